Context: an optimization exercise on an open-source flow, tuned for small area. The choices shown serve that exercise and are no tape-out recipe.
At most, simulation tests tie the RTL to the original design; equivalence was not proved.
Order is by start time. A run may have started before the one above it ended, and the first run may already hold edits.
Some runs may be left out. An edit can pass the tests and still lose a function that they never use.
For runs 2 to 7, 24 to 34 and 38, only the layout was checked, not whether the RTL still works.

==> design.v <==
module buffer(
input    wire          i_clk,
input    wire [1:0]    i_wr_addr,
input    wire [1:0]    i_rd_addr,
input    wire          i_wr_en,
input    wire [46:0]   i_wr_data,
output   wire [46:0]   o_rd_data
);
reg [46:0] mem [0:3];
assign o_rd_data  =  mem[i_rd_addr];
always @(posedge i_clk)
begin
    if(i_wr_en)
	    mem[i_wr_addr]    <=    i_wr_data;
end
endmodule
module cmd_int(
input    wire        i_clk,
input    wire        i_rst,
input    wire        i_data_valid,
input    wire [7:0]  i_data,
output   reg         o_buff_en,
output   wire        o_data_valid,
output   wire [7:0]  o_data,
output   reg         o_srst,
output   reg         o_pgrm_icap,
output   wire [26:0] o_ddr_strt_addr,
output   wire [19:0] o_trans_len,
output   reg         o_load,
input    wire  [19:0]i_icap_clk_cnt,
input    wire  [19:0]i_total_clk_cnt,
input    wire        i_uart_tx_buffer_full,
input    wire        i_dma_done,
output   reg         o_pr_reset
);
reg  [7:0]  cmd_reg [3:0];
reg  [3:0]  state;
wire [31:0] cmd;
reg  [3:0]  len_reg[0:5];
reg  [3:0]  addr_reg[0:5];
reg  [4:0]  len_cnt;
reg  [7:0]  tx_data;
reg         tx_valid;
reg         buff_wr_en;
reg  [1:0]  buff_wr_addr;
reg  [1:0]  buff_rd_addr;
reg  [7:0]  config_cnter[0:3];
wire [26:0] buff_ddr_strt_addr;
wire [19:0] buff_trans_len;
reg         clr_cmd;
wire [1:0]  ncon_idx = i_data - 8'h30;  
parameter CMOD = 'd0,
          DMOD = 'd1,
			 SADR = 'd2,
			 SLEN = 'd3,
			 SRST = 'd4,
			 PICP = 'd5,
			 RST1 = 'd6,
			 RST2 = 'd7,
			 CINT = 'd8,
			 START ='d9,
			 NCON = 'd10,
			 RPRR = 'd11;
assign cmd              = {cmd_reg[3],cmd_reg[2],cmd_reg[1],cmd_reg[0]};
assign o_data_valid     = (state == DMOD) ? 1'b0: i_data_valid|tx_valid;
assign o_data           = tx_valid ? tx_data : i_data;
assign o_trans_len      = (state == START) ? buff_trans_len : {len_reg[0],len_reg[1],len_reg[2],len_reg[3],len_reg[4],len_reg[5]};
assign o_ddr_strt_addr  = (state == START) ? buff_ddr_strt_addr: {addr_reg[0],addr_reg[1],addr_reg[2],addr_reg[3],addr_reg[4],addr_reg[5]};
always @(posedge i_clk)
begin
    if(i_rst|clr_cmd)
	begin
	    cmd_reg[0] <= 0;
	    cmd_reg[1] <= 0;
	    cmd_reg[2] <= 0;
	    cmd_reg[3] <= 0;
	end
	else
	begin
	    if(i_data_valid)
		begin
		   cmd_reg[0] <= i_data;
			cmd_reg[1] <= cmd_reg[0];
			cmd_reg[2] <= cmd_reg[1];
			cmd_reg[3] <= cmd_reg[2];
		end
	end
end
always @(posedge i_clk)
begin
   if(i_rst)
	begin
	   state         <=  CMOD;
		o_buff_en     <=  1'b0;
		len_cnt       <=  0;
		o_srst        <=  1'b0;
		o_pgrm_icap   <=  1'b0;
		o_load        <=  1'b0;
		tx_valid      <=  1'b0;
		buff_wr_en    <=  1'b0;
		buff_wr_addr  <=  2'b00;
      config_cnter[0] <= 0;
      config_cnter[1] <= 0;
      config_cnter[2] <= 0;
      config_cnter[3] <= 0;
		clr_cmd        <=  0;
		o_pr_reset    <=   1'b0;
   end
	else
    begin
	    case(state)
		    CMOD:begin
			   o_buff_en   <= 1'b0;
			   o_srst      <= 1'b0;
		      o_pgrm_icap <= 1'b0;
				o_load      <= 1'b0;
				len_cnt     <= 0;
				tx_valid    <= 1'b0;   
			   if(cmd == 'h444D4F44)
				begin
				   state       <= DMOD;
					buff_wr_en  <= 1'b1;
					clr_cmd     <= 1'b1;
				end
				else if(cmd == 'h53414452)
				begin
				   state <= SADR;
				end
				else if(cmd == 'h534C454E)
				begin
				    state <= SLEN;
				end
				else if(cmd == 'h53525354)
				begin
				    state <= SRST;
				end
				else if(cmd == 'h50494350)
				begin
				   state <= PICP;
					o_pgrm_icap <= 1'b1;
					clr_cmd <= 1'b1;
				end
				else if(cmd == 'h52535431)
				begin
				    state    <= RST1;
					 len_cnt  <= 19;
					 clr_cmd <= 1'b1;
				end
				else if(cmd == 'h52535432)
				begin
				    state    <= RST2;
					 len_cnt  <= 19;
					 clr_cmd <= 1'b1;
				end
				else if(cmd == 'h43494E54)
				begin
				    state    <=    CINT;
					 clr_cmd <= 1'b1;
				end
            else if(cmd == 'h4E434F4E)
            begin
                state   <= NCON;
            end
            else if(cmd == 'h52505252)
				begin
				    state <= RPRR;
				end
			end
			DMOD:begin
			   buff_wr_en   <= 1'b0;
				clr_cmd      <= 1'b0;
			   if(cmd == 'h434D4F44)
				begin
				    state     <= CMOD;
					 o_buff_en <= 1'b0;
					 buff_wr_addr <= buff_wr_addr + 1;
				end
				o_buff_en <= 1'b1;    
			end
			SADR:begin
			   clr_cmd      <= 1'b0;
			   if(i_data_valid)
				begin
				   if(i_data < 58) 
				       addr_reg[len_cnt] <= i_data - 'h30;
					else
					    addr_reg[len_cnt] <= i_data - 'h37;
					len_cnt <= len_cnt + 1;
					if(len_cnt == 5)
					begin
					    state <= CMOD;
						o_load        <=  1'b1;
					end	
				end
			end
			SLEN:begin
			   clr_cmd      <= 1'b0;
			   if(i_data_valid)
				begin
				   if(i_data < 58) 
				       len_reg[len_cnt] <= i_data - 'h30;
					else
  					     len_reg[len_cnt] <= i_data - 'h37;
					len_cnt <= len_cnt + 1;
					if(len_cnt == 5)
					begin
					    state     <= CMOD;
					    o_load    <=  1'b1;
					end	
				end
			end
			SRST:begin
			   clr_cmd      <= 1'b0;
			   if(cmd == 'h434D4F44)
				begin
				    state     <= CMOD;
			       o_srst    <= 1'b0;
				end
				else
				    o_srst    <= 1'b1;
			end
			RPRR:begin
			   clr_cmd      <= 1'b0;
			   if(cmd == 'h434D4F44)
				begin
				    state       <= CMOD;
			       o_pr_reset  <= 1'b0;
				end
				else
				    o_pr_reset    <= 1'b1;
			end
			PICP:begin
			   o_pgrm_icap <= 1'b0;
				clr_cmd      <= 1'b0;
				if(i_dma_done)
				begin
				    state    <= CMOD;
				end	
			end	
         RST1:begin
			    clr_cmd      <= 1'b0;
			    if(~i_uart_tx_buffer_full & len_cnt != 31)
			    begin
			       tx_data <= i_icap_clk_cnt[len_cnt] + 'h30;
			       len_cnt <= len_cnt - 1;
			       tx_valid <= 1'b1;
			    end
             else
			        tx_valid <= 1'b0;
			    if(len_cnt == 31)
			    begin
			        state <= CMOD;
			    end	
         end	
         RST2:begin
			    clr_cmd      <= 1'b0;
			    if(~i_uart_tx_buffer_full & len_cnt != 31)
			    begin
			        tx_data <= i_total_clk_cnt[len_cnt] + 'h30;
			        len_cnt <= len_cnt - 1;
			        tx_valid <= 1'b1;
			    end	
			    else
			        tx_valid <= 1'b0;
			    if(len_cnt == 31)
			    begin
			        state <= CMOD;
			    end	
         end
         CINT:begin
			    clr_cmd      <= 1'b0;
			   if(i_data_valid)
				begin
				   buff_rd_addr    <=    i_data - 'h30;    
					o_load          <=    1'b1;
					state           <=    START;
				end	
         end
         START:begin
			   o_pgrm_icap         <=    1'b1;
				o_load              <=    1'b0;
				state               <=    PICP;
            config_cnter[buff_rd_addr] <= config_cnter[buff_rd_addr] + 1;
         end
         NCON:begin
              if(i_data_valid)
              begin
                tx_data <= config_cnter[ncon_idx] + 'h30;
				    tx_valid <= 1'b1;
                state    <= CMOD;
              end
         end			
		endcase
    end
end
buffer addr_len_buffer(
 .i_clk(i_clk),
 .i_wr_addr(buff_wr_addr),
 .i_rd_addr(buff_rd_addr),
 .i_wr_en(buff_wr_en),
 .i_wr_data({o_ddr_strt_addr,o_trans_len}),
 .o_rd_data({buff_ddr_strt_addr,buff_trans_len})
);
endmodule
==> run.sh <==
#!/bin/bash
# synth_recipe.tcl (not shown) runs the flow's synth.tcl, then flattens the netlist and writes it again
# the make line also repeats each setting of config.mk as NAME=value (left out here)
make -C /OpenROAD-flow-scripts/flow DESIGN_CONFIG=/design/flow/config.mk WORK_HOME=/design/flow/orfs CLKGATE_MAP_FILE= SYNTH_SCRIPT=/design/flow/synth_recipe.tcl finish
==> config.mk <==
export PLATFORM = sky130hd
export DESIGN_NAME = cmd_int
export DESIGN_NICKNAME = cmd_int
export VERILOG_FILES = /design/flow/design.v
export SDC_FILE = /design/flow/constraint.sdc
export NUM_CORES = 8
export LEC_CHECK = 0
export CAP_MARGIN = 20
export CORE_MARGIN = 2
export CORE_UTILIZATION = 40
export SLEW_MARGIN = 20
==> constraint.sdc <==
create_clock -name core_clock -period 5.0 [get_ports {i_clk}]
set_input_delay 1.0000 -clock core_clock [delete_from_list [all_inputs] [get_ports {i_clk}]]
set_output_delay 1.0000 -clock core_clock [all_outputs]
set_load 0.01 [all_outputs]
==> run summary, run 1 <==
status=timing/DRC/antenna clean; area delta synth->final=19.11%; layout cells sized above 1=15.28%; Core ar.=35,400 um2; crit path kind=flip-flop to output port; clock latency on the worst-skew pair=0.52 ns; cts repair resizes=0; post-cts hold buffer count=0; fmax=236.2 MHz; Largest register FFs=188; RSZ-0062 raised after global routing=no; top cell type's share of synthesized area=57.38%; PortBufs=113; vias per inst=5.408; first-pass GRT wire length=51.86 mm; ANT cells=0; CP top delay family=simple AND/OR/NAND/NOR gates; synth unique cells=65; CTS sink count=327; total CTS buffers=36; number of synthesized flops with an enable pin=274; nets@finish=1,183; Final Hold Fails=0; vias in the first global route=8,724; dpl cells=1,542; Top FF cell, synth=edfxtp_1; critical path's largest stage delay=0.62 ns; CP Data Required Time=4.00 ns; Cell Area, Synth=14,340 um2; most numerous cell in the Yosys netlist=edfxtp_1; clock skew=0.01930 ns; Slew headroom=27.37%; DRT Pass-1 Iters=5; nature of the critical path startpoint=flip-flop; Syn Inst Count=1,004; Post-Route WL=33.16 mm; Clock Tree Buf Depth=3; WP data arrival=3.23 ns; Cell Count, Final, Fillers Out=1,606; I/O Pins=114; Yosys top cell by area=edfxtp_1; Initial Util=40.51%; Synth area leaders=edfxtp_1 57%, mux4_2 11%, dfxtp_1 7.4%; sequential share of the synthesized area=64.78%; clk slew on worst S/H paths=0.06 ns; Site Rows=69; most common library cells after synthesis=274 x edfxtp_1, 168 x nand2_1, 97 x nor2_1; Setup TNS=0 ns; CP bufs+invs=2; htree depth=2; TritonCTS clock tree=done; part of the cycle the worst path needs=84.68%; Syn Area/Cell=14.28 um2; gr ovfl total=0; WL/cell=20.65 um; die area=37,380 um2; initial antenna violation count=0; max-slew violations=0; largest net degree at the start of global routing=48; Clock Tree Root=clkbuf_16; GPL Wtd Cong=0.7915; yosys synthesis warning count=3; vias=8,686; final setup vio count=0; DRC violations left=0; die height=193.3 um; Slew @ Worst Pin=1.089 ns; GRT Util Overall=17.74%; HP Class=flip-flop to flip-flop; FF+latch count, synth=327; fillcell total=3,097; slowest cell on the critical path=clkdlybuf4s50_1; crit path max fanout=20; Antenna Nets Post-Route=0; number of max-cap violations=0; Die Wd=193.3 um; CP most frequent cell=nand2_1; Detail Placement HPWL=21.90 mm; crit path cell chain=nor2_1 -> nand2_1 -> nor2_4 -> buf_4 -> nand2_1 -> nand2_1 -> clkdlybuf4s50_1; DRT iter0 DRCs=544; final worst path period need=4.234 ns; CP endpoint kind=output port; Post-CTS Setup Inserts=0; Async SR Flop Fraction=0%
-- final timing paths --
| path | cells after the start | slack [ns] | startpoint | to |
|---|---|---|---|---|
| max reg2reg | 5 | 2.15 | state[2]$_SDFFE_PP0P_ | config_cnter[0][7]$_SDFFCE_PN0P_ |
| min reg2reg | 2 | 0.48 | o_srst$_SDFFE_PP0P_ | o_srst$_SDFFE_PP0P_ |
| max | 7 | 0.77 | state[2]$_SDFFE_PP0P_ | o_trans_len[2] |
| min | 2 | 0.48 | o_srst$_SDFFE_PP0P_ | o_srst$_SDFFE_PP0P_ |
-- logic make-up (layout without fill, tap and decap cells) --
group,count (synthesis),count (layout),share of synthesized area (%)
AO/OA/AOI/OAI,55,55,2.627
XOR/XNOR,20,20,1.222
adder cells (fa/ha/maj),11,11,1.012
buffers and inverters,72,213,2.068
flip-flops,327,327,64.78
multiplexers,125,125,14.75
AND/OR/NAND/NOR,394,394,13.54
-- area by class of cell --
type	instances	area (um2)	area share (%)
Multi-Input combinational cell	605	4775	27.96
Sequential cell	327	9294	54.42
Inverter	19	71.32	0.4176
Clock buffer	52	1012	5.927
Clock inverter	12	96.34	0.5641
Timing Repair Buffer	130	1254	7.341
Tap cell	461	576.8	3.377
-- cells in the final DEF, fill, tap and decap left out, types with 4 or more instances in the layout --
cell / synthesis / final
mux2_2: 10 / 10
nor4_1: 10 / 10
nor2_1: 97 / 96
nor2b_1: 9 / 9
o21ai_0: 8 / 8
nor3_1: 20 / 20
nand4_1: 7 / 7
buf_4: 1 / 17
ha_1: 10 / 10
clkinv_1: 1 / 6
nand2_1: 168 / 168
o22ai_1: 6 / 6
nand2b_1: 10 / 10
mux4_2: 68 / 68
a21oi_1: 19 / 19
or2_2: 4 / 4
clkbuf_16: 0 / 37
nor3b_1: 4 / 4
edfxtp_1: 274 / 274
or3_1: 7 / 7
a211oi_1: 5 / 5
xnor2_1: 11 / 11
nor4_2: 6 / 6
mux2i_1: 47 / 47
nand3_1: 16 / 15
inv_1: 18 / 18
clkbuf_1: 37 / 12
and2_1: 11 / 7
clkdlybuf4s50_1: 0 / 112
xor2_1: 9 / 9
dfxtp_1: 53 / 51
-- worst reg2reg max path, stage by stage, from the launching register on --
cell and delay, ns:
dfxtp_1 0.52, nor2_1 0.37, nand3_2 0.21, or2_1 0.38
or3_1 0.54, nand2b_1 0.46
-- per-layer routing --
metal / vias up / share of wire, % / GRT usage (%)
li1: 4012 / - / -
met1: 4382 / 45 / 24.88
met2: 241 / 47 / 28.37
met3: 51 / 5.9 / 3.696
met4: 0 / 2.1 / 4.439
met5: - / 0 / 0
-- stage by stage --
stage | hold slack, ns | cell area, um2 | setup slack, ns | util (%)
2_1_floorplan | 0.4665 | 14340 | 1.996 | -
3_3_place_gp | 0.4746 | 15970 | 1.330 | 45.12
3_5_place_dp | 0.4722 | 15970 | 1.281 | 45.12
4_1_cts | 0.4827 | 17080 | 0.7293 | 48.25
5_1_grt | 0.5181 | 17080 | 0.5036 | 48.25
6_report | 0.4838 | 17080 | 0.7659 | 48.25
Power of run 1 is not shown: the default activity estimate is doubtful for this run.
==> inputs of run 2 (changes only) <==
==> design.v (replaced) <==
module cmd_int(
input    wire        i_clk,
input    wire        i_rst,
input    wire        i_data_valid,
input    wire [7:0]  i_data,
output   reg         o_buff_en,
output   wire        o_data_valid,
output   wire [7:0]  o_data,
output   reg         o_srst,
output   reg         o_pgrm_icap,
output   wire [26:0] o_ddr_strt_addr,
output   wire [19:0] o_trans_len,
output   reg         o_load,
input    wire  [19:0]i_icap_clk_cnt,
input    wire  [19:0]i_total_clk_cnt,
input    wire        i_uart_tx_buffer_full,
input    wire        i_dma_done,
output   reg         o_pr_reset
);
function [5:0] ac_next;
  input [5:0] s;
  input [7:0] c;
  begin
    case (s)
      6'd0:  
        case (c)
          8'h43: ac_next = 6'd1;
          8'h44: ac_next = 6'd2;
          8'h4E: ac_next = 6'd3;
          8'h50: ac_next = 6'd4;
          8'h52: ac_next = 6'd5;
          8'h53: ac_next = 6'd6;
          default: ac_next = 6'd0;
        endcase
      6'd1:  
        case (c)
          8'h43: ac_next = 6'd1;
          8'h44: ac_next = 6'd2;
          8'h49: ac_next = 6'd7;
          8'h4D: ac_next = 6'd8;
          8'h4E: ac_next = 6'd3;
          8'h50: ac_next = 6'd4;
          8'h52: ac_next = 6'd5;
          8'h53: ac_next = 6'd6;
          default: ac_next = 6'd0;
        endcase
      6'd2:  
        case (c)
          8'h43: ac_next = 6'd1;
          8'h44: ac_next = 6'd2;
          8'h4D: ac_next = 6'd9;
          8'h4E: ac_next = 6'd3;
          8'h50: ac_next = 6'd4;
          8'h52: ac_next = 6'd5;
          8'h53: ac_next = 6'd6;
          default: ac_next = 6'd0;
        endcase
      6'd3:  
        case (c)
          8'h43: ac_next = 6'd10;
          8'h44: ac_next = 6'd2;
          8'h4E: ac_next = 6'd3;
          8'h50: ac_next = 6'd4;
          8'h52: ac_next = 6'd5;
          8'h53: ac_next = 6'd6;
          default: ac_next = 6'd0;
        endcase
      6'd4:  
        case (c)
          8'h43: ac_next = 6'd1;
          8'h44: ac_next = 6'd2;
          8'h49: ac_next = 6'd11;
          8'h4E: ac_next = 6'd3;
          8'h50: ac_next = 6'd4;
          8'h52: ac_next = 6'd5;
          8'h53: ac_next = 6'd6;
          default: ac_next = 6'd0;
        endcase
      6'd5:  
        case (c)
          8'h43: ac_next = 6'd1;
          8'h44: ac_next = 6'd2;
          8'h4E: ac_next = 6'd3;
          8'h50: ac_next = 6'd12;
          8'h52: ac_next = 6'd5;
          8'h53: ac_next = 6'd13;
          default: ac_next = 6'd0;
        endcase
      6'd6:  
        case (c)
          8'h41: ac_next = 6'd14;
          8'h43: ac_next = 6'd1;
          8'h44: ac_next = 6'd2;
          8'h4C: ac_next = 6'd15;
          8'h4E: ac_next = 6'd3;
          8'h50: ac_next = 6'd4;
          8'h52: ac_next = 6'd16;
          8'h53: ac_next = 6'd6;
          default: ac_next = 6'd0;
        endcase
      6'd7:  
        case (c)
          8'h43: ac_next = 6'd1;
          8'h44: ac_next = 6'd2;
          8'h4E: ac_next = 6'd17;
          8'h50: ac_next = 6'd4;
          8'h52: ac_next = 6'd5;
          8'h53: ac_next = 6'd6;
          default: ac_next = 6'd0;
        endcase
      6'd8:  
        case (c)
          8'h43: ac_next = 6'd1;
          8'h44: ac_next = 6'd2;
          8'h4E: ac_next = 6'd3;
          8'h4F: ac_next = 6'd18;
          8'h50: ac_next = 6'd4;
          8'h52: ac_next = 6'd5;
          8'h53: ac_next = 6'd6;
          default: ac_next = 6'd0;
        endcase
      6'd9:  
        case (c)
          8'h43: ac_next = 6'd1;
          8'h44: ac_next = 6'd2;
          8'h4E: ac_next = 6'd3;
          8'h4F: ac_next = 6'd19;
          8'h50: ac_next = 6'd4;
          8'h52: ac_next = 6'd5;
          8'h53: ac_next = 6'd6;
          default: ac_next = 6'd0;
        endcase
      6'd10:  
        case (c)
          8'h43: ac_next = 6'd1;
          8'h44: ac_next = 6'd2;
          8'h49: ac_next = 6'd7;
          8'h4D: ac_next = 6'd8;
          8'h4E: ac_next = 6'd3;
          8'h4F: ac_next = 6'd20;
          8'h50: ac_next = 6'd4;
          8'h52: ac_next = 6'd5;
          8'h53: ac_next = 6'd6;
          default: ac_next = 6'd0;
        endcase
      6'd11:  
        case (c)
          8'h43: ac_next = 6'd21;
          8'h44: ac_next = 6'd2;
          8'h4E: ac_next = 6'd3;
          8'h50: ac_next = 6'd4;
          8'h52: ac_next = 6'd5;
          8'h53: ac_next = 6'd6;
          default: ac_next = 6'd0;
        endcase
      6'd12:  
        case (c)
          8'h43: ac_next = 6'd1;
          8'h44: ac_next = 6'd2;
          8'h49: ac_next = 6'd11;
          8'h4E: ac_next = 6'd3;
          8'h50: ac_next = 6'd4;
          8'h52: ac_next = 6'd22;
          8'h53: ac_next = 6'd6;
          default: ac_next = 6'd0;
        endcase
      6'd13:  
        case (c)
          8'h41: ac_next = 6'd14;
          8'h43: ac_next = 6'd1;
          8'h44: ac_next = 6'd2;
          8'h4C: ac_next = 6'd15;
          8'h4E: ac_next = 6'd3;
          8'h50: ac_next = 6'd4;
          8'h52: ac_next = 6'd16;
          8'h53: ac_next = 6'd6;
          8'h54: ac_next = 6'd23;
          default: ac_next = 6'd0;
        endcase
      6'd14:  
        case (c)
          8'h43: ac_next = 6'd1;
          8'h44: ac_next = 6'd24;
          8'h4E: ac_next = 6'd3;
          8'h50: ac_next = 6'd4;
          8'h52: ac_next = 6'd5;
          8'h53: ac_next = 6'd6;
          default: ac_next = 6'd0;
        endcase
      6'd15:  
        case (c)
          8'h43: ac_next = 6'd1;
          8'h44: ac_next = 6'd2;
          8'h45: ac_next = 6'd25;
          8'h4E: ac_next = 6'd3;
          8'h50: ac_next = 6'd4;
          8'h52: ac_next = 6'd5;
          8'h53: ac_next = 6'd6;
          default: ac_next = 6'd0;
        endcase
      6'd16:  
        case (c)
          8'h43: ac_next = 6'd1;
          8'h44: ac_next = 6'd2;
          8'h4E: ac_next = 6'd3;
          8'h50: ac_next = 6'd12;
          8'h52: ac_next = 6'd5;
          8'h53: ac_next = 6'd26;
          default: ac_next = 6'd0;
        endcase
      6'd17:  
        case (c)
          8'h43: ac_next = 6'd10;
          8'h44: ac_next = 6'd2;
          8'h4E: ac_next = 6'd3;
          8'h50: ac_next = 6'd4;
          8'h52: ac_next = 6'd5;
          8'h53: ac_next = 6'd6;
          8'h54: ac_next = 6'd27;
          default: ac_next = 6'd0;
        endcase
      6'd18:  
        case (c)
          8'h43: ac_next = 6'd1;
          8'h44: ac_next = 6'd28;
          8'h4E: ac_next = 6'd3;
          8'h50: ac_next = 6'd4;
          8'h52: ac_next = 6'd5;
          8'h53: ac_next = 6'd6;
          default: ac_next = 6'd0;
        endcase
      6'd19:  
        case (c)
          8'h43: ac_next = 6'd1;
          8'h44: ac_next = 6'd29;
          8'h4E: ac_next = 6'd3;
          8'h50: ac_next = 6'd4;
          8'h52: ac_next = 6'd5;
          8'h53: ac_next = 6'd6;
          default: ac_next = 6'd0;
        endcase
      6'd20:  
        case (c)
          8'h43: ac_next = 6'd1;
          8'h44: ac_next = 6'd2;
          8'h4E: ac_next = 6'd30;
          8'h50: ac_next = 6'd4;
          8'h52: ac_next = 6'd5;
          8'h53: ac_next = 6'd6;
          default: ac_next = 6'd0;
        endcase
      6'd21:  
        case (c)
          8'h43: ac_next = 6'd1;
          8'h44: ac_next = 6'd2;
          8'h49: ac_next = 6'd7;
          8'h4D: ac_next = 6'd8;
          8'h4E: ac_next = 6'd3;
          8'h50: ac_next = 6'd31;
          8'h52: ac_next = 6'd5;
          8'h53: ac_next = 6'd6;
          default: ac_next = 6'd0;
        endcase
      6'd22:  
        case (c)
          8'h43: ac_next = 6'd1;
          8'h44: ac_next = 6'd2;
          8'h4E: ac_next = 6'd3;
          8'h50: ac_next = 6'd12;
          8'h52: ac_next = 6'd32;
          8'h53: ac_next = 6'd13;
          default: ac_next = 6'd0;
        endcase
      6'd23:  
        case (c)
          8'h31: ac_next = 6'd33;
          8'h32: ac_next = 6'd34;
          8'h43: ac_next = 6'd1;
          8'h44: ac_next = 6'd2;
          8'h4E: ac_next = 6'd3;
          8'h50: ac_next = 6'd4;
          8'h52: ac_next = 6'd5;
          8'h53: ac_next = 6'd6;
          default: ac_next = 6'd0;
        endcase
      6'd24:  
        case (c)
          8'h43: ac_next = 6'd1;
          8'h44: ac_next = 6'd2;
          8'h4D: ac_next = 6'd9;
          8'h4E: ac_next = 6'd3;
          8'h50: ac_next = 6'd4;
          8'h52: ac_next = 6'd35;
          8'h53: ac_next = 6'd6;
          default: ac_next = 6'd0;
        endcase
      6'd25:  
        case (c)
          8'h43: ac_next = 6'd1;
          8'h44: ac_next = 6'd2;
          8'h4E: ac_next = 6'd36;
          8'h50: ac_next = 6'd4;
          8'h52: ac_next = 6'd5;
          8'h53: ac_next = 6'd6;
          default: ac_next = 6'd0;
        endcase
      6'd26:  
        case (c)
          8'h41: ac_next = 6'd14;
          8'h43: ac_next = 6'd1;
          8'h44: ac_next = 6'd2;
          8'h4C: ac_next = 6'd15;
          8'h4E: ac_next = 6'd3;
          8'h50: ac_next = 6'd4;
          8'h52: ac_next = 6'd16;
          8'h53: ac_next = 6'd6;
          8'h54: ac_next = 6'd37;
          default: ac_next = 6'd0;
        endcase
      6'd27:  
        case (c)
          8'h43: ac_next = 6'd1;
          8'h44: ac_next = 6'd2;
          8'h4E: ac_next = 6'd3;
          8'h50: ac_next = 6'd4;
          8'h52: ac_next = 6'd5;
          8'h53: ac_next = 6'd6;
          default: ac_next = 6'd0;
        endcase
      6'd28:  
        case (c)
          8'h43: ac_next = 6'd1;
          8'h44: ac_next = 6'd2;
          8'h4D: ac_next = 6'd9;
          8'h4E: ac_next = 6'd3;
          8'h50: ac_next = 6'd4;
          8'h52: ac_next = 6'd5;
          8'h53: ac_next = 6'd6;
          default: ac_next = 6'd0;
        endcase
      6'd29:  
        case (c)
          8'h43: ac_next = 6'd1;
          8'h44: ac_next = 6'd2;
          8'h4D: ac_next = 6'd9;
          8'h4E: ac_next = 6'd3;
          8'h50: ac_next = 6'd4;
          8'h52: ac_next = 6'd5;
          8'h53: ac_next = 6'd6;
          default: ac_next = 6'd0;
        endcase
      6'd30:  
        case (c)
          8'h43: ac_next = 6'd10;
          8'h44: ac_next = 6'd2;
          8'h4E: ac_next = 6'd3;
          8'h50: ac_next = 6'd4;
          8'h52: ac_next = 6'd5;
          8'h53: ac_next = 6'd6;
          default: ac_next = 6'd0;
        endcase
      6'd31:  
        case (c)
          8'h43: ac_next = 6'd1;
          8'h44: ac_next = 6'd2;
          8'h49: ac_next = 6'd11;
          8'h4E: ac_next = 6'd3;
          8'h50: ac_next = 6'd4;
          8'h52: ac_next = 6'd5;
          8'h53: ac_next = 6'd6;
          default: ac_next = 6'd0;
        endcase
      6'd32:  
        case (c)
          8'h43: ac_next = 6'd1;
          8'h44: ac_next = 6'd2;
          8'h4E: ac_next = 6'd3;
          8'h50: ac_next = 6'd12;
          8'h52: ac_next = 6'd5;
          8'h53: ac_next = 6'd13;
          default: ac_next = 6'd0;
        endcase
      6'd33:  
        case (c)
          8'h43: ac_next = 6'd1;
          8'h44: ac_next = 6'd2;
          8'h4E: ac_next = 6'd3;
          8'h50: ac_next = 6'd4;
          8'h52: ac_next = 6'd5;
          8'h53: ac_next = 6'd6;
          default: ac_next = 6'd0;
        endcase
      6'd34:  
        case (c)
          8'h43: ac_next = 6'd1;
          8'h44: ac_next = 6'd2;
          8'h4E: ac_next = 6'd3;
          8'h50: ac_next = 6'd4;
          8'h52: ac_next = 6'd5;
          8'h53: ac_next = 6'd6;
          default: ac_next = 6'd0;
        endcase
      6'd35:  
        case (c)
          8'h43: ac_next = 6'd1;
          8'h44: ac_next = 6'd2;
          8'h4E: ac_next = 6'd3;
          8'h50: ac_next = 6'd12;
          8'h52: ac_next = 6'd5;
          8'h53: ac_next = 6'd13;
          default: ac_next = 6'd0;
        endcase
      6'd36:  
        case (c)
          8'h43: ac_next = 6'd10;
          8'h44: ac_next = 6'd2;
          8'h4E: ac_next = 6'd3;
          8'h50: ac_next = 6'd4;
          8'h52: ac_next = 6'd5;
          8'h53: ac_next = 6'd6;
          default: ac_next = 6'd0;
        endcase
      6'd37:  
        case (c)
          8'h31: ac_next = 6'd33;
          8'h32: ac_next = 6'd34;
          8'h43: ac_next = 6'd1;
          8'h44: ac_next = 6'd2;
          8'h4E: ac_next = 6'd3;
          8'h50: ac_next = 6'd4;
          8'h52: ac_next = 6'd5;
          8'h53: ac_next = 6'd6;
          default: ac_next = 6'd0;
        endcase
      default: ac_next = 6'd0;
    endcase
  end
endfunction
localparam [5:0] AC_CMOD = 6'd28;
localparam [5:0] AC_DMOD = 6'd29;
localparam [5:0] AC_SADR = 6'd35;
localparam [5:0] AC_SLEN = 6'd36;
localparam [5:0] AC_SRST = 6'd37;
localparam [5:0] AC_PICP = 6'd31;
localparam [5:0] AC_RST1 = 6'd33;
localparam [5:0] AC_RST2 = 6'd34;
localparam [5:0] AC_CINT = 6'd27;
localparam [5:0] AC_NCON = 6'd30;
localparam [5:0] AC_RPRR = 6'd32;
localparam [5:0] AC_ROOT = 6'd0;
localparam [5:0] AC_PEND = 6'd38;
localparam [3:0] CMOD = 4'd0, DMOD = 4'd1, SADR = 4'd2, SLEN = 4'd3, SRST = 4'd4,
                 PICP = 4'd5, RST1 = 4'd6, RST2 = 4'd7, CINT = 4'd8, START = 4'd9,
                 NCON = 4'd10, RPRR = 4'd11;
reg  [5:0]  ac;
reg  [3:0]  state;
reg  [4:0]  len_cnt;
reg         tx_valid;
reg         tx_bit;
reg  [1:0]  buff_wr_addr;
reg  [1:0]  buff_rd_addr;
reg  [7:0]  config_cnter [0:3];
reg  [23:0] addr_reg;                
reg  [19:0] len_reg;                 
reg  [43:0] mem [0:3];               
wire m_cmod = (ac == AC_CMOD);
wire st_cmod  = (state == CMOD);
wire st_start = (state == START);
wire buff_wr_en = (state == DMOD) & (ac == AC_PEND);
wire [7:0] cnt_sel = config_cnter[buff_rd_addr];
wire [7:0] tx_data = st_cmod ? {cnt_sel[7:4] + 4'd3, cnt_sel[3:0]} : {7'b0011000, tx_bit};
assign o_data_valid = (state == DMOD) ? 1'b0 : i_data_valid | tx_valid;
assign o_data       = tx_valid ? tx_data : i_data;
wire [43:0] rd_data = mem[buff_rd_addr];
assign o_ddr_strt_addr = {3'b000, st_start ? rd_data[43:20] : addr_reg};
assign o_trans_len     = st_start ? rd_data[19:0] : len_reg;
wire [3:0] digit = (i_data < 8'd58) ? i_data[3:0] : i_data[3:0] + 4'd9;
wire       rst_bit = (state == RST1) ? i_icap_clk_cnt[len_cnt] : i_total_clk_cnt[len_cnt];
always @(posedge i_clk) begin
    if (i_rst)
        ac <= AC_ROOT;
    else if (st_cmod & ((ac == AC_DMOD) | (ac == AC_PICP) | (ac == AC_RST1) | (ac == AC_RST2) | (ac == AC_CINT)))
        ac <= AC_PEND;
    else if (ac == AC_PEND)
        ac <= AC_ROOT;
    else if (i_data_valid)
        ac <= ac_next(ac, i_data);
end
always @(posedge i_clk) begin
    if (~i_rst & (state == SADR) & i_data_valid) begin
        case (len_cnt[2:0])
            3'd0: addr_reg[23:20] <= digit;
            3'd1: addr_reg[19:16] <= digit;
            3'd2: addr_reg[15:12] <= digit;
            3'd3: addr_reg[11:8]  <= digit;
            3'd4: addr_reg[7:4]   <= digit;
            default: addr_reg[3:0] <= digit;
        endcase
    end
    if (~i_rst & (state == SLEN) & i_data_valid) begin
        case (len_cnt[2:0])
            3'd1: len_reg[19:16] <= digit;
            3'd2: len_reg[15:12] <= digit;
            3'd3: len_reg[11:8]  <= digit;
            3'd4: len_reg[7:4]   <= digit;
            3'd5: len_reg[3:0]   <= digit;
            default: ;
        endcase
    end
    if (buff_wr_en)
        mem[buff_wr_addr] <= {addr_reg, len_reg};
    if (~i_rst & (((state == CINT) | (state == NCON)) & i_data_valid))
        buff_rd_addr <= i_data[1:0];
end
always @(posedge i_clk) begin
    if (i_rst) begin
        state        <= CMOD;
        o_buff_en    <= 1'b0;
        len_cnt      <= 5'd0;
        o_srst       <= 1'b0;
        o_pgrm_icap  <= 1'b0;
        o_load       <= 1'b0;
        tx_valid     <= 1'b0;
        buff_wr_addr <= 2'b00;
        config_cnter[0] <= 8'd0;
        config_cnter[1] <= 8'd0;
        config_cnter[2] <= 8'd0;
        config_cnter[3] <= 8'd0;
        o_pr_reset   <= 1'b0;
    end else begin
        case (state)
            CMOD: begin
                o_buff_en   <= 1'b0;
                o_srst      <= 1'b0;
                o_pgrm_icap <= 1'b0;
                o_load      <= 1'b0;
                len_cnt     <= 5'd0;
                tx_valid    <= 1'b0;
                case (ac)
                    AC_DMOD: state <= DMOD;
                    AC_SADR: state <= SADR;
                    AC_SLEN: state <= SLEN;
                    AC_SRST: state <= SRST;
                    AC_PICP: begin state <= PICP; o_pgrm_icap <= 1'b1; end
                    AC_RST1: begin state <= RST1; len_cnt <= 5'd19; end
                    AC_RST2: begin state <= RST2; len_cnt <= 5'd19; end
                    AC_CINT: state <= CINT;
                    AC_NCON: state <= NCON;
                    AC_RPRR: state <= RPRR;
                    default: ;
                endcase
            end
            DMOD: begin
                if (m_cmod) begin
                    state        <= CMOD;
                    buff_wr_addr <= buff_wr_addr + 2'd1;
                end
                o_buff_en <= 1'b1;
            end
            SADR, SLEN: begin
                if (i_data_valid) begin
                    len_cnt <= len_cnt + 5'd1;
                    if (len_cnt == 5'd5) begin
                        state  <= CMOD;
                        o_load <= 1'b1;
                    end
                end
            end
            SRST: begin
                if (m_cmod) state <= CMOD;
                o_srst <= ~m_cmod;
            end
            RPRR: begin
                if (m_cmod) state <= CMOD;
                o_pr_reset <= ~m_cmod;
            end
            PICP: begin
                o_pgrm_icap <= 1'b0;
                if (i_dma_done) state <= CMOD;
            end
            RST1, RST2: begin
                if (~i_uart_tx_buffer_full & (len_cnt != 5'd31)) begin
                    tx_bit   <= rst_bit;
                    len_cnt  <= len_cnt - 5'd1;
                    tx_valid <= 1'b1;
                end else
                    tx_valid <= 1'b0;
                if (len_cnt == 5'd31) state <= CMOD;
            end
            CINT: begin
                if (i_data_valid) begin
                    o_load <= 1'b1;
                    state  <= START;
                end
            end
            START: begin
                o_pgrm_icap <= 1'b1;
                o_load      <= 1'b0;
                state       <= PICP;
                config_cnter[buff_rd_addr] <= cnt_sel + 8'd1;
            end
            NCON: begin
                if (i_data_valid) begin
                    tx_valid <= 1'b1;
                    state    <= CMOD;
                end
            end
            default: ;
        endcase
    end
end
endmodule
--- a/config.mk
+++ b/config.mk
@@ -8,4 +8,5 @@
 export CAP_MARGIN = 20
 export CORE_MARGIN = 2
 export CORE_UTILIZATION = 40
+export CTS_BUF_LIST = sky130_fd_sc_hd__clkbuf_4
 export SLEW_MARGIN = 20
==> run 2 against run 1 <==
Still clean on timing, DRC and antenna. Register-to-register slack worse by 0.65 ns. Global-route usage up 3.6 points. Cell area down 2.7%. Synthesized area down 2.2%. Final cell count up 7.0%. Clock skew up 0.031 ns. Hold slack better by 0.0012 ns. First-iteration DRC count up 60%. Flip-flop and latch count down 47. Maximum frequency down 2.7%. Non-clock buffer count up 11.
==> run summary, run 2 <==
status=timing/DRC/antenna clean; mux cell area share after synthesis=14.40% (-0.35 points); busiest grt layer=met2; number of max-cap violations=0 (unchanged); clock skew=0.05037 ns (+0.03107 ns); final worst path period need=4.352 ns (+0.1175 ns); part of the cycle the worst path needs=87.03% (+2.3 points); cell depth of the worst hold path=2 (unchanged); Async SR Flop Fraction=0% (unchanged); post-cts hold buffer count=0 (unchanged); number of synthesized flops with an enable pin=255 (-6.9%); Cell Area, Synth=14,020 um2 (-2.2%); endpoint with the worst hold slack=o_srst$_SDFFE_PP0P_; WL/cell=22.48 um (+8.9%); FF+latch count, synth=280 (-14%); Die Wd=191.2 um (-1.1%); Antenna Nets Post-Route=0 (unchanged); most numerous cell in the Yosys netlist=edfxtp_1; PortBufs=110 (-2.7%); r2r setup slk=1.50 ns (-0.65 ns); first-pass GRT wire length=58.51 mm (+13%); placed instance area=15,670 um2 (-1.9%); nature of the critical path startpoint=flip-flop; DRT iter0 DRCs=870 (+60%); crit path kind=flip-flop to output port; vias in the first global route=9,621 (+10%); CTS sink count=280 (-14%); die area=36,560 um2 (-2.2%); Largest register FFs=176 (-6.4%); gr ovfl total=0 (unchanged); grt met1 use=29.22% (+4.3 points); I/O Pins=114 (unchanged); Synth area leaders=edfxtp_1 55%, mux4_2 10%, mux2_2 3.6%; Post-Route WL=38.62 mm (+16%); layout cells sized above 1=23.16% (+7.9 points); Compound-Gate Fraction of Synth Area=8.810% (+6.2 points); HP Class=flip-flop to flip-flop; main combinational cell family by area after synthesis=multiplexers; largest net degree at the start of global routing=45 (-6.3%); Slew headroom=32.56% (+5.2 points); Yosys top cell by area=edfxtp_1; most frequent cells in the layout=255 x edfxtp_1, 110 x clkdlybuf4s50_1, 109 x clkbuf_4; Post-Synth Adder-Cell Area=1.392% (+0.38 points); final instance area=16,620 um2 (-2.7%); clk slew on worst S/H paths=0.07 ns (about the same); dpl ws=0.9751 ns (-0.3062 ns); XOR/XNOR Fraction of Synth Area=1.250% (+0.028 points); Syn Area/Cell=13.10 um2 (-8.3%); clock latency on the worst-skew pair=0.71 ns (+0.19 ns); die height=191.2 um (-1.1%); Initial Util=40.58% (+0.070 points); nets@finish=1,277 (+7.9%); fmax=229.8 MHz (-2.7%); vias per inst=5.703 (+5.4%); Detail Placement HPWL=25.92 mm (+18%); final setup vio count=0 (unchanged); fillcell total=3,089 (-0.26%); Global Route met3 Usage=4.626% (+0.93 points); Slew @ Worst Pin=1.009 ns (-0.08055 ns); area delta synth->final=18.55%; Setup TNS=0 ns (unchanged); initial antenna violation count=3 (+3); Top FF cell, synth=edfxtp_1; RSZ-0062 raised after global routing=no; TritonCTS clock tree=done; crit path max fanout=33 (+65%); WP data arrival=3.35 ns (+0.12 ns); GRT met2 Usage=33.15% (+4.8 points); reg-to-reg endpoint=config_cnter[1][5]$_SDFFCE_PN0P_; min-delay src=o_srst$_SDFFE_PP0P_; Clock Tree Root=clkbuf_4; GRT Util Overall=21.38% (+3.6 points); most common cell after layout, fill and taps aside=edfxtp_1; htree depth=3 (+1); vias=9,797 (+13%); area share of and/or/nand/nor cells after synthesis=12.82% (-0.72 points); Post-CTS Setup Inserts=0 (unchanged); yosys synthesis warning count=1 (-2); top cell type's share of synthesized area=54.63% (-2.8 points); reg2reg start=state[1]$_SDFFE_PP0P_; sequential share of the synthesized area=58.20% (-6.6 points); Clock Tree Buf Depth=3 (unchanged); Site Rows=68 (-1.4%); Final Hold Fails=0 (unchanged); most common library cells after synthesis=255 x edfxtp_1, 100 x nor2_1, 64 x clkbuf_1, 64 x mux4_2, 53 x nand2_1; final setup margin=0.6485 ns (-0.1175 ns); synth unique cells=80 (+23%); CP endpoint kind=output port; Syn Inst Count=1,070 (+6.6%); max-slew violations=0 (unchanged); cts repair resizes=0 (unchanged); Core ar.=34,540 um2 (-2.4%); DRT Pass-1 Iters=6 (+1); Worst Reg-to-Reg Cells=6 (+1); DRC violations left=0 (unchanged); CP Data Required Time=4.00 ns (about the same); GPL Wtd Cong=0.9699 (+23%); total CTS buffers=75 (+110%)
[run 2: cell types whose count changed in the layout (fill, tap and decap cells not counted), moves of 16 or more]
| cell | before | now |
|---|---|---|
| clkbuf_4 | 0 | 109 |
| dfxtp_1 | 51 | 21 |
| a21oi_1 | 19 | 43 |
| edfxtp_1 | 274 | 255 |
| nand2_1 | 168 | 53 |
| mux2_2 | 10 | 45 |
| mux2i_1 | 47 | 7 |
| nand3_1 | 15 | 31 |
| clkbuf_16 | 37 | 0 |
| o21ai_0 | 8 | 42 |
[run 2: per-stage QoR]
step                utilization, %  instances  hold slack, ns
floorplan                        -       1072          0.4692
global placement             45.36       1587          0.4714
detailed placement           45.36       1587          0.4774
CTS                          48.09       1716          0.4940
global route                 48.11       1718          0.5320
finish                       48.11       1718          0.4850
[run 2: layout make-up]
cell class / instances / area, um2 / share of cell area [%]
Antenna cell: 2 / 5.005 / 0.03012
Clock buffer: 109 / 818.3 / 4.924
Clock inverter: 20 / 123.9 / 0.7454
Inverter: 29 / 108.9 / 0.6551
Multi-Input combinational cell: 682 / 5468 / 32.90
Sequential cell: 280 / 8165 / 49.14
Tap cell: 455 / 569.3 / 3.426
Timing Repair Buffer: 141 / 1359 / 8.177
[run 2: worst max-delay path by stage]
stage | slack, ns | endpoint | depth (start not counted) | from
final | 0.65 | o_ddr_strt_addr[1] | 5 | state[1]$_SDFFE_PP0P_
after CTS | 0.56 | o_ddr_strt_addr[1] | 5 | state[1]$_SDFFE_PP0P_
after global placement | 0.98 | ac[0]$_SDFFE_PP0P_ | 8 | i_data[2]
after global routing | 0.47 | o_ddr_strt_addr[1] | 5 | state[1]$_SDFFE_PP0P_
after floorplan | 1.72 | o_ddr_strt_addr[10] | 5 | flip-flop
after detailed placement | 0.98 | o_data[2] | 4 | i_data[2]
[run 2: metal layers]
layer / vias up / routed length (um)
met1: 4892 / 17140
met3: 65 / 2168
li1: 4493 / -
met5: - / 0
met4: 0 / 1071
met2: 347 / 18230
[run 2: critical path, cell delays in order, from the launching register on]
cell	delay, ns
dfxtp_1	0.48
nor2_1	0.34
and3_2	0.59
buf_12	0.31
mux2_2	0.37
clkdlybuf4s50_1	0.55
[run 2: kinds of logic (layout without fill, tap and decap cells)]
family                     count (synthesis)  after routing
and+or+nand+nor                          340            340
DFF                                      280            280
AOI/OAI and AO/OA                        188            188
muxes                                    116            116
buffers and inverters                    110            299
xor gates and xnor gates                  20             20
adders and majority gates                 15             15
other                                      1              5
Power of run 2 is not shown: the default activity estimate is doubtful for this run.
==> inputs of run 3 (changes only) <==
--- a/config.mk
+++ b/config.mk
@@ -5,8 +5,9 @@
 export SDC_FILE = /design/flow/constraint.sdc
 export NUM_CORES = 8
 export LEC_CHECK = 0
+export ABC_AREA = 1
 export CAP_MARGIN = 20
 export CORE_MARGIN = 2
 export CORE_UTILIZATION = 40
-export CTS_BUF_LIST = sky130_fd_sc_hd__clkbuf_4
+export CTS_BUF_LIST = sky130_fd_sc_hd__clkbuf_2 sky130_fd_sc_hd__clkbuf_4
 export SLEW_MARGIN = 20
==> run 3 against run 2 <==
Still clean on timing, DRC and antenna. Synthesized area grew 0.92%. Critical path depth is 1 higher. Clock skew grew 0.0053 ns. Via count rose by 19%. Die area grew 0.90%. Critical endpoint is now o_ddr_strt_addr[22]. Final cell count increased by 27%. Highest routed layer unchanged. Cell area grew 0.93%.
==> run summary, run 3 <==
sequential share of the synthesized area=57.67% (-0.53 points); clk slew on worst S/H paths=0.06 ns (about the same); Cell Area, Synth=14,150 um2 (+0.92%); CTS sink count=280 (unchanged); final worst path period need=4.363 ns (+0.01181 ns); part of the cycle the worst path needs=87.27% (+0.24 points); GPL Wtd Cong=0.9793 (+0.97%); Async SR Flop Fraction=0% (unchanged); RSZ-0062 raised after global routing=no; Slew headroom=38.15% (+5.6 points); clock skew=0.05568 ns (+0.005315 ns); Final Hold Fails=0 (unchanged); fillcell total=3,292 (+6.6%); Syn Area/Cell=9.288 um2 (-29%); crit path cell chain=nand2_1 -> nor2_4 -> buf_12 -> nor2_1 -> a31oi_1 -> clkdlybuf4s50_1; slowest cell on the critical path=nor2_4; htree depth=3 (unchanged); Synth area leaders=edfxtp_1 54%, nor2_1 9.5%, nand2_1 6.7%; critical path's largest stage delay=0.72 ns (+0.13 ns); I/O Pins=114 (unchanged); Antenna Nets Post-Route=0 (unchanged); die area=36,890 um2 (+0.90%); Initial Util=40.75% (+0.17 points); WL/cell=18.12 um (-19%); TritonCTS clock tree=done; nets@finish=1,741 (+36%); PortBufs=110 (unchanged); clock latency on the worst-skew pair=0.70 ns (about the same); nature of the critical path startpoint=flip-flop; vias=11,610 (+19%); cts repair resizes=0 (unchanged); DRT Pass-1 Iters=6 (unchanged); most frequent cells in the layout=354 x nor2_1, 255 x edfxtp_1, 254 x nand2_1; max-slew violations=0 (unchanged); yosys synthesis warning count=1 (unchanged); WP data arrival=3.36 ns (about the same); DRT iter0 DRCs=1,136 (+31%); CP endpoint kind=output port; total CTS buffers=76 (+1.3%); Post-Route WL=39.61 mm (+2.6%); Detail Placement HPWL=25.86 mm (-0.21%); CP Data Required Time=4.00 ns (about the same); top cell type's share of synthesized area=54.13% (-0.50 points); Largest register FFs=176 (unchanged); HP Class=flip-flop to flip-flop; Core ar.=34,710 um2 (+0.49%); synth unique cells=62 (-23%); vias per inst=5.311 (-6.9%); number of synthesized flops with an enable pin=255 (unchanged); crit path kind=flip-flop to output port; post-cts hold buffer count=0 (unchanged); CP top delay family=simple AND/OR/NAND/NOR gates; Register Area=8163 um2 (about the same); fmax=229.2 MHz (-0.27%); die height=192.1 um (+0.45%); CP bufs+invs=2 (unchanged); first-pass GRT wire length=62.19 mm (+6.3%); Site Rows=68 (unchanged); Clock Tree Root=clkbuf_4; most numerous cell in the Yosys netlist=nor2_1; Syn Inst Count=1,523 (+42%); status=timing/DRC/antenna clean; layout cells sized above 1=13.53% (-9.6 points); vias in the first global route=11,390 (+18%); final setup vio count=0 (unchanged); Top FF cell, synth=edfxtp_1; FF+latch count, synth=280 (unchanged); Die Wd=192.1 um (+0.45%); GRT Util Overall=21.85% (+0.47 points); area delta synth->final=18.57% (about the same); area of the multi-input gates=5328 um2 (-2.6%); DRC violations left=0 (unchanged); Yosys top cell by area=edfxtp_1; largest net degree at the start of global routing=89 (+98%); Clock Tree Buf Depth=3 (unchanged); Post-CTS Setup Inserts=0 (unchanged); initial antenna violation count=2 (-1); Slew @ Worst Pin=0.9256 ns (-0.08332 ns); most common cell after layout, fill and taps aside=nor2_1; most common library cells after synthesis=359 x nor2_1, 255 x edfxtp_1, 254 x nand2_1; gr ovfl total=0 (unchanged); number of max-cap violations=0 (unchanged); Setup TNS=0 ns (unchanged); crit path max fanout=51 (+55%)
## run 3: logic make-up (layout without fill, tap and decap cells)
logic type / after synthesis / in the layout / share of synthesized area (%)
and+or+nand+nor: 767 / 767 / 23.28
AOI/OAI and AO/OA: 286 / 286 / 12.11
DFF: 280 / 280 / 57.67
buffers and inverters: 166 / 370 / 5.042
adders and majority gates: 15 / 15 / 1.380
xor gates and xnor gates: 8 / 8 / 0.4953
other: 1 / 5 / 0.02651
## run 3: final cells by class
cell class / instances / area share, %
Clock inverter: 17 / 0.9176
Inverter: 107 / 2.424
Multi-Input combinational cell: 1079 / 31.76
Clock buffer: 117 / 5.237
Antenna cell: 2 / 0.02984
Sequential cell: 280 / 48.67
Timing Repair Buffer: 129 / 7.564
Tap cell: 455 / 3.394
## run 3: worst register-to-register path, cell delays in order, from the launching register on
cell and delay [ns]:
dfxtp_1 0.40, nand2_1 0.24, nor2_4 0.73, inv_1 0.33
nor2_4 0.29, inv_1 0.18, nor2_1 0.16, nand2_1 0.26
nand2_1 0.46
## run 3: metal layers
metal | wire length [um] | global-route usage [%]
met5 | 0 | 0
met4 | 1016 | 7.986
met3 | 2758 | 3.965
met2 | 18240 | 34.59
met1 | 17590 | 30.04
## run 3: through the flow
step / util (%) / cell area (um2) / cells / setup slack, ns / hold WS, ns
after detailed placement: 45.33 / 15740 / 2050 / 1.265 / 0.4659
after floorplan: - / 14150 / 1525 / 1.630 / 0.4823
final: 48.32 / 16770 / 2186 / 0.6367 / 0.4745
after CTS: 48.30 / 16770 / 2184 / 0.6162 / 0.4808
after global placement: 45.33 / 15740 / 2050 / 1.280 / 0.4569
after global routing: 48.32 / 16770 / 2186 / 0.4511 / 0.5030
## run 3: final timing paths
path,start,end,slack (ns),cells past startpoint
worst max-delay path,state[3]$_SDFFE_PP0P_,o_ddr_strt_addr[22],0.64,6
worst min-delay path,o_buff_en$_SDFFE_PP0P_,o_buff_en$_SDFFE_PP0P_,0.47,2
worst max register to register,state[3]$_SDFFE_PP0P_,config_cnter[0][1]$_SDFFCE_PN0P_,1.54,8
worst min register to register,o_buff_en$_SDFFE_PP0P_,o_buff_en$_SDFFE_PP0P_,0.47,2
Power of run 3 is not shown: the default activity estimate is doubtful for this run.
==> inputs of run 4 (changes only) <==
==> design.v (replaced) <==
module cmd_int(
input    wire        i_clk,
input    wire        i_rst,
input    wire        i_data_valid,
input    wire [7:0]  i_data,
output   reg         o_buff_en,
output   wire        o_data_valid,
output   wire [7:0]  o_data,
output   reg         o_srst,
output   reg         o_pgrm_icap,
output   wire [26:0] o_ddr_strt_addr,
output   wire [19:0] o_trans_len,
output   reg         o_load,
input    wire  [19:0]i_icap_clk_cnt,
input    wire  [19:0]i_total_clk_cnt,
input    wire        i_uart_tx_buffer_full,
input    wire        i_dma_done,
output   reg         o_pr_reset
);
function [3:0] cls;
  input [7:0] c;
  case (c)
    8'h31: cls = 4'd1;  
    8'h32: cls = 4'd2;  
    8'h41: cls = 4'd3;  
    8'h43: cls = 4'd4;  
    8'h44: cls = 4'd5;  
    8'h45: cls = 4'd6;  
    8'h49: cls = 4'd7;  
    8'h4C: cls = 4'd8;  
    8'h4D: cls = 4'd9;  
    8'h4E: cls = 4'd10;  
    8'h4F: cls = 4'd11;  
    8'h50: cls = 4'd12;  
    8'h52: cls = 4'd13;  
    8'h53: cls = 4'd14;  
    8'h54: cls = 4'd15;  
    default: cls = 4'd0;
  endcase
endfunction
function [5:0] ac_next;
  input [5:0] s;
  input [7:0] c;
  reg [3:0] cc;
  reg [5:0] x;
  begin
    cc = cls(c);
    x = 6'd0;
    if ((cc == 4'd1) & ((s == 6'd61) | (s == 6'd63))) x = x | 6'd1;  
    if ((cc == 4'd2) & ((s == 6'd61) | (s == 6'd63))) x = x | 6'd1;  
    if ((cc == 4'd3) & ((s[5:2] == 4'd14))) x = x | 6'd1;  
    if ((cc == 4'd4) & ((s[5:2] == 4'd10))) x = x | 6'd1;  
    if ((cc == 4'd4) & ((s == 6'd30))) x = x | 6'd2;  
    if ((cc == 4'd5) & ((s == 6'd13))) x = x | 6'd1;  
    if ((cc == 4'd5) & ((s == 6'd45))) x = x | 6'd2;  
    if ((cc == 4'd5) & ((s == 6'd46))) x = x | 6'd3;  
    if ((cc == 4'd6) & ((s == 6'd33))) x = x | 6'd1;  
    if ((cc == 4'd7) & ((s[5:2] == 4'd4))) x = x | 6'd1;  
    if ((cc == 4'd7) & ((s[5:2] == 4'd12))) x = x | 6'd2;  
    if ((cc == 4'd8) & ((s[5:2] == 4'd14))) x = x | 6'd1;  
    if ((cc == 4'd9) & ((s[5:2] == 4'd4))) x = x | 6'd1;  
    if ((cc == 4'd9) & ((s[5:2] == 4'd5))) x = x | 6'd2;  
    if ((cc == 4'd10) & ((s == 6'd29))) x = x | 6'd1;  
    if ((cc == 4'd10) & ((s == 6'd47))) x = x | 6'd2;  
    if ((cc == 4'd10) & ((s == 6'd25))) x = x | 6'd3;  
    if ((cc == 4'd11) & ((s == 6'd37))) x = x | 6'd1;  
    if ((cc == 4'd11) & ((s == 6'd38))) x = x | 6'd2;  
    if ((cc == 4'd11) & ((s == 6'd17))) x = x | 6'd3;  
    if ((cc == 4'd12) & ((s[5:2] == 4'd13) | (s == 6'd1))) x = x | 6'd1;  
    if ((cc == 4'd12) & ((s == 6'd18))) x = x | 6'd2;  
    if ((cc == 4'd13) & ((s == 6'd54))) x = x | 6'd53;  
    if ((cc == 4'd13) & ((s[5:2] == 4'd14))) x = x | 6'd1;  
    if ((cc == 4'd13) & ((s == 6'd49))) x = x | 6'd2;  
    if ((cc == 4'd13) & ((s == 6'd21))) x = x | 6'd3;  
    if ((cc == 4'd14) & ((s == 6'd1) | (s == 6'd52) | (s == 6'd54) | (s == 6'd55))) x = x | 6'd1;  
    if ((cc == 4'd14) & ((s == 6'd53))) x = x | 6'd2;  
    if ((cc == 4'd15) & ((s == 6'd57))) x = x | 6'd1;  
    if ((cc == 4'd15) & ((s == 6'd41))) x = x | 6'd2;  
    if ((cc == 4'd15) & ((s == 6'd58))) x = x | 6'd3;  
    ac_next = {cc, 2'd0} ^ x;
  end
endfunction
localparam [5:0] AC_CMOD = 6'd22;
localparam [5:0] AC_DMOD = 6'd23;
localparam [5:0] AC_SADR = 6'd55;
localparam [5:0] AC_SLEN = 6'd43;
localparam [5:0] AC_SRST = 6'd63;
localparam [5:0] AC_PICP = 6'd50;
localparam [5:0] AC_RST1 = 6'd5;
localparam [5:0] AC_RST2 = 6'd9;
localparam [5:0] AC_CINT = 6'd62;
localparam [5:0] AC_NCON = 6'd42;
localparam [5:0] AC_RPRR = 6'd1;
localparam [5:0] AC_ROOT = 6'd0;
localparam [5:0] AC_PEND = 6'd2;
localparam [3:0] CMOD = 4'd0, DMOD = 4'd1, SADR = 4'd2, SLEN = 4'd3, SRST = 4'd4,
                 PICP = 4'd5, RST1 = 4'd6, RST2 = 4'd7, CINT = 4'd8, START = 4'd9,
                 NCON = 4'd10, RPRR = 4'd11;
reg  [$bits(AC_ROOT)-1:0] ac;
reg  [3:0]  state;
reg  [4:0]  len_cnt;
reg         tx_valid;
reg         tx_bit;
reg  [1:0]  buff_wr_addr;
reg  [3:0]  sel;                     
reg  [7:0]  cnt0, cnt1, cnt2, cnt3;  
reg  [23:0] addr_reg;                
reg  [19:0] len_reg;                 
reg  [43:0] mem0, mem1, mem2, mem3;  
wire m_cmod   = (ac == AC_CMOD);
wire st_cmod  = (state == CMOD);
wire st_start = (state == START);
wire buff_wr_en = (state == DMOD) & (ac == AC_PEND);
wire [7:0] cnt_sel = ({8{sel[0]}} & cnt0) | ({8{sel[1]}} & cnt1) | ({8{sel[2]}} & cnt2) | ({8{sel[3]}} & cnt3);
wire [7:0] tx_data = st_cmod ? {cnt_sel[7:4] + 4'd3, cnt_sel[3:0]} : {7'b0011000, tx_bit};
assign o_data_valid = (state == DMOD) ? 1'b0 : i_data_valid | tx_valid;
assign o_data       = tx_valid ? tx_data : i_data;
wire [43:0] rd_data = ({44{sel[0]}} & mem0) | ({44{sel[1]}} & mem1) | ({44{sel[2]}} & mem2) | ({44{sel[3]}} & mem3);
wire [43:0] out_data = st_start ? rd_data : {addr_reg, len_reg};
assign o_ddr_strt_addr = {3'b000, out_data[43:20]};
assign o_trans_len     = out_data[19:0];
wire [3:0] digit = (i_data < 8'd58) ? i_data[3:0] : i_data[3:0] + 4'd9;
wire       rst_bit = (state == RST1) ? i_icap_clk_cnt[len_cnt] : i_total_clk_cnt[len_cnt];
always @(posedge i_clk) begin
    if (i_rst)
        ac <= AC_ROOT;
    else if (st_cmod & ((ac == AC_DMOD) | (ac == AC_PICP) | (ac == AC_RST1) | (ac == AC_RST2) | (ac == AC_CINT)))
        ac <= AC_PEND;
    else if (ac == AC_PEND)
        ac <= AC_ROOT;
    else if (i_data_valid)
        ac <= ac_next(ac, i_data);
end
always @(posedge i_clk)
    sel <= {4{((state == CINT) | (state == NCON)) & i_data_valid}} &
           {i_data[1:0] == 2'd3, i_data[1:0] == 2'd2, i_data[1:0] == 2'd1, i_data[1:0] == 2'd0};
always @(posedge i_clk) begin
    if (~i_rst & (state == SADR) & i_data_valid) begin
        case (len_cnt[2:0])
            3'd0: addr_reg[23:20] <= digit;
            3'd1: addr_reg[19:16] <= digit;
            3'd2: addr_reg[15:12] <= digit;
            3'd3: addr_reg[11:8]  <= digit;
            3'd4: addr_reg[7:4]   <= digit;
            default: addr_reg[3:0] <= digit;
        endcase
    end
    if (~i_rst & (state == SLEN) & i_data_valid) begin
        case (len_cnt[2:0])
            3'd1: len_reg[19:16] <= digit;
            3'd2: len_reg[15:12] <= digit;
            3'd3: len_reg[11:8]  <= digit;
            3'd4: len_reg[7:4]   <= digit;
            3'd5: len_reg[3:0]   <= digit;
            default: ;
        endcase
    end
    if (buff_wr_en) begin
        case (buff_wr_addr)
            2'd0: mem0 <= {addr_reg, len_reg};
            2'd1: mem1 <= {addr_reg, len_reg};
            2'd2: mem2 <= {addr_reg, len_reg};
            default: mem3 <= {addr_reg, len_reg};
        endcase
    end
end
wire [7:0] cnt_inc = cnt_sel + 8'd1;
always @(posedge i_clk) begin
    if (i_rst) begin
        cnt0 <= 8'd0; cnt1 <= 8'd0; cnt2 <= 8'd0; cnt3 <= 8'd0;
    end else if (st_start) begin
        if (sel[0]) cnt0 <= cnt_inc;
        if (sel[1]) cnt1 <= cnt_inc;
        if (sel[2]) cnt2 <= cnt_inc;
        if (sel[3]) cnt3 <= cnt_inc;
    end
end
always @(posedge i_clk) begin
    if (i_rst) begin
        state        <= CMOD;
        o_buff_en    <= 1'b0;
        len_cnt      <= 5'd0;
        o_srst       <= 1'b0;
        o_pgrm_icap  <= 1'b0;
        o_load       <= 1'b0;
        tx_valid     <= 1'b0;
        buff_wr_addr <= 2'b00;
        o_pr_reset   <= 1'b0;
    end else begin
        case (state)
            CMOD: begin
                o_buff_en   <= 1'b0;
                o_srst      <= 1'b0;
                o_pgrm_icap <= 1'b0;
                o_load      <= 1'b0;
                len_cnt     <= 5'd0;
                tx_valid    <= 1'b0;
                case (ac)
                    AC_DMOD: state <= DMOD;
                    AC_SADR: state <= SADR;
                    AC_SLEN: state <= SLEN;
                    AC_SRST: state <= SRST;
                    AC_PICP: begin state <= PICP; o_pgrm_icap <= 1'b1; end
                    AC_RST1: begin state <= RST1; len_cnt <= 5'd19; end
                    AC_RST2: begin state <= RST2; len_cnt <= 5'd19; end
                    AC_CINT: state <= CINT;
                    AC_NCON: state <= NCON;
                    AC_RPRR: state <= RPRR;
                    default: ;
                endcase
            end
            DMOD: begin
                if (m_cmod) begin
                    state        <= CMOD;
                    buff_wr_addr <= buff_wr_addr + 2'd1;
                end
                o_buff_en <= 1'b1;
            end
            SADR, SLEN: begin
                if (i_data_valid) begin
                    len_cnt <= len_cnt + 5'd1;
                    if (len_cnt == 5'd5) begin
                        state  <= CMOD;
                        o_load <= 1'b1;
                    end
                end
            end
            SRST: begin
                if (m_cmod) state <= CMOD;
                o_srst <= ~m_cmod;
            end
            RPRR: begin
                if (m_cmod) state <= CMOD;
                o_pr_reset <= ~m_cmod;
            end
            PICP: begin
                o_pgrm_icap <= 1'b0;
                if (i_dma_done) state <= CMOD;
            end
            RST1, RST2: begin
                if (~i_uart_tx_buffer_full & (len_cnt != 5'd31)) begin
                    tx_bit   <= rst_bit;
                    len_cnt  <= len_cnt - 5'd1;
                    tx_valid <= 1'b1;
                end else
                    tx_valid <= 1'b0;
                if (len_cnt == 5'd31) state <= CMOD;
            end
            CINT: begin
                if (i_data_valid) begin
                    o_load <= 1'b1;
                    state  <= START;
                end
            end
            START: begin
                o_pgrm_icap <= 1'b1;
                o_load      <= 1'b0;
                state       <= PICP;
            end
            NCON: begin
                if (i_data_valid) begin
                    tx_valid <= 1'b1;
                    state    <= CMOD;
                end
            end
            default: ;
        endcase
    end
end
endmodule
==> config.mk (replaced) <==
export PLATFORM = sky130hd
export DESIGN_NAME = cmd_int
export DESIGN_NICKNAME = cmd_int
export VERILOG_FILES = /design/flow/design.v
export SDC_FILE = /design/flow/constraint.sdc
export NUM_CORES = 8
export LEC_CHECK = 0
export CAP_MARGIN = 20
export CORE_MARGIN = 2
export CORE_UTILIZATION = 40
export CTS_BUF_LIST = sky130_fd_sc_hd__clkbuf_8
export CTS_CLUSTER_DIAMETER = 50
export CTS_CLUSTER_SIZE = 20
export SLEW_MARGIN = 20
==> run 4 against run 3 <==
Register-to-register slack improved by 0.27 ns. Utilization decreased by 1.6 points. Critical path depth unchanged. Non-clock buffer count decreased by 1. Global-route usage decreased by 3.3 points. Cell area decreased by 13%. Final cell count decreased by 29%. Still clean.
==> run summary, run 4 <==
PortBufs=110 (unchanged); clk slew on worst S/H paths=0.09 ns (+0.03 ns); HP Class=flip-flop to flip-flop; Yosys top cell by area=edfxtp_1; most common library cells after synthesis=221 x edfxtp_1, 119 x nor2_1, 97 x a21oi_1; r2r setup slk=1.81 ns (+0.27 ns); initial antenna violation count=0 (-2); Initial Util=40.29% (-0.46 points); nets@finish=1,205 (-31%); first-pass GRT wire length=48.63 mm (-22%); DRT Pass-1 Iters=5 (-1); die height=181.6 um (-5.5%); synth unique cells=73 (+18%); GRT Util Overall=18.52% (-3.3 points); largest net degree at the start of global routing=56 (-37%); layout cells sized above 1=9.075% (-4.5 points); top cell type's share of synthesized area=52.61% (-1.5 points); slowest cell on the critical path=dfxtp_1; FF+latch count, synth=280 (unchanged); most frequent cells in the layout=221 x edfxtp_1, 119 x nor2_1, 109 x clkdlybuf4s50_1; Post-Route WL=30.97 mm (-22%); area of the multi-input gates=4408 um2 (-17%); clock latency on the worst-skew pair=0.60 ns (-0.10 ns); critical path's largest stage delay=0.63 ns (-0.09 ns); most numerous cell in the Yosys netlist=edfxtp_1; die area=32,970 um2 (-11%); Site Rows=65 (-4.4%); sequential share of the synthesized area=61.97% (+4.3 points); fmax=229.9 MHz (+0.33%); Syn Area/Cell=11.83 um2 (+27%); gr ovfl total=0 (unchanged); Slew @ Worst Pin=1.089 ns (+0.1638 ns); most common cell after layout, fill and taps aside=edfxtp_1; status=timing/DRC/antenna clean; crit path kind=flip-flop to output port; DRT iter0 DRCs=610 (-46%); Register Area=7823 um2 (-4.2%); max-slew violations=0 (unchanged); fillcell total=2,847 (-14%); Worst Setup SP=state[3]$_SDFFE_PP0P_; htree depth=1 (-2); yosys synthesis warning count=1 (unchanged); number of max-cap violations=0 (unchanged); vias per inst=5.661 (+6.6%); CP Data Required Time=4.00 ns (about the same); Detail Placement HPWL=19.37 mm (-25%); Worst Reg-to-Reg Cells=7 (-1); part of the cycle the worst path needs=86.98% (-0.28 points); placed instance area=14,040 um2 (-11%); WL/cell=19.87 um (+9.6%); Core ar.=31,310 um2 (-9.8%); area delta synth->final=15.97%; Async SR Flop Fraction=0% (unchanged); reg2reg start=state[2]$_SDFFE_PP0P_; Post-CTS Setup Inserts=0 (unchanged); ANT cells=0 (-2); Final Hold Fails=0 (unchanged); final worst path period need=4.349 ns (-0.01416 ns); Syn Inst Count=1,066 (-30%); Cell Area, Synth=12,610 um2 (-11%); final instance area=14,630 um2 (-13%); vias in the first global route=8,657 (-24%); Clock Tree Buf Depth=3 (unchanged); Clock Tree Root=clkbuf_8; Die Wd=181.6 um (-5.5%); CP endpoint kind=output port; post-cts hold buffer count=0 (unchanged); reg-to-reg endpoint=tx_bit$_DFFE_PP_; crit path cell chain=nor2b_1 -> and3_4 -> buf_4 -> nor2_1 -> a21oi_1 -> clkdlybuf4s50_1; number of synthesized flops with an enable pin=221 (-13%); CTS sink count=280 (unchanged); RSZ-0062 raised after global routing=no; nature of the critical path startpoint=flip-flop; TritonCTS clock tree=done; I/O Pins=114 (unchanged); cts repair resizes=0 (unchanged); Slew headroom=27.21% (-11 points); total CTS buffers=27 (-64%); vias=8,825 (-24%); final setup vio count=0 (unchanged); crit path max fanout=36 (-29%); WP data arrival=3.35 ns (about the same); GPL Wtd Cong=0.9010 (-8.0%); Antenna Nets Post-Route=0 (unchanged); Setup TNS=0 ns (unchanged); crit path to=o_trans_len[8]; clock skew=0.04157 ns (-0.01411 ns); Synth area leaders=edfxtp_1 53%, dfxtp_1 9.4%, a21oi_1 3.8%; Top FF cell, synth=edfxtp_1; DRC violations left=0 (unchanged)
## run 4: cell count changes in the layout (fill, tap and decap cells not counted), moves of 57 or more
cell      delta
o21ai_0    -119
inv_1       -63
clkbuf_4   -117
nand2_1    -181
a21oi_1     +57
nor2_1     -235
## run 4: worst min path at each step
stage,from,endpoint,slack [ns],cells after the start
floorplan,cnt0[1]$_SDFFE_PP0P_,cnt0[1]$_SDFFE_PP0P_,0.44,2
global placement,cnt2[5]$_SDFFE_PP0P_,cnt2[5]$_SDFFE_PP0P_,0.44,2
detailed placement,cnt2[6]$_SDFFE_PP0P_,cnt2[6]$_SDFFE_PP0P_,0.45,2
CTS,cnt2[1]$_SDFFE_PP0P_,cnt2[1]$_SDFFE_PP0P_,0.46,2
global route,cnt1[3]$_SDFFE_PP0P_,cnt1[3]$_SDFFE_PP0P_,0.48,2
finish,cnt2[1]$_SDFFE_PP0P_,cnt2[1]$_SDFFE_PP0P_,0.46,2
## run 4: through the flow
stage,setup WS (ns),cells,utilization (%),hold WS (ns)
finish,0.6508,1559,46.72,0.4576
global route,0.5372,1559,46.72,0.4759
CTS,0.6799,1559,46.72,0.4605
detailed placement,1.164,1510,44.83,0.4488
global placement,1.175,1510,44.83,0.4424
floorplan,1.887,1068,-,0.4360
## run 4: layout make-up
| type | count | area share, % |
|---|---|---|
| clock buffers | 27 | 2.540 |
| clock inverters | 22 | 1.505 |
| inverters | 16 | 0.4105 |
| multi-input cells | 684 | 30.13 |
| flip-flops and latches | 280 | 53.47 |
| well taps | 402 | 3.438 |
| repair buffers | 128 | 8.502 |
## run 4: logic make-up (layout without fill, tap and decap cells)
| kind of cell | count (synthesis) | after routing | synth area share, % |
|---|---|---|---|
| simple gates | 334 | 334 | 12.68 |
| compound gates | 293 | 293 | 16.43 |
| flops | 280 | 280 | 61.97 |
| buf+inv | 104 | 193 | 3.402 |
| mux | 22 | 22 | 2.767 |
| xor+xnor | 17 | 17 | 1.180 |
| fa+ha+maj | 15 | 15 | 1.547 |
| other cells | 1 | 3 | 0.02973 |
## run 4: layer usage
layer | global-route usage (%) | share of wire [%] | vias to the layer above
li1 | - | - | 4218
met4 | 4.585 | 2.0 | 0
met5 | 0 | 0 | -
met2 | 30.73 | 47 | 257
met3 | 2.547 | 5.0 | 44
met1 | 25.81 | 46 | 4306
## run 4: worst max-delay path, delay by kind of cell (launching register included)
| kind | cells | cell delay (ns) |
|---|---|---|
| AOI/OAI and AO/OA | 1 | 0.35 |
| buffers and inverters | 2 | 1.00 |
| DFF | 1 | 0.63 |
| and+or+nand+nor | 3 | 0.80 |
Power of run 4 is not shown: the default activity estimate is doubtful for this run.
==> inputs of run 5 (changes only) <==
--- a/config.mk
+++ b/config.mk
@@ -8,7 +8,7 @@
 export CAP_MARGIN = 20
 export CORE_MARGIN = 2
 export CORE_UTILIZATION = 40
-export CTS_BUF_LIST = sky130_fd_sc_hd__clkbuf_8
-export CTS_CLUSTER_DIAMETER = 50
-export CTS_CLUSTER_SIZE = 20
+export CTS_BUF_LIST = sky130_fd_sc_hd__clkbuf_16
+export CTS_CLUSTER_DIAMETER = 60
+export CTS_CLUSTER_SIZE = 25
 export SLEW_MARGIN = 20
==> run 5 against run 4 <==
Setup slack gained 0.049 ns. Still clean on timing, DRC and antenna. First-iteration DRC count grew 19%. Critical path type unchanged. Wire length shrank 0.31%. Global-route usage is essentially flat. Largest cell class unchanged.
==> run summary, run 5 <==
clock latency on the worst-skew pair=0.53 ns (-0.07 ns); r2r setup slk=1.78 ns (-0.03 ns); Antenna Nets Post-Route=0 (unchanged); most numerous cell in the Yosys netlist=edfxtp_1; Detail Placement HPWL=19.37 mm (unchanged); first-pass GRT wire length=48.50 mm (-0.27%); CTS sink count=280 (unchanged); Post-CTS Setup Inserts=0 (unchanged); Slew @ Worst Pin=1.029 ns (-0.06057 ns); endpoint with the worst hold slack=cnt2[1]$_SDFFE_PP0P_; reg2reg start=state[2]$_SDFFE_PP0P_; Core ar.=31,310 um2 (unchanged); Syn Area/Cell=11.83 um2 (unchanged); CP Data Required Time=4.00 ns (about the same); most common library cells after synthesis=221 x edfxtp_1, 119 x nor2_1, 97 x a21oi_1; Die Wd=181.6 um (unchanged); initial antenna violation count=0 (unchanged); CP endpoint kind=output port; Site Rows=65 (unchanged); TritonCTS clock tree=done; clock skew=0.02879 ns (-0.01278 ns); final worst path period need=4.301 ns (-0.04854 ns); Syn Inst Count=1,066 (unchanged); number of max-cap violations=0 (unchanged); Clock Tree Root=clkbuf_16; reg-to-reg endpoint=tx_bit$_DFFE_PP_; clk slew on worst S/H paths=0.09 ns (about the same); sequential share of the synthesized area=61.97% (unchanged); nature of the critical path startpoint=flip-flop; DRC violations left=0 (unchanged); die area=32,970 um2 (unchanged); Top FF cell, synth=edfxtp_1; GRT Util Overall=18.51% (about the same); top cell type's share of synthesized area=52.61% (unchanged); Setup TNS=0 ns (unchanged); die height=181.6 um (unchanged); FF+latch count, synth=280 (unchanged); Final Hold Fails=0 (unchanged); vias in the first global route=8,547 (-1.3%); post-cts hold buffer count=0 (unchanged); cts repair resizes=0 (unchanged); Yosys top cell by area=edfxtp_1; total CTS buffers=21 (-22%); Worst Reg-to-Reg Cells=7 (unchanged); Async SR Flop Fraction=0% (unchanged); number of synthesized flops with an enable pin=221 (unchanged); synth unique cells=73 (unchanged); yosys synthesis warning count=1 (unchanged); PortBufs=110 (unchanged); most common cell after layout, fill and taps aside=edfxtp_1; DRT iter0 DRCs=723 (+19%); cell depth of the worst hold path=2 (unchanged); ANT cells=0 (unchanged); RSZ-0062 raised after global routing=no; vias per inst=5.678 (+0.30%); I/O Pins=114 (unchanged); DRT Pass-1 Iters=4 (-1); layout cells sized above 1=8.202% (-0.87 points); nets@finish=1,199 (-0.50%); Cell Area, Synth=12,610 um2 (unchanged); vias=8,789 (-0.41%); final setup vio count=0 (unchanged); HP Class=flip-flop to flip-flop; min-delay src=cnt2[1]$_SDFFE_PP0P_; most frequent cells in the layout=221 x edfxtp_1, 119 x nor2_1, 109 x clkdlybuf4s50_1; Initial Util=40.29% (unchanged); largest net degree at the start of global routing=56 (unchanged); fmax=232.5 MHz (+1.1%); Post-Route WL=30.87 mm (-0.31%); max-slew violations=0 (unchanged); area delta synth->final=17.04%; WL/cell=19.94 um (+0.40%); part of the cycle the worst path needs=86.01% (-0.97 points); gr ovfl total=0 (unchanged); crit path max fanout=36 (unchanged); Slew headroom=31.07% (+3.9 points); WP data arrival=3.30 ns (-0.05 ns); crit path kind=flip-flop to output port; Synth area leaders=edfxtp_1 53%, dfxtp_1 9.4%, a21oi_1 3.8%; GPL Wtd Cong=0.9010 (unchanged); status=timing/DRC/antenna clean; Clock Tree Buf Depth=3 (unchanged); htree depth=1 (unchanged)
-- run 5: changes by cell type in the layout (fill, tap and decap cells not counted), sizes merged --
cell and change:
clkinv -4, inv +4, clkinvlp -3, bufinv -2, clkbuf -6
-- run 5: cells by family (layout without fill, tap and decap cells) --
family / after synthesis / count (layout) / share of synthesized area (%)
AOI/OAI and AO/OA: 293 / 293 / 16.43
other: 1 / 3 / 0.02973
xor gates and xnor gates: 17 / 17 / 1.180
adders and majority gates: 15 / 15 / 1.547
and+or+nand+nor: 334 / 334 / 12.68
muxes: 22 / 22 / 2.767
DFF: 280 / 280 / 61.97
buffers and inverters: 104 / 182 / 3.402
-- run 5: layer usage --
layer	vias to the layer above	global-route usage, %	part of all wire (%)
met5	-	0	0
met4	0	4.195	1.9
met3	35	2.547	4.8
met2	231	30.76	48
met1	4308	25.90	46
li1	4215	-	-
-- run 5: how the worst max path moves through the flow --
stage,startpoint,endpoint,slack [ns],depth (start not counted)
after floorplan,i_data[0],ac[0]$_SDFFE_PP0P_,1.89,11
after global placement,i_data[0],ac[0]$_SDFFE_PP0P_,1.18,10
after detailed placement,i_data[0],ac[0]$_SDFFE_PP0P_,1.16,10
after CTS,state[3]$_SDFFE_PP0P_,o_trans_len[8],0.72,6
after global routing,state[3]$_SDFFE_PP0P_,o_trans_len[8],0.59,6
final,state[3]$_SDFFE_PP0P_,o_trans_len[8],0.70,6
-- run 5: critical path, stage by stage (launching register included) --
cell,delay (ns)
dfxtp_1,0.64
nor2b_1,0.40
and3_4,0.32
buf_4,0.38
nor2_1,0.07
a21oi_1,0.34
clkdlybuf4s50_1,0.61
-- run 5: metrics by stage --
step	cells	hold slack (ns)	setup slack (ns)	instance area [um2]	util (%)
3_5_place_dp	1510	0.4488	1.164	14040	44.83
6_report	1548	0.4586	0.6994	14760	47.15
4_1_cts	1548	0.4602	0.7208	14760	47.15
5_1_grt	1548	0.4735	0.5924	14760	47.15
2_1_floorplan	1068	0.4360	1.887	12620	-
3_3_place_gp	1510	0.4424	1.175	14040	44.83
-- run 5: cell type report --
class	instances	area, um2
fillers	2818	16550
flip-flops and latches	280	7823
multi-input cells	684	4408
repair buffers	128	1244
clock buffers	21	525.5
well taps	402	503.0
clock inverters	17	201.4
inverters	16	60.06
Power of run 5 is not shown: the default activity estimate is doubtful for this run.
==> inputs of run 6 (changes only) <==
==> flow/run.sh (new file) <==
#!/bin/bash
# Own layout flow: the standard ORFS flow (standard.sh, unchanged synthesis),
# with two layout settings that ORFS reads from the environment:
#  - the port buffers that buffer_ports inserts use the smallest buffer cell
#    (every input and output port still gets its own buffer);
#  - clock tree synthesis without dummy loads, with the clustering given below.
set -euo pipefail
export BUFFER_PORTS_ARGS="-buffer_cell sky130_fd_sc_hd__buf_1"
export CTS_ARGS="-sink_clustering_enable -repair_clock_nets -buf_list sky130_fd_sc_hd__clkbuf_8 -sink_clustering_size 20 -sink_clustering_max_diameter 50"
bash standard.sh finish > flow_standard.log 2>&1
==> standard.sh (new file) <==
#!/bin/bash
# synth_recipe.tcl (not shown) runs the flow's synth.tcl, then flattens the netlist and writes it again
# the make line also repeats each setting of config.mk as NAME=value (left out here)
make -C /OpenROAD-flow-scripts/flow DESIGN_CONFIG=/design/flow/config.mk WORK_HOME=/design/flow/orfs CLKGATE_MAP_FILE= SYNTH_SCRIPT=/design/flow/synth_recipe.tcl "${@:-finish}"
--- a/config.mk
+++ b/config.mk
@@ -8,7 +8,4 @@
 export CAP_MARGIN = 20
 export CORE_MARGIN = 2
 export CORE_UTILIZATION = 40
-export CTS_BUF_LIST = sky130_fd_sc_hd__clkbuf_16
-export CTS_CLUSTER_DIAMETER = 60
-export CTS_CLUSTER_SIZE = 25
 export SLEW_MARGIN = 20
removed: run.sh
==> run 6 against run 5 <==
Maximum frequency grew 6.7%. Via count grew 0.38%. Final cell count grew 0.58%. Count of clock-buffer cells in the layout grew 8. Critical path depth is the same. Synthesized cell count is the same. Setup slack gained 0.27 ns. Hold slack gained 0.0017 ns. Clock skew grew 0.0076 ns. Non-clock buffer count shrank 4. First-iteration DRC count shrank 2.6%. Global-route usage shrank 0.26 points. Largest cell class unchanged.
==> run summary, run 6 <==
status=timing/DRC/antenna clean; CTS sink count=280 (unchanged); cts repair resizes=0 (unchanged); vias in the first global route=8,528 (-0.22%); min-delay src=cnt2[1]$_SDFFE_PP0P_; number of max-cap violations=0 (unchanged); crit path max fanout=41 (+14%); Die Wd=181.6 um (unchanged); most common library cells after synthesis=221 x edfxtp_1, 119 x nor2_1, 97 x a21oi_1; yosys synthesis warning count=1 (unchanged); most frequent cells in the layout=221 x edfxtp_1, 119 x nor2_1, 109 x buf_1; Syn Area/Cell=11.83 um2 (unchanged); Antenna Nets Post-Route=0 (unchanged); final worst path period need=4.030 ns (-0.2708 ns); number of synthesized flops with an enable pin=221 (unchanged); Core ar.=31,310 um2 (unchanged); Clock Tree Root=clkbuf_8; Initial Util=40.29% (unchanged); DRC violations left=0 (unchanged); Async SR Flop Fraction=0% (unchanged); clk slew on worst S/H paths=0.10 ns (about the same); nature of the critical path startpoint=flip-flop; dpl cells=1,506 (-0.26%); CP endpoint kind=output port; max-slew violations=0 (unchanged); GPL Wtd Cong=0.8732 (-3.1%); synth unique cells=73 (unchanged); Slew headroom=24.51% (-6.6 points); vias per inst=5.666 (-0.20%); placed instance area=13,330 um2 (-5.1%); total CTS buffers=28 (+33%); first-pass GRT wire length=47.84 mm (-1.4%); fillcell total=2,918 (+3.5%); htree depth=1 (unchanged); initial antenna violation count=0 (unchanged); die area=32,970 um2 (unchanged); ANT cells=0 (unchanged); DRT iter0 DRCs=704 (-2.6%); crit path kind=flip-flop to output port; Setup TNS=0 ns (unchanged); Worst Reg-to-Reg Cells=4 (-3); I/O Pins=114 (unchanged); Yosys top cell by area=edfxtp_1; Syn Inst Count=1,066 (unchanged); Post-Route WL=30.57 mm (-0.97%); vias=8,822 (+0.38%); largest net degree at the start of global routing=55 (-1.8%); PortBufs=110 (unchanged); part of the cycle the worst path needs=80.60% (-5.4 points); RSZ-0062 raised after global routing=no; die height=181.6 um (unchanged); Site Rows=65 (unchanged); fin util=44.66% (-2.5 points); most common cell after layout, fill and taps aside=edfxtp_1; fmax=248.1 MHz (+6.7%); gr ovfl total=0 (unchanged); Final Hold Fails=0 (unchanged); HP Class=flip-flop to flip-flop; WP data arrival=3.03 ns (-0.27 ns); TritonCTS clock tree=done; sequential share of the synthesized area=61.97% (unchanged); area of the multi-input gates=4408 um2 (unchanged); most numerous cell in the Yosys netlist=edfxtp_1; area delta synth->final=10.84%; endpoint with the worst hold slack=cnt2[1]$_SDFFE_PP0P_; final setup vio count=0 (unchanged); reg-to-reg endpoint=mem0[2]$_DFFE_PP_; DRT Pass-1 Iters=6 (+2); Post-CTS Setup Inserts=0 (unchanged); top cell type's share of synthesized area=52.61% (unchanged); final instance area=13,980 um2 (-5.3%); CP Data Required Time=4.00 ns (about the same); cell depth of the worst hold path=2 (unchanged); GRT Util Overall=18.25% (-0.26 points); post-cts hold buffer count=0 (unchanged); nets@finish=1,202 (+0.25%); clock skew=0.03641 ns (+0.007626 ns); WL/cell=19.64 um (-1.5%); Cell Area, Synth=12,610 um2 (unchanged); Register Area=7823 um2 (unchanged); reg2reg start=ac[2]$_SDFFE_PP0P_; FF+latch count, synth=280 (unchanged); r2r setup slk=1.79 ns (about the same); Clock Tree Buf Depth=3 (unchanged); Synth area leaders=edfxtp_1 53%, dfxtp_1 9.4%, a21oi_1 3.8%; layout cells sized above 1=8.658% (+0.46 points); Slew @ Worst Pin=1.124 ns (+0.09479 ns); Top FF cell, synth=edfxtp_1; clock latency on the worst-skew pair=0.60 ns (+0.07 ns); Cell Count, Final, Fillers Out=1,557 (+0.58%); Detail Placement HPWL=18.59 mm (-4.0%)
run 6: cell type report:
class	count	area share [%]
sequential	280	55.95
multi-input combinational	684	31.53
timing repair buffer	124	3.803
tap	402	3.597
clock buffer	29	2.855
clock inverter	22	1.843
inverter	16	0.4295
run 6: cells by family (layout without fill, tap and decap cells):
family | Yosys count | in the layout | synth area share (%)
AOI/OAI and AO/OA | 293 | 293 | 16.43
xor gates and xnor gates | 17 | 17 | 1.180
adders and majority gates | 15 | 15 | 1.547
buffers and inverters | 104 | 191 | 3.402
DFF | 280 | 280 | 61.97
muxes | 22 | 22 | 2.767
other | 1 | 3 | 0.02973
and+or+nand+nor | 334 | 334 | 12.68
run 6: worst max-delay path by stage:
stage | startpoint | endpoint | slack, ns | cells past startpoint
2_1_floorplan | i_data[0] | ac[0]$_SDFFE_PP0P_ | 1.89 | 11
3_5_place_dp | i_data[4] | ac[0]$_SDFFE_PP0P_ | 1.47 | 8
6_report | state[3]$_SDFFE_PP0P_ | o_trans_len[7] | 0.97 | 6
3_3_place_gp | i_data[4] | ac[0]$_SDFFE_PP0P_ | 1.53 | 8
4_1_cts | state[3]$_SDFFE_PP0P_ | o_trans_len[15] | 0.95 | 6
5_1_grt | state[3]$_SDFFE_PP0P_ | o_trans_len[7] | 0.70 | 6
run 6: through the flow:
step / hold slack [ns] / setup slack, ns
after global routing: 0.4824 / 0.6953
after CTS: 0.4635 / 0.9511
final: 0.4603 / 0.9701
after global placement: 0.4422 / 1.528
after floorplan: 0.4360 / 1.887
after detailed placement: 0.4470 / 1.471
run 6: worst max-delay path, stage by stage, from the launching register on:
cell	delay, ns
dfxtp_1	0.64
nor2b_1	0.40
and3_4	0.56
buf_4	0.36
nor2_1	0.06
a21oi_1	0.23
buf_1	0.18
run 6: layer usage:
layer,vias to the layer above,global-route usage (%),wire (um)
met5,-,0,0
met4,0,4.293,576
met3,56,2.427,1547
met2,280,31.07,14900
met1,4277,24.89,13550
li1,4209,-,-
Power of run 6 is not shown: the default activity estimate is doubtful for this run.
==> inputs of run 7 (changes only) <==
--- a/flow/run.sh
+++ b/flow/run.sh
@@ -6,5 +6,5 @@
 #  - clock tree synthesis without dummy loads, with the clustering given below.
 set -euo pipefail
 export BUFFER_PORTS_ARGS="-buffer_cell sky130_fd_sc_hd__buf_1"
-export CTS_ARGS="-sink_clustering_enable -repair_clock_nets -buf_list sky130_fd_sc_hd__clkbuf_8 -sink_clustering_size 20 -sink_clustering_max_diameter 50"
+export CTS_ARGS="-sink_clustering_enable -repair_clock_nets -dont_use_dummy_load -buf_list sky130_fd_sc_hd__clkbuf_8 -sink_clustering_size 20 -sink_clustering_max_diameter 50"
 bash standard.sh finish > flow_standard.log 2>&1
==> run 7 against run 6 <==
Non-clock buffer count stayed put. Still clean. Clock skew is 0.023 ns higher. Sequential share of layout area is 1.1 points higher. Hold slack worse by 0.0012 ns. Count of clock-buffer cells in the layout is 1 lower. Critical path type unchanged. Utilization is 0.87 points lower.
==> run summary, run 7 <==
post-cts hold buffer count=0 (unchanged); most frequent cells in the layout=221 x edfxtp_1, 119 x nor2_1, 109 x buf_1; status=timing/DRC/antenna clean; most common cell after layout, fill and taps aside=edfxtp_1; CP Data Required Time=4.00 ns (about the same); most common library cells after synthesis=221 x edfxtp_1, 119 x nor2_1, 97 x a21oi_1; Synth area leaders=edfxtp_1 53%, dfxtp_1 9.4%, a21oi_1 3.8%; Setup TNS=0 ns (unchanged); crit path max fanout=41 (unchanged); GRT Util Overall=18.17% (-0.072 points); clk slew on worst S/H paths=0.10 ns (about the same); die area=32,970 um2 (unchanged); Core ar.=31,310 um2 (unchanged); DRT iter0 DRCs=792 (+13%); Syn Inst Count=1,066 (unchanged); number of max-cap violations=0 (unchanged); Clock Tree Root=clkbuf_8; Post-CTS Setup Inserts=0 (unchanged); FF+latch count, synth=280 (unchanged); number of synthesized flops with an enable pin=221 (unchanged); layout cells sized above 1=7.244% (-1.4 points); crit path kind=flip-flop to output port; clock skew=0.05902 ns (+0.02260 ns); most numerous cell in the Yosys netlist=edfxtp_1; nature of the critical path startpoint=flip-flop; htree depth=1 (unchanged); Slew @ Worst Pin=1.131 ns (+0.006984 ns); first-pass GRT wire length=47.62 mm (-0.46%); Yosys top cell by area=edfxtp_1; Final Hold Fails=0 (unchanged); Antenna Nets Post-Route=0 (unchanged); cts repair resizes=0 (unchanged); Die Wd=181.6 um (unchanged); Cell Area, Synth=12,610 um2 (unchanged); placed instance area=13,330 um2 (unchanged); WP data arrival=2.98 ns (-0.05 ns); ANT cells=0 (unchanged); Clock Tree Buf Depth=3 (unchanged); GPL Wtd Cong=0.8732 (unchanged); CP endpoint kind=output port; WL/cell=19.91 um (+1.4%); largest net degree at the start of global routing=55 (unchanged); gr ovfl total=0 (unchanged); Detail Placement HPWL=18.59 mm (unchanged); top cell type's share of synthesized area=52.61% (unchanged); CTS sink count=280 (unchanged); yosys synthesis warning count=1 (unchanged); synth unique cells=73 (unchanged); Slew headroom=24.04% (-0.47 points); final worst path period need=3.977 ns (-0.05298 ns); TritonCTS clock tree=done; nets@finish=1,202 (unchanged); Async SR Flop Fraction=0% (unchanged); Syn Area/Cell=11.83 um2 (unchanged); Initial Util=40.29% (unchanged); Worst Setup SP=state[3]$_SDFFE_PP0P_; vias per inst=5.699 (+0.59%); fillcell total=2,939 (+0.72%); final instance area=13,710 um2 (-1.9%); max-slew violations=0 (unchanged); RSZ-0062 raised after global routing=no; die height=181.6 um (unchanged); HP Class=flip-flop to flip-flop; I/O Pins=114 (unchanged); DRC violations left=0 (unchanged); vias in the first global route=8,512 (-0.19%); vias=8,743 (-0.90%); DRT Pass-1 Iters=5 (-1); min-delay src=cnt2[1]$_SDFFE_PP0P_; Post-Route WL=30.54 mm (-0.12%); initial antenna violation count=0 (unchanged); clock latency on the worst-skew pair=0.58 ns (-0.02 ns); final setup vio count=0 (unchanged); reg2reg start=ac[2]$_SDFFE_PP0P_; Site Rows=65 (unchanged); PortBufs=110 (unchanged); part of the cycle the worst path needs=79.54% (-1.1 points); sequential share of the synthesized area=61.97% (unchanged); Top FF cell, synth=edfxtp_1; total CTS buffers=28 (unchanged); area delta synth->final=8.688%; fmax=251.5 MHz (+1.3%)
## run 7: cell types whose count changed in the layout (fill, tap and decap cells not counted), sizes merged
cell      delta
clkinv      -10
inv         -10
bufinv       -1
clkbuf       -1
clkinvlp     -1
## run 7: layout make-up
| class | count | area, um2 | area share, % |
|---|---|---|---|
| Clock buffer | 28 | 385.4 | 2.811 |
| Inverter | 16 | 60.06 | 0.4380 |
| Multi-Input combinational cell | 684 | 4408 | 32.15 |
| Sequential cell | 280 | 7823 | 57.05 |
| Tap cell | 402 | 503.0 | 3.669 |
| Timing Repair Buffer | 124 | 531.8 | 3.878 |
## run 7: final timing paths
check                              end  slack [ns]  cells after the start
hold / removal    cnt2[1]$_SDFFE_PP0P_        0.46                      2
hold reg to reg   cnt2[1]$_SDFFE_PP0P_        0.46                      2
setup reg to reg     mem0[2]$_DFFE_PP_        1.81                      4
setup / recovery        o_trans_len[7]        1.02                      6
## run 7: logic make-up after synthesis
family,Yosys count,share of synthesized area [%]
mux,22,2.767
simple gates,334,12.68
buf+inv,104,3.402
compound gates,293,16.43
xor+xnor,17,1.180
other cells,1,0.02973
fa+ha+maj,15,1.547
flops,280,61.97
## run 7: critical path, cell delays in order (launching register included)
cell and delay, ns:
dfxtp_1 0.62, nor2b_1 0.39, and3_4 0.57, buf_4 0.36
nor2_1 0.06, a21oi_1 0.23, buf_1 0.18
## run 7: metrics by stage
| stage | hold WS [ns] | std cells | utilization (%) | setup slack (ns) |
|---|---|---|---|---|
| after global routing | 0.4791 | 1534 | 43.79 | 0.7547 |
| after detailed placement | 0.4470 | 1506 | 42.56 | 1.471 |
| after floorplan | 0.4360 | 1068 | - | 1.887 |
| after global placement | 0.4422 | 1506 | 42.56 | 1.528 |
| after CTS | 0.4599 | 1534 | 43.79 | 1.013 |
| final | 0.4591 | 1534 | 43.79 | 1.023 |
## run 7: layer usage
metal / track usage (%) / wire [um]
met2: 31.03 / 14900
met4: 4.033 / 502
met5: 0 / 0
met1: 24.75 / 13690
met3: 2.507 / 1443
Power of run 7 is not shown: the default activity estimate is doubtful for this run.
==> inputs of run 8 (changes only) <==
--- a/design.v
+++ b/design.v
@@ -93,10 +93,11 @@
 localparam [5:0] AC_RPRR = 6'd1;
 localparam [5:0] AC_ROOT = 6'd0;
 localparam [5:0] AC_PEND = 6'd2;
+localparam AC_W = 6;
 localparam [3:0] CMOD = 4'd0, DMOD = 4'd1, SADR = 4'd2, SLEN = 4'd3, SRST = 4'd4,
                  PICP = 4'd5, RST1 = 4'd6, RST2 = 4'd7, CINT = 4'd8, START = 4'd9,
                  NCON = 4'd10, RPRR = 4'd11;
-reg  [$bits(AC_ROOT)-1:0] ac;
+reg  [AC_W-1:0] ac;
 reg  [3:0]  state;
 reg  [4:0]  len_cnt;
 reg         tx_valid;
@@ -120,7 +121,9 @@
 assign o_ddr_strt_addr = {3'b000, out_data[43:20]};
 assign o_trans_len     = out_data[19:0];
 wire [3:0] digit = (i_data < 8'd58) ? i_data[3:0] : i_data[3:0] + 4'd9;
-wire       rst_bit = (state == RST1) ? i_icap_clk_cnt[len_cnt] : i_total_clk_cnt[len_cnt];
+wire [19:0] icap_rev  = {i_icap_clk_cnt[0], i_icap_clk_cnt[1], i_icap_clk_cnt[2], i_icap_clk_cnt[3], i_icap_clk_cnt[4], i_icap_clk_cnt[5], i_icap_clk_cnt[6], i_icap_clk_cnt[7], i_icap_clk_cnt[8], i_icap_clk_cnt[9], i_icap_clk_cnt[10], i_icap_clk_cnt[11], i_icap_clk_cnt[12], i_icap_clk_cnt[13], i_icap_clk_cnt[14], i_icap_clk_cnt[15], i_icap_clk_cnt[16], i_icap_clk_cnt[17], i_icap_clk_cnt[18], i_icap_clk_cnt[19]};
+wire [19:0] total_rev = {i_total_clk_cnt[0], i_total_clk_cnt[1], i_total_clk_cnt[2], i_total_clk_cnt[3], i_total_clk_cnt[4], i_total_clk_cnt[5], i_total_clk_cnt[6], i_total_clk_cnt[7], i_total_clk_cnt[8], i_total_clk_cnt[9], i_total_clk_cnt[10], i_total_clk_cnt[11], i_total_clk_cnt[12], i_total_clk_cnt[13], i_total_clk_cnt[14], i_total_clk_cnt[15], i_total_clk_cnt[16], i_total_clk_cnt[17], i_total_clk_cnt[18], i_total_clk_cnt[19]};
+wire       rst_bit = (state == RST1) ? icap_rev[len_cnt] : total_rev[len_cnt];
 always @(posedge i_clk) begin
     if (i_rst)
         ac <= AC_ROOT;
@@ -164,16 +167,13 @@
         endcase
     end
 end
-wire [7:0] cnt_inc = cnt_sel + 8'd1;
-always @(posedge i_clk) begin
-    if (i_rst) begin
-        cnt0 <= 8'd0; cnt1 <= 8'd0; cnt2 <= 8'd0; cnt3 <= 8'd0;
-    end else if (st_start) begin
-        if (sel[0]) cnt0 <= cnt_inc;
-        if (sel[1]) cnt1 <= cnt_inc;
-        if (sel[2]) cnt2 <= cnt_inc;
-        if (sel[3]) cnt3 <= cnt_inc;
-    end
+wire [7:0] cnt_d  = (cnt_sel + 8'd1) & {8{~i_rst}};
+wire [3:0] cnt_we = {4{i_rst}} | ({4{st_start}} & sel);
+always @(posedge i_clk) begin
+    if (cnt_we[0]) cnt0 <= cnt_d;
+    if (cnt_we[1]) cnt1 <= cnt_d;
+    if (cnt_we[2]) cnt2 <= cnt_d;
+    if (cnt_we[3]) cnt3 <= cnt_d;
 end
 always @(posedge i_clk) begin
     if (i_rst) begin
@@ -201,8 +201,8 @@
                     AC_SLEN: state <= SLEN;
                     AC_SRST: state <= SRST;
                     AC_PICP: begin state <= PICP; o_pgrm_icap <= 1'b1; end
-                    AC_RST1: begin state <= RST1; len_cnt <= 5'd19; end
-                    AC_RST2: begin state <= RST2; len_cnt <= 5'd19; end
+                    AC_RST1: state <= RST1;
+                    AC_RST2: state <= RST2;
                     AC_CINT: state <= CINT;
                     AC_NCON: state <= NCON;
                     AC_RPRR: state <= RPRR;
@@ -238,13 +238,13 @@
                 if (i_dma_done) state <= CMOD;
             end
             RST1, RST2: begin
-                if (~i_uart_tx_buffer_full & (len_cnt != 5'd31)) begin
+                if (~i_uart_tx_buffer_full & (len_cnt != 5'd20)) begin
                     tx_bit   <= rst_bit;
-                    len_cnt  <= len_cnt - 5'd1;
+                    len_cnt  <= len_cnt + 5'd1;
                     tx_valid <= 1'b1;
                 end else
                     tx_valid <= 1'b0;
-                if (len_cnt == 5'd31) state <= CMOD;
+                if (len_cnt == 5'd20) state <= CMOD;
             end
             CINT: begin
                 if (i_data_valid) begin
==> run 8 against run 7 <==
Cell area shrank 1.0%. Synthesized area shrank 1.7%. Critical path depth is the same. Die area shrank 1.7%. Utilization grew 0.58 points. Non-clock buffer count grew 4. Clock skew grew 0.037 ns. Global-route usage is essentially flat. Largest cell class unchanged.
==> run summary, run 8 <==
status=timing/DRC/antenna clean; crit path kind=flip-flop to output port; most numerous cell in the Yosys netlist=edfxtp_1; mux cell area share after synthesis=2.856% (+0.089 points); Slew headroom=30.13% (+6.1 points); CTS sink count=280 (unchanged); DRC violations left=0 (unchanged); number of max-cap violations=0 (unchanged); synth unique cells=69 (-5.5%); vias in the first global route=8,096 (-4.9%); crit path cell chain=nand2b_1 -> nor2_4 -> buf_4 -> nor2_1 -> a31oi_1 -> buf_1; Cell Area, Synth=12,400 um2 (-1.7%); area share of and/or/nand/nor cells after synthesis=11.23% (-1.4 points); dpl ws=1.446 ns (-0.02446 ns); CP Data Required Time=4.00 ns (about the same); Antenna Nets Post-Route=0 (unchanged); slowest cell on the critical path=nor2_4; Initial Util=40.53% (+0.24 points); vias=8,298 (-5.1%); FF+latch count, synth=280 (unchanged); GPL Wtd Cong=0.8567 (-1.9%); Final Hold Fails=0 (unchanged); clock skew=0.09621 ns (+0.03719 ns); fmax=248.3 MHz (-1.2%); Syn Area/Cell=13.10 um2 (+11%); Detail Placement HPWL=19.10 mm (+2.7%); Post-CTS Setup Inserts=0 (unchanged); dpl cells=1,402 (-6.9%); most common library cells after synthesis=253 x edfxtp_1, 111 x a22oi_1, 88 x nor2_1; final setup margin=0.9731 ns (-0.05004 ns); Slew @ Worst Pin=1.043 ns (-0.08777 ns); I/O Pins=114 (unchanged); Post-Route WL=30.22 mm (-1.0%); ANT cells=0 (unchanged); main combinational cell family by area after synthesis=compound AO/OA/AOI/OAI gates; Core ar.=30,590 um2 (-2.3%); die area=32,420 um2 (-1.7%); Top FF cell, synth=edfxtp_1; clock latency on the worst-skew pair=0.59 ns (about the same); Cell Count, Final, Fillers Out=1,428 (-6.9%); vias per inst=5.811 (+2.0%); Yosys top cell by area=edfxtp_1; gr ovfl total=0 (unchanged); HP Class=flip-flop to flip-flop; clk slew on worst S/H paths=0.06 ns (-0.04 ns); most frequent cells in the layout=253 x edfxtp_1, 111 x a22oi_1, 110 x buf_1; crit path max fanout=32 (-22%); sequential share of the synthesized area=65.64% (+3.7 points); layout cells sized above 1=8.043% (+0.80 points); CP endpoint kind=output port; WP data arrival=3.03 ns (+0.05 ns); top cell type's share of synthesized area=61.28% (+8.7 points); RSZ-0062 raised after global routing=no; nets@finish=1,103 (-8.2%); DRT Pass-1 Iters=5 (unchanged); Syn Inst Count=946 (-11%); Die Wd=180.0 um (-0.85%); critical path's largest stage delay=0.80 ns (+0.18 ns); GRT Util Overall=18.19% (+0.020 points); Setup TNS=0 ns (unchanged); largest net degree at the start of global routing=33 (-40%); PortBufs=110 (unchanged); most common cell after layout, fill and taps aside=edfxtp_1; post-cts hold buffer count=0 (unchanged); htree depth=1 (unchanged); initial antenna violation count=0 (unchanged); nature of the critical path startpoint=flip-flop; part of the cycle the worst path needs=80.54% (+1.0 points); total CTS buffers=26 (-7.1%); final setup vio count=0 (unchanged); max-slew violations=0 (unchanged); Async SR Flop Fraction=0% (unchanged); XOR/XNOR Fraction of Synth Area=1.130% (-0.050 points); yosys synthesis warning count=1 (unchanged); WL/cell=21.16 um (+6.3%); TritonCTS clock tree=done; number of synthesized flops with an enable pin=253 (+14%); DRT iter0 DRCs=624 (-21%); fin util=44.36% (+0.58 points); Clock Tree Buf Depth=3 (unchanged); Synth area leaders=edfxtp_1 61%, a22oi_1 6.7%, dfxtp_1 4.4%; cts repair resizes=0 (unchanged); final worst path period need=4.027 ns (+0.05004 ns); die height=180.0 um (-0.85%); Site Rows=64 (-1.5%); area delta synth->final=9.467%; Post-Synth Adder-Cell Area=1.615% (+0.068 points); Clock Tree Root=clkbuf_8; first-pass GRT wire length=47.06 mm (-1.2%); Compound-Gate Fraction of Synth Area=14.42% (-2.0 points)
-- run 8: changes by cell type after synthesis, sizes merged, moves of 32 or more --
cell and change:
a21oi -77, a22o -45, a31oi +37, a22oi +95
dfxtp -32, edfxtp +32, a221oi -39
-- run 8: final timing paths --
kind	startpoint	endpoint	slack, ns	cells past startpoint
worst min-delay path	o_buff_en$_SDFFE_PP0P_	o_buff_en$_SDFFE_PP0P_	0.50	2
worst max register to register	ac[0]$_SDFFE_PP0P_	mem2[24]$_DFFE_PP_	1.83	5
worst max-delay path	state[3]$_SDFFE_PP0P_	o_trans_len[3]	0.97	6
worst min register to register	o_buff_en$_SDFFE_PP0P_	o_buff_en$_SDFFE_PP0P_	0.50	2
-- run 8: metal layers --
metal	GRT usage, %	part of all wire [%]	vias to the layer above
li1	-	-	3853
met1	25.55	45	4134
met2	30.41	48	272
met3	2.486	5.1	39
met4	3.806	2.0	0
met5	0	0	-
-- run 8: per-stage QoR --
stage	hold slack, ns	instance area, um2
detailed placement	0.4864	13210
global route	0.5376	13570
finish	0.4987	13570
global placement	0.4683	13210
floorplan	0.4692	12400
CTS	0.5027	13570
-- run 8: area by class of cell --
class	instances	area [um2]
fill	2786	17020
sequential	280	8143
multi-input combinational	575	3928
timing repair buffer	128	560.5
tap	396	495.5
clock buffer	26	357.8
inverter	23	86.33
-- run 8: cells by family (layout without fill, tap and decap cells) --
logic type	count (synthesis)	in the layout
AO/OA/AOI/OAI	246	246
buffers and inverters	93	177
multiplexers	20	20
XOR/XNOR	16	16
AND/OR/NAND/NOR	274	274
adder cells (fa/ha/maj)	16	16
other	1	3
flip-flops	280	280
-- run 8: worst max-delay path, delay by kind of cell, from the launching register on --
family          cells  cell delay [ns]
simple gates        3             1.10
flops               1             0.66
buf+inv             2             0.52
compound gates      1             0.20
Power of run 8 is not shown: the default activity estimate is doubtful for this run.
==> inputs of run 9 (changes only) <==
--- a/config.mk
+++ b/config.mk
@@ -5,7 +5,7 @@
 export SDC_FILE = /design/flow/constraint.sdc
 export NUM_CORES = 8
 export LEC_CHECK = 0
-export CAP_MARGIN = 20
+export CAP_MARGIN = 0
 export CORE_MARGIN = 2
 export CORE_UTILIZATION = 40
-export SLEW_MARGIN = 20
+export SLEW_MARGIN = 0
==> run 9 against run 8 <==
Count of clock-buffer cells in the layout unchanged. Critical path depth unchanged. First-iteration DRC count unchanged. Largest cell class unchanged. Utilization unchanged. Register-to-register slack about the same. Via count unchanged. Wire length unchanged. Synthesized area unchanged. Clock skew unchanged.
==> run summary, run 9 <==
WL/cell=21.16 um (unchanged); Synth area leaders=edfxtp_1 61%, a22oi_1 6.7%, dfxtp_1 4.4%; Worst Reg-to-Reg Cells=5 (unchanged); FF+latch count, synth=280 (unchanged); fmax=248.3 MHz (unchanged); Post-Route WL=30.22 mm (unchanged); crit path max fanout=32 (unchanged); CP endpoint kind=output port; DRT Pass-1 Iters=5 (unchanged); Post-CTS Setup Inserts=0 (unchanged); endpoint with the worst hold slack=o_buff_en$_SDFFE_PP0P_; vias per inst=5.811 (unchanged); PortBufs=110 (unchanged); cell depth of the worst hold path=2 (unchanged); most frequent cells in the layout=253 x edfxtp_1, 111 x a22oi_1, 110 x buf_1; Initial Util=40.53% (unchanged); number of synthesized flops with an enable pin=253 (unchanged); fillcell total=2,786 (unchanged); initial antenna violation count=0 (unchanged); main combinational cell family by area after synthesis=compound AO/OA/AOI/OAI gates; Clock Tree Root=clkbuf_8; Die Wd=180.0 um (unchanged); GRT Util Overall=18.19% (unchanged); sequential share of the synthesized area=65.64% (unchanged); clock latency on the worst-skew pair=0.59 ns (about the same); part of the cycle the worst path needs=80.54% (unchanged); most common library cells after synthesis=253 x edfxtp_1, 111 x a22oi_1, 88 x nor2_1; crit path cell chain=nand2b_1 -> nor2_4 -> buf_4 -> nor2_1 -> a31oi_1 -> buf_1; final setup vio count=0 (unchanged); Slew @ Worst Pin=1.043 ns (unchanged); r2r setup slk=1.83 ns (about the same); max-slew violations=0 (unchanged); Antenna Nets Post-Route=0 (unchanged); DRT iter0 DRCs=624 (unchanged); Top FF cell, synth=edfxtp_1; cts repair resizes=0 (unchanged); first-pass GRT wire length=47.06 mm (unchanged); die area=32,420 um2 (unchanged); vias=8,298 (unchanged); CTS sink count=280 (unchanged); slowest cell on the critical path=nor2_4; area share of and/or/nand/nor cells after synthesis=11.23% (unchanged); Detail Placement HPWL=19.10 mm (unchanged); synth unique cells=69 (unchanged); total CTS buffers=26 (unchanged); XOR/XNOR Fraction of Synth Area=1.130% (unchanged); nets@finish=1,103 (unchanged); vias in the first global route=8,096 (unchanged); number of max-cap violations=0 (unchanged); critical path's largest stage delay=0.80 ns (about the same); area delta synth->final=9.467% (unchanged); HP Class=flip-flop to flip-flop; Syn Area/Cell=13.10 um2 (unchanged); Clock Tree Buf Depth=3 (unchanged); final worst path period need=4.027 ns (unchanged); htree depth=1 (unchanged); Final Hold Fails=0 (unchanged); RSZ-0062 raised after global routing=no; reg2reg start=ac[0]$_SDFFE_PP0P_; Post-Synth Adder-Cell Area=1.615% (unchanged); top cell type's share of synthesized area=61.28% (unchanged); DRC violations left=0 (unchanged); reg-to-reg endpoint=mem2[24]$_DFFE_PP_; Slew headroom=30.13% (unchanged); most common cell after layout, fill and taps aside=edfxtp_1; clock skew=0.09621 ns (unchanged); Syn Inst Count=946 (unchanged); largest net degree at the start of global routing=33 (unchanged); I/O Pins=114 (unchanged); Compound-Gate Fraction of Synth Area=14.42% (unchanged); nature of the critical path startpoint=flip-flop; Site Rows=64 (unchanged); Async SR Flop Fraction=0% (unchanged); layout cells sized above 1=8.043% (unchanged); min-delay src=o_buff_en$_SDFFE_PP0P_; gr ovfl total=0 (unchanged); mux cell area share after synthesis=2.856% (unchanged); crit path kind=flip-flop to output port; TritonCTS clock tree=done; post-cts hold buffer count=0 (unchanged); Setup TNS=0 ns (unchanged); WP data arrival=3.03 ns (about the same); CP Data Required Time=4.00 ns (about the same); ANT cells=0 (unchanged); yosys synthesis warning count=1 (unchanged); most numerous cell in the Yosys netlist=edfxtp_1; die height=180.0 um (unchanged); Cell Area, Synth=12,400 um2 (unchanged); GPL Wtd Cong=0.8567 (unchanged); status=timing/DRC/antenna clean; Core ar.=30,590 um2 (unchanged); Yosys top cell by area=edfxtp_1; clk slew on worst S/H paths=0.06 ns (about the same)
[run 9: cell counts after synthesis]
Identical to the previous run, type by type.
[run 9: worst max path at each step]
| stage | from | endpoint | slack [ns] | cells past startpoint |
|---|---|---|---|---|
| after floorplan | i_data[3] | ac[0]$_SDFFE_PP0P_ | 1.97 | 8 |
| after global routing | state[3]$_SDFFE_PP0P_ | o_trans_len[3] | 0.72 | 6 |
| after CTS | state[3]$_SDFFE_PP0P_ | o_trans_len[3] | 0.92 | 6 |
| final | state[3]$_SDFFE_PP0P_ | o_trans_len[3] | 0.97 | 6 |
| after global placement | i_data[2] | ac[0]$_SDFFE_PP0P_ | 1.48 | 8 |
| after detailed placement | i_data[2] | ac[0]$_SDFFE_PP0P_ | 1.45 | 8 |
[run 9: cells by family after synthesis]
kind of cell,after synthesis
flip-flops,280
AND/OR/NAND/NOR,274
AO/OA/AOI/OAI,246
buffers and inverters,93
multiplexers,20
adder cells (fa/ha/maj),16
XOR/XNOR,16
other,1
[run 9: per-stage QoR]
stage / cells / utilization, % / setup slack (ns) / area, um2 / hold slack, ns
after floorplan: 948 / - / 1.965 / 12400 / 0.4692
after global placement: 1402 / 43.19 / 1.481 / 13210 / 0.4683
after detailed placement: 1402 / 43.19 / 1.446 / 13210 / 0.4864
after CTS: 1428 / 44.36 / 0.9162 / 13570 / 0.5027
after global routing: 1428 / 44.36 / 0.7195 / 13570 / 0.5376
final: 1428 / 44.36 / 0.9731 / 13570 / 0.4987
[run 9: routing by layer]
metal | track usage, % | routed length, um | share of wire (%)
met5 | 0 | 0 | 0
met4 | 3.806 | 600 | 2.0
met3 | 2.486 | 1528 | 5.1
met2 | 30.41 | 14610 | 48
met1 | 25.55 | 13480 | 45
[run 9: worst max-delay path: cells and delay by family (launching register included)]
family	cells	cell delay (ns)
AND/OR/NAND/NOR	3	1.10
AO/OA/AOI/OAI	1	0.20
flip-flops	1	0.66
buffers and inverters	2	0.52
[run 9: area by class of cell]
| class | count | area (um2) | share of cell area [%] |
|---|---|---|---|
| clock buffer | 26 | 357.8 | 2.637 |
| inverter | 23 | 86.33 | 0.6362 |
| multi-input combinational | 575 | 3928 | 28.94 |
| sequential | 280 | 8143 | 60.00 |
| tap | 396 | 495.5 | 3.651 |
| timing repair buffer | 128 | 560.5 | 4.131 |
Power of run 9 is not shown: the default activity estimate is doubtful for this run.
==> inputs of run 10 (changes only) <==
--- a/config.mk
+++ b/config.mk
@@ -5,7 +5,8 @@
 export SDC_FILE = /design/flow/constraint.sdc
 export NUM_CORES = 8
 export LEC_CHECK = 0
-export CAP_MARGIN = 0
+export CAP_MARGIN = 20
 export CORE_MARGIN = 2
-export CORE_UTILIZATION = 40
-export SLEW_MARGIN = 0
+export CORE_UTILIZATION = 60
+export PLACE_DENSITY = 0.7
+export SLEW_MARGIN = 20
==> run 10 against run 9 <==
Still clean. Sequential share of layout area grew 0.93 points. Count of clock-buffer cells in the layout is 2 lower. Hold slack got worse by 0.0035 ns. Clock skew decreased by 0.030 ns. Critical path depth unchanged. Critical endpoint is now o_ddr_strt_addr[0].
==> run summary, run 10 <==
GRT Util Overall=25.46% (+7.3 points); critical path's largest stage delay=0.72 ns (-0.08 ns); yosys synthesis warning count=1 (unchanged); number of max-cap violations=0 (unchanged); number of synthesized flops with an enable pin=253 (unchanged); Clock Tree Buf Depth=3 (unchanged); status=timing/DRC/antenna clean; nature of the critical path startpoint=flip-flop; Top FF cell, synth=edfxtp_1; final worst path period need=4.003 ns (-0.02361 ns); nets@finish=1,098 (-0.45%); WHS=0.4952 ns (-0.003548 ns); GPL Wtd Cong=0.8881 (+3.7%); top cell type's share of synthesized area=61.28% (unchanged); Async SR Flop Fraction=0% (unchanged); ANT cells=0 (unchanged); first-pass GRT wire length=43.73 mm (-7.1%); slowest cell on the critical path=nor2_4; crit path cell chain=nand2b_1 -> nor2_4 -> buf_4 -> nor2_1 -> a31oi_1 -> buf_1; TritonCTS clock tree=done; post-cts hold buffer count=0 (unchanged); die height=147.7 um (-18%); Register Area=8143 um2 (unchanged); Die Wd=147.7 um (-18%); fmax=249.8 MHz (+0.59%); most numerous cell in the Yosys netlist=edfxtp_1; die area=21,830 um2 (-33%); WL/cell=21.58 um (+2.0%); most frequent cells in the layout=253 x edfxtp_1, 111 x a22oi_1, 110 x buf_1; dpl ws=1.410 ns (-0.03616 ns); Clock Tree Root=clkbuf_8; Antenna Nets Post-Route=0 (unchanged); most common cell after layout, fill and taps aside=edfxtp_1; HP Class=flip-flop to flip-flop; synth unique cells=69 (unchanged); Setup TNS=0 ns (unchanged); FF+latch count, synth=280 (unchanged); final setup vio count=0 (unchanged); max-slew violations=0 (unchanged); gr ovfl total=0 (unchanged); vias=8,339 (+0.49%); final setup margin=0.9967 ns (+0.02361 ns); largest net degree at the start of global routing=37 (+12%); Site Rows=52 (-19%); Initial Util=61.27% (+21 points); crit path max fanout=30 (-6.3%); clock latency on the worst-skew pair=0.58 ns (about the same); WP data arrival=3.00 ns (-0.03 ns); Slew @ Worst Pin=1.047 ns (+0.004203 ns); Yosys top cell by area=edfxtp_1; DRC violations left=0 (unchanged); DRT iter0 DRCs=806 (+29%); clock skew=0.06617 ns (-0.03004 ns); clk slew on worst S/H paths=0.12 ns (+0.06 ns); area of the multi-input gates=3928 um2 (unchanged); DRT Pass-1 Iters=5 (unchanged); Post-Route WL=27.98 mm (-7.4%); layout cells sized above 1=7.595% (-0.45 points); RSZ-0062 raised after global routing=no; cts repair resizes=0 (unchanged); total CTS buffers=24 (-7.7%); Core ar.=20,230 um2 (-34%); Post-CTS Setup Inserts=0 (unchanged); CP endpoint kind=output port; CP Data Required Time=4.00 ns (about the same); Slew headroom=29.55% (-0.58 points); vias per inst=6.429 (+11%); Cell Area, Synth=12,400 um2 (unchanged); area delta synth->final=7.792%; crit path kind=flip-flop to output port; CTS sink count=280 (unchanged); Synth area leaders=edfxtp_1 61%, a22oi_1 6.7%, dfxtp_1 4.4%; Syn Inst Count=946 (unchanged); Detail Placement HPWL=17.59 mm (-7.9%); part of the cycle the worst path needs=80.07% (-0.47 points); PortBufs=110 (unchanged); vias in the first global route=7,955 (-1.7%); most common library cells after synthesis=253 x edfxtp_1, 111 x a22oi_1, 88 x nor2_1; htree depth=1 (unchanged); Final Hold Fails=0 (unchanged); Syn Area/Cell=13.10 um2 (unchanged); sequential share of the synthesized area=65.64% (unchanged); fillcell total=1,510 (-46%); initial antenna violation count=0 (unchanged); I/O Pins=114 (unchanged)
run 10: layout make-up:
class                      count  share of cell area, %
clock buffer                  24                  2.472
inverter                      23                 0.6461
multi-input combinational    575                  29.39
sequential                   280                  60.94
tap                          270                  2.528
timing repair buffer         125                  4.026
run 10: critical path: cells and delay by family (launching register included):
family	cells	cell delay, ns
flops	1	0.66
simple gates	3	1.04
compound gates	1	0.16
buf+inv	2	0.59
run 10: stage by stage:
| step | utilization [%] | area (um2) | std cells |
|---|---|---|---|
| 3_5_place_dp | 64.41 | 13030 | 1273 |
| 2_1_floorplan | - | 12400 | 948 |
| 3_3_place_gp | 64.41 | 13030 | 1273 |
| 5_1_grt | 66.04 | 13360 | 1297 |
| 4_1_cts | 66.04 | 13360 | 1297 |
| 6_report | 66.04 | 13360 | 1297 |
run 10: worst paths after layout:
check,endpoint,slack (ns),cells after the start,from
setup reg to reg,mem1[31]$_DFFE_PP_,1.74,5,ac[2]$_SDFFE_PP0P_
hold / removal,mem0[43]$_DFFE_PP_,0.50,0,addr_reg[23]$_DFFE_PP_
hold reg to reg,mem0[43]$_DFFE_PP_,0.50,0,addr_reg[23]$_DFFE_PP_
setup / recovery,o_ddr_strt_addr[0],1.0,6,state[3]$_SDFFE_PP0P_
run 10: logic make-up (layout without fill, tap and decap cells):
logic type | count (synthesis) | in the layout | synth area share (%)
and+or+nand+nor | 274 | 274 | 11.23
AOI/OAI and AO/OA | 246 | 246 | 14.42
buffers and inverters | 93 | 172 | 3.068
adders and majority gates | 16 | 16 | 1.615
other | 1 | 3 | 0.03025
muxes | 20 | 20 | 2.856
xor gates and xnor gates | 16 | 16 | 1.130
DFF | 280 | 280 | 65.64
run 10: per-layer routing:
metal | part of all wire [%] | track usage, % | vias up | wire length, um
met5 | 0 | 0 | - | 0
met4 | 1.6 | 5.529 | 0 | 453
met3 | 7.7 | 3.549 | 39 | 2153
met2 | 49 | 42.02 | 364 | 13620
met1 | 42 | 36.72 | 4087 | 11750
li1 | - | - | 3849 | -
Power of run 10 is not shown: the default activity estimate is doubtful for this run.
==> inputs of run 11 (changes only) <==
--- a/flow/run.sh
+++ b/flow/run.sh
@@ -6,5 +6,5 @@
 #  - clock tree synthesis without dummy loads, with the clustering given below.
 set -euo pipefail
 export BUFFER_PORTS_ARGS="-buffer_cell sky130_fd_sc_hd__buf_1"
-export CTS_ARGS="-sink_clustering_enable -repair_clock_nets -dont_use_dummy_load -buf_list sky130_fd_sc_hd__clkbuf_8 -sink_clustering_size 20 -sink_clustering_max_diameter 50"
+export CTS_ARGS="-sink_clustering_enable -repair_clock_nets -dont_use_dummy_load -buf_list sky130_fd_sc_hd__clkbuf_8 -sink_clustering_size 14 -sink_clustering_max_diameter 40"
 bash standard.sh finish > flow_standard.log 2>&1
==> run 11 against run 10 <==
Global-route usage down 0.093 points. Die area unchanged. Critical endpoint unchanged. Cell area up 0.62%. Via count up 0.80%.
==> run summary, run 11 <==
part of the cycle the worst path needs=80.31% (+0.24 points); vias in the first global route=7,974 (+0.24%); cts repair resizes=0 (unchanged); clock skew=0.05247 ns (-0.01370 ns); reg-to-reg endpoint=mem1[21]$_DFFE_PP_; first-pass GRT wire length=43.64 mm (-0.21%); HP Class=flip-flop to flip-flop; most common cell after layout, fill and taps aside=edfxtp_1; mux cell area share after synthesis=2.856% (unchanged); layout cells sized above 1=8.132% (+0.54 points); number of synthesized flops with an enable pin=253 (unchanged); CP endpoint kind=output port; area share of and/or/nand/nor cells after synthesis=11.23% (unchanged); clk slew on worst S/H paths=0.05 ns (-0.07 ns); PortBufs=110 (unchanged); yosys synthesis warning count=1 (unchanged); Site Rows=52 (unchanged); Clock Tree Buf Depth=3 (unchanged); Post-Route WL=28.00 mm (about the same); area delta synth->final=8.458%; main combinational cell family by area after synthesis=compound AO/OA/AOI/OAI gates; CP Data Required Time=4.00 ns (about the same); Synth area leaders=edfxtp_1 61%, a22oi_1 6.7%, dfxtp_1 4.4%; Die Wd=147.7 um (unchanged); vias=8,406 (+0.80%); GRT Util Overall=25.36% (-0.093 points); placed instance area=13,030 um2 (unchanged); r2r setup slk=1.78 ns (+0.04 ns); crit path max fanout=30 (unchanged); crit path kind=flip-flop to output port; DRT iter0 DRCs=790 (-2.0%); FF+latch count, synth=280 (unchanged); Yosys top cell by area=edfxtp_1; Setup TNS=0 ns (unchanged); final setup vio count=0 (unchanged); initial antenna violation count=0 (unchanged); die height=147.7 um (unchanged); final worst path period need=4.015 ns (+0.01197 ns); clock latency on the worst-skew pair=0.56 ns (-0.02 ns); Core ar.=20,230 um2 (unchanged); CTS sink count=280 (unchanged); WHS=0.4962 ns (+0.0009730 ns); XOR/XNOR Fraction of Synth Area=1.130% (unchanged); reg2reg start=ac[0]$_SDFFE_PP0P_; Slew headroom=30.64% (+1.1 points); Antenna Nets Post-Route=0 (unchanged); Clock Tree Root=clkbuf_8; vias per inst=6.451 (+0.34%); WL/cell=21.49 um (-0.40%); DRC violations left=0 (unchanged); Syn Area/Cell=13.10 um2 (unchanged); Post-CTS Setup Inserts=0 (unchanged); Worst Reg-to-Reg Cells=5 (unchanged); largest net degree at the start of global routing=37 (unchanged); Worst Setup SP=state[0]$_SDFFE_PP0P_; dpl cells=1,273 (unchanged); die area=21,830 um2 (unchanged); Slew @ Worst Pin=1.031 ns (-0.01621 ns); sequential share of the synthesized area=65.64% (unchanged); TritonCTS clock tree=done; RSZ-0062 raised after global routing=no; Cell Count, Final, Fillers Out=1,303 (+0.46%); post-cts hold buffer count=0 (unchanged); final instance area=13,450 um2 (+0.62%); status=timing/DRC/antenna clean; nets@finish=1,104 (+0.55%); WP data arrival=3.02 ns (+0.02 ns); max-slew violations=0 (unchanged); top cell type's share of synthesized area=61.28% (unchanged); Cell Area, Synth=12,400 um2 (unchanged); gr ovfl total=0 (unchanged); synth unique cells=69 (unchanged); I/O Pins=114 (unchanged); nature of the critical path startpoint=flip-flop; Top FF cell, synth=edfxtp_1; Syn Inst Count=946 (unchanged); number of max-cap violations=0 (unchanged); Post-Synth Adder-Cell Area=1.615% (unchanged); Detail Placement HPWL=17.59 mm (unchanged); most common library cells after synthesis=253 x edfxtp_1, 111 x a22oi_1, 88 x nor2_1; Async SR Flop Fraction=0% (unchanged); GPL Wtd Cong=0.8881 (unchanged); ANT cells=0 (unchanged); most numerous cell in the Yosys netlist=edfxtp_1; fmax=249.0 MHz (-0.30%); DRT Pass-1 Iters=6 (+1); crit path to=o_ddr_strt_addr[0]; Initial Util=61.27% (unchanged); most frequent cells in the layout=253 x edfxtp_1, 111 x a22oi_1, 110 x buf_1; total CTS buffers=30 (+25%); htree depth=1 (unchanged); Final Hold Fails=0 (unchanged); Compound-Gate Fraction of Synth Area=14.42% (unchanged)
==> run 11: cell type report <==
cell class                 instances  area, um2
tap                              270      337.8
sequential                       280       8143
clock buffer                      30      412.9
timing repair buffer             125      538.0
inverter                          23      86.33
multi-input combinational        575       3928
fill                            1490       6789
==> run 11: critical path: stages (launching register included) <==
cell	delay (ns)
dfxtp_1	0.68
nand2b_1	0.25
nor2_4	0.70
buf_4	0.42
nor2_1	0.07
a31oi_1	0.16
buf_1	0.17
==> run 11: kinds of logic after synthesis <==
group           count (synthesis)
compound gates                246
xor+xnor                       16
fa+ha+maj                      16
buf+inv                        93
flops                         280
mux                            20
other cells                     1
simple gates                  274
==> run 11: per-stage QoR <==
step | worst slack (ns) | utilization, %
final | 0.9847 | 66.45
after global placement | 1.455 | 64.41
after global routing | 0.6879 | 66.45
after CTS | 0.9597 | 66.45
after detailed placement | 1.410 | 64.41
after floorplan | 1.965 | -
==> run 11: layer usage <==
| metal | global-route usage [%] | part of all wire, % | vias up |
|---|---|---|---|
| li1 | - | - | 3867 |
| met1 | 36.49 | 42 | 4103 |
| met2 | 41.81 | 48 | 394 |
| met3 | 3.858 | 7.8 | 42 |
| met4 | 5.337 | 1.6 | 0 |
| met5 | 0 | 0 | - |
==> run 11: worst min-delay path by stage <==
stage               depth (start not counted)                         start                            to  slack [ns]
global placement                            2        o_buff_en$_SDFFE_PP0P_        o_buff_en$_SDFFE_PP0P_        0.47
detailed placement                          2        o_buff_en$_SDFFE_PP0P_        o_buff_en$_SDFFE_PP0P_        0.48
floorplan                                   2  buff_wr_addr[1]$_SDFFE_PP0P_  buff_wr_addr[1]$_SDFFE_PP0P_        0.47
global route                                2        o_buff_en$_SDFFE_PP0P_        o_buff_en$_SDFFE_PP0P_        0.51
CTS                                         2        o_buff_en$_SDFFE_PP0P_        o_buff_en$_SDFFE_PP0P_        0.50
finish                                      2        o_buff_en$_SDFFE_PP0P_        o_buff_en$_SDFFE_PP0P_        0.50
Power of run 11 is not shown: the default activity estimate is doubtful for this run.
==> inputs of run 12 (changes only) <==
--- a/flow/run.sh
+++ b/flow/run.sh
@@ -6,5 +6,5 @@
 #  - clock tree synthesis without dummy loads, with the clustering given below.
 set -euo pipefail
 export BUFFER_PORTS_ARGS="-buffer_cell sky130_fd_sc_hd__buf_1"
-export CTS_ARGS="-sink_clustering_enable -repair_clock_nets -dont_use_dummy_load -buf_list sky130_fd_sc_hd__clkbuf_8 -sink_clustering_size 14 -sink_clustering_max_diameter 40"
+export CTS_ARGS="-sink_clustering_enable -repair_clock_nets -dont_use_dummy_load -buf_list sky130_fd_sc_hd__clkbuf_16 -sink_clustering_size 24 -sink_clustering_max_diameter 40"
 bash standard.sh finish > flow_standard.log 2>&1
==> run 12 against run 11 <==
Register-to-register slack worse by 0.02 ns. Synthesized cell count is the same. First-iteration DRC count down 4.1%. Global-route usage is 0.40 points higher. Via count is 0.43% lower. Final cell count is the same. Hold slack lost 0.0014 ns. Setup slack worse by 0.0081 ns. Clock skew down 0.019 ns.
==> run summary, run 12 <==
reg2reg start=ac[2]$_SDFFE_PP0P_; Syn Inst Count=946 (unchanged); vias=8,370 (-0.43%); most frequent cells in the layout=253 x edfxtp_1, 111 x a22oi_1, 110 x buf_1; I/O Pins=114 (unchanged); Setup TNS=0 ns (unchanged); final worst path period need=4.023 ns (+0.008106 ns); most common cell after layout, fill and taps aside=edfxtp_1; CP Data Required Time=4.00 ns (about the same); Site Rows=52 (unchanged); PortBufs=110 (unchanged); clock latency on the worst-skew pair=0.54 ns (-0.02 ns); Worst Reg-to-Reg Cells=5 (unchanged); post-cts hold buffer count=0 (unchanged); final setup vio count=0 (unchanged); RSZ-0062 raised after global routing=no; initial antenna violation count=0 (unchanged); die height=147.7 um (unchanged); HP Class=flip-flop to flip-flop; Final Hold Fails=0 (unchanged); Async SR Flop Fraction=0% (unchanged); clk slew on worst S/H paths=0.04 ns (about the same); crit path cell chain=nand2b_1 -> nor2_4 -> buf_4 -> nor2_1 -> a31oi_1 -> buf_1; top cell type's share of synthesized area=61.28% (unchanged); Clock Tree Root=clkbuf_16; Core ar.=20,230 um2 (unchanged); Antenna Nets Post-Route=0 (unchanged); status=timing/DRC/antenna clean; WL/cell=21.75 um (+1.2%); Yosys top cell by area=edfxtp_1; clock skew=0.03353 ns (-0.01894 ns); critical path's largest stage delay=0.70 ns (about the same); crit path kind=flip-flop to output port; reg-to-reg endpoint=mem1[21]$_DFFE_PP_; Cell Area, Synth=12,400 um2 (unchanged); Synth area leaders=edfxtp_1 61%, a22oi_1 6.7%, dfxtp_1 4.4%; die area=21,830 um2 (unchanged); most numerous cell in the Yosys netlist=edfxtp_1; gr ovfl total=0 (unchanged); CP endpoint kind=output port; GRT Util Overall=25.77% (+0.40 points); TritonCTS clock tree=done; r2r setup slk=1.76 ns (-0.02 ns); max-slew violations=0 (unchanged); number of max-cap violations=0 (unchanged); yosys synthesis warning count=1 (unchanged); Slew headroom=26.99% (-3.7 points); ANT cells=0 (unchanged); Die Wd=147.7 um (unchanged); Post-CTS Setup Inserts=0 (unchanged); CP bufs+invs=2 (unchanged); crit path max fanout=30 (unchanged); nets@finish=1,104 (unchanged); FF+latch count, synth=280 (unchanged); htree depth=1 (unchanged); crit path to=o_trans_len[18]; Detail Placement HPWL=17.59 mm (unchanged); WP data arrival=3.02 ns (about the same); first-pass GRT wire length=44.25 mm (+1.4%); Syn Area/Cell=13.10 um2 (unchanged); CP top delay family=simple AND/OR/NAND/NOR gates; nature of the critical path startpoint=flip-flop; cts repair resizes=0 (unchanged); number of synthesized flops with an enable pin=253 (unchanged); sequential share of the synthesized area=65.64% (unchanged); part of the cycle the worst path needs=80.47% (+0.16 points); DRT Pass-1 Iters=5 (-1); most common library cells after synthesis=253 x edfxtp_1, 111 x a22oi_1, 88 x nor2_1; Post-Route WL=28.33 mm (+1.2%); slowest cell on the critical path=nor2_4; synth unique cells=69 (unchanged); GPL Wtd Cong=0.8881 (unchanged); layout cells sized above 1=8.132% (unchanged); area delta synth->final=11.18%; DRC violations left=0 (unchanged); Top FF cell, synth=edfxtp_1; Worst Setup SP=state[0]$_SDFFE_PP0P_; WP depth=6 (unchanged); fmax=248.5 MHz (-0.20%); total CTS buffers=30 (unchanged); DRT iter0 DRCs=758 (-4.1%); Initial Util=61.27% (unchanged); vias per inst=6.424 (-0.43%); Clock Tree Buf Depth=3 (unchanged); min-delay src=o_buff_en$_SDFFE_PP0P_; largest net degree at the start of global routing=37 (unchanged); Slew @ Worst Pin=1.085 ns (+0.05429 ns); CTS sink count=280 (unchanged); vias in the first global route=8,074 (+1.3%)
==> run 12: cell counts after synthesis <==
No cell type changed its count.
==> run 12: layout make-up <==
type,instances,area (um2)
flip-flops and latches,280,8143
fillers,1442,6451
well taps,270,337.8
multi-input cells,575,3928
inverters,23,86.33
clock buffers,30,750.7
repair buffers,125,538.0
==> run 12: worst min-delay path by stage <==
stage                                    to  slack (ns)  cells after the start
2_1_floorplan  buff_wr_addr[1]$_SDFFE_PP0P_        0.47                      2
3_3_place_gp         o_buff_en$_SDFFE_PP0P_        0.47                      2
3_5_place_dp         o_buff_en$_SDFFE_PP0P_        0.48                      2
4_1_cts        buff_wr_addr[1]$_SDFFE_PP0P_        0.50                      2
5_1_grt              o_buff_en$_SDFFE_PP0P_        0.51                      2
6_report             o_buff_en$_SDFFE_PP0P_        0.49                      2
==> run 12: cells by family after synthesis <==
group                    count (synthesis)  share of synthesized area (%)
AO/OA/AOI/OAI                          246                          14.42
XOR/XNOR                                16                          1.130
multiplexers                            20                          2.856
flip-flops                             280                          65.64
buffers and inverters                   93                          3.068
other                                    1                        0.03025
AND/OR/NAND/NOR                        274                          11.23
adder cells (fa/ha/maj)                 16                          1.615
==> run 12: tightest hold or removal path, stage by stage, from the launching register on <==
cell and delay [ns]:
dfxtp_1 0.32, a21oi_1 0.06, nor2_1 0.07
==> run 12: per-layer routing <==
layer  part of all wire [%]  track usage (%)  vias to the layer above
li1                       -                -                     3873
met1                     42            36.19                     4070
met2                     49            42.70                      375
met3                    7.4            4.074                       52
met4                    2.1            6.683                        0
met5                      0                0                        -
==> run 12: per-stage QoR <==
| stage | cell area, um2 | std cells | util, % | worst slack (ns) | hold slack (ns) |
|---|---|---|---|---|---|
| after floorplan | 12400 | 948 | - | 1.965 | 0.4692 |
| after global placement | 13030 | 1273 | 64.41 | 1.455 | 0.4669 |
| after detailed placement | 13030 | 1273 | 64.41 | 1.410 | 0.4829 |
| after CTS | 13780 | 1303 | 68.12 | 0.9445 | 0.5007 |
| after global routing | 13780 | 1303 | 68.12 | 0.7030 | 0.5125 |
| final | 13780 | 1303 | 68.12 | 0.9766 | 0.4947 |
Power of run 12 is not shown: the default activity estimate is doubtful for this run.
==> inputs of run 13 (changes only) <==
--- a/design.v
+++ b/design.v
@@ -104,6 +104,7 @@
 reg         tx_bit;
 reg  [1:0]  buff_wr_addr;
 reg  [3:0]  sel;                     
+reg         cur_sel;                 
 reg  [7:0]  cnt0, cnt1, cnt2, cnt3;  
 reg  [23:0] addr_reg;                
 reg  [19:0] len_reg;                 
@@ -116,8 +117,9 @@
 wire [7:0] tx_data = st_cmod ? {cnt_sel[7:4] + 4'd3, cnt_sel[3:0]} : {7'b0011000, tx_bit};
 assign o_data_valid = (state == DMOD) ? 1'b0 : i_data_valid | tx_valid;
 assign o_data       = tx_valid ? tx_data : i_data;
-wire [43:0] rd_data = ({44{sel[0]}} & mem0) | ({44{sel[1]}} & mem1) | ({44{sel[2]}} & mem2) | ({44{sel[3]}} & mem3);
-wire [43:0] out_data = st_start ? rd_data : {addr_reg, len_reg};
+wire [3:0]  rd_sel  = sel & {4{~cur_sel}};
+wire [43:0] rd_data = ({44{rd_sel[0]}} & mem0) | ({44{rd_sel[1]}} & mem1) | ({44{rd_sel[2]}} & mem2) | ({44{rd_sel[3]}} & mem3);
+wire [43:0] out_data = rd_data | ({44{cur_sel}} & {addr_reg, len_reg});
 assign o_ddr_strt_addr = {3'b000, out_data[43:20]};
 assign o_trans_len     = out_data[19:0];
 wire [3:0] digit = (i_data < 8'd58) ? i_data[3:0] : i_data[3:0] + 4'd9;
@@ -134,9 +136,12 @@
     else if (i_data_valid)
         ac <= ac_next(ac, i_data);
 end
-always @(posedge i_clk)
+always @(posedge i_clk) begin
+    cur_sel <= i_rst | ~((state == CINT) & i_data_valid);
     sel <= {4{((state == CINT) | (state == NCON)) & i_data_valid}} &
            {i_data[1:0] == 2'd3, i_data[1:0] == 2'd2, i_data[1:0] == 2'd1, i_data[1:0] == 2'd0};
+    tx_bit  <= rst_bit;    
+end
 always @(posedge i_clk) begin
     if (~i_rst & (state == SADR) & i_data_valid) begin
         case (len_cnt[2:0])
@@ -239,7 +244,6 @@
             end
             RST1, RST2: begin
                 if (~i_uart_tx_buffer_full & (len_cnt != 5'd20)) begin
-                    tx_bit   <= rst_bit;
                     len_cnt  <= len_cnt + 5'd1;
                     tx_valid <= 1'b1;
                 end else
--- a/flow/run.sh
+++ b/flow/run.sh
@@ -6,5 +6,5 @@
 #  - clock tree synthesis without dummy loads, with the clustering given below.
 set -euo pipefail
 export BUFFER_PORTS_ARGS="-buffer_cell sky130_fd_sc_hd__buf_1"
-export CTS_ARGS="-sink_clustering_enable -repair_clock_nets -dont_use_dummy_load -buf_list sky130_fd_sc_hd__clkbuf_16 -sink_clustering_size 24 -sink_clustering_max_diameter 40"
+export CTS_ARGS="-sink_clustering_enable -repair_clock_nets -dont_use_dummy_load -buf_list sky130_fd_sc_hd__clkbuf_8 -sink_clustering_size 14 -sink_clustering_max_diameter 40"
 bash standard.sh finish > flow_standard.log 2>&1
==> run 13 against run 12 <==
Flip-flop and latch count increased by 1. Cell area decreased by 2.4%. Count of clock-buffer cells in the layout increased by 4. Critical path type unchanged. Hold slack got worse by 0.026 ns. Clock skew increased by 0.019 ns. Still clean. Global-route usage decreased by 0.69 points. Die area decreased by 0.24%.
==> run summary, run 13 <==
status=timing/DRC/antenna clean; fmax=273.2 MHz (+9.9%); area of the multi-input gates=3897 um2 (-0.76%); initial antenna violation count=0 (unchanged); synth unique cells=78 (+13%); post-cts hold buffer count=0 (unchanged); Initial Util=61.12% (-0.15 points); Top FF cell, synth=edfxtp_1; vias=8,197 (-2.1%); sequential share of the synthesized area=65.88% (+0.24 points); TritonCTS clock tree=done; DRT Pass-1 Iters=5 (unchanged); Post-CTS Setup Inserts=0 (unchanged); vias in the first global route=7,786 (-3.6%); total CTS buffers=34 (+13%); CP Data Required Time=4.00 ns (about the same); Synth area leaders=edfxtp_1 61%, a22oi_1 6.3%, dfxtp_1 4.7%; PortBufs=110 (unchanged); die height=147.6 um (-0.12%); Final Hold Fails=0 (unchanged); Clock Tree Root=clkbuf_8; Syn Area/Cell=13.13 um2 (+0.18%); WL/cell=21.12 um (-2.9%); most common cell after layout, fill and taps aside=edfxtp_1; largest net degree at the start of global routing=45 (+22%); nature of the critical path startpoint=flip-flop; number of max-cap violations=0 (unchanged); CP endpoint kind=output port; RSZ-0062 raised after global routing=no; area delta synth->final=8.751%; crit path kind=flip-flop to output port; Setup TNS=0 ns (unchanged); number of synthesized flops with an enable pin=252 (-0.40%); yosys synthesis warning count=1 (unchanged); WP data arrival=2.66 ns (-0.36 ns); top cell type's share of synthesized area=61.19% (-0.094 points); Detail Placement HPWL=17.29 mm (-1.7%); most common library cells after synthesis=252 x edfxtp_1, 104 x a22oi_1, 85 x nand2_1; vias per inst=6.257 (-2.6%); Syn Inst Count=942 (-0.42%); DRC violations left=0 (unchanged); I/O Pins=114 (unchanged); layout cells sized above 1=8.750% (+0.62 points); WHS=0.4687 ns (-0.02606 ns); Slew headroom=32.03% (+5.0 points); final worst path period need=3.661 ns (-0.3625 ns); Die Wd=147.6 um (-0.12%); Yosys top cell by area=edfxtp_1; clk slew on worst S/H paths=0.06 ns (+0.02 ns); most numerous cell in the Yosys netlist=edfxtp_1; cts repair resizes=0 (unchanged); ANT cells=0 (unchanged); gr ovfl total=0 (unchanged); Post-Route WL=27.67 mm (-2.3%); Core ar.=20,230 um2 (unchanged); Antenna Nets Post-Route=0 (unchanged); fillcell total=1,511 (+4.8%); htree depth=2 (+1); most frequent cells in the layout=252 x edfxtp_1, 110 x buf_1, 104 x a22oi_1; Clock Tree Buf Depth=3 (unchanged); Slew @ Worst Pin=1.015 ns (-0.07053 ns); Site Rows=52 (unchanged); GPL Wtd Cong=0.9082 (+2.3%); part of the cycle the worst path needs=73.22% (-7.3 points); clock skew=0.05299 ns (+0.01946 ns); CTS sink count=281 (+0.36%); HP Class=flip-flop to flip-flop; FF+latch count, synth=281 (+0.36%); crit path max fanout=29 (-3.3%); Async SR Flop Fraction=0% (unchanged); GRT Util Overall=25.07% (-0.69 points); Register Area=8149 um2 (about the same); final setup vio count=0 (unchanged); DRT iter0 DRCs=670 (-12%); max-slew violations=0 (unchanged); clock latency on the worst-skew pair=0.53 ns (about the same); nets@finish=1,111 (+0.63%); first-pass GRT wire length=42.67 mm (-3.6%); Cell Area, Synth=12,370 um2 (-0.24%); die area=21,780 um2 (-0.24%)
[run 13: worst paths after layout]
path | start | cells after the start | to | slack, ns
worst max-delay path | sel[0]$_DFF_P_ | 5 | o_trans_len[11] | 1.34
worst min-delay path | o_srst$_SDFFE_PP0P_ | 2 | o_srst$_SDFFE_PP0P_ | 0.47
worst max register to register | ac[2]$_SDFFE_PP0P_ | 5 | mem0[1]$_DFFE_PP_ | 1.51
worst min register to register | o_srst$_SDFFE_PP0P_ | 2 | o_srst$_SDFFE_PP0P_ | 0.47
[run 13: kinds of logic (layout without fill, tap and decap cells)]
group,Yosys count,after routing,synth area share [%]
AND/OR/NAND/NOR,318,318,13.27
flip-flops,281,281,65.88
AO/OA/AOI/OAI,208,208,12.16
buffers and inverters,83,179,3.126
multiplexers,20,20,2.843
adder cells (fa/ha/maj),16,16,1.619
XOR/XNOR,15,15,1.062
other,1,3,0.03032
[run 13: per-stage QoR]
stage          utilization, %  instance area, um2  std cells  worst slack, ns
5_1_grt                 66.47               13450       1310            1.217
3_5_place_dp            64.15               12980       1276            1.453
3_3_place_gp            64.15               12980       1276            1.573
2_1_floorplan               -               12370        944            1.900
4_1_cts                 66.47               13450       1310            1.327
6_report                66.47               13450       1310            1.339
[run 13: layout make-up]
| class | instances | share of cell area (%) |
|---|---|---|
| multi-input cells | 580 | 28.98 |
| flip-flops and latches | 281 | 60.59 |
| well taps | 270 | 2.512 |
| inverters | 21 | 0.5861 |
| repair buffers | 124 | 3.852 |
| clock buffers | 34 | 3.479 |
[run 13: critical path, cell delays in order, from the launching register on]
cell	delay (ns)
dfxtp_1	0.61
nor2b_4	0.77
buf_4	0.37
a22oi_1	0.11
nand3_1	0.13
buf_1	0.17
[run 13: metal layers]
layer / track usage [%] / share of wire, % / vias to the layer above
met4: 7.404 / 2.4 / 0
met5: 0 / 0 / -
met1: 35.70 / 44 / 4030
li1: - / - / 3818
met3: 3.395 / 5.8 / 51
met2: 41.00 / 48 / 298
Power of run 13 is not shown: the default activity estimate is doubtful for this run.
==> inputs of run 14 (changes only) <==
--- a/config.mk
+++ b/config.mk
@@ -7,6 +7,6 @@
 export LEC_CHECK = 0
 export CAP_MARGIN = 20
 export CORE_MARGIN = 2
-export CORE_UTILIZATION = 60
-export PLACE_DENSITY = 0.7
+export CORE_UTILIZATION = 70
+export PLACE_DENSITY = 0.8
 export SLEW_MARGIN = 20
==> run 14 against run 13 <==
Utilization up 11 points. Still clean. Global-route usage increased by 6.6 points. Via count up 4.6%.
==> run summary, run 14 <==
CTS sink count=281 (unchanged); vias in the first global route=8,314 (+6.8%); nature of the critical path startpoint=flip-flop; most frequent cells in the layout=252 x edfxtp_1, 110 x buf_1, 104 x a22oi_1; FF+latch count, synth=281 (unchanged); ANT cells=0 (unchanged); total CTS buffers=30 (-12%); cell depth of the worst hold path=2 (unchanged); Setup TNS=0 ns (unchanged); Yosys top cell by area=edfxtp_1; slowest cell on the critical path=nor2b_4; final instance area=13,340 um2 (-0.83%); final worst path period need=3.705 ns (+0.04448 ns); TritonCTS clock tree=done; clk slew on worst S/H paths=0.07 ns (about the same); reg-to-reg endpoint=mem2[25]$_DFFE_PP_; Worst Setup SP=sel[2]$_DFF_P_; most common cell after layout, fill and taps aside=edfxtp_1; grt met1 use=43.33% (+7.6 points); Post-Route WL=29.29 mm (+5.9%); crit path max fanout=24 (-17%); area of the multi-input gates=3875 um2 (-0.58%); WHS=0.4987 ns (+0.03006 ns); clock skew=0.07160 ns (+0.01861 ns); GRT Util Overall=31.65% (+6.6 points); Die Wd=136.9 um (-7.2%); layout cells sized above 1=8.373% (-0.38 points); CP Data Required Time=4.00 ns (about the same); Final Hold Fails=0 (unchanged); Top FF cell, synth=edfxtp_1; part of the cycle the worst path needs=74.11% (+0.89 points); I/O Pins=114 (unchanged); placed instance area=12,920 um2 (-0.43%); number of max-cap violations=0 (unchanged); crit path kind=flip-flop to output port; htree depth=1 (-1); Slew @ Worst Pin=0.9805 ns (-0.03416 ns); GRT met2 Usage=53.33% (+12 points); dpl cells=1,234 (-3.3%); RSZ-0062 raised after global routing=no; critical path's largest stage delay=0.71 ns (-0.06 ns); PortBufs=110 (unchanged); Worst Reg-to-Reg Cells=5 (unchanged); cts repair resizes=0 (unchanged); Core ar.=17,300 um2 (-15%); vias per inst=6.781 (+8.4%); DRC violations left=0 (unchanged); status=timing/DRC/antenna clean; HP Class=flip-flop to flip-flop; DRT Pass-1 Iters=6 (+1); DRT iter0 DRCs=919 (+37%); fillcell total=1,029 (-32%); max-slew violations=0 (unchanged); Clock Tree Root=clkbuf_8; initial antenna violation count=0 (unchanged); synth unique cells=78 (unchanged); die height=136.9 um (-7.2%); Post-CTS Setup Inserts=0 (unchanged); yosys synthesis warning count=1 (unchanged); Slew headroom=34.03% (+2.0 points); final setup vio count=0 (unchanged); CP bufs+invs=2 (unchanged); largest net degree at the start of global routing=45 (unchanged); busiest grt layer=met2; Cell Area, Synth=12,370 um2 (unchanged); Async SR Flop Fraction=0% (unchanged); nets@finish=1,110 (-0.090%); GPL Wtd Cong=0.9337 (+2.8%); fmax=269.9 MHz (-1.2%); most common library cells after synthesis=252 x edfxtp_1, 104 x a22oi_1, 85 x nand2_1; WP data arrival=2.71 ns (+0.05 ns); Initial Util=71.50% (+10 points); number of synthesized flops with an enable pin=252 (unchanged); Synth area leaders=edfxtp_1 61%, a22oi_1 6.3%, dfxtp_1 4.7%; Cell Count, Final, Fillers Out=1,264 (-3.5%); Global Route met3 Usage=4.667% (+1.3 points); reg2reg start=ac[2]$_SDFFE_PP0P_; Syn Inst Count=942 (unchanged); Syn Area/Cell=13.13 um2 (unchanged); endpoint with the worst hold slack=o_srst$_SDFFE_PP0P_; Site Rows=48 (-7.7%); sequential share of the synthesized area=65.88% (unchanged); CP top delay family=simple AND/OR/NAND/NOR gates; top cell type's share of synthesized area=61.19% (unchanged); Register Area=8149 um2 (unchanged); Detail Placement HPWL=18.57 mm (+7.4%); CP endpoint kind=output port; Antenna Nets Post-Route=0 (unchanged); die area=18,750 um2 (-14%); gr ovfl total=0 (unchanged); WL/cell=23.17 um (+9.7%); first-pass GRT wire length=45.15 mm (+5.8%); post-cts hold buffer count=0 (unchanged); r2r setup slk=1.64 ns (+0.13 ns); vias=8,571 (+4.6%); crit path cell chain=nor2b_4 -> buf_4 -> a22oi_1 -> nand3_1 -> buf_1; min-delay src=o_srst$_SDFFE_PP0P_; clock latency on the worst-skew pair=0.58 ns (+0.05 ns); most numerous cell in the Yosys netlist=edfxtp_1; Clock Tree Buf Depth=3 (unchanged); area delta synth->final=7.851%
==> run 14: changes by cell type in the layout (fill, tap and decap cells not counted), sizes merged <==
cell    change
clkbuf      -4
buf         +3
==> run 14: how the worst max path moves through the flow <==
| stage | slack (ns) | cells past startpoint | to |
|---|---|---|---|
| 2_1_floorplan | 1.90 | 5 | mem0[0]$_DFFE_PP_ |
| 3_3_place_gp | 1.49 | 10 | ac[0]$_SDFFE_PP0P_ |
| 3_5_place_dp | 1.49 | 10 | ac[0]$_SDFFE_PP0P_ |
| 4_1_cts | 1.32 | 5 | o_trans_len[13] |
| 5_1_grt | 1.18 | 5 | o_trans_len[0] |
| 6_report | 1.29 | 5 | o_ddr_strt_addr[12] |
==> run 14: final cells by class <==
class                           instances  area share, %
Sequential cell                       281          61.10
Multi-Input combinational cell        580          29.05
Timing Repair Buffer                  127          4.053
Clock buffer                           30          3.096
Tap cell                              225          2.111
Inverter                               21         0.5910
==> run 14: kinds of logic (layout without fill, tap and decap cells) <==
kind of cell,count (synthesis),count (layout),synth area share [%]
compound gates,208,208,12.16
buf+inv,83,178,3.126
flops,281,281,65.88
other cells,1,3,0.03032
xor+xnor,15,15,1.062
simple gates,318,318,13.27
fa+ha+maj,16,16,1.619
mux,20,20,2.843
==> run 14: metrics by stage <==
step,worst slack [ns],util (%)
floorplan,1.900,-
global placement,1.487,74.73
detailed placement,1.490,74.73
CTS,1.319,77.11
global route,1.178,77.11
finish,1.295,77.11
==> run 14: worst min-delay path: cells and delay by family (launching register included) <==
| kind | cells | cell delay, ns |
|---|---|---|
| simple gates | 1 | 0.07 |
| compound gates | 1 | 0.06 |
| flops | 1 | 0.32 |
==> run 14: routing by layer <==
layer	up-vias	share of wire, %
met4	0	2.2
met3	63	9.1
met2	552	50
li1	3815	-
met1	4141	39
met5	-	0
Power of run 14 is not shown: the default activity estimate is doubtful for this run.
==> inputs of run 15 (changes only) <==
--- a/flow/run.sh
+++ b/flow/run.sh
@@ -6,5 +6,5 @@
 #  - clock tree synthesis without dummy loads, with the clustering given below.
 set -euo pipefail
 export BUFFER_PORTS_ARGS="-buffer_cell sky130_fd_sc_hd__buf_1"
-export CTS_ARGS="-sink_clustering_enable -repair_clock_nets -dont_use_dummy_load -buf_list sky130_fd_sc_hd__clkbuf_8 -sink_clustering_size 14 -sink_clustering_max_diameter 40"
+export CTS_ARGS="-sink_clustering_enable -repair_clock_nets -dont_use_dummy_load -buf_list sky130_fd_sc_hd__clkbuf_16 -sink_clustering_size 30 -sink_clustering_max_diameter 35"
 bash standard.sh finish > flow_standard.log 2>&1
==> run 15 against run 14 <==
Still clean. Setup slack gained 0.0050 ns. Synthesized cell count did not move. Cell area up 3.8%. Register-to-register slack is essentially flat. Critical path type unchanged.
==> run summary, run 15 <==
fin util=80.08% (+3.0 points); die height=136.9 um (unchanged); most common library cells after synthesis=252 x edfxtp_1, 104 x a22oi_1, 85 x nand2_1; Setup TNS=0 ns (unchanged); crit path max fanout=30 (+25%); area delta synth->final=12.00%; Post-CTS Setup Inserts=0 (unchanged); TritonCTS clock tree=done; area of the multi-input gates=3875 um2 (unchanged); HP Class=flip-flop to flip-flop; Syn Inst Count=942 (unchanged); yosys synthesis warning count=1 (unchanged); Async SR Flop Fraction=0% (unchanged); DRT Pass-1 Iters=8 (+2); vias per inst=6.925 (+2.1%); clk slew on worst S/H paths=0.06 ns (about the same); post-cts hold buffer count=0 (unchanged); nets@finish=1,117 (+0.63%); Yosys top cell by area=edfxtp_1; FF+latch count, synth=281 (unchanged); clock skew=0.08165 ns (+0.01005 ns); crit path cell chain=nor2b_4 -> buf_4 -> a22oi_1 -> nand3_1 -> buf_1; total CTS buffers=37 (+23%); most numerous cell in the Yosys netlist=edfxtp_1; layout cells sized above 1=8.987% (+0.61 points); CTS sink count=281 (unchanged); GRT Util Overall=33.11% (+1.5 points); crit path kind=flip-flop to output port; RSZ-0062 raised after global routing=no; Syn Area/Cell=13.13 um2 (unchanged); most frequent cells in the layout=252 x edfxtp_1, 110 x buf_1, 104 x a22oi_1; Cell Area, Synth=12,370 um2 (unchanged); Slew headroom=22.05% (-12 points); fmax=270.2 MHz (+0.14%); status=timing/DRC/antenna clean; gr ovfl total=0 (unchanged); number of synthesized flops with an enable pin=252 (unchanged); Clock Tree Buf Depth=3 (unchanged); top cell type's share of synthesized area=61.19% (unchanged); initial antenna violation count=0 (unchanged); part of the cycle the worst path needs=74.01% (-0.10 points); Initial Util=71.50% (unchanged); Register Area=8149 um2 (unchanged); sequential share of the synthesized area=65.88% (unchanged); WL/cell=24.19 um (+4.4%); Site Rows=48 (unchanged); Synth area leaders=edfxtp_1 61%, a22oi_1 6.3%, dfxtp_1 4.7%; Top FF cell, synth=edfxtp_1; Die Wd=136.9 um (unchanged); Post-Route WL=30.75 mm (+5.0%); Final Hold Fails=0 (unchanged); ANT cells=0 (unchanged); htree depth=2 (+1); DRC violations left=0 (unchanged); number of max-cap violations=0 (unchanged); vias=8,802 (+2.7%); nature of the critical path startpoint=flip-flop; Slew @ Worst Pin=1.159 ns (+0.1781 ns); CP endpoint kind=output port; Clock Tree Root=clkbuf_16; largest net degree at the start of global routing=45 (unchanged); critical path's largest stage delay=0.61 ns (-0.10 ns); I/O Pins=114 (unchanged); DRT iter0 DRCs=1,133 (+23%); CP top delay family=simple AND/OR/NAND/NOR gates; CP Data Required Time=4.00 ns (about the same); final worst path period need=3.700 ns (-0.004990 ns); CP bufs+invs=2 (unchanged); die area=18,750 um2 (unchanged); cts repair resizes=0 (unchanged); PortBufs=110 (unchanged); GPL Wtd Cong=0.9337 (unchanged); synth unique cells=78 (unchanged); Detail Placement HPWL=18.57 mm (unchanged); Antenna Nets Post-Route=0 (unchanged); clock latency on the worst-skew pair=0.53 ns (-0.05 ns); max-slew violations=0 (unchanged); most common cell after layout, fill and taps aside=edfxtp_1; vias in the first global route=8,496 (+2.2%); first-pass GRT wire length=46.66 mm (+3.3%); final setup vio count=0 (unchanged); Core ar.=17,300 um2 (unchanged); r2r setup slk=1.64 ns (about the same); slowest cell on the critical path=dfxtp_1; fillcell total=953 (-7.4%); WP data arrival=2.70 ns (about the same)
==> run 15: changes by cell type in the layout (fill, tap and decap cells not counted), sizes merged <==
cell	previous run	this run
clkbuf	30	37
==> run 15: final timing paths <==
kind                                           start                   to  depth (start not counted)
worst max-delay path                  sel[3]$_DFF_P_  o_ddr_strt_addr[13]                          5
worst min-delay path            len_reg[3]$_DFFE_PP_    mem0[3]$_DFFE_PP_                          0
worst max register to register    ac[2]$_SDFFE_PP0P_   mem2[22]$_DFFE_PP_                          5
worst min register to register  len_reg[3]$_DFFE_PP_    mem0[3]$_DFFE_PP_                          0
==> run 15: per-stage QoR <==
step / setup slack (ns) / area (um2) / instances / hold slack (ns)
finish: 1.300 / 13850 / 1271 / 0.4936
global route: 1.217 / 13850 / 1271 / 0.5026
CTS: 1.330 / 13850 / 1271 / 0.4951
detailed placement: 1.490 / 12920 / 1234 / 0.4825
global placement: 1.487 / 12920 / 1234 / 0.4890
floorplan: 1.900 / 12370 / 944 / 0.4826
==> run 15: area by class of cell <==
cell class | count | area share [%]
flip-flops and latches | 281 | 58.83
multi-input cells | 580 | 27.98
clock buffers | 37 | 6.685
repair buffers | 127 | 3.902
well taps | 225 | 2.033
inverters | 21 | 0.5691
==> run 15: routing by layer <==
layer	track usage [%]	vias up	part of all wire [%]
li1	-	3850	-
met1	44.94	4236	38
met2	54.89	629	50
met5	0	-	0
met3	5.444	87	9.6
met4	11.86	0	2.9
==> run 15: logic make-up after synthesis <==
logic type,Yosys count,synth area share (%)
muxes,20,2.843
other,1,0.03032
xor gates and xnor gates,15,1.062
and+or+nand+nor,318,13.27
buffers and inverters,83,3.126
adders and majority gates,16,1.619
DFF,281,65.88
AOI/OAI and AO/OA,208,12.16
Power of run 15 is not shown: the default activity estimate is doubtful for this run.
==> inputs of run 16 (changes only) <==
--- a/flow/run.sh
+++ b/flow/run.sh
@@ -6,5 +6,5 @@
 #  - clock tree synthesis without dummy loads, with the clustering given below.
 set -euo pipefail
 export BUFFER_PORTS_ARGS="-buffer_cell sky130_fd_sc_hd__buf_1"
-export CTS_ARGS="-sink_clustering_enable -repair_clock_nets -dont_use_dummy_load -buf_list sky130_fd_sc_hd__clkbuf_16 -sink_clustering_size 30 -sink_clustering_max_diameter 35"
+export CTS_ARGS="-sink_clustering_enable -repair_clock_nets -dont_use_dummy_load -buf_list sky130_fd_sc_hd__clkbuf_8 -sink_clustering_size 18 -sink_clustering_max_diameter 35"
 bash standard.sh finish > flow_standard.log 2>&1
==> run 16 against run 15 <==
Synthesized area did not move. Via count fell by 3.0%. Still clean. Critical path type unchanged. Cell area fell by 3.0%.
==> run summary, run 16 <==
DRC violations left=0 (unchanged); TritonCTS clock tree=done; ANT cells=0 (unchanged); gr ovfl total=0 (unchanged); Setup TNS=0 ns (unchanged); sequential share of the synthesized area=65.88% (unchanged); status=timing/DRC/antenna clean; clock skew=0.1101 ns (+0.02844 ns); post-cts hold buffer count=0 (unchanged); slowest cell on the critical path=nor2b_4; most frequent cells in the layout=252 x edfxtp_1, 110 x buf_1, 104 x a22oi_1; RSZ-0062 raised after global routing=no; Clock Tree Buf Depth=3 (unchanged); XOR/XNOR Fraction of Synth Area=1.062% (unchanged); Syn Area/Cell=13.13 um2 (unchanged); Initial Util=71.50% (unchanged); most common library cells after synthesis=252 x edfxtp_1, 104 x a22oi_1, 85 x nand2_1; CP bufs+invs=2 (unchanged); Detail Placement HPWL=18.57 mm (unchanged); Core ar.=17,300 um2 (unchanged); CP endpoint kind=output port; yosys synthesis warning count=1 (unchanged); Final Hold Fails=0 (unchanged); Syn Inst Count=942 (unchanged); Compound-Gate Fraction of Synth Area=12.16% (unchanged); area share of and/or/nand/nor cells after synthesis=13.27% (unchanged); layout cells sized above 1=8.987% (unchanged); DRT iter0 DRCs=1,078 (-4.9%); DRT Pass-1 Iters=7 (-1); final setup vio count=0 (unchanged); Clock Tree Root=clkbuf_8; vias per inst=6.721 (-3.0%); Async SR Flop Fraction=0% (unchanged); crit path cell chain=nor2b_4 -> buf_4 -> a22oi_1 -> nand3_1 -> buf_1; Post-CTS Setup Inserts=0 (unchanged); die height=136.9 um (unchanged); vias in the first global route=8,327 (-2.0%); FF+latch count, synth=281 (unchanged); Post-Synth Adder-Cell Area=1.619% (unchanged); PortBufs=110 (unchanged); clock latency on the worst-skew pair=0.56 ns (+0.03 ns); vias=8,542 (-3.0%); HP Class=flip-flop to flip-flop; clk slew on worst S/H paths=0.10 ns (+0.04 ns); main combinational cell family by area after synthesis=simple AND/OR/NAND/NOR gates; crit path kind=flip-flop to output port; critical path's largest stage delay=0.71 ns (+0.10 ns); htree depth=2 (unchanged); synth unique cells=78 (unchanged); largest net degree at the start of global routing=45 (unchanged); I/O Pins=114 (unchanged); nature of the critical path startpoint=flip-flop; WL/cell=23.52 um (-2.8%); Post-Route WL=29.89 mm (-2.8%); most common cell after layout, fill and taps aside=edfxtp_1; Site Rows=48 (unchanged); total CTS buffers=37 (unchanged); part of the cycle the worst path needs=73.65% (-0.36 points); Die Wd=136.9 um (unchanged); initial antenna violation count=0 (unchanged); number of max-cap violations=0 (unchanged); number of synthesized flops with an enable pin=252 (unchanged); top cell type's share of synthesized area=61.19% (unchanged); fmax=271.6 MHz (+0.49%); Synth area leaders=edfxtp_1 61%, a22oi_1 6.3%, dfxtp_1 4.7%; first-pass GRT wire length=45.49 mm (-2.5%); CP top delay family=simple AND/OR/NAND/NOR gates; WP data arrival=2.68 ns (-0.02 ns); CTS sink count=281 (unchanged); area delta synth->final=8.630%; GPL Wtd Cong=0.9337 (unchanged); Cell Area, Synth=12,370 um2 (unchanged); Antenna Nets Post-Route=0 (unchanged); nets@finish=1,117 (unchanged); cts repair resizes=0 (unchanged); final worst path period need=3.682 ns (-0.01803 ns); most numerous cell in the Yosys netlist=edfxtp_1; Top FF cell, synth=edfxtp_1; mux cell area share after synthesis=2.843% (unchanged); crit path max fanout=24 (-20%); die area=18,750 um2 (unchanged); Yosys top cell by area=edfxtp_1; GRT Util Overall=32.27% (-0.84 points); Slew @ Worst Pin=1.140 ns (-0.01808 ns); CP Data Required Time=4.00 ns (about the same); max-slew violations=0 (unchanged); Slew headroom=23.27% (+1.2 points)
[run 16: cell counts after synthesis]
Identical to the previous run, type by type.
[run 16: worst reg2reg max path: cells and delay by family, from the launching register on]
kind | cells | cell delay [ns]
buffers and inverters | 1 | 0.43
DFF | 1 | 0.51
and+or+nand+nor | 4 | 2.10
[run 16: stage by stage]
stage	cell area (um2)	utilization, %	setup slack, ns	std cells	hold slack, ns
after global routing	13430	77.67	1.199	1271	0.4874
final	13430	77.67	1.318	1271	0.4564
after detailed placement	12920	74.73	1.490	1234	0.4825
after global placement	12920	74.73	1.487	1234	0.4890
after CTS	13430	77.67	1.339	1271	0.4501
after floorplan	12370	-	1.900	944	0.4826
[run 16: logic make-up (layout without fill, tap and decap cells)]
kind of cell    count (synthesis)  count (layout)
xor+xnor                       15              15
simple gates                  318             318
other cells                     1               3
buf+inv                        83             185
mux                            20              20
flops                         281             281
compound gates                208             208
fa+ha+maj                      16              16
[run 16: area by class of cell]
type	instances	area [um2]
multi-input combinational	580	3875
sequential	281	8149
timing repair buffer	127	540.5
inverter	21	78.83
clock buffer	37	509.2
tap	225	281.5
fill	1005	3862
[run 16: metal layers]
| layer | wire length, um | track usage (%) |
|---|---|---|
| met2 | 15020 | 53.36 |
| met5 | 0 | 0 |
| met3 | 2642 | 5.556 |
| met1 | 11400 | 43.40 |
| met4 | 832 | 12.26 |
[run 16: final timing paths]
| check | from | end | slack [ns] | cells after the start |
|---|---|---|---|---|
| worst max-delay path | sel[2]$_DFF_P_ | o_ddr_strt_addr[20] | 1.32 | 5 |
| worst max register to register | ac[2]$_SDFFE_PP0P_ | mem2[22]$_DFFE_PP_ | 1.69 | 5 |
| worst min register to register | addr_reg[18]$_DFFE_PP_ | mem0[38]$_DFFE_PP_ | 0.46 | 0 |
| worst min-delay path | addr_reg[18]$_DFFE_PP_ | mem0[38]$_DFFE_PP_ | 0.46 | 0 |
Power of run 16 is not shown: the default activity estimate is doubtful for this run.
==> inputs of run 17 (changes only) <==
--- a/flow/run.sh
+++ b/flow/run.sh
@@ -6,5 +6,5 @@
 #  - clock tree synthesis without dummy loads, with the clustering given below.
 set -euo pipefail
 export BUFFER_PORTS_ARGS="-buffer_cell sky130_fd_sc_hd__buf_1"
-export CTS_ARGS="-sink_clustering_enable -repair_clock_nets -dont_use_dummy_load -buf_list sky130_fd_sc_hd__clkbuf_8 -sink_clustering_size 18 -sink_clustering_max_diameter 35"
+export CTS_ARGS="-sink_clustering_enable -repair_clock_nets -dont_use_dummy_load -buf_list sky130_fd_sc_hd__clkbuf_16 -sink_clustering_size 40 -sink_clustering_max_diameter 40"
 bash standard.sh finish > flow_standard.log 2>&1
==> run 17 against run 16 <==
Setup slack lost 0.082 ns. Global-route usage grew 0.38 points. Still clean on timing, DRC and antenna. Critical path type unchanged. Via count grew 1.4%. Maximum frequency shrank 2.2%.
==> run summary, run 17 <==
Final Hold Fails=0 (unchanged); CP bufs+invs=2 (unchanged); Initial Util=71.50% (unchanged); placed instance area=12,920 um2 (unchanged); final instance area=13,680 um2 (+1.8%); vias per inst=6.852 (+2.0%); Syn Inst Count=942 (unchanged); status=timing/DRC/antenna clean; Setup TNS=0 ns (unchanged); crit path cell chain=nor2b_4 -> buf_4 -> a22oi_1 -> nand3_1 -> buf_1; Site Rows=48 (unchanged); dpl ws=1.490 ns (unchanged); Post-CTS Setup Inserts=0 (unchanged); I/O Pins=114 (unchanged); part of the cycle the worst path needs=75.29% (+1.6 points); RSZ-0062 raised after global routing=no; GPL Wtd Cong=0.9337 (unchanged); CTS sink count=281 (unchanged); critical path's largest stage delay=0.72 ns (about the same); largest net degree at the start of global routing=45 (unchanged); post-cts hold buffer count=0 (unchanged); htree depth=1 (-1); number of max-cap violations=0 (unchanged); HP Class=flip-flop to flip-flop; initial antenna violation count=0 (unchanged); Async SR Flop Fraction=0% (unchanged); WP data arrival=2.76 ns (+0.08 ns); clk slew on worst S/H paths=0.05 ns (-0.05 ns); sequential share of the synthesized area=65.88% (unchanged); DRC violations left=0 (unchanged); yosys synthesis warning count=1 (unchanged); Cell Count, Final, Fillers Out=1,264 (-0.55%); layout cells sized above 1=8.470% (-0.52 points); most common library cells after synthesis=252 x edfxtp_1, 104 x a22oi_1, 85 x nand2_1; ANT cells=0 (unchanged); CP endpoint kind=output port; Die Wd=136.9 um (unchanged); DRT iter0 DRCs=994 (-7.8%); vias in the first global route=8,483 (+1.9%); Yosys top cell by area=edfxtp_1; Syn Area/Cell=13.13 um2 (unchanged); CP top delay family=simple AND/OR/NAND/NOR gates; WL/cell=24.06 um (+2.3%); first-pass GRT wire length=46.27 mm (+1.7%); area delta synth->final=10.63%; most numerous cell in the Yosys netlist=edfxtp_1; PortBufs=110 (unchanged); Detail Placement HPWL=18.57 mm (unchanged); number of synthesized flops with an enable pin=252 (unchanged); final worst path period need=3.765 ns (+0.08234 ns); slowest cell on the critical path=nor2b_4; final setup vio count=0 (unchanged); nets@finish=1,110 (-0.63%); clock latency on the worst-skew pair=0.55 ns (about the same); DRT Pass-1 Iters=6 (-1); Core ar.=17,300 um2 (unchanged); total CTS buffers=30 (-19%); max-slew violations=0 (unchanged); FF+latch count, synth=281 (unchanged); GRT Util Overall=32.65% (+0.38 points); nature of the critical path startpoint=flip-flop; Slew headroom=35.35% (+12 points); Clock Tree Root=clkbuf_16; Synth area leaders=edfxtp_1 61%, a22oi_1 6.3%, dfxtp_1 4.7%; crit path max fanout=24 (unchanged); dpl cells=1,234 (unchanged); most frequent cells in the layout=252 x edfxtp_1, 110 x buf_1, 104 x a22oi_1; final setup margin=1.235 ns (-0.08234 ns); cts repair resizes=0 (unchanged); synth unique cells=78 (unchanged); vias=8,661 (+1.4%); Post-Route WL=30.42 mm (+1.8%); Cell Area, Synth=12,370 um2 (unchanged); Slew @ Worst Pin=0.9698 ns (-0.1707 ns); TritonCTS clock tree=done; fmax=265.6 MHz (-2.2%); die height=136.9 um (unchanged); Top FF cell, synth=edfxtp_1; crit path kind=flip-flop to output port; clock skew=0.05742 ns (-0.05268 ns); most common cell after layout, fill and taps aside=edfxtp_1; top cell type's share of synthesized area=61.19% (unchanged); Clock Tree Buf Depth=3 (unchanged); CP Data Required Time=4.00 ns (about the same); gr ovfl total=0 (unchanged); Antenna Nets Post-Route=0 (unchanged); die area=18,750 um2 (unchanged)
==> run 17: layer usage <==
metal,GRT usage [%],routed length [um]
met1,44.18,11510
met4,11.23,827
met3,4.519,2723
met5,0,0
met2,55.11,15350
==> run 17: kinds of logic after synthesis <==
logic type | synth area share (%)
xor+xnor | 1.062
simple gates | 13.27
fa+ha+maj | 1.619
buf+inv | 3.126
other cells | 0.03032
flops | 65.88
compound gates | 12.16
mux | 2.843
==> run 17: worst paths after layout <==
path / startpoint / end / slack, ns / cells past startpoint
worst max-delay path: sel[2]$_DFF_P_ / o_ddr_strt_addr[3] / 1.24 / 5
worst min-delay path: o_srst$_SDFFE_PP0P_ / o_srst$_SDFFE_PP0P_ / 0.50 / 2
worst max register to register: ac[2]$_SDFFE_PP0P_ / mem2[25]$_DFFE_PP_ / 1.62 / 5
worst min register to register: o_srst$_SDFFE_PP0P_ / o_srst$_SDFFE_PP0P_ / 0.50 / 2
==> run 17: final cells by class <==
| cell class | count | area, um2 |
|---|---|---|
| Timing Repair Buffer | 127 | 540.5 |
| Tap cell | 225 | 281.5 |
| Inverter | 21 | 78.83 |
| Fill cell | 976 | 3615 |
| Clock buffer | 30 | 750.7 |
| Sequential cell | 281 | 8149 |
| Multi-Input combinational cell | 580 | 3881 |
==> run 17: worst min-delay path: cells and delay by family, from the launching register on <==
kind            cells  cell delay [ns]
simple gates        1             0.07
compound gates      1             0.06
flops               1             0.32
==> run 17: per-stage QoR <==
step	utilization, %	hold WS (ns)
detailed placement	74.73	0.4825
global placement	74.73	0.4890
global route	79.10	0.5036
floorplan	-	0.4826
CTS	79.07	0.4957
finish	79.10	0.5034
Power of run 17 is not shown: the default activity estimate is doubtful for this run.
==> inputs of run 18 (changes only) <==
--- a/flow/run.sh
+++ b/flow/run.sh
@@ -6,5 +6,5 @@
 #  - clock tree synthesis without dummy loads, with the clustering given below.
 set -euo pipefail
 export BUFFER_PORTS_ARGS="-buffer_cell sky130_fd_sc_hd__buf_1"
-export CTS_ARGS="-sink_clustering_enable -repair_clock_nets -dont_use_dummy_load -buf_list sky130_fd_sc_hd__clkbuf_16 -sink_clustering_size 40 -sink_clustering_max_diameter 40"
+export CTS_ARGS="-sink_clustering_enable -repair_clock_nets -dont_use_dummy_load -buf_list sky130_fd_sc_hd__clkbuf_4 -sink_clustering_size 12 -sink_clustering_max_diameter 40"
 bash standard.sh finish > flow_standard.log 2>&1
==> run 18 against run 17 <==
Still clean on timing, DRC and antenna. Clock skew rose by 0.0057 ns. Wire length shrank 8.0%. Cell area is 3.9% lower. Count of clock-buffer cells in the layout unchanged. Hold slack hardly changed. Utilization shrank 3.1 points. Sequential share of layout area grew 2.4 points. Flip-flop and latch count unchanged. Global-route usage down 2.6 points. Synthesized cell count did not move. Critical path type unchanged. Critical endpoint is now o_trans_len[0]. Highest routed layer unchanged.
==> run summary, run 18 <==
status=timing/DRC/antenna clean; DRT iter0 DRCs=846 (-15%); Syn Area/Cell=13.13 um2 (unchanged); Async SR Flop Fraction=0% (unchanged); final setup vio count=0 (unchanged); nets@finish=1,110 (unchanged); reg2reg start=ac[2]$_SDFFE_PP0P_; die area=18,750 um2 (unchanged); area delta synth->final=6.354%; Clock Tree Buf Depth=3 (unchanged); GPL Wtd Cong=0.9337 (unchanged); min-delay src=addr_reg[19]$_DFFE_PP_; fillcell total=1,081 (+11%); fmax=262.0 MHz (-1.4%); Initial Util=71.50% (unchanged); Worst Reg-to-Reg Cells=5 (unchanged); CP bufs+invs=2 (unchanged); crit path max fanout=24 (unchanged); reg-to-reg endpoint=mem2[43]$_DFFE_PP_; GRT Util Overall=30.06% (-2.6 points); cell depth of the worst hold path=0 (-2); clk slew on worst S/H paths=0.11 ns (+0.06 ns); Core ar.=17,300 um2 (unchanged); vias in the first global route=8,043 (-5.2%); most frequent cells in the layout=252 x edfxtp_1, 110 x buf_1, 104 x a22oi_1; DRT Pass-1 Iters=6 (unchanged); FF+latch count, synth=281 (unchanged); vias=8,395 (-3.1%); RSZ-0062 raised after global routing=no; PortBufs=110 (unchanged); most numerous cell in the Yosys netlist=edfxtp_1; CP Data Required Time=4.00 ns (about the same); Post-CTS Setup Inserts=0 (unchanged); I/O Pins=114 (unchanged); initial antenna violation count=1 (+1); Top FF cell, synth=edfxtp_1; total CTS buffers=30 (unchanged); cts repair resizes=0 (unchanged); yosys synthesis warning count=1 (unchanged); top cell type's share of synthesized area=61.19% (unchanged); Clock Tree Root=clkbuf_4; post-cts hold buffer count=0 (unchanged); Synth area leaders=edfxtp_1 61%, a22oi_1 6.3%, dfxtp_1 4.7%; WL/cell=22.11 um (-8.1%); first-pass GRT wire length=42.92 mm (-7.2%); Yosys top cell by area=edfxtp_1; CP endpoint kind=output port; gr ovfl total=0 (unchanged); clock skew=0.06310 ns (+0.005683 ns); r2r setup slk=1.66 ns (+0.04 ns); DRC violations left=0 (unchanged); nature of the critical path startpoint=flip-flop; Detail Placement HPWL=18.57 mm (unchanged); largest net degree at the start of global routing=45 (unchanged); WP data arrival=2.82 ns (+0.06 ns); layout cells sized above 1=8.373% (-0.096 points); CP top delay family=simple AND/OR/NAND/NOR gates; Cell Area, Synth=12,370 um2 (unchanged); Post-Route WL=27.98 mm (-8.0%); endpoint with the worst hold slack=mem1[39]$_DFFE_PP_; final worst path period need=3.816 ns (+0.05181 ns); part of the cycle the worst path needs=76.33% (+1.0 points); Final Hold Fails=0 (unchanged); crit path cell chain=nor2b_4 -> buf_4 -> a22oi_1 -> nand3_1 -> buf_1; vias per inst=6.636 (-3.1%); Syn Inst Count=942 (unchanged); CTS sink count=281 (unchanged); crit path kind=flip-flop to output port; HP Class=flip-flop to flip-flop; number of synthesized flops with an enable pin=252 (unchanged); most common cell after layout, fill and taps aside=edfxtp_1; TritonCTS clock tree=done; htree depth=1 (unchanged); die height=136.9 um (unchanged); max-slew violations=0 (unchanged); clock latency on the worst-skew pair=0.68 ns (+0.13 ns); Antenna Nets Post-Route=0 (unchanged); sequential share of the synthesized area=65.88% (unchanged); most common library cells after synthesis=252 x edfxtp_1, 104 x a22oi_1, 85 x nand2_1; Setup TNS=0 ns (unchanged); critical path's largest stage delay=0.71 ns (about the same); Die Wd=136.9 um (unchanged); Site Rows=48 (unchanged); synth unique cells=78 (unchanged); number of max-cap violations=0 (unchanged); slowest cell on the critical path=nor2b_4; Slew @ Worst Pin=0.9837 ns (+0.01390 ns); Slew headroom=33.82% (-1.5 points)
-- run 18: cell counts after synthesis --
Identical to the previous run, type by type.
-- run 18: worst register-to-register path, cell delays in order, from the launching register on --
cell and delay [ns]:
dfxtp_1 0.51, or2_2 0.45, or4_1 0.50, nor4_1 0.39, and2_2 0.76, buf_4 0.44
-- run 18: logic make-up (layout without fill, tap and decap cells) --
group | Yosys count | in the layout | synth area share, %
AO/OA/AOI/OAI | 208 | 208 | 12.16
other | 1 | 4 | 0.03032
adder cells (fa/ha/maj) | 16 | 16 | 1.619
multiplexers | 20 | 20 | 2.843
AND/OR/NAND/NOR | 318 | 318 | 13.27
flip-flops | 281 | 281 | 65.88
XOR/XNOR | 15 | 15 | 1.062
buffers and inverters | 83 | 178 | 3.126
-- run 18: through the flow --
step,utilization [%],worst slack [ns],cells,hold slack (ns),cell area (um2)
after global placement,74.73,1.487,1234,0.4890,12920
after CTS,76.03,1.195,1264,0.4961,13150
after global routing,76.04,1.023,1265,0.5013,13150
after floorplan,-,1.900,944,0.4826,12370
after detailed placement,74.73,1.490,1234,0.4825,12920
final,76.04,1.184,1265,0.5033,13150
-- run 18: metal layers --
metal  track usage [%]  part of all wire [%]  vias up  wire, um
met4             9.851                   2.5        0       700
met2             49.31                    49      474     13800
li1                  -                     -     3842         -
met3             4.333                   8.5       58      2375
met5                 0                     0        -         0
met1             42.13                    40     4021     11100
-- run 18: how the worst max path moves through the flow --
stage,depth (start not counted),end,startpoint
floorplan,5,mem0[0]$_DFFE_PP_,ac[2]$_SDFFE_PP0P_
global placement,10,ac[0]$_SDFFE_PP0P_,i_data[1]
detailed placement,10,ac[0]$_SDFFE_PP0P_,i_data[1]
CTS,5,o_ddr_strt_addr[20],sel[2]$_DFF_P_
global route,5,o_trans_len[0],sel[2]$_DFF_P_
finish,5,o_trans_len[0],sel[2]$_DFF_P_
-- run 18: layout make-up --
type                            count  area (um2)  area share, %
Clock buffer                       30       225.2          1.712
Sequential cell                   281        8149          61.96
Tap cell                          225       281.5          2.140
Multi-Input combinational cell    580        3875          29.46
Timing Repair Buffer              127       540.5          4.110
Inverter                           21       78.83         0.5993
Antenna cell                        1       2.502        0.01903
Power of run 18 is not shown: the default activity estimate is doubtful for this run.
==> inputs of run 19 (changes only) <==
--- a/flow/run.sh
+++ b/flow/run.sh
@@ -6,5 +6,5 @@
 #  - clock tree synthesis without dummy loads, with the clustering given below.
 set -euo pipefail
 export BUFFER_PORTS_ARGS="-buffer_cell sky130_fd_sc_hd__buf_1"
-export CTS_ARGS="-sink_clustering_enable -repair_clock_nets -dont_use_dummy_load -buf_list sky130_fd_sc_hd__clkbuf_4 -sink_clustering_size 12 -sink_clustering_max_diameter 40"
+export CTS_ARGS="-sink_clustering_enable -repair_clock_nets -dont_use_dummy_load -buf_list sky130_fd_sc_hd__clkbuf_4 -sink_clustering_size 10 -sink_clustering_max_diameter 30"
 bash standard.sh finish > flow_standard.log 2>&1
--- a/config.mk
+++ b/config.mk
@@ -7,6 +7,6 @@
 export LEC_CHECK = 0
 export CAP_MARGIN = 20
 export CORE_MARGIN = 2
-export CORE_UTILIZATION = 70
-export PLACE_DENSITY = 0.8
+export CORE_UTILIZATION = 80
+export PLACE_DENSITY = 0.9
 export SLEW_MARGIN = 20
==> run 19 against run 18 <==
Via count increased by 11%. Count of clock-buffer cells in the layout rose by 11. First-iteration DRC count up 88%. Die area shrank 12%. Utilization increased by 11 points. Critical endpoint is now o_trans_len[10]. Largest cell class unchanged.
==> run summary, run 19 <==
status=timing/DRC/antenna clean; Antenna Nets Post-Route=0 (unchanged); WHS=0.4994 ns (-0.003968 ns); number of synthesized flops with an enable pin=252 (unchanged); Clock Tree Buf Depth=3 (unchanged); Site Rows=45 (-6.3%); clk slew on worst S/H paths=0.10 ns (about the same); Async SR Flop Fraction=0% (unchanged); TritonCTS clock tree=done; total CTS buffers=41 (+37%); PortBufs=110 (unchanged); Final Hold Fails=0 (unchanged); gr ovfl total=0 (unchanged); die area=16,470 um2 (-12%); synth unique cells=78 (unchanged); clock skew=0.1088 ns (+0.04572 ns); initial antenna violation count=1 (unchanged); post-cts hold buffer count=0 (unchanged); CP Data Required Time=4.00 ns (about the same); sequential share of the synthesized area=65.88% (unchanged); most common cell after layout, fill and taps aside=edfxtp_1; largest net degree at the start of global routing=45 (unchanged); Worst Reg-to-Reg Cells=5 (unchanged); Syn Area/Cell=13.13 um2 (unchanged); final instance area=13,160 um2 (about the same); max-slew violations=0 (unchanged); htree depth=2 (+1); Setup TNS=0 ns (unchanged); die height=128.3 um (-6.3%); cell depth of the worst hold path=0 (unchanged); nets@finish=1,117 (+0.63%); Core ar.=15,150 um2 (-12%); crit path kind=flip-flop to output port; first-pass GRT wire length=48.55 mm (+13%); GPL Wtd Cong=0.9483 (+1.6%); final setup vio count=0 (unchanged); placed instance area=12,840 um2 (-0.65%); top cell type's share of synthesized area=61.19% (unchanged); Synth area leaders=edfxtp_1 61%, a22oi_1 6.3%, dfxtp_1 4.7%; Post-CTS Setup Inserts=0 (unchanged); clock latency on the worst-skew pair=0.67 ns (about the same); layout cells sized above 1=9.082% (+0.71 points); CP endpoint kind=output port; Post-Route WL=32.39 mm (+16%); nature of the critical path startpoint=flip-flop; Initial Util=81.65% (+10 points); Top FF cell, synth=edfxtp_1; HP Class=flip-flop to flip-flop; FF+latch count, synth=281 (unchanged); Syn Inst Count=942 (unchanged); number of max-cap violations=0 (unchanged); vias per inst=7.513 (+13%); DRT iter0 DRCs=1,588 (+88%); vias in the first global route=8,579 (+6.7%); CTS sink count=281 (unchanged); Yosys top cell by area=edfxtp_1; I/O Pins=114 (unchanged); most common library cells after synthesis=252 x edfxtp_1, 104 x a22oi_1, 85 x nand2_1; part of the cycle the worst path needs=79.41% (+3.1 points); WL/cell=26.23 um (+19%); DRT Pass-1 Iters=9 (+3); DRC violations left=0 (unchanged); Clock Tree Root=clkbuf_4; GRT Util Overall=39.42% (+9.4 points); WP data arrival=2.97 ns (+0.15 ns); fmax=251.8 MHz (-3.9%); yosys synthesis warning count=1 (unchanged); RSZ-0062 raised after global routing=no; cts repair resizes=0 (unchanged); Slew headroom=24.10% (-9.7 points); Detail Placement HPWL=19.50 mm (+5.0%); Cell Area, Synth=12,370 um2 (unchanged); Slew @ Worst Pin=1.136 ns (+0.1524 ns); most numerous cell in the Yosys netlist=edfxtp_1; fillcell total=607 (-44%); crit path max fanout=32 (+33%); vias=9,278 (+11%); most frequent cells in the layout=252 x edfxtp_1, 110 x buf_1, 104 x a22oi_1; area delta synth->final=6.414% (about the same); Die Wd=128.3 um (-6.3%); final worst path period need=3.971 ns (+0.1542 ns)
run 19: cell type report:
class / instances / area [um2] / area share [%]
repair buffers: 123 / 508.0 / 3.860
clock buffers: 41 / 307.8 / 2.339
flip-flops and latches: 281 / 8149 / 61.92
well taps: 188 / 235.2 / 1.787
multi-input cells: 580 / 3879 / 29.47
inverters: 21 / 78.83 / 0.5990
diodes: 1 / 2.502 / 0.01902
run 19: per-stage QoR:
| stage | cells | setup slack, ns | util [%] |
|---|---|---|---|
| CTS | 1233 | 1.090 | 86.82 |
| detailed placement | 1192 | 1.478 | 84.78 |
| global route | 1235 | 0.9238 | 86.89 |
| global placement | 1192 | 1.505 | 84.78 |
| finish | 1235 | 1.029 | 86.89 |
| floorplan | 944 | 1.900 | - |
run 19: layer usage:
layer	vias to the layer above	share of wire (%)	GRT usage, %
met5	-	0	0
met4	0	3.9	14.09
met3	158	13	7.859
met2	973	50	66.96
met1	4298	33	51.63
li1	3849	-	-
run 19: final timing paths:
kind	startpoint	end	slack, ns
setup / recovery	sel[3]$_DFF_P_	o_trans_len[10]	1.03
hold reg to reg	len_reg[7]$_DFFE_PP_	mem1[7]$_DFFE_PP_	0.50
setup reg to reg	ac[3]$_SDFFE_PP0P_	mem1[34]$_DFFE_PP_	1.35
hold / removal	len_reg[7]$_DFFE_PP_	mem1[7]$_DFFE_PP_	0.50
run 19: cells by family (layout without fill, tap and decap cells):
group | count (synthesis) | in the layout | synth area share (%)
adder cells (fa/ha/maj) | 16 | 16 | 1.619
buffers and inverters | 83 | 185 | 3.126
XOR/XNOR | 15 | 15 | 1.062
other | 1 | 4 | 0.03032
AO/OA/AOI/OAI | 208 | 208 | 12.16
multiplexers | 20 | 20 | 2.843
flip-flops | 281 | 281 | 65.88
AND/OR/NAND/NOR | 318 | 318 | 13.27
run 19: worst max-delay path: stages, from the launching register on:
cell,delay (ns)
dfxtp_1,0.62
nor2b_4,0.87
buf_4,0.34
a22oi_1,0.12
nand3_1,0.19
buf_1,0.18
Power of run 19 is not shown: the default activity estimate is doubtful for this run.
==> inputs of run 20 (changes only) <==
--- a/flow/run.sh
+++ b/flow/run.sh
@@ -6,5 +6,5 @@
 #  - clock tree synthesis without dummy loads, with the clustering given below.
 set -euo pipefail
 export BUFFER_PORTS_ARGS="-buffer_cell sky130_fd_sc_hd__buf_1"
-export CTS_ARGS="-sink_clustering_enable -repair_clock_nets -dont_use_dummy_load -buf_list sky130_fd_sc_hd__clkbuf_4 -sink_clustering_size 10 -sink_clustering_max_diameter 30"
+export CTS_ARGS="-sink_clustering_enable -repair_clock_nets -dont_use_dummy_load -buf_list sky130_fd_sc_hd__clkbuf_2 -sink_clustering_size 6 -sink_clustering_max_diameter 25"
 bash standard.sh finish > flow_standard.log 2>&1
--- a/config.mk
+++ b/config.mk
@@ -7,6 +7,6 @@
 export LEC_CHECK = 0
 export CAP_MARGIN = 20
 export CORE_MARGIN = 2
-export CORE_UTILIZATION = 80
-export PLACE_DENSITY = 0.9
+export CORE_UTILIZATION = 70
+export PLACE_DENSITY = 0.8
 export SLEW_MARGIN = 20
==> run 20 against run 19 <==
Count of clock-buffer cells in the layout is 17 higher. Sequential share of layout area shrank 0.26 points. Final cell count is 4.6% higher. Flip-flop and latch count did not move. Maximum frequency grew 0.47%. Highest routed layer unchanged.
==> run summary, run 20 <==
final instance area=13,220 um2 (+0.42%); WL/cell=21.87 um (-17%); clk slew on worst S/H paths=0.11 ns (about the same); Cell Area, Synth=12,370 um2 (unchanged); reg2reg start=ac[3]$_SDFFE_PP0P_; placed instance area=12,920 um2 (+0.65%); clock latency on the worst-skew pair=0.82 ns (+0.15 ns); initial antenna violation count=0 (-1); Initial Util=71.50% (-10 points); cts repair resizes=0 (unchanged); HP Class=flip-flop to flip-flop; number of max-cap violations=0 (unchanged); Post-CTS Setup Inserts=0 (unchanged); max-slew violations=0 (unchanged); Async SR Flop Fraction=0% (unchanged); Setup TNS=0 ns (unchanged); Compound-Gate Fraction of Synth Area=12.16% (unchanged); Slew headroom=32.20% (+8.1 points); area of the multi-input gates=3875 um2 (about the same); WP data arrival=2.95 ns (-0.02 ns); PortBufs=110 (unchanged); gr ovfl total=0 (unchanged); DRT Pass-1 Iters=6 (-3); most numerous cell in the Yosys netlist=edfxtp_1; first-pass GRT wire length=43.40 mm (-11%); Worst Reg-to-Reg Cells=5 (unchanged); total CTS buffers=58 (+41%); GPL Wtd Cong=0.9337 (-1.5%); Syn Area/Cell=13.13 um2 (unchanged); Yosys top cell by area=edfxtp_1; crit path to=o_ddr_strt_addr[20]; crit path max fanout=24 (-25%); crit path kind=flip-flop to output port; htree depth=2 (unchanged); clock skew=0.1239 ns (+0.01507 ns); Syn Inst Count=942 (unchanged); fillcell total=1,092 (+80%); vias per inst=6.529 (-13%); I/O Pins=114 (unchanged); GRT Util Overall=30.50% (-8.9 points); ANT cells=0 (-1); XOR/XNOR Fraction of Synth Area=1.062% (unchanged); r2r setup slk=1.64 ns (+0.29 ns); fmax=253.0 MHz (+0.47%); Top FF cell, synth=edfxtp_1; most common library cells after synthesis=252 x edfxtp_1, 104 x a22oi_1, 85 x nand2_1; most frequent cells in the layout=252 x edfxtp_1, 110 x buf_1, 104 x a22oi_1; Post-Route WL=28.25 mm (-13%); DRT iter0 DRCs=860 (-46%); CP endpoint kind=output port; Clock Tree Root=clkbuf_2; reg-to-reg endpoint=mem2[42]$_DFFE_PP_; CP Data Required Time=4.00 ns (about the same); min-delay src=addr_reg[10]$_DFFE_PP_; DRC violations left=0 (unchanged); part of the cycle the worst path needs=79.04% (-0.37 points); layout cells sized above 1=10.78% (+1.7 points); sequential share of the synthesized area=65.88% (unchanged); Synth area leaders=edfxtp_1 61%, a22oi_1 6.3%, dfxtp_1 4.7%; area share of and/or/nand/nor cells after synthesis=13.27% (unchanged); RSZ-0062 raised after global routing=no; Final Hold Fails=0 (unchanged); synth unique cells=78 (unchanged); TritonCTS clock tree=done; Detail Placement HPWL=18.57 mm (-4.8%); FF+latch count, synth=281 (unchanged); yosys synthesis warning count=1 (unchanged); vias in the first global route=8,207 (-4.3%); fin util=76.40% (-10 points); CTS sink count=281 (unchanged); post-cts hold buffer count=0 (unchanged); Worst Setup SP=sel[2]$_DFF_P_; die height=136.9 um (+6.7%); area delta synth->final=6.860%; Clock Tree Buf Depth=3 (unchanged); most common cell after layout, fill and taps aside=edfxtp_1; main combinational cell family by area after synthesis=simple AND/OR/NAND/NOR gates; largest net degree at the start of global routing=45 (unchanged); number of synthesized flops with an enable pin=252 (unchanged); nets@finish=1,138 (+1.9%); final setup vio count=0 (unchanged); mux cell area share after synthesis=2.843% (unchanged); Die Wd=136.9 um (+6.7%); Register Area=8149 um2 (unchanged); top cell type's share of synthesized area=61.19% (unchanged); vias=8,436 (-9.1%); die area=18,750 um2 (+14%); Antenna Nets Post-Route=0 (unchanged); Site Rows=48 (+6.7%); status=timing/DRC/antenna clean; nature of the critical path startpoint=flip-flop; final worst path period need=3.952 ns (-0.01854 ns); Slew @ Worst Pin=1.008 ns (-0.1284 ns); Post-Synth Adder-Cell Area=1.619% (unchanged); Core ar.=17,300 um2 (+14%)
[run 20: cell counts after synthesis]
No cell type changed its count.
[run 20: stage by stage]
step                      worst slack, ns  cells  hold slack [ns]
after floorplan                     1.900    944           0.4826
after global routing               0.8947   1292           0.4912
after global placement              1.487   1234           0.4890
after CTS                           1.011   1292           0.4933
final                               1.048   1292           0.4617
after detailed placement            1.490   1234           0.4825
[run 20: cell type report]
type | count | area share (%)
Tap cell | 225 | 2.130
Multi-Input combinational cell | 580 | 29.32
Sequential cell | 281 | 61.66
Timing Repair Buffer | 127 | 4.090
Clock buffer | 58 | 2.197
Inverter | 21 | 0.5965
[run 20: per-layer routing]
layer  up-vias  global-route usage [%]  wire (um)
li1       3898                       -          -
met1      4031                   42.13      11240
met2       456                   49.97      14160
met3        51                   5.630       2315
met4         0                   9.622        534
met5         -                       0          0
[run 20: cell families (layout without fill, tap and decap cells)]
group,Yosys count,count (layout)
other,1,3
adders and majority gates,16,16
muxes,20,20
DFF,281,281
and+or+nand+nor,318,318
AOI/OAI and AO/OA,208,208
buffers and inverters,83,206
xor gates and xnor gates,15,15
[run 20: worst max-delay path, cell delays in order, from the launching register on]
cell,delay [ns]
dfxtp_1,0.58
nor2b_4,0.72
buf_4,0.41
a22oi_1,0.11
nand3_1,0.15
buf_1,0.17
[run 20: worst min path at each step]
stage,cells after the start,slack (ns),endpoint
2_1_floorplan,0,0.48,mem0[0]$_DFFE_PP_
3_3_place_gp,2,0.49,o_srst$_SDFFE_PP0P_
3_5_place_dp,2,0.48,o_srst$_SDFFE_PP0P_
4_1_cts,0,0.49,mem2[30]$_DFFE_PP_
5_1_grt,0,0.49,mem3[34]$_DFFE_PP_
6_report,0,0.46,mem2[30]$_DFFE_PP_
Power of run 20 is not shown: the default activity estimate is doubtful for this run.
==> inputs of run 21 (changes only) <==
--- a/flow/run.sh
+++ b/flow/run.sh
@@ -6,5 +6,5 @@
 #  - clock tree synthesis without dummy loads, with the clustering given below.
 set -euo pipefail
 export BUFFER_PORTS_ARGS="-buffer_cell sky130_fd_sc_hd__buf_1"
-export CTS_ARGS="-sink_clustering_enable -repair_clock_nets -dont_use_dummy_load -buf_list sky130_fd_sc_hd__clkbuf_2 -sink_clustering_size 6 -sink_clustering_max_diameter 25"
+export CTS_ARGS="-sink_clustering_enable -repair_clock_nets -dont_use_dummy_load -buf_list sky130_fd_sc_hd__clkbuf_4 -sink_clustering_buffer sky130_fd_sc_hd__clkbuf_4 -tree_buf sky130_fd_sc_hd__clkbuf_8 -sink_clustering_size 12 -sink_clustering_max_diameter 40"
 bash standard.sh finish > flow_standard.log 2>&1
==> run 21 against run 20 <==
Still clean on timing, DRC and antenna. Die area unchanged. Synthesized cell count did not move. Wire length is 0.98% lower. Final cell count shrank 2.1%. Clock skew is 0.061 ns lower. Flip-flop and latch count is the same. Hold slack improved by 0.042 ns. Setup slack improved by 0.14 ns. Global-route usage is 0.45 points lower. Register-to-register slack better by 0.02 ns. Critical path depth did not move. Critical path type unchanged. Critical endpoint is now o_trans_len[0].
==> run summary, run 21 <==
largest net degree at the start of global routing=45 (unchanged); RSZ-0062 raised after global routing=no; most common cell after layout, fill and taps aside=edfxtp_1; crit path max fanout=24 (unchanged); most common library cells after synthesis=252 x edfxtp_1, 104 x a22oi_1, 85 x nand2_1; fmax=262.0 MHz (+3.6%); FF+latch count, synth=281 (unchanged); layout cells sized above 1=8.373% (-2.4 points); DRT Pass-1 Iters=6 (unchanged); Post-Synth Adder-Cell Area=1.619% (unchanged); max-slew violations=0 (unchanged); Site Rows=48 (unchanged); initial antenna violation count=1 (+1); most numerous cell in the Yosys netlist=edfxtp_1; Slew headroom=33.82% (+1.6 points); vias=8,395 (-0.49%); part of the cycle the worst path needs=76.33% (-2.7 points); main combinational cell family by area after synthesis=simple AND/OR/NAND/NOR gates; final setup vio count=0 (unchanged); Yosys top cell by area=edfxtp_1; top cell type's share of synthesized area=61.19% (unchanged); Cell Area, Synth=12,370 um2 (unchanged); clk slew on worst S/H paths=0.11 ns (about the same); post-cts hold buffer count=0 (unchanged); vias per inst=6.636 (+1.6%); area share of and/or/nand/nor cells after synthesis=13.27% (unchanged); WL/cell=22.11 um (+1.1%); Clock Tree Buf Depth=3 (unchanged); Post-CTS Setup Inserts=0 (unchanged); sequential share of the synthesized area=65.88% (unchanged); HP Class=flip-flop to flip-flop; GPL Wtd Cong=0.9337 (unchanged); critical path's largest stage delay=0.71 ns (about the same); nature of the critical path startpoint=flip-flop; CP endpoint kind=output port; Syn Inst Count=942 (unchanged); slowest cell on the critical path=nor2b_4; crit path cell chain=nor2b_4 -> buf_4 -> a22oi_1 -> nand3_1 -> buf_1; clock latency on the worst-skew pair=0.68 ns (-0.14 ns); Top FF cell, synth=edfxtp_1; CP bufs+invs=2 (unchanged); Setup TNS=0 ns (unchanged); first-pass GRT wire length=42.92 mm (-1.1%); number of synthesized flops with an enable pin=252 (unchanged); CP Data Required Time=4.00 ns (about the same); Post-Route WL=27.98 mm (-0.98%); total CTS buffers=30 (-48%); number of max-cap violations=0 (unchanged); Synth area leaders=edfxtp_1 61%, a22oi_1 6.3%, dfxtp_1 4.7%; Clock Tree Root=clkbuf_4; Detail Placement HPWL=18.57 mm (unchanged); XOR/XNOR Fraction of Synth Area=1.062% (unchanged); area delta synth->final=6.354%; Compound-Gate Fraction of Synth Area=12.16% (unchanged); nets@finish=1,110 (-2.5%); WP data arrival=2.82 ns (-0.13 ns); Cell Count, Final, Fillers Out=1,265 (-2.1%); DRC violations left=0 (unchanged); mux cell area share after synthesis=2.843% (unchanged); final worst path period need=3.816 ns (-0.1357 ns); die area=18,750 um2 (unchanged); CTS sink count=281 (unchanged); PortBufs=110 (unchanged); GRT Util Overall=30.06% (-0.45 points); Syn Area/Cell=13.13 um2 (unchanged); I/O Pins=114 (unchanged); dpl cells=1,234 (unchanged); status=timing/DRC/antenna clean; htree depth=1 (-1); Slew @ Worst Pin=0.9837 ns (-0.02405 ns); Final Hold Fails=0 (unchanged); Die Wd=136.9 um (unchanged); gr ovfl total=0 (unchanged); synth unique cells=78 (unchanged); cts repair resizes=0 (unchanged); CP top delay family=simple AND/OR/NAND/NOR gates; die height=136.9 um (unchanged); Antenna Nets Post-Route=0 (unchanged); yosys synthesis warning count=1 (unchanged); crit path kind=flip-flop to output port; DRT iter0 DRCs=846 (-1.6%); Async SR Flop Fraction=0% (unchanged); most frequent cells in the layout=252 x edfxtp_1, 110 x buf_1, 104 x a22oi_1; Initial Util=71.50% (unchanged); clock skew=0.06310 ns (-0.06079 ns); TritonCTS clock tree=done; vias in the first global route=8,043 (-2.0%); Core ar.=17,300 um2 (unchanged)
==> run 21: cell counts after synthesis <==
No cell type changed its count.
==> run 21: cell type report <==
class | count | area (um2)
clock buffers | 30 | 225.2
multi-input cells | 580 | 3875
diodes | 1 | 2.502
flip-flops and latches | 281 | 8149
well taps | 225 | 281.5
fillers | 1081 | 4144
inverters | 21 | 78.83
repair buffers | 127 | 540.5
==> run 21: worst paths after layout <==
| kind | startpoint | end | slack, ns | cells past startpoint |
|---|---|---|---|---|
| setup / recovery | sel[2]$_DFF_P_ | o_trans_len[0] | 1.18 | 5 |
| hold / removal | addr_reg[19]$_DFFE_PP_ | mem1[39]$_DFFE_PP_ | 0.50 | 0 |
| setup reg to reg | ac[2]$_SDFFE_PP0P_ | mem2[43]$_DFFE_PP_ | 1.66 | 5 |
| hold reg to reg | addr_reg[19]$_DFFE_PP_ | mem1[39]$_DFFE_PP_ | 0.50 | 0 |
==> run 21: per-layer routing <==
metal	wire, um	GRT usage (%)
met1	11100	42.13
met2	13800	49.31
met3	2375	4.333
met4	700	9.851
met5	0	0
==> run 21: kinds of logic (layout without fill, tap and decap cells) <==
kind of cell,count (synthesis),after routing
AND/OR/NAND/NOR,318,318
flip-flops,281,281
AO/OA/AOI/OAI,208,208
buffers and inverters,83,178
multiplexers,20,20
adder cells (fa/ha/maj),16,16
XOR/XNOR,15,15
other,1,4
==> run 21: through the flow <==
step           cell area [um2]  worst slack (ns)  hold WS [ns]  util, %
3_3_place_gp             12920             1.487        0.4890    74.73
4_1_cts                  13150             1.195        0.4961    76.03
6_report                 13150             1.184        0.5033    76.04
3_5_place_dp             12920             1.490        0.4825    74.73
5_1_grt                  13150             1.023        0.5013    76.04
2_1_floorplan            12370             1.900        0.4826        -
Power of run 21 is not shown: the default activity estimate is doubtful for this run.
==> inputs of run 22 (changes only) <==
==> flow/run.sh (replaced) <==
#!/bin/bash
# Own layout flow: the standard ORFS flow (standard.sh, unchanged synthesis),
# with two layout settings that ORFS reads from the environment:
#  - the port buffers that buffer_ports inserts use the smallest buffer cell
#    (every input and output port still gets its own buffer);
#  - clock tree synthesis without dummy loads, with the clustering given below.
set -euo pipefail
export BUFFER_PORTS_ARGS="-buffer_cell sky130_fd_sc_hd__buf_1"
export CTS_ARGS="-sink_clustering_enable -repair_clock_nets -dont_use_dummy_load -buf_list sky130_fd_sc_hd__clkbuf_4 sky130_fd_sc_hd__clkbuf_8 -sink_clustering_size 12 -sink_clustering_max_diameter 40"
bash standard.sh finish > flow_standard.log 2>&1
==> run 22 against run 21 <==
Synthesized area unchanged. Synthesized cell count unchanged. The run now fails in clock tree synthesis (4_1_cts).
==> run summary, run 22 <==
status=did not finish; stage reached=clock tree synthesis (4_1_cts); Error=[ERROR STA-0564] clock_tree_synthesis positional arguments not supported.; Initial Util=71.50% (unchanged); Site Rows=48 (unchanged); Detail Placement HPWL=18.57 mm (unchanged); Async SR Flop Fraction=0% (unchanged); FF+latch count, synth=281 (unchanged); yosys synthesis warning count=1 (unchanged); most numerous cell in the Yosys netlist=edfxtp_1; Die Wd=136.9 um (unchanged); GPL Wtd Cong=0.9337 (unchanged); synth unique cells=78 (unchanged); Syn Inst Count=942 (unchanged); PortBufs=110 (unchanged); die height=136.9 um (unchanged); number of synthesized flops with an enable pin=252 (unchanged); top cell type's share of synthesized area=61.19% (unchanged); Syn Area/Cell=13.13 um2 (unchanged); Top FF cell, synth=edfxtp_1; I/O Pins=114 (unchanged); Synth area leaders=edfxtp_1 61%, a22oi_1 6.3%, dfxtp_1 4.7%; sequential share of the synthesized area=65.88% (unchanged); Cell Area, Synth=12,370 um2 (unchanged); most common library cells after synthesis=252 x edfxtp_1, 104 x a22oi_1, 85 x nand2_1; Yosys top cell by area=edfxtp_1
[run 22: cell counts after synthesis]
No cell type changed its count.
[run 22: logic make-up after synthesis]
kind of cell	count (synthesis)	share of synthesized area, %
muxes	20	2.843
adders and majority gates	16	1.619
buffers and inverters	83	3.126
DFF	281	65.88
other	1	0.03032
and+or+nand+nor	318	13.27
xor gates and xnor gates	15	1.062
AOI/OAI and AO/OA	208	12.16
[run 22: worst max-delay path by stage]
stage / start / end / slack, ns / cells after the start
3_5_place_dp: i_data[1] / ac[0]$_SDFFE_PP0P_ / 1.49 / 10
2_1_floorplan: ac[2]$_SDFFE_PP0P_ / mem0[0]$_DFFE_PP_ / 1.90 / 5
3_3_place_gp: i_data[1] / ac[0]$_SDFFE_PP0P_ / 1.49 / 10
[run 22: through the flow]
step                      worst slack (ns)  instances  cell area, um2  util, %
after floorplan                      1.900        944           12370        -
after global placement               1.487       1234           12920    74.73
after detailed placement             1.490       1234           12920    74.73
==> inputs of run 23 (changes only) <==
--- a/flow/run.sh
+++ b/flow/run.sh
@@ -6,5 +6,5 @@
 #  - clock tree synthesis without dummy loads, with the clustering given below.
 set -euo pipefail
 export BUFFER_PORTS_ARGS="-buffer_cell sky130_fd_sc_hd__buf_1"
-export CTS_ARGS="-sink_clustering_enable -repair_clock_nets -dont_use_dummy_load -buf_list sky130_fd_sc_hd__clkbuf_4 sky130_fd_sc_hd__clkbuf_8 -sink_clustering_size 12 -sink_clustering_max_diameter 40"
+export CTS_ARGS="-sink_clustering_enable -repair_clock_nets -dont_use_dummy_load -buf_list sky130_fd_sc_hd__clkbuf_4 -sink_clustering_size 10 -sink_clustering_max_diameter 30"
 bash standard.sh finish > flow_standard.log 2>&1
==> run 23 against run 22 <==
Now clean on timing, DRC and antenna. Synthesized area unchanged. Synthesized cell count unchanged.
==> run summary, run 23 <==
status=timing/DRC/antenna clean; cts repair resizes=0; first-pass GRT wire length=43.55 mm; most numerous cell in the Yosys netlist=edfxtp_1; final instance area=13,240 um2; cell depth of the worst hold path=0; CTS sink count=281; gr ovfl total=0; RSZ-0062 raised after global routing=no; total CTS buffers=41; I/O Pins=114 (unchanged); top cell type's share of synthesized area=61.19% (unchanged); PortBufs=110 (unchanged); reg2reg start=ac[2]$_SDFFE_PP0P_; reg-to-reg endpoint=mem2[22]$_DFFE_PP_; sequential share of the synthesized area=65.88% (unchanged); WHS=0.4741 ns; yosys synthesis warning count=1 (unchanged); Die Wd=136.9 um (unchanged); vias per inst=6.693; most common cell after layout, fill and taps aside=edfxtp_1; CP Data Required Time=4.00 ns; number of synthesized flops with an enable pin=252 (unchanged); Core ar.=17,300 um2; final setup vio count=0; Top FF cell, synth=edfxtp_1; clock skew=0.08230 ns; Post-Route WL=28.49 mm; WL/cell=22.32 um; Worst Reg-to-Reg Cells=5; clock latency on the worst-skew pair=0.64 ns; GPL Wtd Cong=0.9337 (unchanged); clk slew on worst S/H paths=0.10 ns; WP data arrival=2.78 ns; Syn Area/Cell=13.13 um2 (unchanged); layout cells sized above 1=9.333%; placed instance area=12,920 um2 (unchanged); nets@finish=1,121; GRT Util Overall=30.68%; crit path max fanout=24; synth unique cells=78 (unchanged); FF+latch count, synth=281 (unchanged); die area=18,750 um2; DRT Pass-1 Iters=5; Yosys top cell by area=edfxtp_1; Final Hold Fails=0; fillcell total=1,062; Syn Inst Count=942 (unchanged); Clock Tree Root=clkbuf_4; part of the cycle the worst path needs=75.51%; number of max-cap violations=0; endpoint with the worst hold slack=mem1[39]$_DFFE_PP_; Post-CTS Setup Inserts=0; Slew @ Worst Pin=1.076 ns; HP Class=flip-flop to flip-flop; Clock Tree Buf Depth=3; Detail Placement HPWL=18.57 mm (unchanged); Cell Area, Synth=12,370 um2 (unchanged); vias=8,540; Antenna Nets Post-Route=0; most frequent cells in the layout=252 x edfxtp_1, 110 x buf_1, 104 x a22oi_1; vias in the first global route=8,226; most common library cells after synthesis=252 x edfxtp_1, 104 x a22oi_1, 85 x nand2_1; max-slew violations=0; fmax=264.9 MHz; CP endpoint kind=output port; DRT iter0 DRCs=764; final worst path period need=3.776 ns; min-delay src=addr_reg[19]$_DFFE_PP_; r2r setup slk=1.68 ns; initial antenna violation count=1; largest net degree at the start of global routing=45; Slew headroom=27.62%; Async SR Flop Fraction=0% (unchanged); Synth area leaders=edfxtp_1 61%, a22oi_1 6.3%, dfxtp_1 4.7%; post-cts hold buffer count=0; Register Area=8149 um2; Initial Util=71.50% (unchanged); Setup TNS=0 ns; area of the multi-input gates=3875 um2; nature of the critical path startpoint=flip-flop; Site Rows=48 (unchanged); htree depth=2; area delta synth->final=7.021%; crit path kind=flip-flop to output port; DRC violations left=0; die height=136.9 um (unchanged); TritonCTS clock tree=done
==> run 23: cell counts after synthesis <==
Identical to the previous run, type by type.
==> run 23: stage by stage <==
stage | util, % | setup slack, ns | std cells
floorplan | - | 1.900 | 944
global placement | 74.73 | 1.487 | 1234
detailed placement | 74.73 | 1.490 | 1234
CTS | 76.50 | 1.258 | 1275
global route | 76.52 | 1.090 | 1276
finish | 76.52 | 1.224 | 1276
==> run 23: cell families (layout without fill, tap and decap cells) <==
kind of cell	Yosys count	count (layout)	synth area share, %
buffers and inverters	83	189	3.126
AND/OR/NAND/NOR	318	318	13.27
adder cells (fa/ha/maj)	16	16	1.619
AO/OA/AOI/OAI	208	208	12.16
other	1	4	0.03032
flip-flops	281	281	65.88
XOR/XNOR	15	15	1.062
multiplexers	20	20	2.843
==> run 23: per-layer routing <==
layer / wire (um) / global-route usage [%] / up-vias / share of wire (%)
met1: 11060 / 42.35 / 4109 / 39
met4: 580 / 10.31 / 0 / 2.0
met5: 0 / 0 / - / 0
met3: 2667 / 5.593 / 58 / 9.4
li1: - / - / 3848 / -
met2: 14180 / 50.03 / 525 / 50
==> run 23: how the worst max path moves through the flow <==
stage / cells after the start / end / start
6_report: 5 / o_ddr_strt_addr[20] / sel[2]$_DFF_P_
5_1_grt: 5 / o_trans_len[0] / sel[2]$_DFF_P_
4_1_cts: 5 / o_ddr_strt_addr[20] / sel[2]$_DFF_P_
3_5_place_dp: 10 / ac[0]$_SDFFE_PP0P_ / i_data[1]
3_3_place_gp: 10 / ac[0]$_SDFFE_PP0P_ / i_data[1]
2_1_floorplan: 5 / mem0[0]$_DFFE_PP_ / ac[2]$_SDFFE_PP0P_
==> run 23: layout make-up <==
cell class,count,area share [%]
inverter,21,0.5956
sequential,281,61.57
antenna,1,0.01891
tap,225,2.127
timing repair buffer,127,4.084
clock buffer,41,2.326
multi-input combinational,580,29.28
==> run 23: critical path, stage by stage (launching register included) <==
cell and delay (ns):
dfxtp_1 0.59, nor2b_4 0.70, buf_4 0.40, a22oi_1 0.13, nand3_1 0.16, buf_1 0.17
Power of run 23 is not shown: the default activity estimate is doubtful for this run.
==> inputs of run 24 (changes only) <==
--- a/design.v
+++ b/design.v
@@ -114,7 +114,8 @@
 wire st_start = (state == START);
 wire buff_wr_en = (state == DMOD) & (ac == AC_PEND);
 wire [7:0] cnt_sel = ({8{sel[0]}} & cnt0) | ({8{sel[1]}} & cnt1) | ({8{sel[2]}} & cnt2) | ({8{sel[3]}} & cnt3);
-wire [7:0] tx_data = st_cmod ? {cnt_sel[7:4] + 4'd3, cnt_sel[3:0]} : {7'b0011000, tx_bit};
+wire       tx_rst  = ~st_cmod;
+wire [7:0] tx_data = cnt_sel | {2'b00, tx_rst, tx_rst, 3'b000, tx_bit};
 assign o_data_valid = (state == DMOD) ? 1'b0 : i_data_valid | tx_valid;
 assign o_data       = tx_valid ? tx_data : i_data;
 wire [3:0]  rd_sel  = sel & {4{~cur_sel}};
@@ -140,7 +141,7 @@
     cur_sel <= i_rst | ~((state == CINT) & i_data_valid);
     sel <= {4{((state == CINT) | (state == NCON)) & i_data_valid}} &
            {i_data[1:0] == 2'd3, i_data[1:0] == 2'd2, i_data[1:0] == 2'd1, i_data[1:0] == 2'd0};
-    tx_bit  <= rst_bit;    
+    tx_bit  <= rst_bit & ((state == RST1) | (state == RST2));    
 end
 always @(posedge i_clk) begin
     if (~i_rst & (state == SADR) & i_data_valid) begin
@@ -172,7 +173,7 @@
         endcase
     end
 end
-wire [7:0] cnt_d  = (cnt_sel + 8'd1) & {8{~i_rst}};
+wire [7:0] cnt_d  = i_rst ? 8'h30 : cnt_sel + 8'd1;
 wire [3:0] cnt_we = {4{i_rst}} | ({4{st_start}} & sel);
 always @(posedge i_clk) begin
     if (cnt_we[0]) cnt0 <= cnt_d;
==> run 24 against run 23 <==
Largest cell class unchanged. Still clean. Die area is 0.42% lower. First-iteration DRC count is 3.4% higher. Synthesized area is 0.44% lower. Non-clock buffer count stayed put. Setup slack worse by 0.089 ns. Hold slack better by 0.0034 ns. Critical path type unchanged. Wire length is 2.4% lower. Register-to-register slack better by 0.04 ns. Flip-flop and latch count stayed put.
==> run summary, run 24 <==
status=timing/DRC/antenna clean; Die Wd=136.6 um (-0.21%); crit path kind=flip-flop to output port; CP bufs+invs=2 (unchanged); WP data arrival=2.86 ns (+0.08 ns); GRT Util Overall=30.78% (+0.10 points); Async SR Flop Fraction=0% (unchanged); routed wl met2=13.71 mm (-3.3%); top cell type's share of synthesized area=61.46% (+0.27 points); Yosys top cell by area=edfxtp_1; Syn Area/Cell=12.80 um2 (-2.5%); crit path to=o_ddr_strt_addr[7]; WL/cell=21.56 um (-3.4%); final setup vio count=0 (unchanged); DRT met1 WL=10.81 mm (-2.3%); final worst path period need=3.865 ns (+0.08892 ns); crit path cell chain=nor2b_4 -> buf_4 -> a22oi_1 -> nand3_1 -> buf_1; GPL Wtd Cong=0.9576 (+2.6%); FF+latch count, synth=281 (unchanged); clock skew=0.1102 ns (+0.02790 ns); Setup TNS=0 ns (unchanged); Detail Placement HPWL=17.80 mm (-4.2%); DRT Pass-1 Iters=6 (+1); Max Used Layer=met4; vias=8,572 (+0.37%); cts repair resizes=0 (unchanged); max-slew violations=0 (unchanged); DRC violations left=0 (unchanged); Worst Setup SP=sel[3]$_DFF_P_; Site Rows=48 (unchanged); Clock Tree Root=clkbuf_4; final instance area=13,210 um2 (-0.17%); gr ovfl total=0 (unchanged); most numerous cell in the Yosys netlist=edfxtp_1; first-pass GRT wire length=43.95 mm (+0.92%); placed instance area=12,900 um2 (-0.20%); critical path's largest stage delay=0.81 ns (+0.11 ns); Final Hold Fails=0 (unchanged); most common library cells after synthesis=252 x edfxtp_1, 101 x a22oi_1, 97 x nand2_1; Top FF cell, synth=edfxtp_1; area delta synth->final=7.306%; vias per inst=6.650 (-0.64%); total CTS buffers=41 (unchanged); TritonCTS clock tree=done; PortBufs=110 (unchanged); die height=136.6 um (-0.21%); die area=18,670 um2 (-0.42%); Worst Reg-to-Reg Cells=8 (+3); nets@finish=1,132 (+0.98%); yosys synthesis warning count=1 (unchanged); Core ar.=17,240 um2 (-0.35%); most frequent cells in the layout=252 x edfxtp_1, 110 x buf_1, 101 x a22oi_1; nature of the critical path startpoint=flip-flop; Post-CTS Setup Inserts=0 (unchanged); Slew headroom=29.26% (+1.6 points); number of synthesized flops with an enable pin=252 (unchanged); Initial Util=71.44% (about the same); CP Data Required Time=4.00 ns (about the same); fin util=76.66% (+0.14 points); DRT iter0 DRCs=790 (+3.4%); slowest cell on the critical path=nor2b_4; crit path max fanout=28 (+17%); sequential share of the synthesized area=66.17% (+0.29 points); Syn Inst Count=962 (+2.1%); WL met3=2.511 mm (-5.8%); part of the cycle the worst path needs=77.29% (+1.8 points); CTS sink count=281 (unchanged); Clock Tree Buf Depth=3 (unchanged); largest net degree at the start of global routing=45 (unchanged); clock latency on the worst-skew pair=0.65 ns (about the same); r2r setup slk=1.72 ns (+0.04 ns); synth unique cells=68 (-13%); Antenna Nets Post-Route=0 (unchanged); fmax=258.8 MHz (-2.3%); reg2reg start=len_cnt[0]$_SDFFE_PP0P_; clk slew on worst S/H paths=0.08 ns (-0.02 ns); CP top delay family=simple AND/OR/NAND/NOR gates; WP depth=5 (unchanged); layout cells sized above 1=8.184% (-1.1 points); most common cell after layout, fill and taps aside=edfxtp_1; post-cts hold buffer count=0 (unchanged); I/O Pins=114 (unchanged); reg-to-reg endpoint=state[3]$_SDFFE_PP0P_; Post-Route WL=27.79 mm (-2.4%); Slew @ Worst Pin=1.059 ns (-0.01694 ns); Cell Area, Synth=12,310 um2 (-0.44%); number of max-cap violations=0 (unchanged); Synth area leaders=edfxtp_1 61%, a22oi_1 6.2%, dfxtp_1 4.7%; RSZ-0062 raised after global routing=no; initial antenna violation count=1 (unchanged); CP endpoint kind=output port; htree depth=2 (unchanged); vias in the first global route=8,349 (+1.5%); HP Class=flip-flop to flip-flop
==> run 24: changes by cell type after synthesis, moves of 6 or more <==
cell | before | now
inv_1 | 20 | 13
nand4_1 | 14 | 6
clkbuf_1 | 44 | 56
nor2_1 | 53 | 62
nand2_1 | 85 | 97
nand3_1 | 56 | 62
==> run 24: area by class of cell <==
type | instances | area (um2)
Inverter | 13 | 48.80
Clock buffer | 41 | 307.8
Tap cell | 225 | 281.5
Antenna cell | 1 | 2.502
Timing Repair Buffer | 127 | 540.5
Fill cell | 1066 | 4024
Multi-Input combinational cell | 601 | 3882
Sequential cell | 281 | 8149
==> run 24: routing by layer <==
layer  vias to the layer above  track usage (%)
li1                       3893                -
met1                      4149            41.95
met2                       466            50.06
met3                        64            5.370
met4                         0            11.98
met5                         -                0
==> run 24: through the flow <==
stage | hold WS [ns] | worst slack, ns | cells
after CTS | 0.4835 | 1.103 | 1288
final | 0.4775 | 1.135 | 1289
after global routing | 0.5041 | 0.9440 | 1289
after global placement | 0.4573 | 1.517 | 1247
after detailed placement | 0.4704 | 1.434 | 1247
after floorplan | 0.4692 | 1.894 | 964
==> run 24: kinds of logic (layout without fill, tap and decap cells) <==
logic type / count (synthesis) / in the layout / synth area share, %
buffers and inverters: 82 / 181 / 2.723
AOI/OAI and AO/OA: 205 / 205 / 11.96
xor gates and xnor gates: 15 / 15 / 1.067
adders and majority gates: 14 / 14 / 1.423
and+or+nand+nor: 343 / 343 / 13.88
other: 1 / 4 / 0.03046
muxes: 21 / 21 / 2.744
DFF: 281 / 281 / 66.17
==> run 24: worst reg2reg max path: stages, from the launching register on <==
cell,delay (ns)
dfxtp_1,0.79
ha_1,0.35
nor4bb_1,0.57
a211o_1,0.22
o211ai_1,0.11
a311oi_2,0.51
a21oi_1,0.11
or4_1,0.41
a21oi_1,0.14
==> run 24: how the worst min path moves through the flow <==
| stage | start | endpoint | slack (ns) | cells after the start |
|---|---|---|---|---|
| 4_1_cts | o_srst$_SDFFE_PP0P_ | o_srst$_SDFFE_PP0P_ | 0.48 | 2 |
| 6_report | o_srst$_SDFFE_PP0P_ | o_srst$_SDFFE_PP0P_ | 0.48 | 2 |
| 3_3_place_gp | o_srst$_SDFFE_PP0P_ | o_srst$_SDFFE_PP0P_ | 0.46 | 2 |
| 3_5_place_dp | o_srst$_SDFFE_PP0P_ | o_srst$_SDFFE_PP0P_ | 0.47 | 2 |
| 2_1_floorplan | buff_wr_addr[1]$_SDFFE_PP0P_ | buff_wr_addr[1]$_SDFFE_PP0P_ | 0.47 | 2 |
| 5_1_grt | o_srst$_SDFFE_PP0P_ | o_srst$_SDFFE_PP0P_ | 0.50 | 2 |
Power of run 24 is not shown: the default activity estimate is doubtful for this run.
==> inputs of run 25 (changes only) <==
--- a/config.mk
+++ b/config.mk
@@ -7,6 +7,6 @@
 export LEC_CHECK = 0
 export CAP_MARGIN = 20
 export CORE_MARGIN = 2
-export CORE_UTILIZATION = 70
-export PLACE_DENSITY = 0.8
+export CORE_UTILIZATION = 80
+export PLACE_DENSITY = 0.9
 export SLEW_MARGIN = 20
==> run 25 against run 24 <==
Hold slack improved by 0.0019 ns. Cell area decreased by 0.20%. Sequential share of layout area increased by 0.12 points. Critical path depth unchanged. Final cell count decreased by 2.7%. Count of clock-buffer cells in the layout increased by 1. Synthesized cell count unchanged. Die area decreased by 12%. Still clean. Global-route usage increased by 5.8 points. Via count increased by 4.8%. First-iteration DRC count increased by 50%. Maximum frequency decreased by 1.0%. Largest cell class unchanged.
==> run summary, run 25 <==
Detail Placement HPWL=18.49 mm (+3.9%); Syn Area/Cell=12.80 um2 (unchanged); final instance area=13,190 um2 (-0.20%); part of the cycle the worst path needs=78.08% (+0.79 points); yosys synthesis warning count=1 (unchanged); Core ar.=15,150 um2 (-12%); Yosys top cell by area=edfxtp_1; cts repair resizes=0 (unchanged); Async SR Flop Fraction=0% (unchanged); Cell Area, Synth=12,310 um2 (unchanged); Initial Util=81.30% (+9.9 points); Slew headroom=29.38% (+0.12 points); Site Rows=45 (-6.3%); DRT Pass-1 Iters=6 (unchanged); placed instance area=12,860 um2 (-0.30%); total CTS buffers=42 (+2.4%); Post-CTS Setup Inserts=0 (unchanged); fin util=87.06% (+10 points); GPL Wtd Cong=0.9622 (+0.48%); Final Hold Fails=0 (unchanged); max-slew violations=0 (unchanged); top cell type's share of synthesized area=61.46% (unchanged); Slew @ Worst Pin=1.057 ns (-0.001727 ns); area delta synth->final=7.093%; number of max-cap violations=0 (unchanged); die area=16,400 um2 (-12%); DRC violations left=0 (unchanged); htree depth=2 (unchanged); Post-Route WL=29.93 mm (+7.7%); Global Route met3 Usage=6.302% (+0.93 points); DRT iter0 DRCs=1,186 (+50%); vias per inst=7.166 (+7.8%); first-pass GRT wire length=45.55 mm (+3.6%); Die Wd=128.1 um (-6.3%); vias in the first global route=8,515 (+2.0%); GRT Util Overall=36.58% (+5.8 points); crit path max fanout=27 (-3.6%); crit path kind=flip-flop to output port; clock skew=0.1012 ns (-0.009035 ns); crit path cell chain=nor2b_4 -> buf_4 -> a22oi_1 -> nand3_1 -> buf_1; nature of the critical path startpoint=flip-flop; critical path's largest stage delay=0.75 ns (-0.06 ns); grt met1 use=49.41% (+7.5 points); initial antenna violation count=1 (unchanged); final worst path period need=3.904 ns (+0.03960 ns); CP endpoint kind=output port; busiest grt layer=met2; reg2reg start=len_cnt[0]$_SDFFE_PP0P_; slowest cell on the critical path=nor2b_4; CP Data Required Time=4.00 ns (about the same); WP data arrival=2.90 ns (+0.04 ns); RSZ-0062 raised after global routing=no; layout cells sized above 1=8.357% (+0.17 points); PortBufs=110 (unchanged); number of synthesized flops with an enable pin=252 (unchanged); Antenna Nets Post-Route=0 (unchanged); WL/cell=23.87 um (+11%); most numerous cell in the Yosys netlist=edfxtp_1; most frequent cells in the layout=252 x edfxtp_1, 110 x buf_1, 101 x a22oi_1; gr ovfl total=0 (unchanged); Clock Tree Buf Depth=3 (unchanged); clock latency on the worst-skew pair=0.66 ns (about the same); status=timing/DRC/antenna clean; most common library cells after synthesis=252 x edfxtp_1, 101 x a22oi_1, 97 x nand2_1; Synth area leaders=edfxtp_1 61%, a22oi_1 6.2%, dfxtp_1 4.7%; GRT met2 Usage=60.11% (+10 points); fmax=256.1 MHz (-1.0%); Worst Setup SP=sel[1]$_DFF_P_; HP Class=flip-flop to flip-flop; clk slew on worst S/H paths=0.09 ns (about the same); Syn Inst Count=962 (unchanged); Top FF cell, synth=edfxtp_1; synth unique cells=68 (unchanged); vias=8,986 (+4.8%); I/O Pins=114 (unchanged); largest net degree at the start of global routing=45 (unchanged); min-delay src=len_reg[4]$_DFFE_PP_; TritonCTS clock tree=done; dpl ws=1.469 ns (+0.03449 ns); nets@finish=1,134 (+0.18%); final setup margin=1.096 ns (-0.03960 ns); most common cell after layout, fill and taps aside=edfxtp_1; die height=128.1 um (-6.3%); FF+latch count, synth=281 (unchanged); post-cts hold buffer count=0 (unchanged); sequential share of the synthesized area=66.17% (unchanged); Clock Tree Root=clkbuf_4; Setup TNS=0 ns (unchanged); CTS sink count=281 (unchanged); final setup vio count=0 (unchanged)
[run 25: cell counts after synthesis]
Identical to the previous run, type by type.
[run 25: cells by family (layout without fill, tap and decap cells)]
family	after synthesis	after routing	share of synthesized area [%]
and+or+nand+nor	343	343	13.88
DFF	281	281	66.17
AOI/OAI and AO/OA	205	205	11.96
buffers and inverters	82	183	2.723
muxes	21	21	2.744
xor gates and xnor gates	15	15	1.067
adders and majority gates	14	14	1.423
other	1	4	0.03046
[run 25: area by class of cell]
class	count	area, um2
antenna	1	2.502
clock buffer	42	315.3
fill	694	1959
inverter	13	48.80
multi-input combinational	601	3887
sequential	281	8149
tap	188	235.2
timing repair buffer	128	548.0
[run 25: path summary, 6_finish.rpt]
kind,to,slack (ns),depth (start not counted)
max,o_trans_len[1],1.10,5
min,mem0[4]$_DFFE_PP_,0.48,0
max reg2reg,state[3]$_SDFFE_PP0P_,1.71,8
min reg2reg,mem0[4]$_DFFE_PP_,0.48,0
[run 25: critical path, delay by kind of cell, from the launching register on]
kind                   cells  cell delay (ns)
and+or+nand+nor            2             0.96
DFF                        1             0.60
buffers and inverters      2             0.57
AOI/OAI and AO/OA          1             0.15
[run 25: stage by stage]
step | hold WS, ns | cells
after floorplan | 0.4692 | 964
after CTS | 0.4709 | 1253
final | 0.4794 | 1254
after detailed placement | 0.4866 | 1211
after global placement | 0.4568 | 1211
after global routing | 0.4855 | 1254
[run 25: metal layers]
metal	wire length [um]	share of wire [%]
met5	0	0
met4	1293	4.3
met3	3263	11
met2	14600	49
met1	10770	36
Power of run 25 is not shown: the default activity estimate is doubtful for this run.
==> inputs of run 26 (changes only) <==
--- a/config.mk
+++ b/config.mk
@@ -7,6 +7,8 @@
 export LEC_CHECK = 0
 export CAP_MARGIN = 20
 export CORE_MARGIN = 2
-export CORE_UTILIZATION = 80
-export PLACE_DENSITY = 0.9
+export CORE_UTILIZATION = 70
+export GPL_ROUTABILITY_DRIVEN = 0
+export GPL_TIMING_DRIVEN = 0
+export PLACE_DENSITY = 0.8
 export SLEW_MARGIN = 20
==> run 26 against run 25 <==
Sequential share of layout area is 1.0 points lower. Global-route usage down 6.1 points. Synthesized cell count stayed put.
==> run summary, run 26 <==
status=timing/DRC/antenna clean; final setup vio count=0 (unchanged); Yosys top cell by area=edfxtp_1; most common library cells after synthesis=252 x edfxtp_1, 101 x a22oi_1, 97 x nand2_1; clock skew=0.07421 ns (-0.02695 ns); most numerous cell in the Yosys netlist=edfxtp_1; GRT Util Overall=30.51% (-6.1 points); area delta synth->final=8.881%; Core ar.=17,240 um2 (+14%); Final Hold Fails=0 (unchanged); PortBufs=108 (-1.8%); total CTS buffers=44 (+4.8%); nature of the critical path startpoint=flip-flop; number of max-cap violations=0 (unchanged); DRT Pass-1 Iters=5 (-1); sequential share of the synthesized area=66.17% (unchanged); WP data arrival=3.08 ns (+0.18 ns); Site Rows=48 (+6.7%); number of synthesized flops with an enable pin=252 (unchanged); crit path cell chain=clkbuf_1 -> nor2b_1 -> clkbuf_1 -> clkbuf_1 -> a22oi_1 -> nand3_1 -> buf_1; vias in the first global route=8,372 (-1.7%); cts repair resizes=0 (unchanged); Slew headroom=23.56% (-5.8 points); Cell Area, Synth=12,310 um2 (unchanged); Clock Tree Buf Depth=3 (unchanged); largest net degree at the start of global routing=45 (unchanged); most frequent cells in the layout=252 x edfxtp_1, 110 x buf_1, 101 x a22oi_1; Clock Tree Root=clkbuf_4; CP endpoint kind=output port; I/O Pins=114 (unchanged); synth unique cells=68 (unchanged); WL/cell=20.89 um (-12%); Post-CTS Setup Inserts=0 (unchanged); Syn Inst Count=962 (unchanged); post-cts hold buffer count=0 (unchanged); TritonCTS clock tree=done; Initial Util=71.44% (-9.9 points); die height=136.6 um (+6.7%); part of the cycle the worst path needs=81.68% (+3.6 points); crit path kind=flip-flop to output port; DRT iter0 DRCs=875 (-26%); die area=18,670 um2 (+14%); fmax=244.8 MHz (-4.4%); most common cell after layout, fill and taps aside=edfxtp_1; vias per inst=6.557 (-8.5%); Slew @ Worst Pin=1.136 ns (+0.07893 ns); Die Wd=136.6 um (+6.7%); final worst path period need=4.084 ns (+0.1799 ns); Async SR Flop Fraction=0% (unchanged); CTS sink count=281 (unchanged); Setup TNS=0 ns (unchanged); clk slew on worst S/H paths=0.09 ns (about the same); ANT cells=0 (-1); slowest cell on the critical path=clkbuf_1; max-slew violations=0 (unchanged); Detail Placement HPWL=18.85 mm (+2.0%); initial antenna violation count=0 (-1); Post-Route WL=28.03 mm (-6.3%); clock latency on the worst-skew pair=0.67 ns (about the same); Top FF cell, synth=edfxtp_1; RSZ-0062 raised after global routing=no; fillcell total=1,095 (+58%); Synth area leaders=edfxtp_1 61%, a22oi_1 6.2%, dfxtp_1 4.7%; CP most frequent cell=clkbuf_1; htree depth=2 (unchanged); nets@finish=1,186 (+4.6%); Antenna Nets Post-Route=0 (unchanged); Syn Area/Cell=12.80 um2 (unchanged); gr ovfl total=0 (unchanged); crit path max fanout=10 (-63%); first-pass GRT wire length=43.36 mm (-4.8%); top cell type's share of synthesized area=61.46% (unchanged); HP Class=flip-flop to flip-flop; CP Data Required Time=4.00 ns (about the same); DRC violations left=0 (unchanged); layout cells sized above 1=7.520% (-0.84 points); critical path's largest stage delay=0.59 ns (-0.16 ns); WHS=0.4803 ns (+0.0009080 ns); FF+latch count, synth=281 (unchanged); yosys synthesis warning count=1 (unchanged); vias=8,800 (-2.1%)
run 26: cell types whose count changed in the layout (fill, tap and decap cells not counted), sizes merged:
cell	delta
clkbuf	+58
buf	-6
diode	-1
run 26: cells by family (layout without fill, tap and decap cells):
kind of cell	count (synthesis)	in the layout	share of synthesized area (%)
AO/OA/AOI/OAI	205	205	11.96
XOR/XNOR	15	15	1.067
adder cells (fa/ha/maj)	14	14	1.423
buffers and inverters	82	235	2.723
flip-flops	281	281	66.17
multiplexers	21	21	2.744
other	1	3	0.03046
AND/OR/NAND/NOR	343	343	13.88
run 26: final timing paths:
| path | from | cells past startpoint | to | slack [ns] |
|---|---|---|---|---|
| setup / recovery | sel[1]$_DFF_P_ | 7 | o_ddr_strt_addr[3] | 0.92 |
| hold / removal | o_buff_en$_SDFFE_PP0P_ | 2 | o_buff_en$_SDFFE_PP0P_ | 0.48 |
| setup reg to reg | ac[2]$_SDFFE_PP0P_ | 7 | mem0[42]$_DFFE_PP_ | 1.96 |
| hold reg to reg | o_buff_en$_SDFFE_PP0P_ | 2 | o_buff_en$_SDFFE_PP0P_ | 0.48 |
run 26: metrics by stage:
stage               cells  utilization [%]  worst slack (ns)  area, um2
floorplan             964                -             1.894      12320
global placement     1297            75.46            0.9959      13010
detailed placement   1298            75.86             1.228      13080
CTS                  1342            77.78            0.9054      13410
global route         1342            77.78            0.7760      13410
finish               1342            77.78            0.9158      13410
run 26: layout make-up:
class	instances	area (um2)	area share, %
Buffer	69	286.5	2.137
Clock buffer	44	330.3	2.464
Inverter	13	48.80	0.3640
Multi-Input combinational cell	601	3886	28.99
Sequential cell	281	8148	60.77
Tap cell	225	281.5	2.100
Timing Repair Buffer	109	425.4	3.173
run 26: worst max-delay path, delay by kind of cell (launching register included):
kind	cells	cell delay [ns]
AOI/OAI and AO/OA	1	0.21
buffers and inverters	4	1.57
DFF	1	0.33
and+or+nand+nor	2	0.37
run 26: metal layers:
| metal | vias to the layer above | track usage, % | wire length, um |
|---|---|---|---|
| li1 | 4001 | - | - |
| met1 | 4232 | 39.59 | 10840 |
| met2 | 479 | 51.47 | 13950 |
| met3 | 88 | 5.630 | 2287 |
| met4 | 0 | 11.98 | 951 |
| met5 | - | 0 | 0 |
Power of run 26 is not shown: the default activity estimate is doubtful for this run.
==> inputs of run 27 (changes only) <==
--- a/config.mk
+++ b/config.mk
@@ -8,7 +8,6 @@
 export CAP_MARGIN = 20
 export CORE_MARGIN = 2
 export CORE_UTILIZATION = 70
-export GPL_ROUTABILITY_DRIVEN = 0
 export GPL_TIMING_DRIVEN = 0
 export PLACE_DENSITY = 0.8
 export SLEW_MARGIN = 20
==> run 27 against run 26 <==
Still clean on timing, DRC and antenna. Register-to-register slack gained 0.02 ns. First-iteration DRC count up 3.2%. Critical path depth is the same. Synthesized area is the same. Setup slack improved by 0.0051 ns. Cell area is 0.37% higher. Non-clock buffer count up 3. Clock skew rose by 0.012 ns. Flip-flop and latch count unchanged. Synthesized cell count unchanged. Wire length increased by 6.2%. Critical endpoint is now o_ddr_strt_addr[21]. Largest cell class unchanged.
==> run summary, run 27 <==
Worst Reg-to-Reg Cells=8 (+1); Initial Util=71.44% (unchanged); Final Hold Fails=0 (unchanged); most frequent cells in the layout=252 x edfxtp_1, 110 x buf_1, 101 x a22oi_1; nature of the critical path startpoint=flip-flop; most common library cells after synthesis=252 x edfxtp_1, 101 x a22oi_1, 97 x nand2_1; Die Wd=136.6 um (unchanged); number of max-cap violations=0 (unchanged); Top FF cell, synth=edfxtp_1; Site Rows=48 (unchanged); DRC violations left=0 (unchanged); vias per inst=6.584 (+0.40%); clock skew=0.08667 ns (+0.01246 ns); top cell type's share of synthesized area=61.46% (unchanged); Antenna Nets Post-Route=0 (unchanged); WP depth=7 (unchanged); Slew headroom=32.50% (+8.9 points); PortBufs=108 (unchanged); FF+latch count, synth=281 (unchanged); largest net degree at the start of global routing=45 (unchanged); crit path to=o_ddr_strt_addr[21]; crit path cell chain=clkbuf_1 -> nor2b_1 -> clkbuf_1 -> clkbuf_1 -> a22oi_1 -> nand3_1 -> buf_1; initial antenna violation count=1 (+1); RSZ-0062 raised after global routing=no; number of synthesized flops with an enable pin=252 (unchanged); Syn Inst Count=962 (unchanged); r2r setup slk=1.98 ns (+0.02 ns); synth unique cells=68 (unchanged); most numerous cell in the Yosys netlist=edfxtp_1; reg-to-reg endpoint=mem0[6]$_DFFE_PP_; fmax=245.2 MHz (+0.12%); Clock Tree Root=clkbuf_4; I/O Pins=114 (unchanged); area delta synth->final=9.288%; clock latency on the worst-skew pair=0.67 ns (about the same); final worst path period need=4.079 ns (-0.005056 ns); vias in the first global route=8,690 (+3.8%); DRT Pass-1 Iters=6 (+1); CP most frequent cell=clkbuf_1; die height=136.6 um (unchanged); cts repair resizes=0 (unchanged); yosys synthesis warning count=1 (unchanged); Syn Area/Cell=12.80 um2 (unchanged); Post-CTS Setup Inserts=0 (unchanged); status=timing/DRC/antenna clean; clk slew on worst S/H paths=0.10 ns (about the same); WL/cell=22.14 um (+6.0%); Detail Placement HPWL=20.14 mm (+6.9%); Clock Tree Buf Depth=3 (unchanged); CTS sink count=281 (unchanged); total CTS buffers=43 (-2.3%); Core ar.=17,240 um2 (unchanged); first-pass GRT wire length=45.91 mm (+5.9%); Post-Route WL=29.78 mm (+6.2%); crit path kind=flip-flop to output port; Cell Area, Synth=12,310 um2 (unchanged); reg2reg start=ac[2]$_SDFFE_PP0P_; DRT iter0 DRCs=903 (+3.2%); die area=18,670 um2 (unchanged); crit path max fanout=10 (unchanged); Yosys top cell by area=edfxtp_1; sequential share of the synthesized area=66.17% (unchanged); GPL Wtd Cong=0.9607; slowest cell on the critical path=clkbuf_1; most common cell after layout, fill and taps aside=edfxtp_1; critical path's largest stage delay=0.57 ns (-0.02 ns); Setup TNS=0 ns (unchanged); Slew @ Worst Pin=1.003 ns (-0.1328 ns); layout cells sized above 1=7.596% (+0.076 points); final setup vio count=0 (unchanged); Async SR Flop Fraction=0% (unchanged); CP top delay family=buffers and inverters; CP endpoint kind=output port; max-slew violations=0 (unchanged); post-cts hold buffer count=0 (unchanged); gr ovfl total=0 (unchanged); WP data arrival=3.08 ns (about the same); CP Data Required Time=4.00 ns (about the same); CP bufs+invs=4 (unchanged); TritonCTS clock tree=done; part of the cycle the worst path needs=81.58% (-0.10 points); Worst Setup SP=sel[0]$_DFF_P_; nets@finish=1,188 (+0.17%); htree depth=2 (unchanged); Synth area leaders=edfxtp_1 61%, a22oi_1 6.2%, dfxtp_1 4.7%; vias=8,855 (+0.63%); GRT Util Overall=32.64% (+2.1 points); HP Class=flip-flop to flip-flop
## run 27: cell count changes in the layout (fill, tap and decap cells not counted)
cell      change
and3_2        +1
and3_4        -1
buf_16        +2
buf_4         +1
clkbuf_4      -1
diode_2       +1
o21ai_1       +1
o21ai_2       -1
## run 27: worst min path at each step
stage                                  from                           end  slack, ns  cells past startpoint
2_1_floorplan  buff_wr_addr[1]$_SDFFE_PP0P_  buff_wr_addr[1]$_SDFFE_PP0P_       0.47                      2
3_3_place_gp         o_buff_en$_SDFFE_PP0P_        o_buff_en$_SDFFE_PP0P_       0.48                      2
3_5_place_dp         o_buff_en$_SDFFE_PP0P_        o_buff_en$_SDFFE_PP0P_       0.48                      2
4_1_cts                len_reg[1]$_DFFE_PP_             mem1[1]$_DFFE_PP_       0.47                      0
5_1_grt                len_reg[1]$_DFFE_PP_             mem1[1]$_DFFE_PP_       0.49                      0
6_report               len_reg[3]$_DFFE_PP_             mem2[3]$_DFFE_PP_       0.45                      0
## run 27: metal layers
layer	routed length, um	part of all wire (%)	vias to the layer above	track usage (%)
met5	0	0	-	0
met3	2460	8.3	81	5.519
met4	890	3.0	0	13.31
met2	15260	51	499	55.31
li1	-	-	4024	-
met1	11170	37	4251	42.25
## run 27: cell type report
type                    count  area (um2)
inverters                  13       48.80
repair buffers            112       488.0
well taps                 225       281.5
multi-input cells         601        3879
flip-flops and latches    281        8148
diodes                      1       2.502
plain buffers              69       286.5
clock buffers              43       322.8
fillers                  1046        3780
## run 27: cell families after synthesis
group	count (synthesis)	share of synthesized area, %
buf+inv	82	2.723
flops	281	66.17
mux	21	2.744
compound gates	205	11.96
xor+xnor	15	1.067
simple gates	343	13.88
other cells	1	0.03046
fa+ha+maj	14	1.423
## run 27: metrics by stage
stage,hold slack [ns],setup WS (ns),instance area [um2],util [%],std cells
3_3_place_gp,0.4758,0.9507,13010,75.46,1297
6_report,0.4549,0.9209,13460,78.07,1345
4_1_cts,0.4711,0.9238,13450,78.06,1344
2_1_floorplan,0.4692,1.894,12320,-,964
5_1_grt,0.4914,0.7751,13460,78.07,1345
3_5_place_dp,0.4842,1.102,13130,76.18,1301
Power of run 27 is not shown: the default activity estimate is doubtful for this run.
==> inputs of run 28 (changes only) <==
--- a/flow/run.sh
+++ b/flow/run.sh
@@ -6,5 +6,5 @@
 #  - clock tree synthesis without dummy loads, with the clustering given below.
 set -euo pipefail
 export BUFFER_PORTS_ARGS="-buffer_cell sky130_fd_sc_hd__buf_1"
-export CTS_ARGS="-sink_clustering_enable -repair_clock_nets -dont_use_dummy_load -buf_list sky130_fd_sc_hd__clkbuf_4 -sink_clustering_size 10 -sink_clustering_max_diameter 30"
+export CTS_ARGS="-sink_clustering_enable -repair_clock_nets -dont_use_dummy_load -buf_list sky130_fd_sc_hd__clkbuf_4 -sink_clustering_size 14 -sink_clustering_max_diameter 30"
 bash standard.sh finish > flow_standard.log 2>&1
--- a/config.mk
+++ b/config.mk
@@ -8,6 +8,5 @@
 export CAP_MARGIN = 20
 export CORE_MARGIN = 2
 export CORE_UTILIZATION = 70
-export GPL_TIMING_DRIVEN = 0
 export PLACE_DENSITY = 0.8
 export SLEW_MARGIN = 20
==> run 28 against run 27 <==
Still clean. Non-clock buffer count down 54. Hold slack better by 0.023 ns. Cell area down 1.9%. Sequential share of layout area up 1.2 points. Synthesized cell count unchanged. Maximum frequency up 5.6%. First-iteration DRC count down 15%. Count of clock-buffer cells in the layout down 4. Utilization down 1.5 points. Global-route usage down 1.9 points.
==> run summary, run 28 <==
fmax=259.0 MHz (+5.6%); PortBufs=110 (+1.9%); yosys synthesis warning count=1 (unchanged); I/O Pins=114 (unchanged); Initial Util=71.44% (unchanged); vias=8,539 (-3.6%); DRT Pass-1 Iters=7 (+1); Cell Count, Final, Fillers Out=1,287 (-4.3%); status=timing/DRC/antenna clean; WL/cell=21.58 um (-2.5%); vias in the first global route=8,370 (-3.7%); Syn Area/Cell=12.80 um2 (unchanged); CP endpoint kind=output port; nets@finish=1,130 (-4.9%); htree depth=2 (unchanged); clk slew on worst S/H paths=0.08 ns (-0.02 ns); top cell type's share of synthesized area=61.46% (unchanged); crit path to=o_ddr_strt_addr[1]; GRT Util Overall=30.74% (-1.9 points); DRC violations left=0 (unchanged); FF+latch count, synth=281 (unchanged); GPL Wtd Cong=0.9576 (-0.32%); Yosys top cell by area=edfxtp_1; number of synthesized flops with an enable pin=252 (unchanged); Worst Reg-to-Reg Cells=8 (unchanged); reg-to-reg endpoint=state[3]$_SDFFE_PP0P_; post-cts hold buffer count=0 (unchanged); Slew @ Worst Pin=1.055 ns (+0.05153 ns); vias per inst=6.635 (+0.78%); Site Rows=48 (unchanged); initial antenna violation count=1 (unchanged); nature of the critical path startpoint=flip-flop; Antenna Nets Post-Route=0 (unchanged); clock latency on the worst-skew pair=0.64 ns (-0.03 ns); clock skew=0.09957 ns (+0.01290 ns); TritonCTS clock tree=done; dpl cells=1,247 (-4.2%); Syn Inst Count=962 (unchanged); Top FF cell, synth=edfxtp_1; Clock Tree Buf Depth=3 (unchanged); DRT iter0 DRCs=766 (-15%); r2r setup slk=1.76 ns (-0.22 ns); WP data arrival=2.86 ns (-0.22 ns); Register Area=8149 um2 (about the same); Post-Route WL=27.77 mm (-6.7%); cts repair resizes=0 (unchanged); area of the multi-input gates=3882 um2 (about the same); most frequent cells in the layout=252 x edfxtp_1, 110 x buf_1, 101 x a22oi_1; first-pass GRT wire length=43.86 mm (-4.4%); most common cell after layout, fill and taps aside=edfxtp_1; Clock Tree Root=clkbuf_4; most numerous cell in the Yosys netlist=edfxtp_1; most common library cells after synthesis=252 x edfxtp_1, 101 x a22oi_1, 97 x nand2_1; Detail Placement HPWL=17.80 mm (-12%); crit path max fanout=28 (+18); RSZ-0062 raised after global routing=no; final worst path period need=3.861 ns (-0.2179 ns); number of max-cap violations=0 (unchanged); Worst Setup SP=sel[3]$_DFF_P_; largest net degree at the start of global routing=45 (unchanged); CP Data Required Time=4.00 ns (about the same); Async SR Flop Fraction=0% (unchanged); Die Wd=136.6 um (unchanged); synth unique cells=68 (unchanged); die area=18,670 um2 (unchanged); CTS sink count=281 (unchanged); Slew headroom=29.53% (-3.0 points); gr ovfl total=0 (unchanged); die height=136.6 um (unchanged); sequential share of the synthesized area=66.17% (unchanged); total CTS buffers=39 (-9.3%); max-slew violations=0 (unchanged); area delta synth->final=7.185%; Synth area leaders=edfxtp_1 61%, a22oi_1 6.2%, dfxtp_1 4.7%; part of the cycle the worst path needs=77.22% (-4.4 points); Setup TNS=0 ns (unchanged); Cell Area, Synth=12,310 um2 (unchanged); Post-CTS Setup Inserts=0 (unchanged); reg2reg start=len_cnt[0]$_SDFFE_PP0P_; layout cells sized above 1=8.011% (+0.42 points); HP Class=flip-flop to flip-flop; Final Hold Fails=0 (unchanged); final setup vio count=0 (unchanged); fillcell total=1,060 (+1.3%); Core ar.=17,240 um2 (unchanged); crit path kind=flip-flop to output port
## run 28: worst min-delay path by stage
| stage | startpoint | endpoint | slack, ns | cells after the start |
|---|---|---|---|---|
| after global routing | o_srst$_SDFFE_PP0P_ | o_srst$_SDFFE_PP0P_ | 0.50 | 2 |
| after global placement | o_srst$_SDFFE_PP0P_ | o_srst$_SDFFE_PP0P_ | 0.46 | 2 |
| after floorplan | buff_wr_addr[1]$_SDFFE_PP0P_ | buff_wr_addr[1]$_SDFFE_PP0P_ | 0.47 | 2 |
| final | o_srst$_SDFFE_PP0P_ | o_srst$_SDFFE_PP0P_ | 0.48 | 2 |
| after detailed placement | o_srst$_SDFFE_PP0P_ | o_srst$_SDFFE_PP0P_ | 0.47 | 2 |
| after CTS | o_srst$_SDFFE_PP0P_ | o_srst$_SDFFE_PP0P_ | 0.48 | 2 |
## run 28: kinds of logic (layout without fill, tap and decap cells)
| kind of cell | Yosys count | in the layout | share of synthesized area, % |
|---|---|---|---|
| simple gates | 343 | 343 | 13.88 |
| flops | 281 | 281 | 66.17 |
| compound gates | 205 | 205 | 11.96 |
| buf+inv | 82 | 179 | 2.723 |
| mux | 21 | 21 | 2.744 |
| xor+xnor | 15 | 15 | 1.067 |
| fa+ha+maj | 14 | 14 | 1.423 |
| other cells | 1 | 4 | 0.03046 |
## run 28: per-stage QoR
stage                     cell area, um2  hold WS, ns  setup slack [ns]  util, %
final                              13200       0.4775             1.139    76.57
after global routing               13200       0.5041            0.9552    76.57
after CTS                          13190       0.4835             1.102    76.53
after detailed placement           12900       0.4704             1.434    74.83
after global placement             12900       0.4573             1.517    74.83
after floorplan                    12320       0.4692             1.894        -
## run 28: metal layers
layer	up-vias	routed length, um	part of all wire [%]	global-route usage, %
li1	3888	-	-	-
met1	4073	10620	38	41.74
met2	509	13710	49	50.03
met3	69	2603	9.4	5.259
met4	0	844	3.0	12.38
met5	-	0	0	0
## run 28: cell type report
cell class	count	share of cell area, %
Tap cell	225	2.133
Inverter	13	0.3697
Sequential cell	281	61.75
Multi-Input combinational cell	601	29.42
Antenna cell	1	0.01896
Clock buffer	39	2.218
Timing Repair Buffer	127	4.096
## run 28: critical path: stages (launching register included)
cell	delay [ns]
dfxtp_1	0.60
nor2b_4	0.79
buf_4	0.38
a22oi_1	0.12
nand3_1	0.18
buf_1	0.17
Power of run 28 is not shown: the default activity estimate is doubtful for this run.
==> inputs of run 29 (changes only) <==
--- a/flow/run.sh
+++ b/flow/run.sh
@@ -6,5 +6,5 @@
 #  - clock tree synthesis without dummy loads, with the clustering given below.
 set -euo pipefail
 export BUFFER_PORTS_ARGS="-buffer_cell sky130_fd_sc_hd__buf_1"
-export CTS_ARGS="-sink_clustering_enable -repair_clock_nets -dont_use_dummy_load -buf_list sky130_fd_sc_hd__clkbuf_4 -sink_clustering_size 14 -sink_clustering_max_diameter 30"
+export CTS_ARGS="-sink_clustering_enable -repair_clock_nets -dont_use_dummy_load -buf_list sky130_fd_sc_hd__clkbuf_4 -sink_clustering_size 12 -sink_clustering_max_diameter 30"
 bash standard.sh finish > flow_standard.log 2>&1
--- a/config.mk
+++ b/config.mk
@@ -7,6 +7,6 @@
 export LEC_CHECK = 0
 export CAP_MARGIN = 20
 export CORE_MARGIN = 2
-export CORE_UTILIZATION = 70
-export PLACE_DENSITY = 0.8
+export CORE_UTILIZATION = 75
+export PLACE_DENSITY = 0.85
 export SLEW_MARGIN = 20
==> run 29 against run 28 <==
Final cell count is 0.54% lower. Non-clock buffer count stayed put. Hold slack better by 0.021 ns. Critical endpoint is now o_ddr_strt_addr[3]. Via count is 0.59% higher. Largest cell class unchanged. Cell area stayed put. Clock skew is 0.014 ns higher.
==> run summary, run 29 <==
status=timing/DRC/antenna clean; top cell type's share of synthesized area=61.46% (unchanged); CP endpoint kind=output port; Initial Util=77.23% (+5.8 points); min-delay src=buff_wr_addr[1]$_SDFFE_PP0P_; Syn Area/Cell=12.80 um2 (unchanged); clock skew=0.1134 ns (+0.01378 ns); nature of the critical path startpoint=flip-flop; Async SR Flop Fraction=0% (unchanged); Setup TNS=0 ns (unchanged); reg2reg start=len_cnt[0]$_SDFFE_PP0P_; Cell Count, Final, Fillers Out=1,280 (-0.54%); CTS sink count=281 (unchanged); fillcell total=876 (-17%); most common cell after layout, fill and taps aside=edfxtp_1; TritonCTS clock tree=done; layout cells sized above 1=8.184% (+0.17 points); Clock Tree Root=clkbuf_4; Detail Placement HPWL=17.80 mm (about the same); total CTS buffers=41 (+5.1%); dpl cells=1,238 (-0.72%); initial antenna violation count=1 (unchanged); Worst Reg-to-Reg Cells=8 (unchanged); post-cts hold buffer count=0 (unchanged); first-pass GRT wire length=43.46 mm (-0.93%); I/O Pins=114 (unchanged); r2r setup slk=1.74 ns (-0.02 ns); WL/cell=21.86 um (+1.3%); crit path max fanout=31 (+11%); RSZ-0062 raised after global routing=no; synth unique cells=68 (unchanged); most common library cells after synthesis=252 x edfxtp_1, 101 x a22oi_1, 97 x nand2_1; Final Hold Fails=0 (unchanged); Synth area leaders=edfxtp_1 61%, a22oi_1 6.2%, dfxtp_1 4.7%; number of synthesized flops with an enable pin=252 (unchanged); number of max-cap violations=0 (unchanged); Post-Route WL=27.98 mm (+0.75%); Slew @ Worst Pin=1.084 ns (+0.02923 ns); DRT iter0 DRCs=812 (+6.0%); Site Rows=46 (-4.2%); nets@finish=1,132 (+0.18%); largest net degree at the start of global routing=43 (-4.4%); GPL Wtd Cong=0.9615 (+0.41%); Cell Area, Synth=12,310 um2 (unchanged); Die Wd=132.1 um (-3.3%); Antenna Nets Post-Route=0 (unchanged); Yosys top cell by area=edfxtp_1; most numerous cell in the Yosys netlist=edfxtp_1; htree depth=2 (unchanged); part of the cycle the worst path needs=77.15% (-0.078 points); DRC violations left=0 (unchanged); fmax=259.2 MHz (+0.10%); crit path kind=flip-flop to output port; CP Data Required Time=4.00 ns (about the same); die area=17,460 um2 (-6.5%); final setup vio count=0 (unchanged); PortBufs=110 (unchanged); GRT Util Overall=32.09% (+1.3 points); vias per inst=6.710 (+1.1%); FF+latch count, synth=281 (unchanged); reg-to-reg endpoint=state[3]$_SDFFE_PP0P_; Syn Inst Count=962 (unchanged); clock latency on the worst-skew pair=0.65 ns (about the same); Clock Tree Buf Depth=3 (unchanged); cell depth of the worst hold path=2 (unchanged); final worst path period need=3.857 ns (-0.003880 ns); vias in the first global route=8,235 (-1.6%); cts repair resizes=0 (unchanged); clk slew on worst S/H paths=0.06 ns (-0.02 ns); most frequent cells in the layout=252 x edfxtp_1, 110 x buf_1, 101 x a22oi_1; sequential share of the synthesized area=66.17% (unchanged); WP data arrival=2.86 ns (about the same); Top FF cell, synth=edfxtp_1; endpoint with the worst hold slack=buff_wr_addr[1]$_SDFFE_PP0P_; Core ar.=15,940 um2 (-7.5%); DRT Pass-1 Iters=5 (-2); max-slew violations=0 (unchanged); Slew headroom=27.06% (-2.5 points); die height=132.1 um (-3.3%); gr ovfl total=0 (unchanged); Post-CTS Setup Inserts=0 (unchanged); HP Class=flip-flop to flip-flop; yosys synthesis warning count=1 (unchanged); vias=8,589 (+0.59%); area delta synth->final=7.185% (unchanged)
==> run 29: cell counts after synthesis <==
No cell type changed its count.
==> run 29: area by class of cell <==
| class | count | area [um2] | share of cell area (%) |
|---|---|---|---|
| inverter | 13 | 48.80 | 0.3697 |
| multi-input combinational | 601 | 3879 | 29.39 |
| tap | 216 | 270.3 | 2.048 |
| clock buffer | 41 | 307.8 | 2.332 |
| sequential | 281 | 8149 | 61.75 |
| antenna | 1 | 2.502 | 0.01896 |
| timing repair buffer | 127 | 540.5 | 4.096 |
==> run 29: critical path, stage by stage (launching register included) <==
cell and delay [ns]:
dfxtp_1 0.57, nor2b_4 0.85, buf_4 0.36, a22oi_1 0.10, nand3_1 0.18, buf_1 0.17
==> run 29: worst max path at each step <==
stage / start / endpoint / slack, ns / cells after the start
after floorplan: i_data[0] / ac[0]$_SDFFE_PP0P_ / 1.89 / 11
final: sel[3]$_DFF_P_ / o_ddr_strt_addr[3] / 1.14 / 5
after global routing: sel[3]$_DFF_P_ / o_trans_len[16] / 1.03 / 5
after detailed placement: i_data_valid / addr_reg[0]$_DFFE_PP_ / 1.41 / 5
after global placement: i_data[2] / ac[0]$_SDFFE_PP0P_ / 1.52 / 7
after CTS: sel[1]$_DFF_P_ / o_ddr_strt_addr[2] / 1.12 / 5
==> run 29: metrics by stage <==
step                      worst slack (ns)  cell area [um2]  util, %  hold WS [ns]
after floorplan                      1.894            12320        -        0.4692
after global placement               1.523            12890    80.84        0.4553
after detailed placement             1.411            12890    80.84        0.4646
after CTS                            1.118            13200    82.77        0.5018
after global routing                 1.027            13200    82.78        0.5068
final                                1.143            13200    82.78        0.4984
==> run 29: cell families (layout without fill, tap and decap cells) <==
| kind of cell | count (synthesis) | in the layout | synth area share [%] |
|---|---|---|---|
| compound gates | 205 | 205 | 11.96 |
| xor+xnor | 15 | 15 | 1.067 |
| fa+ha+maj | 14 | 14 | 1.423 |
| buf+inv | 82 | 181 | 2.723 |
| flops | 281 | 281 | 66.17 |
| mux | 21 | 21 | 2.744 |
| other cells | 1 | 4 | 0.03046 |
| simple gates | 343 | 343 | 13.88 |
==> run 29: metal layers <==
metal	vias up	part of all wire, %	global-route usage (%)
met1	4086	38	43.44
met4	0	3.5	14.19
met3	85	9.3	5.575
met2	525	49	52.08
li1	3893	-	-
met5	-	0	0
Power of run 29 is not shown: the default activity estimate is doubtful for this run.
==> inputs of run 30 (changes only) <==
--- a/flow/run.sh
+++ b/flow/run.sh
@@ -6,5 +6,5 @@
 #  - clock tree synthesis without dummy loads, with the clustering given below.
 set -euo pipefail
 export BUFFER_PORTS_ARGS="-buffer_cell sky130_fd_sc_hd__buf_1"
-export CTS_ARGS="-sink_clustering_enable -repair_clock_nets -dont_use_dummy_load -buf_list sky130_fd_sc_hd__clkbuf_4 -sink_clustering_size 12 -sink_clustering_max_diameter 30"
+export CTS_ARGS="-sink_clustering_enable -repair_clock_nets -dont_use_dummy_load -buf_list {sky130_fd_sc_hd__clkbuf_4 sky130_fd_sc_hd__clkbuf_8} -root_buf sky130_fd_sc_hd__clkbuf_8 -sink_clustering_buffer sky130_fd_sc_hd__clkbuf_4 -sink_clustering_size 12 -sink_clustering_max_diameter 35"
 bash standard.sh finish > flow_standard.log 2>&1
--- a/config.mk
+++ b/config.mk
@@ -7,6 +7,6 @@
 export LEC_CHECK = 0
 export CAP_MARGIN = 20
 export CORE_MARGIN = 2
-export CORE_UTILIZATION = 75
-export PLACE_DENSITY = 0.85
+export CORE_UTILIZATION = 70
+export PLACE_DENSITY = 0.8
 export SLEW_MARGIN = 20
==> run 30 against run 29 <==
Global-route usage fell by 1.5 points. Register-to-register slack got worse by 0.05 ns. Critical path depth did not move. Clock skew fell by 0.053 ns. Setup slack improved by 0.076 ns. Count of clock-buffer cells in the layout fell by 7. Non-clock buffer count did not move. Highest routed layer unchanged.
==> run summary, run 30 <==
max-slew violations=0 (unchanged); yosys synthesis warning count=1 (unchanged); vias per inst=6.642 (-1.0%); Syn Area/Cell=12.80 um2 (unchanged); final worst path period need=3.781 ns (-0.07613 ns); min-delay src=o_srst$_SDFFE_PP0P_; initial antenna violation count=0 (-1); Detail Placement HPWL=17.80 mm (about the same); Antenna Nets Post-Route=0 (unchanged); CP endpoint kind=output port; htree depth=2 (unchanged); FF+latch count, synth=281 (unchanged); vias=8,508 (-0.94%); grt met1 use=41.09% (-2.4 points); PortBufs=110 (unchanged); Worst Setup SP=sel[3]$_DFF_P_; most common library cells after synthesis=252 x edfxtp_1, 101 x a22oi_1, 97 x nand2_1; Core ar.=17,240 um2 (+8.1%); clock latency on the worst-skew pair=0.52 ns (-0.13 ns); TritonCTS clock tree=done; nets@finish=1,125 (-0.62%); most frequent cells in the layout=252 x edfxtp_1, 110 x buf_1, 101 x a22oi_1; crit path kind=flip-flop to output port; largest net degree at the start of global routing=45 (+4.7%); die area=18,670 um2 (+6.9%); final setup vio count=0 (unchanged); GRT Util Overall=30.58% (-1.5 points); crit path max fanout=28 (-9.7%); Slew @ Worst Pin=1.086 ns (+0.002102 ns); Synth area leaders=edfxtp_1 61%, a22oi_1 6.2%, dfxtp_1 4.7%; area delta synth->final=7.113% (about the same); number of max-cap violations=0 (unchanged); nature of the critical path startpoint=flip-flop; Clock Tree Buf Depth=3 (unchanged); Initial Util=71.44% (-5.8 points); Setup TNS=0 ns (unchanged); first-pass GRT wire length=43.68 mm (+0.52%); fmax=264.5 MHz (+2.0%); vias in the first global route=8,298 (+0.77%); Global Route met3 Usage=5.185% (-0.39 points); Syn Inst Count=962 (unchanged); Async SR Flop Fraction=0% (unchanged); GRT met2 Usage=50.31% (-1.8 points); WL/cell=21.51 um (-1.6%); Die Wd=136.6 um (+3.4%); Post-Route WL=27.55 mm (-1.5%); DRT iter0 DRCs=775 (-4.6%); most common cell after layout, fill and taps aside=edfxtp_1; Clock Tree Root=clkbuf_8; RSZ-0062 raised after global routing=no; GPL Wtd Cong=0.9576 (-0.41%); Yosys top cell by area=edfxtp_1; busiest grt layer=met2; Top FF cell, synth=edfxtp_1; cts repair resizes=0 (unchanged); synth unique cells=68 (unchanged); number of synthesized flops with an enable pin=252 (unchanged); reg2reg start=len_cnt[0]$_SDFFE_PP0P_; HP Class=flip-flop to flip-flop; CP Data Required Time=4.00 ns (about the same); ANT cells=0 (-1); die height=136.6 um (+3.4%); Cell Area, Synth=12,310 um2 (unchanged); gr ovfl total=0 (unchanged); Final Hold Fails=0 (unchanged); Post-CTS Setup Inserts=0 (unchanged); Site Rows=48 (+4.3%); DRC violations left=0 (unchanged); dpl cells=1,247 (+0.73%); clock skew=0.06033 ns (-0.05303 ns); Slew headroom=27.44% (+0.37 points); sequential share of the synthesized area=66.17% (unchanged); I/O Pins=114 (unchanged); Cell Count, Final, Fillers Out=1,281 (+0.078%); top cell type's share of synthesized area=61.46% (unchanged); WP data arrival=2.78 ns (-0.08 ns); most numerous cell in the Yosys netlist=edfxtp_1; layout cells sized above 1=7.576% (-0.61 points); post-cts hold buffer count=0 (unchanged); total CTS buffers=34 (-17%); CTS sink count=281 (unchanged); clk slew on worst S/H paths=0.11 ns (+0.05 ns); part of the cycle the worst path needs=75.62% (-1.5 points); DRT Pass-1 Iters=5 (unchanged); status=timing/DRC/antenna clean
-- run 30: cell counts after synthesis --
Identical to the previous run, type by type.
-- run 30: per-stage QoR --
step | instance area (um2) | util, % | setup slack [ns] | hold WS (ns)
floorplan | 12320 | - | 1.894 | 0.4692
global placement | 12900 | 74.83 | 1.517 | 0.4573
detailed placement | 12900 | 74.83 | 1.434 | 0.4704
CTS | 13190 | 76.50 | 1.200 | 0.4834
global route | 13190 | 76.52 | 1.039 | 0.5040
finish | 13190 | 76.52 | 1.219 | 0.4763
-- run 30: critical path: stages, from the launching register on --
cell and delay, ns:
dfxtp_1 0.60, nor2b_4 0.82, buf_4 0.38, a22oi_1 0.12
nand3_1 0.18, buf_1 0.17
-- run 30: cell type report --
| class | instances | area [um2] |
|---|---|---|
| Fill cell | 1070 | 4048 |
| Sequential cell | 281 | 8149 |
| Clock buffer | 34 | 286.5 |
| Timing Repair Buffer | 127 | 540.5 |
| Inverter | 13 | 48.80 |
| Tap cell | 225 | 281.5 |
| Multi-Input combinational cell | 601 | 3882 |
-- run 30: kinds of logic (layout without fill, tap and decap cells) --
family / count (synthesis) / after routing / share of synthesized area, %
AO/OA/AOI/OAI: 205 / 205 / 11.96
AND/OR/NAND/NOR: 343 / 343 / 13.88
multiplexers: 21 / 21 / 2.744
flip-flops: 281 / 281 / 66.17
adder cells (fa/ha/maj): 14 / 14 / 1.423
XOR/XNOR: 15 / 15 / 1.067
other: 1 / 3 / 0.03046
buffers and inverters: 82 / 174 / 2.723
-- run 30: worst paths after layout --
| check | to | slack [ns] | cells past startpoint |
|---|---|---|---|
| worst min-delay path | o_srst$_SDFFE_PP0P_ | 0.48 | 2 |
| worst max register to register | state[3]$_SDFFE_PP0P_ | 1.69 | 8 |
| worst max-delay path | o_ddr_strt_addr[1] | 1.22 | 5 |
| worst min register to register | o_srst$_SDFFE_PP0P_ | 0.48 | 2 |
-- run 30: per-layer routing --
layer / share of wire, % / wire (um)
met4: 2.8 / 762
met5: 0 / 0
met3: 8.6 / 2358
met2: 50 / 13770
met1: 39 / 10660
Power of run 30 is not shown: the default activity estimate is doubtful for this run.
==> inputs of run 31 (changes only) <==
==> flow/run.sh (replaced) <==
#!/bin/bash
# Own layout flow: the standard ORFS flow (standard.sh, unchanged synthesis),
# with two layout settings that ORFS reads from the environment:
#  - the port buffers that buffer_ports inserts use the smallest buffer cell
#    (every input and output port still gets its own buffer);
#  - clock tree synthesis without dummy loads, with the clustering given below.
set -euo pipefail
export BUFFER_PORTS_ARGS="-buffer_cell sky130_fd_sc_hd__buf_1"
export CTS_ARGS="-sink_clustering_enable -repair_clock_nets -dont_use_dummy_load -buf_list sky130_fd_sc_hd__clkbuf_4 -root_buf sky130_fd_sc_hd__clkbuf_16 -sink_clustering_size 12 -sink_clustering_max_diameter 35"
bash standard.sh finish > flow_standard.log 2>&1
==> run 31 against run 30 <==
Non-clock buffer count did not move. Flip-flop and latch count did not move. First-iteration DRC count fell by 0.39%. Sequential share of layout area fell by 0.26 points. Setup slack improved by 0.029 ns. Critical path type unchanged.
==> run summary, run 31 <==
status=timing/DRC/antenna clean; crit path max fanout=28 (unchanged); Core ar.=17,240 um2 (unchanged); htree depth=2 (unchanged); RSZ-0062 raised after global routing=no; WL/cell=21.86 um (+1.6%); Die Wd=136.6 um (unchanged); most numerous cell in the Yosys netlist=edfxtp_1; most common cell after layout, fill and taps aside=edfxtp_1; sequential share of the synthesized area=66.17% (unchanged); dpl cells=1,247 (unchanged); most frequent cells in the layout=252 x edfxtp_1, 110 x buf_1, 101 x a22oi_1; Clock Tree Root=clkbuf_16; Slew @ Worst Pin=1.070 ns (-0.01625 ns); nature of the critical path startpoint=flip-flop; Post-Route WL=28.00 mm (+1.6%); Final Hold Fails=0 (unchanged); die height=136.6 um (unchanged); fin util=76.84% (+0.33 points); initial antenna violation count=0 (unchanged); DRT Pass-1 Iters=6 (+1); gr ovfl total=0 (unchanged); max-slew violations=0 (unchanged); clock skew=0.05034 ns (-0.009988 ns); CP endpoint kind=output port; Antenna Nets Post-Route=0 (unchanged); GRT Util Overall=31.00% (+0.42 points); Slew headroom=28.52% (+1.1 points); fmax=266.5 MHz (+0.77%); reg2reg start=ac[1]$_SDFFE_PP0P_; number of max-cap violations=0 (unchanged); Clock Tree Buf Depth=3 (unchanged); synth unique cells=68 (unchanged); Top FF cell, synth=edfxtp_1; Synth area leaders=edfxtp_1 61%, a22oi_1 6.2%, dfxtp_1 4.7%; crit path cell chain=nor2b_4 -> buf_4 -> a22oi_1 -> nand3_1 -> buf_1; placed instance area=12,900 um2 (unchanged); part of the cycle the worst path needs=75.05% (-0.58 points); FF+latch count, synth=281 (unchanged); yosys synthesis warning count=1 (unchanged); TritonCTS clock tree=done; Post-CTS Setup Inserts=0 (unchanged); I/O Pins=114 (unchanged); reg-to-reg endpoint=mem3[33]$_DFFE_PP_; most common library cells after synthesis=252 x edfxtp_1, 101 x a22oi_1, 97 x nand2_1; Initial Util=71.44% (unchanged); crit path to=o_ddr_strt_addr[1]; vias per inst=6.691 (+0.74%); CP bufs+invs=2 (unchanged); layout cells sized above 1=7.576% (unchanged); HP Class=flip-flop to flip-flop; vias=8,571 (+0.74%); largest net degree at the start of global routing=45 (unchanged); total CTS buffers=34 (unchanged); GPL Wtd Cong=0.9576 (unchanged); slowest cell on the critical path=nor2b_4; Yosys top cell by area=edfxtp_1; final worst path period need=3.752 ns (-0.02876 ns); first-pass GRT wire length=44.07 mm (+0.89%); r2r setup slk=1.70 ns (about the same); area delta synth->final=7.570%; crit path kind=flip-flop to output port; cts repair resizes=0 (unchanged); Cell Count, Final, Fillers Out=1,281 (unchanged); WP data arrival=2.75 ns (-0.03 ns); Setup TNS=0 ns (unchanged); final instance area=13,250 um2 (+0.43%); WP depth=5 (unchanged); clk slew on worst S/H paths=0.11 ns (about the same); post-cts hold buffer count=0 (unchanged); critical path's largest stage delay=0.81 ns (about the same); PortBufs=110 (unchanged); Site Rows=48 (unchanged); Cell Area, Synth=12,310 um2 (unchanged); ANT cells=0 (unchanged); DRC violations left=0 (unchanged); die area=18,670 um2 (unchanged); vias in the first global route=8,331 (+0.40%); final setup vio count=0 (unchanged); Async SR Flop Fraction=0% (unchanged); Syn Inst Count=962 (unchanged); Detail Placement HPWL=17.80 mm (unchanged); Worst Setup SP=sel[3]$_DFF_P_; CTS sink count=281 (unchanged); top cell type's share of synthesized area=61.46% (unchanged); clock latency on the worst-skew pair=0.49 ns (-0.03 ns); CP Data Required Time=4.00 ns (about the same); Worst Reg-to-Reg Cells=5 (-3); DRT iter0 DRCs=772 (-0.39%); CP top delay family=simple AND/OR/NAND/NOR gates; number of synthesized flops with an enable pin=252 (unchanged); Syn Area/Cell=12.80 um2 (unchanged); nets@finish=1,125 (unchanged)
[run 31: cell counts after synthesis]
No cell type changed its count.
[run 31: stage by stage]
stage / setup WS (ns) / hold WS [ns]
floorplan: 1.894 / 0.4692
global placement: 1.517 / 0.4573
detailed placement: 1.434 / 0.4704
CTS: 1.238 / 0.4834
global route: 1.080 / 0.5040
finish: 1.248 / 0.4783
[run 31: worst reg2reg max path: stages (launching register included)]
cell	delay (ns)
dfxtp_1	0.63
nor2b_1	0.44
nand2_1	0.15
nor3_1	0.52
and3_2	0.81
buf_4	0.42
[run 31: layout make-up]
| cell class | count | area, um2 |
|---|---|---|
| Clock buffer | 34 | 342.8 |
| Fill cell | 1058 | 3991 |
| Inverter | 13 | 48.80 |
| Multi-Input combinational cell | 601 | 3882 |
| Sequential cell | 281 | 8149 |
| Tap cell | 225 | 281.5 |
| Timing Repair Buffer | 127 | 540.5 |
[run 31: kinds of logic after synthesis]
| group | share of synthesized area, % |
|---|---|
| AOI/OAI and AO/OA | 11.96 |
| xor gates and xnor gates | 1.067 |
| adders and majority gates | 1.423 |
| buffers and inverters | 2.723 |
| DFF | 66.17 |
| muxes | 2.744 |
| other | 0.03046 |
| and+or+nand+nor | 13.88 |
[run 31: how the worst min path moves through the flow]
| stage | from | to | slack (ns) | cells after the start |
|---|---|---|---|---|
| after floorplan | buff_wr_addr[1]$_SDFFE_PP0P_ | buff_wr_addr[1]$_SDFFE_PP0P_ | 0.47 | 2 |
| after global placement | o_srst$_SDFFE_PP0P_ | o_srst$_SDFFE_PP0P_ | 0.46 | 2 |
| after detailed placement | o_srst$_SDFFE_PP0P_ | o_srst$_SDFFE_PP0P_ | 0.47 | 2 |
| after CTS | o_srst$_SDFFE_PP0P_ | o_srst$_SDFFE_PP0P_ | 0.48 | 2 |
| after global routing | o_srst$_SDFFE_PP0P_ | o_srst$_SDFFE_PP0P_ | 0.50 | 2 |
| final | o_srst$_SDFFE_PP0P_ | o_srst$_SDFFE_PP0P_ | 0.48 | 2 |
[run 31: routing by layer]
layer / up-vias / share of wire, % / track usage, %
met5: - / 0 / 0
met2: 475 / 50 / 50.81
met1: 4150 / 39 / 41.91
met3: 66 / 8.1 / 5.074
met4: 0 / 2.7 / 12.50
li1: 3880 / - / -
Power of run 31 is not shown: the default activity estimate is doubtful for this run.
==> inputs of run 32 (changes only) <==
--- a/flow/run.sh
+++ b/flow/run.sh
@@ -6,5 +6,5 @@
 #  - clock tree synthesis without dummy loads, with the clustering given below.
 set -euo pipefail
 export BUFFER_PORTS_ARGS="-buffer_cell sky130_fd_sc_hd__buf_1"
-export CTS_ARGS="-sink_clustering_enable -repair_clock_nets -dont_use_dummy_load -buf_list sky130_fd_sc_hd__clkbuf_4 -root_buf sky130_fd_sc_hd__clkbuf_16 -sink_clustering_size 12 -sink_clustering_max_diameter 35"
+export CTS_ARGS="-sink_clustering_enable -repair_clock_nets -dont_use_dummy_load -buf_list {sky130_fd_sc_hd__clkbuf_2 sky130_fd_sc_hd__clkbuf_4 sky130_fd_sc_hd__clkbuf_8} -root_buf sky130_fd_sc_hd__clkbuf_8 -sink_clustering_buffer sky130_fd_sc_hd__clkbuf_4 -sink_clustering_size 12 -sink_clustering_max_diameter 40"
 bash standard.sh finish > flow_standard.log 2>&1
==> run 32 against run 31 <==
Synthesized cell count stayed put. Flip-flop and latch count stayed put. Final cell count is 0.39% lower. Setup slack worse by 0.064 ns. Maximum frequency is 1.7% lower. Critical path type unchanged.
==> run summary, run 32 <==
Post-Route WL=27.49 mm (-1.8%); Detail Placement HPWL=17.80 mm (unchanged); number of max-cap violations=0 (unchanged); r2r setup slk=1.73 ns (+0.03 ns); critical path's largest stage delay=0.81 ns (about the same); Cell Area, Synth=12,310 um2 (unchanged); Setup TNS=0 ns (unchanged); most common library cells after synthesis=252 x edfxtp_1, 101 x a22oi_1, 97 x nand2_1; Die Wd=136.6 um (unchanged); PortBufs=110 (unchanged); HP Class=flip-flop to flip-flop; yosys synthesis warning count=1 (unchanged); nets@finish=1,120 (-0.44%); gr ovfl total=0 (unchanged); largest net degree at the start of global routing=45 (unchanged); WL/cell=21.54 um (-1.4%); Synth area leaders=edfxtp_1 61%, a22oi_1 6.2%, dfxtp_1 4.7%; total CTS buffers=29 (-15%); CP top delay family=simple AND/OR/NAND/NOR gates; WP depth=5 (unchanged); WP data arrival=2.82 ns (+0.07 ns); Worst Reg-to-Reg Cells=8 (+3); Initial Util=71.44% (unchanged); CP bufs+invs=2 (unchanged); synth unique cells=68 (unchanged); I/O Pins=114 (unchanged); cts repair resizes=0 (unchanged); Site Rows=48 (unchanged); Post-CTS Setup Inserts=0 (unchanged); clock latency on the worst-skew pair=0.54 ns (+0.05 ns); Syn Inst Count=962 (unchanged); vias per inst=6.615 (-1.1%); status=timing/DRC/antenna clean; sequential share of the synthesized area=66.17% (unchanged); Async SR Flop Fraction=0% (unchanged); vias in the first global route=8,257 (-0.89%); crit path to=o_ddr_strt_addr[1]; final worst path period need=3.816 ns (+0.06404 ns); Slew headroom=28.03% (-0.49 points); fin util=76.23% (-0.62 points); GRT Util Overall=30.22% (-0.78 points); Syn Area/Cell=12.80 um2 (unchanged); slowest cell on the critical path=nor2b_4; most frequent cells in the layout=252 x edfxtp_1, 110 x buf_1, 101 x a22oi_1; min-delay src=o_srst$_SDFFE_PP0P_; crit path cell chain=nor2b_4 -> buf_4 -> a22oi_1 -> nand3_1 -> buf_1; reg2reg start=len_cnt[0]$_SDFFE_PP0P_; reg-to-reg endpoint=state[3]$_SDFFE_PP0P_; max-slew violations=0 (unchanged); Worst Setup SP=sel[3]$_DFF_P_; vias=8,441 (-1.5%); number of synthesized flops with an enable pin=252 (unchanged); DRC violations left=0 (unchanged); clk slew on worst S/H paths=0.11 ns (about the same); Clock Tree Root=clkbuf_8; TritonCTS clock tree=done; final setup vio count=0 (unchanged); Yosys top cell by area=edfxtp_1; first-pass GRT wire length=43.44 mm (-1.4%); Clock Tree Buf Depth=3 (unchanged); FF+latch count, synth=281 (unchanged); fmax=262.0 MHz (-1.7%); Top FF cell, synth=edfxtp_1; initial antenna violation count=0 (unchanged); CP endpoint kind=output port; Final Hold Fails=0 (unchanged); Slew @ Worst Pin=1.077 ns (+0.007367 ns); DRT iter0 DRCs=687 (-11%); Antenna Nets Post-Route=0 (unchanged); layout cells sized above 1=7.136% (-0.44 points); GPL Wtd Cong=0.9576 (unchanged); nature of the critical path startpoint=flip-flop; die height=136.6 um (unchanged); most numerous cell in the Yosys netlist=edfxtp_1; RSZ-0062 raised after global routing=no; die area=18,670 um2 (unchanged); Core ar.=17,240 um2 (unchanged); CP Data Required Time=4.00 ns (about the same); top cell type's share of synthesized area=61.46% (unchanged); area delta synth->final=6.707%; crit path kind=flip-flop to output port; ANT cells=0 (unchanged); part of the cycle the worst path needs=76.33% (+1.3 points); clock skew=0.06503 ns (+0.01468 ns); DRT Pass-1 Iters=5 (-1); post-cts hold buffer count=0 (unchanged); CTS sink count=281 (unchanged); most common cell after layout, fill and taps aside=edfxtp_1; crit path max fanout=28 (unchanged); htree depth=1 (-1)
-- run 32: cell counts after synthesis --
Identical to the previous run, type by type.
-- run 32: cells by family after synthesis --
kind of cell,Yosys count,synth area share (%)
AO/OA/AOI/OAI,205,11.96
XOR/XNOR,15,1.067
adder cells (fa/ha/maj),14,1.423
buffers and inverters,82,2.723
flip-flops,281,66.17
multiplexers,21,2.744
other,1,0.03046
AND/OR/NAND/NOR,343,13.88
-- run 32: through the flow --
step	worst slack, ns	instances	cell area (um2)	hold slack [ns]
finish	1.184	1276	13140	0.4840
CTS	1.162	1276	13140	0.4882
global route	1.007	1276	13140	0.5092
global placement	1.517	1247	12900	0.4573
detailed placement	1.434	1247	12900	0.4704
floorplan	1.894	964	12320	0.4692
-- run 32: how the worst min path moves through the flow --
stage                                         to  slack [ns]  depth (start not counted)
floorplan           buff_wr_addr[1]$_SDFFE_PP0P_        0.47                          2
global placement             o_srst$_SDFFE_PP0P_        0.46                          2
detailed placement           o_srst$_SDFFE_PP0P_        0.47                          2
CTS                          o_srst$_SDFFE_PP0P_        0.49                          2
global route                 o_srst$_SDFFE_PP0P_        0.51                          2
finish                       o_srst$_SDFFE_PP0P_        0.48                          2
-- run 32: cell type report --
class,count,area (um2)
multi-input cells,601,3882
well taps,225,281.5
repair buffers,127,540.5
fillers,1079,4098
flip-flops and latches,281,8149
clock buffers,29,236.5
inverters,13,48.80
-- run 32: routing by layer --
layer	wire length, um	GRT usage (%)	vias to the layer above
li1	-	-	3864
met1	10860	41.27	4072
met2	13780	50.39	442
met3	2158	4.148	63
met4	693	10.71	0
met5	0	0	-
-- run 32: worst register-to-register path: stages (launching register included) --
cell	delay [ns]
dfxtp_1	0.80
ha_1	0.35
nor4bb_1	0.57
a211o_1	0.22
o211ai_1	0.11
a311oi_2	0.51
a21oi_1	0.12
or4_1	0.41
a21oi_1	0.14
Power of run 32 is not shown: the default activity estimate is doubtful for this run.
==> inputs of run 33 (changes only) <==
==> flow/run.sh (replaced) <==
#!/bin/bash
# Own layout flow: the standard ORFS flow (standard.sh, unchanged synthesis),
# with two layout settings that ORFS reads from the environment:
#  - the port buffers that buffer_ports inserts use the smallest buffer cell
#    (every input and output port still gets its own buffer);
#  - clock tree synthesis without dummy loads, with the clustering given below.
set -euo pipefail
export BUFFER_PORTS_ARGS="-buffer_cell sky130_fd_sc_hd__buf_1"
export CTS_ARGS="-sink_clustering_enable -repair_clock_nets -dont_use_dummy_load -buf_list sky130_fd_sc_hd__clkbuf_4 -sink_clustering_size 10 -sink_clustering_max_diameter 40"
bash standard.sh finish > flow_standard.log 2>&1
==> run 33 against run 32 <==
Synthesized area stayed put. Hold slack got worse by 0.0015 ns. Clock skew up 0.0040 ns. Utilization increased by 0.12 points. Non-clock buffer count unchanged. Cell area up 0.16%. Global-route usage increased by 0.58 points. Sequential share of layout area is 0.10 points lower.
==> run summary, run 33 <==
status=timing/DRC/antenna clean; HP Class=flip-flop to flip-flop; Clock Tree Buf Depth=3 (unchanged); most common cell after layout, fill and taps aside=edfxtp_1; total CTS buffers=34 (+17%); max-slew violations=0 (unchanged); initial antenna violation count=1 (+1); post-cts hold buffer count=0 (unchanged); largest net degree at the start of global routing=45 (unchanged); vias per inst=6.612 (about the same); GRT Util Overall=30.79% (+0.58 points); yosys synthesis warning count=1 (unchanged); htree depth=2 (+1); Yosys top cell by area=edfxtp_1; synth unique cells=68 (unchanged); fmax=256.0 MHz (-2.3%); layout cells sized above 1=7.576% (+0.44 points); clk slew on worst S/H paths=0.10 ns (about the same); DRT iter0 DRCs=734 (+6.8%); RSZ-0062 raised after global routing=no; cts repair resizes=0 (unchanged); number of max-cap violations=0 (unchanged); DRC violations left=0 (unchanged); gr ovfl total=0 (unchanged); GPL Wtd Cong=0.9576 (unchanged); crit path kind=flip-flop to output port; Setup TNS=0 ns (unchanged); FF+latch count, synth=281 (unchanged); WP data arrival=2.91 ns (+0.09 ns); area delta synth->final=6.879%; I/O Pins=114 (unchanged); part of the cycle the worst path needs=78.11% (+1.8 points); Die Wd=136.6 um (unchanged); Slew @ Worst Pin=1.076 ns (-0.001314 ns); final worst path period need=3.906 ns (+0.08922 ns); most numerous cell in the Yosys netlist=edfxtp_1; Clock Tree Root=clkbuf_4; Syn Inst Count=962 (unchanged); Top FF cell, synth=edfxtp_1; Core ar.=17,240 um2 (unchanged); PortBufs=110 (unchanged); Initial Util=71.44% (unchanged); Site Rows=48 (unchanged); clock latency on the worst-skew pair=0.61 ns (+0.07 ns); sequential share of the synthesized area=66.17% (unchanged); Synth area leaders=edfxtp_1 61%, a22oi_1 6.2%, dfxtp_1 4.7%; crit path max fanout=28 (unchanged); WL/cell=21.57 um (+0.12%); CP Data Required Time=4.00 ns (about the same); top cell type's share of synthesized area=61.46% (unchanged); die area=18,670 um2 (unchanged); clock skew=0.06901 ns (+0.003985 ns); TritonCTS clock tree=done; number of synthesized flops with an enable pin=252 (unchanged); vias=8,477 (+0.43%); Cell Count, Final, Fillers Out=1,282 (+0.47%); Final Hold Fails=0 (unchanged); final setup vio count=0 (unchanged); Post-CTS Setup Inserts=0 (unchanged); Syn Area/Cell=12.80 um2 (unchanged); CTS sink count=281 (unchanged); nets@finish=1,125 (+0.45%); vias in the first global route=8,379 (+1.5%); Post-Route WL=27.65 mm (+0.59%); Async SR Flop Fraction=0% (unchanged); Antenna Nets Post-Route=0 (unchanged); Slew headroom=28.12% (+0.088 points); dpl cells=1,247 (unchanged); Cell Area, Synth=12,310 um2 (unchanged); most frequent cells in the layout=252 x edfxtp_1, 110 x buf_1, 101 x a22oi_1; DRT Pass-1 Iters=5 (unchanged); Detail Placement HPWL=17.80 mm (unchanged); nature of the critical path startpoint=flip-flop; die height=136.6 um (unchanged); first-pass GRT wire length=43.93 mm (+1.1%); most common library cells after synthesis=252 x edfxtp_1, 101 x a22oi_1, 97 x nand2_1; CP endpoint kind=output port
==> run 33: cell types whose count changed in the layout (fill, tap and decap cells not counted), sizes merged <==
cell / previous run / this run
clkbuf: 29 / 34
diode: 0 / 1
==> run 33: final cells by class <==
type | instances | area (um2)
multi-input combinational | 601 | 3882
antenna | 1 | 2.502
inverter | 13 | 48.80
timing repair buffer | 127 | 540.5
clock buffer | 34 | 255.2
sequential | 281 | 8149
fill | 1073 | 4076
tap | 225 | 281.5
==> run 33: critical path, cell delays in order, from the launching register on <==
cell and delay (ns):
dfxtp_1 0.63, nor2b_4 0.80, buf_4 0.37, a22oi_1 0.13
nand3_1 0.18, buf_1 0.17
==> run 33: per-layer routing <==
layer / vias up / GRT usage, % / share of wire [%]
met4: 0 / 12.38 / 2.7
met5: - / 0 / 0
met3: 65 / 5.370 / 8.9
li1: 3885 / - / -
met2: 460 / 50.42 / 50
met1: 4067 / 41.47 / 39
==> run 33: cell families (layout without fill, tap and decap cells) <==
| logic type | after synthesis | after routing | synth area share, % |
|---|---|---|---|
| and+or+nand+nor | 343 | 343 | 13.88 |
| DFF | 281 | 281 | 66.17 |
| AOI/OAI and AO/OA | 205 | 205 | 11.96 |
| buffers and inverters | 82 | 174 | 2.723 |
| muxes | 21 | 21 | 2.744 |
| xor gates and xnor gates | 15 | 15 | 1.067 |
| adders and majority gates | 14 | 14 | 1.423 |
| other | 1 | 4 | 0.03046 |
==> run 33: path summary, 6_finish.rpt <==
check | cells after the start | endpoint | slack [ns] | startpoint
setup / recovery | 5 | o_ddr_strt_addr[1] | 1.09 | sel[3]$_DFF_P_
hold / removal | 2 | o_srst$_SDFFE_PP0P_ | 0.48 | o_srst$_SDFFE_PP0P_
setup reg to reg | 5 | mem2[5]$_DFFE_PP_ | 1.71 | ac[1]$_SDFFE_PP0P_
hold reg to reg | 2 | o_srst$_SDFFE_PP0P_ | 0.48 | o_srst$_SDFFE_PP0P_
==> run 33: metrics by stage <==
step           cell area [um2]  utilization [%]  hold WS (ns)  worst slack, ns
5_1_grt                  13160            76.35        0.5092           0.9184
4_1_cts                  13150            76.31        0.4882            1.079
3_3_place_gp             12900            74.83        0.4573            1.517
6_report                 13160            76.35        0.4825            1.094
3_5_place_dp             12900            74.83        0.4704            1.434
2_1_floorplan            12320                -        0.4692            1.894
Power of run 33 is not shown: the default activity estimate is doubtful for this run.
==> inputs of run 34 (changes only) <==
--- a/design.v
+++ b/design.v
@@ -6,16 +6,16 @@
 output   reg         o_buff_en,
 output   wire        o_data_valid,
 output   wire [7:0]  o_data,
-output   reg         o_srst,
-output   reg         o_pgrm_icap,
+output   wire        o_srst,
+output   wire        o_pgrm_icap,
 output   wire [26:0] o_ddr_strt_addr,
 output   wire [19:0] o_trans_len,
-output   reg         o_load,
+output   wire        o_load,
 input    wire  [19:0]i_icap_clk_cnt,
 input    wire  [19:0]i_total_clk_cnt,
 input    wire        i_uart_tx_buffer_full,
 input    wire        i_dma_done,
-output   reg         o_pr_reset
+output   wire        o_pr_reset
 );
 function [3:0] cls;
   input [7:0] c;
@@ -94,9 +94,7 @@
 localparam [5:0] AC_ROOT = 6'd0;
 localparam [5:0] AC_PEND = 6'd2;
 localparam AC_W = 6;
-localparam [3:0] CMOD = 4'd0, DMOD = 4'd1, SADR = 4'd2, SLEN = 4'd3, SRST = 4'd4,
-                 PICP = 4'd5, RST1 = 4'd6, RST2 = 4'd7, CINT = 4'd8, START = 4'd9,
-                 NCON = 4'd10, RPRR = 4'd11;
+localparam [3:0] CMOD = 4'd7, CMODL = 4'd15, DMOD = 4'd0, SADR = 4'd14, SLEN = 4'd1, SRST1 = 4'd6, SRST2 = 4'd5, PICP1 = 4'd9, PICP2 = 4'd11, RST1 = 4'd3, RST2 = 4'd12, CINT = 4'd2, START = 4'd13, NCON = 4'd10, RPRR1 = 4'd4, RPRR2 = 4'd8;
 reg  [AC_W-1:0] ac;
 reg  [3:0]  state;
 reg  [4:0]  len_cnt;
@@ -110,7 +108,11 @@
 reg  [19:0] len_reg;                 
 reg  [43:0] mem0, mem1, mem2, mem3;  
 wire m_cmod   = (ac == AC_CMOD);
-wire st_cmod  = (state == CMOD);
+wire st_cmod  = (state == CMOD) | (state == CMODL);
+assign o_srst      = (state == SRST2);
+assign o_pr_reset  = (state == RPRR2);
+assign o_pgrm_icap = (state == PICP1);
+assign o_load      = (state == CMODL) | (state == START);
 wire st_start = (state == START);
 wire buff_wr_en = (state == DMOD) & (ac == AC_PEND);
 wire [7:0] cnt_sel = ({8{sel[0]}} & cnt0) | ({8{sel[1]}} & cnt1) | ({8{sel[2]}} & cnt2) | ({8{sel[3]}} & cnt3);
@@ -186,33 +188,26 @@
         state        <= CMOD;
         o_buff_en    <= 1'b0;
         len_cnt      <= 5'd0;
-        o_srst       <= 1'b0;
-        o_pgrm_icap  <= 1'b0;
-        o_load       <= 1'b0;
         tx_valid     <= 1'b0;
         buff_wr_addr <= 2'b00;
-        o_pr_reset   <= 1'b0;
     end else begin
         case (state)
-            CMOD: begin
+            CMOD, CMODL: begin
                 o_buff_en   <= 1'b0;
-                o_srst      <= 1'b0;
-                o_pgrm_icap <= 1'b0;
-                o_load      <= 1'b0;
                 len_cnt     <= 5'd0;
                 tx_valid    <= 1'b0;
                 case (ac)
                     AC_DMOD: state <= DMOD;
                     AC_SADR: state <= SADR;
                     AC_SLEN: state <= SLEN;
-                    AC_SRST: state <= SRST;
-                    AC_PICP: begin state <= PICP; o_pgrm_icap <= 1'b1; end
+                    AC_SRST: state <= SRST1;
+                    AC_PICP: state <= PICP1;
                     AC_RST1: state <= RST1;
                     AC_RST2: state <= RST2;
                     AC_CINT: state <= CINT;
                     AC_NCON: state <= NCON;
-                    AC_RPRR: state <= RPRR;
-                    default: ;
+                    AC_RPRR: state <= RPRR1;
+                    default: state <= CMOD;
                 endcase
             end
             DMOD: begin
@@ -225,24 +220,12 @@
             SADR, SLEN: begin
                 if (i_data_valid) begin
                     len_cnt <= len_cnt + 5'd1;
-                    if (len_cnt == 5'd5) begin
-                        state  <= CMOD;
-                        o_load <= 1'b1;
-                    end
+                    if (len_cnt == 5'd5) state <= CMODL;
                 end
             end
-            SRST: begin
-                if (m_cmod) state <= CMOD;
-                o_srst <= ~m_cmod;
-            end
-            RPRR: begin
-                if (m_cmod) state <= CMOD;
-                o_pr_reset <= ~m_cmod;
-            end
-            PICP: begin
-                o_pgrm_icap <= 1'b0;
-                if (i_dma_done) state <= CMOD;
-            end
+            SRST1, SRST2: state <= m_cmod ? CMOD : SRST2;
+            RPRR1, RPRR2: state <= m_cmod ? CMOD : RPRR2;
+            PICP1, PICP2: state <= i_dma_done ? CMOD : PICP2;
             RST1, RST2: begin
                 if (~i_uart_tx_buffer_full & (len_cnt != 5'd20)) begin
                     len_cnt  <= len_cnt + 5'd1;
@@ -251,17 +234,8 @@
                     tx_valid <= 1'b0;
                 if (len_cnt == 5'd20) state <= CMOD;
             end
-            CINT: begin
-                if (i_data_valid) begin
-                    o_load <= 1'b1;
-                    state  <= START;
-                end
-            end
-            START: begin
-                o_pgrm_icap <= 1'b1;
-                o_load      <= 1'b0;
-                state       <= PICP;
-            end
+            CINT: if (i_data_valid) state <= START;
+            START: state <= PICP1;
             NCON: begin
                 if (i_data_valid) begin
                     tx_valid <= 1'b1;
--- a/flow/run.sh
+++ b/flow/run.sh
@@ -6,5 +6,5 @@
 #  - clock tree synthesis without dummy loads, with the clustering given below.
 set -euo pipefail
 export BUFFER_PORTS_ARGS="-buffer_cell sky130_fd_sc_hd__buf_1"
-export CTS_ARGS="-sink_clustering_enable -repair_clock_nets -dont_use_dummy_load -buf_list sky130_fd_sc_hd__clkbuf_4 -sink_clustering_size 10 -sink_clustering_max_diameter 40"
+export CTS_ARGS="-sink_clustering_enable -repair_clock_nets -dont_use_dummy_load -buf_list {sky130_fd_sc_hd__clkbuf_4 sky130_fd_sc_hd__clkbuf_8} -root_buf sky130_fd_sc_hd__clkbuf_8 -sink_clustering_buffer sky130_fd_sc_hd__clkbuf_4 -sink_clustering_size 12 -sink_clustering_max_diameter 35"
 bash standard.sh finish > flow_standard.log 2>&1
==> run 34 against run 33 <==
Critical endpoint is now o_trans_len[2]. Register-to-register slack better by 0.26 ns. Highest routed layer unchanged. Count of clock-buffer cells in the layout rose by 3. Die area down 1.2%.
==> run summary, run 34 <==
area share of and/or/nand/nor cells after synthesis=12.72% (-1.2 points); most common cell after layout, fill and taps aside=edfxtp_1; sequential share of the synthesized area=66.35% (+0.18 points); DRT iter0 DRCs=707 (-3.7%); crit path max fanout=25 (-11%); most common library cells after synthesis=252 x edfxtp_1, 104 x a22oi_1, 83 x nand2_1; area of the multi-input gates=3805 um2 (-2.0%); top cell type's share of synthesized area=62.24% (+0.78 points); GRT Util Overall=29.75% (-1.0 points); Post-Synth Adder-Cell Area=1.523% (+0.10 points); largest net degree at the start of global routing=45 (unchanged); number of synthesized flops with an enable pin=252 (unchanged); Async SR Flop Fraction=0% (unchanged); reg-to-reg endpoint=mem2[24]$_DFFE_PP_; ANT cells=0 (-1); fillcell total=1,091 (+1.7%); htree depth=2 (unchanged); Register Area=8069 um2 (-0.98%); Top FF cell, synth=edfxtp_1; CP bufs+invs=2 (unchanged); nature of the critical path startpoint=flip-flop; clk slew on worst S/H paths=0.05 ns (-0.05 ns); WP data arrival=2.75 ns (-0.16 ns); CP endpoint kind=output port; I/O Pins=114 (unchanged); Post-Route WL=27.04 mm (-2.2%); number of max-cap violations=0 (unchanged); crit path kind=flip-flop to output port; Antenna Nets Post-Route=0 (unchanged); part of the cycle the worst path needs=74.91% (-3.2 points); nets@finish=1,096 (-2.6%); final worst path period need=3.746 ns (-0.1601 ns); vias in the first global route=7,887 (-5.9%); most numerous cell in the Yosys netlist=edfxtp_1; Initial Util=71.04% (-0.40 points); most frequent cells in the layout=252 x edfxtp_1, 110 x buf_1, 104 x a22oi_1; r2r setup slk=1.97 ns (+0.26 ns); initial antenna violation count=0 (-1); Worst Setup SP=sel[3]$_DFF_P_; critical path's largest stage delay=0.80 ns (about the same); PortBufs=110 (unchanged); DRC violations left=0 (unchanged); cts repair resizes=0 (unchanged); gr ovfl total=0 (unchanged); die height=135.8 um (-0.61%); Die Wd=135.8 um (-0.61%); vias per inst=6.647 (+0.52%); layout cells sized above 1=8.666% (+1.1 points); Site Rows=48 (unchanged); status=timing/DRC/antenna clean; yosys synthesis warning count=1 (unchanged); Post-CTS Setup Inserts=0 (unchanged); slowest cell on the critical path=nor2b_4; WP depth=5 (unchanged); Compound-Gate Fraction of Synth Area=12.56% (+0.60 points); crit path to=o_trans_len[2]; reg2reg start=ac[3]$_SDFFE_PP0P_; GPL Wtd Cong=0.9369 (-2.2%); Setup TNS=0 ns (unchanged); RSZ-0062 raised after global routing=no; Clock Tree Root=clkbuf_8; TritonCTS clock tree=done; Yosys top cell by area=edfxtp_1; final setup vio count=0 (unchanged); main combinational cell family by area after synthesis=simple AND/OR/NAND/NOR gates; Worst Reg-to-Reg Cells=5 (unchanged); DRT Pass-1 Iters=5 (unchanged); crit path cell chain=nor2b_4 -> buf_4 -> a22oi_1 -> nand3_1 -> buf_1; Final Hold Fails=0 (unchanged); post-cts hold buffer count=0 (unchanged); WL/cell=21.59 um (+0.13%); Syn Inst Count=929 (-3.4%); Synth area leaders=edfxtp_1 62%, a22oi_1 6.4%, dfxtp_1 4.1%; CTS sink count=277 (-1.4%); Cell Area, Synth=12,160 um2 (-1.2%); Core ar.=17,120 um2 (-0.70%); die area=18,440 um2 (-1.2%); vias=8,322 (-1.8%); Slew @ Worst Pin=0.9995 ns (-0.07649 ns); Slew headroom=33.23% (+5.1 points); FF+latch count, synth=277 (-1.4%); XOR/XNOR Fraction of Synth Area=1.080% (+0.014 points); Clock Tree Buf Depth=3 (unchanged); max-slew violations=0 (unchanged); mux cell area share after synthesis=2.902% (+0.16 points); Detail Placement HPWL=17.47 mm (-1.8%); clock skew=0.06212 ns (-0.006891 ns); clock latency on the worst-skew pair=0.53 ns (-0.08 ns); total CTS buffers=37 (+8.8%); Syn Area/Cell=13.09 um2 (+2.3%); synth unique cells=75 (+10%); HP Class=flip-flop to flip-flop; first-pass GRT wire length=41.95 mm (-4.5%); CP Data Required Time=4.00 ns (about the same); CP top delay family=simple AND/OR/NAND/NOR gates; area delta synth->final=7.296%; fmax=267.0 MHz (+4.3%)
## run 34: cell count changes in the layout (fill, tap and decap cells not counted), sizes merged, moves of 5 or more
cell and change:
a21oi -11, nor3 +5, nand3 -5, nor2b -6, nand2 -14
## run 34: worst min-delay path by stage
stage	from	endpoint	slack [ns]	cells past startpoint
4_1_cts	addr_reg[17]$_DFFE_PP_	mem1[37]$_DFFE_PP_	0.49	0
2_1_floorplan	buff_wr_addr[1]$_SDFFE_PP0P_	buff_wr_addr[1]$_SDFFE_PP0P_	0.47	2
6_report	o_buff_en$_SDFFE_PP0P_	o_buff_en$_SDFFE_PP0P_	0.49	2
3_3_place_gp	o_buff_en$_SDFFE_PP0P_	o_buff_en$_SDFFE_PP0P_	0.47	2
5_1_grt	addr_reg[17]$_DFFE_PP_	mem0[37]$_DFFE_PP_	0.50	0
3_5_place_dp	o_buff_en$_SDFFE_PP0P_	o_buff_en$_SDFFE_PP0P_	0.48	2
## run 34: cells by family after synthesis
kind of cell,after synthesis
DFF,277
muxes,20
buffers and inverters,80
other,1
xor gates and xnor gates,15
adders and majority gates,15
and+or+nand+nor,313
AOI/OAI and AO/OA,208
## run 34: final cells by class
cell class | count | area share [%]
flip-flops and latches | 277 | 61.85
multi-input cells | 574 | 29.16
repair buffers | 126 | 4.086
clock buffers | 37 | 2.369
well taps | 225 | 2.158
inverters | 13 | 0.3740
## run 34: worst register-to-register path, cell delays in order, from the launching register on
cell	delay [ns]
dfxtp_1	0.60
nor2_1	0.41
nand2_1	0.17
nor3_1	0.36
and2_2	0.75
buf_4	0.42
## run 34: per-stage QoR
stage / instance area, um2 / util [%] / instances / setup WS [ns] / hold slack (ns)
final: 13050 / 76.22 / 1252 / 1.254 / 0.4942
after global routing: 13050 / 76.22 / 1252 / 1.132 / 0.5025
after floorplan: 12170 / - / 931 / 1.966 / 0.4692
after detailed placement: 12740 / 74.42 / 1215 / 1.459 / 0.4812
after CTS: 13050 / 76.22 / 1252 / 1.269 / 0.4898
after global placement: 12740 / 74.42 / 1215 / 1.454 / 0.4701
## run 34: metal layers
metal | vias to the layer above | track usage [%] | share of wire [%]
met2 | 406 | 46.72 | 49
met1 | 4067 | 42.41 | 40
met3 | 57 | 5.013 | 7.7
met4 | 0 | 11.52 | 3.1
li1 | 3792 | - | -
met5 | - | 0 | 0
Power of run 34 is not shown: the default activity estimate is doubtful for this run.
==> inputs of run 35 (changes only) <==
--- a/design.v
+++ b/design.v
@@ -94,7 +94,7 @@
 localparam [5:0] AC_ROOT = 6'd0;
 localparam [5:0] AC_PEND = 6'd2;
 localparam AC_W = 6;
-localparam [3:0] CMOD = 4'd7, CMODL = 4'd15, DMOD = 4'd0, SADR = 4'd14, SLEN = 4'd1, SRST1 = 4'd6, SRST2 = 4'd5, PICP1 = 4'd9, PICP2 = 4'd11, RST1 = 4'd3, RST2 = 4'd12, CINT = 4'd2, START = 4'd13, NCON = 4'd10, RPRR1 = 4'd4, RPRR2 = 4'd8;
+localparam [3:0] CMOD = 4'd14, CMODL = 4'd10, DMOD = 4'd8, SADR = 4'd15, SLEN = 4'd9, SRST1 = 4'd4, SRST2 = 4'd13, PICP1 = 4'd11, PICP2 = 4'd12, RST1 = 4'd1, RST2 = 4'd0, CINT = 4'd3, START = 4'd2, NCON = 4'd6, RPRR1 = 4'd5, RPRR2 = 4'd7;
 reg  [AC_W-1:0] ac;
 reg  [3:0]  state;
 reg  [4:0]  len_cnt;
==> run 35 against run 34 <==
Die area fell by 0.15%. Critical endpoint is now o_trans_len[12]. Highest routed layer unchanged. Critical path depth did not move. Flip-flop and latch count did not move. Utilization fell by 0.37 points. Synthesized cell count fell by 1.6%. Count of clock-buffer cells in the layout fell by 1. Hold slack got worse by 0.0065 ns. Maximum frequency rose by 0.64%.
==> run summary, run 35 <==
Clock Tree Buf Depth=3 (unchanged); most common cell after layout, fill and taps aside=edfxtp_1; Slew @ Worst Pin=1.074 ns (+0.07493 ns); I/O Pins=114 (unchanged); number of synthesized flops with an enable pin=252 (unchanged); most common library cells after synthesis=252 x edfxtp_1, 102 x a22oi_1, 82 x nand2_1; Async SR Flop Fraction=0% (unchanged); nature of the critical path startpoint=flip-flop; WHS=0.4877 ns (-0.006476 ns); area delta synth->final=6.936%; cts repair resizes=0 (unchanged); crit path kind=flip-flop to output port; top cell type's share of synthesized area=62.33% (+0.096 points); final worst path period need=3.722 ns (-0.02401 ns); clock skew=0.07757 ns (+0.01545 ns); ANT cells=0 (unchanged); clk slew on worst S/H paths=0.12 ns (+0.07 ns); CP endpoint kind=output port; GPL Wtd Cong=0.9675 (+3.3%); gr ovfl total=0 (unchanged); vias=8,142 (-2.2%); Synth area leaders=edfxtp_1 62%, a22oi_1 6.3%, dfxtp_1 4.1%; part of the cycle the worst path needs=74.43% (-0.48 points); final setup vio count=0 (unchanged); Site Rows=48 (unchanged); Detail Placement HPWL=17.25 mm (-1.3%); Cell Area, Synth=12,140 um2 (-0.15%); number of max-cap violations=0 (unchanged); most numerous cell in the Yosys netlist=edfxtp_1; slowest cell on the critical path=nor2b_4; PortBufs=110 (unchanged); fillcell total=1,074 (-1.6%); first-pass GRT wire length=41.57 mm (-0.92%); yosys synthesis warning count=1 (unchanged); final instance area=12,980 um2 (-0.49%); clock latency on the worst-skew pair=0.54 ns (about the same); DRT Pass-1 Iters=5 (unchanged); htree depth=2 (unchanged); GRT Util Overall=29.57% (-0.18 points); largest net degree at the start of global routing=42 (-6.7%); Yosys top cell by area=edfxtp_1; critical path's largest stage delay=0.91 ns (+0.11 ns); Final Hold Fails=0 (unchanged); Post-CTS Setup Inserts=0 (unchanged); Initial Util=70.93% (-0.11 points); Antenna Nets Post-Route=0 (unchanged); Slew headroom=27.71% (-5.5 points); Post-Route WL=26.65 mm (-1.4%); Die Wd=135.7 um (about the same); die area=18,410 um2 (-0.15%); Core ar.=17,120 um2 (unchanged); most frequent cells in the layout=252 x edfxtp_1, 110 x buf_1, 102 x a22oi_1; Clock Tree Root=clkbuf_8; TritonCTS clock tree=done; fmax=268.7 MHz (+0.64%); WL/cell=21.44 um (-0.70%); Syn Area/Cell=13.28 um2 (+1.5%); die height=135.7 um (about the same); HP Class=flip-flop to flip-flop; crit path cell chain=nor2b_4 -> buf_4 -> nand2_1 -> nand3_1 -> buf_1; DRC violations left=0 (unchanged); post-cts hold buffer count=0 (unchanged); sequential share of the synthesized area=66.45% (+0.10 points); synth unique cells=78 (+4.0%); total CTS buffers=36 (-2.7%); CP bufs+invs=2 (unchanged); DRT iter0 DRCs=735 (+4.0%); placed instance area=12,680 um2 (-0.44%); vias per inst=6.550 (-1.5%); Top FF cell, synth=edfxtp_1; CP top delay family=simple AND/OR/NAND/NOR gates; RSZ-0062 raised after global routing=no; status=timing/DRC/antenna clean; layout cells sized above 1=9.037% (+0.37 points); Syn Inst Count=914 (-1.6%); CP Data Required Time=4.00 ns (about the same); initial antenna violation count=0 (unchanged); CTS sink count=277 (unchanged); vias in the first global route=7,859 (-0.36%); nets@finish=1,087 (-0.82%); FF+latch count, synth=277 (unchanged); max-slew violations=0 (unchanged); WP data arrival=2.72 ns (-0.03 ns); crit path max fanout=36 (+44%); Setup TNS=0 ns (unchanged)
run 35: cells by family after synthesis:
family | count (synthesis) | share of synthesized area (%)
AOI/OAI and AO/OA | 197 | 11.89
xor gates and xnor gates | 18 | 1.299
adders and majority gates | 14 | 1.443
buffers and inverters | 77 | 3.205
DFF | 277 | 66.45
muxes | 22 | 2.968
other | 1 | 0.03089
and+or+nand+nor | 308 | 12.71
run 35: layout make-up:
type,instances,area [um2],area share (%)
multi-input combinational,562,3726,28.70
tap,225,281.5,2.168
clock buffer,36,301.5,2.323
timing repair buffer,128,548.0,4.221
inverter,15,56.30,0.4337
sequential,277,8069,62.15
run 35: worst paths after layout:
kind                                           to  slack [ns]  depth (start not counted)             startpoint
worst max-delay path              o_trans_len[12]        1.28                          5         sel[0]$_DFF_P_
worst min-delay path            mem0[8]$_DFFE_PP_        0.49                          0   len_reg[8]$_DFFE_PP_
worst max register to register     tx_bit$_DFF_P_        1.90                          7  state[0]$_SDFFE_PP0P_
worst min register to register  mem0[8]$_DFFE_PP_        0.49                          0   len_reg[8]$_DFFE_PP_
run 35: per-layer routing:
layer,GRT usage (%),wire (um)
met1,39.73,10520
met2,50.28,13530
met3,4.676,2024
met4,9.201,573
met5,0,0
run 35: metrics by stage:
stage          std cells  util, %  worst slack [ns]
3_3_place_gp        1207    74.09             1.518
5_1_grt             1243    75.85             1.159
4_1_cts             1243    75.85             1.300
6_report            1243    75.85             1.278
2_1_floorplan        916        -             2.119
3_5_place_dp        1207    74.09             1.511
Power of run 35 is not shown: the default activity estimate is doubtful for this run.
==> inputs of run 36 (changes only) <==
==> flow/run.sh (replaced) <==
#!/bin/bash
# Own layout flow: the standard ORFS flow (standard.sh, unchanged synthesis),
# with two layout settings that ORFS reads from the environment:
#  - the port buffers that buffer_ports inserts use the smallest buffer cell
#    (every input and output port still gets its own buffer);
#  - clock tree synthesis without dummy loads, with the clustering given below.
set -euo pipefail
export BUFFER_PORTS_ARGS="-buffer_cell sky130_fd_sc_hd__buf_1"
export CTS_ARGS="-sink_clustering_enable -repair_clock_nets -dont_use_dummy_load -buf_list {sky130_fd_sc_hd__clkbuf_2 sky130_fd_sc_hd__clkbuf_4 sky130_fd_sc_hd__clkbuf_8} -root_buf sky130_fd_sc_hd__clkbuf_8 -sink_clustering_buffer sky130_fd_sc_hd__clkbuf_4 -sink_clustering_size 12 -sink_clustering_max_diameter 40"
bash standard.sh finish > flow_standard.log 2>&1
==> run 36 against run 35 <==
Critical path depth stayed put. Still clean on timing, DRC and antenna. Wire length is 1.3% lower. Critical path type unchanged. First-iteration DRC count is 3.1% lower. Highest routed layer unchanged.
==> run summary, run 36 <==
placed instance area=12,680 um2 (unchanged); vias=8,054 (-1.1%); cts repair resizes=0 (unchanged); WP data arrival=2.72 ns (about the same); Yosys top cell by area=edfxtp_1; PortBufs=110 (unchanged); RSZ-0062 raised after global routing=no; first-pass GRT wire length=41.09 mm (-1.1%); Top FF cell, synth=edfxtp_1; CP Data Required Time=4.00 ns (about the same); Initial Util=70.93% (unchanged); Syn Area/Cell=13.28 um2 (unchanged); final setup vio count=0 (unchanged); crit path kind=flip-flop to output port; initial antenna violation count=0 (unchanged); Die Wd=135.7 um (unchanged); area delta synth->final=6.462%; HP Class=flip-flop to flip-flop; Antenna Nets Post-Route=0 (unchanged); top cell type's share of synthesized area=62.33% (unchanged); die height=135.7 um (unchanged); Site Rows=48 (unchanged); Core ar.=17,120 um2 (unchanged); GRT Util Overall=28.97% (-0.60 points); clock skew=0.06763 ns (-0.009940 ns); Final Hold Fails=0 (unchanged); clk slew on worst S/H paths=0.11 ns (about the same); WL/cell=21.27 um (-0.80%); sequential share of the synthesized area=66.45% (unchanged); I/O Pins=114 (unchanged); post-cts hold buffer count=0 (unchanged); most common cell after layout, fill and taps aside=edfxtp_1; max-slew violations=0 (unchanged); Clock Tree Buf Depth=3 (unchanged); Setup TNS=0 ns (unchanged); Clock Tree Root=clkbuf_8; gr ovfl total=0 (unchanged); crit path max fanout=36 (unchanged); GPL Wtd Cong=0.9675 (unchanged); DRC violations left=0 (unchanged); vias per inst=6.511 (-0.60%); most frequent cells in the layout=252 x edfxtp_1, 110 x buf_1, 102 x a22oi_1; die area=18,410 um2 (unchanged); clock latency on the worst-skew pair=0.55 ns (about the same); yosys synthesis warning count=1 (unchanged); Slew headroom=28.62% (+0.91 points); most common library cells after synthesis=252 x edfxtp_1, 102 x a22oi_1, 82 x nand2_1; htree depth=1 (-1); vias in the first global route=7,849 (-0.13%); part of the cycle the worst path needs=74.45% (about the same); nets@finish=1,081 (-0.55%); total CTS buffers=30 (-17%); Cell Area, Synth=12,140 um2 (unchanged); layout cells sized above 1=8.498% (-0.54 points); Post-Route WL=26.31 mm (-1.3%); number of max-cap violations=0 (unchanged); largest net degree at the start of global routing=42 (unchanged); r2r setup slk=1.88 ns (-0.02 ns); final instance area=12,920 um2 (-0.44%); number of synthesized flops with an enable pin=252 (unchanged); ANT cells=0 (unchanged); DRT iter0 DRCs=712 (-3.1%); status=timing/DRC/antenna clean; FF+latch count, synth=277 (unchanged); CP endpoint kind=output port; DRT Pass-1 Iters=6 (+1); final worst path period need=3.722 ns (+0.0006200 ns); Syn Inst Count=914 (unchanged); Slew @ Worst Pin=1.061 ns (-0.01347 ns); CTS sink count=277 (unchanged); nature of the critical path startpoint=flip-flop; Synth area leaders=edfxtp_1 62%, a22oi_1 6.3%, dfxtp_1 4.1%; Detail Placement HPWL=17.25 mm (unchanged); most numerous cell in the Yosys netlist=edfxtp_1; Async SR Flop Fraction=0% (unchanged); synth unique cells=78 (unchanged); fmax=268.7 MHz (about the same); TritonCTS clock tree=done; Post-CTS Setup Inserts=0 (unchanged)
## run 36: cell type report
type,instances,area [um2]
sequential,277,8069
tap,225,281.5
inverter,15,56.30
fill,1090,4192
timing repair buffer,128,548.0
multi-input combinational,562,3726
clock buffer,30,244.0
## run 36: per-layer routing
layer / global-route usage (%) / up-vias / part of all wire, %
met1: 39.08 / 3901 / 39
met5: 0 / - / 0
met3: 3.704 / 39 / 7.4
met4: 7.755 / 0 / 1.7
li1: - / 3731 / -
met2: 50.36 / 383 / 51
## run 36: worst paths after layout
check | startpoint | endpoint | depth (start not counted)
min reg2reg | buff_wr_addr[1]$_SDFFE_PP0P_ | buff_wr_addr[1]$_SDFFE_PP0P_ | 2
max reg2reg | state[0]$_SDFFE_PP0P_ | tx_bit$_DFF_P_ | 7
max | sel[0]$_DFF_P_ | o_trans_len[12] | 5
min | buff_wr_addr[1]$_SDFFE_PP0P_ | buff_wr_addr[1]$_SDFFE_PP0P_ | 2
## run 36: critical path, stage by stage, from the launching register on
cell	delay (ns)
dfxtp_1	0.61
nor2b_4	0.90
buf_4	0.32
nand2_1	0.09
nand3_1	0.09
buf_1	0.16
## run 36: cell families (layout without fill, tap and decap cells)
logic type	count (synthesis)	after routing	synth area share [%]
other	1	3	0.03089
buffers and inverters	77	173	3.205
DFF	277	277	66.45
muxes	22	22	2.968
xor gates and xnor gates	18	18	1.299
and+or+nand+nor	308	308	12.71
AOI/OAI and AO/OA	197	197	11.89
adders and majority gates	14	14	1.443
## run 36: stage by stage
| step | utilization [%] | std cells | setup WS [ns] | hold slack, ns |
|---|---|---|---|---|
| floorplan | - | 916 | 2.119 | 0.4692 |
| global placement | 74.09 | 1207 | 1.518 | 0.4846 |
| detailed placement | 74.09 | 1207 | 1.511 | 0.4876 |
| CTS | 75.51 | 1237 | 1.276 | 0.5032 |
| global route | 75.51 | 1237 | 1.130 | 0.5381 |
| finish | 75.51 | 1237 | 1.278 | 0.4997 |
Power of run 36 is not shown: the default activity estimate is doubtful for this run.
==> inputs of run 37 (changes only) <==
==> flow/run.sh (replaced) <==
#!/bin/bash
# Own layout flow: the standard ORFS flow (standard.sh, unchanged synthesis),
# with two layout settings that ORFS reads from the environment:
#  - the port buffers that buffer_ports inserts use the smallest buffer cell
#    (every input and output port still gets its own buffer);
#  - clock tree synthesis without dummy loads, with the clustering given below.
set -euo pipefail
export BUFFER_PORTS_ARGS="-buffer_cell sky130_fd_sc_hd__buf_1"
export CTS_ARGS="-sink_clustering_enable -repair_clock_nets -dont_use_dummy_load -buf_list sky130_fd_sc_hd__clkbuf_4 -sink_clustering_size 10 -sink_clustering_max_diameter 40"
bash standard.sh finish > flow_standard.log 2>&1
==> run 37 against run 36 <==
Still clean. Critical endpoint unchanged. Flip-flop and latch count unchanged. Critical path depth unchanged. Synthesized cell count unchanged. Highest routed layer unchanged. Hold slack got worse by 0.0019 ns. Synthesized area unchanged. Largest cell class unchanged.
==> run summary, run 37 <==
Initial Util=70.93% (unchanged); Syn Inst Count=914 (unchanged); DRT iter0 DRCs=700 (-1.7%); initial antenna violation count=1 (+1); area delta synth->final=6.761%; Slew @ Worst Pin=1.074 ns (+0.01268 ns); most numerous cell in the Yosys netlist=edfxtp_1; GRT Util Overall=29.51% (+0.54 points); most common library cells after synthesis=252 x edfxtp_1, 102 x a22oi_1, 82 x nand2_1; Antenna Nets Post-Route=0 (unchanged); Core ar.=17,120 um2 (unchanged); slowest cell on the critical path=nor2b_4; vias in the first global route=7,889 (+0.51%); Synth area leaders=edfxtp_1 62%, a22oi_1 6.3%, dfxtp_1 4.1%; Final Hold Fails=0 (unchanged); yosys synthesis warning count=1 (unchanged); htree depth=2 (+1); Syn Area/Cell=13.28 um2 (unchanged); crit path cell chain=nor2b_4 -> buf_4 -> nand2_1 -> nand3_1 -> buf_1; Post-CTS Setup Inserts=0 (unchanged); total CTS buffers=37 (+23%); nature of the critical path startpoint=flip-flop; Detail Placement HPWL=17.25 mm (unchanged); RSZ-0062 raised after global routing=no; die area=18,410 um2 (unchanged); gr ovfl total=0 (unchanged); Post-Route WL=26.66 mm (+1.3%); Site Rows=48 (unchanged); clock latency on the worst-skew pair=0.63 ns (+0.08 ns); top cell type's share of synthesized area=62.33% (unchanged); Cell Area, Synth=12,140 um2 (unchanged); fin util=75.72% (+0.21 points); vias=8,198 (+1.8%); first-pass GRT wire length=41.59 mm (+1.2%); Clock Tree Buf Depth=3 (unchanged); part of the cycle the worst path needs=76.79% (+2.3 points); FF+latch count, synth=277 (unchanged); DRC violations left=0 (unchanged); most common cell after layout, fill and taps aside=edfxtp_1; WP data arrival=2.84 ns (+0.12 ns); post-cts hold buffer count=0 (unchanged); CP endpoint kind=output port; layout cells sized above 1=9.127% (+0.63 points); Yosys top cell by area=edfxtp_1; GPL Wtd Cong=0.9675 (unchanged); Top FF cell, synth=edfxtp_1; most frequent cells in the layout=252 x edfxtp_1, 110 x buf_1, 102 x a22oi_1; Async SR Flop Fraction=0% (unchanged); HP Class=flip-flop to flip-flop; clk slew on worst S/H paths=0.10 ns (about the same); PortBufs=110 (unchanged); number of max-cap violations=0 (unchanged); TritonCTS clock tree=done; CP Data Required Time=4.00 ns (about the same); sequential share of the synthesized area=66.45% (unchanged); largest net degree at the start of global routing=42 (unchanged); CTS sink count=277 (unchanged); critical path's largest stage delay=0.92 ns (+0.02 ns); final worst path period need=3.840 ns (+0.1174 ns); Die Wd=135.7 um (unchanged); cts repair resizes=0 (unchanged); DRT Pass-1 Iters=5 (-1); vias per inst=6.585 (+1.1%); synth unique cells=78 (unchanged); crit path max fanout=36 (unchanged); Slew headroom=27.76% (-0.85 points); WL/cell=21.41 um (+0.67%); final setup vio count=0 (unchanged); Clock Tree Root=clkbuf_4; clock skew=0.09926 ns (+0.03163 ns); max-slew violations=0 (unchanged); die height=135.7 um (unchanged); nets@finish=1,088 (+0.65%); number of synthesized flops with an enable pin=252 (unchanged); Setup TNS=0 ns (unchanged); fmax=260.4 MHz (-3.1%); status=timing/DRC/antenna clean; I/O Pins=114 (unchanged); crit path kind=flip-flop to output port
[run 37: kinds of logic (layout without fill, tap and decap cells)]
kind of cell	after synthesis	after routing	synth area share [%]
AOI/OAI and AO/OA	197	197	11.89
xor gates and xnor gates	18	18	1.299
other	1	4	0.03089
buffers and inverters	77	180	3.205
DFF	277	277	66.45
and+or+nand+nor	308	308	12.71
adders and majority gates	14	14	1.443
muxes	22	22	2.968
[run 37: worst paths after layout]
check,start,to,slack (ns),cells past startpoint
worst max-delay path,sel[0]$_DFF_P_,o_trans_len[12],1.16,5
worst min-delay path,buff_wr_addr[1]$_SDFFE_PP0P_,buff_wr_addr[1]$_SDFFE_PP0P_,0.50,2
worst max register to register,state[0]$_SDFFE_PP0P_,tx_bit$_DFF_P_,1.90,7
worst min register to register,buff_wr_addr[1]$_SDFFE_PP0P_,buff_wr_addr[1]$_SDFFE_PP0P_,0.50,2
[run 37: cell type report]
cell class	instances	area [um2]
Antenna cell	1	2.502
Clock buffer	37	277.8
Fill cell	1086	4155
Inverter	15	56.30
Multi-Input combinational cell	562	3726
Sequential cell	277	8069
Tap cell	225	281.5
Timing Repair Buffer	128	548.0
[run 37: metrics by stage]
stage                     area [um2]  setup slack, ns  hold WS (ns)  cells
after CTS                      12960            1.156        0.5009   1244
after global placement         12680            1.518        0.4846   1207
after detailed placement       12680            1.511        0.4876   1207
after floorplan                12150            2.119        0.4692    916
after global routing           12960            1.037        0.5302   1245
final                          12960            1.160        0.4978   1245
[run 37: critical path, delay by kind of cell, from the launching register on]
| kind | cells | cell delay (ns) |
|---|---|---|
| and+or+nand+nor | 3 | 1.09 |
| DFF | 1 | 0.63 |
| buffers and inverters | 2 | 0.48 |
[run 37: metal layers]
metal / vias up / GRT usage [%] / wire, um
li1: 3749 / - / -
met1: 4005 / 39.55 / 10520
met2: 398 / 50.42 / 13650
met3: 46 / 4.714 / 2008
met4: 0 / 8.854 / 484
met5: - / 0 / 0
Power of run 37 is not shown: the default activity estimate is doubtful for this run.
==> inputs of run 38 (changes only) <==
--- a/design.v
+++ b/design.v
@@ -3,7 +3,7 @@
 input    wire        i_rst,
 input    wire        i_data_valid,
 input    wire [7:0]  i_data,
-output   reg         o_buff_en,
+output   wire        o_buff_en,
 output   wire        o_data_valid,
 output   wire [7:0]  o_data,
 output   wire        o_srst,
@@ -94,11 +94,10 @@
 localparam [5:0] AC_ROOT = 6'd0;
 localparam [5:0] AC_PEND = 6'd2;
 localparam AC_W = 6;
-localparam [3:0] CMOD = 4'd14, CMODL = 4'd10, DMOD = 4'd8, SADR = 4'd15, SLEN = 4'd9, SRST1 = 4'd4, SRST2 = 4'd13, PICP1 = 4'd11, PICP2 = 4'd12, RST1 = 4'd1, RST2 = 4'd0, CINT = 4'd3, START = 4'd2, NCON = 4'd6, RPRR1 = 4'd5, RPRR2 = 4'd7;
+localparam [4:0] CMOD = 5'd0, CMODL = 5'd1, CMODB = 5'd2, CMODT = 5'd3, DMOD1 = 5'd4, DMOD2 = 5'd5, SADR = 5'd6, SLEN = 5'd7, SRST1 = 5'd8, SRST2 = 5'd9, RPRR1 = 5'd10, RPRR2 = 5'd11, PICP1 = 5'd12, PICP2 = 5'd13, RST1N = 5'd14, RST1T = 5'd15, RST2N = 5'd16, RST2T = 5'd17, CINT = 5'd18, START = 5'd19, NCON = 5'd20;
 reg  [AC_W-1:0] ac;
-reg  [3:0]  state;
+reg  [4:0]  state;
 reg  [4:0]  len_cnt;
-reg         tx_valid;
 reg         tx_bit;
 reg  [1:0]  buff_wr_addr;
 reg  [3:0]  sel;                     
@@ -108,17 +107,22 @@
 reg  [19:0] len_reg;                 
 reg  [43:0] mem0, mem1, mem2, mem3;  
 wire m_cmod   = (ac == AC_CMOD);
-wire st_cmod  = (state == CMOD) | (state == CMODL);
+wire st_cmod  = (state == CMOD) | (state == CMODL) | (state == CMODB) | (state == CMODT);
+wire st_dmod  = (state == DMOD1) | (state == DMOD2);
+wire st_rst1  = (state == RST1N) | (state == RST1T);
+wire st_rst2  = (state == RST2N) | (state == RST2T);
+wire tx_valid = (state == CMODT) | (state == RST1T) | (state == RST2T);
+assign o_buff_en   = (state == CMODB) | (state == DMOD2);
 assign o_srst      = (state == SRST2);
 assign o_pr_reset  = (state == RPRR2);
 assign o_pgrm_icap = (state == PICP1);
 assign o_load      = (state == CMODL) | (state == START);
 wire st_start = (state == START);
-wire buff_wr_en = (state == DMOD) & (ac == AC_PEND);
+wire buff_wr_en = (state == DMOD1);
 wire [7:0] cnt_sel = ({8{sel[0]}} & cnt0) | ({8{sel[1]}} & cnt1) | ({8{sel[2]}} & cnt2) | ({8{sel[3]}} & cnt3);
 wire       tx_rst  = ~st_cmod;
 wire [7:0] tx_data = cnt_sel | {2'b00, tx_rst, tx_rst, 3'b000, tx_bit};
-assign o_data_valid = (state == DMOD) ? 1'b0 : i_data_valid | tx_valid;
+assign o_data_valid = st_dmod ? 1'b0 : i_data_valid | tx_valid;
 assign o_data       = tx_valid ? tx_data : i_data;
 wire [3:0]  rd_sel  = sel & {4{~cur_sel}};
 wire [43:0] rd_data = ({44{rd_sel[0]}} & mem0) | ({44{rd_sel[1]}} & mem1) | ({44{rd_sel[2]}} & mem2) | ({44{rd_sel[3]}} & mem3);
@@ -128,7 +132,7 @@
 wire [3:0] digit = (i_data < 8'd58) ? i_data[3:0] : i_data[3:0] + 4'd9;
 wire [19:0] icap_rev  = {i_icap_clk_cnt[0], i_icap_clk_cnt[1], i_icap_clk_cnt[2], i_icap_clk_cnt[3], i_icap_clk_cnt[4], i_icap_clk_cnt[5], i_icap_clk_cnt[6], i_icap_clk_cnt[7], i_icap_clk_cnt[8], i_icap_clk_cnt[9], i_icap_clk_cnt[10], i_icap_clk_cnt[11], i_icap_clk_cnt[12], i_icap_clk_cnt[13], i_icap_clk_cnt[14], i_icap_clk_cnt[15], i_icap_clk_cnt[16], i_icap_clk_cnt[17], i_icap_clk_cnt[18], i_icap_clk_cnt[19]};
 wire [19:0] total_rev = {i_total_clk_cnt[0], i_total_clk_cnt[1], i_total_clk_cnt[2], i_total_clk_cnt[3], i_total_clk_cnt[4], i_total_clk_cnt[5], i_total_clk_cnt[6], i_total_clk_cnt[7], i_total_clk_cnt[8], i_total_clk_cnt[9], i_total_clk_cnt[10], i_total_clk_cnt[11], i_total_clk_cnt[12], i_total_clk_cnt[13], i_total_clk_cnt[14], i_total_clk_cnt[15], i_total_clk_cnt[16], i_total_clk_cnt[17], i_total_clk_cnt[18], i_total_clk_cnt[19]};
-wire       rst_bit = (state == RST1) ? icap_rev[len_cnt] : total_rev[len_cnt];
+wire       rst_bit = st_rst1 ? icap_rev[len_cnt] : total_rev[len_cnt];
 always @(posedge i_clk) begin
     if (i_rst)
         ac <= AC_ROOT;
@@ -143,7 +147,7 @@
     cur_sel <= i_rst | ~((state == CINT) & i_data_valid);
     sel <= {4{((state == CINT) | (state == NCON)) & i_data_valid}} &
            {i_data[1:0] == 2'd3, i_data[1:0] == 2'd2, i_data[1:0] == 2'd1, i_data[1:0] == 2'd0};
-    tx_bit  <= rst_bit & ((state == RST1) | (state == RST2));    
+    tx_bit  <= rst_bit & (st_rst1 | st_rst2);    
 end
 always @(posedge i_clk) begin
     if (~i_rst & (state == SADR) & i_data_valid) begin
@@ -186,36 +190,32 @@
 always @(posedge i_clk) begin
     if (i_rst) begin
         state        <= CMOD;
-        o_buff_en    <= 1'b0;
         len_cnt      <= 5'd0;
-        tx_valid     <= 1'b0;
         buff_wr_addr <= 2'b00;
     end else begin
         case (state)
-            CMOD, CMODL: begin
-                o_buff_en   <= 1'b0;
-                len_cnt     <= 5'd0;
-                tx_valid    <= 1'b0;
+            CMOD, CMODL, CMODB, CMODT: begin
+                len_cnt <= 5'd0;
                 case (ac)
-                    AC_DMOD: state <= DMOD;
+                    AC_DMOD: state <= DMOD1;
                     AC_SADR: state <= SADR;
                     AC_SLEN: state <= SLEN;
                     AC_SRST: state <= SRST1;
                     AC_PICP: state <= PICP1;
-                    AC_RST1: state <= RST1;
-                    AC_RST2: state <= RST2;
+                    AC_RST1: state <= RST1N;
+                    AC_RST2: state <= RST2N;
                     AC_CINT: state <= CINT;
                     AC_NCON: state <= NCON;
                     AC_RPRR: state <= RPRR1;
                     default: state <= CMOD;
                 endcase
             end
-            DMOD: begin
+            DMOD1, DMOD2: begin
                 if (m_cmod) begin
-                    state        <= CMOD;
+                    state        <= CMODB;
                     buff_wr_addr <= buff_wr_addr + 2'd1;
-                end
-                o_buff_en <= 1'b1;
+                end else
+                    state        <= DMOD2;
             end
             SADR, SLEN: begin
                 if (i_data_valid) begin
@@ -226,22 +226,18 @@
             SRST1, SRST2: state <= m_cmod ? CMOD : SRST2;
             RPRR1, RPRR2: state <= m_cmod ? CMOD : RPRR2;
             PICP1, PICP2: state <= i_dma_done ? CMOD : PICP2;
-            RST1, RST2: begin
-                if (~i_uart_tx_buffer_full & (len_cnt != 5'd20)) begin
-                    len_cnt  <= len_cnt + 5'd1;
-                    tx_valid <= 1'b1;
+            RST1N, RST1T, RST2N, RST2T: begin
+                if (len_cnt == 5'd20)
+                    state <= CMOD;
+                else if (~i_uart_tx_buffer_full) begin
+                    len_cnt <= len_cnt + 5'd1;
+                    state   <= st_rst1 ? RST1T : RST2T;
                 end else
-                    tx_valid <= 1'b0;
-                if (len_cnt == 5'd20) state <= CMOD;
+                    state   <= st_rst1 ? RST1N : RST2N;
             end
             CINT: if (i_data_valid) state <= START;
             START: state <= PICP1;
-            NCON: begin
-                if (i_data_valid) begin
-                    tx_valid <= 1'b1;
-                    state    <= CMOD;
-                end
-            end
+            NCON: if (i_data_valid) state <= CMODT;
             default: ;
         endcase
     end
==> run 38 against run 37 <==
Still clean. Setup slack worse by 0.13 ns. Maximum frequency is 3.3% lower. Via count is 2.0% higher. Hold slack better by 0.016 ns. Die area is 0.29% higher. Critical path depth stayed put. Non-clock buffer count stayed put. Global-route usage is 0.20 points higher. Wire length is 1.7% higher. Flip-flop and latch count is 1 lower. Clock skew is 0.022 ns lower. Critical path type unchanged. Highest routed layer unchanged.
==> run summary, run 38 <==
status=timing/DRC/antenna clean; DRT met1 WL=10.85 mm (+3.1%); Synth area leaders=edfxtp_1 62%, a22oi_1 6.7%, dfxtp_1 3.9%; final worst path period need=3.969 ns (+0.1299 ns); total CTS buffers=36 (-2.7%); clock skew=0.07733 ns (-0.02194 ns); XOR/XNOR Fraction of Synth Area=1.151% (-0.15 points); die height=135.9 um (+0.14%); Initial Util=70.89% (about the same); area share of and/or/nand/nor cells after synthesis=13.43% (+0.72 points); Top FF cell, synth=edfxtp_1; vias per inst=6.624 (+0.60%); vias=8,360 (+2.0%); HP Class=flip-flop to flip-flop; Slew headroom=31.32% (+3.6 points); Post-Route WL=27.12 mm (+1.7%); DRT iter0 DRCs=723 (+3.3%); Slew @ Worst Pin=1.023 ns (-0.05028 ns); WL/cell=21.49 um (+0.36%); layout cells sized above 1=8.591% (-0.54 points); area of the multi-input gates=3844 um2 (+3.2%); Yosys top cell by area=edfxtp_1; gr ovfl total=0 (unchanged); area delta synth->final=7.275%; largest net degree at the start of global routing=45 (+7.1%); RSZ-0062 raised after global routing=no; part of the cycle the worst path needs=79.39% (+2.6 points); cts repair resizes=0 (unchanged); Async SR Flop Fraction=0% (unchanged); Die Wd=135.9 um (+0.14%); clock latency on the worst-skew pair=0.63 ns (about the same); number of synthesized flops with an enable pin=252 (unchanged); vias in the first global route=7,907 (+0.23%); die area=18,470 um2 (+0.29%); Final Hold Fails=0 (unchanged); FF+latch count, synth=276 (-0.36%); WL met3=2.261 mm (+13%); Core ar.=17,180 um2 (+0.35%); Worst Reg-to-Reg Cells=8 (+1); Syn Inst Count=932 (+2.0%); WP data arrival=2.97 ns (+0.13 ns); Site Rows=48 (unchanged); initial antenna violation count=1 (unchanged); Detail Placement HPWL=17.69 mm (+2.5%); CP endpoint kind=output port; nets@finish=1,105 (+1.6%); clk slew on worst S/H paths=0.11 ns (about the same); Register Area=8049 um2 (-0.25%); Syn Area/Cell=13.07 um2 (-1.6%); max-slew violations=0 (unchanged); yosys synthesis warning count=1 (unchanged); main combinational cell family by area after synthesis=simple AND/OR/NAND/NOR gates; GRT Util Overall=29.71% (+0.20 points); CTS sink count=276 (-0.36%); CP Data Required Time=4.00 ns (about the same); cell depth of the worst hold path=2 (unchanged); top cell type's share of synthesized area=62.15% (-0.19 points); post-cts hold buffer count=0 (unchanged); htree depth=2 (unchanged); mux cell area share after synthesis=3.144% (+0.18 points); fmax=251.9 MHz (-3.3%); Clock Tree Buf Depth=3 (unchanged); Max Used Layer=met4; dpl cells=1,225 (+1.5%); first-pass GRT wire length=42.01 mm (+1.0%); fillcell total=1,117 (+2.9%); most frequent cells in the layout=252 x edfxtp_1, 110 x buf_1, 108 x a22oi_1; DRT Pass-1 Iters=5 (unchanged); Post-Synth Adder-Cell Area=1.439% (-0.0043 points); synth unique cells=76 (-2.6%); Compound-Gate Fraction of Synth Area=12.02% (+0.13 points); PortBufs=110 (unchanged); I/O Pins=114 (unchanged); crit path max fanout=17 (-53%); fin util=76.05% (+0.33 points); GPL Wtd Cong=0.9709 (+0.35%); DRC violations left=0 (unchanged); nature of the critical path startpoint=flip-flop; final setup vio count=0 (unchanged); crit path kind=flip-flop to output port; routed wl met2=13.21 mm (-3.2%); Cell Area, Synth=12,180 um2 (+0.30%); most common library cells after synthesis=252 x edfxtp_1, 108 x a22oi_1, 91 x nand2_1; number of max-cap violations=0 (unchanged); Cell Count, Final, Fillers Out=1,262 (+1.4%); most common cell after layout, fill and taps aside=edfxtp_1; Clock Tree Root=clkbuf_4; TritonCTS clock tree=done; Antenna Nets Post-Route=0 (unchanged); sequential share of the synthesized area=66.09% (-0.36 points); most numerous cell in the Yosys netlist=edfxtp_1; Setup TNS=0 ns (unchanged); Post-CTS Setup Inserts=0 (unchanged)
-- run 38: cell count changes after synthesis, sizes merged, moves of 6 or more --
cell / delta
nand2b: -9
o22ai: -7
nor2b: +7
o21ai: +6
nor3b: +6
and3: +8
and2: -6
a22oi: +6
nand3: +9
nand2: +9
-- run 38: final cells by class --
cell class                 instances  share of cell area, %
sequential                       276                  61.62
inverter                          18                 0.5172
tap                              225                  2.155
clock buffer                      36                  2.069
multi-input combinational        578                  29.43
antenna                            1                0.01916
timing repair buffer             128                  4.195
-- run 38: worst max-delay path, stage by stage, from the launching register on --
cell     delay (ns)
dfxtp_1        0.66
or2_2          0.26
nor3b_1        0.08
o21ai_1        0.84
mux2_2         0.42
buf_1          0.13
-- run 38: stage by stage --
stage | area [um2] | setup slack, ns | hold slack (ns)
global placement | 12790 | 1.675 | 0.4854
finish | 13060 | 1.031 | 0.5142
floorplan | 12180 | 2.108 | 0.4692
CTS | 13060 | 1.036 | 0.5135
global route | 13060 | 0.8702 | 0.5327
detailed placement | 12790 | 1.587 | 0.5019
-- run 38: final timing paths --
check                                                  start                            to  slack [ns]
worst max-delay path                   state[2]$_SDFFE_PP0P_                     o_data[3]        1.03
worst min-delay path            buff_wr_addr[1]$_SDFFE_PP0P_  buff_wr_addr[1]$_SDFFE_PP0P_        0.51
worst max register to register         state[1]$_SDFFE_PP0P_                tx_bit$_DFF_P_        2.07
worst min register to register  buff_wr_addr[1]$_SDFFE_PP0P_  buff_wr_addr[1]$_SDFFE_PP0P_        0.51
-- run 38: metal layers --
layer  track usage (%)  up-vias
li1                  -     3807
met1             41.94     4061
met2             47.00      434
met3             5.257       58
met4             11.46        0
met5                 0        -
-- run 38: logic make-up after synthesis --
kind of cell | count (synthesis)
muxes | 24
adders and majority gates | 14
xor gates and xnor gates | 16
DFF | 276
other | 1
buffers and inverters | 80
AOI/OAI and AO/OA | 199
and+or+nand+nor | 322
Power of run 38 is not shown: the default activity estimate is doubtful for this run.
==> inputs of run 39 (changes only) <==
==> design.v: back to that of run 35 <==
--- a/flow/run.sh
+++ b/flow/run.sh
@@ -6,5 +6,5 @@
 #  - clock tree synthesis without dummy loads, with the clustering given below.
 set -euo pipefail
 export BUFFER_PORTS_ARGS="-buffer_cell sky130_fd_sc_hd__buf_1"
-export CTS_ARGS="-sink_clustering_enable -repair_clock_nets -dont_use_dummy_load -buf_list sky130_fd_sc_hd__clkbuf_4 -sink_clustering_size 10 -sink_clustering_max_diameter 40"
+export CTS_ARGS="-sink_clustering_enable -repair_clock_nets -dont_use_dummy_load -buf_list sky130_fd_sc_hd__clkbuf_4 -sink_clustering_size 11 -sink_clustering_max_diameter 45"
 bash standard.sh finish > flow_standard.log 2>&1
==> run 39 against run 38 <==
Hold slack worse by 0.017 ns. Global-route usage is 0.54 points lower. Final cell count is 1.8% lower. Sequential share of layout area is 0.85 points higher. Clock skew is 0.017 ns lower. Non-clock buffer count stayed put. Still clean. Largest cell class unchanged.
==> run summary, run 39 <==
nature of the critical path startpoint=flip-flop; die height=135.7 um (-0.14%); I/O Pins=114 (unchanged); crit path max fanout=36 (+19); Yosys top cell by area=edfxtp_1; synth unique cells=78 (+2.6%); reg-to-reg endpoint=tx_bit$_DFF_P_; Top FF cell, synth=edfxtp_1; Clock Tree Root=clkbuf_4; crit path to=o_trans_len[12]; CP bufs+invs=2 (+1); crit path cell chain=nor2b_4 -> buf_4 -> nand2_1 -> nand3_1 -> buf_1; Cell Area, Synth=12,140 um2 (-0.30%); Core ar.=17,120 um2 (-0.35%); CP endpoint kind=output port; most common cell after layout, fill and taps aside=edfxtp_1; fmax=258.5 MHz (+2.6%); Slew @ Worst Pin=1.105 ns (+0.08206 ns); htree depth=1 (-1); reg2reg start=state[0]$_SDFFE_PP0P_; crit path kind=flip-flop to output port; max-slew violations=0 (unchanged); Antenna Nets Post-Route=0 (unchanged); CP top delay family=simple AND/OR/NAND/NOR gates; most frequent cells in the layout=252 x edfxtp_1, 110 x buf_1, 102 x a22oi_1; top cell type's share of synthesized area=62.33% (+0.19 points); clock latency on the worst-skew pair=0.68 ns (+0.05 ns); status=timing/DRC/antenna clean; DRT Pass-1 Iters=5 (unchanged); GRT Util Overall=29.17% (-0.54 points); most numerous cell in the Yosys netlist=edfxtp_1; PortBufs=110 (unchanged); Site Rows=48 (unchanged); WP data arrival=2.87 ns (-0.10 ns); Async SR Flop Fraction=0% (unchanged); DRC violations left=0 (unchanged); slowest cell on the critical path=nor2b_4; vias per inst=6.573 (-0.78%); die area=18,410 um2 (-0.29%); area delta synth->final=6.389%; number of max-cap violations=0 (unchanged); r2r setup slk=1.91 ns (-0.16 ns); total CTS buffers=31 (-14%); TritonCTS clock tree=done; CTS sink count=277 (+0.36%); Worst Reg-to-Reg Cells=7 (-1); yosys synthesis warning count=1 (unchanged); Slew headroom=25.63% (-5.7 points); GPL Wtd Cong=0.9675 (-0.35%); Clock Tree Buf Depth=3 (unchanged); initial antenna violation count=1 (unchanged); vias=8,144 (-2.6%); critical path's largest stage delay=0.90 ns (+0.06 ns); CP Data Required Time=4.00 ns (about the same); largest net degree at the start of global routing=42 (-6.7%); HP Class=flip-flop to flip-flop; first-pass GRT wire length=41.32 mm (-1.7%); Syn Area/Cell=13.28 um2 (+1.7%); Syn Inst Count=914 (-1.9%); Post-CTS Setup Inserts=0 (unchanged); gr ovfl total=0 (unchanged); WP depth=5 (unchanged); final setup vio count=0 (unchanged); clk slew on worst S/H paths=0.11 ns (about the same); part of the cycle the worst path needs=77.38% (-2.0 points); post-cts hold buffer count=0 (unchanged); nets@finish=1,082 (-2.1%); WL/cell=21.46 um (-0.12%); Die Wd=135.7 um (-0.14%); most common library cells after synthesis=252 x edfxtp_1, 102 x a22oi_1, 82 x nand2_1; Worst Setup SP=sel[0]$_DFF_P_; number of synthesized flops with an enable pin=252 (unchanged); vias in the first global route=7,877 (-0.38%); sequential share of the synthesized area=66.45% (+0.36 points); RSZ-0062 raised after global routing=no; FF+latch count, synth=277 (+0.36%); clock skew=0.05991 ns (-0.01742 ns); Synth area leaders=edfxtp_1 62%, a22oi_1 6.3%, dfxtp_1 4.1%; Initial Util=70.93% (about the same); Post-Route WL=26.59 mm (-1.9%); cts repair resizes=0 (unchanged); DRT iter0 DRCs=848 (+17%); layout cells sized above 1=8.588% (about the same); Setup TNS=0 ns (unchanged); Detail Placement HPWL=17.25 mm (-2.5%); Final Hold Fails=0 (unchanged); final worst path period need=3.869 ns (-0.1006 ns)
run 39: how the worst min path moves through the flow:
stage                                            start  depth (start not counted)  slack (ns)                      endpoint
after floorplan           buff_wr_addr[1]$_SDFFE_PP0P_                          2        0.47  buff_wr_addr[1]$_SDFFE_PP0P_
after global placement    buff_wr_addr[1]$_SDFFE_PP0P_                          2        0.48  buff_wr_addr[1]$_SDFFE_PP0P_
after detailed placement  buff_wr_addr[1]$_SDFFE_PP0P_                          2        0.49  buff_wr_addr[1]$_SDFFE_PP0P_
after CTS                 buff_wr_addr[1]$_SDFFE_PP0P_                          2        0.50  buff_wr_addr[1]$_SDFFE_PP0P_
after global routing              len_reg[5]$_DFFE_PP_                          0        0.51             mem2[5]$_DFFE_PP_
final                     buff_wr_addr[1]$_SDFFE_PP0P_                          2        0.50  buff_wr_addr[1]$_SDFFE_PP0P_
run 39: layer usage:
metal	track usage (%)	routed length [um]	vias to the layer above	share of wire [%]
met5	0	0	-	0
met4	8.912	640	0	2.4
met3	3.816	1858	57	7.0
met2	50.08	13630	369	51
met1	39.39	10460	3980	39
li1	-	-	3738	-
run 39: worst register-to-register path: stages, from the launching register on:
cell and delay [ns]:
dfxtp_1 0.62, nand2b_1 0.27, nor3_2 0.67, mux4_2 0.43
mux4_2 0.47, nand2b_1 0.15, a31oi_1 0.26, nor2b_1 0.10
run 39: kinds of logic after synthesis:
logic type / Yosys count / synth area share, %
flops: 277 / 66.45
other cells: 1 / 0.03089
mux: 22 / 2.968
fa+ha+maj: 14 / 1.443
xor+xnor: 18 / 1.299
simple gates: 308 / 12.71
buf+inv: 77 / 3.205
compound gates: 197 / 11.89
run 39: final cells by class:
class	count	area, um2
Antenna cell	1	2.502
Sequential cell	277	8069
Fill cell	1089	4200
Timing Repair Buffer	128	548.0
Tap cell	225	281.5
Clock buffer	31	232.7
Inverter	15	56.30
Multi-Input combinational cell	562	3726
run 39: through the flow:
step                      util (%)  cells  worst slack [ns]  cell area [um2]  hold slack, ns
final                        75.46   1239             1.131            12920          0.4977
after global routing         75.46   1239            0.9853            12920          0.5091
after CTS                    75.45   1238             1.121            12910          0.5023
after detailed placement     74.09   1207             1.511            12680          0.4876
after global placement       74.09   1207             1.518            12680          0.4846
after floorplan                  -    916             2.119            12150          0.4692
Power of run 39 is not shown: the default activity estimate is doubtful for this run.
==> inputs of run 40 (changes only) <==
--- a/flow/run.sh
+++ b/flow/run.sh
@@ -6,5 +6,5 @@
 #  - clock tree synthesis without dummy loads, with the clustering given below.
 set -euo pipefail
 export BUFFER_PORTS_ARGS="-buffer_cell sky130_fd_sc_hd__buf_1"
-export CTS_ARGS="-sink_clustering_enable -repair_clock_nets -dont_use_dummy_load -buf_list sky130_fd_sc_hd__clkbuf_4 -sink_clustering_size 11 -sink_clustering_max_diameter 45"
+export CTS_ARGS="-sink_clustering_enable -repair_clock_nets -dont_use_dummy_load -buf_list sky130_fd_sc_hd__clkbuf_4 -sink_clustering_size 10 -sink_clustering_max_diameter 40"
 bash standard.sh finish > flow_standard.log 2>&1
--- a/config.mk
+++ b/config.mk
@@ -7,6 +7,6 @@
 export LEC_CHECK = 0
 export CAP_MARGIN = 20
 export CORE_MARGIN = 2
-export CORE_UTILIZATION = 70
-export PLACE_DENSITY = 0.8
+export CORE_UTILIZATION = 65
+export PLACE_DENSITY = 0.75
 export SLEW_MARGIN = 20
==> run 40 against run 39 <==
Still clean on timing, DRC and antenna. Maximum frequency up 8.7%. Sequential share of layout area decreased by 0.10 points. Count of clock-buffer cells in the layout rose by 6. Setup slack gained 0.31 ns. Clock skew grew 0.037 ns. Synthesized cell count did not move. Critical path type unchanged. Largest cell class unchanged. Highest routed layer unchanged.
==> run summary, run 40 <==
status=timing/DRC/antenna clean; Synth area leaders=edfxtp_1 62%, a22oi_1 6.3%, dfxtp_1 4.1%; clock skew=0.09709 ns (+0.03718 ns); Worst Reg-to-Reg Cells=5 (-2); final setup vio count=0 (unchanged); Post-CTS Setup Inserts=0 (unchanged); Final Hold Fails=0 (unchanged); DRT met1 WL=11.14 mm (+6.5%); WL/cell=22.42 um (+4.5%); part of the cycle the worst path needs=71.20% (-6.2 points); most frequent cells in the layout=252 x edfxtp_1, 110 x buf_1, 102 x a22oi_1; die area=19,790 um2 (+7.5%); PortBufs=110 (unchanged); area delta synth->final=6.565%; fillcell total=1,245 (+14%); critical path's largest stage delay=0.64 ns (-0.26 ns); yosys synthesis warning count=1 (unchanged); Async SR Flop Fraction=0% (unchanged); Antenna Nets Post-Route=0 (unchanged); post-cts hold buffer count=0 (unchanged); most numerous cell in the Yosys netlist=edfxtp_1; Syn Inst Count=914 (unchanged); I/O Pins=114 (unchanged); reg-to-reg endpoint=mem1[9]$_DFFE_PP_; htree depth=2 (+1); Die Wd=140.7 um (+3.7%); layout cells sized above 1=9.064% (+0.48 points); Yosys top cell by area=edfxtp_1; Worst Setup SP=sel[1]$_DFF_P_; Syn Area/Cell=13.28 um2 (unchanged); total CTS buffers=37 (+19%); crit path cell chain=nor2b_2 -> buf_4 -> a22oi_1 -> nand3_1 -> buf_1; max-slew violations=0 (unchanged); CP endpoint kind=output port; Compound-Gate Fraction of Synth Area=11.89% (unchanged); WP data arrival=2.56 ns (-0.31 ns); vias=8,286 (+1.7%); most common library cells after synthesis=252 x edfxtp_1, 102 x a22oi_1, 82 x nand2_1; final worst path period need=3.560 ns (-0.3089 ns); area share of and/or/nand/nor cells after synthesis=12.71% (unchanged); clock latency on the worst-skew pair=0.66 ns (-0.02 ns); routed wl met2=14.11 mm (+3.5%); Max Used Layer=met4; nature of the critical path startpoint=flip-flop; number of synthesized flops with an enable pin=252 (unchanged); DRT iter0 DRCs=820 (-3.3%); XOR/XNOR Fraction of Synth Area=1.299% (unchanged); CP bufs+invs=2 (unchanged); number of max-cap violations=0 (unchanged); Slew @ Worst Pin=1.075 ns (-0.03070 ns); CTS sink count=277 (unchanged); cts repair resizes=0 (unchanged); Clock Tree Buf Depth=3 (unchanged); WP depth=5 (unchanged); main combinational cell family by area after synthesis=simple AND/OR/NAND/NOR gates; Slew headroom=28.04% (+2.4 points); Post-Route WL=27.91 mm (+5.0%); die height=140.7 um (+3.7%); min-delay src=len_reg[6]$_DFFE_PP_; Setup TNS=0 ns (unchanged); crit path kind=flip-flop to output port; clk slew on worst S/H paths=0.10 ns (about the same); Post-Synth Adder-Cell Area=1.443% (unchanged); synth unique cells=78 (unchanged); most common cell after layout, fill and taps aside=edfxtp_1; crit path max fanout=44 (+22%); slowest cell on the critical path=dfxtp_1; CP top delay family=buffers and inverters; HP Class=flip-flop to flip-flop; WL met3=2.044 mm (+10%); first-pass GRT wire length=44.03 mm (+6.6%); Clock Tree Root=clkbuf_4; crit path to=o_trans_len[6]; Top FF cell, synth=edfxtp_1; vias per inst=6.655 (+1.3%); RSZ-0062 raised after global routing=no; FF+latch count, synth=277 (unchanged); fmax=280.9 MHz (+8.7%); vias in the first global route=8,249 (+4.7%); largest net degree at the start of global routing=45 (+7.1%); top cell type's share of synthesized area=62.33% (unchanged); Initial Util=66.90% (-4.0 points); sequential share of the synthesized area=66.45% (unchanged); GRT Util Overall=28.39% (-0.79 points); DRT Pass-1 Iters=5 (unchanged); DRC violations left=0 (unchanged); TritonCTS clock tree=done; Detail Placement HPWL=17.62 mm (+2.2%); initial antenna violation count=1 (unchanged); Core ar.=18,150 um2 (+6.0%); r2r setup slk=1.90 ns (about the same); Cell Area, Synth=12,140 um2 (unchanged); mux cell area share after synthesis=2.968% (unchanged); nets@finish=1,084 (+0.18%); reg2reg start=state[3]$_SDFFE_PP1P_; gr ovfl total=0 (unchanged); CP Data Required Time=4.00 ns (about the same); Site Rows=49 (+2.1%); GPL Wtd Cong=0.9335 (-3.5%)
==> run 40: layout make-up <==
cell class,count,area (um2),area share [%]
Tap cell,229,286.5,2.215
Clock buffer,37,277.8,2.147
Inverter,15,56.30,0.4352
Multi-Input combinational cell,562,3727,28.81
Timing Repair Buffer,124,518.0,4.004
Antenna cell,1,2.502,0.01934
Sequential cell,277,8069,62.37
==> run 40: kinds of logic after synthesis <==
family | Yosys count
AND/OR/NAND/NOR | 308
flip-flops | 277
AO/OA/AOI/OAI | 197
buffers and inverters | 77
multiplexers | 22
XOR/XNOR | 18
adder cells (fa/ha/maj) | 14
other | 1
==> run 40: through the flow <==
| stage | cells | hold slack (ns) | setup slack, ns | instance area, um2 | util (%) |
|---|---|---|---|---|---|
| floorplan | 916 | 0.4692 | 2.119 | 12150 | - |
| global placement | 1207 | 0.4757 | 1.570 | 12650 | 69.71 |
| detailed placement | 1207 | 0.5122 | 1.428 | 12650 | 69.71 |
| CTS | 1244 | 0.4969 | 1.469 | 12930 | 71.24 |
| global route | 1245 | 0.4959 | 1.363 | 12940 | 71.29 |
| finish | 1245 | 0.4905 | 1.440 | 12940 | 71.29 |
==> run 40: how the worst min path moves through the flow <==
stage                              endpoint  slack [ns]  cells after the start
6_report                  mem2[6]$_DFFE_PP_        0.49                      0
5_1_grt                   mem1[5]$_DFFE_PP_        0.50                      0
4_1_cts                   mem1[5]$_DFFE_PP_        0.50                      0
3_5_place_dp   buff_wr_addr[1]$_SDFFE_PP0P_        0.51                      2
3_3_place_gp   buff_wr_addr[1]$_SDFFE_PP0P_        0.48                      2
2_1_floorplan  buff_wr_addr[1]$_SDFFE_PP0P_        0.47                      2
==> run 40: routing by layer <==
metal  global-route usage [%]  vias up
li1                         -     3729
met1                    37.62     4100
met2                    48.73      397
met3                    4.586       60
met4                    9.211        0
met5                        0        -
Power of run 40 is not shown: the default activity estimate is doubtful for this run.
==> inputs of run 41 (changes only) <==
--- a/flow/run.sh
+++ b/flow/run.sh
@@ -6,5 +6,5 @@
 #  - clock tree synthesis without dummy loads, with the clustering given below.
 set -euo pipefail
 export BUFFER_PORTS_ARGS="-buffer_cell sky130_fd_sc_hd__buf_1"
-export CTS_ARGS="-sink_clustering_enable -repair_clock_nets -dont_use_dummy_load -buf_list sky130_fd_sc_hd__clkbuf_4 -sink_clustering_size 10 -sink_clustering_max_diameter 40"
+export CTS_ARGS="-sink_clustering_enable -repair_clock_nets -dont_use_dummy_load -buf_list sky130_fd_sc_hd__clkbuf_4 -sink_clustering_size 9 -sink_clustering_max_diameter 50"
 bash standard.sh finish > flow_standard.log 2>&1
--- a/config.mk
+++ b/config.mk
@@ -7,6 +7,6 @@
 export LEC_CHECK = 0
 export CAP_MARGIN = 20
 export CORE_MARGIN = 2
-export CORE_UTILIZATION = 65
-export PLACE_DENSITY = 0.75
+export CORE_UTILIZATION = 70
+export PLACE_DENSITY = 0.8
 export SLEW_MARGIN = 20
==> run 41 against run 40 <==
Setup slack got worse by 0.24 ns. Flip-flop and latch count unchanged. Critical path depth unchanged. Utilization increased by 4.4 points. Die area decreased by 6.9%. Sequential share of layout area decreased by 0.11 points. Via count decreased by 0.66%. Synthesized cell count unchanged. Maximum frequency decreased by 6.3%. Global-route usage increased by 1.0 points. Highest routed layer unchanged.
==> run summary, run 41 <==
first-pass GRT wire length=41.41 mm (-5.9%); htree depth=2 (unchanged); vias in the first global route=7,903 (-4.2%); dpl ws=1.511 ns (+0.08287 ns); Die Wd=135.7 um (-3.5%); I/O Pins=114 (unchanged); status=timing/DRC/antenna clean; Post-CTS Setup Inserts=0 (unchanged); most numerous cell in the Yosys netlist=edfxtp_1; CP Data Required Time=4.00 ns (about the same); CTS sink count=277 (unchanged); sequential share of the synthesized area=66.45% (unchanged); top cell type's share of synthesized area=62.33% (unchanged); initial antenna violation count=1 (unchanged); Top FF cell, synth=edfxtp_1; DRT iter0 DRCs=695 (-15%); Syn Area/Cell=13.28 um2 (unchanged); number of max-cap violations=0 (unchanged); clk slew on worst S/H paths=0.10 ns (about the same); final setup vio count=0 (unchanged); WP data arrival=2.80 ns (+0.24 ns); GRT Util Overall=29.40% (+1.0 points); Core ar.=17,120 um2 (-5.7%); vias per inst=6.611 (-0.66%); Detail Placement HPWL=17.25 mm (-2.1%); Clock Tree Root=clkbuf_4; most frequent cells in the layout=252 x edfxtp_1, 110 x buf_1, 102 x a22oi_1; Setup TNS=0 ns (unchanged); r2r setup slk=1.86 ns (-0.04 ns); gr ovfl total=0 (unchanged); Cell Area, Synth=12,140 um2 (unchanged); nature of the critical path startpoint=flip-flop; Initial Util=70.93% (+4.0 points); number of synthesized flops with an enable pin=252 (unchanged); DRT Pass-1 Iters=5 (unchanged); FF+latch count, synth=277 (unchanged); most common cell after layout, fill and taps aside=edfxtp_1; most common library cells after synthesis=252 x edfxtp_1, 102 x a22oi_1, 82 x nand2_1; die area=18,410 um2 (-6.9%); Slew headroom=28.56% (+0.52 points); DRC violations left=0 (unchanged); WL/cell=21.38 um (-4.6%); Cell Count, Final, Fillers Out=1,245 (unchanged); HP Class=flip-flop to flip-flop; post-cts hold buffer count=0 (unchanged); area delta synth->final=6.761%; yosys synthesis warning count=1 (unchanged); crit path max fanout=36 (-18%); CP endpoint kind=output port; GPL Wtd Cong=0.9675 (+3.6%); dpl cells=1,207 (unchanged); TritonCTS clock tree=done; Site Rows=48 (-2.0%); synth unique cells=78 (unchanged); Slew @ Worst Pin=1.062 ns (-0.01294 ns); max-slew violations=0 (unchanged); Post-Route WL=26.62 mm (-4.6%); fmax=263.2 MHz (-6.3%); final setup margin=1.201 ns (-0.2391 ns); cts repair resizes=0 (unchanged); clock skew=0.07111 ns (-0.02598 ns); Syn Inst Count=914 (unchanged); Async SR Flop Fraction=0% (unchanged); Yosys top cell by area=edfxtp_1; largest net degree at the start of global routing=42 (-6.7%); total CTS buffers=37 (unchanged); RSZ-0062 raised after global routing=no; final worst path period need=3.799 ns (+0.2391 ns); PortBufs=110 (unchanged); Clock Tree Buf Depth=3 (unchanged); vias=8,231 (-0.66%); crit path kind=flip-flop to output port; Antenna Nets Post-Route=0 (unchanged); Synth area leaders=edfxtp_1 62%, a22oi_1 6.3%, dfxtp_1 4.1%; Final Hold Fails=0 (unchanged); part of the cycle the worst path needs=75.98% (+4.8 points); clock latency on the worst-skew pair=0.63 ns (-0.03 ns); layout cells sized above 1=9.127% (+0.063 points); nets@finish=1,088 (+0.37%); die height=135.7 um (-3.5%)
-- run 41: cell counts after synthesis --
No cell type changed its count.
-- run 41: final timing paths --
kind / from / endpoint / depth (start not counted)
worst min-delay path: buff_wr_addr[1]$_SDFFE_PP0P_ / buff_wr_addr[1]$_SDFFE_PP0P_ / 2
worst max register to register: state[0]$_SDFFE_PP0P_ / tx_bit$_DFF_P_ / 7
worst min register to register: buff_wr_addr[1]$_SDFFE_PP0P_ / buff_wr_addr[1]$_SDFFE_PP0P_ / 2
worst max-delay path: sel[0]$_DFF_P_ / o_trans_len[12] / 5
-- run 41: metrics by stage --
| stage | utilization, % | instance area [um2] | hold WS (ns) |
|---|---|---|---|
| final | 75.72 | 12960 | 0.4960 |
| after global routing | 75.72 | 12960 | 0.5435 |
| after CTS | 75.71 | 12960 | 0.4995 |
| after detailed placement | 74.09 | 12680 | 0.4876 |
| after global placement | 74.09 | 12680 | 0.4846 |
| after floorplan | - | 12150 | 0.4692 |
-- run 41: logic make-up after synthesis --
family	count (synthesis)	share of synthesized area [%]
and+or+nand+nor	308	12.71
DFF	277	66.45
AOI/OAI and AO/OA	197	11.89
buffers and inverters	77	3.205
muxes	22	2.968
xor gates and xnor gates	18	1.299
adders and majority gates	14	1.443
other	1	0.03089
-- run 41: critical path: stages, from the launching register on --
cell and delay, ns:
dfxtp_1 0.62, nor2b_4 0.90, buf_4 0.32, nand2_1 0.09, nand3_1 0.09, buf_1 0.16
-- run 41: cell type report --
cell class              count  area, um2
fillers                  1088       4155
diodes                      1      2.502
multi-input cells         562       3726
clock buffers              37      277.8
well taps                 225      281.5
flip-flops and latches    277       8069
inverters                  15      56.30
repair buffers            128      548.0
-- run 41: routing by layer --
metal	global-route usage (%)	wire length (um)
met3	5.013	2016
met2	50.00	13660
met1	39.21	10380
met4	9.201	563
met5	0	0
Power of run 41 is not shown: the default activity estimate is doubtful for this run.
==> inputs of run 42 (changes only) <==
--- a/flow/run.sh
+++ b/flow/run.sh
@@ -6,5 +6,5 @@
 #  - clock tree synthesis without dummy loads, with the clustering given below.
 set -euo pipefail
 export BUFFER_PORTS_ARGS="-buffer_cell sky130_fd_sc_hd__buf_1"
-export CTS_ARGS="-sink_clustering_enable -repair_clock_nets -dont_use_dummy_load -buf_list sky130_fd_sc_hd__clkbuf_4 -sink_clustering_size 9 -sink_clustering_max_diameter 50"
+export CTS_ARGS="-sink_clustering_enable -repair_clock_nets -dont_use_dummy_load -buf_list sky130_fd_sc_hd__clkbuf_4 -sink_clustering_size 10 -sink_clustering_max_diameter 40"
 bash standard.sh finish > flow_standard.log 2>&1
--- a/config.mk
+++ b/config.mk
@@ -7,6 +7,6 @@
 export LEC_CHECK = 0
 export CAP_MARGIN = 20
 export CORE_MARGIN = 2
-export CORE_UTILIZATION = 70
-export PLACE_DENSITY = 0.8
+export CORE_UTILIZATION = 85
+export PLACE_DENSITY = 0.92
 export SLEW_MARGIN = 20
==> run 42 against run 41 <==
Largest cell class unchanged. Critical path depth stayed put. Non-clock buffer count down 4. Setup slack improved by 0.16 ns.
==> run summary, run 42 <==
slowest cell on the critical path=dfxtp_1; r2r setup slk=1.52 ns (-0.34 ns); PortBufs=110 (unchanged); die height=123.5 um (-9.0%); part of the cycle the worst path needs=72.82% (-3.2 points); WP data arrival=2.64 ns (-0.16 ns); reg2reg start=state[3]$_SDFFE_PP1P_; HP Class=flip-flop to flip-flop; number of synthesized flops with an enable pin=252 (unchanged); WL/cell=27.51 um (+29%); dpl cells=1,158 (-4.1%); TritonCTS clock tree=done; sequential share of the synthesized area=66.45% (unchanged); Final Hold Fails=0 (unchanged); most frequent cells in the layout=252 x edfxtp_1, 110 x buf_1, 102 x a22oi_1; first-pass GRT wire length=48.78 mm (+18%); placed instance area=12,570 um2 (-0.85%); Clock Tree Buf Depth=3 (unchanged); Initial Util=87.12% (+16 points); RSZ-0062 raised after global routing=no; WP depth=5 (unchanged); fmax=274.7 MHz (+4.3%); max-slew violations=0 (unchanged); Worst Reg-to-Reg Cells=5 (-2); layout cells sized above 1=8.597% (-0.53 points); vias=9,158 (+11%); Clock Tree Root=clkbuf_4; area delta synth->final=5.751%; crit path cell chain=nand2b_1 -> nor3_1 -> buf_4 -> nor2_1 -> buf_1; final setup vio count=0 (unchanged); Die Wd=123.5 um (-9.0%); yosys synthesis warning count=1 (unchanged); Cell Area, Synth=12,140 um2 (unchanged); Site Rows=43 (-10%); DRT iter0 DRCs=1,400 (+100%); final instance area=12,840 um2 (-0.95%); vias per inst=7.683 (+16%); crit path to=o_data_valid; clock latency on the worst-skew pair=0.62 ns (about the same); ANT cells=0 (-1); final worst path period need=3.641 ns (-0.1582 ns); post-cts hold buffer count=0 (unchanged); initial antenna violation count=0 (-1); CP Data Required Time=4.00 ns (about the same); reg-to-reg endpoint=mem0[33]$_DFFE_PP_; GRT Util Overall=43.61% (+14 points); Syn Inst Count=914 (unchanged); crit path max fanout=21 (-42%); GPL Wtd Cong=1.115 (+15%); Synth area leaders=edfxtp_1 62%, a22oi_1 6.3%, dfxtp_1 4.1%; number of max-cap violations=0 (unchanged); CP top delay family=flip-flops; crit path kind=flip-flop to output port; most numerous cell in the Yosys netlist=edfxtp_1; top cell type's share of synthesized area=62.33% (unchanged); most common library cells after synthesis=252 x edfxtp_1, 102 x a22oi_1, 82 x nand2_1; total CTS buffers=34 (-8.1%); Post-Route WL=32.79 mm (+23%); Cell Count, Final, Fillers Out=1,192 (-4.3%); die area=15,250 um2 (-17%); largest net degree at the start of global routing=49 (+17%); Antenna Nets Post-Route=0 (unchanged); DRC violations left=0 (unchanged); Top FF cell, synth=edfxtp_1; Syn Area/Cell=13.28 um2 (unchanged); CP bufs+invs=2 (unchanged); vias in the first global route=8,843 (+12%); FF+latch count, synth=277 (unchanged); clock skew=0.05120 ns (-0.01991 ns); clk slew on worst S/H paths=0.10 ns (about the same); DRT Pass-1 Iters=8 (+3); gr ovfl total=0 (unchanged); cts repair resizes=0 (unchanged); Slew @ Worst Pin=1.070 ns (+0.007754 ns); status=timing/DRC/antenna clean; Worst Setup SP=state[3]$_SDFFE_PP1P_; nature of the critical path startpoint=flip-flop; Slew headroom=28.04% (-0.52 points); most common cell after layout, fill and taps aside=edfxtp_1; Post-CTS Setup Inserts=0 (unchanged); synth unique cells=78 (unchanged); CTS sink count=277 (unchanged); Yosys top cell by area=edfxtp_1; Detail Placement HPWL=18.99 mm (+10%); htree depth=2 (unchanged); Core ar.=13,930 um2 (-19%); critical path's largest stage delay=0.88 ns (-0.02 ns); I/O Pins=114 (unchanged); nets@finish=1,081 (-0.64%); Async SR Flop Fraction=0% (unchanged); Setup TNS=0 ns (unchanged); CP endpoint kind=output port
## run 42: cell counts after synthesis
Identical to the previous run, type by type.
## run 42: area by class of cell
cell class | instances | area, um2
fill | 458 | 1096
tap | 180 | 225.2
multi-input combinational | 562 | 3716
clock buffer | 34 | 255.2
inverter | 15 | 56.30
sequential | 277 | 8068
timing repair buffer | 124 | 518.0
## run 42: worst reg2reg max path, stage by stage, from the launching register on
cell	delay [ns]
dfxtp_1	0.88
nand2b_1	0.39
nor3_1	0.37
and4_1	0.37
and2_2	0.73
buf_4	0.42
## run 42: cells by family (layout without fill, tap and decap cells)
| family | count (synthesis) | count (layout) | synth area share [%] |
|---|---|---|---|
| other | 1 | 3 | 0.03089 |
| muxes | 22 | 22 | 2.968 |
| AOI/OAI and AO/OA | 197 | 197 | 11.89 |
| adders and majority gates | 14 | 14 | 1.443 |
| and+or+nand+nor | 308 | 308 | 12.71 |
| buffers and inverters | 77 | 173 | 3.205 |
| DFF | 277 | 277 | 66.45 |
| xor gates and xnor gates | 18 | 18 | 1.299 |
## run 42: worst min path at each step
stage / from / end / cells after the start
finish: o_buff_en$_SDFFE_PP0P_ / o_buff_en$_SDFFE_PP0P_ / 2
floorplan: buff_wr_addr[1]$_SDFFE_PP0P_ / buff_wr_addr[1]$_SDFFE_PP0P_ / 2
CTS: o_buff_en$_SDFFE_PP0P_ / o_buff_en$_SDFFE_PP0P_ / 2
global placement: o_buff_en$_SDFFE_PP0P_ / o_buff_en$_SDFFE_PP0P_ / 2
detailed placement: o_buff_en$_SDFFE_PP0P_ / o_buff_en$_SDFFE_PP0P_ / 2
global route: addr_reg[23]$_DFFE_PP_ / mem3[43]$_DFFE_PP_ / 0
## run 42: per-stage QoR
stage / worst slack (ns) / hold WS (ns) / util (%)
floorplan: 2.119 / 0.4692 / -
global placement: 1.728 / 0.4755 / 90.23
detailed placement: 1.442 / 0.4762 / 90.23
CTS: 1.488 / 0.5006 / 92.06
global route: 1.321 / 0.5534 / 92.13
finish: 1.359 / 0.5005 / 92.13
## run 42: metal layers
metal / share of wire (%) / wire (um) / global-route usage [%]
met1: 31 / 10040 / 53.09
met2: 48 / 15850 / 71.70
met3: 14 / 4635 / 10.84
met4: 6.9 / 2269 / 24.72
met5: 0 / 0 / 0
Power of run 42 is not shown: the default activity estimate is doubtful for this run.
==> inputs of run 43 (changes only) <==
--- a/config.mk
+++ b/config.mk
@@ -7,6 +7,6 @@
 export LEC_CHECK = 0
 export CAP_MARGIN = 20
 export CORE_MARGIN = 2
-export CORE_UTILIZATION = 85
-export PLACE_DENSITY = 0.92
+export CORE_UTILIZATION = 75
+export PLACE_DENSITY = 0.85
 export SLEW_MARGIN = 20
==> run 43 against run 42 <==
Critical path depth down 1. Hold slack improved by 0.037 ns. Sequential share of layout area decreased by 0.13 points. Non-clock buffer count fell by 3. Count of clock-buffer cells in the layout up 1. Utilization down 11 points. Wire length rose by 2.1%. Cell area is 0.20% higher. Setup slack worse by 0.13 ns. Flip-flop and latch count did not move. Final cell count increased by 2.9%. Critical path type unchanged.
==> run summary, run 43 <==
DRT Pass-1 Iters=6 (-2); top cell type's share of synthesized area=62.33% (unchanged); GRT Util Overall=39.03% (-4.6 points); largest net degree at the start of global routing=45 (-8.2%); number of synthesized flops with an enable pin=252 (unchanged); Core ar.=15,830 um2 (+14%); final setup vio count=0 (unchanged); crit path cell chain=nand2b_1 -> nor3_1 -> nor2_1 -> buf_1; FF+latch count, synth=277 (unchanged); number of max-cap violations=0 (unchanged); total CTS buffers=35 (+2.9%); DRC violations left=0 (unchanged); Post-Route WL=33.49 mm (+2.1%); Async SR Flop Fraction=0% (unchanged); WL/cell=27.30 um (-0.78%); most numerous cell in the Yosys netlist=edfxtp_1; initial antenna violation count=1 (+1); Final Hold Fails=0 (unchanged); area delta synth->final=5.967%; gr ovfl total=0 (unchanged); status=timing/DRC/antenna clean; Setup TNS=0 ns (unchanged); I/O Pins=114 (unchanged); Worst Reg-to-Reg Cells=5 (unchanged); fin util=81.28% (-11 points); vias per inst=7.390 (-3.8%); Slew @ Worst Pin=1.114 ns (+0.04419 ns); DRT iter0 DRCs=1,576 (+13%); Yosys top cell by area=edfxtp_1; most common cell after layout, fill and taps aside=edfxtp_1; post-cts hold buffer count=0 (unchanged); nature of the critical path startpoint=flip-flop; yosys synthesis warning count=1 (unchanged); vias in the first global route=8,824 (-0.21%); Synth area leaders=edfxtp_1 62%, a22oi_1 6.3%, dfxtp_1 4.1%; Initial Util=76.70% (-10 points); area share of and/or/nand/nor cells after synthesis=12.71% (unchanged); fmax=265.4 MHz (-3.4%); TritonCTS clock tree=done; Post-Synth Adder-Cell Area=1.443% (unchanged); Post-CTS Setup Inserts=0 (unchanged); PortBufs=110 (unchanged); WP data arrival=2.77 ns (+0.13 ns); clock skew=0.05073 ns (-0.0004687 ns); Syn Inst Count=914 (unchanged); nets@finish=1,079 (-0.19%); htree depth=2 (unchanged); sequential share of the synthesized area=66.45% (unchanged); layout cells sized above 1=8.218% (-0.38 points); Top FF cell, synth=edfxtp_1; cell depth of the worst hold path=2 (unchanged); RSZ-0062 raised after global routing=no; most frequent cells in the layout=252 x edfxtp_1, 110 x buf_1, 102 x a22oi_1; Die Wd=131.2 um (+6.3%); clk slew on worst S/H paths=0.12 ns (+0.02 ns); critical path's largest stage delay=0.83 ns (-0.05 ns); die area=17,220 um2 (+13%); Cell Area, Synth=12,140 um2 (unchanged); main combinational cell family by area after synthesis=simple AND/OR/NAND/NOR gates; CP endpoint kind=output port; Site Rows=46 (+7.0%); cts repair resizes=0 (unchanged); Register Area=8068 um2 (unchanged); Syn Area/Cell=13.28 um2 (unchanged); die height=131.2 um (+6.3%); CP Data Required Time=4.00 ns (about the same); first-pass GRT wire length=51.61 mm (+5.8%); clock latency on the worst-skew pair=0.66 ns (+0.04 ns); vias=9,068 (-0.98%); Detail Placement HPWL=20.02 mm (+5.4%); most common library cells after synthesis=252 x edfxtp_1, 102 x a22oi_1, 82 x nand2_1; XOR/XNOR Fraction of Synth Area=1.299% (unchanged); Clock Tree Root=clkbuf_4; reg2reg start=state[3]$_SDFFE_PP1P_; crit path kind=flip-flop to output port; Antenna Nets Post-Route=0 (unchanged); r2r setup slk=1.41 ns (-0.11 ns); final worst path period need=3.768 ns (+0.1275 ns); max-slew violations=0 (unchanged); min-delay src=o_buff_en$_SDFFE_PP0P_; Clock Tree Buf Depth=3 (unchanged); part of the cycle the worst path needs=75.37% (+2.5 points); CTS sink count=277 (unchanged); area of the multi-input gates=3710 um2 (-0.17%); crit path max fanout=21 (unchanged); synth unique cells=78 (unchanged); GPL Wtd Cong=0.8913 (-20%); Slew headroom=25.07% (-3.0 points); slowest cell on the critical path=dfxtp_1; endpoint with the worst hold slack=o_buff_en$_SDFFE_PP0P_; Compound-Gate Fraction of Synth Area=11.89% (unchanged); fillcell total=772 (+69%); mux cell area share after synthesis=2.968% (unchanged); HP Class=flip-flop to flip-flop; reg-to-reg endpoint=mem0[3]$_DFFE_PP_
## run 43: cell count changes in the layout (fill, tap and decap cells not counted), sizes merged
| cell | before | now |
|---|---|---|
| buf | 124 | 121 |
| diode | 0 | 1 |
| clkbuf | 34 | 35 |
## run 43: layout make-up
cell class,instances,area share [%]
flip-flops and latches,277,62.71
multi-input cells,562,28.84
repair buffers,121,3.851
well taps,216,2.101
clock buffers,35,2.042
inverters,15,0.4377
diodes,1,0.01945
## run 43: routing by layer
metal | vias to the layer above | share of wire (%) | routed length (um) | GRT usage (%)
li1 | 3716 | - | - | -
met4 | 0 | 5.0 | 1675 | 16.49
met5 | - | 0 | 0 | 0
met3 | 180 | 13 | 4296 | 7.639
met1 | 4246 | 33 | 10960 | 50.33
met2 | 926 | 49 | 16560 | 65.76
## run 43: critical path, delay by kind of cell, from the launching register on
family	cells	cell delay, ns
AND/OR/NAND/NOR	3	1.13
flip-flops	1	0.83
buffers and inverters	1	0.17
## run 43: kinds of logic after synthesis
logic type               Yosys count
AND/OR/NAND/NOR                  308
multiplexers                      22
adder cells (fa/ha/maj)           14
AO/OA/AOI/OAI                    197
XOR/XNOR                          18
flip-flops                       277
buffers and inverters             77
other                              1
## run 43: per-stage QoR
stage          setup WS, ns  cell area [um2]  hold slack, ns  std cells
2_1_floorplan         2.119            12150          0.4692        916
3_5_place_dp          1.467            12600          0.5158       1191
4_1_cts               1.343            12860          0.5309       1226
6_report              1.232            12860          0.5375       1227
5_1_grt               1.173            12860          0.5630       1227
3_3_place_gp          1.391            12590          0.4777       1190
## run 43: how the worst max path moves through the flow
stage | from | endpoint | slack [ns] | depth (start not counted)
detailed placement | i_data[4] | ac[0]$_SDFFE_PP0P_ | 1.47 | 8
CTS | state[3]$_SDFFE_PP1P_ | o_data_valid | 1.34 | 4
global placement | i_data[4] | ac[0]$_SDFFE_PP0P_ | 1.39 | 8
global route | state[3]$_SDFFE_PP1P_ | o_data_valid | 1.17 | 4
floorplan | i_data[0] | ac[0]$_SDFFE_PP0P_ | 2.12 | 9
finish | state[3]$_SDFFE_PP1P_ | o_data_valid | 1.23 | 4
Power of run 43 is not shown: the default activity estimate is doubtful for this run.
==> inputs of run 44 (changes only) <==
--- a/config.mk
+++ b/config.mk
@@ -8,5 +8,5 @@
 export CAP_MARGIN = 20
 export CORE_MARGIN = 2
 export CORE_UTILIZATION = 75
-export PLACE_DENSITY = 0.85
+export PLACE_DENSITY = 0.8
 export SLEW_MARGIN = 20
==> run 44 against run 43 <==
Clock skew is 0.018 ns higher. Count of clock-buffer cells in the layout rose by 1. Flip-flop and latch count unchanged. Utilization grew 0.087 points. Critical path type unchanged. Largest cell class unchanged.
==> run summary, run 44 <==
status=timing/DRC/antenna clean; die area=17,220 um2 (unchanged); dpl cells=1,191 (unchanged); Core ar.=15,830 um2 (unchanged); Setup TNS=0 ns (unchanged); Slew headroom=27.52% (+2.4 points); fmax=254.6 MHz (-4.1%); RSZ-0062 raised after global routing=no; FF+latch count, synth=277 (unchanged); DRT iter0 DRCs=1,449 (-8.1%); post-cts hold buffer count=0 (unchanged); clock skew=0.06863 ns (+0.01791 ns); total CTS buffers=36 (+2.9%); Clock Tree Root=clkbuf_4; die height=131.2 um (unchanged); layout cells sized above 1=8.506% (+0.29 points); Syn Inst Count=914 (unchanged); GPL Wtd Cong=0.9470 (+6.2%); initial antenna violation count=1 (unchanged); max-slew violations=0 (unchanged); Synth area leaders=edfxtp_1 62%, a22oi_1 6.3%, dfxtp_1 4.1%; HP Class=flip-flop to flip-flop; Post-Route WL=30.68 mm (-8.4%); WP data arrival=2.93 ns (+0.16 ns); Yosys top cell by area=edfxtp_1; cts repair resizes=0 (unchanged); most common cell after layout, fill and taps aside=edfxtp_1; Slew @ Worst Pin=1.077 ns (-0.03640 ns); Cell Count, Final, Fillers Out=1,228 (+0.081%); clk slew on worst S/H paths=0.11 ns (about the same); PortBufs=110 (unchanged); TritonCTS clock tree=done; Initial Util=76.70% (unchanged); Detail Placement HPWL=18.85 mm (-5.8%); Async SR Flop Fraction=0% (unchanged); clock latency on the worst-skew pair=0.62 ns (-0.04 ns); Cell Area, Synth=12,140 um2 (unchanged); largest net degree at the start of global routing=48 (+6.7%); I/O Pins=114 (unchanged); vias per inst=7.195 (-2.6%); number of max-cap violations=0 (unchanged); most numerous cell in the Yosys netlist=edfxtp_1; Die Wd=131.2 um (unchanged); DRC violations left=0 (unchanged); nets@finish=1,080 (+0.093%); DRT Pass-1 Iters=6 (unchanged); vias in the first global route=8,673 (-1.7%); Site Rows=46 (unchanged); first-pass GRT wire length=48.20 mm (-6.6%); CP Data Required Time=4.00 ns (about the same); vias=8,835 (-2.6%); synth unique cells=78 (unchanged); htree depth=2 (unchanged); Top FF cell, synth=edfxtp_1; Clock Tree Buf Depth=3 (unchanged); part of the cycle the worst path needs=78.55% (+3.2 points); crit path kind=flip-flop to output port; final setup vio count=0 (unchanged); sequential share of the synthesized area=66.45% (unchanged); nature of the critical path startpoint=flip-flop; gr ovfl total=0 (unchanged); Antenna Nets Post-Route=0 (unchanged); most common library cells after synthesis=252 x edfxtp_1, 102 x a22oi_1, 82 x nand2_1; most frequent cells in the layout=252 x edfxtp_1, 110 x buf_1, 102 x a22oi_1; top cell type's share of synthesized area=62.33% (unchanged); crit path max fanout=33 (+57%); area delta synth->final=6.081%; final setup margin=1.072 ns (-0.1594 ns); Syn Area/Cell=13.28 um2 (unchanged); CTS sink count=277 (unchanged); number of synthesized flops with an enable pin=252 (unchanged); GRT Util Overall=35.89% (-3.1 points); CP endpoint kind=output port; final worst path period need=3.928 ns (+0.1594 ns); dpl ws=1.455 ns (-0.01229 ns); WL/cell=24.99 um (-8.5%); fillcell total=786 (+1.8%); Final Hold Fails=0 (unchanged); yosys synthesis warning count=1 (unchanged); Post-CTS Setup Inserts=0 (unchanged)
[run 44: cell counts after synthesis]
Identical to the previous run, type by type.
[run 44: worst paths after layout]
path                                        startpoint                      to  slack, ns  cells past startpoint
worst max register to register   state[0]$_SDFFE_PP0P_          tx_bit$_DFF_P_       1.62                      7
worst max-delay path                    sel[2]$_DFF_P_         o_trans_len[10]       1.07                      5
worst min register to register  o_buff_en$_SDFFE_PP0P_  o_buff_en$_SDFFE_PP0P_       0.53                      2
worst min-delay path            o_buff_en$_SDFFE_PP0P_  o_buff_en$_SDFFE_PP0P_       0.53                      2
[run 44: kinds of logic (layout without fill, tap and decap cells)]
| logic type | Yosys count | in the layout | share of synthesized area, % |
|---|---|---|---|
| adders and majority gates | 14 | 14 | 1.443 |
| muxes | 22 | 22 | 2.968 |
| AOI/OAI and AO/OA | 197 | 197 | 11.89 |
| buffers and inverters | 77 | 172 | 3.205 |
| other | 1 | 4 | 0.03089 |
| and+or+nand+nor | 308 | 308 | 12.71 |
| xor gates and xnor gates | 18 | 18 | 1.299 |
| DFF | 277 | 277 | 66.45 |
[run 44: worst max-delay path, stage by stage (launching register included)]
cell and delay (ns):
dfxtp_1 0.60, nor2b_2 0.65, buf_4 0.50, a22oi_1 0.18, nand3_1 0.17, buf_1 0.19
[run 44: through the flow]
step	area (um2)	utilization, %	hold slack, ns
finish	12880	81.37	0.5252
global route	12880	81.37	0.5258
CTS	12880	81.35	0.5218
detailed placement	12610	79.64	0.4906
global placement	12600	79.59	0.4755
floorplan	12150	-	0.4692
[run 44: per-layer routing]
metal	routed length [um]	vias up	track usage, %
li1	-	3727	-
met1	10770	4164	47.36
met2	15190	812	59.74
met3	3510	132	6.790
met4	1220	0	14.67
met5	0	-	0
[run 44: layout make-up]
| type | count | area [um2] | area share, % |
|---|---|---|---|
| tap | 216 | 270.3 | 2.099 |
| clock buffer | 36 | 270.3 | 2.099 |
| inverter | 15 | 56.30 | 0.4372 |
| antenna | 1 | 2.502 | 0.01943 |
| timing repair buffer | 121 | 495.5 | 3.847 |
| sequential | 277 | 8069 | 62.65 |
| multi-input combinational | 562 | 3715 | 28.84 |
Power of run 44 is not shown: the default activity estimate is doubtful for this run.
==> inputs of run 45 (changes only) <==
--- a/config.mk
+++ b/config.mk
@@ -8,5 +8,5 @@
 export CAP_MARGIN = 20
 export CORE_MARGIN = 2
 export CORE_UTILIZATION = 75
-export PLACE_DENSITY = 0.8
+export PLACE_DENSITY = 0.9
 export SLEW_MARGIN = 20
==> run 45 against run 44 <==
Maximum frequency rose by 3.3%. Still clean on timing, DRC and antenna. Critical path depth is the same. Register-to-register slack improved by 0.11 ns. Setup slack better by 0.12 ns. Final cell count grew 0.41%.
==> run summary, run 45 <==
status=timing/DRC/antenna clean; Synth area leaders=edfxtp_1 62%, a22oi_1 6.3%, dfxtp_1 4.1%; CTS sink count=277 (unchanged); synth unique cells=78 (unchanged); area delta synth->final=6.483%; max-slew violations=0 (unchanged); Detail Placement HPWL=17.54 mm (-6.9%); nature of the critical path startpoint=flip-flop; Slew @ Worst Pin=1.003 ns (-0.07428 ns); Clock Tree Root=clkbuf_4; vias in the first global route=8,183 (-5.6%); cts repair resizes=0 (unchanged); final worst path period need=3.803 ns (-0.1247 ns); Syn Inst Count=914 (unchanged); Antenna Nets Post-Route=0 (unchanged); GPL Wtd Cong=0.9219 (-2.7%); number of max-cap violations=0 (unchanged); gr ovfl total=0 (unchanged); most numerous cell in the Yosys netlist=edfxtp_1; TritonCTS clock tree=done; fmax=262.9 MHz (+3.3%); Die Wd=131.2 um (unchanged); Syn Area/Cell=13.28 um2 (unchanged); CP endpoint kind=output port; Post-Route WL=27.45 mm (-11%); PortBufs=110 (unchanged); RSZ-0062 raised after global routing=no; clock latency on the worst-skew pair=0.64 ns (+0.02 ns); FF+latch count, synth=277 (unchanged); area of the multi-input gates=3726 um2 (+0.30%); fillcell total=884 (+12%); total CTS buffers=37 (+2.8%); number of synthesized flops with an enable pin=252 (unchanged); DRC violations left=0 (unchanged); final instance area=12,930 um2 (+0.38%); WL/cell=22.26 um (-11%); sequential share of the synthesized area=66.45% (unchanged); CP Data Required Time=4.00 ns (about the same); HP Class=flip-flop to flip-flop; die height=131.2 um (unchanged); Core ar.=15,830 um2 (unchanged); DRT Pass-1 Iters=5 (-1); Setup TNS=0 ns (unchanged); post-cts hold buffer count=0 (unchanged); crit path kind=flip-flop to output port; layout cells sized above 1=8.858% (+0.35 points); most common library cells after synthesis=252 x edfxtp_1, 102 x a22oi_1, 82 x nand2_1; nets@finish=1,085 (+0.46%); vias=8,372 (-5.2%); Slew headroom=32.84% (+5.3 points); top cell type's share of synthesized area=62.33% (unchanged); most frequent cells in the layout=252 x edfxtp_1, 110 x buf_1, 102 x a22oi_1; Register Area=8069 um2 (unchanged); WP data arrival=2.80 ns (-0.13 ns); Final Hold Fails=0 (unchanged); initial antenna violation count=1 (unchanged); die area=17,220 um2 (unchanged); yosys synthesis warning count=1 (unchanged); Cell Area, Synth=12,140 um2 (unchanged); Site Rows=46 (unchanged); first-pass GRT wire length=43.44 mm (-9.9%); Clock Tree Buf Depth=3 (unchanged); DRT iter0 DRCs=873 (-40%); htree depth=2 (unchanged); clock skew=0.08885 ns (+0.02021 ns); most common cell after layout, fill and taps aside=edfxtp_1; Async SR Flop Fraction=0% (unchanged); Top FF cell, synth=edfxtp_1; final setup vio count=0 (unchanged); Yosys top cell by area=edfxtp_1; vias per inst=6.790 (-5.6%); part of the cycle the worst path needs=76.06% (-2.5 points); I/O Pins=114 (unchanged); Post-CTS Setup Inserts=0 (unchanged); largest net degree at the start of global routing=46 (-4.2%); GRT Util Overall=32.16% (-3.7 points); Initial Util=76.70% (unchanged); clk slew on worst S/H paths=0.11 ns (about the same); placed instance area=12,650 um2 (+0.33%); crit path max fanout=23 (-30%)
[run 45: critical path: stages, from the launching register on]
cell and delay (ns):
dfxtp_1 0.61, nor2b_4 0.64, buf_4 0.41, a22oi_1 0.16, nand3_1 0.19, buf_1 0.17
[run 45: worst paths after layout]
path / start / slack, ns / depth (start not counted) / to
setup reg to reg: state[3]$_SDFFE_PP1P_ / 1.73 / 5 / mem3[6]$_DFFE_PP_
setup / recovery: sel[1]$_DFF_P_ / 1.20 / 5 / o_trans_len[2]
hold / removal: buff_wr_addr[1]$_SDFFE_PP0P_ / 0.50 / 2 / buff_wr_addr[1]$_SDFFE_PP0P_
hold reg to reg: buff_wr_addr[1]$_SDFFE_PP0P_ / 0.50 / 2 / buff_wr_addr[1]$_SDFFE_PP0P_
[run 45: through the flow]
step / instances / setup slack, ns / util [%] / hold WS [ns]
finish: 1233 / 1.197 / 81.68 / 0.5039
detailed placement: 1195 / 1.542 / 79.91 / 0.4879
global placement: 1195 / 1.517 / 79.91 / 0.4659
floorplan: 916 / 2.119 / - / 0.4692
CTS: 1232 / 1.187 / 81.66 / 0.5028
global route: 1233 / 1.066 / 81.68 / 0.5321
[run 45: kinds of logic (layout without fill, tap and decap cells)]
family	after synthesis	after routing	share of synthesized area, %
fa+ha+maj	14	14	1.443
buf+inv	77	177	3.205
flops	277	277	66.45
xor+xnor	18	18	1.299
simple gates	308	308	12.71
mux	22	22	2.968
compound gates	197	197	11.89
other cells	1	4	0.03089
[run 45: layout make-up]
type / instances / share of cell area [%]
repair buffers: 125 / 4.065
inverters: 15 / 0.4355
well taps: 216 / 2.091
clock buffers: 37 / 2.149
flip-flops and latches: 277 / 62.42
diodes: 1 / 0.01936
multi-input cells: 562 / 28.82
[run 45: metal layers]
| metal | vias to the layer above | share of wire, % | GRT usage [%] |
|---|---|---|---|
| met4 | 0 | 3.8 | 13.59 |
| met1 | 3979 | 38 | 43.86 |
| met5 | - | 0 | 0 |
| li1 | 3732 | - | - |
| met3 | 100 | 9.5 | 6.211 |
| met2 | 561 | 49 | 51.75 |
Power of run 45 is not shown: the default activity estimate is doubtful for this run.

separate check: timing with driven ports:
How much do the figures lean on ideal ports? The routed layouts below were timed once more, with nothing changed but the port constraints. Step 1, drivers: a clkbuf_16 drives i_clk and a buf_2 each remaining input, both assumed. Step 2 times the ports against the registers' clock, not the clock port: input delays grow and output delays shrink by t, the midpoint of the rising clock arrivals with the driver on. Slacks: no drivers / after step 1 / after step 2; pairs: no drivers / after step 1.
run	shift t [ns]	slack for setup (ns)	hold slack, ns	latest minus earliest clock arrival (ns)
run 1	0.562	0.766 / 0.718 / 1.280	0.484 / 0.484 / 0.484	0.022 / 0.022
run 2	0.737	0.648 / 0.599 / 0.926	0.485 / 0.485 / 0.485	0.051 / 0.050
run 3	0.718	0.637 / 0.588 / 1.227	0.475 / 0.475 / 0.475	0.058 / 0.057
run 4	0.621	0.651 / 0.605 / 1.103	0.458 / 0.458 / 0.458	0.041 / 0.042
run 5	0.571	0.699 / 0.649 / 1.111	0.459 / 0.459 / 0.459	0.028 / 0.029
run 6	0.632	0.970 / 0.923 / 1.428	0.460 / 0.460 / 0.460	0.036 / 0.036
run 7	0.599	1.023 / 0.976 / 1.369	0.459 / 0.459 / 0.459	0.065 / 0.064
run 8	0.586	0.973 / 0.928 / 1.340	0.499 / 0.499 / 0.499	0.097 / 0.096
run 9	0.586	0.973 / 0.928 / 1.340	0.499 / 0.499 / 0.499	0.097 / 0.096
run 10	0.582	0.997 / 0.960 / 1.296	0.495 / 0.495 / 0.495	0.066 / 0.067
run 11	0.576	0.985 / 0.948 / 1.335	0.496 / 0.496 / 0.496	0.066 / 0.065
run 12	0.560	0.977 / 0.934 / 1.319	0.495 / 0.495 / 0.495	0.049 / 0.050
run 13	0.537	1.339 / 1.298 / 1.400	0.469 / 0.469 / 0.469	0.069 / 0.069
run 14	0.580	1.295 / 1.257 / 1.412	0.499 / 0.499 / 0.499	0.072 / 0.071
run 15	0.532	1.300 / 1.257 / 1.258	0.494 / 0.494 / 0.494	0.081 / 0.082
run 16	0.540	1.318 / 1.279 / 1.373	0.456 / 0.456 / 0.456	0.110 / 0.110
run 17	0.567	1.235 / 1.193 / 1.409	0.503 / 0.503 / 0.503	0.057 / 0.057
run 18	0.684	1.184 / 1.149 / 1.430	0.503 / 0.503 / 0.503	0.064 / 0.063
run 19	0.655	1.029 / 0.988 / 1.353	0.499 / 0.499 / 0.499	0.109 / 0.109
run 20	0.798	1.048 / 1.012 / 1.402	0.462 / 0.462 / 0.462	0.128 / 0.128
run 21	0.684	1.184 / 1.149 / 1.430	0.503 / 0.503 / 0.503	0.064 / 0.063
run 23	0.635	1.224 / 1.190 / 1.395	0.474 / 0.474 / 0.474	0.082 / 0.083
run 24	0.634	1.135 / 1.097 / 1.355	0.477 / 0.477 / 0.477	0.110 / 0.110
run 25	0.650	1.096 / 1.055 / 1.396	0.479 / 0.479 / 0.479	0.101 / 0.101
run 26	0.648	0.916 / 0.882 / 1.108	0.480 / 0.480 / 0.480	0.102 / 0.102
run 27	0.669	0.921 / 0.878 / 1.018	0.455 / 0.455 / 0.455	0.087 / 0.087
run 28	0.633	1.139 / 1.101 / 1.365	0.477 / 0.477 / 0.477	0.100 / 0.100
run 29	0.635	1.143 / 1.103 / 1.334	0.498 / 0.498 / 0.498	0.117 / 0.118
run 30	0.526	1.219 / 1.180 / 1.423	0.476 / 0.476 / 0.476	0.060 / 0.060
run 31	0.504	1.248 / 1.204 / 1.426	0.478 / 0.478 / 0.478	0.050 / 0.050
run 32	0.549	1.184 / 1.144 / 1.424	0.484 / 0.484 / 0.484	0.066 / 0.066
run 33	0.611	1.094 / 1.057 / 1.437	0.483 / 0.483 / 0.483	0.069 / 0.069
run 34	0.528	1.254 / 1.219 / 1.456	0.494 / 0.494 / 0.494	0.066 / 0.066
run 35	0.545	1.278 / 1.232 / 1.354	0.488 / 0.488 / 0.488	0.081 / 0.080
run 36	0.559	1.278 / 1.232 / 1.405	0.500 / 0.500 / 0.500	0.067 / 0.068
run 37	0.629	1.160 / 1.116 / 1.373	0.498 / 0.498 / 0.498	0.099 / 0.099
run 38	0.631	1.031 / 0.990 / 1.616	0.514 / 0.514 / 0.514	0.084 / 0.084
run 39	0.697	1.131 / 1.086 / 1.381	0.498 / 0.498 / 0.498	0.060 / 0.060
run 40	0.642	1.440 / 1.399 / 1.304	0.490 / 0.490 / 0.490	0.109 / 0.109
run 41	0.633	1.201 / 1.163 / 1.375	0.496 / 0.496 / 0.496	0.071 / 0.071
run 42	0.635	1.359 / 1.323 / 1.087	0.500 / 0.500 / 0.500	0.051 / 0.052
run 43	0.673	1.232 / 1.188 / 1.269	0.538 / 0.538 / 0.538	0.051 / 0.051
run 44	0.631	1.072 / 1.030 / 1.388	0.525 / 0.525 / 0.525	0.073 / 0.073
run 45	0.629	1.197 / 1.160 / 1.425	0.504 / 0.504 / 0.504	0.089 / 0.089
After both steps every run listed still meets setup and hold. The setup slack of run 42, which loses most, moves by -0.036 ns with the drivers and by -0.272 ns with both steps.
